This is an optimization exercise on Yosys and OpenROAD, whose aim is small area and a short achievable clock period, not a production implementation.
At most, simulation tests tie the RTL to the original design; equivalence was not proved.
Runs are listed by start time; runs that overlapped did not see each other's results, and the first one shown may already differ from the original design.
Not every run is shown, and edits may drop behaviour that the tests do not exercise.
No functional check of the RTL was part of runs 2 to 10, 12, 18, 21 to 24, 38 and 39.

==> flow/design.v <==
module FIR1_MultiplyBlock (
  X,
  Y1,
  Y2,
  Y3,
  Y4,
  Y5,
  Y6,
  Y7,
  Y8,
  Y9,
  Y10,
  Y11,
  Y12,
  Y13,
  Y14,
  Y15,
  Y16,
  Y17,
  Y18,
  Y19,
	Y20,
	Y21,
	Y22,
	Y23
);
  input signed   [13:0] X;  
  output signed [13:0] Y2, Y4, Y6, Y8, Y10, Y14, Y16, Y18, Y20, Y22;
  output signed [17:0] Y1, Y23;
  output signed [20:0] Y3, Y21;
  output signed [22:0] Y5, Y19;
  output signed [23:0] Y7, Y17;
  output signed [25:0] Y9, Y15;
  output signed [27:0] Y11, Y12, Y13;
  wire signed [13:0] W1, W3, W5, W7, W9, W13, W15, W17, W19, W21;
  wire signed [17:0] W0, W22;
  wire signed [20:0] W2, W20;
  wire signed [22:0] W4, W18;
  wire signed [23:0] W6, W16;
  wire signed [25:0] W8, W14;
  wire signed [27:0] W10, W11, W12;
  assign Y1 = W0;
  assign Y2 = W1;
  assign Y3 = W2;
  assign Y4 = W3;
  assign Y5 = W4;
  assign Y6 = W5;
  assign Y7 = W6;
  assign Y8 = W7;
  assign Y9 = W8;
  assign Y10 = W9;
  assign Y11 = W10;
  assign Y12 = W11;
  assign Y13 = W12;
  assign Y14 = W13;
  assign Y15 = W14;
  assign Y16 = W15;
  assign Y17 = W16;
  assign Y18 = W17;
  assign Y19 = W18;
  assign Y20 = W19;
  assign Y21 = W20;
  assign Y22 = W21;
  assign Y23 = W22;
  wire signed [13:0] w0, w1;
  wire signed [15:0] w3, w4;
  wire signed [17:0] w12, w12_;
  wire signed [18:0] w21, w24;
  wire signed [19:0] w63, w64;
  wire signed [20:0] w84;
  wire signed [21:0] w252;
  wire signed [22:0] w315, w336, w337, w337_;
  wire signed [23:0] w1008;
  wire signed [25:0] w2693, w2693_, w2696;
  wire signed [26:0] w5071, w5386;
  wire signed [27:0] w10142, w16384;
  assign w1 = X;
  assign w0 = 0;
  assign w1008 = w63 << 4; 
  assign w10142 = w5071 << 1; 
  assign w12 = w3 << 2; 
  assign w12_ = -1 * w12; 
  assign w16384 = w1 << 14; 
  assign w21 = w24 - w3; 
  assign w24 = w3 << 3; 
  assign w252 = w63 << 2; 
  assign w2693 = w2696 - w3; 
  assign w2693_ = -1 * w2693;
  assign w2696 = w337 << 3; 
  assign w3 = w4 - w1; 
  assign w315 = w63 + w252;
  assign w336 = w21 << 4;
  assign w337 = w1 + w336;
  assign w337_ = -1 * w337;
  assign w4 = w1 << 2;
  assign w5071 = w5386 - w315;
  assign w5386 = w2693 << 1;
  assign w63 = w64 - w1;
  assign w64 = w1 << 6;
  assign w84 = w21 << 2;
  assign W0 = w12_; 
  assign W1 = w0; 
  assign W2 = w84; 
  assign W3 = w0; 
  assign W4 = w337_; 
  assign W5 = w0;
  assign W6 = w1008;
  assign W7 = w0;
  assign W8 = w2693_;
  assign W9 = w0;
  assign W10 = w10142;
  assign W11 = w16384;
  assign W12 = w10142;
  assign W13 = w0;
  assign W14 = w2693_;
  assign W15 = w0;
  assign W16 = w1008;
  assign W17 = w0;
  assign W18 = w337_;
  assign W19 = w0;
  assign W20 = w84;
  assign W21 = w0;
  assign W22 = w12_;
endmodule
module FIR1 (
    X,
    clk,
    Y,
    reset
);
  input   [13:0] X;
  input    clk;
  output  [13:0] Y;
  input    reset;
  reg [13:0] Y;
  wire [29:0] Y_in;
  always@(posedge clk or posedge reset) begin
    if(reset) begin
      Y <= 14'h0000;
    end  else begin
      Y <= Y_in[29:16];
    end
  end
  wire signed [13:0] multProducts1, multProducts3, multProducts5, multProducts7, multProducts9, multProducts13, multProducts15, multProducts17, multProducts19, multProducts21;
  wire signed [17:0] multProducts0, multProducts22;
  wire signed [20:0] multProducts2, multProducts20;
  wire signed [22:0] multProducts4, multProducts18;
  wire signed [23:0] multProducts6, multProducts16;
  wire signed [25:0] multProducts8, multProducts14;
  wire signed [27:0] multProducts10, multProducts11, multProducts12;
  FIR1_MultiplyBlock fir_multiply(
    .X(X),
    .Y1(multProducts0),
    .Y2(multProducts1),
    .Y3(multProducts2),
    .Y4(multProducts3),
    .Y5(multProducts4),
    .Y6(multProducts5),
    .Y7(multProducts6),
    .Y8(multProducts7),
    .Y9(multProducts8),
    .Y10(multProducts9),
    .Y11(multProducts10),
    .Y12(multProducts11),
    .Y13(multProducts12),
    .Y14(multProducts13),
    .Y15(multProducts14),
    .Y16(multProducts15),
    .Y17(multProducts16),
    .Y18(multProducts17),
    .Y19(multProducts18),
    .Y20(multProducts19),
    .Y21(multProducts20),
    .Y22(multProducts21),
    .Y23(multProducts22)
  );
  reg signed [17:0] firStep0, firStep1;
  reg signed [20:0] firStep2, firStep3;
  reg signed [22:0] firStep4, firStep5;
  reg signed [24:0] firStep6, firStep7;
  reg signed [26:0] firStep8, firStep9;
  reg signed [27:0] firStep10;
  reg signed [28:0] firStep11;
  reg signed [29:0] firStep12, firStep13, firStep14, firStep15, firStep16, firStep17, firStep18, firStep19, firStep20, firStep21;
  always@(posedge clk or posedge reset) begin
    if(reset) begin
      firStep0  <= 18'h00000;
      firStep1  <= 18'h00000;
      firStep2  <= 21'h000000;
      firStep3  <= 21'h000000;
      firStep4  <= 23'h000000;
      firStep5  <= 23'h000000;
      firStep6  <= 24'h000000;
      firStep7  <= 24'h000000;
      firStep8  <= 26'h0000000;
      firStep9  <= 26'h0000000;
      firStep10 <= 28'h0000000;
      firStep11 <= 29'h00000000;
      firStep12 <= 30'h00000000;
      firStep13 <= 30'h00000000;
      firStep14 <= 30'h00000000;
      firStep15 <= 30'h00000000;
      firStep16 <= 30'h00000000;
      firStep17 <= 30'h00000000;
      firStep18 <= 30'h00000000;
      firStep19 <= 30'h00000000;
	    firStep20 <= 30'h00000000;
	    firStep21 <= 30'h00000000;
    end
    else begin
      firStep0  <=  multProducts0;
      firStep1  <=  firStep0 + multProducts1;
      firStep2  <=  firStep1 + multProducts2;
      firStep3  <=  firStep2 + multProducts3;
      firStep4  <=  firStep3 + multProducts4;
      firStep5  <=  firStep4 + multProducts5;
      firStep6  <=  firStep5 + multProducts6;
      firStep7  <=  firStep6 + multProducts7;
      firStep8  <=  firStep7 + multProducts8;
      firStep9  <=  firStep8 + multProducts9;
      firStep10 <=  firStep9 + multProducts10;
      firStep11 <=  firStep10 + multProducts11;
      firStep12 <=  firStep11 + multProducts12;
      firStep13 <=  firStep12 + multProducts13;
      firStep14 <=  firStep13 + multProducts14;
      firStep15 <=  firStep14 + multProducts15;
      firStep16 <=  firStep15 + multProducts16;
      firStep17 <=  firStep16 + multProducts17;
	    firStep18 <=  firStep17 + multProducts18;
	    firStep19 <=  firStep18 + multProducts19;
	    firStep20 <=  firStep19 + multProducts20;
	    firStep21 <=  firStep20 + multProducts21;
    end
  end
  assign Y_in = firStep21+ multProducts22;
endmodule
==> flow/run.sh <==
#!/bin/bash
# synth_recipe.tcl (not shown) runs the flow's synth.tcl, then flattens the netlist and writes it again
# the make line also repeats each setting of config.mk as NAME=value (left out here)
make -C /OpenROAD-flow-scripts/flow DESIGN_CONFIG=/design/flow/config.mk WORK_HOME=/design/flow/orfs CLKGATE_MAP_FILE= SYNTH_SCRIPT=/design/flow/synth_recipe.tcl finish
==> flow/config.mk <==
export PLATFORM = sky130hd
export DESIGN_NAME = FIR1
export DESIGN_NICKNAME = FIR1
export VERILOG_FILES = /design/flow/design.v
export SDC_FILE = /design/flow/constraint.sdc
export NUM_CORES = 4
export LEC_CHECK = 0
export CAP_MARGIN = 20
export CORE_MARGIN = 2
export CORE_UTILIZATION = 40
export SLEW_MARGIN = 20
==> flow/constraint.sdc <==
create_clock -name core_clock -period 10.0 [get_ports {clk}]
set_input_delay 2.0000 -clock core_clock [delete_from_list [all_inputs] [get_ports {clk}]]
set_output_delay 2.0000 -clock core_clock [all_outputs]
set_load 0.01 [all_outputs]
==> qor.yml, run 1 <==
critPathKind: "in -> reg"
slowest_delay_ns: 0.53
synthAdderAreaFrac_pct: 16.8
io_buffer_count: 29
syn_inst: 3028
synth_simple_gate_area_share_pct: 9.86
required_ns: 10.50
crit_arrival_ns: 10.22
synth_area_leaders: "dfrtp_1, ha_1, xnor2_1, a21oi_1, xor2_1"
grt_pass1_vias: 24900
core.rowCount: 105
multi_input_area_um2: 18300
drc_errors: 0
cts_root_buffer: "clkbuf_16"
synth-compound-area-share_pct: 15.4
drtIter0Drc: 1277
cp-end-kind: "flip-flop"
crit_slowest_cell: "or4_4"
cts.sinks: 581
final-hold-violation-count: 0
pre_cts_slack_ns: -1.15
finalSetupTns_ns: 0
clock_latency_ns: 0.61
setup_viol: 0
yosys.area.top_type_share_pct: 44.3
fin_crit_ns: 9.72
yosysWarnings: 1
wl_per_cell_um: 17.3
num_io_pins: 30
fill_cells: 7258
synth_xor_area_share_pct: 11.0
netlist-cell-type-count: 107
vias: 24400
hold_depth: 0
mostFrequentLayoutCells: "dfrtp_1, buf_4, ha_1"
rrSetupSlack_ns: 5.20
synth_top_area_cell: "dfrtp_1"
die-area_um2: 84400
relSlewSlack_pct: 28.0
cts_buffers: 67
htreeDepth: 3
r2r_start: "firStep15[5]$_DFF_PP0_"
hold_path_class: "reg -> reg"
synth.avg_cell_area_um2: 10.8
fmaxAchievable_mhz: 103
synth_async_sr_flop_share_pct: 100
cts.clk_slew.worst_paths_ns: 0.06
synth_seq_cells: 581
drive_gt1_share_pct: 23.2
start_kind: "input port"
final_common_cell: "dfrtp_1"
status: "no timing/DRC/antenna violations"
cts_tree: "yes"
initial_core_util_pct: 40.2
synth_top_flop_cell: "dfrtp_1"
layout_setup_ws_ns: 0.280
grt.overflow.total: 0
period_share_pct: 97.2
seq_area_frac_synth_pct: 44.3
final_util_pct: 51.1
hold_start: "firStep14[8]$_DFF_PP0_"
grt_pass1_wl_mm: 133
synth_top_family_by_area: "adder cells"
first_pass_iters: 8
drv_slew: 0
synth.area.mux_share_pct: 0.137
seq_area_um2: 14500
crit_top_cell: "xnor2_2"
grt_max_degree: 183
r2r_cells: 15
skew_ns: 0.0310
vias_per_cell: 5.09
min_to: "firStep15[8]$_DFF_PP0_"
synth_fp_nets: 3464
synth-edff-count: 0
routed_wl_mm: 82.6
startpoint: "X[0]"
syn_area_um2: 32900
drv_cap: 0
grt_usage_pct: 19.9
drtAntennaViolNets: 0
core_area_um2: 81700
worstReg2RegEnd: "firStep16[29]$_DFF_PP0_"
syn_to_final_growth_pct: 27.0
worst_hold_slack_ns: 0.331
nets: 4099
worst_pin_slew_ns: 1.07
place_congestion: 0.887
dpl.hpwl_mm: 64.4
clockBufferDepth: 3
fp.dieW_um: 291
cp_max_fo: 6
grt_antenna_before_repair: 2
die_h_um: 291
-- metal layers --
metal	track usage [%]	routed length (um)	vias up	part of all wire [%]
met5	0	0	-	0
met4	5.12	1720	0	2.1
met3	2.24	3160	108	3.8
met2	32.1	37600	427	45
met1	28.6	40200	11800	49
li1	-	-	12000	-
-- timing repair --
item | in CTS | in global routing
hold buffers | 0 | 0
cloned | 0 | 0
resized for setup | 42 | 122
buffers inserted | 7 | 22
pin swaps | 20 | 62
hold endpoints to repair | 0 | 0
endpoints found under the setup margin | 12 | 25
-- final cells by class --
type / count / share of cell area, %
clock buffers: 88 / 4.57
clock inverters: 29 / 1.02
flip-flops and latches: 581 / 34.8
inverters: 200 / 1.81
well taps: 1070 / 3.21
diodes: 1 / 0.00600
multi-input cells: 2233 / 43.8
repair buffers: 580 / 10.7
-- state kept, by name, indices dropped and copies added (netlist names), 29 cells and up --
register   count
firStep16     30
firStep17     30
firStep14     30
firStep11     29
firStep15     30
firStep13     30
firStep12     30
-- metrics by stage --
| step | cell area (um^2) | std cells |
|---|---|---|
| 6_report | 41700 | 4782 |
| 2_1_floorplan | 32900 | 3028 |
| 3_3_place_gp | 38400 | 4635 |
| 4_1_cts | 41000 | 4759 |
| 5_1_grt | 41700 | 4781 |
| 3_5_place_dp | 38400 | 4635 |
-- kinds of logic after synthesis --
group           Yosys count
mux                       4
simple gates            646
xor+xnor                398
buf+inv                 214
compound gates          760
fa+ha+maj               425
flops                   581
-- cell usage after synthesis (all sizes together), types with 5 or more instances --
cell	n
dfrtp	581
ha	391
xnor2	306
a21oi	248
inv	200
nor2	196
nand2	120
o21ai	109
a21o	97
o21bai	90
xor2	88
nor3	77
nand3	59
o21a	45
nor2b	31
fa	29
a31oi	25
nand2b	25
and3	23
or3	23
and2	21
a211oi	18
nand4	17
a31o	14
o31ai	12
clkbuf	11
a41o	10
nor4	10
nor3b	9
a211o	8
or2	8
a21boi	7
o2111ai	6
o211ai	6
o41ai	6
or4	6
and3b	5
maj3	5
nand3b	5
o31a	5
-- worst max-delay path: cells and delay by family --
family | cells | cell delay, ns
AOI/OAI and AO/OA | 11 | 2.74
and+or+nand+nor | 9 | 2.00
adders and majority gates | 7 | 1.93
buffers and inverters | 8 | 0.85
xor gates and xnor gates | 5 | 0.69
-- how the worst max path moves through the flow --
stage	end	cells after the start
detailed placement	firStep10[27]$_DFF_PP0_	43
global placement	firStep12[28]$_DFF_PP0_	36
finish	firStep12[28]$_DFF_PP0_	40
CTS	firStep10[27]$_DFF_PP0_	42
global route	firStep12[28]$_DFF_PP0_	41
floorplan	firStep12[28]$_DFF_PP0_	40
Power of run 1 is not shown: default switching activity piles up to over one toggle a cycle in this logic, so the estimate is an artifact.
==> run 2: changes to the inputs <==
==> flow/design.v (replaced) <==
module FIR1 (X, clk, Y, reset);
  input  [13:0] X;
  input         clk;
  output [13:0] Y;
  input         reset;
  reg [13:0] d1;
  reg [13:0] d2;
  reg [13:0] d3;
  reg [13:0] d4;
  reg [13:0] d5;
  reg [13:0] d6;
  reg [13:0] d7;
  reg [13:0] d8;
  reg [13:0] d9;
  reg [13:0] d10;
  reg [13:0] d11;
  reg [13:0] d12;
  reg [13:0] d13;
  reg [13:0] d14;
  reg [13:0] d15;
  reg [13:0] d16;
  reg [13:0] d17;
  reg [13:0] d18;
  reg [13:0] d19;
  reg [13:0] d20;
  reg [27:0] r2;
  reg [27:0] r1;
  reg [13:0] Y;
  wire signed [14:0] p2_0 = $signed(d2) + $signed(d16);
  wire signed [14:0] p2_1 = $signed(d4) + $signed(d14);
  wire signed [14:0] p2_2 = $signed(d6) + $signed(d12);
  wire signed [14:0] p2_3 = $signed(d8) + $signed(d10);
  wire s1 = ~p2_0[11] ^ ~p2_0[7] ^ ~p2_0[5];
  wire c2 = (~p2_0[11] & ~p2_0[7]) | (~p2_0[11] & ~p2_0[5]) | (~p2_0[7] & ~p2_0[5]);
  wire s3 = ~p2_0[12] ^ ~p2_0[8] ^ ~p2_0[6];
  wire c4 = (~p2_0[12] & ~p2_0[8]) | (~p2_0[12] & ~p2_0[6]) | (~p2_0[8] & ~p2_0[6]);
  wire s5 = ~p2_0[13] ^ ~p2_0[9] ^ ~p2_0[7];
  wire c6 = (~p2_0[13] & ~p2_0[9]) | (~p2_0[13] & ~p2_0[7]) | (~p2_0[9] & ~p2_0[7]);
  wire s7 = ~p2_0[5] ^ ~p2_1[9];
  wire c8 = ~p2_0[5] & ~p2_1[9];
  wire s9 = p2_0[14] ^ ~p2_0[10] ^ ~p2_0[8];
  wire c10 = (p2_0[14] & ~p2_0[10]) | (p2_0[14] & ~p2_0[8]) | (~p2_0[10] & ~p2_0[8]);
  wire s11 = ~p2_0[6] ^ ~p2_1[10] ^ p2_1[4];
  wire c12 = (~p2_0[6] & ~p2_1[10]) | (~p2_0[6] & p2_1[4]) | (~p2_1[10] & p2_1[4]);
  wire s13 = p2_2[14] ^ ~p2_2[12];
  wire c14 = p2_2[14] & ~p2_2[12];
  wire s15 = ~p2_0[11] ^ ~p2_0[9] ^ ~p2_0[7];
  wire c16 = (~p2_0[11] & ~p2_0[9]) | (~p2_0[11] & ~p2_0[7]) | (~p2_0[9] & ~p2_0[7]);
  wire s17 = ~p2_1[11] ^ p2_1[5] ^ ~p2_2[13];
  wire c18 = (~p2_1[11] & p2_1[5]) | (~p2_1[11] & ~p2_2[13]) | (p2_1[5] & ~p2_2[13]);
  wire s19 = ~p2_0[12] ^ ~p2_0[10];
  wire c20 = ~p2_0[12] & ~p2_0[10];
  wire s21 = ~p2_0[6] ^ ~p2_0[2];
  wire c22 = ~p2_0[6] & ~p2_0[2];
  wire s23 = ~p2_0[7] ^ ~p2_0[3] ^ ~p2_0[1];
  wire c24 = (~p2_0[7] & ~p2_0[3]) | (~p2_0[7] & ~p2_0[1]) | (~p2_0[3] & ~p2_0[1]);
  wire s25 = ~p2_1[3] ^ ~p2_2[7];
  wire c26 = ~p2_1[3] & ~p2_2[7];
  wire s27 = ~p2_0[8] ^ ~p2_0[4] ^ ~p2_0[2];
  wire c28 = (~p2_0[8] & ~p2_0[4]) | (~p2_0[8] & ~p2_0[2]) | (~p2_0[4] & ~p2_0[2]);
  wire s29 = ~p2_0[0] ^ ~p2_1[4] ^ ~p2_2[8];
  wire c30 = (~p2_0[0] & ~p2_1[4]) | (~p2_0[0] & ~p2_2[8]) | (~p2_1[4] & ~p2_2[8]);
  wire s31 = ~p2_2[6] ^ ~p2_2[1];
  wire c32 = ~p2_2[6] & ~p2_2[1];
  wire s33 = ~p2_0[9] ^ ~p2_0[5] ^ ~p2_0[3];
  wire c34 = (~p2_0[9] & ~p2_0[5]) | (~p2_0[9] & ~p2_0[3]) | (~p2_0[5] & ~p2_0[3]);
  wire s35 = ~p2_0[1] ^ ~p2_1[5] ^ ~p2_2[9];
  wire c36 = (~p2_0[1] & ~p2_1[5]) | (~p2_0[1] & ~p2_2[9]) | (~p2_1[5] & ~p2_2[9]);
  wire s37 = ~p2_2[7] ^ ~p2_2[2] ^ ~p2_2[0];
  wire c38 = (~p2_2[7] & ~p2_2[2]) | (~p2_2[7] & ~p2_2[0]) | (~p2_2[2] & ~p2_2[0]);
  wire s39 = ~p2_3[8] ^ p2_3[4];
  wire c40 = ~p2_3[8] & p2_3[4];
  wire s41 = ~p2_0[10] ^ ~p2_0[6] ^ ~p2_0[4];
  wire c42 = (~p2_0[10] & ~p2_0[6]) | (~p2_0[10] & ~p2_0[4]) | (~p2_0[6] & ~p2_0[4]);
  wire s43 = ~p2_0[2] ^ ~p2_1[6] ^ p2_1[0];
  wire c44 = (~p2_0[2] & ~p2_1[6]) | (~p2_0[2] & p2_1[0]) | (~p2_1[6] & p2_1[0]);
  wire s45 = ~p2_2[10] ^ ~p2_2[8] ^ ~p2_2[3];
  wire c46 = (~p2_2[10] & ~p2_2[8]) | (~p2_2[10] & ~p2_2[3]) | (~p2_2[8] & ~p2_2[3]);
  wire s47 = ~p2_2[1] ^ ~p2_3[9] ^ p2_3[5];
  wire c48 = (~p2_2[1] & ~p2_3[9]) | (~p2_2[1] & p2_3[5]) | (~p2_3[9] & p2_3[5]);
  wire s49 = ~p2_3[3] ^ d18[8] ^ d18[6];
  wire c50 = (~p2_3[3] & d18[8]) | (~p2_3[3] & d18[6]) | (d18[8] & d18[6]);
  wire s51 = ~p2_0[3] ^ ~p2_1[7] ^ p2_1[1];
  wire c52 = (~p2_0[3] & ~p2_1[7]) | (~p2_0[3] & p2_1[1]) | (~p2_1[7] & p2_1[1]);
  wire s53 = ~p2_2[11] ^ ~p2_2[9] ^ ~p2_2[4];
  wire c54 = (~p2_2[11] & ~p2_2[9]) | (~p2_2[11] & ~p2_2[4]) | (~p2_2[9] & ~p2_2[4]);
  wire s55 = ~p2_2[2] ^ ~p2_2[0] ^ ~p2_3[10];
  wire c56 = (~p2_2[2] & ~p2_2[0]) | (~p2_2[2] & ~p2_3[10]) | (~p2_2[0] & ~p2_3[10]);
  wire s57 = p2_3[6] ^ ~p2_3[4] ^ p2_3[0];
  wire c58 = (p2_3[6] & ~p2_3[4]) | (p2_3[6] & p2_3[0]) | (~p2_3[4] & p2_3[0]);
  wire s59 = d18[9] ^ d18[7] ^ d18[5];
  wire c60 = (d18[9] & d18[7]) | (d18[9] & d18[5]) | (d18[7] & d18[5]);
  wire s61 = d20[9] ^ ~d20[7];
  wire c62 = d20[9] & ~d20[7];
  wire s63 = ~p2_0[4] ^ ~p2_1[8] ^ p2_1[2];
  wire c64 = (~p2_0[4] & ~p2_1[8]) | (~p2_0[4] & p2_1[2]) | (~p2_1[8] & p2_1[2]);
  wire s65 = ~p2_2[12] ^ ~p2_2[10] ^ ~p2_2[5];
  wire c66 = (~p2_2[12] & ~p2_2[10]) | (~p2_2[12] & ~p2_2[5]) | (~p2_2[10] & ~p2_2[5]);
  wire s67 = ~p2_2[3] ^ ~p2_2[1] ^ ~p2_3[11];
  wire c68 = (~p2_2[3] & ~p2_2[1]) | (~p2_2[3] & ~p2_3[11]) | (~p2_2[1] & ~p2_3[11]);
  wire s69 = p2_3[7] ^ ~p2_3[5] ^ p2_3[1];
  wire c70 = (p2_3[7] & ~p2_3[5]) | (p2_3[7] & p2_3[1]) | (~p2_3[5] & p2_3[1]);
  wire s71 = d18[10] ^ d18[8] ^ d18[6];
  wire c72 = (d18[10] & d18[8]) | (d18[10] & d18[6]) | (d18[8] & d18[6]);
  wire s73 = d20[10] ^ ~d20[8] ^ c2;
  wire c74 = (d20[10] & ~d20[8]) | (d20[10] & c2) | (~d20[8] & c2);
  wire s75 = p2_1[3] ^ ~p2_2[13] ^ ~p2_2[11];
  wire c76 = (p2_1[3] & ~p2_2[13]) | (p2_1[3] & ~p2_2[11]) | (~p2_2[13] & ~p2_2[11]);
  wire s77 = ~p2_2[6] ^ ~p2_2[4] ^ ~p2_2[2];
  wire c78 = (~p2_2[6] & ~p2_2[4]) | (~p2_2[6] & ~p2_2[2]) | (~p2_2[4] & ~p2_2[2]);
  wire s79 = ~p2_3[12] ^ p2_3[8] ^ ~p2_3[6];
  wire c80 = (~p2_3[12] & p2_3[8]) | (~p2_3[12] & ~p2_3[6]) | (p2_3[8] & ~p2_3[6]);
  wire s81 = p2_3[2] ^ p2_3[0] ^ d18[11];
  wire c82 = (p2_3[2] & p2_3[0]) | (p2_3[2] & d18[11]) | (p2_3[0] & d18[11]);
  wire s83 = d18[9] ^ d18[7] ^ d20[11];
  wire c84 = (d18[9] & d18[7]) | (d18[9] & d20[11]) | (d18[7] & d20[11]);
  wire s85 = ~d20[9] ^ c4 ^ s5;
  wire c86 = (~d20[9] & c4) | (~d20[9] & s5) | (c4 & s5);
  wire s87 = ~p2_2[7] ^ ~p2_2[5] ^ ~p2_2[3];
  wire c88 = (~p2_2[7] & ~p2_2[5]) | (~p2_2[7] & ~p2_2[3]) | (~p2_2[5] & ~p2_2[3]);
  wire s89 = ~p2_3[13] ^ p2_3[9] ^ ~p2_3[7];
  wire c90 = (~p2_3[13] & p2_3[9]) | (~p2_3[13] & ~p2_3[7]) | (p2_3[9] & ~p2_3[7]);
  wire s91 = p2_3[3] ^ p2_3[1] ^ d9[0];
  wire c92 = (p2_3[3] & p2_3[1]) | (p2_3[3] & d9[0]) | (p2_3[1] & d9[0]);
  wire s93 = d18[12] ^ d18[10] ^ d18[8];
  wire c94 = (d18[12] & d18[10]) | (d18[12] & d18[8]) | (d18[10] & d18[8]);
  wire s95 = d20[12] ^ ~d20[10] ^ c6;
  wire c96 = (d20[12] & ~d20[10]) | (d20[12] & c6) | (~d20[10] & c6);
  wire s97 = c8 ^ s9 ^ s11;
  wire c98 = (c8 & s9) | (c8 & s11) | (s9 & s11);
  wire s99 = ~p2_2[8] ^ ~p2_2[6] ^ ~p2_2[4];
  wire c100 = (~p2_2[8] & ~p2_2[6]) | (~p2_2[8] & ~p2_2[4]) | (~p2_2[6] & ~p2_2[4]);
  wire s101 = p2_3[14] ^ p2_3[10] ^ ~p2_3[8];
  wire c102 = (p2_3[14] & p2_3[10]) | (p2_3[14] & ~p2_3[8]) | (p2_3[10] & ~p2_3[8]);
  wire s103 = p2_3[4] ^ p2_3[2] ^ d9[1];
  wire c104 = (p2_3[4] & p2_3[2]) | (p2_3[4] & d9[1]) | (p2_3[2] & d9[1]);
  wire s105 = ~d18[13] ^ d18[11] ^ d18[9];
  wire c106 = (~d18[13] & d18[11]) | (~d18[13] & d18[9]) | (d18[11] & d18[9]);
  wire s107 = ~d20[13] ^ ~d20[11] ^ c10;
  wire c108 = (~d20[13] & ~d20[11]) | (~d20[13] & c10) | (~d20[11] & c10);
  wire s109 = c12 ^ c14 ^ s15;
  wire c110 = (c12 & c14) | (c12 & s15) | (c14 & s15);
  wire s111 = ~p2_0[8] ^ ~p2_1[12] ^ p2_1[6];
  wire c112 = (~p2_0[8] & ~p2_1[12]) | (~p2_0[8] & p2_1[6]) | (~p2_1[12] & p2_1[6]);
  wire s113 = p2_2[14] ^ ~p2_2[9] ^ ~p2_2[7];
  wire c114 = (p2_2[14] & ~p2_2[9]) | (p2_2[14] & ~p2_2[7]) | (~p2_2[9] & ~p2_2[7]);
  wire s115 = ~p2_2[5] ^ p2_3[11] ^ ~p2_3[9];
  wire c116 = (~p2_2[5] & p2_3[11]) | (~p2_2[5] & ~p2_3[9]) | (p2_3[11] & ~p2_3[9]);
  wire s117 = p2_3[5] ^ p2_3[3] ^ d9[2];
  wire c118 = (p2_3[5] & p2_3[3]) | (p2_3[5] & d9[2]) | (p2_3[3] & d9[2]);
  wire s119 = d18[12] ^ d18[10] ^ ~d20[12];
  wire c120 = (d18[12] & d18[10]) | (d18[12] & ~d20[12]) | (d18[10] & ~d20[12]);
  wire s121 = 1'b1 ^ c16 ^ c18;
  wire c122 = (1'b1 & c16) | (1'b1 & c18) | (c16 & c18);
  wire s123 = ~p2_0[13] ^ ~p2_0[11] ^ ~p2_0[9];
  wire c124 = (~p2_0[13] & ~p2_0[11]) | (~p2_0[13] & ~p2_0[9]) | (~p2_0[11] & ~p2_0[9]);
  wire s125 = ~p2_1[13] ^ p2_1[7] ^ ~p2_2[10];
  wire c126 = (~p2_1[13] & p2_1[7]) | (~p2_1[13] & ~p2_2[10]) | (p2_1[7] & ~p2_2[10]);
  wire s127 = ~p2_2[8] ^ ~p2_2[6] ^ p2_3[12];
  wire c128 = (~p2_2[8] & ~p2_2[6]) | (~p2_2[8] & p2_3[12]) | (~p2_2[6] & p2_3[12]);
  wire s129 = ~p2_3[10] ^ p2_3[6] ^ p2_3[4];
  wire c130 = (~p2_3[10] & p2_3[6]) | (~p2_3[10] & p2_3[4]) | (p2_3[6] & p2_3[4]);
  wire s131 = d9[3] ^ ~d18[13] ^ d18[11];
  wire c132 = (d9[3] & ~d18[13]) | (d9[3] & d18[11]) | (~d18[13] & d18[11]);
  wire s133 = p2_0[14] ^ ~p2_0[12] ^ ~p2_0[10];
  wire c134 = (p2_0[14] & ~p2_0[12]) | (p2_0[14] & ~p2_0[10]) | (~p2_0[12] & ~p2_0[10]);
  wire s135 = p2_1[14] ^ p2_1[8] ^ ~p2_2[11];
  wire c136 = (p2_1[14] & p2_1[8]) | (p2_1[14] & ~p2_2[11]) | (p2_1[8] & ~p2_2[11]);
  wire s137 = ~p2_2[9] ^ ~p2_2[7] ^ p2_3[13];
  wire c138 = (~p2_2[9] & ~p2_2[7]) | (~p2_2[9] & p2_3[13]) | (~p2_2[7] & p2_3[13]);
  wire s139 = ~p2_0[13] ^ ~p2_0[11] ^ p2_1[9];
  wire c140 = (~p2_0[13] & ~p2_0[11]) | (~p2_0[13] & p2_1[9]) | (~p2_0[11] & p2_1[9]);
  wire s141 = ~p2_0[4] ^ ~p2_0[0] ^ ~p2_1[0];
  wire c142 = (~p2_0[4] & ~p2_0[0]) | (~p2_0[4] & ~p2_1[0]) | (~p2_0[0] & ~p2_1[0]);
  wire s143 = ~p2_0[5] ^ ~p2_0[1] ^ ~p2_1[1];
  wire c144 = (~p2_0[5] & ~p2_0[1]) | (~p2_0[5] & ~p2_1[1]) | (~p2_0[1] & ~p2_1[1]);
  wire s145 = ~p2_2[5] ^ ~p2_2[3] ^ ~p2_3[4];
  wire c146 = (~p2_2[5] & ~p2_2[3]) | (~p2_2[5] & ~p2_3[4]) | (~p2_2[3] & ~p2_3[4]);
  wire s147 = ~p2_0[0] ^ ~p2_1[2] ^ ~p2_2[6];
  wire c148 = (~p2_0[0] & ~p2_1[2]) | (~p2_0[0] & ~p2_2[6]) | (~p2_1[2] & ~p2_2[6]);
  wire s149 = ~p2_2[4] ^ ~p2_3[5] ^ p2_3[1];
  wire c150 = (~p2_2[4] & ~p2_3[5]) | (~p2_2[4] & p2_3[1]) | (~p2_3[5] & p2_3[1]);
  wire s151 = d18[4] ^ d18[2] ^ d18[0];
  wire c152 = (d18[4] & d18[2]) | (d18[4] & d18[0]) | (d18[2] & d18[0]);
  wire s153 = ~p2_2[5] ^ ~p2_2[0] ^ ~p2_3[6];
  wire c154 = (~p2_2[5] & ~p2_2[0]) | (~p2_2[5] & ~p2_3[6]) | (~p2_2[0] & ~p2_3[6]);
  wire s155 = p2_3[2] ^ ~p2_3[0] ^ d18[5];
  wire c156 = (p2_3[2] & ~p2_3[0]) | (p2_3[2] & d18[5]) | (~p2_3[0] & d18[5]);
  wire s157 = d18[3] ^ d18[1] ^ d20[5];
  wire c158 = (d18[3] & d18[1]) | (d18[3] & d20[5]) | (d18[1] & d20[5]);
  wire s159 = ~d20[3] ^ c22;
  wire c160 = ~d20[3] & c22;
  wire s161 = ~p2_3[7] ^ p2_3[3] ^ ~p2_3[1];
  wire c162 = (~p2_3[7] & p2_3[3]) | (~p2_3[7] & ~p2_3[1]) | (p2_3[3] & ~p2_3[1]);
  wire s163 = d18[6] ^ d18[4] ^ d18[2];
  wire c164 = (d18[6] & d18[4]) | (d18[6] & d18[2]) | (d18[4] & d18[2]);
  wire s165 = d20[6] ^ ~d20[4] ^ c24;
  wire c166 = (d20[6] & ~d20[4]) | (d20[6] & c24) | (~d20[4] & c24);
  wire s167 = c26 ^ s27 ^ s29;
  wire c168 = (c26 & s27) | (c26 & s29) | (s27 & s29);
  wire s169 = ~p2_3[2] ^ d18[7] ^ d18[5];
  wire c170 = (~p2_3[2] & d18[7]) | (~p2_3[2] & d18[5]) | (d18[7] & d18[5]);
  wire s171 = d18[3] ^ d20[7] ^ ~d20[5];
  wire c172 = (d18[3] & d20[7]) | (d18[3] & ~d20[5]) | (d20[7] & ~d20[5]);
  wire s173 = c28 ^ c30 ^ c32;
  wire c174 = (c28 & c30) | (c28 & c32) | (c30 & c32);
  wire s175 = s33 ^ s35 ^ s37;
  wire c176 = (s33 & s35) | (s33 & s37) | (s35 & s37);
  wire s177 = d18[4] ^ d20[8] ^ ~d20[6];
  wire c178 = (d18[4] & d20[8]) | (d18[4] & ~d20[6]) | (d20[8] & ~d20[6]);
  wire s179 = 1'b1 ^ c34 ^ c36;
  wire c180 = (1'b1 & c34) | (1'b1 & c36) | (c34 & c36);
  wire s181 = c38 ^ c40 ^ s41;
  wire c182 = (c38 & c40) | (c38 & s41) | (c40 & s41);
  wire s183 = s43 ^ s45 ^ s47;
  wire c184 = (s43 & s45) | (s43 & s47) | (s45 & s47);
  wire s185 = 1'b1 ^ s1 ^ c42;
  wire c186 = (1'b1 & s1) | (1'b1 & c42) | (s1 & c42);
  wire s187 = c44 ^ c46 ^ c48;
  wire c188 = (c44 & c46) | (c44 & c48) | (c46 & c48);
  wire s189 = c50 ^ s51 ^ s53;
  wire c190 = (c50 & s51) | (c50 & s53) | (s51 & s53);
  wire s191 = s55 ^ s57 ^ s59;
  wire c192 = (s55 & s57) | (s55 & s59) | (s57 & s59);
  wire s193 = s3 ^ c52 ^ c54;
  wire c194 = (s3 & c52) | (s3 & c54) | (c52 & c54);
  wire s195 = c56 ^ c58 ^ c60;
  wire c196 = (c56 & c58) | (c56 & c60) | (c58 & c60);
  wire s197 = c62 ^ s63 ^ s65;
  wire c198 = (c62 & s63) | (c62 & s65) | (s63 & s65);
  wire s199 = s67 ^ s69 ^ s71;
  wire c200 = (s67 & s69) | (s67 & s71) | (s69 & s71);
  wire s201 = s7 ^ c64 ^ c66;
  wire c202 = (s7 & c64) | (s7 & c66) | (c64 & c66);
  wire s203 = c68 ^ c70 ^ c72;
  wire c204 = (c68 & c70) | (c68 & c72) | (c70 & c72);
  wire s205 = c74 ^ s75 ^ s77;
  wire c206 = (c74 & s75) | (c74 & s77) | (s75 & s77);
  wire s207 = s79 ^ s81 ^ s83;
  wire c208 = (s79 & s81) | (s79 & s83) | (s81 & s83);
  wire s209 = s13 ^ c76 ^ c78;
  wire c210 = (s13 & c76) | (s13 & c78) | (c76 & c78);
  wire s211 = c80 ^ c82 ^ c84;
  wire c212 = (c80 & c82) | (c80 & c84) | (c82 & c84);
  wire s213 = c86 ^ s87 ^ s89;
  wire c214 = (c86 & s87) | (c86 & s89) | (s87 & s89);
  wire s215 = s91 ^ s93 ^ s95;
  wire c216 = (s91 & s93) | (s91 & s95) | (s93 & s95);
  wire s217 = s17 ^ c88 ^ c90;
  wire c218 = (s17 & c88) | (s17 & c90) | (c88 & c90);
  wire s219 = c92 ^ c94 ^ c96;
  wire c220 = (c92 & c94) | (c92 & c96) | (c94 & c96);
  wire s221 = c98 ^ s99 ^ s101;
  wire c222 = (c98 & s99) | (c98 & s101) | (s99 & s101);
  wire s223 = s103 ^ s105 ^ s107;
  wire c224 = (s103 & s105) | (s103 & s107) | (s105 & s107);
  wire s225 = s19 ^ c100 ^ c102;
  wire c226 = (s19 & c100) | (s19 & c102) | (c100 & c102);
  wire s227 = c104 ^ c106 ^ c108;
  wire c228 = (c104 & c106) | (c104 & c108) | (c106 & c108);
  wire s229 = c110 ^ s111 ^ s113;
  wire c230 = (c110 & s111) | (c110 & s113) | (s111 & s113);
  wire s231 = s115 ^ s117 ^ s119;
  wire c232 = (s115 & s117) | (s115 & s119) | (s117 & s119);
  wire s233 = d20[13] ^ c20 ^ c112;
  wire c234 = (d20[13] & c20) | (d20[13] & c112) | (c20 & c112);
  wire s235 = c114 ^ c116 ^ c118;
  wire c236 = (c114 & c116) | (c114 & c118) | (c116 & c118);
  wire s237 = c120 ^ c122 ^ s123;
  wire c238 = (c120 & c122) | (c120 & s123) | (c122 & s123);
  wire s239 = s125 ^ s127 ^ s129;
  wire c240 = (s125 & s127) | (s125 & s129) | (s127 & s129);
  wire s241 = ~p2_3[11] ^ p2_3[7] ^ p2_3[5];
  wire c242 = (~p2_3[11] & p2_3[7]) | (~p2_3[11] & p2_3[5]) | (p2_3[7] & p2_3[5]);
  wire s243 = d9[4] ^ d18[12] ^ c124;
  wire c244 = (d9[4] & d18[12]) | (d9[4] & c124) | (d18[12] & c124);
  wire s245 = c126 ^ c128 ^ c130;
  wire c246 = (c126 & c128) | (c126 & c130) | (c128 & c130);
  wire s247 = c132 ^ s133 ^ s135;
  wire c248 = (c132 & s133) | (c132 & s135) | (s133 & s135);
  wire s249 = ~p2_2[12] ^ ~p2_2[10] ^ ~p2_2[8];
  wire c250 = (~p2_2[12] & ~p2_2[10]) | (~p2_2[12] & ~p2_2[8]) | (~p2_2[10] & ~p2_2[8]);
  wire s251 = ~p2_3[14] ^ ~p2_3[12] ^ p2_3[8];
  wire c252 = (~p2_3[14] & ~p2_3[12]) | (~p2_3[14] & p2_3[8]) | (~p2_3[12] & p2_3[8]);
  wire s253 = p2_3[6] ^ d9[5] ^ ~d18[13];
  wire c254 = (p2_3[6] & d9[5]) | (p2_3[6] & ~d18[13]) | (d9[5] & ~d18[13]);
  wire s255 = c134 ^ c136 ^ c138;
  wire c256 = (c134 & c136) | (c134 & c138) | (c136 & c138);
  wire s257 = p2_0[14] ^ ~p2_0[12] ^ p2_1[10];
  wire c258 = (p2_0[14] & ~p2_0[12]) | (p2_0[14] & p2_1[10]) | (~p2_0[12] & p2_1[10]);
  wire s259 = ~p2_2[13] ^ ~p2_2[11] ^ ~p2_2[9];
  wire c260 = (~p2_2[13] & ~p2_2[11]) | (~p2_2[13] & ~p2_2[9]) | (~p2_2[11] & ~p2_2[9]);
  wire s261 = ~p2_3[13] ^ p2_3[9] ^ p2_3[7];
  wire c262 = (~p2_3[13] & p2_3[9]) | (~p2_3[13] & p2_3[7]) | (p2_3[9] & p2_3[7]);
  wire s263 = d9[6] ^ 1'b1;
  wire c264 = d9[6] & 1'b1;
  wire s265 = ~p2_0[13] ^ p2_1[11] ^ p2_2[14];
  wire c266 = (~p2_0[13] & p2_1[11]) | (~p2_0[13] & p2_2[14]) | (p2_1[11] & p2_2[14]);
  wire s267 = ~p2_2[12] ^ ~p2_2[10] ^ p2_3[14];
  wire c268 = (~p2_2[12] & ~p2_2[10]) | (~p2_2[12] & p2_3[14]) | (~p2_2[10] & p2_3[14]);
  wire s269 = p2_0[14] ^ p2_1[12];
  wire c270 = p2_0[14] & p2_1[12];
  wire s271 = ~p2_0[3] ^ ~p2_2[3];
  wire c272 = ~p2_0[3] & ~p2_2[3];
  wire s273 = ~p2_2[4] ^ ~p2_2[2] ^ ~p2_3[3];
  wire c274 = (~p2_2[4] & ~p2_2[2]) | (~p2_2[4] & ~p2_3[3]) | (~p2_2[2] & ~p2_3[3]);
  wire s275 = d18[2] ^ d18[0] ^ d20[2];
  wire c276 = (d18[2] & d18[0]) | (d18[2] & d20[2]) | (d18[0] & d20[2]);
  wire s277 = p2_3[0] ^ d18[3] ^ d18[1];
  wire c278 = (p2_3[0] & d18[3]) | (p2_3[0] & d18[1]) | (d18[3] & d18[1]);
  wire s279 = d20[3] ^ ~d20[1] ^ 1'b1;
  wire c280 = (d20[3] & ~d20[1]) | (d20[3] & 1'b1) | (~d20[1] & 1'b1);
  wire s281 = c142 ^ s143;
  wire c282 = c142 & s143;
  wire s283 = d20[4] ^ ~d20[2] ^ 1'b1;
  wire c284 = (d20[4] & ~d20[2]) | (d20[4] & 1'b1) | (~d20[2] & 1'b1);
  wire s285 = s21 ^ c144 ^ c146;
  wire c286 = (s21 & c144) | (s21 & c146) | (c144 & c146);
  wire s287 = s147 ^ s149 ^ s151;
  wire c288 = (s147 & s149) | (s147 & s151) | (s149 & s151);
  wire s289 = s23 ^ s25 ^ c148;
  wire c290 = (s23 & s25) | (s23 & c148) | (s25 & c148);
  wire s291 = c150 ^ c152 ^ s153;
  wire c292 = (c150 & c152) | (c150 & s153) | (c152 & s153);
  wire s293 = s155 ^ s157 ^ s159;
  wire c294 = (s155 & s157) | (s155 & s159) | (s157 & s159);
  wire s295 = s31 ^ c154 ^ c156;
  wire c296 = (s31 & c154) | (s31 & c156) | (c154 & c156);
  wire s297 = c158 ^ c160 ^ s161;
  wire c298 = (c158 & c160) | (c158 & s161) | (c160 & s161);
  wire s299 = s163 ^ s165 ^ s167;
  wire c300 = (s163 & s165) | (s163 & s167) | (s165 & s167);
  wire s301 = s39 ^ c162 ^ c164;
  wire c302 = (s39 & c162) | (s39 & c164) | (c162 & c164);
  wire s303 = c166 ^ c168 ^ s169;
  wire c304 = (c166 & c168) | (c166 & s169) | (c168 & s169);
  wire s305 = s171 ^ s173 ^ s175;
  wire c306 = (s171 & s173) | (s171 & s175) | (s173 & s175);
  wire s307 = s49 ^ c170 ^ c172;
  wire c308 = (s49 & c170) | (s49 & c172) | (c170 & c172);
  wire s309 = c174 ^ c176 ^ s177;
  wire c310 = (c174 & c176) | (c174 & s177) | (c176 & s177);
  wire s311 = s179 ^ s181 ^ s183;
  wire c312 = (s179 & s181) | (s179 & s183) | (s181 & s183);
  wire s313 = s61 ^ c178 ^ c180;
  wire c314 = (s61 & c178) | (s61 & c180) | (c178 & c180);
  wire s315 = c182 ^ c184 ^ s185;
  wire c316 = (c182 & c184) | (c182 & s185) | (c184 & s185);
  wire s317 = s187 ^ s189 ^ s191;
  wire c318 = (s187 & s189) | (s187 & s191) | (s189 & s191);
  wire s319 = s73 ^ c186 ^ c188;
  wire c320 = (s73 & c186) | (s73 & c188) | (c186 & c188);
  wire s321 = c190 ^ c192 ^ s193;
  wire c322 = (c190 & c192) | (c190 & s193) | (c192 & s193);
  wire s323 = s195 ^ s197 ^ s199;
  wire c324 = (s195 & s197) | (s195 & s199) | (s197 & s199);
  wire s325 = s85 ^ c194 ^ c196;
  wire c326 = (s85 & c194) | (s85 & c196) | (c194 & c196);
  wire s327 = c198 ^ c200 ^ s201;
  wire c328 = (c198 & c200) | (c198 & s201) | (c200 & s201);
  wire s329 = s203 ^ s205 ^ s207;
  wire c330 = (s203 & s205) | (s203 & s207) | (s205 & s207);
  wire s331 = s97 ^ c202 ^ c204;
  wire c332 = (s97 & c202) | (s97 & c204) | (c202 & c204);
  wire s333 = c206 ^ c208 ^ s209;
  wire c334 = (c206 & c208) | (c206 & s209) | (c208 & s209);
  wire s335 = s211 ^ s213 ^ s215;
  wire c336 = (s211 & s213) | (s211 & s215) | (s213 & s215);
  wire s337 = s109 ^ c210 ^ c212;
  wire c338 = (s109 & c210) | (s109 & c212) | (c210 & c212);
  wire s339 = c214 ^ c216 ^ s217;
  wire c340 = (c214 & c216) | (c214 & s217) | (c216 & s217);
  wire s341 = s219 ^ s221 ^ s223;
  wire c342 = (s219 & s221) | (s219 & s223) | (s221 & s223);
  wire s343 = s121 ^ c218 ^ c220;
  wire c344 = (s121 & c218) | (s121 & c220) | (c218 & c220);
  wire s345 = c222 ^ c224 ^ s225;
  wire c346 = (c222 & c224) | (c222 & s225) | (c224 & s225);
  wire s347 = s227 ^ s229 ^ s231;
  wire c348 = (s227 & s229) | (s227 & s231) | (s229 & s231);
  wire s349 = s131 ^ c226 ^ c228;
  wire c350 = (s131 & c226) | (s131 & c228) | (c226 & c228);
  wire s351 = c230 ^ c232 ^ s233;
  wire c352 = (c230 & c232) | (c230 & s233) | (c232 & s233);
  wire s353 = s235 ^ s237 ^ s239;
  wire c354 = (s235 & s237) | (s235 & s239) | (s237 & s239);
  wire s355 = s137 ^ c234 ^ c236;
  wire c356 = (s137 & c234) | (s137 & c236) | (c234 & c236);
  wire s357 = c238 ^ c240 ^ s241;
  wire c358 = (c238 & c240) | (c238 & s241) | (c240 & s241);
  wire s359 = s243 ^ s245 ^ s247;
  wire c360 = (s243 & s245) | (s243 & s247) | (s245 & s247);
  wire s361 = s139 ^ c242 ^ c244;
  wire c362 = (s139 & c242) | (s139 & c244) | (c242 & c244);
  wire s363 = c246 ^ c248 ^ s249;
  wire c364 = (c246 & c248) | (c246 & s249) | (c248 & s249);
  wire s365 = s251 ^ s253 ^ s255;
  wire c366 = (s251 & s253) | (s251 & s255) | (s253 & s255);
  wire s367 = c140 ^ c250 ^ c252;
  wire c368 = (c140 & c250) | (c140 & c252) | (c250 & c252);
  wire s369 = c254 ^ c256 ^ s257;
  wire c370 = (c254 & c256) | (c254 & s257) | (c256 & s257);
  wire s371 = s259 ^ s261 ^ s263;
  wire c372 = (s259 & s261) | (s259 & s263) | (s261 & s263);
  wire s373 = p2_3[10] ^ p2_3[8] ^ d9[7];
  wire c374 = (p2_3[10] & p2_3[8]) | (p2_3[10] & d9[7]) | (p2_3[8] & d9[7]);
  wire s375 = c258 ^ c260 ^ c262;
  wire c376 = (c258 & c260) | (c258 & c262) | (c260 & c262);
  wire s377 = c264 ^ s265 ^ s267;
  wire c378 = (c264 & s265) | (c264 & s267) | (s265 & s267);
  wire s379 = ~p2_2[13] ^ ~p2_2[11] ^ p2_3[11];
  wire c380 = (~p2_2[13] & ~p2_2[11]) | (~p2_2[13] & p2_3[11]) | (~p2_2[11] & p2_3[11]);
  wire s381 = p2_3[9] ^ d9[8] ^ 1'b1;
  wire c382 = (p2_3[9] & d9[8]) | (p2_3[9] & 1'b1) | (d9[8] & 1'b1);
  wire s383 = c266 ^ c268 ^ s269;
  wire c384 = (c266 & c268) | (c266 & s269) | (c268 & s269);
  wire s385 = p2_1[13] ^ p2_2[14] ^ ~p2_2[12];
  wire c386 = (p2_1[13] & p2_2[14]) | (p2_1[13] & ~p2_2[12]) | (p2_2[14] & ~p2_2[12]);
  wire s387 = p2_3[12] ^ p2_3[10] ^ d9[9];
  wire c388 = (p2_3[12] & p2_3[10]) | (p2_3[12] & d9[9]) | (p2_3[10] & d9[9]);
  wire s389 = 1'b1 ^ c270;
  wire c390 = 1'b1 & c270;
  wire s391 = ~p2_1[14] ^ ~p2_2[13] ^ p2_3[13];
  wire c392 = (~p2_1[14] & ~p2_2[13]) | (~p2_1[14] & p2_3[13]) | (~p2_2[13] & p2_3[13]);
  wire s393 = p2_3[11] ^ d9[10];
  wire c394 = p2_3[11] & d9[10];
  wire s395 = ~p2_0[2] ^ ~p2_2[2] ^ ~p2_2[0];
  wire c396 = (~p2_0[2] & ~p2_2[2]) | (~p2_0[2] & ~p2_2[0]) | (~p2_2[2] & ~p2_2[0]);
  wire s397 = ~p2_2[1] ^ ~p2_3[2] ^ d18[1];
  wire c398 = (~p2_2[1] & ~p2_3[2]) | (~p2_2[1] & d18[1]) | (~p2_3[2] & d18[1]);
  wire s399 = d20[1] ^ 1'b1;
  wire c400 = d20[1] & 1'b1;
  wire s401 = ~d20[0] ^ 1'b1 ^ s141;
  wire c402 = (~d20[0] & 1'b1) | (~d20[0] & s141) | (1'b1 & s141);
  wire s403 = c272 ^ s273 ^ s275;
  wire c404 = (c272 & s273) | (c272 & s275) | (s273 & s275);
  wire s405 = s145 ^ c274 ^ c276;
  wire c406 = (s145 & c274) | (s145 & c276) | (c274 & c276);
  wire s407 = s277 ^ s279 ^ s281;
  wire c408 = (s277 & s279) | (s277 & s281) | (s279 & s281);
  wire s409 = c278 ^ c280 ^ c282;
  wire c410 = (c278 & c280) | (c278 & c282) | (c280 & c282);
  wire s411 = s283 ^ s285 ^ s287;
  wire c412 = (s283 & s285) | (s283 & s287) | (s285 & s287);
  wire s413 = c284 ^ c286 ^ c288;
  wire c414 = (c284 & c286) | (c284 & c288) | (c286 & c288);
  wire s415 = s289 ^ s291 ^ s293;
  wire c416 = (s289 & s291) | (s289 & s293) | (s291 & s293);
  wire s417 = c290 ^ c292 ^ c294;
  wire c418 = (c290 & c292) | (c290 & c294) | (c292 & c294);
  wire s419 = s295 ^ s297 ^ s299;
  wire c420 = (s295 & s297) | (s295 & s299) | (s297 & s299);
  wire s421 = c296 ^ c298 ^ c300;
  wire c422 = (c296 & c298) | (c296 & c300) | (c298 & c300);
  wire s423 = s301 ^ s303 ^ s305;
  wire c424 = (s301 & s303) | (s301 & s305) | (s303 & s305);
  wire s425 = c302 ^ c304 ^ c306;
  wire c426 = (c302 & c304) | (c302 & c306) | (c304 & c306);
  wire s427 = s307 ^ s309 ^ s311;
  wire c428 = (s307 & s309) | (s307 & s311) | (s309 & s311);
  wire s429 = c308 ^ c310 ^ c312;
  wire c430 = (c308 & c310) | (c308 & c312) | (c310 & c312);
  wire s431 = s313 ^ s315 ^ s317;
  wire c432 = (s313 & s315) | (s313 & s317) | (s315 & s317);
  wire s433 = c314 ^ c316 ^ c318;
  wire c434 = (c314 & c316) | (c314 & c318) | (c316 & c318);
  wire s435 = s319 ^ s321 ^ s323;
  wire c436 = (s319 & s321) | (s319 & s323) | (s321 & s323);
  wire s437 = c320 ^ c322 ^ c324;
  wire c438 = (c320 & c322) | (c320 & c324) | (c322 & c324);
  wire s439 = s325 ^ s327 ^ s329;
  wire c440 = (s325 & s327) | (s325 & s329) | (s327 & s329);
  wire s441 = c326 ^ c328 ^ c330;
  wire c442 = (c326 & c328) | (c326 & c330) | (c328 & c330);
  wire s443 = s331 ^ s333 ^ s335;
  wire c444 = (s331 & s333) | (s331 & s335) | (s333 & s335);
  wire s445 = c332 ^ c334 ^ c336;
  wire c446 = (c332 & c334) | (c332 & c336) | (c334 & c336);
  wire s447 = s337 ^ s339 ^ s341;
  wire c448 = (s337 & s339) | (s337 & s341) | (s339 & s341);
  wire s449 = c338 ^ c340 ^ c342;
  wire c450 = (c338 & c340) | (c338 & c342) | (c340 & c342);
  wire s451 = s343 ^ s345 ^ s347;
  wire c452 = (s343 & s345) | (s343 & s347) | (s345 & s347);
  wire s453 = c344 ^ c346 ^ c348;
  wire c454 = (c344 & c346) | (c344 & c348) | (c346 & c348);
  wire s455 = s349 ^ s351 ^ s353;
  wire c456 = (s349 & s351) | (s349 & s353) | (s351 & s353);
  wire s457 = c350 ^ c352 ^ c354;
  wire c458 = (c350 & c352) | (c350 & c354) | (c352 & c354);
  wire s459 = s355 ^ s357 ^ s359;
  wire c460 = (s355 & s357) | (s355 & s359) | (s357 & s359);
  wire s461 = c356 ^ c358 ^ c360;
  wire c462 = (c356 & c358) | (c356 & c360) | (c358 & c360);
  wire s463 = s361 ^ s363 ^ s365;
  wire c464 = (s361 & s363) | (s361 & s365) | (s363 & s365);
  wire s465 = c362 ^ c364 ^ c366;
  wire c466 = (c362 & c364) | (c362 & c366) | (c364 & c366);
  wire s467 = s367 ^ s369 ^ s371;
  wire c468 = (s367 & s369) | (s367 & s371) | (s369 & s371);
  wire s469 = c368 ^ c370 ^ c372;
  wire c470 = (c368 & c370) | (c368 & c372) | (c370 & c372);
  wire s471 = s373 ^ s375 ^ s377;
  wire c472 = (s373 & s375) | (s373 & s377) | (s375 & s377);
  wire s473 = c374 ^ c376 ^ c378;
  wire c474 = (c374 & c376) | (c374 & c378) | (c376 & c378);
  wire s475 = s379 ^ s381 ^ s383;
  wire c476 = (s379 & s381) | (s379 & s383) | (s381 & s383);
  wire s477 = c380 ^ c382 ^ c384;
  wire c478 = (c380 & c382) | (c380 & c384) | (c382 & c384);
  wire s479 = s385 ^ s387 ^ s389;
  wire c480 = (s385 & s387) | (s385 & s389) | (s387 & s389);
  wire s481 = 1'b1 ^ c386 ^ c388;
  wire c482 = (1'b1 & c386) | (1'b1 & c388) | (c386 & c388);
  wire s483 = c390 ^ s391 ^ s393;
  wire c484 = (c390 & s391) | (c390 & s393) | (s391 & s393);
  wire s485 = p2_2[14] ^ ~p2_3[14] ^ p2_3[12];
  wire c486 = (p2_2[14] & ~p2_3[14]) | (p2_2[14] & p2_3[12]) | (~p2_3[14] & p2_3[12]);
  wire s487 = d9[11] ^ c392 ^ c394;
  wire c488 = (d9[11] & c392) | (d9[11] & c394) | (c392 & c394);
  wire s489 = ~p2_3[1] ^ d18[0];
  wire c490 = ~p2_3[1] & d18[0];
  wire s491 = s271 ^ c396 ^ s397;
  wire c492 = (s271 & c396) | (s271 & s397) | (c396 & s397);
  wire s493 = c398 ^ c400 ^ s401;
  wire c494 = (c398 & c400) | (c398 & s401) | (c400 & s401);
  wire s495 = c402 ^ c404 ^ s405;
  wire c496 = (c402 & c404) | (c402 & s405) | (c404 & s405);
  wire s497 = c406 ^ c408 ^ s409;
  wire c498 = (c406 & c408) | (c406 & s409) | (c408 & s409);
  wire s499 = c410 ^ c412 ^ s413;
  wire c500 = (c410 & c412) | (c410 & s413) | (c412 & s413);
  wire s501 = c414 ^ c416 ^ s417;
  wire c502 = (c414 & c416) | (c414 & s417) | (c416 & s417);
  wire s503 = c418 ^ c420 ^ s421;
  wire c504 = (c418 & c420) | (c418 & s421) | (c420 & s421);
  wire s505 = c422 ^ c424 ^ s425;
  wire c506 = (c422 & c424) | (c422 & s425) | (c424 & s425);
  wire s507 = c426 ^ c428 ^ s429;
  wire c508 = (c426 & c428) | (c426 & s429) | (c428 & s429);
  wire s509 = c430 ^ c432 ^ s433;
  wire c510 = (c430 & c432) | (c430 & s433) | (c432 & s433);
  wire s511 = c434 ^ c436 ^ s437;
  wire c512 = (c434 & c436) | (c434 & s437) | (c436 & s437);
  wire s513 = c438 ^ c440 ^ s441;
  wire c514 = (c438 & c440) | (c438 & s441) | (c440 & s441);
  wire s515 = c442 ^ c444 ^ s445;
  wire c516 = (c442 & c444) | (c442 & s445) | (c444 & s445);
  wire s517 = c446 ^ c448 ^ s449;
  wire c518 = (c446 & c448) | (c446 & s449) | (c448 & s449);
  wire s519 = c450 ^ c452 ^ s453;
  wire c520 = (c450 & c452) | (c450 & s453) | (c452 & s453);
  wire s521 = c454 ^ c456 ^ s457;
  wire c522 = (c454 & c456) | (c454 & s457) | (c456 & s457);
  wire s523 = c458 ^ c460 ^ s461;
  wire c524 = (c458 & c460) | (c458 & s461) | (c460 & s461);
  wire s525 = c462 ^ c464 ^ s465;
  wire c526 = (c462 & c464) | (c462 & s465) | (c464 & s465);
  wire s527 = c466 ^ c468 ^ s469;
  wire c528 = (c466 & c468) | (c466 & s469) | (c468 & s469);
  wire s529 = c470 ^ c472 ^ s473;
  wire c530 = (c470 & c472) | (c470 & s473) | (c472 & s473);
  wire s531 = c474 ^ c476 ^ s477;
  wire c532 = (c474 & c476) | (c474 & s477) | (c476 & s477);
  wire s533 = c478 ^ c480 ^ s481;
  wire c534 = (c478 & c480) | (c478 & s481) | (c480 & s481);
  wire s535 = c482 ^ c484 ^ s485;
  wire c536 = (c482 & c484) | (c482 & s485) | (c484 & s485);
  wire s537 = p2_3[13] ^ d9[12] ^ c486;
  wire c538 = (p2_3[13] & d9[12]) | (p2_3[13] & c486) | (d9[12] & c486);
  wire s539 = ~p2_3[14] ^ ~d9[13];
  wire c540 = ~p2_3[14] & ~d9[13];
  wire s541 = ~p2_0[1] ^ ~p2_2[1];
  wire c542 = ~p2_0[1] & ~p2_2[1];
  wire s543 = d20[0] ^ s395 ^ s489;
  wire c544 = (d20[0] & s395) | (d20[0] & s489) | (s395 & s489);
  wire s545 = s399 ^ c490 ^ s491;
  wire c546 = (s399 & c490) | (s399 & s491) | (c490 & s491);
  wire s547 = s403 ^ c492 ^ s493;
  wire c548 = (s403 & c492) | (s403 & s493) | (c492 & s493);
  wire s549 = s407 ^ c494 ^ s495;
  wire c550 = (s407 & c494) | (s407 & s495) | (c494 & s495);
  wire s551 = s411 ^ c496 ^ s497;
  wire c552 = (s411 & c496) | (s411 & s497) | (c496 & s497);
  wire s553 = s415 ^ c498 ^ s499;
  wire c554 = (s415 & c498) | (s415 & s499) | (c498 & s499);
  wire s555 = s419 ^ c500 ^ s501;
  wire c556 = (s419 & c500) | (s419 & s501) | (c500 & s501);
  wire s557 = s423 ^ c502 ^ s503;
  wire c558 = (s423 & c502) | (s423 & s503) | (c502 & s503);
  wire s559 = s427 ^ c504 ^ s505;
  wire c560 = (s427 & c504) | (s427 & s505) | (c504 & s505);
  wire s561 = s431 ^ c506 ^ s507;
  wire c562 = (s431 & c506) | (s431 & s507) | (c506 & s507);
  wire s563 = s435 ^ c508 ^ s509;
  wire c564 = (s435 & c508) | (s435 & s509) | (c508 & s509);
  wire s565 = s439 ^ c510 ^ s511;
  wire c566 = (s439 & c510) | (s439 & s511) | (c510 & s511);
  wire s567 = s443 ^ c512 ^ s513;
  wire c568 = (s443 & c512) | (s443 & s513) | (c512 & s513);
  wire s569 = s447 ^ c514 ^ s515;
  wire c570 = (s447 & c514) | (s447 & s515) | (c514 & s515);
  wire s571 = s451 ^ c516 ^ s517;
  wire c572 = (s451 & c516) | (s451 & s517) | (c516 & s517);
  wire s573 = s455 ^ c518 ^ s519;
  wire c574 = (s455 & c518) | (s455 & s519) | (c518 & s519);
  wire s575 = s459 ^ c520 ^ s521;
  wire c576 = (s459 & c520) | (s459 & s521) | (c520 & s521);
  wire s577 = s463 ^ c522 ^ s523;
  wire c578 = (s463 & c522) | (s463 & s523) | (c522 & s523);
  wire s579 = s467 ^ c524 ^ s525;
  wire c580 = (s467 & c524) | (s467 & s525) | (c524 & s525);
  wire s581 = s471 ^ c526 ^ s527;
  wire c582 = (s471 & c526) | (s471 & s527) | (c526 & s527);
  wire s583 = s475 ^ c528 ^ s529;
  wire c584 = (s475 & c528) | (s475 & s529) | (c528 & s529);
  wire s585 = s479 ^ c530 ^ s531;
  wire c586 = (s479 & c530) | (s479 & s531) | (c530 & s531);
  wire s587 = s483 ^ c532 ^ s533;
  wire c588 = (s483 & c532) | (s483 & s533) | (c532 & s533);
  wire s589 = s487 ^ c534 ^ s535;
  wire c590 = (s487 & c534) | (s487 & s535) | (c534 & s535);
  wire s591 = c488 ^ c536 ^ s537;
  wire c592 = (c488 & c536) | (c488 & s537) | (c536 & s537);
  wire s593 = 1'b1 ^ c538 ^ s539;
  wire c594 = (1'b1 & c538) | (1'b1 & s539) | (c538 & s539);
  wire [29:0] ra2 = {1'b1, c540, c592, c590, c588, c586, c584, c582, c580, c578, c576, c574, c572, c570, c568, c566, c564, c562, c560, c558, c556, c554, c552, c550, c548, c546, c544, c542, ~p2_3[0], ~p2_0[0]};
  wire [29:0] rb2 = {1'b0, c594, s593, s591, s589, s587, s585, s583, s581, s579, s577, s575, s573, s571, s569, s567, s565, s563, s561, s559, s557, s555, s553, s551, s549, s547, s545, s543, s541, ~p2_2[0]};
  wire [29:0] rs2 = ra2 + rb2;
  wire s595 = r2[13] ^ ~d1[13];
  wire c596 = r2[13] & ~d1[13];
  wire s597 = r2[14] ^ d1[12];
  wire c598 = r2[14] & d1[12];
  wire s599 = r2[4] ^ d1[4];
  wire c600 = r2[4] & d1[4];
  wire s601 = r2[5] ^ d1[5] ^ d1[3];
  wire c602 = (r2[5] & d1[5]) | (r2[5] & d1[3]) | (d1[5] & d1[3]);
  wire s603 = r2[6] ^ d1[6] ^ d1[4];
  wire c604 = (r2[6] & d1[6]) | (r2[6] & d1[4]) | (d1[6] & d1[4]);
  wire s605 = r2[7] ^ d1[7] ^ d1[5];
  wire c606 = (r2[7] & d1[7]) | (r2[7] & d1[5]) | (d1[7] & d1[5]);
  wire s607 = r2[8] ^ d1[8] ^ d1[6];
  wire c608 = (r2[8] & d1[8]) | (r2[8] & d1[6]) | (d1[8] & d1[6]);
  wire s609 = r2[9] ^ d1[9] ^ d1[7];
  wire c610 = (r2[9] & d1[9]) | (r2[9] & d1[7]) | (d1[9] & d1[7]);
  wire s611 = r2[10] ^ d1[10] ^ d1[8];
  wire c612 = (r2[10] & d1[10]) | (r2[10] & d1[8]) | (d1[10] & d1[8]);
  wire s613 = r2[11] ^ d1[11] ^ d1[9];
  wire c614 = (r2[11] & d1[11]) | (r2[11] & d1[9]) | (d1[11] & d1[9]);
  wire s615 = r2[12] ^ d1[12] ^ d1[10];
  wire c616 = (r2[12] & d1[12]) | (r2[12] & d1[10]) | (d1[12] & d1[10]);
  wire s617 = d1[11] ^ d1[9] ^ 1'b1;
  wire c618 = (d1[11] & d1[9]) | (d1[11] & 1'b1) | (d1[9] & 1'b1);
  wire s619 = d1[10] ^ 1'b1 ^ c596;
  wire c620 = (d1[10] & 1'b1) | (d1[10] & c596) | (1'b1 & c596);
  wire s621 = r2[15] ^ ~d1[13] ^ d1[11];
  wire c622 = (r2[15] & ~d1[13]) | (r2[15] & d1[11]) | (~d1[13] & d1[11]);
  wire s623 = r2[16] ^ d1[12];
  wire c624 = r2[16] & d1[12];
  wire s625 = r2[2] ^ d1[2];
  wire c626 = r2[2] & d1[2];
  wire s627 = r2[3] ^ d1[3] ^ d1[1];
  wire c628 = (r2[3] & d1[3]) | (r2[3] & d1[1]) | (d1[3] & d1[1]);
  wire s629 = d1[2] ^ d1[0] ^ s599;
  wire c630 = (d1[2] & d1[0]) | (d1[2] & s599) | (d1[0] & s599);
  wire s631 = d1[1] ^ c600 ^ s601;
  wire c632 = (d1[1] & c600) | (d1[1] & s601) | (c600 & s601);
  wire s633 = d1[2] ^ c602 ^ s603;
  wire c634 = (d1[2] & c602) | (d1[2] & s603) | (c602 & s603);
  wire s635 = d1[3] ^ c604 ^ s605;
  wire c636 = (d1[3] & c604) | (d1[3] & s605) | (c604 & s605);
  wire s637 = d1[4] ^ c606 ^ s607;
  wire c638 = (d1[4] & c606) | (d1[4] & s607) | (c606 & s607);
  wire s639 = d1[5] ^ c608 ^ s609;
  wire c640 = (d1[5] & c608) | (d1[5] & s609) | (c608 & s609);
  wire s641 = d1[6] ^ c610 ^ s611;
  wire c642 = (d1[6] & c610) | (d1[6] & s611) | (c610 & s611);
  wire s643 = d1[7] ^ c612 ^ s613;
  wire c644 = (d1[7] & c612) | (d1[7] & s613) | (c612 & s613);
  wire s645 = d1[8] ^ c614 ^ s615;
  wire c646 = (d1[8] & c614) | (d1[8] & s615) | (c614 & s615);
  wire s647 = s595 ^ c616 ^ s617;
  wire c648 = (s595 & c616) | (s595 & s617) | (c616 & s617);
  wire s649 = s597 ^ c618 ^ s619;
  wire c650 = (s597 & c618) | (s597 & s619) | (c618 & s619);
  wire s651 = c598 ^ c620 ^ s621;
  wire c652 = (c598 & c620) | (c598 & s621) | (c620 & s621);
  wire s653 = 1'b1 ^ c622 ^ s623;
  wire c654 = (1'b1 & c622) | (1'b1 & s623) | (c622 & s623);
  wire s655 = r2[17] ^ ~d1[13] ^ c624;
  wire c656 = (r2[17] & ~d1[13]) | (r2[17] & c624) | (~d1[13] & c624);
  wire s657 = r2[18] ^ 1'b1;
  wire c658 = r2[18] & 1'b1;
  wire s659 = r2[19] ^ 1'b1;
  wire c660 = r2[19] & 1'b1;
  wire s661 = r2[20] ^ 1'b1;
  wire c662 = r2[20] & 1'b1;
  wire s663 = r2[21] ^ 1'b1;
  wire c664 = r2[21] & 1'b1;
  wire s665 = r2[22] ^ 1'b1;
  wire c666 = r2[22] & 1'b1;
  wire s667 = r2[23] ^ 1'b1;
  wire c668 = r2[23] & 1'b1;
  wire s669 = r2[24] ^ 1'b1;
  wire c670 = r2[24] & 1'b1;
  wire s671 = r2[25] ^ 1'b1;
  wire c672 = r2[25] & 1'b1;
  wire s673 = r2[26] ^ 1'b1;
  wire c674 = r2[26] & 1'b1;
  wire [29:0] ra1 = {~r2[27], c672, c670, c668, c666, c664, c662, c660, c658, c656, c654, c652, c650, c648, c646, c644, c642, c640, c638, c636, c634, c632, c630, c628, c626, d1[0], r2[1], r2[0], 1'b0, 1'b0};
  wire [29:0] rb1 = {c674, s673, s671, s669, s667, s665, s663, s661, s659, s657, s655, s653, s651, s649, s647, s645, s643, s641, s639, s637, s635, s633, s631, s629, s627, s625, d1[1], d1[0], 1'b0, 1'b0};
  wire [29:0] rs1 = ra1 + rb1;
  wire s675 = r1[2] ^ X[2];
  wire c676 = r1[2] & X[2];
  wire s677 = r1[3] ^ X[3];
  wire c678 = r1[3] & X[3];
  wire s679 = r1[4] ^ X[4];
  wire c680 = r1[4] & X[4];
  wire s681 = r1[5] ^ X[5];
  wire c682 = r1[5] & X[5];
  wire s683 = r1[6] ^ X[6];
  wire c684 = r1[6] & X[6];
  wire s685 = r1[7] ^ X[7];
  wire c686 = r1[7] & X[7];
  wire s687 = r1[8] ^ X[8];
  wire c688 = r1[8] & X[8];
  wire s689 = r1[9] ^ X[9];
  wire c690 = r1[9] & X[9];
  wire s691 = r1[10] ^ X[10];
  wire c692 = r1[10] & X[10];
  wire s693 = r1[11] ^ X[11];
  wire c694 = r1[11] & X[11];
  wire s695 = r1[12] ^ X[12];
  wire c696 = r1[12] & X[12];
  wire s697 = r1[13] ^ ~X[13] ^ ~X[11];
  wire c698 = (r1[13] & ~X[13]) | (r1[13] & ~X[11]) | (~X[13] & ~X[11]);
  wire s699 = r1[14] ^ ~X[12];
  wire c700 = r1[14] & ~X[12];
  wire s701 = ~X[0] ^ 1'b1;
  wire c702 = ~X[0] & 1'b1;
  wire s703 = ~X[1] ^ c676 ^ s677;
  wire c704 = (~X[1] & c676) | (~X[1] & s677) | (c676 & s677);
  wire s705 = ~X[2] ^ c678 ^ s679;
  wire c706 = (~X[2] & c678) | (~X[2] & s679) | (c678 & s679);
  wire s707 = ~X[3] ^ c680 ^ s681;
  wire c708 = (~X[3] & c680) | (~X[3] & s681) | (c680 & s681);
  wire s709 = ~X[4] ^ c682 ^ s683;
  wire c710 = (~X[4] & c682) | (~X[4] & s683) | (c682 & s683);
  wire s711 = ~X[5] ^ c684 ^ s685;
  wire c712 = (~X[5] & c684) | (~X[5] & s685) | (c684 & s685);
  wire s713 = ~X[6] ^ c686 ^ s687;
  wire c714 = (~X[6] & c686) | (~X[6] & s687) | (c686 & s687);
  wire s715 = ~X[7] ^ c688 ^ s689;
  wire c716 = (~X[7] & c688) | (~X[7] & s689) | (c688 & s689);
  wire s717 = ~X[8] ^ c690 ^ s691;
  wire c718 = (~X[8] & c690) | (~X[8] & s691) | (c690 & s691);
  wire s719 = ~X[9] ^ c692 ^ s693;
  wire c720 = (~X[9] & c692) | (~X[9] & s693) | (c692 & s693);
  wire s721 = ~X[10] ^ c694 ^ s695;
  wire c722 = (~X[10] & c694) | (~X[10] & s695) | (c694 & s695);
  wire s723 = 1'b1 ^ c696 ^ s697;
  wire c724 = (1'b1 & c696) | (1'b1 & s697) | (c696 & s697);
  wire s725 = 1'b1 ^ c698 ^ s699;
  wire c726 = (1'b1 & c698) | (1'b1 & s699) | (c698 & s699);
  wire s727 = r1[15] ^ X[13] ^ c700;
  wire c728 = (r1[15] & X[13]) | (r1[15] & c700) | (X[13] & c700);
  wire s729 = r1[16] ^ 1'b1;
  wire c730 = r1[16] & 1'b1;
  wire s731 = r1[17] ^ 1'b1;
  wire c732 = r1[17] & 1'b1;
  wire s733 = r1[18] ^ 1'b1;
  wire c734 = r1[18] & 1'b1;
  wire s735 = r1[19] ^ 1'b1;
  wire c736 = r1[19] & 1'b1;
  wire s737 = r1[20] ^ 1'b1;
  wire c738 = r1[20] & 1'b1;
  wire s739 = r1[21] ^ 1'b1;
  wire c740 = r1[21] & 1'b1;
  wire s741 = r1[22] ^ 1'b1;
  wire c742 = r1[22] & 1'b1;
  wire s743 = r1[23] ^ 1'b1;
  wire c744 = r1[23] & 1'b1;
  wire s745 = r1[24] ^ 1'b1;
  wire c746 = r1[24] & 1'b1;
  wire s747 = r1[25] ^ 1'b1;
  wire c748 = r1[25] & 1'b1;
  wire s749 = r1[26] ^ 1'b1;
  wire c750 = r1[26] & 1'b1;
  wire [29:0] fa = {~r1[27], c748, c746, c744, c742, c740, c738, c736, c734, c732, c730, c728, c726, c724, c722, c720, c718, c716, c714, c712, c710, c708, c706, c704, c702, s675, r1[1], r1[0], 1'b0, 1'b0};
  wire [29:0] fb = {c750, s749, s747, s745, s743, s741, s739, s737, s735, s733, s731, s729, s727, s725, s723, s721, s719, s717, s715, s713, s711, s709, s707, s705, s703, s701, X[1], X[0], 1'b0, 1'b0};
  wire [29:0] fs = fa + fb;
  always @(posedge clk or posedge reset) begin
    if (reset) begin
      d1 <= 14'd0;
      d2 <= 14'd0;
      d3 <= 14'd0;
      d4 <= 14'd0;
      d5 <= 14'd0;
      d6 <= 14'd0;
      d7 <= 14'd0;
      d8 <= 14'd0;
      d9 <= 14'd0;
      d10 <= 14'd0;
      d11 <= 14'd0;
      d12 <= 14'd0;
      d13 <= 14'd0;
      d14 <= 14'd0;
      d15 <= 14'd0;
      d16 <= 14'd0;
      d17 <= 14'd0;
      d18 <= 14'd0;
      d19 <= 14'd0;
      d20 <= 14'd0;
      r2 <= 28'd0;
      r1 <= 28'd0;
      Y <= 14'd0;
    end else begin
      d1 <= X;
      d2 <= d1;
      d3 <= d2;
      d4 <= d3;
      d5 <= d4;
      d6 <= d5;
      d7 <= d6;
      d8 <= d7;
      d9 <= d8;
      d10 <= d9;
      d11 <= d10;
      d12 <= d11;
      d13 <= d12;
      d14 <= d13;
      d15 <= d14;
      d16 <= d15;
      d17 <= d16;
      d18 <= d17;
      d19 <= d18;
      d20 <= d19;
      r2 <= rs2[29:2];
      r1 <= rs1[29:2];
      Y <= fs[29:16];
    end
  end
endmodule
==> run 2 against run 1 <==
Still clean on timing, DRC and antenna; sequential share of layout area down 0.73 points; clock-buffer cell count down 35; first-iteration DRC count down 45%; clock skew down 0.0062 ns; die area down 30%; largest cell class unchanged.
==> qor.yml, run 2 <==
crit_top_cell: "fa_1"
mostFrequentLayoutCells: "inv_1, dfrtp_1, fa_1"
relSlewSlack_pct: 31.1
syn_to_final_growth_pct: 11.5
reg_top3: "r1 x28, r2 x28"
synth_async_sr_flop_share_pct: 100
yosysWarnings: 1
synthTopCellsByCount: "inv_1, dfrtp_1, fa_1"
cp-end-kind: "flip-flop"
required_ns: 10.47
die_h_um: 244
cts.clk_slew.worst_paths_ns: 0.07
grt_usage_pct: 19.7
final_common_cell: "inv_1"
skew_ns: 0.0248
fp.dieW_um: 244
yosys.area.top_type_share_pct: 38.0
rrSetupSlack_ns: 1.49
multi_input_area_um2: 12600
grt.overflow.total: 0
hold_depth: 0
clockBufferDepth: 3
seq_area_um2: 8760
synth.avg_cell_area_um2: 11.9
drv_slew: 0
rsz0062_at_grt: "false"
netlist-cell-type-count: 70
num_antenna_cells: 0
htreeDepth: 2
synth_top_area_cell: "dfrtp_1"
hold_buffers: 0
startpoint: "d8[0]$_DFF_PP0_"
synth_top_flop_cell: "dfrtp_1"
fin_crit_ns: 8.51
crit_slowest_cell: "xnor2_1"
cts_setup_buffers: 0
cts_tree: "yes"
synth_seq_cells: 350
setup_viol: 0
clock_latency_ns: 0.58
syn_area_um2: 23000
vias_per_cell: 4.93
core.rowCount: 87
critPathKind: "reg -> reg"
drc_errors: 0
wl_per_cell_um: 19.7
initial_core_util_pct: 40.7
drv_cap: 0
nets: 2513
start_kind: "flip-flop"
crit_arrival_ns: 8.98
hold_start: "d15[13]$_DFF_PP0_"
routed_wl_mm: 55.3
seq_area_frac_synth_pct: 38.0
status: "no timing/DRC/antenna violations"
vias: 13800
cp_max_fo: 9
num_io_pins: 30
grt_antenna_before_repair: 3
hold_path_class: "reg -> reg"
grt_pass1_vias: 15500
finalSetupTns_ns: 0
grt_pass1_wl_mm: 88.3
fmaxAchievable_mhz: 118
drtIter0Drc: 701
drtAntennaViolNets: 0
fill_cells: 5192
core_area_um2: 56600
worst_pin_slew_ns: 1.03
drive_gt1_share_pct: 4.79
cts.sinks: 350
dpl.hpwl_mm: 45.0
min_to: "d16[13]$_DFF_PP0_"
r2r_cells: 26
synth_fp_nets: 2440
io_buffer_count: 29
slowest_delay_ns: 0.68
yosysMostFrequentCell: "inv_1"
r2r_start: "d8[0]$_DFF_PP0_"
worstReg2RegEnd: "r2[26]$_DFF_PP0_"
grt_max_degree: 139
synth_area_leaders: "dfrtp_1, fa_1, ha_1, inv_1, xnor2_1"
final-hold-violation-count: 0
place_congestion: 0.930
cts_buffers: 40
synth-edff-count: 0
die-area_um2: 59500
syn_inst: 1942
first_pass_iters: 5
cts-resized-gates: 0
period_share_pct: 85.1
cts_root_buffer: "clkbuf_16"
## run 2: cell count changes in the layout (fill, tap and decap cells not counted), sizes merged, moves of 77 or more
cell,previous run,this run
inv,204,442
dfrtp,581,350
ha,391,186
buf,551,11
nand2,120,43
xnor2,306,96
a21oi,248,75
fa,29,296
nor2,196,65
o21bai,90,8
## run 2: stage by stage
stage | hold WS, ns | instances | setup WS, ns | util [%] | area [um^2]
6_report | 0.341 | 2801 | 1.49 | 45.4 | 25700
5_1_grt | 0.350 | 2801 | 0.938 | 45.4 | 25700
4_1_cts | 0.345 | 2801 | 1.45 | 45.3 | 25700
3_5_place_dp | 0.335 | 2729 | 1.53 | 43.0 | 24300
3_3_place_gp | 0.331 | 2729 | 1.56 | 43.0 | 24300
2_1_floorplan | 0.331 | 1942 | 2.63 | - | 23000
## run 2: how the worst max path moves through the flow
stage / depth (start not counted) / endpoint / slack, ns
after floorplan: 25 / r2[26]$_DFF_PP0_ / 2.63
after global placement: 27 / r2[26]$_DFF_PP0_ / 1.56
after detailed placement: 27 / r2[26]$_DFF_PP0_ / 1.53
after CTS: 27 / r2[26]$_DFF_PP0_ / 1.45
after global routing: 27 / r2[26]$_DFF_PP0_ / 0.94
final: 26 / r2[26]$_DFF_PP0_ / 1.49
## run 2: cell type report
type | count | share of cell area [%]
multi-input cells | 1143 | 49.0
flip-flops and latches | 350 | 34.1
inverters | 440 | 6.45
clock buffers | 53 | 4.28
well taps | 756 | 3.68
repair buffers | 40 | 1.52
clock inverters | 19 | 0.945
## run 2: critical path, delay by kind of cell (launching register included)
kind	cells	cell delay (ns)
AOI/OAI and AO/OA	8	1.86
xor gates and xnor gates	1	0.68
adders and majority gates	9	4.04
buffers and inverters	3	0.34
DFF	1	0.36
and+or+nand+nor	5	1.12
## run 2: per-layer routing
| layer | track usage [%] | share of wire, % | vias up |
|---|---|---|---|
| met5 | 0 | 0 | - |
| met4 | 5.58 | 2.5 | 0 |
| met3 | 3.12 | 4.4 | 85 |
| met2 | 32.9 | 48 | 265 |
| met1 | 26.6 | 45 | 7137 |
| li1 | - | - | 6311 |
## run 2: kinds of logic (layout without fill, tap and decap cells)
family          Yosys count  after routing  share of synthesized area (%)
compound gates          280            280                           8.14
xor+xnor                123            123                           4.74
fa+ha+maj               492            492                           36.3
buf+inv                 449            552                           7.33
flops                   350            350                           38.0
mux                       1              1                         0.0435
simple gates            247            247                           5.42
Power of run 2 is left out for the same reason.
==> run 3: changes to the inputs <==
--- a/flow/config.mk
+++ b/flow/config.mk
@@ -10,2 +10,3 @@
 export CORE_UTILIZATION = 40
+export SETUP_SLACK_MARGIN = 5
 export SLEW_MARGIN = 20
==> run 3 against run 2 <==
Register-to-register slack improved by 1.2 ns; critical path type unchanged; synthesized area did not move; utilization rose by 3.4 points; still clean on timing, DRC and antenna; worst setup slack better by 1.2 ns; final area increased by 7.6%; die area is the same; wire length is 5.9% higher; maximum frequency is 16% higher; hold slack worse by 0.0084 ns; flip-flop and latch count stayed put; sequential share of layout area down 2.4 points; largest cell class unchanged.
==> qor.yml, run 3 <==
dr_wl_met2_mm: 27.8
crit_top_cell: "fa_2"
nets: 2597
grt_max_degree: 167
synth.avg_cell_area_um2: 11.9
wl_per_cell_um: 20.3
die-area_um2: 59500
seq_area_um2: 8760
rsz0062_at_grt: "true"
required_ns: 10.46
seq_area_frac_synth_pct: 38.0
drv_cap: 0
first_pass_iters: 5
initial_core_util_pct: 40.7
yosys.area.top_type_share_pct: 38.0
fmaxAchievable_mhz: 136
pre_cts_slack_ns: 2.01
grt.overflow.total: 0
r2r_cells: 30
yosysWarnings: 1
hold_start: "d19[9]$_DFF_PP0_"
wl_met1_mm: 26.5
die_h_um: 244
reg_top3: "r1 x28, r2 x28"
relSlewSlack_pct: 27.2
routed.top_layer: "met5"
cp_max_fo: 4
period_share_pct: 73.4
cts.sinks: 350
cts.clk_slew.worst_paths_ns: 0.06
rrSetupSlack_ns: 2.66
skew_ns: 0.0209
final_common_cell: "inv_1"
synth_area_leaders: "dfrtp_1, fa_1, ha_1, inv_1, xnor2_1"
final_cells: 2887
cts_tree: "yes"
vias: 14200
crit_slowest_cell: "fa_1"
worst_pin_slew_ns: 1.08
htreeDepth: 2
place_inst: 2724
hold_buffers: 0
grt_antenna_before_repair: 5
cts_buffers: 41
grt_pass1_wl_mm: 93.1
io_buffer_count: 29
drive_gt1_share_pct: 18.3
routed_wl_mm: 58.6
min_to: "d20[9]$_DFF_PP0_"
worstReg2RegEnd: "r2[17]$_DFF_PP0_"
syn_area_um2: 23000
synth_top_area_cell: "dfrtp_1"
layout_setup_ws_ns: 2.66
synth_top_flop_cell: "dfrtp_1"
fp.dieW_um: 244
multi_input_area_um2: 13800
finalSetupTns_ns: 0
synth_async_sr_flop_share_pct: 100
critPathKind: "reg -> reg"
num_io_pins: 30
clock_latency_ns: 0.58
core_area_um2: 56600
slowest_delay_ns: 0.58
syn_inst: 1942
synth-edff-count: 0
yosysMostFrequentCell: "inv_1"
place_congestion: 0.931
clockBufferDepth: 3
grt_usage_pct: 20.6
drv_slew: 0
drc_errors: 0
crit_arrival_ns: 7.80
mostFrequentLayoutCells: "inv_1, dfrtp_1, fa_1"
fin_crit_ns: 7.34
num_antenna_cells: 0
synthTopCellsByCount: "inv_1, dfrtp_1, fa_1"
core.rowCount: 87
synth_seq_cells: 350
syn_to_final_growth_pct: 20.0
cts_root_buffer: "clkbuf_16"
final-hold-violation-count: 0
dpl.hpwl_mm: 45.6
drtIter0Drc: 829
status: "no timing/DRC/antenna violations"
hold_depth: 0
setup_viol: 0
synth_fp_nets: 2440
drtAntennaViolNets: 0
r2r_start: "d6[0]$_DFF_PP0_"
vias_per_cell: 4.93
wl_met3_mm: 2.67
netlist-cell-type-count: 70
hold_path_class: "reg -> reg"
grt_pass1_vias: 15900
start_kind: "flip-flop"
fill_cells: 5082
cp-end-kind: "flip-flop"
## run 3: changes by cell type in the layout (fill, tap and decap cells not counted), sizes merged
cell,delta
buf,+83
clkinvlp,+2
clkdlybuf4s50,-2
clkbuf,+2
inv,+1
dlygate4sd2,+2
clkinv,+2
bufinv,-4
## run 3: metal layers
layer | global-route usage [%] | vias up
met4 | 5.34 | 2
li1 | - | 6461
met1 | 29.0 | 7419
met2 | 33.3 | 265
met3 | 3.49 | 96
met5 | 0 | -
## run 3: kinds of logic (layout without fill, tap and decap cells)
kind of cell    after synthesis  count (layout)  synth area share [%]
simple gates                247             247                  5.42
buf+inv                     449             638                  7.33
mux                           1               1                0.0435
flops                       350             350                  38.0
compound gates              280             280                  8.14
xor+xnor                    123             123                  4.74
fa+ha+maj                   492             492                  36.3
## run 3: area by class of cell
type / instances / share of cell area [%]
Sequential cell: 350 / 31.7
Inverter: 440 / 6.00
Tap cell: 756 / 3.42
Clock buffer: 55 / 4.16
Clock inverter: 20 / 0.593
Multi-Input combinational cell: 1143 / 50.1
Timing Repair Buffer: 123 / 4.00
## run 3: timing repair
item / CTS / global route
endpoints found under the setup margin: 32 / 28
gates resized for setup: 82 / 89
pin swaps: 73 / 85
buffers inserted: 33 / 55
## run 3: worst max-delay path, delay by kind of cell, from the launching register on
kind | cells | cell delay [ns]
compound gates | 11 | 2.36
xor+xnor | 2 | 0.49
fa+ha+maj | 9 | 3.31
buf+inv | 7 | 0.57
flops | 1 | 0.40
simple gates | 1 | 0.05
## run 3: worst max path at each step
stage / start / to / slack, ns / cells past startpoint
floorplan: d8[0]$_DFF_PP0_ / r2[27]$_DFF_PP0_ / 3.17 / 28
global placement: d6[0]$_DFF_PP0_ / r2[27]$_DFF_PP0_ / 2.06 / 28
detailed placement: d6[0]$_DFF_PP0_ / r2[27]$_DFF_PP0_ / 2.01 / 28
CTS: d6[0]$_DFF_PP0_ / r2[23]$_DFF_PP0_ / 2.63 / 28
global route: d6[1]$_DFF_PP0_ / r2[17]$_DFF_PP0_ / 2.46 / 27
finish: d6[0]$_DFF_PP0_ / r2[17]$_DFF_PP0_ / 2.66 / 30
## run 3: per-stage QoR
stage	utilization, %	instance area [um^2]	hold slack [ns]
final	48.8	27600	0.333
after global routing	48.8	27600	0.334
after CTS	47.3	26800	0.328
after detailed placement	43.7	24700	0.335
after global placement	43.7	24700	0.332
after floorplan	-	23500	0.331
Power of run 3 is left out for the same reason.
--- run 4: outline of the changes from run 3 ---
flow/design.v: 843 -> 977 lines; modules unchanged: 0
  FIR1: edited, 843 -> 977 lines, shown in part
==> module FIR1, changes in run 4, first 42 of 1672 lines <==
@@ -25,767 +25,895 @@
   reg [13:0] d20;
-  reg [27:0] r2;
+  reg [29:0] r3a;
+  reg [28:0] r3b;
+  reg [29:0] r2a;
+  reg [29:0] r2b;
   reg [27:0] r1;
   reg [13:0] Y;
+  wire signed [14:0] p3_0 = $signed(d7) + $signed(d9);
+  wire signed [14:0] p3_1 = $signed(d5) + $signed(d11);
+  wire s1 = ~p3_0[10] ^ p3_0[6];
+  wire c2 = ~p3_0[10] & p3_0[6];
+  wire s3 = ~p3_0[11] ^ p3_0[7];
+  wire c4 = ~p3_0[11] & p3_0[7];
+  wire s5 = ~p3_0[12] ^ p3_0[8] ^ ~p3_0[6];
+  wire c6 = (~p3_0[12] & p3_0[8]) | (~p3_0[12] & ~p3_0[6]) | (p3_0[8] & ~p3_0[6]);
+  wire s7 = ~p3_0[13] ^ p3_0[9] ^ ~p3_0[7];
+  wire c8 = (~p3_0[13] & p3_0[9]) | (~p3_0[13] & ~p3_0[7]) | (p3_0[9] & ~p3_0[7]);
+  wire s9 = p3_0[3] ^ p3_0[1] ^ p3_1[14];
+  wire c10 = (p3_0[3] & p3_0[1]) | (p3_0[3] & p3_1[14]) | (p3_0[1] & p3_1[14]);
+  wire s11 = p3_0[14] ^ p3_0[10] ^ ~p3_0[8];
+  wire c12 = (p3_0[14] & p3_0[10]) | (p3_0[14] & ~p3_0[8]) | (p3_0[10] & ~p3_0[8]);
+  wire s13 = p3_0[4] ^ p3_0[2];
+  wire c14 = p3_0[4] & p3_0[2];
+  wire s15 = p3_0[11] ^ ~p3_0[9] ^ p3_0[5];
+  wire c16 = (p3_0[11] & ~p3_0[9]) | (p3_0[11] & p3_0[5]) | (~p3_0[9] & p3_0[5]);
+  wire s17 = p3_0[12] ^ ~p3_0[10];
+  wire c18 = p3_0[12] & ~p3_0[10];
+  wire s19 = p3_0[13] ^ ~p3_0[11];
+  wire c20 = p3_0[13] & ~p3_0[11];
+  wire s21 = ~p3_0[7] ^ p3_0[3];
+  wire c22 = ~p3_0[7] & p3_0[3];
+  wire s23 = ~p3_0[8] ^ p3_0[4] ^ ~p3_0[2];
+  wire c24 = (~p3_0[8] & p3_0[4]) | (~p3_0[8] & ~p3_0[2]) | (p3_0[4] & ~p3_0[2]);
+  wire s25 = ~p3_1[9] ^ ~p3_1[7];
+  wire c26 = ~p3_1[9] & ~p3_1[7];
+  wire s27 = ~p3_0[9] ^ p3_0[5] ^ ~p3_0[3];
+  wire c28 = (~p3_0[9] & p3_0[5]) | (~p3_0[9] & ~p3_0[3]) | (p3_0[5] & ~p3_0[3]);
+  wire s29 = ~p3_1[10] ^ ~p3_1[8];
+  wire c30 = ~p3_1[10] & ~p3_1[8];
+  wire s31 = ~p3_0[4] ^ p3_0[0] ^ ~p3_1[11];
==> run 4 against run 3 <==
Wire length is 14% lower; maximum frequency is 48% higher; still clean on timing, DRC and antenna; synthesized area is 8.9% higher; via count is 6.5% lower; final area is 4.0% higher; synthesized cell count is 1.7% higher; die area is 8.8% higher; register-to-register slack better by 2.4 ns; clock skew is 0.0019 ns higher; critical path type unchanged; hold slack better by 0.0055 ns; critical path depth is 10 lower; clock-buffer cell count is 11 higher.
==> qor.yml, run 4 <==
cts_buffers: 48
core_area_um2: 61800
fp.dieW_um: 254
synth_area_leaders: "dfrtp_1, fa_1, ha_1, inv_1, xnor2_1"
drv_cap: 0
vias_per_cell: 4.49
multi_input_area_um2: 12600
setup_viol: 0
reg_top3: "r2a x30, r2b x30, r3b x29"
status: "no timing/DRC/antenna violations"
hold_path_class: "reg -> reg"
cp_max_fo: 3
required_ns: 10.46
crit_arrival_ns: 5.43
drv_slew: 0
clock_latency_ns: 0.59
die-area_um2: 64700
start_kind: "flip-flop"
core.rowCount: 91
yosysWarnings: 1
synth-edff-count: 0
seq_area_frac_synth_pct: 43.8
r2r_cells: 20
yosys.area.top_type_share_pct: 43.8
nets: 2620
num_io_pins: 30
period_share_pct: 49.7
htreeDepth: 2
synth_top_area_cell: "dfrtp_1"
syn_inst: 1975
drive_gt1_share_pct: 10.6
synthTopCellsByCount: "inv_1, dfrtp_1, fa_1"
seq_area_um2: 11000
netlist-cell-type-count: 63
fill_cells: 5470
mostFrequentLayoutCells: "inv_1, dfrtp_1, fa_1"
grt_pass1_vias: 15300
drc_errors: 0
cts_root_buffer: "clkbuf_16"
syn_area_um2: 25100
cts.clk_slew.worst_paths_ns: 0.06
rrSetupSlack_ns: 5.03
critPathKind: "reg -> reg"
grt_pass1_wl_mm: 83.2
drtIter0Drc: 676
synth_async_sr_flop_share_pct: 100
grt.overflow.total: 0
rsz0062_at_grt: "true"
die_h_um: 254
grt_max_degree: 161
grt_usage_pct: 16.9
hold_buffers: 0
place_congestion: 0.855
skew_ns: 0.0227
cts_tree: "yes"
syn_to_final_growth_pct: 14.6
num_antenna_cells: 0
synth.avg_cell_area_um2: 12.7
grt_antenna_before_repair: 1
relSlewSlack_pct: 35.2
final_common_cell: "inv_1"
first_pass_iters: 4
yosysMostFrequentCell: "inv_1"
drtAntennaViolNets: 0
vias: 13300
cts.sinks: 439
hold_depth: 0
dpl.hpwl_mm: 40.1
final-hold-violation-count: 0
fin_crit_ns: 4.97
routed_wl_mm: 50.6
fmaxAchievable_mhz: 201
io_buffer_count: 29
worst_pin_slew_ns: 0.968
synth_fp_nets: 2504
synth_top_flop_cell: "dfrtp_1"
cp-end-kind: "flip-flop"
finalSetupTns_ns: 0
synth_seq_cells: 439
wl_per_cell_um: 17.0
clockBufferDepth: 3
initial_core_util_pct: 40.6
-- run 4: cell types whose count changed after synthesis, sizes merged, moves of 13 or more --
| cell | delta |
|---|---|
| nor2b | -14 |
| nor2 | -16 |
| ha | +21 |
| a31oi | -13 |
| nand2 | -16 |
| dfrtp | +89 |
| o21ai | -21 |
| inv | +92 |
| a21o | -14 |
-- run 4: critical path: stages, from the launching register on --
cell      delay, ns
dfrtp_1        0.39
ha_2           0.19
inv_2          0.06
fa_2           0.20
nor2b_1        0.05
o21a_1         0.20
o21ai_2        0.19
a21oi_2        0.11
a211oi_2       0.35
o21bai_1       0.16
a21oi_2        0.29
xnor2_2        0.11
buf_4          0.17
fa_1           0.48
inv_1          0.05
fa_1           0.50
inv_2          0.04
fa_2           0.33
fa_1           0.50
inv_1          0.05
fa_1           0.42
-- run 4: area by class of cell --
cell class,count,share of cell area (%)
multi-input cells,1004,43.8
flip-flops and latches,439,38.2
well taps,837,3.65
clock buffers,66,4.66
clock inverters,22,0.671
repair buffers,66,2.05
inverters,532,6.97
-- run 4: logic make-up after synthesis --
logic type	count (synthesis)	synth area share [%]
xor gates and xnor gates	126	4.55
and+or+nand+nor	151	2.90
other	1	0.0150
AOI/OAI and AO/OA	202	5.54
adders and majority gates	523	35.2
DFF	439	43.8
buffers and inverters	532	7.96
muxes	1	0.0549
-- run 4: final timing paths --
check                                    end        startpoint
max in group asynchronous     Y[0]$_DFF_PP0_             reset
min in group asynchronous   d10[1]$_DFF_PP0_             reset
max reg2reg                r2b[13]$_DFF_PP0_   d2[0]$_DFF_PP0_
max                        r2b[13]$_DFF_PP0_   d2[0]$_DFF_PP0_
min                         d18[3]$_DFF_PP0_  d17[3]$_DFF_PP0_
min reg2reg                 d18[3]$_DFF_PP0_  d17[3]$_DFF_PP0_
-- run 4: layer usage --
layer  vias up  global-route usage [%]  share of wire (%)
met5         -                       0                  0
li1       6241                       -                  -
met4         0                    4.76                2.5
met3        70                    2.70                3.4
met1      6852                    22.3                 45
met2       151                    29.2                 49
-- run 4: metrics by stage --
step / utilization (%) / hold WS, ns / area (um^2) / worst slack, ns / cells
global route: 46.5 / 0.345 / 28700 / 4.84 / 2966
global placement: 42.9 / 0.331 / 26500 / 4.22 / 2851
floorplan: - / 0.331 / 25100 / 2.07 / 1975
CTS: 45.9 / 0.333 / 28300 / 4.99 / 2951
detailed placement: 42.9 / 0.335 / 26500 / 4.20 / 2851
finish: 46.5 / 0.338 / 28700 / 5.03 / 2966
-- run 4: timing repair --
action	in CTS	in global routing
gates resized for setup	39	56
buffers inserted	12	15
cloned	0	0
pin swaps	9	44
endpoints found under the setup margin	40	40
Power of run 4 is not shown: the default activity estimate is doubtful for this run.
## Run 5: large edit since run 4, in outline
flow/design.v: 977 -> 926 lines; modules unchanged: 0
  FIR1: edited, 977 -> 926 lines, not shown
removed: flow/run.sh
==> flow/flow/run.sh (new file) <==
#!/bin/bash
set -euo pipefail
bash standard.sh SETUP_SLACK_MARGIN=6 finish > standard_run.log 2>&1
==> flow/standard.sh (new file) <==
#!/bin/bash
# synth_recipe.tcl (not shown) runs the flow's synth.tcl, then flattens the netlist and writes it again
# the make line also repeats each setting of config.mk as NAME=value (left out here)
make -C /OpenROAD-flow-scripts/flow DESIGN_CONFIG=/design/flow/config.mk WORK_HOME=/design/flow/orfs CLKGATE_MAP_FILE= SYNTH_SCRIPT=/design/flow/synth_recipe.tcl "${@:-finish}"
--- a/flow/config.mk
+++ b/flow/config.mk
@@ -10,3 +10,2 @@
 export CORE_UTILIZATION = 40
-export SETUP_SLACK_MARGIN = 5
 export SLEW_MARGIN = 20
==> run 5 against run 4 <==
Register-to-register slack better by 0.57 ns; synthesized area is 4.5% lower; critical path type unchanged; clock-buffer cell count is 2 higher; non-clock buffer count is 8 higher; sequential share of layout area is 0.43 points higher; hold slack hardly changed; final area is 3.6% lower; maximum frequency is 13% higher; die area is 4.4% lower; flip-flop and latch count is 13 lower; utilization is 0.38 points higher.
==> qor.yml, run 5 <==
core_area_um2: 59100
core.rowCount: 89
grt_usage_pct: 17.7
seq_area_frac_synth_pct: 44.6
netlist-cell-type-count: 60
skew_ns: 0.0176
yosysMostFrequentCell: "inv_1"
final_common_cell: "inv_1"
fin_crit_ns: 4.40
dpl.hpwl_mm: 40.1
cts.clk_slew.worst_paths_ns: 0.06
cp-end-kind: "flip-flop"
fmaxAchievable_mhz: 227
wl_per_cell_um: 18.5
num_antenna_cells: 0
hold_start: "d13[7]$_DFF_PP0_"
regMostFlops: "r2a"
die-area_um2: 61900
hold_path_class: "reg -> reg"
io_buffer_count: 29
first_pass_iters: 22
synthTopCellsByCount: "inv_1, dfrtp_1, fa_1"
drtIter0Drc: 655
cts_root_buffer: "clkbuf_16"
cp_max_fo: 5
grt_pass1_wl_mm: 82.6
initial_core_util_pct: 40.5
synth_fp_nets: 2346
status: "no timing/DRC/antenna violations"
clock_latency_ns: 0.58
final_cell_area_um2: 27700
startpoint: "d1[4]$_DFF_PP0_"
fp.dieW_um: 249
grt_max_degree: 179
nets: 2463
synth.avg_cell_area_um2: 13.1
syn_inst: 1831
vias_per_cell: 4.59
drive_gt1_share_pct: 14.2
grt_antenna_before_repair: 0
period_share_pct: 44.0
crit_arrival_ns: 4.89
dpl_cell_area_um2: 25300
relSlewSlack_pct: 29.2
syn_to_final_growth_pct: 15.6
finalSetupTns_ns: 0
vias: 12700
cts_tree: "yes"
synth_async_sr_flop_share_pct: 100
reg_top3: "r2a x30, r2b x29, r1 x28"
r2r_start: "d1[4]$_DFF_PP0_"
critPathKind: "reg -> reg"
yosysWarnings: 1
largest_register_ffs: 30
die_h_um: 249
setup_viol: 0
syn_area_um2: 24000
place_congestion: 0.900
worst_pin_slew_ns: 1.06
synth-edff-count: 0
synth_top_area_cell: "dfrtp_1"
mostFrequentLayoutCells: "inv_1, dfrtp_1, fa_1"
final-hold-violation-count: 0
drv_cap: 0
worst_hold_slack_ns: 0.338
start_kind: "flip-flop"
grt.overflow.total: 0
routed_wl_mm: 51.1
drc_errors: 0
cts_buffers: 47
drv_slew: 0
required_ns: 10.49
synth_seq_cells: 426
htreeDepth: 2
num_io_pins: 30
rsz0062_at_grt: "true"
synth_top_flop_cell: "dfrtp_1"
clockBufferDepth: 3
synth_area_leaders: "dfrtp_1, fa_1, inv_1, ha_1, xnor2_1"
drtAntennaViolNets: 0
yosys.area.top_type_share_pct: 42.9
grt_pass1_vias: 14600
cts.sinks: 426
final_util_pct: 46.8
hold_buffers: 0
run 5: changes by cell type in the layout (fill, tap and decap cells not counted), moves of 11 or more:
cell             delta
fa_1               +52
a21o_1             -13
xor2_1             -11
clkdlybuf4s50_1    -13
xnor2_1            -29
ha_1               -66
dfrtp_1            -54
dfstp_2            +15
dfrtp_2            +26
a21oi_1            -17
run 5: cell type report:
class | count | area [um^2]
well taps | 773 | 967
clock buffers | 68 | 1390
clock inverters | 18 | 238
multi-input cells | 865 | 11700
fillers | 5145 | 31400
flip-flops and latches | 426 | 10700
repair buffers | 74 | 676
inverters | 534 | 2030
run 5: layer usage:
layer | share of wire [%] | vias up | global-route usage (%)
met4 | 2.3 | 0 | 4.61
met2 | 50 | 204 | 30.2
met5 | 0 | - | 0
li1 | - | 5696 | -
met1 | 44 | 6676 | 23.6
met3 | 3.4 | 74 | 2.87
run 5: through the flow:
step,setup slack (ns),cells
after floorplan,2.26,1831
after global placement,4.47,2630
after detailed placement,4.42,2630
after CTS,5.62,2745
after global routing,5.44,2758
final,5.60,2758
run 5: worst max-delay path, cell delays in order (launching register included):
cell and delay, ns:
dfrtp_2 0.40, inv_4 0.06, fa_2 0.53, inv_2 0.04
fa_2 0.32, fa_1 0.50, fa_1 0.45, ha_4 0.32
nand3_4 0.09, o211ai_1 0.37, nor3_4 0.09, o31ai_4 0.23
buf_12 0.15, a31oi_4 0.13, a21o_1 0.24, a21oi_2 0.16
xor2_1 0.21
run 5: cell families (layout without fill, tap and decap cells):
logic type | after synthesis | count (layout) | share of synthesized area, %
flip-flops | 426 | 426 | 44.6
buffers and inverters | 540 | 694 | 8.46
AND/OR/NAND/NOR | 147 | 147 | 2.93
XOR/XNOR | 70 | 70 | 2.56
AO/OA/AOI/OAI | 147 | 147 | 4.42
other | 1 | 1 | 0.0157
adder cells (fa/ha/maj) | 499 | 499 | 37.0
multiplexers | 1 | 1 | 0.0418
run 5: final timing paths:
kind | endpoint | slack (ns) | cells after the start
hold / removal | d14[7]$_DFF_PP0_ | 0.34 | 0
min in group asynchronous | d2[1]$_DFF_PP0_ | 2.08 | 3
max in group asynchronous | q2_0[9]$_DFF_PP0_ | 6.39 | 4
setup / recovery | r1[24]$_DFF_PP1_ | 5.60 | 16
setup reg to reg | r1[24]$_DFF_PP1_ | 5.60 | 16
hold reg to reg | d14[7]$_DFF_PP0_ | 0.34 | 0
run 5: timing repair:
item	4_1_cts	5_1_grt
buffers inserted	29	13
pin swaps	63	38
gates resized for setup	133	55
endpoints found under the setup margin	42	34
Power of run 5 is left out: the tool's default activity adds up to more than one toggle a clock period on the data nets, which glitch-free logic cannot reach.
==> run 6: changes to the inputs <==
==> flow/run.sh (new file) <==
#!/bin/bash
# synth_recipe.tcl (not shown) runs the flow's synth.tcl, then flattens the netlist and writes it again
# the make line also repeats each setting of config.mk as NAME=value (left out here)
make -C /OpenROAD-flow-scripts/flow DESIGN_CONFIG=/design/flow/config.mk WORK_HOME=/design/flow/orfs CLKGATE_MAP_FILE= SYNTH_SCRIPT=/design/flow/synth_recipe.tcl finish
--- a/flow/config.mk
+++ b/flow/config.mk
@@ -10,2 +10,3 @@
 export CORE_UTILIZATION = 40
+export SETUP_SLACK_MARGIN = 5
 export SLEW_MARGIN = 20
removed: flow/flow/run.sh
removed: flow/standard.sh
==> run 6 against run 5 <==
Sequential share of layout area increased by 0.74 points; clock-buffer cell count decreased by 15; flip-flop and latch count unchanged; clock skew about the same; hold slack improved by 0.0040 ns; highest routed layer unchanged; synthesized cell count unchanged; final area decreased by 2.1%; final cell count decreased by 1.5%; via count decreased by 0.62%; wire length decreased by 0.16%.
==> qor.yml, run 6 <==
rsz0062_at_grt: "false"
pre_cts_slack_ns: 4.55
required_ns: 10.51
grt_pass1_vias: 14600
cp-end-kind: "flip-flop"
fp.dieW_um: 249
crit_slowest_cell: "fa_1"
clockBufferDepth: 3
fmaxAchievable_mhz: 207
final_cells: 2718
grt_util_met3_pct: 2.53
grt_antenna_before_repair: 1
dpl.hpwl_mm: 40.2
num_antenna_cells: 0
syn_inst: 1831
synth_top_area_cell: "dfrtp_1"
crit_family: "adder cells"
netlist-cell-type-count: 60
regMostFlops: "r2a"
synth_fp_nets: 2346
io_buffer_count: 29
grt.overflow.total: 0
mostFrequentLayoutCells: "inv_1, dfrtp_1, fa_1"
synth_seq_cells: 426
yosys.area.top_type_share_pct: 42.9
setup_viol: 0
drv_slew: 0
final-hold-violation-count: 0
vias: 12600
syn_area_um2: 24000
place_inst: 2630
grt_usage_pct: 17.5
drive_gt1_share_pct: 6.79
synthTopCellsByCount: "inv_1, dfrtp_1, fa_1"
vias_per_cell: 4.63
largest_register_ffs: 30
worst_pin_slew_ns: 1.01
status: "no timing/DRC/antenna violations"
yosysMostFrequentCell: "inv_1"
clock_latency_ns: 0.59
worst-path-buf-inv: 3
initial_core_util_pct: 40.5
finalSetupTns_ns: 0
synth-edff-count: 0
cts_root_buffer: "clkbuf_16"
nets: 2423
cts_tree: "yes"
drtIter0Drc: 664
grt_use_met1_pct: 23.3
htreeDepth: 2
final_common_cell: "inv_1"
drtAntennaViolNets: 0
busiest_layer: "met2"
drv_cap: 0
synth_area_leaders: "dfrtp_1, fa_1, inv_1, ha_1, xnor2_1"
yosysWarnings: 1
seq_area_frac_synth_pct: 44.6
core_area_um2: 59100
grt_pass1_wl_mm: 82.3
drc_errors: 0
hold_path_class: "reg -> reg"
synth_top_flop_cell: "dfrtp_1"
synth_async_sr_flop_share_pct: 100
cts.sinks: 426
reg_top3: "r2a x30, r2b x29, r1 x28"
hold_buffers: 0
worst_hold_slack_ns: 0.342
fin_crit_ns: 4.83
die_h_um: 249
die-area_um2: 61900
cts.clk_slew.worst_paths_ns: 0.06
grt_max_degree: 180
crit_arrival_ns: 5.34
syn_to_final_growth_pct: 13.1
synth.avg_cell_area_um2: 13.1
critPathKind: "reg -> reg"
layout_setup_ws_ns: 5.17
num_io_pins: 30
first_pass_iters: 18
crit_top_cell: "fa_1"
cts_buffers: 46
path_cells: "inv_1, fa_1, inv_1, fa_1, fa_1, fa_1, ha_1, or3_1, nor3_4, o31ai_4, buf_12, a31oi_4, nor2_1, o41ai_2, xnor2_1"
use_met2_pct: 30.2
wl_per_cell_um: 18.8
slowest_delay_ns: 0.56
place_congestion: 0.922
core.rowCount: 89
period_share_pct: 48.3
skew_ns: 0.0176
start_kind: "flip-flop"
cp_max_fo: 5
relSlewSlack_pct: 32.9
routed_wl_mm: 51.0
[run 6: cell counts after synthesis]
Identical to the previous run, type by type.
[run 6: final timing paths]
kind | end | start | cells past startpoint | slack (ns)
setup / recovery | r1[27]$_DFF_PP1_ | d1[7]$_DFF_PP0_ | 15 | 5.17
hold / removal | d9[12]$_DFF_PP0_ | d8[12]$_DFF_PP0_ | 0 | 0.34
setup reg to reg | r1[27]$_DFF_PP1_ | d1[7]$_DFF_PP0_ | 15 | 5.17
hold reg to reg | d9[12]$_DFF_PP0_ | d8[12]$_DFF_PP0_ | 0 | 0.34
max in group asynchronous | d15[13]$_DFF_PP0_ | reset | 4 | 6.35
min in group asynchronous | d10[2]$_DFF_PP0_ | reset | 3 | 2.08
[run 6: timing repair]
action	in CTS	in global routing
setup endpoints to repair	0	9
hold endpoints to repair	0	0
buffers inserted	0	3
gates resized for setup	0	7
[run 6: layout make-up]
type | count | area (um^2)
multi-input cells | 865 | 11300
repair buffers | 35 | 373
well taps | 773 | 967
inverters | 534 | 2010
flip-flops and latches | 426 | 10700
fillers | 5211 | 32000
clock buffers | 53 | 1230
clock inverters | 32 | 569
[run 6: cell families (layout without fill, tap and decap cells)]
logic type                 Yosys count  after routing  share of synthesized area, %
AOI/OAI and AO/OA                  147            147                          4.42
xor gates and xnor gates            70             70                          2.56
adders and majority gates          499            499                          37.0
buffers and inverters              540            654                          8.46
DFF                                426            426                          44.6
muxes                                1              1                        0.0418
other                                1              1                        0.0157
and+or+nand+nor                    147            147                          2.93
[run 6: layer usage]
layer / wire [um] / up-vias
li1: - / 5609
met2: 25600 / 173
met3: 1530 / 75
met5: 0 / -
met4: 1170 / 0
met1: 22700 / 6715
[run 6: per-stage QoR]
step / cell area (um^2) / util, %
after detailed placement: 25200 / 42.7
final: 27100 / 45.8
after floorplan: 24000 / -
after CTS: 27000 / 45.7
after global placement: 25200 / 42.7
after global routing: 27100 / 45.8
Power of run 6 is left out for the same reason.
## Run 7: large edit since run 6, in outline
flow/design.v: 926 -> 911 lines; modules unchanged: 0
  FIR1: edited, 926 -> 911 lines, not shown
removed: flow/run.sh
==> flow/flow/run.sh (new file) <==
#!/bin/bash
set -euo pipefail
bash standard.sh SETUP_SLACK_MARGIN=6.3 finish > standard_run.log 2>&1
==> flow/standard.sh (new file) <==
#!/bin/bash
# synth_recipe.tcl (not shown) runs the flow's synth.tcl, then flattens the netlist and writes it again
# the make line also repeats each setting of config.mk as NAME=value (left out here)
make -C /OpenROAD-flow-scripts/flow DESIGN_CONFIG=/design/flow/config.mk WORK_HOME=/design/flow/orfs CLKGATE_MAP_FILE= SYNTH_SCRIPT=/design/flow/synth_recipe.tcl "${@:-finish}"
--- a/flow/config.mk
+++ b/flow/config.mk
@@ -10,3 +10,2 @@
 export CORE_UTILIZATION = 40
-export SETUP_SLACK_MARGIN = 5
 export SLEW_MARGIN = 20
==> run 7 against run 6 <==
Wire length is 11% higher; register-to-register slack gained 0.88 ns; utilization up 1.7 points; clock skew rose by 0.014 ns; first-iteration DRC count fell by 15%; sequential share of layout area down 1.5 points.
==> qor.yml, run 7 <==
initial_core_util_pct: 40.6
drc_errors: 0
drtIter0Drc: 564
num_antenna_cells: 0
synth_xor_area_share_pct: 2.82
relSlewSlack_pct: 36.2
synth_top_family_by_area: "adder cells"
pre_cts_slack_ns: 4.68
finalSetupTns_ns: 0
syn_inst: 1982
cts.clk_slew.worst_paths_ns: 0.06
status: "no timing/DRC/antenna violations"
final_common_cell: "inv_1"
crit_slowest_cell: "fa_2"
fmaxAchievable_mhz: 253
hold_buffers: 0
core_area_um2: 61900
critPathKind: "reg -> reg"
die-area_um2: 64800
place_congestion: 0.946
crit_arrival_ns: 4.41
synth_seq_cells: 443
die_h_um: 255
grt.overflow.total: 0
grt_antenna_before_repair: 0
grt_pass1_wl_mm: 88.9
start_kind: "flip-flop"
worst_pin_slew_ns: 0.956
htreeDepth: 2
first_pass_iters: 5
cp-end-kind: "flip-flop"
period_share_pct: 39.5
synth.avg_cell_area_um2: 12.7
synth_top_area_cell: "dfrtp_1"
final-hold-violation-count: 0
worst_hold_slack_ns: 0.330
drive_gt1_share_pct: 21.2
grt_max_degree: 179
num_io_pins: 30
clock_latency_ns: 0.59
synth-edff-count: 0
core.rowCount: 91
netlist-cell-type-count: 62
synth_simple_gate_area_share_pct: 3.28
drtAntennaViolNets: 0
cts_root_buffer: "clkbuf_16"
largest_register_ffs: 30
setup_viol: 0
synth-compound-area-share_pct: 5.69
cts_buffers: 48
syn_to_final_growth_pct: 17.1
fp.dieW_um: 255
cts_tree: "yes"
synthTopCellsByCount: "inv_1, dfrtp_1, fa_1"
synth.area.mux_share_pct: 0.0398
drv_slew: 0
vias_per_cell: 4.65
hold_path_class: "reg -> reg"
cp_max_fo: 2
grt_usage_pct: 18.4
skew_ns: 0.0318
syn_area_um2: 25100
io_buffer_count: 29
regMostFlops: "r2a"
seq_area_frac_synth_pct: 44.2
required_ns: 10.46
rsz0062_at_grt: "true"
dpl.hpwl_mm: 44.2
cts.sinks: 443
crit_top_cell: "fa_2"
yosys.area.top_type_share_pct: 42.6
reg_top3: "r2a x30, r2b x29, r1 x28"
synthAdderAreaFrac_pct: 35.4
nets: 2655
yosysWarnings: 1
clockBufferDepth: 3
mostFrequentLayoutCells: "inv_1, dfrtp_1, fa_1"
synth_async_sr_flop_share_pct: 100
layout_setup_ws_ns: 6.05
vias: 14000
fin_crit_ns: 3.95
grt_pass1_vias: 15500
slowest_delay_ns: 0.57
synth_area_leaders: "dfrtp_1, fa_1, ha_1, inv_1, xnor2_1"
wl_per_cell_um: 18.8
yosysMostFrequentCell: "inv_1"
drv_cap: 0
path_cells: "inv_2, fa_2, inv_2, fa_2, fa_1, fa_2, fa_2, fa_1, inv_2, fa_2"
synth_fp_nets: 2508
synth_top_flop_cell: "dfrtp_1"
routed_wl_mm: 56.4
run 7: what timing repair did:
action | 4_1_cts | 5_1_grt
hold endpoints to repair | 0 | 0
pin swaps | 62 | 78
endpoints found under the setup margin | 54 | 46
gates resized for setup | 229 | 101
setup buffers | 50 | 22
run 7: area by class of cell:
class / count / area [um^2]
Clock inverter: 21 / 229
Sequential cell: 443 / 11200
Clock buffer: 66 / 1360
Inverter: 564 / 2170
Multi-Input combinational cell: 968 / 12500
Fill cell: 5424 / 32500
Timing Repair Buffer: 104 / 980
Tap cell: 837 / 1050
run 7: worst paths after layout:
check	cells past startpoint	start	slack [ns]	end
setup / recovery	10	q2_0[8]$_DFF_PP0_	6.05	r2b[15]$_DFF_PP0_
hold / removal	0	d13[3]$_DFF_PP0_	0.33	d14[3]$_DFF_PP0_
setup reg to reg	10	q2_0[8]$_DFF_PP0_	6.05	r2b[15]$_DFF_PP0_
hold reg to reg	0	d13[3]$_DFF_PP0_	0.33	d14[3]$_DFF_PP0_
max in group asynchronous	3	reset	6.69	q2_3[10]$_DFF_PP0_
min in group asynchronous	2	reset	1.90	d20[3]$_DFF_PP0_
run 7: through the flow:
step / cell area [um^2] / instances / util, %
final: 29400 / 3003 / 47.5
after global placement: 26700 / 2844 / 43.2
after detailed placement: 26700 / 2844 / 43.2
after CTS: 29000 / 2981 / 46.8
after floorplan: 25400 / 1982 / -
after global routing: 29400 / 3003 / 47.5
run 7: kinds of logic after synthesis:
family	after synthesis
compound gates	211
xor+xnor	81
fa+ha+maj	510
buf+inv	571
flops	443
mux	1
other cells	1
simple gates	164
run 7: metal layers:
| layer | track usage (%) | share of wire [%] | vias to the layer above |
|---|---|---|---|
| met1 | 24.8 | 45 | 7194 |
| met3 | 2.52 | 4.1 | 144 |
| li1 | - | - | 6281 |
| met2 | 29.7 | 46 | 331 |
| met4 | 8.74 | 5.1 | 0 |
| met5 | 0 | 0 | - |
run 7: critical path: cells and delay by family (launching register included):
kind	cells	cell delay, ns
DFF	1	0.39
adders and majority gates	7	3.27
buffers and inverters	3	0.18
Power of run 7 is left out for the same reason.
==> run 8: changes to the inputs <==
--- a/flow/config.mk
+++ b/flow/config.mk
@@ -7,2 +7,3 @@
 export LEC_CHECK = 0
+export ABC_AREA = 1
 export CAP_MARGIN = 20
==> run 8 against run 7 <==
Hold slack improved by 0.015 ns; synthesized cell count is 33% higher; synthesized area grew 8.3%; first-iteration DRC count grew 82%; wire length grew 25%; maximum frequency decreased by 2.0%; via count grew 24%; critical path depth did not move.
==> qor.yml, run 8 <==
syn_area_um2: 27200
crit_arrival_ns: 4.57
yosysWarnings: 1
synth_top_flop_cell: "dfrtp_1"
cp_max_fo: 3
core.rowCount: 95
skew_ns: 0.0151
grt_pass1_wl_mm: 110
synthTopCellsByCount: "inv_1, nand2_1, dfrtp_1"
first_pass_iters: 5
cts_tree: "yes"
drtIter0Drc: 1025
synth_async_sr_flop_share_pct: 100
clock_latency_ns: 0.61
final_cells: 3709
synth.avg_cell_area_um2: 10.3
synth_top_area_cell: "dfrtp_1"
dpl.hpwl_mm: 56.8
yosys.area.top_type_share_pct: 39.4
cts_buffers: 51
cp-end-kind: "flip-flop"
grt_pass1_vias: 18900
hold_buffers: 0
synth_seq_cells: 443
initial_core_util_pct: 40.4
wl_per_cell_um: 19.0
clockBufferDepth: 3
num_io_pins: 30
fp.dieW_um: 265
fin_crit_ns: 4.03
crit_slowest_cell: "fa_1"
crit_top_cell: "fa_2"
layout_setup_ws_ns: 5.97
drv_cap: 0
crit_family: "adder cells"
regMostFlops: "r2a"
vias_per_cell: 4.66
path_cells: "inv_4, fa_1, fa_1, inv_1, fa_2, fa_2, fa_2, fa_1, inv_2, fa_2"
final_common_cell: "inv_1"
cts.clk_slew.worst_paths_ns: 0.06
place_inst: 3549
grt_antenna_before_repair: 6
synth_fp_nets: 3170
status: "no timing/DRC/antenna violations"
rsz0062_at_grt: "true"
finalSetupTns_ns: 0
slowest_delay_ns: 0.55
synth-edff-count: 0
worst_hold_slack_ns: 0.345
mostFrequentLayoutCells: "inv_1, nand2_1, dfrtp_1"
drtAntennaViolNets: 0
cts.sinks: 443
relSlewSlack_pct: 36.4
fill_cells: 6256
critPathKind: "reg -> reg"
io_buffer_count: 29
required_ns: 10.54
place_congestion: 0.888
syn_to_final_growth_pct: 15.4
netlist-cell-type-count: 34
drv_slew: 0
grt.overflow.total: 0
final-hold-violation-count: 0
fmaxAchievable_mhz: 248
drc_errors: 0
htreeDepth: 2
reg_top3: "r2a x30, r2b x29, r1 x28"
die_h_um: 265
die-area_um2: 70100
core_area_um2: 67300
cts_root_buffer: "clkbuf_16"
routed_wl_mm: 70.3
synth_area_leaders: "dfrtp_1, fa_1, inv_1, ha_1, nand2_1"
largest_register_ffs: 30
vias: 17300
hold_path_class: "reg -> reg"
worst-path-buf-inv: 3
grt_usage_pct: 21.1
worst_pin_slew_ns: 0.954
start_kind: "flip-flop"
seq_area_frac_synth_pct: 40.8
nets: 3318
yosysMostFrequentCell: "inv_1"
drive_gt1_share_pct: 14.7
pre_cts_slack_ns: 5.07
syn_inst: 2644
period_share_pct: 40.3
grt_max_degree: 180
setup_viol: 0
[run 8: cells by family (layout without fill, tap and decap cells)]
kind of cell	count (synthesis)	in the layout	share of synthesized area, %
adder cells (fa/ha/maj)	510	510	32.7
AO/OA/AOI/OAI	136	136	2.86
AND/OR/NAND/NOR	738	738	11.4
XOR/XNOR	54	54	1.74
flip-flops	443	443	40.8
buffers and inverters	762	953	10.5
other	1	2	0.0138
[run 8: worst register-to-register path, stage by stage, from the launching register on]
cell and delay (ns):
dfrtp_2 0.40, inv_4 0.07, fa_1 0.46, fa_1 0.55, inv_1 0.07, fa_2 0.54, fa_2 0.44, fa_2 0.35
fa_1 0.52, inv_2 0.04, fa_2 0.53
[run 8: cell type report]
class                   count  area [um^2]  share of cell area (%)
clock buffers              62         1410                    4.49
repair buffers             95          792                    2.52
flip-flops and latches    443        11200                    35.6
inverters                 762         2900                    9.25
well taps                 873         1090                    3.48
diodes                      1         2.50                 0.00797
multi-input cells        1439        13500                    42.9
clock inverters            34          563                    1.79
[run 8: final timing paths]
| check | from | endpoint | slack [ns] | depth (start not counted) |
|---|---|---|---|---|
| worst min register to register | d2[0]$_DFF_PP0_ | d3[0]$_DFF_PP0_ | 0.34 | 0 |
| max in group asynchronous | reset | d4[12]$_DFF_PP0_ | 6.77 | 3 |
| worst max register to register | q2_0[7]$_DFF_PP0_ | r2b[15]$_DFF_PP0_ | 5.97 | 10 |
| worst min-delay path | d2[0]$_DFF_PP0_ | d3[0]$_DFF_PP0_ | 0.34 | 0 |
| min in group asynchronous | reset | d9[3]$_DFF_PP0_ | 1.83 | 2 |
| worst max-delay path | q2_0[7]$_DFF_PP0_ | r2b[15]$_DFF_PP0_ | 5.97 | 10 |
[run 8: stage by stage]
stage	cell area [um^2]	utilization (%)
after global routing	31400	46.7
after global placement	28700	42.7
after detailed placement	28700	42.7
final	31400	46.7
after floorplan	27300	-
after CTS	31200	46.3
[run 8: what timing repair did]
item,CTS,global route
setup buffers,43,20
pin swaps,27,22
gates resized for setup,141,89
setup endpoints to repair,53,49
[run 8: layer usage]
metal  vias to the layer above  GRT usage, %  part of all wire, %
li1                       8030             -                    -
met1                      8731          27.7                   44
met2                       387          36.3                   49
met3                       135          2.97                  4.2
met4                         4          6.60                  3.2
met5                         -             0                0.030
Power of run 8 is left out for the same reason.
--- run 9: outline of the changes from run 8 ---
flow/design.v: 911 -> 917 lines; modules unchanged: 0
  FIR1: edited, 911 -> 905 lines, not shown
  FIR1_fa: new, 6 lines
  FIR1_ha: new, 6 lines
==> module FIR1_fa as of run 9 <==
module FIR1_fa (a, b, c, s, co);
  input a, b, c;
  output s, co;
  assign s = a ^ b ^ c;
  assign co = (a & b) | (a & c) | (b & c);
endmodule
==> module FIR1_ha as of run 9 <==
module FIR1_ha (a, b, s, co);
  input a, b;
  output s, co;
  assign s = a ^ b;
  assign co = a & b;
endmodule
removed: flow/flow/run.sh
removed: flow/standard.sh
==> flow/run.sh (new file) <==
#!/bin/bash
# synth_recipe.tcl (not shown) runs the flow's synth.tcl, then flattens the netlist and writes it again
# the make line also repeats each setting of config.mk as NAME=value (left out here)
make -C /OpenROAD-flow-scripts/flow DESIGN_CONFIG=/design/flow/config.mk WORK_HOME=/design/flow/orfs CLKGATE_MAP_FILE= SYNTH_SCRIPT=/design/flow/synth_recipe.tcl finish
--- a/flow/config.mk
+++ b/flow/config.mk
@@ -7,3 +7,2 @@
 export LEC_CHECK = 0
-export ABC_AREA = 1
 export CAP_MARGIN = 20
@@ -11,2 +10,5 @@
 export CORE_UTILIZATION = 40
+export SETUP_SLACK_MARGIN = 5
 export SLEW_MARGIN = 20
+export SYNTH_HIERARCHICAL = 1
+export SYNTH_MINIMUM_KEEP_SIZE = 0
==> run 9 against run 8 <==
Still clean on timing, DRC and antenna; global-route usage is 3.0 points lower; final cell count down 31%; first-iteration DRC count is 28% lower; die area decreased by 12%.
==> qor.yml, run 9 <==
netlist-cell-type-count: 63
crit_arrival_ns: 5.17
synth_top_flop_cell: "dfrtp_1"
first_pass_iters: 24
core_area_um2: 59100
final-hold-violation-count: 0
cts_buffers: 48
regMostFlops: "r2a"
rrSetupSlack_ns: 5.46
synth_fp_nets: 2180
yosys.area.top_type_share_pct: 43.0
synth_area_leaders: "dfrtp_1, fa_1, ha_1, dfstp_2, inv_1"
relSlewSlack_pct: 32.2
cp_max_fo: 8
worst_hold_slack_ns: 0.331
drtAntennaViolNets: 0
synth-edff-count: 0
vias: 12600
period_share_pct: 47.0
syn_area_um2: 23900
grt_pass1_wl_mm: 83.9
place_congestion: 0.875
reg_top3: "r2a x30, r2b x29, r1 x28"
vias_per_cell: 4.95
synthTopCellsByCount: "dfrtp_1, fa_1, inv_1"
nets: 2258
yosysMostFrequentCell: "dfrtp_1"
initial_core_util_pct: 40.5
finalSetupTns_ns: 0
drc_errors: 0
seq_area_um2: 11100
clock_latency_ns: 0.59
worst_pin_slew_ns: 1.02
layout_setup_ws_ns: 5.30
synth_seq_cells: 443
cts.sinks: 443
io_buffer_count: 29
status: "no timing/DRC/antenna violations"
drive_gt1_share_pct: 7.50
largest_register_ffs: 30
drtIter0Drc: 738
drv_cap: 0
mostFrequentLayoutCells: "dfrtp_1, fa_1, inv_1"
final_common_cell: "dfrtp_1"
start_kind: "input port"
synth.avg_cell_area_um2: 14.5
clockBufferDepth: 3
cts_root_buffer: "clkbuf_16"
fp.dieW_um: 249
skew_ns: 0.0286
fill_cells: 5159
die_h_um: 249
yosysWarnings: 7
pre_cts_slack_ns: 4.41
num_io_pins: 30
multi_input_area_um2: 12000
setup_viol: 0
num_antenna_cells: 0
hold_path_class: "reg -> reg"
final_cells: 2546
fmaxAchievable_mhz: 213
required_ns: 10.47
cp-end-kind: "flip-flop"
core.rowCount: 89
drv_slew: 0
routed_wl_mm: 52.7
fin_crit_ns: 4.70
grt_max_degree: 183
grt_antenna_before_repair: 2
die-area_um2: 61800
syn_to_final_growth_pct: 12.7
critPathKind: "in -> reg"
rsz0062_at_grt: "false"
synth_top_area_cell: "dfrtp_1"
grt.overflow.total: 0
synth_async_sr_flop_share_pct: 100
seq_area_frac_synth_pct: 46.5
dpl.hpwl_mm: 41.3
grt_pass1_vias: 14400
cts_tree: "yes"
htreeDepth: 2
grt_usage_pct: 18.1
wl_per_cell_um: 20.7
place_inst: 2455
cts.clk_slew.worst_paths_ns: 0.06
syn_inst: 1655
## run 9: cell count changes after synthesis, moves of 18 or more
cell	change
nand3_1	-76
xor2_1	-23
xnor2_1	+51
nand2_1	-451
a21o_1	+18
nor2_1	-39
inv_1	-558
## run 9: cell type report
| type | count | area share (%) |
|---|---|---|
| tap | 773 | 3.58 |
| clock buffer | 65 | 5.14 |
| multi-input combinational | 1004 | 44.6 |
| clock inverter | 25 | 1.27 |
| timing repair buffer | 33 | 1.33 |
| inverter | 203 | 2.84 |
| sequential | 443 | 41.2 |
## run 9: critical path, cell delays in order
cell and delay [ns]:
clkdlybuf4s50_1 0.69, inv_1 0.10, fa_1 0.46, ha_1 0.31, nand2_1 0.08, o21ai_0 0.30
a221oi_1 0.19, a31oi_2 0.46, and4_1 0.34, nand3_1 0.11, xnor2_1 0.13
## run 9: path summary, 6_finish.rpt
kind,from,cells after the start,end
worst max-delay path,X[8],11,Y[13]$_DFF_PP0_
worst min-delay path,d16[3]$_DFF_PP0_,0,d17[3]$_DFF_PP0_
worst max register to register,q2_3[3]$_DFF_PP0_,9,r2b[14]$_DFF_PP0_
worst min register to register,d16[3]$_DFF_PP0_,0,d17[3]$_DFF_PP0_
max in group asynchronous,reset,4,r2b[18]$_DFF_PP0_
min in group asynchronous,reset,2,d5[4]$_DFF_PP0_
## run 9: metrics by stage
step                      cell area (um^2)  util [%]
after floorplan                      23900         -
after global placement               25200      42.7
after detailed placement             25200      42.7
after CTS                            27000      45.6
after global routing                 27000      45.6
final                                27000      45.6
## run 9: repair_timing
item | in CTS | in global routing
resized for setup | 0 | 2
hold buffers | 0 | 0
endpoints found under the setup margin | 0 | 3
setup buffers | 0 | 0
## run 9: logic make-up after synthesis
kind of cell	share of synthesized area, %
other cells	0.0157
simple gates	3.78
compound gates	6.42
xor+xnor	3.00
flops	46.5
fa+ha+maj	37.0
buf+inv	3.26
## run 9: layer usage
metal | part of all wire [%] | vias up | global-route usage, %
met5 | 0 | - | 0
met4 | 2.3 | 0 | 4.66
met3 | 4.8 | 70 | 3.98
met2 | 48 | 245 | 29.9
met1 | 45 | 6710 | 24.4
li1 | - | 5584 | -
## run 9: per-module statistics from Yosys (local to each module, per instance)
module,flops+latches,cell area (um^2),cells
FIR1_ha,0,12.5,1
FIR1_fa,0,20.0,1
FIR1,443,16900,1289
Power of run 9 is left out for the same reason.
==> run 10: changes to the inputs <==
==> flow/flow/run.sh (new file) <==
#!/bin/bash
set -euo pipefail
bash standard.sh SETUP_SLACK_MARGIN=6.3 finish > standard_run.log 2>&1
==> flow/standard.sh (new file) <==
#!/bin/bash
# synth_recipe.tcl (not shown) runs the flow's synth.tcl, then flattens the netlist and writes it again
# the make line also repeats each setting of config.mk as NAME=value (left out here)
make -C /OpenROAD-flow-scripts/flow DESIGN_CONFIG=/design/flow/config.mk WORK_HOME=/design/flow/orfs CLKGATE_MAP_FILE= SYNTH_SCRIPT=/design/flow/synth_recipe.tcl "${@:-finish}"
--- a/flow/config.mk
+++ b/flow/config.mk
@@ -10,3 +10,2 @@
 export CORE_UTILIZATION = 40
-export SETUP_SLACK_MARGIN = 5
 export SLEW_MARGIN = 20
removed: flow/run.sh
==> run 10 against run 9 <==
Highest routed layer unchanged; flip-flop and latch count stayed put; wire length is 9.9% higher; still clean on timing, DRC and antenna; synthesized area stayed put; clock skew is 0.013 ns lower; global-route usage is 1.5 points higher; final cell count is 2.3% higher; non-clock buffer count is 68 higher; synthesized cell count stayed put.
==> qor.yml, run 10 <==
skew_ns: 0.0158
grt.overflow.total: 0
crit_slowest_cell: "fa_1"
synth_area_leaders: "dfrtp_1, fa_1, ha_1, dfstp_2, inv_1"
vias: 13000
grt_max_degree: 167
mostFrequentLayoutCells: "dfrtp_1, fa_1, inv_1"
synth_async_sr_flop_share_pct: 100
io_buffer_count: 29
synth_top_area_cell: "dfrtp_1"
worstReg2RegEnd: "r2b[13]$_DFF_PP1_"
fmaxAchievable_mhz: 240
hold_path_class: "reg -> reg"
synth_seq_cells: 443
core.rowCount: 89
status: "no timing/DRC/antenna violations"
final-hold-violation-count: 0
drtIter0Drc: 858
drc_errors: 0
cp_max_fo: 2
grt_usage_pct: 19.6
syn_inst: 1655
r2r_start: "q2_0[13]$_DFF_PP0_"
netlist-cell-type-count: 63
core_area_um2: 59100
synth-edff-count: 0
clock_latency_ns: 0.59
rrSetupSlack_ns: 5.83
largest_register_ffs: 30
syn_to_final_growth_pct: 16.6
grt_antenna_before_repair: 3
crit_arrival_ns: 4.70
reg_top3: "r2a x30, r2b x29, r1 x28"
drv_cap: 0
synthTopCellsByCount: "dfrtp_1, fa_1, inv_1"
fp.dieW_um: 249
cp-endpoint: "r2b[13]$_DFF_PP1_"
grt_pass1_vias: 14500
die-area_um2: 61800
wl_per_cell_um: 22.2
r2r_cells: 9
synth.avg_cell_area_um2: 14.5
routed_wl_mm: 57.9
cts_tree: "yes"
cts.clk_slew.worst_paths_ns: 0.06
cts.sinks: 443
place_congestion: 0.882
period_share_pct: 41.7
critPathKind: "reg -> reg"
cp-end-kind: "flip-flop"
synth_fp_nets: 2180
nets: 2323
setup_viol: 0
path_cells: "fa_1, inv_2, fa_1, fa_1, fa_1, fa_1, fa_1, inv_1, fa_2"
htreeDepth: 2
startpoint: "q2_0[13]$_DFF_PP0_"
final_common_cell: "dfrtp_1"
syn_area_um2: 23900
first_pass_iters: 16
cts_buffers: 45
cts_root_buffer: "clkbuf_16"
drive_gt1_share_pct: 19.9
dpl.hpwl_mm: 45.5
grt_pass1_wl_mm: 89.3
required_ns: 10.52
fin_crit_ns: 4.17
worst_hold_slack_ns: 0.342
drv_slew: 0
vias_per_cell: 4.98
clockBufferDepth: 3
crit_top_cell: "fa_1"
synth_top_flop_cell: "dfrtp_1"
yosysWarnings: 7
die_h_um: 249
drtAntennaViolNets: 0
rsz0062_at_grt: "true"
slowest_delay_ns: 0.57
initial_core_util_pct: 40.5
yosysMostFrequentCell: "dfrtp_1"
relSlewSlack_pct: 41.1
start_kind: "flip-flop"
worst_pin_slew_ns: 0.883
num_io_pins: 30
yosys.area.top_type_share_pct: 43.0
regMostFlops: "r2a"
finalSetupTns_ns: 0
seq_area_frac_synth_pct: 46.5
-- run 10: changes by cell type in the layout (fill, tap and decap cells not counted), moves of 13 or more --
cell	previous run	this run
inv_2	0	13
dfrtp_2	0	54
fa_1	333	282
inv_1	202	188
clkdlybuf4s50_1	29	15
fa_2	0	51
dfrtp_1	411	357
buf_4	1	63
-- run 10: worst min path at each step --
stage | startpoint | endpoint | slack (ns) | cells past startpoint
final | d10[7]$_DFF_PP0_ | d11[7]$_DFF_PP0_ | 0.34 | 0
after global routing | d17[8]$_DFF_PP0_ | d18[8]$_DFF_PP0_ | 0.35 | 0
after CTS | d17[8]$_DFF_PP0_ | d18[8]$_DFF_PP0_ | 0.34 | 0
after detailed placement | d12[8]$_DFF_PP0_ | d13[8]$_DFF_PP0_ | 0.33 | 0
after global placement | d19[1]$_DFF_PP0_ | d20[1]$_DFF_PP0_ | 0.33 | 0
after floorplan | d10[0]$_DFF_PP0_ | d11[0]$_DFF_PP0_ | 0.33 | 0
-- run 10: Yosys stat by module, one instance, submodules excluded --
module / cells / area (um^2) / flops+latches / times used
FIR1: 1289 / 16900 / 443 / 1
FIR1_fa: 1 / 20.0 / 0 / 329
FIR1_ha: 1 / 12.5 / 0 / 37
-- run 10: stage by stage --
stage	util [%]	cell area [um^2]	cells	setup slack, ns
floorplan	-	24100	1655	2.04
global placement	43.0	25400	2457	4.72
detailed placement	43.0	25400	2457	4.66
CTS	46.6	27600	2584	5.84
global route	47.2	27900	2601	5.75
finish	47.2	27900	2604	5.83
-- run 10: kinds of logic after synthesis --
group | synth area share [%]
other | 0.0157
AO/OA/AOI/OAI | 6.42
adder cells (fa/ha/maj) | 37.0
flip-flops | 46.5
buffers and inverters | 3.26
XOR/XNOR | 3.00
AND/OR/NAND/NOR | 3.78
-- run 10: critical path, delay by kind of cell, from the launching register on --
family,cells,cell delay [ns]
buffers and inverters,2,0.10
adders and majority gates,7,3.57
DFF,1,0.44
-- run 10: cell type report --
class                      count  area [um^2]
clock inverter                20          278
multi-input combinational   1004        12500
sequential                   443        11200
antenna                        3         7.51
inverter                     203          773
tap                          773          967
clock buffer                  57         1230
fill                        5057        31200
timing repair buffer         101          948
-- run 10: layer usage --
metal | GRT usage, % | up-vias | share of wire [%]
li1 | - | 5705 | -
met1 | 27.5 | 6914 | 45
met2 | 31.0 | 281 | 47
met3 | 4.13 | 72 | 5.7
met4 | 5.21 | 0 | 2.5
met5 | 0 | - | 0
-- run 10: what timing repair did --
| action | in CTS | in global routing |
|---|---|---|
| setup buffers | 50 | 17 |
| resized for setup | 202 | 61 |
| setup endpoints to repair | 59 | 279 |
| cloned | 0 | 0 |
| hold buffers | 0 | 0 |
| pin swaps | 67 | 78 |
Power of run 10 is left out for the same reason.
--- run 11: outline of the changes from run 10 ---
flow/design.v: 917 -> 884 lines; modules unchanged: 2
  FIR1: edited, 905 -> 872 lines, shown in part
==> module FIR1, changes in run 11, first 53 of 1215 lines <==
@@ -30,13 +30,12 @@
   reg [28:0] r2b;
-  reg [18:0] m1_0;
   reg [27:0] r1;
   reg [13:0] Y;
-  wire s1, c2;
-  FIR1_fa us1 (d4[0], d14[0], q2_3[5], s1, c2);
-  wire s3, c4;
-  FIR1_fa us3 (d4[1], d14[1], q2_3[6], s3, c4);
+  wire s1 = d4[0] ^ d14[0];
+  wire c2 = d4[0] | d14[0];
+  wire s3 = d4[1] ^ d14[1];
+  wire c4 = d4[1] | d14[1];
   wire s5, c6;
-  FIR1_fa us5 (q2_3[0], d20[9], d18[9], s5, c6);
+  FIR1_fa us5 (q2_3[6], q2_3[0], d20[9], s5, c6);
   wire s7, c8;
-  FIR1_ha us7 (d18[7], d18[5], s7, c8);
+  FIR1_ha us7 (d18[9], d18[7], s7, c8);
   wire s9, c10;
@@ -48,9 +47,9 @@
   wire s15, c16;
-  FIR1_fa us15 (q2_0[13], q2_0[9], q2_0[7], s15, c16);
+  FIR1_fa us15 (d4[3], d14[3], q2_3[8], s15, c16);
   wire s17, c18;
-  FIR1_fa us17 (q2_0[5], d4[9], d14[9], s17, c18);
+  FIR1_fa us17 (q2_3[2], q2_3[0], d20[11], s17, c18);
   wire s19, c20;
-  FIR1_fa us19 (d4[3], d14[3], q2_3[8], s19, c20);
-  wire s21, c22;
-  FIR1_ha us21 (q2_3[2], q2_3[0], s21, c22);
+  FIR1_fa us19 (d18[11], d18[9], d18[7], s19, c20);
+  wire s21 = q2_0[13] ^ q2_0[9];
+  wire c22 = q2_0[13] | q2_0[9];
   wire s23, c24;
@@ -58,23 +57,23 @@
   wire s25, c26;
-  FIR1_fa us25 (q2_0[10], q2_0[8], q2_0[6], s25, c26);
+  FIR1_fa us25 (q2_2[14], q2_3[9], q2_3[3], s25, c26);
   wire s27, c28;
-  FIR1_fa us27 (q2_2[14], q2_3[9], q2_3[3], s27, c28);
+  FIR1_fa us27 (q2_3[1], d9[0], d20[12], s27, c28);
   wire s29, c30;
-  FIR1_fa us29 (d4[10], d14[10], q2_2[12], s29, c30);
-  wire s31, c32;
-  FIR1_ha us31 (q2_3[1], d9[0], s31, c32);
+  FIR1_fa us29 (d18[12], d18[10], d18[8], s29, c30);
+  wire s31 = q2_0[10] ^ q2_0[8];
+  wire c32 = q2_0[10] | q2_0[8];
   wire s33, c34;
-  FIR1_fa us33 (q2_0[11], q2_0[9], q2_0[7], s33, c34);
+  FIR1_fa us33 (d4[5], d14[5], q2_3[14], s33, c34);
   wire s35, c36;
==> run 11 against run 10 <==
Wire length shrank 15%; synthesized cell count shrank 6.5%; final area shrank 3.0%; global-route usage shrank 1.6 points.
==> qor.yml, run 11 <==
period_share_pct: 39.6
skew_ns: 0.0249
cts.clk_slew.worst_paths_ns: 0.06
synthTopCellsByCount: "dfrtp_1, fa_1, inv_1"
synth_async_sr_flop_share_pct: 100
die-area_um2: 59100
drv_cap: 0
r2r_cells: 8
clockBufferDepth: 3
synth.area.mux_share_pct: 0.0438
r2r_start: "d18[11]$_DFF_PP0_"
core.rowCount: 87
hold_buffers: 0
yosysMostFrequentCell: "dfrtp_1"
core_area_um2: 56500
fp.dieW_um: 243
finalSetupTns_ns: 0
start_kind: "flip-flop"
synth-compound-area-share_pct: 4.69
grt_pass1_vias: 13800
crit_top_cell: "fa_2"
drc_errors: 0
final-hold-violation-count: 0
status: "no timing/DRC/antenna violations"
syn_to_final_growth_pct: 18.4
cts_root_buffer: "clkbuf_16"
worst-path-buf-inv: 1
critPathKind: "reg -> reg"
syn_inst: 1547
synth_area_leaders: "dfrtp_1, fa_1, dfstp_2, ha_1, inv_1"
setup_viol: 0
reg_top3: "r2a x30, r2b x29, r1 x28"
vias_per_cell: 4.73
hold_path_class: "reg -> reg"
htreeDepth: 2
worstReg2RegEnd: "r2b[16]$_DFF_PP1_"
synth_top_area_cell: "dfrtp_1"
grt_max_degree: 181
grt_pass1_wl_mm: 78.7
seq_area_frac_synth_pct: 46.9
vias: 11800
drv_slew: 0
cts_tree: "yes"
clock_latency_ns: 0.59
largest_register_ffs: 30
syn_area_um2: 22900
dpl_cell_area_um2: 24200
cp-end-kind: "flip-flop"
drtIter0Drc: 750
grt.overflow.total: 0
grt_usage_pct: 17.9
required_ns: 10.51
fin_crit_ns: 3.96
worst_pin_slew_ns: 0.980
grt_antenna_before_repair: 1
routed_wl_mm: 49.4
relSlewSlack_pct: 34.7
rrSetupSlack_ns: 6.04
regMostFlops: "r2a"
mostFrequentLayoutCells: "fa_1, dfrtp_1, inv_1"
nets: 2191
crit_arrival_ns: 4.48
synth_fp_nets: 2039
synth_top_family_by_area: "adder cells"
cts.sinks: 426
cp.depth: 8
first_pass_iters: 5
netlist-cell-type-count: 56
synthAdderAreaFrac_pct: 37.9
num_io_pins: 30
path_cells: "fa_1, fa_2, fa_2, fa_2, fa_2, inv_2, fa_1, fa_2"
cp-endpoint: "r2b[16]$_DFF_PP1_"
initial_core_util_pct: 40.5
crit_family: "adder cells"
synth.avg_cell_area_um2: 14.8
cp_max_fo: 3
slowest_delay_ns: 0.56
rsz0062_at_grt: "true"
synth-edff-count: 0
synth_seq_cells: 426
synth_simple_gate_area_share_pct: 2.92
crit_slowest_cell: "fa_2"
yosys.area.top_type_share_pct: 39.7
drtAntennaViolNets: 0
wl_per_cell_um: 19.8
dpl.hpwl_mm: 36.8
final_common_cell: "fa_1"
yosysWarnings: 7
final_cell_area_um2: 27100
io_buffer_count: 29
synth_xor_area_share_pct: 2.72
place_congestion: 0.893
startpoint: "d18[11]$_DFF_PP0_"
drive_gt1_share_pct: 26.1
synth_top_flop_cell: "dfrtp_1"
fmaxAchievable_mhz: 252
cts_buffers: 44
die_h_um: 243
[run 11: cell count changes in the layout (fill, tap and decap cells not counted), moves of 9 or more]
cell / change
ha_4: +10
a21oi_1: -40
dfstp_2: +31
a21oi_2: +10
dfrtp_1: -55
xor2_1: -9
fa_1: +26
inv_2: +13
o21ai_0: -29
o21a_1: -11
nand2_1: -10
ha_1: -71
inv_1: +70
[run 11: what timing repair did]
| action | 4_1_cts | 5_1_grt |
|---|---|---|
| pin swaps | 49 | 84 |
| endpoints found under the setup margin | 121 | 112 |
| gates cloned | 1 | 0 |
| buffers inserted | 48 | 27 |
| resized for setup | 175 | 112 |
[run 11: per-stage QoR]
stage               utilization [%]  hold WS [ns]  worst slack, ns  instances
global route                   47.9         0.339             5.97       2491
global placement               42.8         0.331             4.95       2332
CTS                            47.0         0.324             6.03       2462
floorplan                         -         0.331             2.30       1547
finish                         47.9         0.330             6.04       2491
detailed placement             42.8         0.335             4.88       2332
[run 11: logic make-up (layout without fill, tap and decap cells)]
family	count (synthesis)	in the layout
adder cells (fa/ha/maj)	476	476
buffers and inverters	290	477
other	1	2
flip-flops	426	426
XOR/XNOR	71	71
AND/OR/NAND/NOR	140	140
multiplexers	1	1
AO/OA/AOI/OAI	142	142
[run 11: cell type report]
type | count | area (um^2)
repair buffers | 109 | 1010
flip-flops and latches | 426 | 10800
well taps | 756 | 946
clock buffers | 57 | 1260
repair inverters | 1 | 5.00
multi-input cells | 831 | 11700
inverters | 286 | 1080
diodes | 1 | 2.50
fillers | 4803 | 29400
clock inverters | 24 | 302
[run 11: how the worst min path moves through the flow]
stage	from	end	slack [ns]	cells past startpoint
2_1_floorplan	d10[0]$_DFF_PP0_	d11[0]$_DFF_PP0_	0.33	0
3_3_place_gp	d19[5]$_DFF_PP0_	d20[5]$_DFF_PP0_	0.33	0
3_5_place_dp	d10[0]$_DFF_PP0_	d11[0]$_DFF_PP0_	0.33	0
4_1_cts	d13[5]$_DFF_PP0_	d14[5]$_DFF_PP0_	0.32	0
5_1_grt	d13[5]$_DFF_PP0_	d14[5]$_DFF_PP0_	0.34	0
6_report	d12[2]$_DFF_PP0_	d13[2]$_DFF_PP0_	0.33	0
[run 11: metal layers]
layer | track usage (%) | routed length, um | vias up
met5 | 0 | 0 | -
met1 | 23.4 | 20800 | 6393
met3 | 4.16 | 2580 | 81
met4 | 5.77 | 1440 | 0
met2 | 29.8 | 24600 | 210
li1 | - | - | 5101
[run 11: modules after synthesis, one instance, submodules excluded]
module,flops+latches,cells
FIR1,426,1176
FIR1_fa,0,1
FIR1_ha,0,1
Power of run 11 is left out for the same reason.
==> run 12: changes to the inputs <==
==> flow/design.v (replaced) <==
module FIR1 (X, clk, Y, reset);
  input  [13:0] X;
  input         clk;
  output [13:0] Y;
  input         reset;
  reg [13:0] d1;
  reg [13:0] d2;
  reg [13:0] d3;
  reg [13:0] d4;
  reg [13:0] d5;
  reg [13:0] d6;
  reg [13:0] d7;
  reg [13:0] d8;
  reg [13:0] d9;
  reg [13:0] d10;
  reg [13:0] d11;
  reg [13:0] d12;
  reg [13:0] d13;
  reg [13:0] d14;
  reg [13:0] d15;
  reg [13:0] d16;
  reg [13:0] d17;
  reg [13:0] d18;
  reg [13:0] d19;
  reg [13:0] d20;
  reg [14:0] q2_0;
  reg [14:0] q2_2;
  reg [14:0] q2_3;
  reg [29:0] r2a;
  reg [28:0] r2b;
  reg [27:0] r1;
  reg [13:0] Y;
  wire s1 = q2_0[10] ^ q2_0[6];
  wire c2 = q2_0[10] | q2_0[6];
  wire s3 = q2_0[11] ^ q2_0[7];
  wire c4 = q2_0[11] | q2_0[7];
  wire s5, c6;
  FIR1_fa us5 (q2_0[5], q2_0[3], d4[1], s5, c6);
  wire s7, c8;
  FIR1_ha us7 (d14[1], q2_2[11], s7, c8);
  wire s9, c10;
  FIR1_fa us9 (q2_0[12], q2_0[8], q2_0[6], s9, c10);
  wire s11, c12;
  FIR1_fa us11 (q2_0[4], d4[2], d14[2], s11, c12);
  wire s13, c14;
  FIR1_fa us13 (q2_2[12], q2_2[10], q2_2[5], s13, c14);
  wire s15, c16;
  FIR1_fa us15 (q2_0[13], q2_0[9], q2_0[7], s15, c16);
  wire s17, c18;
  FIR1_fa us17 (q2_0[5], d4[3], d14[3], s17, c18);
  wire s19, c20;
  FIR1_fa us19 (q2_2[13], q2_2[11], q2_2[6], s19, c20);
  wire s21, c22;
  FIR1_ha us21 (q2_2[4], q2_2[2], s21, c22);
  wire s23, c24;
  FIR1_fa us23 (q2_0[10], q2_0[8], q2_0[6], s23, c24);
  wire s25, c26;
  FIR1_fa us25 (d4[4], d14[4], q2_2[12], s25, c26);
  wire s27, c28;
  FIR1_fa us27 (q2_2[7], q2_2[5], q2_2[3], s27, c28);
  wire s29, c30;
  FIR1_fa us29 (q2_3[9], q2_3[3], q2_3[1], s29, c30);
  wire s31, c32;
  FIR1_ha us31 (d9[0], d20[12], s31, c32);
  wire s33, c34;
  FIR1_fa us33 (q2_0[11], q2_0[9], q2_0[7], s33, c34);
  wire s35, c36;
  FIR1_fa us35 (d4[5], d14[5], q2_2[13], s35, c36);
  wire s37, c38;
  FIR1_fa us37 (q2_2[8], q2_2[6], q2_2[4], s37, c38);
  wire s39, c40;
  FIR1_fa us39 (q2_3[14], q2_3[10], q2_3[4], s39, c40);
  wire s41 = q2_0[12] ^ q2_0[10];
  wire c42 = q2_0[12] | q2_0[10];
  wire s43, c44;
  FIR1_fa us43 (q2_0[8], d4[6], d14[6], s43, c44);
  wire s45, c46;
  FIR1_ha us45 (q2_2[9], q2_2[7], s45, c46);
  wire s47, c48;
  FIR1_fa us47 (q2_0[13], q2_0[11], q2_0[9], s47, c48);
  wire s49, c50;
  FIR1_ha us49 (q2_0[6], q2_0[2], s49, c50);
  wire s51 = q2_0[7] ^ q2_0[3];
  wire c52 = q2_0[7] | q2_0[3];
  wire s53, c54;
  FIR1_fa us53 (q2_0[1], q2_2[7], q2_2[5], s53, c54);
  wire s55, c56;
  FIR1_ha us55 (q2_2[0], q2_3[2], s55, c56);
  wire s57, c58;
  FIR1_fa us57 (q2_0[8], q2_0[4], q2_0[2], s57, c58);
  wire s59, c60;
  FIR1_fa us59 (q2_0[0], q2_2[8], q2_2[6], s59, c60);
  wire s61, c62;
  FIR1_fa us61 (q2_2[1], q2_3[3], d20[6], s61, c62);
  wire s63, c64;
  FIR1_ha us63 (d18[6], d18[4], s63, c64);
  wire s65, c66;
  FIR1_fa us65 (q2_0[9], q2_0[5], q2_0[3], s65, c66);
  wire s67, c68;
  FIR1_fa us67 (q2_0[1], q2_2[9], q2_2[7], s67, c68);
  wire s69, c70;
  FIR1_fa us69 (q2_2[2], q2_2[0], q2_3[4], s69, c70);
  wire s71, c72;
  FIR1_fa us71 (d20[7], d18[7], d18[5], s71, c72);
  wire s73 = d18[3] ^ d4[5];
  wire c74 = d18[3] & ~d4[5];
  wire s75, c76;
  FIR1_fa us75 (q2_0[4], q2_0[2], d4[0], s75, c76);
  wire s77, c78;
  FIR1_fa us77 (d14[0], q2_2[10], q2_2[8], s77, c78);
  wire s79, c80;
  FIR1_fa us79 (q2_2[3], q2_2[1], q2_3[5], s79, c80);
  wire s81, c82;
  FIR1_fa us81 (d20[8], d18[8], d18[6], s81, c82);
  wire s83, c84;
  FIR1_fa us83 (d4[6], d14[6], q2_3[9], s83, c84);
  wire s85 = d18[4] ^ q2_3[3];
  wire c86 = d18[4] & ~q2_3[3];
  wire s87, c88;
  FIR1_fa us87 (q2_2[9], q2_2[4], q2_2[2], s87, c88);
  wire s89, c90;
  FIR1_fa us89 (q2_2[0], q2_3[6], q2_3[0], s89, c90);
  wire s91, c92;
  FIR1_fa us91 (d20[9], d18[9], d18[7], s91, c92);
  wire s93, c94;
  FIR1_fa us93 (d4[7], d14[7], q2_3[10], s93, c94);
  wire s95, c96;
  FIR1_fa us95 (~d18[5], q2_3[4], d20[7], s95, c96);
  wire s97, c98;
  FIR1_fa us97 (c2, ~s3, s7, s97, c98);
  wire s99, c100;
  FIR1_fa us99 (q2_2[3], q2_2[1], q2_3[7], s99, c100);
  wire s101, c102;
  FIR1_fa us101 (q2_3[1], d20[10], d18[10], s101, c102);
  wire s103, c104;
  FIR1_fa us103 (d4[8], d14[8], q2_3[11], s103, c104);
  wire s105, c106;
  FIR1_fa us105 (d18[8], d18[6], ~q2_3[5], s105, c106);
  wire s107, c108;
  FIR1_fa us107 (~d20[8], c4, c8, s107, c108);
  wire s109, c110;
  FIR1_fa us109 (c6, s9, s11, s109, c110);
  wire s111, c112;
  FIR1_fa us111 (q2_3[8], q2_3[2], q2_3[0], s111, c112);
  wire s113, c114;
  FIR1_fa us113 (d20[11], d18[11], d18[9], s113, c114);
  wire s115, c116;
  FIR1_fa us115 (d4[9], d14[9], q2_3[12], s115, c116);
  wire s117, c118;
  FIR1_fa us117 (~d18[7], q2_3[6], d20[9], s117, c118);
  wire s119, c120;
  FIR1_fa us119 (s21, c10, c12, s119, c120);
  wire s121, c122;
  FIR1_fa us121 (c14, s15, s17, s121, c122);
  wire s123, c124;
  FIR1_fa us123 (d18[12], d18[10], d18[8], s123, c124);
  wire s125, c126;
  FIR1_fa us125 (q2_0[14], d4[10], d14[10], s125, c126);
  wire s127, c128;
  FIR1_fa us127 (q2_2[14], q2_3[13], q2_3[7], s127, c128);
  wire s129, c130;
  FIR1_fa us129 (~d20[10], c22, s31, s129, c130);
  wire s131, c132;
  FIR1_fa us131 (c16, c18, c20, s131, c132);
  wire s133, c134;
  FIR1_fa us133 (s23, s25, s27, s133, c134);
  wire s135, c136;
  FIR1_fa us135 (q2_3[2], d9[1], d18[11], s135, c136);
  wire s137, c138;
  FIR1_fa us137 (d4[11], d14[11], q2_3[8], s137, c138);
  wire s139, c140;
  FIR1_fa us139 (d20[13], d20[11], d18[13], s139, c140);
  wire s141, c142;
  FIR1_fa us141 (d18[9], c32, c24, s141, c142);
  wire s143, c144;
  FIR1_fa us143 (c26, c28, c30, s143, c144);
  wire s145, c146;
  FIR1_fa us145 (s33, s35, s37, s145, c146);
  wire s147, c148;
  FIR1_fa us147 (q2_2[5], q2_3[11], q2_3[5], s147, c148);
  wire s149, c150;
  FIR1_fa us149 (q2_3[3], d9[2], d18[12], s149, c150);
  wire s151, c152;
  FIR1_fa us151 (d4[12], d14[12], q2_2[14], s151, c152);
  wire s153, c154;
  FIR1_fa us153 (~d18[10], q2_3[9], d20[12], s153, c154);
  wire s155, c156;
  FIR1_fa us155 (s45, c34, c36, s155, c156);
  wire s157, c158;
  FIR1_fa us157 (~s41, c38, c40, s157, c158);
  wire s159, c160;
  FIR1_fa us159 (d4[13], d14[13], d4[7], s159, c160);
  wire s161, c162;
  FIR1_fa us161 (d14[7], q2_2[10], q2_2[8], s161, c162);
  wire s163, c164;
  FIR1_fa us163 (q2_2[6], q2_3[12], q2_3[6], s163, c164);
  wire s165, c166;
  FIR1_fa us165 (q2_3[4], d9[3], d20[13], s165, c166);
  wire s167, c168;
  FIR1_fa us167 (~d18[11], q2_3[10], d18[13], s167, c168);
  wire s169, c170;
  FIR1_fa us169 (c42, c46, c44, s169, c170);
  wire s171, c172;
  FIR1_fa us171 (q2_0[12], q2_0[10], d4[8], s171, c172);
  wire s173, c174;
  FIR1_fa us173 (d14[8], q2_2[11], q2_2[9], s173, c174);
  wire s175, c176;
  FIR1_fa us175 (q2_2[7], q2_3[13], q2_3[7], s175, c176);
  wire s177, c178;
  FIR1_fa us177 (q2_3[5], d9[4], d18[12], s177, c178);
  wire s179, c180;
  FIR1_fa us179 (q2_0[13], q2_0[11], d4[9], s179, c180);
  wire s181, c182;
  FIR1_fa us181 (d14[9], q2_2[12], q2_2[10], s181, c182);
  wire s183, c184;
  FIR1_fa us183 (q2_0[4], q2_0[0], q2_2[4], s183, c184);
  wire s185, c186;
  FIR1_fa us185 (q2_0[5], q2_0[1], q2_2[5], s185, c186);
  wire s187, c188;
  FIR1_fa us187 (q2_2[3], q2_3[0], d20[3], s187, c188);
  wire s189, c190;
  FIR1_fa us189 (q2_0[0], q2_2[6], q2_2[4], s189, c190);
  wire s191, c192;
  FIR1_fa us191 (q2_3[1], d20[4], d18[4], s191, c192);
  wire s193, c194;
  FIR1_fa us193 (d4[2], d14[2], q2_3[5], s193, c194);
  wire s195, c196;
  FIR1_fa us195 (d20[5], d18[5], d18[3], s195, c196);
  wire s197, c198;
  FIR1_fa us197 (d4[3], d14[3], q2_3[6], s197, c198);
  wire s199, c200;
  FIR1_fa us199 (~d18[1], q2_3[0], d20[3], s199, c200);
  wire s201 = c50 ^ s51;
  wire c202 = c50 & ~s51;
  wire s203, c204;
  FIR1_fa us203 (d4[4], d14[4], q2_3[7], s203, c204);
  wire s205, c206;
  FIR1_fa us205 (~d18[2], q2_3[1], d20[4], s205, c206);
  wire s207, c208;
  FIR1_fa us207 (c52, c56, s63, s207, c208);
  wire s209, c210;
  FIR1_fa us209 (c54, s57, s59, s209, c210);
  wire s211, c212;
  FIR1_fa us211 (d14[5], q2_3[8], q2_3[2], s211, c212);
  wire s213, c214;
  FIR1_fa us213 (d20[5], ~c64, s73, s213, c214);
  wire s215, c216;
  FIR1_fa us215 (c58, c60, c62, s215, c216);
  wire s217, c218;
  FIR1_fa us217 (s65, s67, s69, s217, c218);
  wire s219, c220;
  FIR1_fa us219 (d20[6], s1, s85, s219, c220);
  wire s221, c222;
  FIR1_fa us221 (c74, c66, c68, s221, c222);
  wire s223, c224;
  FIR1_fa us223 (c70, c72, s75, s223, c224);
  wire s225, c226;
  FIR1_fa us225 (s77, s79, s81, s225, c226);
  wire s227, c228;
  FIR1_fa us227 (c86, c76, c78, s227, c228);
  wire s229, c230;
  FIR1_fa us229 (c80, c82, ~c84, s229, c230);
  wire s231, c232;
  FIR1_fa us231 (s5, s87, s89, s231, c232);
  wire s233, c234;
  FIR1_fa us233 (~s91, s93, s95, s233, c234);
  wire s235, c236;
  FIR1_fa us235 (c88, c90, c92, s235, c236);
  wire s237, c238;
  FIR1_fa us237 (s13, s99, s101, s237, c238);
  wire s239, c240;
  FIR1_fa us239 (c94, c96, s103, s239, c240);
  wire s241, c242;
  FIR1_fa us241 (s105, c98, s107, s241, c242);
  wire s243, c244;
  FIR1_fa us243 (c100, c102, ~c104, s243, c244);
  wire s245, c246;
  FIR1_fa us245 (c106, s19, s111, s245, c246);
  wire s247, c248;
  FIR1_fa us247 (~s113, s115, s117, s247, c248);
  wire s249, c250;
  FIR1_fa us249 (c108, c110, s119, s249, c250);
  wire s251, c252;
  FIR1_fa us251 (c112, c114, ~c116, s251, c252);
  wire s253, c254;
  FIR1_fa us253 (c118, s125, s127, s253, c254);
  wire s255, c256;
  FIR1_fa us255 (s29, s123, c120, s255, c256);
  wire s257, c258;
  FIR1_fa us257 (s129, c122, s131, s257, c258);
  wire s259, c260;
  FIR1_fa us259 (~c124, c126, c128, s259, c260);
  wire s261, c262;
  FIR1_fa us261 (s39, s135, ~s137, s261, c262);
  wire s263, c264;
  FIR1_fa us263 (~s139, c130, c132, s263, c264);
  wire s265, c266;
  FIR1_fa us265 (c134, s141, s143, s265, c266);
  wire s267, c268;
  FIR1_fa us267 (~c136, c138, c140, s267, c268);
  wire s269, c270;
  FIR1_fa us269 (s43, s147, s149, s269, c270);
  wire s271, c272;
  FIR1_fa us271 (s151, s153, ~c142, s271, c272);
  wire s273, c274;
  FIR1_fa us273 (c144, c146, s155, s273, c274);
  wire s275, c276;
  FIR1_fa us275 (c148, c150, ~c152, s275, c276);
  wire s277, c278;
  FIR1_fa us277 (s47, s159, s161, s277, c278);
  wire s279, c280;
  FIR1_fa us279 (~c154, s163, s165, s279, c280);
  wire s281, c282;
  FIR1_fa us281 (c156, c158, s169, s281, c282);
  wire s283, c284;
  FIR1_fa us283 (c48, c160, c162, s283, c284);
  wire s285, c286;
  FIR1_fa us285 (q2_0[14], q2_3[11], ~c164, s285, c286);
  wire s287, c288;
  FIR1_fa us287 (c166, s171, s173, s287, c288);
  wire s289, c290;
  FIR1_fa us289 (~c168, s175, s177, s289, c290);
  wire s291, c292;
  FIR1_fa us291 (q2_2[8], q2_3[8], q2_3[6], s291, c292);
  wire s293, c294;
  FIR1_fa us293 (q2_3[14], q2_3[12], d18[13], s293, c294);
  wire s295, c296;
  FIR1_fa us295 (d9[5], c172, c174, s295, c296);
  wire s297, c298;
  FIR1_fa us297 (c176, c178, s179, s297, c298);
  wire s299, c300;
  FIR1_fa us299 (d4[10], d14[10], q2_2[13], s299, c300);
  wire s301, c302;
  FIR1_fa us301 (q2_2[11], q2_2[9], q2_3[9], s301, c302);
  wire s303, c304;
  FIR1_fa us303 (q2_3[7], d9[6], ~q2_0[14], s303, c304);
  wire s305, c306;
  FIR1_fa us305 (q2_3[13], q2_0[12], ~c180, s305, c306);
  wire s307, c308;
  FIR1_fa us307 (q2_0[13], d4[11], d14[11], s307, c308);
  wire s309, c310;
  FIR1_fa us309 (q2_2[12], q2_2[10], q2_3[14], s309, c310);
  wire s311, c312;
  FIR1_fa us311 (q2_3[10], q2_3[8], d9[7], s311, c312);
  wire s313 = d4[12] ^ d14[12];
  wire c314 = d4[12] | d14[12];
  wire s315, c316;
  FIR1_ha us315 (q2_2[13], q2_2[11], s315, c316);
  wire s317, c318;
  FIR1_fa us317 (q2_2[2], d20[2], d18[2], s317, c318);
  wire s319, c320;
  FIR1_fa us319 (d4[0], d14[0], q2_3[3], s319, c320);
  wire s321, c322;
  FIR1_fa us321 (d4[1], d14[1], q2_3[4], s321, c322);
  wire s323, c324;
  FIR1_fa us323 (d18[3], d18[1], ~d20[1], s323, c324);
  wire s325, c326;
  FIR1_ha us325 (c184, s185, s325, c326);
  wire s327, c328;
  FIR1_fa us327 (d18[2], d18[0], ~d20[2], s327, c328);
  wire s329, c330;
  FIR1_fa us329 (s49, c186, c188, s329, c330);
  wire s331, c332;
  FIR1_fa us331 (s189, s191, ~s193, s331, c332);
  wire s333, c334;
  FIR1_fa us333 (s55, c190, c192, s333, c334);
  wire s335, c336;
  FIR1_fa us335 (c194, s197, s201, s335, c336);
  wire s337, c338;
  FIR1_fa us337 (s53, s195, ~s199, s337, c338);
  wire s339, c340;
  FIR1_fa us339 (c196, s61, c202, s339, c340);
  wire s341, c342;
  FIR1_fa us341 (c198, c200, s203, s341, c342);
  wire s343, c344;
  FIR1_fa us343 (~s205, s207, s209, s343, c344);
  wire s345, c346;
  FIR1_fa us345 (c204, c206, s211, s345, c346);
  wire s347, c348;
  FIR1_fa us347 (s71, c208, c210, s347, c348);
  wire s349, c350;
  FIR1_fa us349 (~s213, s215, s217, s349, c350);
  wire s351, c352;
  FIR1_fa us351 (c212, s83, c214, s351, c352);
  wire s353, c354;
  FIR1_fa us353 (c216, c218, s221, s353, c354);
  wire s355, c356;
  FIR1_fa us355 (~s219, s223, s225, s355, c356);
  wire s357, c358;
  FIR1_fa us357 (c222, s97, c224, s357, c358);
  wire s359, c360;
  FIR1_fa us359 (~c220, c226, s227, s359, c360);
  wire s361, c362;
  FIR1_fa us361 (s229, s231, ~s233, s361, c362);
  wire s363, c364;
  FIR1_fa us363 (c228, c230, c232, s363, c364);
  wire s365, c366;
  FIR1_fa us365 (s235, s109, s237, s365, c366);
  wire s367, c368;
  FIR1_fa us367 (s239, c234, ~s241, s367, c368);
  wire s369, c370;
  FIR1_fa us369 (c236, c238, ~c240, s369, c370);
  wire s371, c372;
  FIR1_fa us371 (s243, s121, s245, s371, c372);
  wire s373, c374;
  FIR1_fa us373 (~s247, c242, s249, s373, c374);
  wire s375, c376;
  FIR1_fa us375 (c244, c246, s251, s375, c376);
  wire s377, c378;
  FIR1_fa us377 (~s133, s253, c248, s377, c378);
  wire s379, c380;
  FIR1_fa us379 (c250, s255, s257, s379, c380);
  wire s381, c382;
  FIR1_fa us381 (~c252, c254, s259, s381, c382);
  wire s383, c384;
  FIR1_fa us383 (s145, s261, c256, s383, c384);
  wire s385, c386;
  FIR1_fa us385 (c258, s263, s265, s385, c386);
  wire s387, c388;
  FIR1_fa us387 (s157, c262, s269, s387, c388);
  wire s389, c390;
  FIR1_fa us389 (c260, s267, ~c264, s389, c390);
  wire s391, c392;
  FIR1_fa us391 (c266, ~s271, s273, s391, c392);
  wire s393, c394;
  FIR1_fa us393 (s167, c268, ~c270, s393, c394);
  wire s395, c396;
  FIR1_fa us395 (s275, s277, s279, s395, c396);
  wire s397, c398;
  FIR1_fa us397 (~c272, c274, s281, s397, c398);
  wire s399, c400;
  FIR1_fa us399 (c170, c276, c278, s399, c400);
  wire s401, c402;
  FIR1_fa us401 (s283, c280, s287, s401, c402);
  wire s403, c404;
  FIR1_fa us403 (~s285, s289, c282, s403, c404);
  wire s405, c406;
  FIR1_fa us405 (s181, s291, ~s293, s405, c406);
  wire s407, c408;
  FIR1_fa us407 (c284, c288, s295, s407, c408);
  wire s409, c410;
  FIR1_fa us409 (~c286, c290, s297, s409, c410);
  wire s411, c412;
  FIR1_fa us411 (c182, c292, ~c294, s411, c412);
  wire s413, c414;
  FIR1_fa us413 (s299, s301, s303, s413, c414);
  wire s415, c416;
  FIR1_fa us415 (c296, c298, ~s305, s415, c416);
  wire s417, c418;
  FIR1_fa us417 (q2_0[12], c300, c302, s417, c418);
  wire s419, c420;
  FIR1_fa us419 (c304, s307, s309, s419, c420);
  wire s421, c422;
  FIR1_fa us421 (q2_2[14], ~s311, c306, s421, c422);
  wire s423, c424;
  FIR1_fa us423 (q2_3[11], q2_3[9], d9[8], s423, c424);
  wire s425, c426;
  FIR1_fa us425 (q2_0[14], s313, ~s315, s425, c426);
  wire s427, c428;
  FIR1_fa us427 (c308, c310, c312, s427, c428);
  wire s429, c430;
  FIR1_fa us429 (q2_3[12], q2_3[10], d9[9], s429, c430);
  wire s431, c432;
  FIR1_fa us431 (d4[13], d14[13], q2_2[14], s431, c432);
  wire s433, c434;
  FIR1_fa us433 (c314, c316, ~q2_2[12], s433, c434);
  wire s435 = q2_2[13] ^ q2_3[13];
  wire c436 = q2_2[13] | q2_3[13];
  wire s437, c438;
  FIR1_ha us437 (q2_3[11], d9[10], s437, c438);
  wire s439, c440;
  FIR1_fa us439 (q2_0[2], q2_2[2], q2_2[0], s439, c440);
  wire s441, c442;
  FIR1_fa us441 (q2_2[3], q2_2[1], d20[1], s441, c442);
  wire s443 = d18[1] ^ q2_3[2];
  wire c444 = d18[1] & ~q2_3[2];
  wire s445, c446;
  FIR1_fa us445 (d18[0], ~d20[0], q2_0[3], s445, c446);
  wire s447, c448;
  FIR1_fa us447 (s183, s317, ~s319, s447, c448);
  wire s449, c450;
  FIR1_fa us449 (c318, ~c320, s187, s449, c450);
  wire s451, c452;
  FIR1_fa us451 (~s321, s323, s325, s451, c452);
  wire s453, c454;
  FIR1_fa us453 (~c322, c324, s327, s453, c454);
  wire s455, c456;
  FIR1_fa us455 (c326, s329, s331, s455, c456);
  wire s457, c458;
  FIR1_fa us457 (c328, c330, s333, s457, c458);
  wire s459, c460;
  FIR1_fa us459 (c332, ~s335, s337, s459, c460);
  wire s461, c462;
  FIR1_fa us461 (c334, s339, c338, s461, c462);
  wire s463, c464;
  FIR1_fa us463 (c336, s341, ~s343, s463, c464);
  wire s465, c466;
  FIR1_fa us465 (~c340, c342, s345, s465, c466);
  wire s467, c468;
  FIR1_fa us467 (s347, c344, s349, s467, c468);
  wire s469, c470;
  FIR1_fa us469 (c346, s351, ~c348, s469, c470);
  wire s471, c472;
  FIR1_fa us471 (s353, c350, s355, s471, c472);
  wire s473, c474;
  FIR1_fa us473 (~c352, c354, s357, s473, c474);
  wire s475, c476;
  FIR1_fa us475 (s359, c356, s361, s475, c476);
  wire s477, c478;
  FIR1_fa us477 (c358, c360, s363, s477, c478);
  wire s479, c480;
  FIR1_fa us479 (s365, c362, ~s367, s479, c480);
  wire s481, c482;
  FIR1_fa us481 (c364, c366, s369, s481, c482);
  wire s483, c484;
  FIR1_fa us483 (s371, ~c368, s373, s483, c484);
  wire s485, c486;
  FIR1_fa us485 (c370, c372, s375, s485, c486);
  wire s487, c488;
  FIR1_fa us487 (~s377, c374, s379, s487, c488);
  wire s489, c490;
  FIR1_fa us489 (~c376, c378, s381, s489, c490);
  wire s491, c492;
  FIR1_fa us491 (s383, c380, s385, s491, c492);
  wire s493, c494;
  FIR1_fa us493 (~c382, s387, c384, s493, c494);
  wire s495, c496;
  FIR1_fa us495 (c386, ~s389, s391, s495, c496);
  wire s497, c498;
  FIR1_fa us497 (c388, ~s393, s395, s497, c498);
  wire s499, c500;
  FIR1_fa us499 (~c390, c392, s397, s499, c500);
  wire s501, c502;
  FIR1_fa us501 (s399, c396, s401, s501, c502);
  wire s503, c504;
  FIR1_fa us503 (~c394, c398, s403, s503, c504);
  wire s505, c506;
  FIR1_fa us505 (s405, c400, c402, s505, c506);
  wire s507, c508;
  FIR1_fa us507 (s407, s409, c404, s507, c508);
  wire s509, c510;
  FIR1_fa us509 (s411, c406, s413, s509, c510);
  wire s511, c512;
  FIR1_fa us511 (c408, c410, s415, s511, c512);
  wire s513, c514;
  FIR1_fa us513 (c412, s417, c414, s513, c514);
  wire s515, c516;
  FIR1_fa us515 (s419, c416, ~s421, s515, c516);
  wire s517, c518;
  FIR1_fa us517 (s423, c418, c420, s517, c518);
  wire s519, c520;
  FIR1_fa us519 (s425, ~s427, c422, s519, c520);
  wire s521, c522;
  FIR1_fa us521 (c424, s429, ~s431, s521, c522);
  wire s523, c524;
  FIR1_fa us523 (~c426, c428, s433, s523, c524);
  wire s525, c526;
  FIR1_fa us525 (q2_2[12], ~s435, s437, s525, c526);
  wire s527, c528;
  FIR1_fa us527 (c430, ~c432, c434, s527, c528);
  wire s529, c530;
  FIR1_fa us529 (q2_3[12], d9[11], ~q2_2[14], s529, c530);
  wire s531, c532;
  FIR1_fa us531 (~q2_3[14], c436, c438, s531, c532);
  wire s533, c534;
  FIR1_ha us533 (d20[0], d18[0], s533, c534);
  wire s535, c536;
  FIR1_fa us535 (q2_0[3], s443, ~c440, s535, c536);
  wire s537, c538;
  FIR1_fa us537 (c444, c442, s445, s537, c538);
  wire s539, c540;
  FIR1_fa us539 (c446, c448, s449, s539, c540);
  wire s541, c542;
  FIR1_fa us541 (c450, s453, c452, s541, c542);
  wire s543, c544;
  FIR1_fa us543 (c454, s457, c456, s543, c544);
  wire s545, c546;
  FIR1_fa us545 (c458, s461, c460, s545, c546);
  wire s547, c548;
  FIR1_fa us547 (~c462, s465, c464, s547, c548);
  wire s549, c550;
  FIR1_fa us549 (c466, s469, ~c468, s549, c550);
  wire s551, c552;
  FIR1_fa us551 (~c470, s473, c472, s551, c552);
  wire s553, c554;
  FIR1_fa us553 (c474, s477, c476, s553, c554);
  wire s555, c556;
  FIR1_fa us555 (c478, s481, c480, s555, c556);
  wire s557, c558;
  FIR1_fa us557 (c482, s485, c484, s557, c558);
  wire s559, c560;
  FIR1_fa us559 (c486, c488, s491, s559, c560);
  wire s561, c562;
  FIR1_fa us561 (~c490, s493, c492, s561, c562);
  wire s563, c564;
  FIR1_fa us563 (c494, s497, c496, s563, c564);
  wire s565, c566;
  FIR1_fa us565 (s501, c498, c500, s565, c566);
  wire s567, c568;
  FIR1_fa us567 (c502, s505, s507, s567, c568);
  wire s569, c570;
  FIR1_fa us569 (s509, c506, s511, s569, c570);
  wire s571, c572;
  FIR1_fa us571 (c510, s513, c512, s571, c572);
  wire s573, c574;
  FIR1_fa us573 (c514, s517, c516, s573, c574);
  wire s575, c576;
  FIR1_fa us575 (s521, c518, s523, s575, c576);
  wire s577, c578;
  FIR1_fa us577 (s525, c522, c524, s577, c578);
  wire s579, c580;
  FIR1_fa us579 (s529, c526, s531, s579, c580);
  wire s581, c582;
  FIR1_fa us581 (q2_3[13], d9[12], c530, s581, c582);
  wire s583, c584;
  FIR1_ha us583 (q2_0[1], q2_2[1], s583, c584);
  wire s585, c586;
  FIR1_fa us585 (~q2_3[1], s533, s439, s585, c586);
  wire s587, c588;
  FIR1_fa us587 (c534, s441, ~s535, s587, c588);
  wire s589, c590;
  FIR1_fa us589 (~c536, s447, s537, s589, c590);
  wire s591, c592;
  FIR1_fa us591 (c538, s451, s539, s591, c592);
  wire s593, c594;
  FIR1_fa us593 (c540, s455, s541, s593, c594);
  wire s595, c596;
  FIR1_fa us595 (c542, s459, s543, s595, c596);
  wire s597, c598;
  FIR1_fa us597 (c544, s545, ~s463, s597, c598);
  wire s599, c600;
  FIR1_fa us599 (c546, s467, ~s547, s599, c600);
  wire s601, c602;
  FIR1_fa us601 (~s471, c548, s549, s601, c602);
  wire s603, c604;
  FIR1_fa us603 (s475, ~c550, s551, s603, c604);
  wire s605, c606;
  FIR1_fa us605 (c552, s479, s553, s605, c606);
  wire s607, c608;
  FIR1_fa us607 (c554, s483, s555, s607, c608);
  wire s609, c610;
  FIR1_fa us609 (s487, c556, s557, s609, c610);
  wire s611, c612;
  FIR1_fa us611 (~s489, c558, s559, s611, c612);
  wire s613, c614;
  FIR1_fa us613 (s495, c560, s561, s613, c614);
  wire s615, c616;
  FIR1_fa us615 (s499, c562, s563, s615, c616);
  wire s617, c618;
  FIR1_fa us617 (s503, c564, s565, s617, c618);
  wire s619, c620;
  FIR1_fa us619 (c504, s567, c566, s619, c620);
  wire s621, c622;
  FIR1_fa us621 (c508, s569, c568, s621, c622);
  wire s623, c624;
  FIR1_fa us623 (s515, c570, s571, s623, c624);
  wire s625, c626;
  FIR1_fa us625 (~s519, c572, s573, s625, c626);
  wire s627, c628;
  FIR1_fa us627 (~c520, s575, c574, s627, c628);
  wire s629, c630;
  FIR1_fa us629 (s527, c576, s577, s629, c630);
  wire s631, c632;
  FIR1_fa us631 (c528, s579, c578, s631, c632);
  wire s633, c634;
  FIR1_fa us633 (c532, s581, c580, s633, c634);
  wire s635, c636;
  FIR1_fa us635 (~d9[13], q2_3[14], c582, s635, c636);
  wire s637, c638;
  FIR1_ha us637 (r2a[6], r2b[6], s637, c638);
  wire s639, c640;
  FIR1_fa us639 (r2a[7], r2b[7], d1[5], s639, c640);
  wire s641, c642;
  FIR1_fa us641 (r2a[8], r2b[8], d1[6], s641, c642);
  wire s643, c644;
  FIR1_fa us643 (r2a[9], r2b[9], d1[7], s643, c644);
  wire s645, c646;
  FIR1_fa us645 (r2a[10], d1[8], d1[6], s645, c646);
  wire s647, c648;
  FIR1_fa us647 (r2b[11], d1[9], d1[7], s647, c648);
  wire s649, c650;
  FIR1_fa us649 (r2a[12], r2b[12], d1[10], s649, c650);
  wire s651, c652;
  FIR1_fa us651 (r2a[13], r2b[13], d1[11], s651, c652);
  wire s653, c654;
  FIR1_fa us653 (r2a[14], r2b[14], d1[12], s653, c654);
  wire s655, c656;
  FIR1_fa us655 (r2a[15], r2b[15], d1[11], s655, c656);
  wire s657, c658;
  FIR1_ha us657 (r2a[16], r2b[16], s657, c658);
  wire s659, c660;
  FIR1_ha us659 (r2a[17], r2b[17], s659, c660);
  wire s661 = r2a[3] ^ r2b[3];
  wire c662 = r2a[3] | r2b[3];
  wire s663, c664;
  FIR1_fa us663 (r2a[4], r2b[4], d1[2], s663, c664);
  wire s665, c666;
  FIR1_fa us665 (r2a[5], r2b[5], d1[3], s665, c666);
  wire s667, c668;
  FIR1_fa us667 (d1[4], d1[2], d1[0], s667, c668);
  wire s669, c670;
  FIR1_fa us669 (d1[3], d1[1], c638, s669, c670);
  wire s671, c672;
  FIR1_fa us671 (d1[4], d1[2], c640, s671, c672);
  wire s673, c674;
  FIR1_fa us673 (d1[5], d1[3], c642, s673, c674);
  wire s675, c676;
  FIR1_fa us675 (d1[4], ~r2b[10], c644, s675, c676);
  wire s677, c678;
  FIR1_fa us677 (d1[5], ~r2a[11], c646, s677, c678);
  wire s679, c680;
  FIR1_fa us679 (d1[8], d1[6], c648, s679, c680);
  wire s681, c682;
  FIR1_fa us681 (d1[9], d1[7], c650, s681, c682);
  wire s683, c684;
  FIR1_fa us683 (d1[10], d1[8], c652, s683, c684);
  wire s685, c686;
  FIR1_fa us685 (d1[9], ~d1[13], c654, s685, c686);
  wire s687, c688;
  FIR1_fa us687 (d1[12], d1[10], s657, s687, c688);
  wire s689, c690;
  FIR1_fa us689 (d1[11], c658, s659, s689, c690);
  wire s691, c692;
  FIR1_fa us691 (r2b[18], d1[12], c660, s691, c692);
  wire s693, c694;
  FIR1_fa us693 (r2a[19], r2b[19], ~d1[13], s693, c694);
  wire s695, c696;
  FIR1_ha us695 (r2b[2], d1[0], s695, c696);
  wire s697, c698;
  FIR1_fa us697 (d1[1], r2a[2], ~s661, s697, c698);
  wire s699, c700;
  FIR1_fa us699 (d1[0], c662, s663, s699, c700);
  wire s701, c702;
  FIR1_fa us701 (d1[1], c664, s665, s701, c702);
  wire s703, c704;
  FIR1_fa us703 (s637, c666, s667, s703, c704);
  wire s705, c706;
  FIR1_fa us705 (c668, s639, s669, s705, c706);
  wire s707, c708;
  FIR1_fa us707 (s641, c670, s671, s707, c708);
  wire s709, c710;
  FIR1_fa us709 (s643, c672, s673, s709, c710);
  wire s711, c712;
  FIR1_fa us711 (s645, c674, s675, s711, c712);
  wire s713, c714;
  FIR1_fa us713 (s647, c676, s677, s713, c714);
  wire s715, c716;
  FIR1_fa us715 (s649, c678, s679, s715, c716);
  wire s717, c718;
  FIR1_fa us717 (s651, c680, s681, s717, c718);
  wire s719, c720;
  FIR1_fa us719 (s653, c682, s683, s719, c720);
  wire s721, c722;
  FIR1_fa us721 (s655, c684, s685, s721, c722);
  wire s723, c724;
  FIR1_fa us723 (c656, s687, c686, s723, c724);
  wire s725, c726;
  FIR1_fa us725 (~d1[13], c688, s689, s725, c726);
  wire s727, c728;
  FIR1_fa us727 (~r2a[18], c690, s691, s727, c728);
  wire s729, c730;
  FIR1_fa us729 (r2a[18], s693, c692, s729, c730);
  wire s731, c732;
  FIR1_fa us731 (r2b[20], ~r2a[20], c694, s731, c732);
  wire s733, c734;
  FIR1_fa us733 (r2b[21], r2a[20], ~r2a[21], s733, c734);
  wire s735, c736;
  FIR1_fa us735 (r2b[22], r2a[21], ~r2a[22], s735, c736);
  wire s737, c738;
  FIR1_fa us737 (r2b[23], r2a[22], ~r2a[23], s737, c738);
  wire s739, c740;
  FIR1_fa us739 (r2b[24], r2a[23], ~r2a[24], s739, c740);
  wire s741, c742;
  FIR1_fa us741 (r2b[25], r2a[24], ~r2a[25], s741, c742);
  wire s743, c744;
  FIR1_fa us743 (r2b[26], r2a[25], ~r2a[26], s743, c744);
  wire s745, c746;
  FIR1_fa us745 (r2b[27], r2a[26], ~r2a[27], s745, c746);
  wire s747, c748;
  FIR1_fa us747 (r2a[28], ~r2a[27], r2b[28], s747, c748);
  wire s749 = r2a[29] ^ r2b[28];
  wire c750 = r2a[29] | r2b[28];
  wire [29:0] rs1 = {~c748, c746, c744, c742, c740, c738, c736, c734, c732, c730, c728, c726, c724, c722, c720, c718, c716, c714, c712, c710, c708, c706, c704, c702, c700, c698, c696, ~r2a[2], r2b[1], r2a[0]} + {~s749, ~s747, s745, s743, s741, s739, s737, s735, s733, s731, s729, s727, s725, s723, s721, s719, s717, s715, s713, s711, s709, s707, s705, s703, s701, s699, s697, s695, ~r2a[1], r2b[0]};
  wire s751 = r1[1] ^ X[0];
  wire c752 = r1[1] & ~X[0];
  wire s753, c754;
  FIR1_fa us753 (~r1[2], X[1], X[2], s753, c754);
  wire s755, c756;
  FIR1_fa us755 (~r1[3], X[2], X[3], s755, c756);
  wire s757, c758;
  FIR1_fa us757 (~r1[4], X[3], X[4], s757, c758);
  wire s759, c760;
  FIR1_fa us759 (~r1[5], X[4], X[5], s759, c760);
  wire s761, c762;
  FIR1_fa us761 (~r1[6], X[5], X[6], s761, c762);
  wire s763, c764;
  FIR1_fa us763 (~r1[7], X[6], X[7], s763, c764);
  wire s765, c766;
  FIR1_fa us765 (~r1[8], X[7], X[8], s765, c766);
  wire s767, c768;
  FIR1_fa us767 (~r1[9], X[8], X[9], s767, c768);
  wire s769, c770;
  FIR1_fa us769 (~r1[10], X[9], X[10], s769, c770);
  wire s771, c772;
  FIR1_fa us771 (~r1[11], X[10], X[11], s771, c772);
  wire s773, c774;
  FIR1_fa us773 (~r1[12], X[11], X[12], s773, c774);
  wire s775, c776;
  FIR1_fa us775 (r1[13], X[13], ~X[12], s775, c776);
  wire s777, c778;
  FIR1_ha us777 (r1[14], X[13], s777, c778);
  wire [29:0] fs = {r1[27], r1[26], r1[25], r1[24], r1[23], r1[22], r1[21], r1[20], r1[19], r1[18], r1[17], r1[16], r1[15], c776, ~c774, ~c772, ~c770, ~c768, ~c766, ~c764, ~c762, ~c760, ~c758, ~c756, ~c754, c752, ~X[1], r1[0], 1'b0, 1'b0} + {1'b0, 1'b0, 1'b0, 1'b0, 1'b0, 1'b0, 1'b0, 1'b0, 1'b0, 1'b0, 1'b0, 1'b0, c778, s777, s775, ~s773, ~s771, ~s769, ~s767, ~s765, ~s763, ~s761, ~s759, ~s757, ~s755, ~s753, ~s751, ~X[0], 1'b0, 1'b0};
  always @(posedge clk or posedge reset) begin
    if (reset) begin
      d1 <= 14'd0;
      d2 <= 14'd0;
      d3 <= 14'd0;
      d4 <= 14'd0;
      d5 <= 14'd0;
      d6 <= 14'd0;
      d7 <= 14'd0;
      d8 <= 14'd0;
      d9 <= 14'd0;
      d10 <= 14'd0;
      d11 <= 14'd0;
      d12 <= 14'd0;
      d13 <= 14'd0;
      d14 <= 14'd0;
      d15 <= 14'd0;
      d16 <= 14'd0;
      d17 <= 14'd0;
      d18 <= 14'd0;
      d19 <= 14'd0;
      d20 <= 14'd0;
      q2_0 <= 15'd32767;
      q2_2 <= 15'd32767;
      q2_3 <= 15'd0;
      r2a <= 30'd268437506;
      r2b <= 29'd1024;
      r1 <= 28'd268410883;
      Y <= 14'd0;
    end else begin
      d1 <= X;
      d2 <= d1;
      d3 <= d2;
      d4 <= d3;
      d5 <= d4;
      d6 <= d5;
      d7 <= d6;
      d8 <= d7;
      d9 <= d8;
      d10 <= d9;
      d11 <= d10;
      d12 <= d11;
      d13 <= d12;
      d14 <= d13;
      d15 <= d14;
      d16 <= d15;
      d17 <= d16;
      d18 <= d17;
      d19 <= d18;
      d20 <= d19;
      q2_0 <= ~({d1[13], d1} + {d15[13], d15});
      q2_2 <= ~({d5[13], d5} + {d11[13], d11});
      q2_3 <= {d7[13], d7} + {d9[13], d9};
      r2a <= {1'b1, q2_3[14], c634, c632, c630, c628, c626, c624, c622, c620, c618, c616, c614, c612, c610, c608, c606, c604, c602, c600, c598, c596, c594, c592, c590, c588, c586, c584, q2_3[0], q2_0[0]};
      r2b <= {c636, s635, s633, s631, s629, s627, s625, s623, s621, s619, s617, s615, s613, s611, s609, s607, s605, s603, s601, s599, s597, s595, s593, s591, s589, s587, s585, s583, q2_2[0]};
      r1 <= rs1[29:2];
      Y <= fs[29:16];
    end
  end
endmodule
module FIR1_fa (a, b, c, s, co);
  input a, b, c;
  output s, co;
  assign s = a ^ b ^ c;
  assign co = (a & b) | (a & c) | (b & c);
endmodule
module FIR1_ha (a, b, s, co);
  input a, b;
  output s, co;
  assign s = a ^ b;
  assign co = a & b;
endmodule
==> run 12 against run 11 <==
Critical path depth down 1; final cell count down 4.2%; clock skew down 0.0079 ns; final area down 1.5%; clock-buffer cell count up 8; synthesized area down 2.1%; maximum frequency down 4.4%; sequential share of layout area up 0.42 points; first-iteration DRC count down 17%; flip-flop and latch count unchanged; synthesized cell count down 6.4%; highest routed layer unchanged.
==> qor.yml, run 12 <==
cp-endpoint: "r2b[15]$_DFF_PP0_"
worst_hold_slack_ns: 0.338
final-hold-violation-count: 0
fmaxAchievable_mhz: 241
cts_buffers: 45
status: "no timing/DRC/antenna violations"
cts_root_buffer: "clkbuf_16"
fp.dieW_um: 241
dpl.hpwl_mm: 36.8
seq_area_frac_synth_pct: 47.9
drv_slew: 0
rsz0062_at_grt: "true"
nets: 2094
drv_cap: 0
drtAntennaViolNets: 0
syn_inst: 1448
syn_area_um2: 22400
cts.sinks: 426
grt_antenna_before_repair: 0
synth_top_flop_cell: "dfrtp_1"
critPathKind: "reg -> reg"
synthTopCellsByCount: "dfrtp_1, fa_1, inv_1"
routed_wl_mm: 49.6
dpl_cell_area_um2: 23800
startpoint: "q2_2[12]$_DFF_PP1_"
mostFrequentLayoutCells: "dfrtp_1, fa_1, inv_1"
rrSetupSlack_ns: 5.86
start_kind: "flip-flop"
clock_latency_ns: 0.57
synth-edff-count: 0
cp_max_fo: 3
htreeDepth: 2
finalSetupTns_ns: 0
yosysWarnings: 7
grt_pass1_wl_mm: 76.6
r2r_cells: 7
hold_buffers: 0
initial_core_util_pct: 40.6
cts.clk_slew.worst_paths_ns: 0.06
drc_errors: 0
grt_pass1_vias: 13000
fin_crit_ns: 4.14
worstReg2RegEnd: "r2b[15]$_DFF_PP0_"
grt.overflow.total: 0
vias_per_cell: 4.83
synth_seq_cells: 426
die_h_um: 241
relSlewSlack_pct: 31.6
final_cell_area_um2: 26700
num_antenna_cells: 0
syn_to_final_growth_pct: 19.1
netlist-cell-type-count: 46
worst_pin_slew_ns: 1.03
grt_max_degree: 188
synth_fp_nets: 1940
vias: 11500
clockBufferDepth: 3
num_io_pins: 30
yosysMostFrequentCell: "dfrtp_1"
place_congestion: 0.894
die-area_um2: 57900
drtIter0Drc: 623
final_common_cell: "dfrtp_1"
r2r_start: "q2_2[12]$_DFF_PP1_"
synth_area_leaders: "dfrtp_1, fa_1, ha_1, dfstp_2, inv_1"
drive_gt1_share_pct: 24.5
reg_top3: "r2a x30, r2b x29, r1 x28"
first_pass_iters: 5
period_share_pct: 41.4
regMostFlops: "r2a"
setup_viol: 0
synth.avg_cell_area_um2: 15.5
largest_register_ffs: 30
yosys.area.top_type_share_pct: 42.0
synth_top_area_cell: "dfrtp_1"
required_ns: 10.51
io_buffer_count: 29
skew_ns: 0.0170
hold_path_class: "reg -> reg"
fill_cells: 4700
cp-end-kind: "flip-flop"
wl_per_cell_um: 20.8
cts_tree: "yes"
core_area_um2: 55200
grt_usage_pct: 18.1
synth_async_sr_flop_share_pct: 100
core.rowCount: 86
crit_arrival_ns: 4.65
## run 12: cell count changes in the layout (fill, tap and decap cells not counted), sizes merged, moves of 8 or more
cell,change
nor2,-18
clkbuf,+11
a21o,-9
inv,-83
dfstp,-13
and3,+8
clkinv,-9
dfrtp,+13
## run 12: kinds of logic after synthesis
family	Yosys count	share of synthesized area, %
flip-flops	426	47.9
buffers and inverters	203	3.41
AND/OR/NAND/NOR	129	2.80
AO/OA/AOI/OAI	139	4.26
XOR/XNOR	74	2.89
adder cells (fa/ha/maj)	476	38.7
other	1	0.0167
## run 12: worst min-delay path by stage
stage / start / to / slack [ns] / cells past startpoint
after global placement: d13[1]$_DFF_PP0_ / d14[1]$_DFF_PP0_ / 0.33 / 0
after global routing: d16[1]$_DFF_PP0_ / d17[1]$_DFF_PP0_ / 0.35 / 0
final: d19[10]$_DFF_PP0_ / d20[10]$_DFF_PP0_ / 0.34 / 0
after floorplan: d10[0]$_DFF_PP0_ / d11[0]$_DFF_PP0_ / 0.33 / 0
after detailed placement: d10[8]$_DFF_PP0_ / d11[8]$_DFF_PP0_ / 0.33 / 0
after CTS: d19[10]$_DFF_PP0_ / d20[10]$_DFF_PP0_ / 0.35 / 0
## run 12: critical path, cell delays in order, from the launching register on
cell and delay (ns):
dfstp_4 0.66, fa_2 0.47, fa_2 0.40, fa_2 0.55
fa_2 0.45, fa_2 0.58, fa_2 0.44, fa_2 0.54
## run 12: per-module statistics from Yosys, one instance, submodules excluded
module / flops+latches / copies in the design / area [um^2] / cells inside
FIR1_ha: 0 / 17 / 12.5 / 1
FIR1_fa: 0 / 359 / 20.0 / 1
FIR1: 426 / 1 / 15000 / 1072
## run 12: through the flow
step	util [%]	worst slack, ns	instances
2_1_floorplan	-	2.29	1448
3_3_place_gp	43.2	4.68	2227
3_5_place_dp	43.2	4.61	2227
4_1_cts	47.5	5.79	2364
5_1_grt	48.3	5.80	2386
6_report	48.3	5.86	2386
## run 12: area by class of cell
class / count / area [um^2] / share of cell area, %
timing repair buffer: 108 / 995 / 3.73
clock buffer: 65 / 1330 / 5.00
tap: 748 / 936 / 3.51
clock inverter: 18 / 283 / 1.06
inverter: 202 / 762 / 2.86
sequential: 426 / 10800 / 40.4
multi-input combinational: 819 / 11600 / 43.5
## run 12: timing repair
item	in CTS	in global routing
gates resized for setup	159	77
setup buffers	54	21
cloned	0	1
endpoints found under the setup margin	205	199
pin swaps	53	56
## run 12: per-layer routing
layer	up-vias	part of all wire [%]	global-route usage [%]
met3	63	3.5	2.44
met1	6354	43	24.8
li1	4911	-	-
met5	-	0	0
met4	0	2.1	5.10
met2	185	51	30.5
Power of run 12 is left out for the same reason.
==> run 13: changes to the inputs <==
==> flow/design.v: back to that of run 11 <==
==> flow/flow/run.sh (replaced) <==
#!/bin/bash
set -euo pipefail
bash standard.sh SETUP_SLACK_MARGIN=6.6 finish > standard_run.log 2>&1
==> run 13 against run 12 <==
Die area increased by 2.1%; synthesized area grew 2.2%; hold slack is essentially flat; sequential share of layout area decreased by 0.86 points; via count up 3.4%; synthesized cell count increased by 6.8%; critical path type unchanged; critical endpoint is now r2b[16]$_DFF_PP1_.
==> qor.yml, run 13 <==
worst_hold_slack_ns: 0.338
vias_per_cell: 4.74
syn_to_final_growth_pct: 19.8
drv_slew: 0
finalSetupTns_ns: 0
grt_pass1_vias: 13700
crit_arrival_ns: 4.45
dpl.hpwl_mm: 36.9
final_cells: 2513
synth.avg_cell_area_um2: 14.8
period_share_pct: 39.4
hold_path_class: "reg -> reg"
clock_latency_ns: 0.58
cts.sinks: 426
grt_usage_pct: 18.3
fin_crit_ns: 3.94
initial_core_util_pct: 40.5
synth_top_flop_cell: "dfrtp_1"
routed_wl_mm: 50.9
fmaxAchievable_mhz: 254
io_buffer_count: 29
yosys.area.top_type_share_pct: 39.7
setup_viol: 0
drc_errors: 0
clockBufferDepth: 3
start_kind: "flip-flop"
synth-edff-count: 0
num_io_pins: 30
largest_register_ffs: 30
synth_fp_nets: 2039
place_congestion: 0.868
critPathKind: "reg -> reg"
drtAntennaViolNets: 0
final_common_cell: "dfrtp_1"
worst_pin_slew_ns: 0.754
cts.clk_slew.worst_paths_ns: 0.06
regMostFlops: "r2a"
rsz0062_at_grt: "true"
seq_area_frac_synth_pct: 46.9
status: "no timing/DRC/antenna violations"
drive_gt1_share_pct: 30.3
hold_start: "d8[0]$_DFF_PP0_"
synth_area_leaders: "dfrtp_1, fa_1, dfstp_2, ha_1, inv_1"
synth_async_sr_flop_share_pct: 100
drtIter0Drc: 625
mostFrequentLayoutCells: "dfrtp_1, fa_1, inv_1"
final-hold-violation-count: 0
wl_per_cell_um: 20.2
syn_inst: 1547
dpl_cell_area_um2: 24200
die-area_um2: 59100
place_inst: 2333
cts_buffers: 43
first_pass_iters: 7
yosysMostFrequentCell: "dfrtp_1"
cp_max_fo: 2
synth_top_area_cell: "dfrtp_1"
reg_top3: "r2a x30, r2b x29, r1 x28"
num_antenna_cells: 0
vias: 11900
syn_area_um2: 22900
required_ns: 10.50
cp-end-kind: "flip-flop"
relSlewSlack_pct: 49.4
grt_antenna_before_repair: 2
grt.overflow.total: 0
grt_pass1_wl_mm: 80.2
startpoint: "q2_3[14]$_DFF_PP0_"
yosysWarnings: 7
netlist-cell-type-count: 56
hold_buffers: 0
nets: 2220
skew_ns: 0.0244
final_cell_area_um2: 27400
fp.dieW_um: 243
drv_cap: 0
htreeDepth: 2
core.rowCount: 87
grt_max_degree: 89
cts_root_buffer: "clkbuf_16"
r2r_start: "q2_3[14]$_DFF_PP0_"
core_area_um2: 56500
cts_tree: "yes"
synthTopCellsByCount: "dfrtp_1, fa_1, inv_1"
synth_seq_cells: 426
die_h_um: 243
## run 13: cell types whose count changed after synthesis, moves of 7 or more
cell	delta
inv_1	+84
nor2_1	+18
dfrtp_1	-13
dfstp_2	+13
o21ai_0	-13
a21o_1	+9
a21oi_2	+8
and3_1	-8
nor3_1	-7
## run 13: final timing paths
kind | depth (start not counted) | end | slack [ns]
worst min-delay path | 0 | d9[0]$_DFF_PP0_ | 0.34
max in group asynchronous | 4 | r2a[28]$_DFF_PP1_ | 6.91
worst max register to register | 8 | r2b[16]$_DFF_PP1_ | 6.06
min in group asynchronous | 2 | d7[4]$_DFF_PP0_ | 2.01
worst max-delay path | 8 | r2b[16]$_DFF_PP1_ | 6.06
worst min register to register | 0 | d9[0]$_DFF_PP0_ | 0.34
## run 13: modules after synthesis (local to each module, per instance)
module | times used | cells
FIR1_ha | 12 | 1
FIR1_fa | 359 | 1
FIR1 | 1 | 1176
## run 13: routing by layer
| layer | track usage, % | up-vias | part of all wire, % |
|---|---|---|---|
| met1 | 24.7 | 6452 | 43 |
| li1 | - | 5155 | - |
| met5 | 0 | - | 0.026 |
| met4 | 4.94 | 2 | 2.6 |
| met2 | 30.4 | 205 | 49 |
| met3 | 3.77 | 88 | 4.9 |
## run 13: cell type report
type	count	area [um^2]
timing repair buffer	139	1290
sequential	426	10800
multi-input combinational	831	11800
tap	756	946
inverter	286	1080
fill	4746	29100
clock buffer	58	1210
timing repair inverter	1	5.00
clock inverter	16	225
## run 13: what timing repair did
item                                    in CTS  in global routing
buffers inserted                            66                 38
gates cloned                                 2                  0
hold endpoints to repair                     0                  0
pin swaps                                   90                 61
endpoints found under the setup margin     301                191
gates resized for setup                    311                 67
## run 13: metrics by stage
stage / util, % / setup slack (ns)
finish: 48.5 / 6.06
global route: 48.5 / 5.97
CTS: 47.7 / 6.02
detailed placement: 42.8 / 4.88
global placement: 42.8 / 4.90
floorplan: - / 2.30
## run 13: cells by family (layout without fill, tap and decap cells)
| family | Yosys count | in the layout | synth area share [%] |
|---|---|---|---|
| fa+ha+maj | 476 | 476 | 37.9 |
| flops | 426 | 426 | 46.9 |
| buf+inv | 290 | 500 | 4.76 |
| compound gates | 142 | 142 | 4.69 |
| simple gates | 140 | 140 | 2.92 |
| xor+xnor | 71 | 71 | 2.72 |
| other cells | 1 | 1 | 0.0164 |
| mux | 1 | 1 | 0.0438 |
## run 13: worst max-delay path: stages, from the launching register on
cell     delay (ns)
dfrtp_2        0.47
fa_2           0.60
fa_2           0.43
fa_1           0.51
fa_2           0.46
fa_2           0.37
inv_2          0.06
fa_1           0.43
fa_2           0.56
Power of run 13 is left out for the same reason.
==> run 14: changes to the inputs <==
==> flow/flow/run.sh (replaced) <==
#!/bin/bash
set -euo pipefail
bash standard.sh SETUP_SLACK_MARGIN=6.3 finish > standard_run.log 2>&1
--- a/flow/config.mk
+++ b/flow/config.mk
@@ -9,3 +9,4 @@
 export CORE_MARGIN = 2
-export CORE_UTILIZATION = 40
+export CORE_UTILIZATION = 55
+export PLACE_DENSITY = 0.7
 export SLEW_MARGIN = 20
==> run 14 against run 13 <==
Largest cell class unchanged; hold slack improved by 0.0023 ns; final area fell by 2.9%; flip-flop and latch count did not move; maximum frequency fell by 2.0%; synthesized area did not move; still clean on timing, DRC and antenna; non-clock buffer count fell by 42; die area fell by 27%.
==> qor.yml, run 14 <==
core_area_um2: 40900
grt_max_degree: 183
fmaxAchievable_mhz: 249
crit_top_cell: "nand4_1"
cp-end-kind: "flip-flop"
required_ns: 10.45
synth_area_leaders: "dfrtp_1, fa_1, dfstp_2, ha_1, inv_1"
drtAntennaViolNets: 0
cp_max_fo: 6
path_cells: "buf_8, fa_1, inv_2, ha_4, nand4_1, a21oi_2, o21ai_2, a21o_1, a21bo_4, nor3_4, nand4_1, xnor2_1"
largest_register_ffs: 30
hold_path_class: "reg -> reg"
clockBufferDepth: 3
clock_latency_ns: 0.58
worst_hold_slack_ns: 0.341
cp-endpoint: "Y[11]$_DFF_PP0_"
slowest_delay_ns: 0.56
mostFrequentLayoutCells: "fa_1, dfrtp_1, inv_1"
die-area_um2: 43200
multi_input_area_um2: 11600
place_inst: 2107
grt_usage_pct: 24.9
regMostFlops: "r2a"
synth_fp_nets: 2039
synth_top_area_cell: "dfrtp_1"
syn_inst: 1547
initial_core_util_pct: 55.9
grt_pass1_vias: 14300
dpl_cell_area_um2: 23900
drc_errors: 0
relSlewSlack_pct: 38.6
io_buffer_count: 29
syn_to_final_growth_pct: 16.3
htreeDepth: 2
fill_cells: 2885
netlist-cell-type-count: 56
vias_per_cell: 5.33
place_congestion: 0.906
start_kind: "input port"
status: "no timing/DRC/antenna violations"
r2r_start: "d18[11]$_DFF_PP0_"
fp.dieW_um: 208
cts.sinks: 426
setup_viol: 0
synthTopCellsByCount: "dfrtp_1, fa_1, inv_1"
startpoint: "X[7]"
drtIter0Drc: 671
wl_per_cell_um: 22.1
cts_buffers: 44
drive_gt1_share_pct: 24.3
synth_seq_cells: 426
drv_cap: 0
syn_area_um2: 22900
num_io_pins: 30
fin_crit_ns: 4.02
first_pass_iters: 5
crit_slowest_cell: "fa_1"
finalSetupTns_ns: 0
seq_area_um2: 10800
r2r_cells: 8
hold_depth: 0
yosys.area.top_type_share_pct: 39.7
final_cells: 2254
worst_pin_slew_ns: 0.920
hold_buffers: 0
final-hold-violation-count: 0
grt_antenna_before_repair: 1
synth-edff-count: 0
grt.overflow.total: 0
skew_ns: 0.0195
nets: 2178
grt_pass1_wl_mm: 79.6
cts_tree: "yes"
yosysWarnings: 7
cts.clk_slew.worst_paths_ns: 0.06
dpl.hpwl_mm: 35.8
core.rowCount: 74
rrSetupSlack_ns: 6.05
yosysMostFrequentCell: "dfrtp_1"
reg_top3: "r2a x30, r2b x29, r1 x28"
period_share_pct: 40.2
routed_wl_mm: 49.9
final_common_cell: "fa_1"
critPathKind: "in -> reg"
seq_area_frac_synth_pct: 46.9
cts_root_buffer: "clkbuf_16"
vias: 12000
rsz0062_at_grt: "true"
synth.avg_cell_area_um2: 14.8
synth_async_sr_flop_share_pct: 100
worstReg2RegEnd: "r2b[16]$_DFF_PP1_"
crit_arrival_ns: 4.48
drv_slew: 0
synth_top_flop_cell: "dfrtp_1"
final_cell_area_um2: 26600
die_h_um: 208
==> run 14: through the flow <==
stage,utilization [%],worst slack [ns]
after floorplan,-,2.30
after global placement,58.4,5.00
after detailed placement,58.4,4.88
after CTS,64.1,5.96
after global routing,65.0,5.92
final,65.0,5.98
==> run 14: worst min path at each step <==
| stage | start | slack, ns | end |
|---|---|---|---|
| finish | d2[12]$_DFF_PP0_ | 0.34 | d3[12]$_DFF_PP0_ |
| global route | d17[6]$_DFF_PP0_ | 0.35 | d18[6]$_DFF_PP0_ |
| CTS | d2[12]$_DFF_PP0_ | 0.34 | d3[12]$_DFF_PP0_ |
| detailed placement | d10[9]$_DFF_PP0_ | 0.33 | d11[9]$_DFF_PP0_ |
| global placement | d10[5]$_DFF_PP0_ | 0.33 | d11[5]$_DFF_PP0_ |
| floorplan | d10[0]$_DFF_PP0_ | 0.33 | d11[0]$_DFF_PP0_ |
==> run 14: repair_timing <==
item	in CTS	in global routing
endpoints found under the setup margin	51	325
resized for setup	169	79
pin swaps	50	49
buffers inserted	51	13
cloned	0	1
==> run 14: logic make-up (layout without fill, tap and decap cells) <==
kind of cell / after synthesis / in the layout / synth area share [%]
other cells: 1 / 2 / 0.0164
flops: 426 / 426 / 46.9
mux: 1 / 1 / 0.0438
buf+inv: 290 / 464 / 4.76
simple gates: 140 / 140 / 2.92
fa+ha+maj: 476 / 476 / 37.9
xor+xnor: 71 / 71 / 2.72
compound gates: 142 / 142 / 4.69
==> run 14: critical path: cells and delay by family <==
family | cells | cell delay (ns)
XOR/XNOR | 1 | 0.16
adder cells (fa/ha/maj) | 2 | 0.85
AO/OA/AOI/OAI | 4 | 0.70
buffers and inverters | 2 | 0.16
AND/OR/NAND/NOR | 3 | 0.59
==> run 14: area by class of cell <==
class	count	share of cell area [%]
multi-input combinational	831	43.5
sequential	426	40.7
clock buffer	61	4.80
inverter	286	4.05
timing repair buffer	97	3.29
tap	532	2.50
clock inverter	20	1.21
antenna	1	0.00940
==> run 14: per-module statistics from Yosys (local to each module, per instance) <==
module	flip-flops and latches	cell area (um^2)
FIR1	426	15500
FIR1_ha	0	12.5
FIR1_fa	0	20.0
==> run 14: layer usage <==
layer / vias up / GRT usage, % / wire length, um
li1: 5075 / - / -
met1: 6529 / 31.8 / 19900
met2: 284 / 42.8 / 25600
met3: 129 / 4.17 / 2240
met4: 0 / 10.3 / 2070
met5: - / 0 / 0
Power of run 14 is left out for the same reason.
==> run 15: changes to the inputs <==
--- a/flow/config.mk
+++ b/flow/config.mk
@@ -9,4 +9,5 @@
 export CORE_MARGIN = 2
-export CORE_UTILIZATION = 55
-export PLACE_DENSITY = 0.7
+export CORE_UTILIZATION = 40
+export CTS_BUF_LIST = sky130_fd_sc_hd__clkbuf_4 sky130_fd_sc_hd__clkbuf_8
+export CTS_CLUSTER_SIZE = 30
 export SLEW_MARGIN = 20
==> run 15 against run 14 <==
Synthesized cell count unchanged; final cell count is 12% higher; still clean on timing, DRC and antenna; critical path depth shrank 4; final area is 1.4% higher; largest cell class unchanged; critical path type is now reg -> reg; die area grew 37%; hold slack worse by 0.0098 ns; flip-flop and latch count unchanged; highest routed layer unchanged.
==> qor.yml, run 15 <==
drv_slew: 0
drc_errors: 0
drv_cap: 0
fmaxAchievable_mhz: 254
cts.clk_slew.worst_paths_ns: 0.06
routed_wl_mm: 49.5
syn_inst: 1547
hold_buffers: 0
reg_top3: "r2a x30, r2b x29, r1 x28"
num_io_pins: 30
htreeDepth: 3
seq_area_frac_synth_pct: 46.9
synth.avg_cell_area_um2: 14.8
clockBufferDepth: 3
synth_fp_nets: 2039
synthTopCellsByCount: "dfrtp_1, fa_1, inv_1"
core_area_um2: 56500
drtAntennaViolNets: 0
grt_pass1_vias: 13900
grt_antenna_before_repair: 2
grt_usage_pct: 18.0
yosysMostFrequentCell: "dfrtp_1"
regMostFlops: "r2a"
cp_max_fo: 2
vias_per_cell: 4.71
critPathKind: "reg -> reg"
relSlewSlack_pct: 34.7
grt_max_degree: 181
synth_top_flop_cell: "dfrtp_1"
status: "no timing/DRC/antenna violations"
cts_root_buffer: "clkbuf_8"
cts_tree: "yes"
rsz0062_at_grt: "true"
hold_path_class: "reg -> reg"
nets: 2209
grt.overflow.total: 0
die_h_um: 243
final_util_pct: 47.8
cts.sinks: 426
netlist-cell-type-count: 56
period_share_pct: 39.3
crit_arrival_ns: 4.50
synth-edff-count: 0
synth_seq_cells: 426
syn_to_final_growth_pct: 18.0
final-hold-violation-count: 0
core.rowCount: 87
clock_latency_ns: 0.65
fp.dieW_um: 243
required_ns: 10.57
die-area_um2: 59100
mostFrequentLayoutCells: "fa_1, dfrtp_1, inv_1"
setup_viol: 0
finalSetupTns_ns: 0
fin_crit_ns: 3.93
worst_pin_slew_ns: 0.980
io_buffer_count: 29
first_pass_iters: 5
cp-end-kind: "flip-flop"
drive_gt1_share_pct: 26.5
skew_ns: 0.0323
yosysWarnings: 7
fill_cells: 4840
wl_per_cell_um: 19.6
synth_area_leaders: "dfrtp_1, fa_1, dfstp_2, ha_1, inv_1"
vias: 11900
final_common_cell: "fa_1"
initial_core_util_pct: 40.5
dpl.hpwl_mm: 36.8
synth_top_area_cell: "dfrtp_1"
syn_area_um2: 22900
grt_pass1_wl_mm: 78.9
largest_register_ffs: 30
place_congestion: 0.893
drtIter0Drc: 750
yosys.area.top_type_share_pct: 39.7
start_kind: "flip-flop"
synth_async_sr_flop_share_pct: 100
cts_buffers: 71
==> run 15: worst paths after layout <==
path                                    startpoint           endpoint  slack (ns)  cells after the start
worst max-delay path            q2_3[14]$_DFF_PP0_  r2b[16]$_DFF_PP1_        6.07                      8
worst min-delay path               d2[4]$_DFF_PP0_    d3[4]$_DFF_PP0_        0.33                      0
worst max register to register  q2_3[14]$_DFF_PP0_  r2b[16]$_DFF_PP1_        6.07                      8
worst min register to register     d2[4]$_DFF_PP0_    d3[4]$_DFF_PP0_        0.33                      0
max in group asynchronous                    reset  q2_3[0]$_DFF_PP0_        6.69                      4
min in group asynchronous                    reset  q2_3[9]$_DFF_PP0_        1.87                      2
==> run 15: logic make-up after synthesis <==
kind of cell	synth area share, %
AO/OA/AOI/OAI	4.69
XOR/XNOR	2.72
adder cells (fa/ha/maj)	37.9
buffers and inverters	4.76
flip-flops	46.9
multiplexers	0.0438
other	0.0164
AND/OR/NAND/NOR	2.92
==> run 15: worst max-delay path, stage by stage (launching register included) <==
cell     delay (ns)
dfrtp_2        0.45
fa_2           0.50
fa_2           0.58
fa_1           0.42
fa_1           0.50
fa_2           0.36
inv_2          0.07
fa_1           0.42
fa_2           0.56
==> run 15: per-module statistics from Yosys (local to each module, per instance) <==
module / flops+latches / area (um^2)
FIR1_ha: 0 / 12.5
FIR1_fa: 0 / 20.0
FIR1: 426 / 15500
==> run 15: cell type report <==
cell class                 count  area, um^2  area share (%)
timing repair buffer         100         927            3.44
timing repair inverter         1        5.00          0.0185
inverter                     286        1080            3.99
clock inverter                19         218           0.807
tap                          756         946            3.50
multi-input combinational    831       11600            43.0
clock buffer                 109        1390            5.14
antenna                        2        5.00          0.0185
sequential                   426       10800            40.0
==> run 15: routing by layer <==
metal  track usage, %  share of wire [%]  wire length [um]  vias to the layer above
met5                0                  0                 0                        -
met4             5.49                2.8              1390                        0
met3             5.06                5.7              2830                       90
met2             29.6                 50             24500                      250
met1             23.3                 42             20800                     6443
li1                 -                  -                 -                     5145
==> run 15: through the flow <==
step | cells | cell area (um^2) | hold WS [ns] | setup WS [ns]
2_1_floorplan | 1547 | 22900 | 0.331 | 2.30
3_3_place_gp | 2332 | 24200 | 0.331 | 4.95
3_5_place_dp | 2332 | 24200 | 0.335 | 4.88
4_1_cts | 2511 | 26600 | 0.326 | 6.06
5_1_grt | 2529 | 27000 | 0.345 | 6.03
6_report | 2530 | 27000 | 0.331 | 6.07
==> run 15: what timing repair did <==
item / in CTS / in global routing
pin swaps: 49 / 62
gates cloned: 0 / 1
gates resized for setup: 183 / 72
buffers inserted: 51 / 15
setup endpoints to repair: 119 / 109
hold endpoints to repair: 0 / 0
Power of run 15 is left out for the same reason.
==> run 16: changes to the inputs <==
==> flow/flow/run.sh (replaced) <==
#!/bin/bash
set -euo pipefail
bash standard.sh SETUP_SLACK_MARGIN=6.0 finish > standard_run.log 2>&1
--- a/flow/config.mk
+++ b/flow/config.mk
@@ -10,4 +10,2 @@
 export CORE_UTILIZATION = 40
-export CTS_BUF_LIST = sky130_fd_sc_hd__clkbuf_4 sky130_fd_sc_hd__clkbuf_8
-export CTS_CLUSTER_SIZE = 30
 export SLEW_MARGIN = 20
==> run 16 against run 15 <==
Register-to-register slack worse by 0.03 ns; global-route usage is 0.64 points lower; final area fell by 2.4%; first-iteration DRC count decreased by 8.7%; utilization is 1.2 points lower; final cell count shrank 2.7%; hold slack improved by 0.011 ns; still clean; clock-buffer cell count is 47 lower; die area unchanged; maximum frequency decreased by 0.74%.
==> qor.yml, run 16 <==
grt_usage_pct: 17.4
critPathKind: "reg -> reg"
die-area_um2: 59100
synthTopCellsByCount: "dfrtp_1, fa_1, inv_1"
dpl.hpwl_mm: 36.8
nets: 2163
cp-end-kind: "flip-flop"
num_io_pins: 30
slowest_delay_ns: 0.57
crit_top_cell: "fa_1"
drtIter0Drc: 685
final_util_pct: 46.6
worst_pin_slew_ns: 0.884
relSlewSlack_pct: 41.1
clock_latency_ns: 0.56
path_cells: "fa_1, fa_1, fa_1, fa_1, fa_1, inv_1, fa_1, fa_1"
clockBufferDepth: 3
yosys.area.top_type_share_pct: 39.7
yosysMostFrequentCell: "dfrtp_1"
crit_slowest_cell: "fa_1"
cts.clk_slew.worst_paths_ns: 0.06
drv_cap: 0
skew_ns: 0.0111
wl_per_cell_um: 19.6
yosysWarnings: 7
drive_gt1_share_pct: 17.1
synth_top_area_cell: "dfrtp_1"
fp.dieW_um: 243
cts_buffers: 43
syn_area_um2: 22900
seq_area_frac_synth_pct: 46.9
crit_arrival_ns: 4.46
final_common_cell: "fa_1"
reg_top3: "r2a x30, r2b x29, r1 x28"
finalSetupTns_ns: 0
start_kind: "flip-flop"
syn_inst: 1547
drc_errors: 0
place_congestion: 0.898
grt_antenna_before_repair: 0
mostFrequentLayoutCells: "fa_1, dfrtp_1, inv_1"
drv_slew: 0
synth_area_leaders: "dfrtp_1, fa_1, dfstp_2, ha_1, inv_1"
initial_core_util_pct: 40.5
synth.avg_cell_area_um2: 14.8
fmaxAchievable_mhz: 253
grt_pass1_wl_mm: 76.5
rsz0062_at_grt: "true"
htreeDepth: 2
hold_buffers: 0
largest_register_ffs: 30
io_buffer_count: 29
dpl_cell_area_um2: 24200
vias: 11700
final_cell_area_um2: 26300
synth-edff-count: 0
cts_tree: "yes"
regMostFlops: "r2a"
syn_to_final_growth_pct: 15.1
synth_fp_nets: 2039
drtAntennaViolNets: 0
die_h_um: 243
status: "no timing/DRC/antenna violations"
cp_max_fo: 2
synth_top_flop_cell: "dfrtp_1"
synth_async_sr_flop_share_pct: 100
core.rowCount: 87
synth_seq_cells: 426
cts.sinks: 426
routed_wl_mm: 48.3
grt.overflow.total: 0
place_inst: 2331
setup_viol: 0
num_antenna_cells: 0
cts_root_buffer: "clkbuf_16"
vias_per_cell: 4.74
grt_max_degree: 185
required_ns: 10.50
fin_crit_ns: 3.96
final_cells: 2461
period_share_pct: 39.6
hold_path_class: "reg -> reg"
netlist-cell-type-count: 56
first_pass_iters: 5
grt_pass1_vias: 13400
final-hold-violation-count: 0
core_area_um2: 56500
## run 16: timing repair
item	in CTS	in global routing
setup buffers	17	33
gates cloned	0	1
resized for setup	81	55
pin swaps	17	28
setup endpoints to repair	34	77
## run 16: layer usage
layer / share of wire [%] / wire [um] / global-route usage (%)
met1: 43 / 21000 / 22.9
met2: 50 / 24300 / 29.5
met3: 3.6 / 1740 / 2.92
met4: 2.8 / 1350 / 5.54
met5: 0 / 0 / 0
## run 16: logic make-up (layout without fill, tap and decap cells)
group / count (synthesis) / after routing / synth area share [%]
adder cells (fa/ha/maj): 476 / 476 / 37.9
flip-flops: 426 / 426 / 46.9
buffers and inverters: 290 / 448 / 4.76
AO/OA/AOI/OAI: 142 / 142 / 4.69
AND/OR/NAND/NOR: 140 / 140 / 2.92
XOR/XNOR: 71 / 71 / 2.72
other: 1 / 1 / 0.0164
multiplexers: 1 / 1 / 0.0438
## run 16: layout make-up
class	count	area [um^2]
Fill cell	4929	30200
Multi-Input combinational cell	831	11300
Sequential cell	426	10800
Clock buffer	62	1240
Inverter	286	1080
Tap cell	756	946
Timing Repair Buffer	83	728
Clock inverter	17	277
## run 16: path summary, 6_finish.rpt
kind / startpoint / endpoint / slack [ns] / depth (start not counted)
max in group asynchronous: reset / d1[2]$_DFF_PP0_ / 6.44 / 4
setup reg to reg: d4[5]$_DFF_PP0_ / r2b[16]$_DFF_PP1_ / 6.04 / 8
setup / recovery: d4[5]$_DFF_PP0_ / r2b[16]$_DFF_PP1_ / 6.04 / 8
hold / removal: d13[12]$_DFF_PP0_ / d14[12]$_DFF_PP0_ / 0.34 / 0
hold reg to reg: d13[12]$_DFF_PP0_ / d14[12]$_DFF_PP0_ / 0.34 / 0
min in group asynchronous: reset / d6[8]$_DFF_PP0_ / 1.95 / 2
## run 16: metrics by stage
step	setup slack, ns	hold WS (ns)
after floorplan	2.30	0.331
after global placement	4.94	0.331
after detailed placement	4.90	0.335
after CTS	5.99	0.346
after global routing	5.93	0.345
final	6.04	0.341
## run 16: Yosys stat by module, one instance, submodules excluded
module,cells inside,area [um^2],flops+latches,copies in the design
FIR1,1176,15500,426,1
FIR1_fa,1,20.0,0,359
FIR1_ha,1,12.5,0,12
## run 16: critical path, delay by kind of cell (launching register included)
| family | cells | cell delay, ns |
|---|---|---|
| adders and majority gates | 7 | 3.36 |
| buffers and inverters | 1 | 0.08 |
| DFF | 1 | 0.46 |
Power of run 16 is left out for the same reason.
==> run 17: changes to the inputs <==
==> flow/flow/run.sh (replaced) <==
#!/bin/bash
set -euo pipefail
bash standard.sh SETUP_SLACK_MARGIN=5.7 finish > standard_run.log 2>&1
==> run 17 against run 16 <==
Synthesized area unchanged; largest cell class unchanged; highest routed layer unchanged; clock skew grew 0.0076 ns; still clean; wire length shrank 1.2%; flip-flop and latch count unchanged; via count down 2.1%.
==> qor.yml, run 17 <==
rrSetupSlack_ns: 5.79
num_antenna_cells: 0
synth_fp_nets: 2039
synth_seq_cells: 426
drtIter0Drc: 617
clock_latency_ns: 0.57
mostFrequentLayoutCells: "fa_1, dfrtp_1, inv_1"
required_ns: 10.49
crit_slowest_cell: "dfrtp_1"
num_io_pins: 30
cts.sinks: 426
drtAntennaViolNets: 0
final-hold-violation-count: 0
grt_antenna_before_repair: 0
slowest_delay_ns: 0.69
crit_arrival_ns: 4.70
core_area_um2: 56500
synth_top_flop_cell: "dfrtp_1"
start_kind: "flip-flop"
drive_gt1_share_pct: 11.3
grt_pass1_vias: 13300
synth_top_area_cell: "dfrtp_1"
place_congestion: 0.896
grt_use_met1_pct: 22.7
path_cells: "fa_1, fa_1, fa_1, fa_1, fa_1, inv_1, fa_1, fa_1"
routed_wl_mm: 47.8
finalSetupTns_ns: 0
syn_area_um2: 22900
io_buffer_count: 29
first_pass_iters: 5
synth_area_leaders: "dfrtp_1, fa_1, dfstp_2, ha_1, inv_1"
status: "no timing/DRC/antenna violations"
grt_pass1_wl_mm: 76.9
seq_area_frac_synth_pct: 46.9
rsz0062_at_grt: "false"
drv_cap: 0
cts_tree: "yes"
reg_top3: "r2a x30, r2b x29, r1 x28"
busiest_layer: "met2"
grt_usage_pct: 17.5
relSlewSlack_pct: 38.4
setup_viol: 0
dpl.hpwl_mm: 37.3
syn_inst: 1547
cts_buffers: 44
die-area_um2: 59100
clockBufferDepth: 3
grt_max_degree: 150
r2r_cells: 8
fp.dieW_um: 243
critPathKind: "reg -> reg"
synthTopCellsByCount: "dfrtp_1, fa_1, inv_1"
worst-path-buf-inv: 1
crit_family: "adder cells"
cp-end-kind: "flip-flop"
cp.depth: 8
synth.avg_cell_area_um2: 14.8
nets: 2117
htreeDepth: 2
use_met2_pct: 29.2
hold_depth: 0
cts.clk_slew.worst_paths_ns: 0.06
netlist-cell-type-count: 56
yosysWarnings: 7
largest_register_ffs: 30
crit_top_cell: "fa_1"
drc_errors: 0
fin_crit_ns: 4.21
cp_max_fo: 5
die_h_um: 243
period_share_pct: 42.1
regMostFlops: "r2a"
skew_ns: 0.0187
fmaxAchievable_mhz: 237
hold_path_class: "reg -> reg"
yosys.area.top_type_share_pct: 39.7
grt_util_met3_pct: 3.62
synth-edff-count: 0
initial_core_util_pct: 40.5
drv_slew: 0
core.rowCount: 87
wl_per_cell_um: 19.8
vias: 11400
yosysMostFrequentCell: "dfrtp_1"
final_common_cell: "fa_1"
synth_async_sr_flop_share_pct: 100
worst_pin_slew_ns: 0.924
vias_per_cell: 4.73
syn_to_final_growth_pct: 13.1
grt.overflow.total: 0
hold_buffers: 0
cts_root_buffer: "clkbuf_16"
==> run 17: cell counts after synthesis <==
No cell type changed its count.
==> run 17: layout make-up <==
class	count	area [um^2]
Multi-Input combinational cell	831	11100
Clock buffer	57	1230
Clock inverter	23	403
Fill cell	4930	30600
Sequential cell	426	10700
Timing Repair Buffer	36	368
Inverter	286	1080
Tap cell	756	946
==> run 17: logic make-up (layout without fill, tap and decap cells) <==
kind of cell | Yosys count | after routing | synth area share, %
adder cells (fa/ha/maj) | 476 | 476 | 37.9
AO/OA/AOI/OAI | 142 | 142 | 4.69
XOR/XNOR | 71 | 71 | 2.72
buffers and inverters | 290 | 402 | 4.76
other | 1 | 1 | 0.0164
flip-flops | 426 | 426 | 46.9
AND/OR/NAND/NOR | 140 | 140 | 2.92
multiplexers | 1 | 1 | 0.0438
==> run 17: per-layer routing <==
metal,wire length [um],up-vias
met4,1780,0
met5,0,-
met2,23700,215
met3,2250,104
li1,-,4954
met1,20000,6143
==> run 17: modules after synthesis, one instance, submodules excluded <==
module	cells	times used	flip-flops and latches
FIR1_fa	1	359	0
FIR1_ha	1	12	0
FIR1	1176	1	426
==> run 17: path summary, 6_finish.rpt <==
kind,startpoint,to
setup / recovery,q2_3[9]$_DFF_PP0_,r2b[16]$_DFF_PP1_
hold / removal,d19[9]$_DFF_PP0_,d20[9]$_DFF_PP0_
setup reg to reg,q2_3[9]$_DFF_PP0_,r2b[16]$_DFF_PP1_
hold reg to reg,d19[9]$_DFF_PP0_,d20[9]$_DFF_PP0_
max in group asynchronous,reset,d17[7]$_DFF_PP0_
min in group asynchronous,reset,d6[8]$_DFF_PP0_
==> run 17: what timing repair did <==
item | 4_1_cts | 5_1_grt
endpoints found under the setup margin | 11 | 13
buffers inserted | 1 | 1
gates resized for setup | 13 | 24
endpoints found under the hold margin | 0 | 0
pin swaps | 1 | 10
==> run 17: through the flow <==
stage / instances / cell area, um^2 / worst slack (ns) / util [%] / hold WS, ns
2_1_floorplan: 1547 / 22900 / 2.30 / - / 0.331
3_5_place_dp: 2332 / 24200 / 4.80 / 42.8 / 0.335
3_3_place_gp: 2332 / 24200 / 4.85 / 42.8 / 0.332
5_1_grt: 2415 / 25900 / 5.70 / 45.8 / 0.348
6_report: 2415 / 25900 / 5.79 / 45.8 / 0.339
4_1_cts: 2413 / 25800 / 5.71 / 45.7 / 0.341
==> run 17: worst register-to-register path, stage by stage (launching register included) <==
cell,delay (ns)
dfrtp_1,0.69
fa_1,0.54
fa_1,0.43
fa_1,0.56
fa_1,0.46
fa_1,0.38
inv_1,0.11
fa_1,0.44
fa_1,0.54
Power of run 17 is left out for the same reason.
--- run 18: outline of the changes from run 17 ---
flow/design.v: 884 -> 1016 lines; modules unchanged: 2
  FIR1: edited, 872 -> 1004 lines, shown in part
==> module FIR1, changes in run 18, first 48 of 1289 lines <==
@@ -31,97 +31,98 @@
   reg [27:0] r1;
+  reg [14:0] r1d;
   reg [13:0] Y;
-  wire s1 = d4[0] ^ d14[0];
-  wire c2 = d4[0] | d14[0];
-  wire s3 = d4[1] ^ d14[1];
-  wire c4 = d4[1] | d14[1];
+  wire s1 = q2_0[10] ^ q2_0[6];
+  wire c2 = q2_0[10] | q2_0[6];
+  wire s3 = q2_0[11] ^ q2_0[7];
+  wire c4 = q2_0[11] | q2_0[7];
   wire s5, c6;
-  FIR1_fa us5 (q2_3[6], q2_3[0], d20[9], s5, c6);
+  FIR1_fa us5 (q2_0[5], q2_0[3], d4[1], s5, c6);
   wire s7, c8;
-  FIR1_ha us7 (d18[9], d18[7], s7, c8);
+  FIR1_ha us7 (d14[1], q2_2[11], s7, c8);
   wire s9, c10;
-  FIR1_fa us9 (d4[2], d14[2], q2_3[7], s9, c10);
+  FIR1_fa us9 (q2_0[12], q2_0[8], q2_0[6], s9, c10);
   wire s11, c12;
-  FIR1_fa us11 (q2_3[1], d20[10], d18[10], s11, c12);
+  FIR1_fa us11 (q2_0[4], d4[2], d14[2], s11, c12);
   wire s13, c14;
-  FIR1_fa us13 (q2_0[12], q2_0[8], q2_0[6], s13, c14);
+  FIR1_fa us13 (q2_2[12], q2_2[10], q2_2[5], s13, c14);
   wire s15, c16;
-  FIR1_fa us15 (d4[3], d14[3], q2_3[8], s15, c16);
+  FIR1_fa us15 (q2_0[13], q2_0[9], q2_0[7], s15, c16);
   wire s17, c18;
-  FIR1_fa us17 (q2_3[2], q2_3[0], d20[11], s17, c18);
+  FIR1_fa us17 (q2_0[5], d4[3], d14[3], s17, c18);
   wire s19, c20;
-  FIR1_fa us19 (d18[11], d18[9], d18[7], s19, c20);
-  wire s21 = q2_0[13] ^ q2_0[9];
-  wire c22 = q2_0[13] | q2_0[9];
+  FIR1_fa us19 (q2_2[13], q2_2[11], q2_2[6], s19, c20);
+  wire s21, c22;
+  FIR1_ha us21 (q2_2[4], q2_2[2], s21, c22);
   wire s23, c24;
-  FIR1_fa us23 (q2_0[14], d4[4], d14[4], s23, c24);
+  FIR1_fa us23 (q2_0[10], q2_0[8], q2_0[6], s23, c24);
   wire s25, c26;
-  FIR1_fa us25 (q2_2[14], q2_3[9], q2_3[3], s25, c26);
+  FIR1_fa us25 (d4[4], d14[4], q2_2[12], s25, c26);
   wire s27, c28;
-  FIR1_fa us27 (q2_3[1], d9[0], d20[12], s27, c28);
==> flow/flow/run.sh (replaced) <==
#!/bin/bash
set -euo pipefail
bash standard.sh SETUP_SLACK_MARGIN=6.0 finish > standard_run.log 2>&1
==> run 18 against run 17 <==
Via count is 2.7% higher; still clean on timing, DRC and antenna; utilization is 1.4 points higher; critical endpoint is now r1[27]$_DFF_PP1_; synthesized area is 0.46% higher.
==> qor.yml, run 18 <==
fmaxAchievable_mhz: 236
syn_area_um2: 23000
period_share_pct: 42.4
hold_buffers: 0
mostFrequentLayoutCells: "dfrtp_1, fa_1, inv_1"
synth-edff-count: 0
slowest_delay_ns: 0.56
vias_per_cell: 4.79
die-area_um2: 59400
final-hold-violation-count: 0
relSlewSlack_pct: 37.4
fin_crit_ns: 4.24
setup_viol: 0
cts_tree: "yes"
drv_slew: 0
synth_top_flop_cell: "dfrtp_1"
rsz0062_at_grt: "true"
synth_seq_cells: 440
drtAntennaViolNets: 0
clock_latency_ns: 0.57
pre_cts_slack_ns: 4.97
grt_pass1_wl_mm: 77.8
worst_pin_slew_ns: 0.940
r2r_start: "d1[6]$_DFF_PP0_"
synth_async_sr_flop_share_pct: 100
busiest_layer: "met2"
io_buffer_count: 29
grt_util_met3_pct: 2.65
initial_core_util_pct: 40.6
yosysMostFrequentCell: "dfrtp_1"
place_congestion: 0.874
grt_pass1_vias: 13100
syn_to_final_growth_pct: 16.2
yosysWarnings: 7
required_ns: 10.50
cp-end-kind: "flip-flop"
regMostFlops: "r2a"
hold_depth: 0
seq_area_frac_synth_pct: 48.2
fp.dieW_um: 244
finalSetupTns_ns: 0
use_met2_pct: 29.2
grt_usage_pct: 17.5
nets: 2122
grt_use_met1_pct: 23.9
synth_area_leaders: "dfrtp_1, fa_1, dfstp_2, ha_1, inv_1"
largest_register_ffs: 30
layout_setup_ws_ns: 5.76
hold_start: "d12[1]$_DFF_PP0_"
status: "no timing/DRC/antenna violations"
cts_buffers: 45
vias: 11700
worstReg2RegEnd: "r1[27]$_DFF_PP1_"
grt_antenna_before_repair: 0
num_antenna_cells: 0
drc_errors: 0
crit_slowest_cell: "fa_1"
wl_per_cell_um: 20.2
netlist-cell-type-count: 72
hold_path_class: "reg -> reg"
reg_top3: "r2a x30, r2b x29, r1 x27"
crit_arrival_ns: 4.74
final_common_cell: "dfrtp_1"
critPathKind: "reg -> reg"
fill_cells: 4920
cts.clk_slew.worst_paths_ns: 0.06
synth.avg_cell_area_um2: 15.1
drtIter0Drc: 663
syn_inst: 1519
synthTopCellsByCount: "dfrtp_1, fa_1, inv_1"
routed_wl_mm: 49.4
yosys.area.top_type_share_pct: 41.3
min_to: "d13[1]$_DFF_PP0_"
path_cells: "fa_2, fa_1, fa_1, ha_4, and3_4, a221o_1, a221o_1, nor4b_4, o31ai_4, a211oi_2, o21ai_2, a21oi_2, xnor2_1"
grt.overflow.total: 0
num_io_pins: 30
drv_cap: 0
first_pass_iters: 5
worst_hold_slack_ns: 0.340
skew_ns: 0.0140
r2r_cells: 13
cp_max_fo: 4
core.rowCount: 87
clockBufferDepth: 3
rrSetupSlack_ns: 5.76
synth_top_area_cell: "dfrtp_1"
drive_gt1_share_pct: 18.7
cts_root_buffer: "clkbuf_16"
die_h_um: 244
core_area_um2: 56600
dpl.hpwl_mm: 37.3
htreeDepth: 2
synth_fp_nets: 1987
start_kind: "flip-flop"
cts.sinks: 440
grt_max_degree: 191
[run 18: changes by cell type in the layout (fill, tap and decap cells not counted), moves of 14 or more]
| cell | previous run | this run |
|---|---|---|
| inv_1 | 285 | 186 |
| ha_1 | 112 | 95 |
| fa_1 | 362 | 324 |
| buf_4 | 4 | 57 |
| o21ai_0 | 3 | 22 |
| fa_2 | 0 | 26 |
| a21o_1 | 28 | 14 |
[run 18: layout make-up]
class                   instances  area [um^2]  share of cell area, %
flip-flops and latches        440        11100                   41.7
inverters                     191          723                   2.71
repair buffers                 96          833                   3.12
clock inverters                20          239                  0.895
clock buffers                  63         1260                   4.74
multi-input cells             880        11600                   43.3
well taps                     756          946                   3.54
[run 18: how the worst max path moves through the flow]
stage / from / endpoint / slack (ns) / depth (start not counted)
2_1_floorplan: reset / Y[0]$_DFF_PP0_ / 2.10 / 1
3_3_place_gp: X[7] / Y[11]$_DFF_PP0_ / 5.05 / 10
3_5_place_dp: X[7] / Y[9]$_DFF_PP0_ / 4.97 / 10
4_1_cts: d1[6]$_DFF_PP0_ / r1[27]$_DFF_PP1_ / 5.69 / 13
5_1_grt: d1[6]$_DFF_PP0_ / r1[24]$_DFF_PP1_ / 5.60 / 13
6_report: d1[6]$_DFF_PP0_ / r1[27]$_DFF_PP1_ / 5.76 / 13
[run 18: Yosys stat by module, one instance, submodules excluded]
module,copies in the design,area [um^2]
FIR1_fa,347,20.0
FIR1,1,15800
FIR1_ha,16,12.5
[run 18: kinds of logic (layout without fill, tap and decap cells)]
| kind of cell | count (synthesis) | in the layout | share of synthesized area [%] |
|---|---|---|---|
| buf+inv | 199 | 370 | 3.29 |
| xor+xnor | 84 | 84 | 3.20 |
| flops | 440 | 440 | 48.2 |
| compound gates | 170 | 170 | 5.22 |
| fa+ha+maj | 454 | 454 | 36.1 |
| mux | 3 | 3 | 0.131 |
| simple gates | 168 | 168 | 3.77 |
| other cells | 1 | 1 | 0.0163 |
[run 18: repair_timing]
| action | 4_1_cts | 5_1_grt |
|---|---|---|
| pin swaps | 37 | 33 |
| buffers inserted | 34 | 29 |
| resized for setup | 79 | 60 |
| setup endpoints to repair | 45 | 37 |
[run 18: per-stage QoR]
step / util (%) / instance area (um^2) / cells
finish: 47.2 / 26700 / 2446
global route: 47.2 / 26700 / 2446
global placement: 42.9 / 24300 / 2299
floorplan: - / 23100 / 1519
detailed placement: 42.9 / 24300 / 2299
CTS: 46.5 / 26300 / 2416
[run 18: worst max-delay path: cells and delay by family, from the launching register on]
| kind | cells | cell delay [ns] |
|---|---|---|
| AO/OA/AOI/OAI | 6 | 1.44 |
| XOR/XNOR | 1 | 0.14 |
| adder cells (fa/ha/maj) | 4 | 1.59 |
| flip-flops | 1 | 0.46 |
| AND/OR/NAND/NOR | 2 | 0.55 |
[run 18: layer usage]
layer  vias up  share of wire [%]
met5         -                  0
met4         0                2.5
met3        68                3.4
met2       168                 51
met1      6324                 43
li1       5161                  -
Power of run 18 is left out for the same reason.
==> run 19: changes to the inputs <==
==> flow/design.v: back to that of run 11 <==
--- a/flow/config.mk
+++ b/flow/config.mk
@@ -10,2 +10,4 @@
 export CORE_UTILIZATION = 40
+export CTS_CLUSTER_DIAMETER = 150
+export CTS_CLUSTER_SIZE = 26
 export SLEW_MARGIN = 20
==> run 19 against run 18 <==
Wire length shrank 3.5%; global-route usage decreased by 0.50 points; die area decreased by 0.45%.
==> qor.yml, run 19 <==
synth_top_area_cell: "dfrtp_1"
die-area_um2: 59100
skew_ns: 0.0260
required_ns: 10.44
synth-edff-count: 0
initial_core_util_pct: 40.5
drive_gt1_share_pct: 15.2
reg_top3: "r2a x30, r2b x29, r1 x28"
drtIter0Drc: 762
drtAntennaViolNets: 0
dpl.hpwl_mm: 36.8
grt_pass1_vias: 13100
fmaxAchievable_mhz: 254
rsz0062_at_grt: "true"
syn_area_um2: 22900
cts_tree: "yes"
grt_usage_pct: 17.0
startpoint: "X[12]"
critPathKind: "in -> reg"
mostFrequentLayoutCells: "fa_1, dfrtp_1, inv_1"
wl_per_cell_um: 19.7
grt_max_degree: 185
core_area_um2: 56500
nets: 2144
drc_errors: 0
drv_slew: 0
fin_crit_ns: 3.93
seq_area_frac_synth_pct: 46.9
netlist-cell-type-count: 56
cts.sinks: 426
final_common_cell: "fa_1"
syn_to_final_growth_pct: 11.1
synthTopCellsByCount: "dfrtp_1, fa_1, inv_1"
start_kind: "input port"
synth_async_sr_flop_share_pct: 100
status: "no timing/DRC/antenna violations"
first_pass_iters: 5
setup_viol: 0
synth.avg_cell_area_um2: 14.8
syn_inst: 1547
grt.overflow.total: 0
cp-end-kind: "flip-flop"
yosysWarnings: 7
vias: 11500
synth_seq_cells: 426
cp_max_fo: 6
routed_wl_mm: 47.7
io_buffer_count: 29
vias_per_cell: 4.74
cts.clk_slew.worst_paths_ns: 0.10
hold_buffers: 0
cts_root_buffer: "clkbuf_16"
hold_start: "d8[6]$_DFF_PP0_"
final-hold-violation-count: 0
crit_arrival_ns: 4.37
htreeDepth: 1
yosys.area.top_type_share_pct: 39.7
period_share_pct: 39.3
clockBufferDepth: 3
hold_path_class: "reg -> reg"
cts_buffers: 20
relSlewSlack_pct: 42.5
grt_antenna_before_repair: 1
regMostFlops: "r2a"
finalSetupTns_ns: 0
r2r_start: "q2_3[14]$_DFF_PP0_"
worst_pin_slew_ns: 0.863
synth_fp_nets: 2039
fp.dieW_um: 243
place_congestion: 0.898
clock_latency_ns: 0.56
largest_register_ffs: 30
yosysMostFrequentCell: "dfrtp_1"
die_h_um: 243
core.rowCount: 87
num_antenna_cells: 0
synth_top_flop_cell: "dfrtp_1"
grt_pass1_wl_mm: 75.1
drv_cap: 0
num_io_pins: 30
synth_area_leaders: "dfrtp_1, fa_1, dfstp_2, ha_1, inv_1"
## run 19: cell count changes in the layout (fill, tap and decap cells not counted), sizes merged, moves of 7 or more
cell,delta
a21o,+12
clkbuf,-35
clkinv,-13
dfrtp,-16
fa,+12
ha,+12
inv,+95
nand2b,-7
o21ai,-14
xor2,-12
## run 19: final timing paths
| check | end | slack (ns) | cells after the start |
|---|---|---|---|
| worst max register to register | r2b[16]$_DFF_PP1_ | 6.08 | 8 |
| max in group asynchronous | d4[6]$_DFF_PP0_ | 6.45 | 4 |
| worst min-delay path | d9[6]$_DFF_PP0_ | 0.34 | 0 |
| worst max-delay path | Y[11]$_DFF_PP0_ | 6.07 | 11 |
| min in group asynchronous | d6[8]$_DFF_PP0_ | 1.95 | 2 |
| worst min register to register | d9[6]$_DFF_PP0_ | 0.34 | 0 |
## run 19: logic make-up (layout without fill, tap and decap cells)
| group | after synthesis | count (layout) | share of synthesized area (%) |
|---|---|---|---|
| xor+xnor | 71 | 71 | 2.72 |
| fa+ha+maj | 476 | 476 | 37.9 |
| other cells | 1 | 1 | 0.0164 |
| mux | 1 | 1 | 0.0438 |
| buf+inv | 290 | 409 | 4.76 |
| simple gates | 140 | 140 | 2.92 |
| compound gates | 142 | 142 | 4.69 |
| flops | 426 | 426 | 46.9 |
## run 19: worst max-delay path, cell delays in order
cell and delay (ns):
dlygate4sd2_1 0.29, fa_1 0.50, inv_1 0.06, ha_4 0.27
a21o_1 0.10, a21o_1 0.15, a31oi_2 0.12, a21bo_4 0.27
nor3_4 0.29, nand4_1 0.15, xnor2_1 0.15
## run 19: cell type report
cell class,instances,area (um^2)
Fill cell,5023,31100
Sequential cell,426,10800
Clock buffer,35,578
Clock inverter,1,16.3
Tap cell,756,946
Inverter,286,1080
Multi-Input combinational cell,831,11300
Timing Repair Buffer,87,754
## run 19: Yosys stat by module (local to each module, per instance)
module	cells inside	area, um^2
FIR1	1176	15500
FIR1_ha	1	12.5
FIR1_fa	1	20.0
## run 19: what timing repair did
action                                  in CTS  in global routing
resized for setup                           89                 43
endpoints found under the setup margin      35                 76
buffers inserted                            18                 36
pin swaps                                   21                 25
cloned                                       0                  1
## run 19: through the flow
| stage | utilization [%] | cell area (um^2) | hold WS [ns] | setup WS, ns | cells |
|---|---|---|---|---|---|
| detailed placement | 42.8 | 24200 | 0.335 | 4.90 | 2331 |
| finish | 45.0 | 25400 | 0.338 | 6.07 | 2422 |
| global route | 45.0 | 25400 | 0.338 | 5.94 | 2422 |
| floorplan | - | 22900 | 0.331 | 2.30 | 1547 |
| CTS | 44.2 | 24900 | 0.337 | 6.00 | 2385 |
| global placement | 42.8 | 24200 | 0.331 | 4.94 | 2331 |
## run 19: layer usage
metal / wire, um / part of all wire (%) / up-vias / global-route usage, %
li1: - / - / 4989 / -
met1: 20600 / 43 / 6215 / 22.7
met2: 23700 / 50 / 200 / 29.0
met3: 1810 / 3.8 / 81 / 2.52
met4: 1560 / 3.3 / 0 / 4.84
met5: 0 / 0 / - / 0
Power of run 19 is left out for the same reason.
==> run 20: changes to the inputs <==
--- a/flow/config.mk
+++ b/flow/config.mk
@@ -11,3 +11,3 @@
 export CTS_CLUSTER_DIAMETER = 150
-export CTS_CLUSTER_SIZE = 26
+export CTS_CLUSTER_SIZE = 20
 export SLEW_MARGIN = 20
==> run 20 against run 19 <==
Maximum frequency increased by 0.44%; non-clock buffer count decreased by 12; global-route usage increased by 0.10 points; highest routed layer unchanged.
==> qor.yml, run 20 <==
dpl.hpwl_mm: 36.8
synth_seq_cells: 426
mostFrequentLayoutCells: "fa_1, dfrtp_1, inv_1"
reg_top3: "r2a x30, r2b x29, r1 x28"
synth_area_leaders: "dfrtp_1, fa_1, dfstp_2, ha_1, inv_1"
grt_antenna_before_repair: 1
crit_slowest_cell: "fa_1"
core.rowCount: 87
crit_family: "adder cells"
skew_ns: 0.0233
netlist-cell-type-count: 56
die_h_um: 243
yosys.area.top_type_share_pct: 39.7
wl_per_cell_um: 19.8
fmaxAchievable_mhz: 255
drv_slew: 0
clockBufferDepth: 3
drv_cap: 0
cts.sinks: 426
critPathKind: "reg -> reg"
synth-edff-count: 0
grt_pass1_wl_mm: 75.5
synth_fp_nets: 2039
period_share_pct: 39.2
rsz0062_at_grt: "true"
vias: 11500
first_pass_iters: 5
die-area_um2: 59100
status: "no timing/DRC/antenna violations"
syn_area_um2: 22900
crit_arrival_ns: 4.42
cts_buffers: 25
fin_crit_ns: 3.92
synth_async_sr_flop_share_pct: 100
finalSetupTns_ns: 0
worst-path-buf-inv: 1
drtIter0Drc: 734
place_congestion: 0.898
fp.dieW_um: 243
syn_inst: 1547
required_ns: 10.50
seq_area_frac_synth_pct: 46.9
cp-end-kind: "flip-flop"
clock_latency_ns: 0.58
cts_tree: "yes"
start_kind: "flip-flop"
synth_top_flop_cell: "dfrtp_1"
hold_buffers: 0
yosysMostFrequentCell: "dfrtp_1"
initial_core_util_pct: 40.5
yosysWarnings: 7
largest_register_ffs: 30
regMostFlops: "r2a"
vias_per_cell: 4.75
grt.overflow.total: 0
nets: 2137
cts_root_buffer: "clkbuf_16"
fill_cells: 5018
num_io_pins: 30
setup_viol: 0
syn_to_final_growth_pct: 11.3
final-hold-violation-count: 0
htreeDepth: 1
hold_path_class: "reg -> reg"
path_cells: "fa_2, fa_1, fa_1, fa_1, fa_2, inv_1, fa_1, fa_1"
num_antenna_cells: 0
cp_max_fo: 2
relSlewSlack_pct: 42.2
core_area_um2: 56500
multi_input_area_um2: 11300
worst_pin_slew_ns: 0.867
routed_wl_mm: 47.9
seq_area_um2: 10800
cts.clk_slew.worst_paths_ns: 0.08
synth.avg_cell_area_um2: 14.8
synth_top_area_cell: "dfrtp_1"
final_common_cell: "fa_1"
drive_gt1_share_pct: 14.7
drtAntennaViolNets: 0
grt_pass1_vias: 13200
grt_max_degree: 185
synthTopCellsByCount: "dfrtp_1, fa_1, inv_1"
grt_usage_pct: 17.1
slowest_delay_ns: 0.57
io_buffer_count: 29
crit_top_cell: "fa_1"
drc_errors: 0
-- run 20: cell counts after synthesis --
Identical to the previous run, type by type.
-- run 20: final cells by class --
cell class	instances	share of cell area, %
Multi-Input combinational cell	831	44.3
Sequential cell	426	42.4
Inverter	286	4.23
Tap cell	756	3.71
Clock buffer	44	2.74
Timing Repair Buffer	75	2.53
Clock inverter	2	0.0982
-- run 20: routing by layer --
metal | track usage, % | up-vias | routed length, um
li1 | - | 4981 | -
met1 | 22.9 | 6249 | 20500
met2 | 29.0 | 201 | 23700
met3 | 2.85 | 73 | 2070
met4 | 4.89 | 0 | 1610
met5 | 0 | - | 0
-- run 20: cell families (layout without fill, tap and decap cells) --
group | count (synthesis) | in the layout | synth area share [%]
mux | 1 | 1 | 0.0438
compound gates | 142 | 142 | 4.69
simple gates | 140 | 140 | 2.92
fa+ha+maj | 476 | 476 | 37.9
buf+inv | 290 | 407 | 4.76
flops | 426 | 426 | 46.9
other cells | 1 | 1 | 0.0164
xor+xnor | 71 | 71 | 2.72
-- run 20: per-stage QoR --
step	utilization, %	hold WS (ns)	instance area, um^2	cells	worst slack, ns
final	45.1	0.335	25500	2420	6.08
after floorplan	-	0.331	22900	1547	2.30
after global routing	45.1	0.344	25500	2420	5.98
after global placement	42.8	0.331	24200	2331	4.94
after CTS	44.5	0.332	25100	2400	6.00
after detailed placement	42.8	0.335	24200	2331	4.90
-- run 20: path summary, 6_finish.rpt --
kind                                  from           endpoint  slack, ns  cells past startpoint
max in group asynchronous            reset    d1[1]$_DFF_PP0_       6.46                      4
max reg2reg                d4[5]$_DFF_PP0_  r2b[16]$_DFF_PP1_       6.08                      8
min reg2reg                d6[9]$_DFF_PP0_    d7[9]$_DFF_PP0_       0.33                      0
min                        d6[9]$_DFF_PP0_    d7[9]$_DFF_PP0_       0.33                      0
min in group asynchronous            reset    d6[8]$_DFF_PP0_       1.93                      2
max                        d4[5]$_DFF_PP0_  r2b[16]$_DFF_PP1_       6.08                      8
-- run 20: modules after synthesis (local to each module, per instance) --
module   times used  cell area, um^2
FIR1              1            15500
FIR1_fa         359             20.0
FIR1_ha          12             12.5
-- run 20: timing repair --
| action | CTS | global route |
|---|---|---|
| setup endpoints to repair | 33 | 78 |
| cloned | 0 | 1 |
| pin swaps | 18 | 27 |
| buffers inserted | 23 | 19 |
| gates resized for setup | 80 | 48 |
Power of run 20 is left out for the same reason.
==> run 21: changes to the inputs <==
==> flow/design.v: back to that of run 12 <==
==> run 21 against run 20 <==
Final cell count down 4.2%; utilization up 0.39 points; maximum frequency down 5.3%; largest cell class unchanged.
==> qor.yml, run 21 <==
syn_area_um2: 22400
place_inst: 2227
htreeDepth: 1
initial_core_util_pct: 40.6
nets: 2044
synth_fp_nets: 1940
worst_pin_slew_ns: 0.987
cts.clk_slew.worst_paths_ns: 0.09
wl_met1_mm: 20.7
start_kind: "flip-flop"
wl_met3_mm: 1.93
io_buffer_count: 29
first_pass_iters: 5
setup_viol: 0
num_antenna_cells: 0
core.rowCount: 86
fp.dieW_um: 241
finalSetupTns_ns: 0
skew_ns: 0.0193
critPathKind: "reg -> reg"
cts_root_buffer: "clkbuf_16"
crit_top_cell: "fa_2"
grt_usage_pct: 17.5
path_cells: "buf_4, buf_6, buf_4, fa_2, fa_1, fa_2, fa_1, fa_2, fa_2, fa_2"
fin_crit_ns: 4.14
dr_wl_met2_mm: 23.8
fmaxAchievable_mhz: 242
cp-end-kind: "flip-flop"
synth-edff-count: 0
period_share_pct: 41.4
core_area_um2: 55200
drtAntennaViolNets: 0
cts.sinks: 426
crit_arrival_ns: 4.58
yosysWarnings: 7
rsz0062_at_grt: "true"
hold_path_class: "reg -> reg"
grt_antenna_before_repair: 0
cp_max_fo: 3
slowest_delay_ns: 0.55
final_common_cell: "dfrtp_1"
grt_max_degree: 190
status: "no timing/DRC/antenna violations"
netlist-cell-type-count: 46
required_ns: 10.45
synth_async_sr_flop_share_pct: 100
synth_area_leaders: "dfrtp_1, fa_1, ha_1, dfstp_2, inv_1"
relSlewSlack_pct: 34.2
syn_to_final_growth_pct: 12.1
vias: 11100
reg_top3: "r2a x30, r2b x29, r1 x28"
die_h_um: 241
drtIter0Drc: 598
final-hold-violation-count: 0
grt_pass1_wl_mm: 74.0
die-area_um2: 57900
drv_slew: 0
mostFrequentLayoutCells: "dfrtp_1, fa_1, inv_1"
cts_buffers: 25
routed_wl_mm: 47.8
drive_gt1_share_pct: 14.6
final_cells: 2319
place_congestion: 0.916
grt.overflow.total: 0
crit_family: "adder cells"
dpl.hpwl_mm: 36.9
clock_latency_ns: 0.58
wl_per_cell_um: 20.6
crit_slowest_cell: "fa_2"
synth.avg_cell_area_um2: 15.5
fill_cells: 4859
drc_errors: 0
regMostFlops: "r2a"
synth_top_flop_cell: "dfrtp_1"
drv_cap: 0
synth_seq_cells: 426
yosysMostFrequentCell: "dfrtp_1"
grt_pass1_vias: 12500
worst-path-buf-inv: 3
synthTopCellsByCount: "dfrtp_1, fa_1, inv_1"
yosys.area.top_type_share_pct: 42.0
syn_inst: 1448
clockBufferDepth: 3
largest_register_ffs: 30
num_io_pins: 30
vias_per_cell: 4.78
routed.top_layer: "met4"
cts_tree: "yes"
seq_area_frac_synth_pct: 47.9
synth_top_area_cell: "dfrtp_1"
==> run 21: cell count changes in the layout (fill, tap and decap cells not counted), moves of 9 or more <==
cell | before | now
nor2_1 | 50 | 35
dfstp_2 | 63 | 45
dfrtp_2 | 41 | 13
o21ai_0 | 3 | 15
fa_1 | 356 | 336
dfrtp_1 | 322 | 363
fa_2 | 6 | 26
a21o_1 | 28 | 19
inv_1 | 282 | 191
==> run 21: final timing paths <==
path                                      to  cells after the start  slack [ns]               from
setup / recovery           r2b[18]$_DFF_PP0_                     10        5.86  q2_0[8]$_DFF_PP1_
hold / removal               d4[8]$_DFF_PP0_                      0        0.34    d3[8]$_DFF_PP0_
setup reg to reg           r2b[18]$_DFF_PP0_                     10        5.86  q2_0[8]$_DFF_PP1_
hold reg to reg              d4[8]$_DFF_PP0_                      0        0.34    d3[8]$_DFF_PP0_
max in group asynchronous    d4[3]$_DFF_PP0_                      4        6.41              reset
min in group asynchronous  r2b[28]$_DFF_PP0_                      3        1.98              reset
==> run 21: repair_timing <==
item	4_1_cts	5_1_grt
setup endpoints to repair	36	29
setup buffers	32	14
gates resized for setup	102	39
pin swaps	33	26
hold buffers	0	0
==> run 21: final cells by class <==
type	instances	area [um^2]	share of cell area (%)
repair buffers	78	687	2.74
well taps	748	936	3.73
multi-input cells	819	11200	44.8
clock buffers	44	697	2.78
inverters	202	762	3.04
clock inverters	2	25.0	0.0997
flip-flops and latches	426	10800	42.9
==> run 21: Yosys stat by module, one instance, submodules excluded <==
module	cells	area (um^2)	copies in the design	flip-flops and latches
FIR1	1072	15000	1	426
FIR1_fa	1	20.0	359	0
FIR1_ha	1	12.5	17	0
==> run 21: logic make-up after synthesis <==
| logic type | share of synthesized area [%] |
|---|---|
| adder cells (fa/ha/maj) | 38.7 |
| flip-flops | 47.9 |
| AND/OR/NAND/NOR | 2.80 |
| AO/OA/AOI/OAI | 4.26 |
| other | 0.0167 |
| XOR/XNOR | 2.89 |
| buffers and inverters | 3.41 |
==> run 21: metrics by stage <==
stage,instance area [um^2],util [%],hold slack (ns),setup WS (ns)
floorplan,22500,-,0.331,2.29
global placement,23800,43.1,0.331,4.67
detailed placement,23800,43.1,0.335,4.64
CTS,24900,45.1,0.343,5.83
global route,25100,45.5,0.353,5.82
finish,25100,45.5,0.341,5.86
==> run 21: layer usage <==
layer	track usage (%)	vias to the layer above
li1	-	4786
met1	23.8	6049
met2	29.1	172
met3	3.15	69
met4	4.82	0
met5	0	-
Power of run 21 is left out for the same reason.
==> run 22: changes to the inputs <==
==> flow/design.v: back to that of run 18 <==
==> flow/flow/run.sh (replaced) <==
#!/bin/bash
set -euo pipefail
bash standard.sh SETUP_SLACK_MARGIN=6.6 finish > standard_run.log 2>&1
==> run 22 against run 21 <==
Die area rose by 2.6%; utilization rose by 1.7 points; wire length rose by 4.2%; maximum frequency fell by 3.2%; highest routed layer unchanged; clock-buffer cell count did not move; final cell count rose by 5.1%; largest cell class unchanged.
==> qor.yml, run 22 <==
syn_inst: 1519
mostFrequentLayoutCells: "dfrtp_1, fa_1, inv_1"
yosysMostFrequentCell: "dfrtp_1"
grt_use_met1_pct: 23.9
grt_usage_pct: 17.5
drtIter0Drc: 573
die-area_um2: 59400
clock_latency_ns: 0.57
cp_max_fo: 3
wl_per_cell_um: 20.4
grt_pass1_vias: 13400
period_share_pct: 42.7
final-hold-violation-count: 0
largest_register_ffs: 30
drv_cap: 0
synth_top_family_by_area: "adder cells"
initial_core_util_pct: 40.6
fp.dieW_um: 244
num_antenna_cells: 0
synth_top_area_cell: "dfrtp_1"
finalSetupTns_ns: 0
grt_antenna_before_repair: 0
fill_cells: 4949
vias_per_cell: 4.83
grt_util_met3_pct: 2.29
clockBufferDepth: 3
setup_viol: 0
io_buffer_count: 29
drive_gt1_share_pct: 23.5
final_common_cell: "dfrtp_1"
synthTopCellsByCount: "dfrtp_1, fa_1, inv_1"
synth_xor_area_share_pct: 3.20
dpl_cell_area_um2: 24400
synth-compound-area-share_pct: 5.22
r2r_start: "r2a[7]$_DFF_PP0_"
critPathKind: "reg -> reg"
cts.sinks: 440
synth_fp_nets: 1987
worst_pin_slew_ns: 0.722
relSlewSlack_pct: 51.9
synth.avg_cell_area_um2: 15.1
synth_top_flop_cell: "dfrtp_1"
grt.overflow.total: 0
synthAdderAreaFrac_pct: 36.1
rsz0062_at_grt: "true"
cp-end-kind: "flip-flop"
hold_path_class: "reg -> reg"
synth_simple_gate_area_share_pct: 3.77
worst_hold_slack_ns: 0.348
required_ns: 10.50
fmaxAchievable_mhz: 234
netlist-cell-type-count: 72
drtAntennaViolNets: 0
seq_area_frac_synth_pct: 48.2
drc_errors: 0
fin_crit_ns: 4.27
reg_top3: "r2a x30, r2b x29, r1 x27"
crit_arrival_ns: 4.77
startpoint: "r2a[7]$_DFF_PP0_"
syn_to_final_growth_pct: 16.3
start_kind: "flip-flop"
yosys.area.top_type_share_pct: 41.3
hold_buffers: 0
skew_ns: 0.0132
synth_async_sr_flop_share_pct: 100
final_cell_area_um2: 26700
core.rowCount: 87
busiest_layer: "met2"
cts_root_buffer: "clkbuf_16"
place_congestion: 0.872
cts.clk_slew.worst_paths_ns: 0.08
regMostFlops: "r2a"
syn_area_um2: 23000
routed_wl_mm: 49.8
die_h_um: 244
cts_tree: "yes"
yosysWarnings: 7
synth-edff-count: 0
num_io_pins: 30
htreeDepth: 1
first_pass_iters: 5
vias: 11800
status: "no timing/DRC/antenna violations"
cts_buffers: 25
hold_start: "d8[7]$_DFF_PP0_"
nets: 2132
drv_slew: 0
dpl.hpwl_mm: 37.3
core_area_um2: 56600
grt_max_degree: 172
synth_seq_cells: 440
synth.area.mux_share_pct: 0.131
use_met2_pct: 30.2
grt_pass1_wl_mm: 78.5
synth_area_leaders: "dfrtp_1, fa_1, dfstp_2, ha_1, inv_1"
==> run 22: critical path, cell delays in order, from the launching register on <==
cell and delay, ns:
dfrtp_1 0.40, fa_2 0.39, fa_1 0.45, fa_1 0.54, ha_4 0.21, a21o_1 0.17
a221o_1 0.37, a221o_1 0.43, buf_4 0.17, buf_6 0.11, o31ai_4 0.27, nand2_2 0.12
a31o_4 0.27, a31oi_4 0.17, xnor2_1 0.14
==> run 22: final cells by class <==
class / count / area (um^2) / share of cell area, %
Timing Repair Buffer: 126 / 1230 / 4.60
Sequential cell: 440 / 11100 / 41.6
Inverter: 191 / 726 / 2.72
Clock inverter: 1 / 8.76 / 0.0328
Clock buffer: 44 / 697 / 2.61
Tap cell: 756 / 946 / 3.54
Multi-Input combinational cell: 880 / 12000 / 44.9
==> run 22: path summary, 6_finish.rpt <==
kind | cells past startpoint | slack, ns | endpoint
setup / recovery | 14 | 5.73 | r1[25]$_DFF_PP1_
hold / removal | 0 | 0.35 | d9[7]$_DFF_PP0_
setup reg to reg | 14 | 5.73 | r1[25]$_DFF_PP1_
hold reg to reg | 0 | 0.35 | d9[7]$_DFF_PP0_
max in group asynchronous | 4 | 6.83 | q2_3[3]$_DFF_PP0_
min in group asynchronous | 3 | 2.00 | Y[2]$_DFF_PP0_
==> run 22: kinds of logic (layout without fill, tap and decap cells) <==
logic type,Yosys count,count (layout)
adder cells (fa/ha/maj),454,454
flip-flops,440,440
buffers and inverters,199,362
AO/OA/AOI/OAI,170,170
AND/OR/NAND/NOR,168,168
XOR/XNOR,84,84
multiplexers,3,3
other,1,1
==> run 22: routing by layer <==
metal,vias to the layer above,share of wire (%)
met5,-,0
met4,0,2.1
met3,61,3.3
met2,138,51
met1,6429,43
li1,5149,-
==> run 22: repair_timing <==
action / in CTS / in global routing
setup buffers: 70 / 22
resized for setup: 237 / 60
setup endpoints to repair: 272 / 287
pin swaps: 78 / 63
hold endpoints to repair: 0 / 0
gates cloned: 0 / 1
==> run 22: metrics by stage <==
stage / std cells / util [%] / setup WS (ns)
floorplan: 1519 / - / 2.10
global route: 2438 / 47.2 / 5.55
CTS: 2415 / 46.4 / 5.76
global placement: 2300 / 43.2 / 5.07
detailed placement: 2300 / 43.2 / 4.99
finish: 2438 / 47.2 / 5.73
==> run 22: per-module statistics from Yosys (local to each module, per instance) <==
module   area (um^2)  times used  cells inside  flops+latches
FIR1_ha         12.5          16             1              0
FIR1           15800           1          1156            440
FIR1_fa         20.0         347             1              0
Power of run 22 is left out for the same reason.
--- run 23: outline of the changes from run 22 ---
flow/design.v: 1016 -> 906 lines; modules unchanged: 2
  FIR1: edited, 1004 -> 894 lines, shown in part
==> module FIR1, changes in run 23, first 52 of 1138 lines <==
@@ -24,8 +24,10 @@
   reg [13:0] d19;
-  reg [13:0] d20;
   reg [14:0] q2_0;
+  reg [14:0] q2_1;
   reg [14:0] q2_2;
   reg [14:0] q2_3;
+  reg [16:0] t2_5;
   reg [29:0] r2a;
   reg [28:0] r2b;
+  reg [16:0] m1_0;
   reg [27:0] r1;
@@ -33,753 +35,637 @@
   reg [13:0] Y;
-  wire s1 = q2_0[10] ^ q2_0[6];
-  wire c2 = q2_0[10] | q2_0[6];
-  wire s3 = q2_0[11] ^ q2_0[7];
-  wire c4 = q2_0[11] | q2_0[7];
+  wire s1 = d17[2] ^ d19[2];
+  wire c2 = d17[2] | d19[2];
+  wire s3, c4;
+  FIR1_fa us3 (~d17[0], d17[3], d19[3], s3, c4);
   wire s5, c6;
-  FIR1_fa us5 (q2_0[5], q2_0[3], d4[1], s5, c6);
+  FIR1_fa us5 (d17[4], d19[4], ~d17[1], s5, c6);
   wire s7, c8;
-  FIR1_ha us7 (d14[1], q2_2[11], s7, c8);
+  FIR1_fa us7 (~d17[2], d17[5], d19[5], s7, c8);
   wire s9, c10;
-  FIR1_fa us9 (q2_0[12], q2_0[8], q2_0[6], s9, c10);
+  FIR1_fa us9 (~d17[3], d17[6], d19[6], s9, c10);
   wire s11, c12;
-  FIR1_fa us11 (q2_0[4], d4[2], d14[2], s11, c12);
+  FIR1_fa us11 (~d17[4], d17[7], d19[7], s11, c12);
   wire s13, c14;
-  FIR1_fa us13 (q2_2[12], q2_2[10], q2_2[5], s13, c14);
+  FIR1_fa us13 (~d17[5], d17[8], d19[8], s13, c14);
   wire s15, c16;
-  FIR1_fa us15 (q2_0[13], q2_0[9], q2_0[7], s15, c16);
+  FIR1_fa us15 (~d17[6], d17[9], d19[9], s15, c16);
   wire s17, c18;
-  FIR1_fa us17 (q2_0[5], d4[3], d14[3], s17, c18);
+  FIR1_fa us17 (~d17[7], d17[10], d19[10], s17, c18);
   wire s19, c20;
-  FIR1_fa us19 (q2_2[13], q2_2[11], q2_2[6], s19, c20);
+  FIR1_fa us19 (~d17[8], d17[11], d19[11], s19, c20);
   wire s21, c22;
-  FIR1_ha us21 (q2_2[4], q2_2[2], s21, c22);
+  FIR1_fa us21 (~d17[9], d17[12], d19[12], s21, c22);
   wire s23, c24;
-  FIR1_fa us23 (q2_0[10], q2_0[8], q2_0[6], s23, c24);
+  FIR1_fa us23 (d17[13], d17[10], d19[13], s23, c24);
==> flow/flow/run.sh (replaced) <==
#!/bin/bash
set -euo pipefail
bash standard.sh SETUP_SLACK_MARGIN=6.4 finish > standard_run.log 2>&1
==> run 23 against run 22 <==
Sequential share of layout area grew 1.3 points; utilization shrank 1.2 points; worst setup slack gained 0.53 ns; flip-flop and latch count grew 31; synthesized area grew 6.3%; die area grew 6.2%; via count grew 11%; final cell count grew 10%.
==> qor.yml, run 23 <==
netlist-cell-type-count: 82
cts.clk_slew.worst_paths_ns: 0.09
synthAdderAreaFrac_pct: 31.3
io_buffer_count: 29
start_kind: "flip-flop"
cts_root_buffer: "clkbuf_16"
crit_slowest_cell: "dfstp_2"
worst_pin_slew_ns: 0.876
die-area_um2: 63000
relSlewSlack_pct: 41.6
synth_async_sr_flop_share_pct: 100
core_area_um2: 60400
syn_inst: 1762
required_ns: 10.45
drtIter0Drc: 637
syn_area_um2: 24400
cts_tree: "yes"
syn_to_final_growth_pct: 13.6
cp_max_fo: 4
rsz0062_at_grt: "true"
synth-edff-count: 0
synth_xor_area_share_pct: 4.38
drtAntennaViolNets: 0
synth_simple_gate_area_share_pct: 4.65
vias_per_cell: 4.88
core.rowCount: 90
seq_area_frac_synth_pct: 48.7
crit_arrival_ns: 4.20
skew_ns: 0.0223
dpl.hpwl_mm: 41.4
first_pass_iters: 6
grt_pass1_wl_mm: 83.4
synth_top_family_by_area: "adder cells"
cp-end-kind: "flip-flop"
clock_latency_ns: 0.59
clockBufferDepth: 3
synth_area_leaders: "dfrtp_1, fa_1, ha_1, dfstp_2, inv_1"
htreeDepth: 1
fp.dieW_um: 251
grt.overflow.total: 0
critPathKind: "reg -> reg"
initial_core_util_pct: 40.5
period_share_pct: 37.5
nets: 2342
final-hold-violation-count: 0
hold_path_class: "reg -> reg"
path_cells: "fa_1, fa_2, fa_2, fa_2, fa_2, fa_2"
drv_slew: 0
fmaxAchievable_mhz: 267
vias: 13100
synth_top_flop_cell: "dfrtp_1"
final_common_cell: "dfrtp_1"
setup_viol: 0
reg_top3: "r2a x29, r2b x29, r1 x27"
grt_pass1_vias: 14500
drv_cap: 0
grt_antenna_before_repair: 0
crit_top_cell: "fa_2"
synthTopCellsByCount: "dfrtp_1, fa_1, inv_1"
grt_max_degree: 178
synth.area.mux_share_pct: 0.297
synth_seq_cells: 471
fin_crit_ns: 3.75
yosysMostFrequentCell: "dfrtp_1"
num_io_pins: 30
drc_errors: 0
finalSetupTns_ns: 0
cts_buffers: 27
slowest_delay_ns: 0.69
drive_gt1_share_pct: 18.2
die_h_um: 251
grt_usage_pct: 17.6
synth_top_area_cell: "dfrtp_1"
mostFrequentLayoutCells: "dfrtp_1, fa_1, inv_1"
synth_fp_nets: 2219
wl_per_cell_um: 19.9
yosysWarnings: 7
hold_buffers: 0
synth.avg_cell_area_um2: 13.9
status: "no timing/DRC/antenna violations"
cts.sinks: 471
yosys.area.top_type_share_pct: 40.5
synth-compound-area-share_pct: 6.78
place_congestion: 0.892
routed_wl_mm: 53.6
-- run 23: cell types whose count changed in the layout (fill, tap and decap cells not counted), moves of 20 or more --
cell     before  now
fa_1        271  251
ha_1         93  148
buf_6        36    7
a21oi_1      36   64
nor2_1       42   72
inv_1       181  230
fa_2         79   29
xnor2_1      48   71
-- run 23: cells by family after synthesis --
logic type               after synthesis
adder cells (fa/ha/maj)              444
AO/OA/AOI/OAI                        244
AND/OR/NAND/NOR                      227
buffers and inverters                250
multiplexers                           7
XOR/XNOR                             119
flip-flops                           471
-- run 23: modules after synthesis, one instance, submodules excluded --
module / times used / area (um^2)
FIR1_ha: 26 / 12.5
FIR1_fa: 274 / 20.0
FIR1: 1 / 18600
-- run 23: path summary, 6_finish.rpt --
check / start / end / slack (ns) / cells after the start
min reg2reg: d10[3]$_DFF_PP0_ / d11[3]$_DFF_PP0_ / 0.35 / 0
min in group asynchronous: reset / d11[1]$_DFF_PP0_ / 1.75 / 2
max in group asynchronous: reset / r2a[27]$_DFF_PP1_ / 6.81 / 4
max: q2_0[12]$_DFF_PP1_ / r2b[19]$_DFF_PP0_ / 6.25 / 6
min: d10[3]$_DFF_PP0_ / d11[3]$_DFF_PP0_ / 0.35 / 0
max reg2reg: q2_0[12]$_DFF_PP1_ / r2b[19]$_DFF_PP0_ / 6.25 / 6
-- run 23: cell type report --
cell class | instances | area (um^2)
repair buffers | 106 | 1030
flip-flops and latches | 471 | 11900
well taps | 782 | 978
diodes | 1 | 2.50
clock buffers | 47 | 751
multi-input cells | 1041 | 12200
fillers | 5308 | 32600
inverters | 238 | 902
clock inverters | 1 | 11.3
-- run 23: critical path, delay by kind of cell (launching register included) --
kind                     cells  cell delay [ns]
flip-flops                   1             0.69
adder cells (fa/ha/maj)      6             2.92
-- run 23: per-layer routing --
layer,wire length [um],GRT usage (%)
met5,0,0
met4,1530,5.07
met3,1940,2.03
met2,26100,29.5
met1,24000,24.2
-- run 23: per-stage QoR --
step | hold WS [ns] | instance area (um^2) | util [%] | setup slack, ns | instances
floorplan | 0.331 | 24600 | - | 1.68 | 1762
global placement | 0.332 | 25800 | 42.7 | 4.85 | 2565
detailed placement | 0.335 | 25800 | 42.7 | 4.78 | 2565
CTS | 0.345 | 27200 | 45.1 | 6.25 | 2658
global route | 0.347 | 27700 | 46.0 | 6.19 | 2686
finish | 0.345 | 27700 | 46.0 | 6.25 | 2687
-- run 23: timing repair --
item | 4_1_cts | 5_1_grt
setup endpoints to repair | 120 | 248
setup buffers | 45 | 27
gates cloned | 0 | 1
pin swaps | 47 | 62
gates resized for setup | 153 | 72
Power of run 23 is left out for the same reason.
==> run 24: changes to the inputs <==
==> flow/flow/run.sh (replaced) <==
#!/bin/bash
set -euo pipefail
bash standard.sh SETUP_SLACK_MARGIN=6.2 finish > standard_run.log 2>&1
==> run 24 against run 23 <==
Wire length decreased by 2.4%; highest routed layer unchanged; synthesized area unchanged; largest cell class unchanged; clock skew decreased by 0.00082 ns; utilization decreased by 1.2 points; flip-flop and latch count unchanged; critical path depth unchanged; via count decreased by 1.2%; die area unchanged.
==> qor.yml, run 24 <==
status: "no timing/DRC/antenna violations"
nets: 2299
crit_arrival_ns: 4.18
drtAntennaViolNets: 0
setup_viol: 0
cts.clk_slew.worst_paths_ns: 0.08
synth_async_sr_flop_share_pct: 100
drv_cap: 0
syn_to_final_growth_pct: 10.7
htreeDepth: 1
seq_area_frac_synth_pct: 48.7
rsz0062_at_grt: "true"
hold_buffers: 0
synth_seq_cells: 471
grt_antenna_before_repair: 3
yosys.area.top_type_share_pct: 40.5
synth_fp_nets: 2219
r2r_start: "q2_3[10]$_DFF_PP0_"
initial_core_util_pct: 40.5
fin_crit_ns: 3.74
cp_max_fo: 5
grt.overflow.total: 0
hold_start: "d4[6]$_DFF_PP0_"
synthTopCellsByCount: "dfrtp_1, fa_1, inv_1"
vias: 13000
min_to: "d5[6]$_DFF_PP0_"
cts_buffers: 27
num_antenna_cells: 0
grt_pass1_vias: 14600
startpoint: "q2_3[10]$_DFF_PP0_"
final-hold-violation-count: 0
final_common_cell: "dfrtp_1"
synth_top_flop_cell: "dfrtp_1"
first_pass_iters: 4
syn_inst: 1762
clock_latency_ns: 0.58
critPathKind: "reg -> reg"
fp.dieW_um: 251
synth_top_area_cell: "dfrtp_1"
hold_path_class: "reg -> reg"
cp-end-kind: "flip-flop"
drive_gt1_share_pct: 13.3
rrSetupSlack_ns: 6.26
num_io_pins: 30
yosysWarnings: 7
place_congestion: 0.893
finalSetupTns_ns: 0
cts_tree: "yes"
mostFrequentLayoutCells: "dfrtp_1, fa_1, inv_1"
cts.sinks: 471
grt_pass1_wl_mm: 83.8
netlist-cell-type-count: 82
skew_ns: 0.0214
r2r_cells: 6
drc_errors: 0
drv_slew: 0
yosysMostFrequentCell: "dfrtp_1"
final_util_pct: 44.8
vias_per_cell: 4.90
syn_area_um2: 24400
fill_cells: 5386
core_area_um2: 60400
start_kind: "flip-flop"
required_ns: 10.44
die-area_um2: 63000
synth.avg_cell_area_um2: 13.9
reg_top3: "r2a x29, r2b x29, r1 x27"
fmaxAchievable_mhz: 267
grt_max_degree: 168
grt_usage_pct: 17.5
core.rowCount: 90
wl_per_cell_um: 19.8
hold_depth: 0
dpl.hpwl_mm: 41.0
relSlewSlack_pct: 33.2
worst_pin_slew_ns: 1.00
routed_wl_mm: 52.3
synth_area_leaders: "dfrtp_1, fa_1, ha_1, dfstp_2, inv_1"
io_buffer_count: 29
die_h_um: 251
drtIter0Drc: 627
synth-edff-count: 0
clockBufferDepth: 3
period_share_pct: 37.4
cts_root_buffer: "clkbuf_16"
worstReg2RegEnd: "r2b[16]$_DFF_PP0_"
-- run 24: final cells by class --
class                      count  area [um^2]  area share (%)
sequential                   471        11900            44.1
clock inverter                 1         11.3          0.0417
timing repair buffer          63          553            2.05
inverter                     238          897            3.32
clock buffer                  47          751            2.78
tap                          782          978            3.62
multi-input combinational   1041        11900            44.1
-- run 24: metal layers --
layer	global-route usage (%)	vias up	share of wire [%]
met1	24.1	6848	45
li1	-	5856	-
met4	4.64	0	2.5
met5	0	-	0
met3	2.13	60	3.5
met2	29.4	195	49
-- run 24: critical path: stages, from the launching register on --
cell and delay [ns]:
dfrtp_1 0.67, fa_1 0.51, fa_1 0.53, fa_1 0.44
fa_1 0.42, fa_1 0.54, fa_1 0.48
-- run 24: metrics by stage --
step / worst slack, ns / instances / hold WS (ns) / cell area, um^2
after floorplan: 1.68 / 1762 / 0.331 / 24500
after global placement: 4.84 / 2565 / 0.331 / 25800
after detailed placement: 4.73 / 2565 / 0.335 / 25800
after CTS: 6.21 / 2621 / 0.348 / 26700
after global routing: 6.13 / 2643 / 0.349 / 27000
final: 6.26 / 2643 / 0.344 / 27000
-- run 24: kinds of logic (layout without fill, tap and decap cells) --
logic type	after synthesis	after routing	share of synthesized area (%)
buffers and inverters	250	349	3.93
XOR/XNOR	119	119	4.38
multiplexers	7	7	0.297
AND/OR/NAND/NOR	227	227	4.65
AO/OA/AOI/OAI	244	244	6.78
flip-flops	471	471	48.7
adder cells (fa/ha/maj)	444	444	31.3
-- run 24: Yosys stat by module, one instance, submodules excluded --
module | copies in the design | cells
FIR1 | 1 | 1462
FIR1_fa | 274 | 1
FIR1_ha | 26 | 1
-- run 24: how the worst max path moves through the flow --
stage	to	depth (start not counted)	slack (ns)
2_1_floorplan	Y[0]$_DFF_PP0_	1	1.68
3_3_place_gp	Y[3]$_DFF_PP0_	12	4.84
3_5_place_dp	Y[3]$_DFF_PP0_	12	4.73
4_1_cts	r1[27]$_DFF_PP1_	13	6.21
5_1_grt	r1[26]$_DFF_PP1_	13	6.13
6_report	r2b[16]$_DFF_PP0_	6	6.26
-- run 24: timing repair --
item	CTS	global route
buffers inserted	8	22
setup endpoints to repair	28	153
pin swaps	8	19
resized for setup	83	46
Power of run 24 is left out for the same reason.
==> run 25: changes to the inputs <==
==> flow/design.v: back to that of run 11 <==
==> flow/flow/run.sh (replaced) <==
#!/bin/bash
set -euo pipefail
bash standard.sh SETUP_SLACK_MARGIN=6.0 finish > standard_run.log 2>&1
--- a/flow/config.mk
+++ b/flow/config.mk
@@ -9,5 +9,6 @@
 export CORE_MARGIN = 2
-export CORE_UTILIZATION = 40
+export CORE_UTILIZATION = 50
 export CTS_CLUSTER_DIAMETER = 150
 export CTS_CLUSTER_SIZE = 20
+export PLACE_DENSITY = 0.7
 export SLEW_MARGIN = 20
==> run 25 against run 24 <==
Still clean on timing, DRC and antenna; wire length shrank 12%; final area shrank 6.8%; clock skew grew 0.0071 ns; via count shrank 11%; non-clock buffer count grew 14; highest routed layer unchanged.
==> qor.yml, run 25 <==
synthAdderAreaFrac_pct: 37.9
core.rowCount: 78
syn_area_um2: 22900
yosysMostFrequentCell: "dfrtp_1"
critPathKind: "reg -> reg"
synth_xor_area_share_pct: 2.72
drtAntennaViolNets: 0
required_ns: 10.50
clock_latency_ns: 0.58
min_to: "d7[5]$_DFF_PP0_"
routed_wl_mm: 46.0
fmaxAchievable_mhz: 250
period_share_pct: 40.0
vias: 11600
grt_antenna_before_repair: 2
crit_family: "adder cells"
grt_pass1_wl_mm: 73.6
slowest_delay_ns: 0.61
cts_root_buffer: "clkbuf_16"
worst_pin_slew_ns: 1.08
die-area_um2: 47500
worst-path-buf-inv: 1
initial_core_util_pct: 50.5
core_area_um2: 45300
final-hold-violation-count: 0
synth_top_flop_cell: "dfrtp_1"
crit_arrival_ns: 4.50
cp-end-kind: "flip-flop"
synth_fp_nets: 2039
synth.area.mux_share_pct: 0.0438
io_buffer_count: 29
grt.overflow.total: 0
drv_slew: 0
wl_met1_mm: 18.9
cts_buffers: 25
largest_register_ffs: 30
grt_pass1_vias: 13100
final_cell_area_um2: 25200
dr_wl_met2_mm: 23.3
netlist-cell-type-count: 56
hold_start: "d6[5]$_DFF_PP0_"
yosysWarnings: 7
worstReg2RegEnd: "r2b[16]$_DFF_PP1_"
synth_seq_cells: 426
drtIter0Drc: 845
skew_ns: 0.0285
fp.dieW_um: 218
cp_max_fo: 2
final_common_cell: "fa_1"
synthTopCellsByCount: "dfrtp_1, fa_1, inv_1"
routed.top_layer: "met4"
htreeDepth: 1
start_kind: "flip-flop"
hold_buffers: 0
die_h_um: 218
place_congestion: 0.908
syn_to_final_growth_pct: 10.1
num_io_pins: 30
r2r_cells: 8
synth_area_leaders: "dfrtp_1, fa_1, dfstp_2, ha_1, inv_1"
crit_top_cell: "fa_1"
wl_per_cell_um: 20.3
relSlewSlack_pct: 28.3
cts.sinks: 426
grt_max_degree: 181
rsz0062_at_grt: "true"
fin_crit_ns: 4.00
status: "no timing/DRC/antenna violations"
synth_async_sr_flop_share_pct: 100
setup_viol: 0
vias_per_cell: 5.10
yosys.area.top_type_share_pct: 39.7
dpl.hpwl_mm: 35.5
synth_simple_gate_area_share_pct: 2.92
synth_top_family_by_area: "adder cells"
synth-edff-count: 0
seq_area_frac_synth_pct: 46.9
drv_cap: 0
nets: 2139
finalSetupTns_ns: 0
drive_gt1_share_pct: 14.0
synth-compound-area-share_pct: 4.69
drc_errors: 0
first_pass_iters: 6
reg_top3: "r2a x30, r2b x29, r1 x28"
synth_top_area_cell: "dfrtp_1"
crit_slowest_cell: "fa_2"
dpl_cell_area_um2: 24000
rrSetupSlack_ns: 6.00
synth.avg_cell_area_um2: 14.8
r2r_start: "q2_3[14]$_DFF_PP0_"
cts.clk_slew.worst_paths_ns: 0.08
hold_depth: 0
mostFrequentLayoutCells: "fa_1, dfrtp_1, inv_1"
syn_inst: 1547
hold_path_class: "reg -> reg"
path_cells: "fa_2, fa_2, fa_1, fa_1, fa_1, inv_1, fa_1, fa_1"
wl_met3_mm: 2.33
clockBufferDepth: 3
regMostFlops: "r2a"
grt_usage_pct: 21.0
cts_tree: "yes"
## run 25: cell count changes in the layout (fill, tap and decap cells not counted), moves of 22 or more
cell / before / now
dfrtp_2: 15 / 37
nor2_1: 73 / 50
fa_1: 277 / 357
dfrtp_1: 380 / 326
a21oi_1: 69 / 36
inv_1: 236 / 283
o21ai_0: 34 / 3
ha_1: 154 / 108
xor2_1: 37 / 15
## run 25: cell families after synthesis
group / after synthesis
other cells: 1
xor+xnor: 71
flops: 426
simple gates: 140
mux: 1
fa+ha+maj: 476
compound gates: 142
buf+inv: 290
## run 25: layout make-up
type | count | area (um^2)
well taps | 600 | 751
repair buffers | 77 | 637
diodes | 2 | 5.00
fillers | 3604 | 20100
flip-flops and latches | 426 | 10800
inverters | 286 | 1080
multi-input cells | 831 | 11200
clock buffers | 44 | 697
clock inverters | 2 | 25.0
## run 25: how the worst max path moves through the flow
stage                       start                end  depth (start not counted)
3_3_place_gp                 X[6]    Y[13]$_DFF_PP0_                         12
2_1_floorplan               reset     Y[0]$_DFF_PP0_                          1
4_1_cts                      X[7]    Y[13]$_DFF_PP0_                         12
5_1_grt                      X[9]    Y[13]$_DFF_PP0_                         12
3_5_place_dp                 X[6]    Y[13]$_DFF_PP0_                         12
6_report       q2_3[14]$_DFF_PP0_  r2b[16]$_DFF_PP1_                          8
## run 25: worst register-to-register path, cell delays in order, from the launching register on
cell and delay, ns:
dfrtp_2 0.47, fa_2 0.62, fa_2 0.43, fa_1 0.52
fa_1 0.44, fa_1 0.38, inv_1 0.11, fa_1 0.44
fa_1 0.52
## run 25: repair_timing
action,4_1_cts,5_1_grt
pin swaps,15,23
gates resized for setup,72,38
setup buffers,14,30
endpoints found under the setup margin,29,26
endpoints found under the hold margin,0,0
## run 25: per-layer routing
| layer | vias up | GRT usage, % |
|---|---|---|
| met5 | - | 0 |
| met4 | 0 | 6.26 |
| met3 | 78 | 3.86 |
| met2 | 245 | 35.4 |
| met1 | 6265 | 28.0 |
| li1 | 4975 | - |
## run 25: modules after synthesis, one instance, submodules excluded
module / flip-flops and latches / area (um^2)
FIR1_fa: 0 / 20.0
FIR1_ha: 0 / 12.5
FIR1: 426 / 15500
## run 25: through the flow
step | worst slack (ns) | std cells | hold slack [ns] | utilization, %
2_1_floorplan | 2.30 | 1547 | 0.331 | -
3_3_place_gp | 5.00 | 2176 | 0.331 | 52.9
6_report | 6.00 | 2268 | 0.336 | 55.6
3_5_place_dp | 4.91 | 2176 | 0.335 | 52.9
4_1_cts | 5.99 | 2236 | 0.344 | 54.9
5_1_grt | 5.89 | 2266 | 0.350 | 55.6
Power of run 25 is left out for the same reason.
==> run 26: changes to the inputs <==
--- a/flow/config.mk
+++ b/flow/config.mk
@@ -7,9 +7,8 @@
 export LEC_CHECK = 0
-export CAP_MARGIN = 20
+export CAP_MARGIN = 10
 export CORE_MARGIN = 2
-export CORE_UTILIZATION = 50
+export CORE_UTILIZATION = 40
 export CTS_CLUSTER_DIAMETER = 150
 export CTS_CLUSTER_SIZE = 20
-export PLACE_DENSITY = 0.7
-export SLEW_MARGIN = 20
+export SLEW_MARGIN = 10
 export SYNTH_HIERARCHICAL = 1
==> run 26 against run 25 <==
Clock-buffer cell count unchanged; wire length rose by 4.2%; critical path depth unchanged; register-to-register slack better by 0.08 ns; worst setup slack gained 0.083 ns; maximum frequency is 2.1% higher; still clean on timing, DRC and antenna; non-clock buffer count down 2; sequential share of layout area down 0.46 points.
==> qor.yml, run 26 <==
rsz0062_at_grt: "true"
period_share_pct: 39.2
cts_buffers: 25
final_common_cell: "fa_1"
final_cell_area_um2: 25500
critPathKind: "reg -> reg"
vias_per_cell: 4.75
synth_seq_cells: 426
num_io_pins: 30
rrSetupSlack_ns: 6.08
mostFrequentLayoutCells: "fa_1, dfrtp_1, inv_1"
place_inst: 2331
worst_pin_slew_ns: 0.867
cts.sinks: 426
drv_cap: 0
die-area_um2: 59100
cts_tree: "yes"
core_area_um2: 56500
synth_fp_nets: 2039
synthTopCellsByCount: "dfrtp_1, fa_1, inv_1"
required_ns: 10.50
fp.dieW_um: 243
grt_max_degree: 185
final_util_pct: 45.1
grt_antenna_before_repair: 1
grt_pass1_vias: 13200
syn_to_final_growth_pct: 11.3
status: "no timing/DRC/antenna violations"
synth.avg_cell_area_um2: 14.8
setup_viol: 0
synth_top_flop_cell: "dfrtp_1"
finalSetupTns_ns: 0
yosysMostFrequentCell: "dfrtp_1"
yosys.area.top_type_share_pct: 39.7
syn_inst: 1547
yosysWarnings: 7
seq_area_frac_synth_pct: 46.9
htreeDepth: 1
fill_cells: 5018
regMostFlops: "r2a"
final_cells: 2420
first_pass_iters: 5
clock_latency_ns: 0.58
nets: 2137
drc_errors: 0
crit_top_cell: "fa_1"
min_to: "d7[9]$_DFF_PP0_"
slowest_delay_ns: 0.57
start_kind: "flip-flop"
vias: 11500
drive_gt1_share_pct: 14.7
synth_async_sr_flop_share_pct: 100
hold_path_class: "reg -> reg"
fmaxAchievable_mhz: 255
cp_max_fo: 2
place_congestion: 0.898
dpl.hpwl_mm: 36.8
relSlewSlack_pct: 42.2
grt.overflow.total: 0
drtIter0Drc: 734
cts_root_buffer: "clkbuf_16"
grt_usage_pct: 17.1
crit_arrival_ns: 4.42
num_antenna_cells: 0
synth_top_area_cell: "dfrtp_1"
hold_depth: 0
wl_per_cell_um: 19.8
drv_slew: 0
drtAntennaViolNets: 0
cp-end-kind: "flip-flop"
reg_top3: "r2a x30, r2b x29, r1 x28"
synth_area_leaders: "dfrtp_1, fa_1, dfstp_2, ha_1, inv_1"
largest_register_ffs: 30
skew_ns: 0.0233
r2r_cells: 8
die_h_um: 243
hold_start: "d6[9]$_DFF_PP0_"
io_buffer_count: 29
synth-edff-count: 0
netlist-cell-type-count: 56
r2r_start: "d4[5]$_DFF_PP0_"
worstReg2RegEnd: "r2b[16]$_DFF_PP1_"
fin_crit_ns: 3.92
cts.clk_slew.worst_paths_ns: 0.08
path_cells: "fa_2, fa_1, fa_1, fa_1, fa_2, inv_1, fa_1, fa_1"
routed_wl_mm: 47.9
crit_slowest_cell: "fa_1"
grt_pass1_wl_mm: 75.5
final-hold-violation-count: 0
initial_core_util_pct: 40.5
clockBufferDepth: 3
core.rowCount: 87
dpl_cell_area_um2: 24200
syn_area_um2: 22900
==> run 26: cell families after synthesis <==
logic type / count (synthesis) / synth area share (%)
AND/OR/NAND/NOR: 140 / 2.92
adder cells (fa/ha/maj): 476 / 37.9
buffers and inverters: 290 / 4.76
flip-flops: 426 / 46.9
XOR/XNOR: 71 / 2.72
other: 1 / 0.0164
multiplexers: 1 / 0.0438
AO/OA/AOI/OAI: 142 / 4.69
==> run 26: per-stage QoR <==
step                      hold WS (ns)  setup WS, ns
after floorplan                  0.331          2.30
after global placement           0.331          4.94
after detailed placement         0.335          4.90
after CTS                        0.332          6.00
after global routing             0.344          5.98
final                            0.335          6.08
==> run 26: worst max path at each step <==
stage	to	from	slack (ns)
5_1_grt	r2b[16]$_DFF_PP1_	q2_2[14]$_DFF_PP0_	5.98
6_report	r2b[16]$_DFF_PP1_	d4[5]$_DFF_PP0_	6.08
3_5_place_dp	Y[11]$_DFF_PP0_	X[7]	4.90
4_1_cts	Y[11]$_DFF_PP0_	X[8]	6.00
3_3_place_gp	Y[13]$_DFF_PP0_	X[6]	4.94
2_1_floorplan	Y[0]$_DFF_PP0_	reset	2.30
==> run 26: critical path, delay by kind of cell (launching register included) <==
kind,cells,cell delay [ns]
DFF,1,0.47
adders and majority gates,7,3.30
buffers and inverters,1,0.07
==> run 26: layout make-up <==
cell class	instances	area, um^2	share of cell area (%)
inverter	286	1080	4.23
clock inverter	2	25.0	0.0982
multi-input combinational	831	11300	44.3
timing repair buffer	75	646	2.53
tap	756	946	3.71
clock buffer	44	697	2.74
sequential	426	10800	42.4
==> run 26: modules after synthesis, one instance, submodules excluded <==
module   cells inside  flip-flops and latches  area [um^2]  times used
FIR1             1176                     426        15500           1
FIR1_fa             1                       0         20.0         359
FIR1_ha             1                       0         12.5          12
==> run 26: what timing repair did <==
item / 4_1_cts / 5_1_grt
buffers inserted: 23 / 19
pin swaps: 18 / 27
setup endpoints to repair: 33 / 78
cloned: 0 / 1
hold buffers: 0 / 0
resized for setup: 80 / 48
==> run 26: layer usage <==
layer | track usage (%) | part of all wire, %
met1 | 22.9 | 43
met3 | 2.85 | 4.3
met5 | 0 | 0
met2 | 29.0 | 50
met4 | 4.89 | 3.4
Power of run 26 is left out for the same reason.
==> run 27: changes to the inputs <==
--- a/flow/config.mk
+++ b/flow/config.mk
@@ -7,3 +7,3 @@
 export LEC_CHECK = 0
-export CAP_MARGIN = 10
+export CAP_MARGIN = 20
 export CORE_MARGIN = 2
@@ -12,4 +12,5 @@
 export CTS_CLUSTER_SIZE = 20
-export SLEW_MARGIN = 10
+export SLEW_MARGIN = 20
 export SYNTH_HIERARCHICAL = 1
 export SYNTH_MINIMUM_KEEP_SIZE = 0
+export TNS_END_PERCENT = 10
==> run 27 against run 26 <==
Still clean on timing, DRC and antenna; synthesized cell count unchanged; synthesized area did not move; utilization is 0.095 points lower; sequential share of layout area increased by 0.090 points; via count decreased by 0.77%; critical path depth unchanged; flip-flop and latch count stayed put; critical endpoint unchanged.
==> qor.yml, run 27 <==
status: "no timing/DRC/antenna violations"
die_h_um: 243
synth_area_leaders: "dfrtp_1, fa_1, dfstp_2, ha_1, inv_1"
critPathKind: "reg -> reg"
crit_top_cell: "fa_1"
io_buffer_count: 29
slowest_delay_ns: 0.58
synth_simple_gate_area_share_pct: 2.92
crit_slowest_cell: "fa_1"
drc_errors: 0
synth-compound-area-share_pct: 4.69
cts_root_buffer: "clkbuf_16"
initial_core_util_pct: 40.5
path_cells: "fa_1, fa_1, fa_1, fa_1, fa_1, inv_1, fa_1, fa_1"
cts_tree: "yes"
vias: 11400
grt_antenna_before_repair: 0
final_common_cell: "fa_1"
synthTopCellsByCount: "dfrtp_1, fa_1, inv_1"
place_congestion: 0.896
grt_max_degree: 150
nets: 2137
final_cells: 2419
seq_area_frac_synth_pct: 46.9
cts.clk_slew.worst_paths_ns: 0.09
core.rowCount: 87
final-hold-violation-count: 0
synth_seq_cells: 426
finalSetupTns_ns: 0
skew_ns: 0.0261
clockBufferDepth: 3
worst_pin_slew_ns: 0.852
fin_crit_ns: 4.06
drtIter0Drc: 621
synth_top_flop_cell: "dfrtp_1"
syn_inst: 1547
pre_cts_slack_ns: 4.80
hold_path_class: "reg -> reg"
required_ns: 10.49
mostFrequentLayoutCells: "fa_1, dfrtp_1, inv_1"
regMostFlops: "r2a"
start_kind: "flip-flop"
routed_wl_mm: 47.7
relSlewSlack_pct: 43.2
place_inst: 2332
cp-end-kind: "flip-flop"
synth.area.mux_share_pct: 0.0438
drtAntennaViolNets: 0
grt_usage_pct: 17.2
synth_fp_nets: 2039
grt.overflow.total: 0
dpl.hpwl_mm: 37.3
synthAdderAreaFrac_pct: 37.9
synth_xor_area_share_pct: 2.72
fp.dieW_um: 243
cts.sinks: 426
drv_slew: 0
first_pass_iters: 5
period_share_pct: 40.6
drv_cap: 0
synth-edff-count: 0
fill_cells: 5018
synth_top_family_by_area: "adder cells"
clock_latency_ns: 0.57
synth_async_sr_flop_share_pct: 100
crit_arrival_ns: 4.55
syn_area_um2: 22900
largest_register_ffs: 30
grt_pass1_vias: 13100
fmaxAchievable_mhz: 247
yosysMostFrequentCell: "dfrtp_1"
rrSetupSlack_ns: 5.94
cp_max_fo: 3
die-area_um2: 59100
setup_viol: 0
synth_top_area_cell: "dfrtp_1"
layout_setup_ws_ns: 5.94
num_antenna_cells: 0
drive_gt1_share_pct: 13.9
worst-path-buf-inv: 1
core_area_um2: 56500
crit_family: "adder cells"
synth.avg_cell_area_um2: 14.8
netlist-cell-type-count: 56
final_util_pct: 45.0
htreeDepth: 1
yosysWarnings: 7
reg_top3: "r2a x30, r2b x29, r1 x28"
yosys.area.top_type_share_pct: 39.7
syn_to_final_growth_pct: 11.1
rsz0062_at_grt: "true"
wl_per_cell_um: 19.7
cts_buffers: 25
grt_pass1_wl_mm: 76.1
vias_per_cell: 4.72
num_io_pins: 30
[run 27: cell counts after synthesis]
No cell type changed its count.
[run 27: kinds of logic after synthesis]
| logic type | Yosys count |
|---|---|
| adders and majority gates | 476 |
| DFF | 426 |
| buffers and inverters | 290 |
| AOI/OAI and AO/OA | 142 |
| and+or+nand+nor | 140 |
| xor gates and xnor gates | 71 |
| other | 1 |
| muxes | 1 |
[run 27: area by class of cell]
cell class                 count  area, um^2  area share, %
clock buffer                  44         697           2.74
clock inverter                 1        16.3         0.0640
inverter                     286        1080           4.24
multi-input combinational    831       11200           44.1
sequential                   426       10800           42.5
tap                          756         946           3.72
timing repair buffer          75         671           2.64
[run 27: final timing paths]
| path | startpoint | to | cells past startpoint |
|---|---|---|---|
| setup / recovery | d4[5]$_DFF_PP0_ | r2b[16]$_DFF_PP1_ | 8 |
| hold / removal | d19[9]$_DFF_PP0_ | d20[9]$_DFF_PP0_ | 0 |
| setup reg to reg | d4[5]$_DFF_PP0_ | r2b[16]$_DFF_PP1_ | 8 |
| hold reg to reg | d19[9]$_DFF_PP0_ | d20[9]$_DFF_PP0_ | 0 |
| max in group asynchronous | reset | q2_0[8]$_DFF_PP0_ | 4 |
| min in group asynchronous | reset | d8[9]$_DFF_PP0_ | 2 |
[run 27: repair_timing]
item,in CTS,in global routing
pin swaps,12,16
setup endpoints to repair,109,31
setup buffers,2,39
hold buffers,0,0
resized for setup,62,60
[run 27: per-module statistics from Yosys, one instance, submodules excluded]
module,copies in the design,flops+latches
FIR1_fa,359,0
FIR1_ha,12,0
FIR1,1,426
[run 27: layer usage]
metal / share of wire (%) / global-route usage, % / vias to the layer above
li1: - / - / 4969
met1: 43 / 22.8 / 6174
met2: 50 / 29.2 / 198
met3: 4.0 / 3.11 / 74
met4: 3.1 / 4.98 / 0
met5: 0 / 0 / -
[run 27: through the flow]
step	area [um^2]	hold WS, ns
finish	25400	0.339
global route	25400	0.332
CTS	25000	0.322
detailed placement	24200	0.335
global placement	24200	0.332
floorplan	22900	0.331
Power of run 27 is left out for the same reason.
==> run 28: changes to the inputs <==
==> flow/flow/run.sh (replaced) <==
#!/bin/bash
set -euo pipefail
bash standard.sh SETUP_SLACK_MARGIN=6.2 finish > standard_run.log 2>&1
==> run 28 against run 27 <==
Largest cell class unchanged; worst setup slack improved by 0.067 ns; flip-flop and latch count unchanged; synthesized cell count unchanged; sequential share of layout area down 0.27 points; die area did not move; final area up 0.67%; still clean.
==> qor.yml, run 28 <==
status: "no timing/DRC/antenna violations"
core_area_um2: 56500
regMostFlops: "r2a"
yosys.area.top_type_share_pct: 39.7
hold_buffers: 0
cp_max_fo: 2
io_buffer_count: 29
relSlewSlack_pct: 42.5
period_share_pct: 39.9
critPathKind: "reg -> reg"
nets: 2148
num_io_pins: 30
syn_area_um2: 22900
fill_cells: 4987
grt_usage_pct: 17.4
drive_gt1_share_pct: 15.7
wl_per_cell_um: 19.8
synth_area_leaders: "dfrtp_1, fa_1, dfstp_2, ha_1, inv_1"
yosysMostFrequentCell: "dfrtp_1"
fp.dieW_um: 243
synthTopCellsByCount: "dfrtp_1, fa_1, inv_1"
clockBufferDepth: 3
hold_path_class: "reg -> reg"
synth_fp_nets: 2039
dpl.hpwl_mm: 37.3
cts.sinks: 426
rsz0062_at_grt: "true"
cts_root_buffer: "clkbuf_16"
routed_wl_mm: 48.2
synth_top_flop_cell: "dfrtp_1"
drc_errors: 0
htreeDepth: 1
cts.clk_slew.worst_paths_ns: 0.09
num_antenna_cells: 0
final-hold-violation-count: 0
grt_pass1_wl_mm: 76.8
vias: 11500
synth-edff-count: 0
cp-end-kind: "flip-flop"
clock_latency_ns: 0.57
start_kind: "flip-flop"
grt_max_degree: 150
skew_ns: 0.0242
yosysWarnings: 7
largest_register_ffs: 30
initial_core_util_pct: 40.5
cts_tree: "yes"
die-area_um2: 59100
finalSetupTns_ns: 0
die_h_um: 243
synth_async_sr_flop_share_pct: 100
synth.avg_cell_area_um2: 14.8
syn_to_final_growth_pct: 11.8
drv_cap: 0
fin_crit_ns: 3.99
drtIter0Drc: 645
required_ns: 10.50
vias_per_cell: 4.72
place_congestion: 0.896
reg_top3: "r2a x30, r2b x29, r1 x28"
setup_viol: 0
drv_slew: 0
synth_top_area_cell: "dfrtp_1"
final_common_cell: "fa_1"
syn_inst: 1547
grt.overflow.total: 0
mostFrequentLayoutCells: "fa_1, dfrtp_1, inv_1"
fmaxAchievable_mhz: 251
synth_seq_cells: 426
grt_antenna_before_repair: 0
netlist-cell-type-count: 56
cts_buffers: 25
core.rowCount: 87
drtAntennaViolNets: 0
worst_pin_slew_ns: 0.863
seq_area_frac_synth_pct: 46.9
crit_arrival_ns: 4.48
grt_pass1_vias: 13200
first_pass_iters: 5
==> run 28: cell counts after synthesis <==
Identical to the previous run, type by type.
==> run 28: critical path, cell delays in order (launching register included) <==
cell and delay (ns):
dfrtp_2 0.46, fa_1 0.52, fa_1 0.58, fa_1 0.43, fa_1 0.50, fa_2 0.36
inv_2 0.07, fa_1 0.43, fa_1 0.56
==> run 28: cells by family (layout without fill, tap and decap cells) <==
group | count (synthesis) | count (layout) | share of synthesized area [%]
AOI/OAI and AO/OA | 142 | 142 | 4.69
buffers and inverters | 290 | 417 | 4.76
and+or+nand+nor | 140 | 140 | 2.92
muxes | 1 | 1 | 0.0438
DFF | 426 | 426 | 46.9
adders and majority gates | 476 | 476 | 37.9
other | 1 | 1 | 0.0164
xor gates and xnor gates | 71 | 71 | 2.72
==> run 28: area by class of cell <==
cell class | instances | area [um^2] | share of cell area [%]
clock inverter | 1 | 16.3 | 0.0636
tap | 756 | 946 | 3.70
timing repair buffer | 86 | 764 | 2.99
sequential | 426 | 10800 | 42.2
clock buffer | 44 | 697 | 2.72
inverter | 286 | 1080 | 4.21
multi-input combinational | 831 | 11300 | 44.1
==> run 28: timing repair <==
item                                    in CTS  in global routing
endpoints found under the setup margin     138                 42
pin swaps                                   22                 23
setup buffers                               28                 24
gates cloned                                 0                  0
hold endpoints to repair                     0                  0
gates resized for setup                    111                 34
==> run 28: routing by layer <==
layer | vias up | wire (um) | track usage (%) | share of wire (%)
met3 | 72 | 1870 | 3.02 | 3.9
met1 | 6242 | 20800 | 23.1 | 43
met4 | 0 | 1470 | 5.09 | 3.0
met2 | 177 | 24000 | 29.4 | 50
met5 | - | 0 | 0 | 0
li1 | 4989 | - | - | -
==> run 28: Yosys stat by module (local to each module, per instance) <==
module | area (um^2) | times used | cells inside
FIR1_fa | 20.0 | 359 | 1
FIR1_ha | 12.5 | 12 | 1
FIR1 | 15500 | 1 | 1176
==> run 28: per-stage QoR <==
stage	std cells	utilization (%)	instance area, um^2	setup slack (ns)	hold WS [ns]
after floorplan	1547	-	22900	2.30	0.331
after global placement	2332	42.8	24200	4.85	0.332
after detailed placement	2332	42.8	24200	4.80	0.335
after CTS	2405	44.7	25200	6.00	0.322
after global routing	2430	45.3	25600	5.91	0.332
final	2430	45.3	25600	6.01	0.337
==> run 28: final timing paths <==
check,from,to,slack (ns),cells after the start
setup / recovery,q2_3[14]$_DFF_PP0_,r2b[16]$_DFF_PP1_,6.01,8
hold / removal,d19[9]$_DFF_PP0_,d20[9]$_DFF_PP0_,0.34,0
setup reg to reg,q2_3[14]$_DFF_PP0_,r2b[16]$_DFF_PP1_,6.01,8
hold reg to reg,d19[9]$_DFF_PP0_,d20[9]$_DFF_PP0_,0.34,0
max in group asynchronous,reset,q2_0[8]$_DFF_PP0_,6.50,4
min in group asynchronous,reset,d8[9]$_DFF_PP0_,1.85,2
Power of run 28 is left out for the same reason.
==> run 29: too many edits to list; what changed since run 28 <==
flow/design.v: 884 -> 939 lines; modules unchanged: 2
  FIR1: edited, 872 -> 927 lines, shown in part
==> module FIR1, changes in run 29, first 55 of 1362 lines <==
@@ -24,790 +24,835 @@
   reg [13:0] d19;
-  reg [13:0] d20;
   reg [14:0] q2_0;
+  reg [14:0] q2_1;
   reg [14:0] q2_2;
   reg [14:0] q2_3;
+  reg [16:0] t2_5;
   reg [29:0] r2a;
   reg [28:0] r2b;
-  reg [27:0] r1;
+  reg [15:0] r1;
+  reg [0:0] r1c;
+  reg [11:0] r1ha;
+  reg [11:0] r1hb;
+  reg [14:0] r1d;
   reg [13:0] Y;
-  wire s1 = d4[0] ^ d14[0];
-  wire c2 = d4[0] | d14[0];
-  wire s3 = d4[1] ^ d14[1];
-  wire c4 = d4[1] | d14[1];
+  wire s1 = d17[2] ^ d19[2];
+  wire c2 = d17[2] | d19[2];
+  wire s3, c4;
+  FIR1_fa us3 (~d17[0], d17[3], d19[3], s3, c4);
   wire s5, c6;
-  FIR1_fa us5 (q2_3[6], q2_3[0], d20[9], s5, c6);
+  FIR1_fa us5 (d17[4], d19[4], ~d17[1], s5, c6);
   wire s7, c8;
-  FIR1_ha us7 (d18[9], d18[7], s7, c8);
+  FIR1_fa us7 (~d17[2], d17[5], d19[5], s7, c8);
   wire s9, c10;
-  FIR1_fa us9 (d4[2], d14[2], q2_3[7], s9, c10);
+  FIR1_fa us9 (~d17[3], d17[6], d19[6], s9, c10);
   wire s11, c12;
-  FIR1_fa us11 (q2_3[1], d20[10], d18[10], s11, c12);
+  FIR1_fa us11 (~d17[4], d17[7], d19[7], s11, c12);
   wire s13, c14;
-  FIR1_fa us13 (q2_0[12], q2_0[8], q2_0[6], s13, c14);
+  FIR1_fa us13 (~d17[5], d17[8], d19[8], s13, c14);
   wire s15, c16;
-  FIR1_fa us15 (d4[3], d14[3], q2_3[8], s15, c16);
+  FIR1_fa us15 (~d17[6], d17[9], d19[9], s15, c16);
   wire s17, c18;
-  FIR1_fa us17 (q2_3[2], q2_3[0], d20[11], s17, c18);
+  FIR1_fa us17 (~d17[7], d17[10], d19[10], s17, c18);
   wire s19, c20;
-  FIR1_fa us19 (d18[11], d18[9], d18[7], s19, c20);
-  wire s21 = q2_0[13] ^ q2_0[9];
-  wire c22 = q2_0[13] | q2_0[9];
+  FIR1_fa us19 (~d17[8], d17[11], d19[11], s19, c20);
+  wire s21, c22;
+  FIR1_fa us21 (~d17[9], d17[12], d19[12], s21, c22);
   wire s23, c24;
-  FIR1_fa us23 (q2_0[14], d4[4], d14[4], s23, c24);
==> flow/flow/run.sh (replaced) <==
#!/bin/bash
set -euo pipefail
bash standard.sh SETUP_SLACK_MARGIN=6.4 finish > standard_run.log 2>&1
--- a/flow/config.mk
+++ b/flow/config.mk
@@ -15,2 +15 @@
 export SYNTH_MINIMUM_KEEP_SIZE = 0
-export TNS_END_PERCENT = 10
==> run 29 against run 28 <==
Still clean on timing, DRC and antenna; clock skew is 0.0017 ns higher; via count is 10% higher; flip-flop and latch count is 43 higher; sequential share of layout area is 1.8 points higher; non-clock buffer count is 12 higher; highest routed layer unchanged.
==> qor.yml, run 29 <==
yosys.area.top_type_share_pct: 41.2
fp.dieW_um: 249
routed_wl_mm: 50.8
synth-edff-count: 0
startpoint: "X[8]"
fmaxAchievable_mhz: 264
final-hold-violation-count: 0
final_cells: 2592
setup_viol: 0
synth_top_area_cell: "dfrtp_1"
yosysMostFrequentCell: "dfrtp_1"
grt_pass1_wl_mm: 82.1
yosysWarnings: 7
grt_max_degree: 171
netlist-cell-type-count: 69
worst_pin_slew_ns: 0.881
core.rowCount: 89
initial_core_util_pct: 40.5
critPathKind: "in -> reg"
clockBufferDepth: 3
cp-endpoint: "Y[13]$_DFF_PP0_"
first_pass_iters: 22
mostFrequentLayoutCells: "dfrtp_1, fa_1, inv_1"
cts_buffers: 27
cts.clk_slew.worst_paths_ns: 0.09
place_congestion: 0.870
skew_ns: 0.0259
grt_pass1_vias: 14200
dpl.hpwl_mm: 38.9
htreeDepth: 1
syn_area_um2: 23900
r2r_cells: 7
worst_hold_slack_ns: 0.344
hold_buffers: 0
drv_slew: 0
start_kind: "input port"
synth_seq_cells: 469
grt.overflow.total: 0
reg_top3: "r2a x29, r2b x29, t2_5 x17"
die-area_um2: 61800
syn_to_final_growth_pct: 12.6
core_area_um2: 59100
clock_latency_ns: 0.60
syn_inst: 1681
status: "no timing/DRC/antenna violations"
period_share_pct: 37.9
drtAntennaViolNets: 0
place_inst: 2477
die_h_um: 249
cts.sinks: 469
drv_cap: 0
final_common_cell: "dfrtp_1"
worstReg2RegEnd: "r2b[16]$_DFF_PP0_"
fin_crit_ns: 3.79
drc_errors: 0
cp-end-kind: "flip-flop"
seq_area_frac_synth_pct: 49.4
num_io_pins: 30
vias_per_cell: 4.89
grt_usage_pct: 17.2
hold_path_class: "reg -> reg"
nets: 2253
relSlewSlack_pct: 41.2
cts_tree: "yes"
cts_root_buffer: "clkbuf_16"
synthTopCellsByCount: "dfrtp_1, fa_1, inv_1"
final_util_pct: 45.6
synth_area_leaders: "dfrtp_1, fa_1, dfstp_2, ha_1, inv_1"
rrSetupSlack_ns: 6.32
rsz0062_at_grt: "true"
synth_fp_nets: 2136
crit_arrival_ns: 4.27
io_buffer_count: 29
drive_gt1_share_pct: 15.5
synth_top_flop_cell: "dfrtp_1"
drtIter0Drc: 688
finalSetupTns_ns: 0
r2r_start: "q2_2[6]$_DFF_PP1_"
synth_async_sr_flop_share_pct: 100
wl_per_cell_um: 19.6
grt_antenna_before_repair: 2
required_ns: 10.48
vias: 12700
cp_max_fo: 9
synth.avg_cell_area_um2: 14.2
==> run 29: changes by cell type after synthesis, sizes merged, moves of 17 or more <==
cell   before  now
ha        114  147
fa        362  292
a21o       28   11
inv       286  225
o21ai      11   34
dfrtp     363  394
nor3       15   34
nand3      12   29
xor2       15   42
==> run 29: how the worst min path moves through the flow <==
stage | cells after the start | to | slack, ns | start
after CTS | 0 | d17[12]$_DFF_PP0_ | 0.35 | d16[12]$_DFF_PP0_
final | 0 | d15[3]$_DFF_PP0_ | 0.34 | d14[3]$_DFF_PP0_
after floorplan | 0 | d11[0]$_DFF_PP0_ | 0.33 | d10[0]$_DFF_PP0_
after global routing | 0 | d9[6]$_DFF_PP0_ | 0.35 | d8[6]$_DFF_PP0_
after detailed placement | 0 | d17[12]$_DFF_PP0_ | 0.33 | d16[12]$_DFF_PP0_
after global placement | 0 | d9[1]$_DFF_PP0_ | 0.33 | d8[1]$_DFF_PP0_
==> run 29: kinds of logic after synthesis <==
| family | after synthesis | share of synthesized area [%] |
|---|---|---|
| XOR/XNOR | 110 | 4.09 |
| adder cells (fa/ha/maj) | 439 | 32.1 |
| AND/OR/NAND/NOR | 228 | 4.83 |
| multiplexers | 8 | 0.340 |
| flip-flops | 469 | 49.4 |
| buffers and inverters | 236 | 3.76 |
| AO/OA/AOI/OAI | 191 | 5.50 |
==> run 29: timing repair <==
action | 4_1_cts | 5_1_grt
setup buffers | 53 | 10
pin swaps | 43 | 29
gates cloned | 1 | 1
resized for setup | 140 | 24
endpoints found under the setup margin | 84 | 82
==> run 29: worst max-delay path: stages <==
cell and delay (ns):
buf_6 0.13, xor2_4 0.19, o211a_1 0.13, nor4_2 0.32, nand3_1 0.13, buf_6 0.16, a21oi_1 0.36, nor4_4 0.10
buf_12 0.16, nor4_4 0.26, nand4_1 0.16, xnor2_1 0.15
==> run 29: Yosys stat by module, one instance, submodules excluded <==
module   cells inside  times used  cell area (um^2)  flops+latches
FIR1_ha             1          26              12.5              0
FIR1             1370           1             17900            469
FIR1_fa             1         285              20.0              0
==> run 29: through the flow <==
stage / setup slack, ns / instance area (um^2)
2_1_floorplan: 1.71 / 24100
3_3_place_gp: 4.97 / 25300
3_5_place_dp: 4.90 / 25300
4_1_cts: 6.13 / 26800
5_1_grt: 6.05 / 27000
6_report: 6.21 / 27000
==> run 29: layer usage <==
metal	global-route usage (%)	routed length (um)
met1	25.0	23800
met5	0	0
met4	4.50	1310
met2	28.0	24000
met3	1.72	1710
==> run 29: cell type report <==
type,instances,area [um^2]
diodes,1,2.50
clock buffers,47,751
clock inverters,2,25.0
fillers,5166,32200
inverters,225,848
multi-input cells,976,11600
flip-flops and latches,469,11900
well taps,773,967
repair buffers,98,901
repair inverters,1,5.00
Power of run 29 is left out for the same reason.
==> run 30: changes to the inputs <==
==> flow/flow/run.sh (replaced) <==
#!/bin/bash
set -euo pipefail
bash standard.sh SETUP_SLACK_MARGIN=6.2 finish > standard_run.log 2>&1
==> run 30 against run 29 <==
Die area is the same; clock skew shrank 0.0020 ns; worst setup slack lost 0.066 ns; still clean; flip-flop and latch count is the same; via count shrank 2.3%; hold slack lost 0.0052 ns; synthesized area is the same; final area shrank 2.2%.
==> qor.yml, run 30 <==
fmaxAchievable_mhz: 259
worst-path-buf-inv: 3
core_area_um2: 59100
clockBufferDepth: 3
seq_area_frac_synth_pct: 49.4
drc_errors: 0
synth_seq_cells: 469
crit_top_cell: "nand2_1"
fin_crit_ns: 3.85
nets: 2207
yosysMostFrequentCell: "dfrtp_1"
critPathKind: "in -> reg"
grt_max_degree: 177
first_pass_iters: 21
wl_per_cell_um: 19.6
hold_depth: 0
finalSetupTns_ns: 0
slowest_delay_ns: 0.39
setup_viol: 0
synth_area_leaders: "dfrtp_1, fa_1, dfstp_2, ha_1, inv_1"
crit_arrival_ns: 4.32
synth_top_area_cell: "dfrtp_1"
synth.area.mux_share_pct: 0.340
dpl.hpwl_mm: 38.9
grt_antenna_before_repair: 3
status: "no timing/DRC/antenna violations"
cts_root_buffer: "clkbuf_16"
path_cells: "buf_2, nand2_1, nand2_1, o21ai_1, ha_2, inv_1, a21oi_1, nor2_1, or3b_4, or2_4, nor4_4, buf_4, nand4_1, xnor2_1"
grt_pass1_vias: 14200
cp-end-kind: "flip-flop"
layout_setup_ws_ns: 6.15
start_kind: "input port"
synthAdderAreaFrac_pct: 32.1
reg_top3: "r2a x29, r2b x29, t2_5 x17"
htreeDepth: 1
required_ns: 10.47
syn_to_final_growth_pct: 10.1
r2r_cells: 6
synth.avg_cell_area_um2: 14.2
drtIter0Drc: 788
die-area_um2: 61800
cts.clk_slew.worst_paths_ns: 0.09
syn_inst: 1681
period_share_pct: 38.5
vias: 12400
synth-edff-count: 0
yosysWarnings: 7
synth_fp_nets: 2136
final-hold-violation-count: 0
synth_xor_area_share_pct: 4.09
synthTopCellsByCount: "dfrtp_1, fa_1, inv_1"
cp_max_fo: 8
mostFrequentLayoutCells: "dfrtp_1, fa_1, inv_1"
place_congestion: 0.861
initial_core_util_pct: 40.5
cp.depth: 14
cts_buffers: 27
vias_per_cell: 4.87
drive_gt1_share_pct: 11.3
synth_top_family_by_area: "adder cells"
pre_cts_slack_ns: 4.88
crit_slowest_cell: "or3b_4"
num_io_pins: 30
clock_latency_ns: 0.58
relSlewSlack_pct: 36.3
grt.overflow.total: 0
crit_family: "simple AND/OR/NAND/NOR gates"
cts_tree: "yes"
synth_top_flop_cell: "dfrtp_1"
grt_usage_pct: 16.9
synth_simple_gate_area_share_pct: 4.83
core.rowCount: 89
drv_cap: 0
io_buffer_count: 29
final_common_cell: "dfrtp_1"
routed_wl_mm: 49.8
place_inst: 2476
hold_path_class: "reg -> reg"
drv_slew: 0
yosys.area.top_type_share_pct: 41.2
synth-compound-area-share_pct: 5.50
synth_async_sr_flop_share_pct: 100
final_cells: 2545
skew_ns: 0.0239
drtAntennaViolNets: 0
die_h_um: 249
grt_pass1_wl_mm: 80.3
netlist-cell-type-count: 69
rsz0062_at_grt: "true"
syn_area_um2: 23900
worst_pin_slew_ns: 0.956
fp.dieW_um: 249
cts.sinks: 469
run 30: cell counts after synthesis:
Identical to the previous run, type by type.
run 30: area by class of cell:
class                           count  area [um^2]
Timing Repair Buffer               53          493
Sequential cell                   469        11800
Multi-Input combinational cell    976        11400
Inverter                          225          848
Clock buffer                       47          751
Antenna cell                        1         2.50
Clock inverter                      1         16.3
Fill cell                        5242        32800
Tap cell                          773          967
run 30: cell families (layout without fill, tap and decap cells):
group                      Yosys count  in the layout
DFF                                469            469
xor gates and xnor gates           110            110
adders and majority gates          439            439
AOI/OAI and AO/OA                  191            191
muxes                                8              8
buffers and inverters              236            326
other                                0              1
and+or+nand+nor                    228            228
run 30: path summary, 6_finish.rpt:
kind	startpoint	endpoint	slack [ns]
setup reg to reg	q2_2[4]$_DFF_PP1_	r2b[16]$_DFF_PP0_	6.28
max in group asynchronous	reset	r1hb[6]$_DFF_PP0_	6.51
hold reg to reg	d16[3]$_DFF_PP0_	d17[3]$_DFF_PP0_	0.34
min in group asynchronous	reset	d11[0]$_DFF_PP0_	2.07
setup / recovery	X[12]	Y[13]$_DFF_PP0_	6.15
hold / removal	d16[3]$_DFF_PP0_	d17[3]$_DFF_PP0_	0.34
run 30: through the flow:
stage	cell area, um^2	hold WS [ns]	util (%)
finish	26400	0.339	44.6
global route	26400	0.344	44.6
CTS	26300	0.341	44.4
detailed placement	25300	0.335	42.8
global placement	25300	0.331	42.8
floorplan	24100	0.331	-
run 30: Yosys stat by module, one instance, submodules excluded:
module   copies in the design  flops+latches  cells  area [um^2]
FIR1_fa                   285              0      1         20.0
FIR1_ha                    26              0      1         12.5
FIR1                        1            469   1370        17900
run 30: timing repair:
item                                    4_1_cts  5_1_grt
buffers inserted                             15        5
hold buffers                                  0        0
resized for setup                            87       27
gates cloned                                  0        0
pin swaps                                    20       16
endpoints found under the setup margin       20       25
run 30: metal layers:
| layer | vias up | part of all wire, % | wire [um] | global-route usage, % |
|---|---|---|---|---|
| met2 | 180 | 48 | 23800 | 28.3 |
| li1 | 5576 | - | - | - |
| met3 | 55 | 3.8 | 1900 | 2.46 |
| met1 | 6586 | 46 | 23100 | 23.7 |
| met4 | 0 | 2.0 | 973 | 3.45 |
| met5 | - | 0 | 0 | 0 |
Power of run 30 is not shown: the default activity estimate is doubtful for this run.
==> run 31: changes to the inputs <==
==> flow/design.v: back to that of run 11 <==
==> flow/run.sh (new file) <==
#!/bin/bash
# synth_recipe.tcl (not shown) runs the flow's synth.tcl, then flattens the netlist and writes it again
# the make line also repeats each setting of config.mk as NAME=value (left out here)
make -C /OpenROAD-flow-scripts/flow DESIGN_CONFIG=/design/flow/config.mk WORK_HOME=/design/flow/orfs CLKGATE_MAP_FILE= SYNTH_SCRIPT=/design/flow/synth_recipe.tcl finish
--- a/flow/config.mk
+++ b/flow/config.mk
@@ -12,2 +12,3 @@
 export CTS_CLUSTER_SIZE = 20
+export SETUP_SLACK_MARGIN = 5
 export SLEW_MARGIN = 20
removed: flow/flow/run.sh
removed: flow/standard.sh
==> run 31 against run 30 <==
Synthesized area is 4.5% lower; final area is 5.6% lower; first-iteration DRC count is 22% lower; final cell count is 6.6% lower; die area is 4.4% lower; clock skew is 0.0039 ns higher; sequential share of layout area is 1.8 points lower; register-to-register slack worse by 0.57 ns; maximum frequency is 15% lower; hold slack worse by 0.0032 ns; worst setup slack worse by 0.68 ns; via count is 9.1% lower; largest cell class is now multi-input combinational cells.
==> qor.yml, run 31 <==
status: "no timing/DRC/antenna violations"
fill_cells: 5033
multi_input_area_um2: 11000
yosysMostFrequentCell: "dfrtp_1"
cts-resized-gates: 0
core.rowCount: 87
rsz0062_at_grt: "false"
cts.sinks: 426
worst_pin_slew_ns: 0.923
required_ns: 10.45
io_buffer_count: 29
synth_top_family_by_area: "adder cells"
vias: 11300
first_pass_iters: 5
finalSetupTns_ns: 0
critPathKind: "in -> reg"
synth_xor_area_share_pct: 2.72
dpl.hpwl_mm: 37.3
yosysWarnings: 7
core_area_um2: 56500
synth_fp_nets: 2039
start_kind: "input port"
final_cell_area_um2: 24900
cts_tree: "yes"
grt_antenna_before_repair: 0
fmaxAchievable_mhz: 221
regMostFlops: "r2a"
relSlewSlack_pct: 38.5
cts_root_buffer: "clkbuf_16"
synth_area_leaders: "dfrtp_1, fa_1, dfstp_2, ha_1, inv_1"
synth.area.mux_share_pct: 0.0438
synth_seq_cells: 426
worst_hold_slack_ns: 0.336
yosys.area.top_type_share_pct: 39.7
drive_gt1_share_pct: 7.46
cts.clk_slew.worst_paths_ns: 0.09
synth.avg_cell_area_um2: 14.8
grt_pass1_wl_mm: 75.9
final_common_cell: "dfrtp_1"
cts_buffers: 25
period_share_pct: 45.3
wl_per_cell_um: 19.8
grt_usage_pct: 17.2
drtAntennaViolNets: 0
final-hold-violation-count: 0
vias_per_cell: 4.74
skew_ns: 0.0278
nets: 2096
num_io_pins: 30
num_antenna_cells: 0
clockBufferDepth: 3
cts_setup_buffers: 0
cp-end-kind: "flip-flop"
drtIter0Drc: 612
hold_buffers: 0
crit_arrival_ns: 4.98
syn_area_um2: 22900
synth-compound-area-share_pct: 4.69
synth-edff-count: 0
dpl_cell_area_um2: 24200
die-area_um2: 59100
reg_top3: "r2a x30, r2b x29, r1 x28"
htreeDepth: 1
drv_slew: 0
hold_path_class: "reg -> reg"
synth_top_area_cell: "dfrtp_1"
grt_pass1_vias: 13100
grt_max_degree: 150
synth_simple_gate_area_share_pct: 2.92
syn_to_final_growth_pct: 8.83
setup_viol: 0
drc_errors: 0
final_util_pct: 44.1
grt.overflow.total: 0
routed_wl_mm: 47.1
synth_top_flop_cell: "dfrtp_1"
fin_crit_ns: 4.53
drv_cap: 0
netlist-cell-type-count: 56
synth_async_sr_flop_share_pct: 100
seq_area_um2: 10700
fp.dieW_um: 243
die_h_um: 243
mostFrequentLayoutCells: "dfrtp_1, fa_1, inv_1"
syn_inst: 1547
synthTopCellsByCount: "dfrtp_1, fa_1, inv_1"
cp_max_fo: 6
seq_area_frac_synth_pct: 46.9
largest_register_ffs: 30
synthAdderAreaFrac_pct: 37.9
initial_core_util_pct: 40.5
place_congestion: 0.896
rrSetupSlack_ns: 5.71
clock_latency_ns: 0.57
run 31: cell count changes after synthesis, sizes merged, moves of 12 or more:
cell,change
xnor2,-12
dfstp,-12
a21o,+17
xor2,-27
o21ai,-23
fa,+70
ha,-33
nand3,-17
dfrtp,-31
nor2,-12
nor3,-19
inv,+61
run 31: worst paths after layout:
check | start | to | depth (start not counted)
worst max-delay path | X[1] | Y[11]$_DFF_PP0_ | 12
worst min-delay path | d19[9]$_DFF_PP0_ | d20[9]$_DFF_PP0_ | 0
worst max register to register | q2_3[14]$_DFF_PP0_ | r2b[16]$_DFF_PP1_ | 8
worst min register to register | d19[9]$_DFF_PP0_ | d20[9]$_DFF_PP0_ | 0
max in group asynchronous | reset | q2_0[8]$_DFF_PP0_ | 4
min in group asynchronous | reset | d8[9]$_DFF_PP0_ | 2
run 31: final cells by class:
cell class | count | area share [%]
multi-input cells | 831 | 44.4
flip-flops and latches | 426 | 43.1
inverters | 286 | 4.33
well taps | 756 | 3.80
clock buffers | 44 | 2.80
repair buffers | 34 | 1.50
clock inverters | 1 | 0.0653
run 31: kinds of logic after synthesis:
kind of cell | count (synthesis)
fa+ha+maj | 476
flops | 426
buf+inv | 290
compound gates | 142
simple gates | 140
xor+xnor | 71
other cells | 1
mux | 1
run 31: critical path, stage by stage:
cell,delay [ns]
clkdlybuf4s50_1,0.49
fa_1,0.53
inv_1,0.05
ha_1,0.30
nand4b_1,0.11
a21oi_1,0.16
o21ai_0,0.22
a21o_1,0.23
a21bo_2,0.27
nor3_4,0.32
nand4_1,0.16
xnor2_1,0.14
run 31: metal layers:
metal	routed length, um	up-vias	track usage [%]
li1	-	4885	-
met1	20100	6109	22.7
met2	23400	199	29.1
met3	2030	81	3.08
met4	1590	0	4.93
met5	0	-	0
run 31: per-stage QoR:
stage | setup WS, ns | cells
floorplan | 2.30 | 1547
global placement | 4.85 | 2332
detailed placement | 4.80 | 2332
CTS | 5.40 | 2377
global route | 5.28 | 2378
finish | 5.47 | 2378
run 31: modules after synthesis (local to each module, per instance):
module   copies in the design  cell area, um^2  cells inside
FIR1_ha                    12             12.5             1
FIR1                        1            15500          1176
FIR1_fa                   359             20.0             1
Power of run 31 is not shown: default switching activity piles up to over one toggle a cycle in this logic, so the estimate is an artifact.
==> run 32: changes to the inputs <==
==> flow/flow/run.sh (new file) <==
#!/bin/bash
set -euo pipefail
bash standard.sh SETUP_SLACK_MARGIN=6.1 finish > standard_run.log 2>&1
==> flow/standard.sh (new file) <==
#!/bin/bash
# synth_recipe.tcl (not shown) runs the flow's synth.tcl, then flattens the netlist and writes it again
# the make line also repeats each setting of config.mk as NAME=value (left out here)
make -C /OpenROAD-flow-scripts/flow DESIGN_CONFIG=/design/flow/config.mk WORK_HOME=/design/flow/orfs CLKGATE_MAP_FILE= SYNTH_SCRIPT=/design/flow/synth_recipe.tcl "${@:-finish}"
--- a/flow/config.mk
+++ b/flow/config.mk
@@ -12,3 +12,2 @@
 export CTS_CLUSTER_SIZE = 20
-export SETUP_SLACK_MARGIN = 5
 export SLEW_MARGIN = 20
removed: flow/run.sh
==> run 32 against run 31 <==
Clock-buffer cell count stayed put; flip-flop and latch count is the same; non-clock buffer count increased by 64; clock skew is 0.0016 ns higher; hold slack worse by 0.0016 ns; die area did not move; maximum frequency increased by 14%; register-to-register slack improved by 0.32 ns; sequential share of layout area shrank 1.3 points; largest cell class unchanged.
==> qor.yml, run 32 <==
num_io_pins: 30
seq_area_um2: 10800
io_buffer_count: 29
drive_gt1_share_pct: 18.3
yosysMostFrequentCell: "dfrtp_1"
syn_inst: 1547
synth-edff-count: 0
drv_cap: 0
status: "no timing/DRC/antenna violations"
startpoint: "X[6]"
setup_viol: 0
syn_area_um2: 22900
die-area_um2: 59100
period_share_pct: 39.9
yosysWarnings: 7
drtIter0Drc: 706
fill_cells: 4959
fmaxAchievable_mhz: 251
fin_crit_ns: 3.99
synth_top_flop_cell: "dfrtp_1"
vias_per_cell: 4.76
yosys.area.top_type_share_pct: 39.7
hold_buffers: 0
dpl.hpwl_mm: 37.0
clock_latency_ns: 0.57
mostFrequentLayoutCells: "fa_1, dfrtp_1, inv_1"
drtAntennaViolNets: 0
largest_register_ffs: 30
nets: 2160
grt_max_degree: 178
start_kind: "input port"
num_antenna_cells: 0
cts_root_buffer: "clkbuf_16"
htreeDepth: 1
critPathKind: "in -> reg"
synth_fp_nets: 2039
hold_path_class: "reg -> reg"
regMostFlops: "r2a"
grt_antenna_before_repair: 0
vias: 11600
reg_top3: "r2a x30, r2b x29, r1 x28"
synthTopCellsByCount: "dfrtp_1, fa_1, inv_1"
cts_tree: "yes"
worst_hold_slack_ns: 0.334
place_congestion: 0.901
synth_seq_cells: 426
wl_per_cell_um: 19.9
cts_buffers: 25
synth_async_sr_flop_share_pct: 100
cts.clk_slew.worst_paths_ns: 0.09
grt_usage_pct: 17.3
grt_pass1_vias: 13300
required_ns: 10.44
cp-end-kind: "flip-flop"
routed_wl_mm: 48.5
initial_core_util_pct: 40.5
drc_errors: 0
r2r_start: "q2_3[10]$_DFF_PP0_"
multi_input_area_um2: 11400
skew_ns: 0.0294
grt.overflow.total: 0
die_h_um: 243
syn_to_final_growth_pct: 12.9
final_common_cell: "fa_1"
synth_area_leaders: "dfrtp_1, fa_1, dfstp_2, ha_1, inv_1"
core_area_um2: 56500
cts.sinks: 426
rsz0062_at_grt: "true"
cp_max_fo: 6
clockBufferDepth: 3
worst_pin_slew_ns: 0.886
synth_top_area_cell: "dfrtp_1"
relSlewSlack_pct: 40.9
crit_arrival_ns: 4.43
grt_pass1_wl_mm: 76.2
fp.dieW_um: 243
finalSetupTns_ns: 0
drv_slew: 0
final-hold-violation-count: 0
netlist-cell-type-count: 56
synth.avg_cell_area_um2: 14.8
seq_area_frac_synth_pct: 46.9
core.rowCount: 87
first_pass_iters: 5
hold_start: "d13[3]$_DFF_PP0_"
## run 32: per-stage QoR
step                util [%]  instances  setup slack, ns  cell area, um^2
finish                  45.7       2442             6.01            25800
global route            45.7       2442             5.91            25800
CTS                     44.7       2407             5.95            25300
detailed placement      42.8       2331             4.85            24200
global placement        42.8       2331             4.94            24200
floorplan                  -       1547             2.30            22900
## run 32: cell families (layout without fill, tap and decap cells)
kind of cell | Yosys count | in the layout | synth area share [%]
xor gates and xnor gates | 71 | 71 | 2.72
other | 1 | 1 | 0.0164
muxes | 1 | 1 | 0.0438
AOI/OAI and AO/OA | 142 | 142 | 4.69
DFF | 426 | 426 | 46.9
and+or+nand+nor | 140 | 140 | 2.92
buffers and inverters | 290 | 429 | 4.76
adders and majority gates | 476 | 476 | 37.9
## run 32: modules after synthesis (local to each module, per instance)
module | flip-flops and latches | times used | cells inside
FIR1_fa | 0 | 359 | 1
FIR1 | 426 | 1 | 1176
FIR1_ha | 0 | 12 | 1
## run 32: per-layer routing
metal | GRT usage (%) | vias to the layer above | wire (um) | share of wire (%)
li1 | - | 5016 | - | -
met1 | 22.8 | 6311 | 20600 | 42
met2 | 29.5 | 225 | 24200 | 50
met3 | 3.34 | 82 | 2270 | 4.7
met4 | 4.20 | 0 | 1430 | 3.0
met5 | 0 | - | 0 | 0
## run 32: final cells by class
| class | instances | area share, % |
|---|---|---|
| clock inverters | 1 | 0.0630 |
| clock buffers | 44 | 2.70 |
| flip-flops and latches | 426 | 41.8 |
| inverters | 286 | 4.17 |
| repair buffers | 98 | 3.28 |
| well taps | 756 | 3.66 |
| multi-input cells | 831 | 44.3 |
## run 32: repair_timing
item | 4_1_cts | 5_1_grt
pin swaps | 29 | 40
cloned | 0 | 1
setup endpoints to repair | 112 | 102
buffers inserted | 31 | 34
resized for setup | 115 | 63
endpoints found under the hold margin | 0 | 0
## run 32: worst max-delay path: stages
cell and delay, ns:
buf_8 0.10, fa_1 0.52, inv_2 0.05, ha_4 0.27
nand4_1 0.13, a21oi_2 0.17, o21ai_2 0.11, a21o_1 0.19
a21bo_4 0.26, nor3_4 0.29, nand4_1 0.17, xnor2_1 0.17
## run 32: path summary, 6_finish.rpt
path | endpoint | cells past startpoint | slack, ns
setup / recovery | Y[11]$_DFF_PP0_ | 12 | 6.01
max in group asynchronous | d4[6]$_DFF_PP0_ | 4 | 6.56
hold reg to reg | d14[3]$_DFF_PP0_ | 0 | 0.33
min in group asynchronous | q2_2[12]$_DFF_PP0_ | 2 | 1.90
setup reg to reg | r2b[16]$_DFF_PP1_ | 8 | 6.03
hold / removal | d14[3]$_DFF_PP0_ | 0 | 0.33
Power of run 32 is left out for the same reason.
==> run 33: changes to the inputs <==
==> flow/flow/run.sh (replaced) <==
#!/bin/bash
set -euo pipefail
bash standard.sh SETUP_SLACK_MARGIN=6.0 finish > standard_run.log 2>&1
--- a/flow/config.mk
+++ b/flow/config.mk
@@ -7,2 +7,3 @@
 export LEC_CHECK = 0
+export ABC_AREA = 1
 export CAP_MARGIN = 20
==> run 33 against run 32 <==
Clock skew grew 0.0031 ns; non-clock buffer count shrank 23; final area grew 6.5%; worst setup slack gained 0.036 ns; utilization shrank 1.1 points; hold slack lost 0.015 ns; still clean; via count grew 27%; maximum frequency grew 0.92%; wire length grew 22%.
==> qor.yml, run 33 <==
core.rowCount: 91
final_common_cell: "nand2_1"
critPathKind: "reg -> reg"
die-area_um2: 64400
setup_viol: 0
required_ns: 10.51
syn_inst: 2199
synthTopCellsByCount: "inv_1, nand2_1, dfrtp_1"
fp.dieW_um: 254
vias: 14800
vias_per_cell: 4.69
seq_area_frac_synth_pct: 43.0
grt_pass1_wl_mm: 93.3
drc_errors: 0
relSlewSlack_pct: 35.3
yosysWarnings: 7
hold_path_class: "reg -> reg"
io_buffer_count: 29
synth_seq_cells: 426
dr_wl_met2_mm: 28.2
core_area_um2: 61700
status: "no timing/DRC/antenna violations"
finalSetupTns_ns: 0
clock_latency_ns: 0.60
place_congestion: 0.879
nets: 2794
cts_root_buffer: "clkbuf_16"
largest_register_ffs: 30
rsz0062_at_grt: "false"
period_share_pct: 39.5
syn_to_final_growth_pct: 10.2
drv_cap: 0
cts.sinks: 426
drtIter0Drc: 1066
worst_pin_slew_ns: 0.970
drtAntennaViolNets: 0
skew_ns: 0.0326
yosysMostFrequentCell: "inv_1"
start_kind: "flip-flop"
cp_max_fo: 4
final-hold-violation-count: 0
initial_core_util_pct: 40.4
htreeDepth: 1
synth_area_leaders: "dfrtp_1, fa_1, inv_1, nand2_1, dfstp_2"
reg_top3: "r2a x30, r2b x29, r1 x28"
grt.overflow.total: 0
grt_usage_pct: 19.5
synth_top_flop_cell: "dfrtp_1"
crit_arrival_ns: 4.46
wl_met1_mm: 26.8
grt_pass1_vias: 16200
routed.top_layer: "met5"
fin_crit_ns: 3.95
cts_buffers: 25
rrSetupSlack_ns: 6.05
grt_antenna_before_repair: 3
hold_buffers: 0
clockBufferDepth: 3
die_h_um: 254
grt_max_degree: 179
cp-end-kind: "flip-flop"
synth_async_sr_flop_share_pct: 100
dpl.hpwl_mm: 47.5
drv_slew: 0
first_pass_iters: 5
drive_gt1_share_pct: 9.69
cts.clk_slew.worst_paths_ns: 0.10
netlist-cell-type-count: 31
wl_per_cell_um: 18.7
mostFrequentLayoutCells: "nand2_1, inv_1, fa_1"
synth_fp_nets: 2691
syn_area_um2: 25000
fmaxAchievable_mhz: 253
cts_tree: "yes"
synth.avg_cell_area_um2: 11.4
synth-edff-count: 0
synth_top_area_cell: "dfrtp_1"
num_io_pins: 30
yosys.area.top_type_share_pct: 36.4
routed_wl_mm: 59.2
regMostFlops: "r2a"
wl_met3_mm: 2.70
==> run 33: changes by cell type in the layout (fill, tap and decap cells not counted), moves of 27 or more <==
cell / delta
xnor2_1: -53
nand3_1: +61
xor2_1: +27
inv_1: +187
nand2_1: +439
a21oi_1: +27
nor2_1: +44
==> run 33: metrics by stage <==
step	std cells	util (%)	hold WS [ns]	instance area (um^2)	setup slack (ns)
2_1_floorplan	2199	-	0.331	25000	2.30
4_1_cts	3115	43.9	0.334	27100	5.97
5_1_grt	3158	44.6	0.339	27500	5.96
6_report	3159	44.6	0.319	27500	6.05
3_3_place_gp	3068	42.7	0.331	26400	5.42
3_5_place_dp	3068	42.7	0.335	26400	5.36
==> run 33: repair_timing <==
action,4_1_cts,5_1_grt
gates cloned,0,1
buffers inserted,1,42
resized for setup,20,28
endpoints found under the setup margin,12,172
pin swaps,0,10
==> run 33: final cells by class <==
cell class              count  area (um^2)
diodes                      1         2.50
clock buffers              44          697
clock inverters             2         36.3
fillers                  5772        34200
inverters                 470         1770
multi-input cells        1303        12500
flip-flops and latches    426        10800
well taps                 837         1050
repair buffers             75          672
repair inverters            1         5.00
==> run 33: final timing paths <==
path                                     endpoint  depth (start not counted)              start
max in group asynchronous       d18[12]$_DFF_PP0_                          4              reset
min in group asynchronous        d14[5]$_DFF_PP0_                          2              reset
worst max-delay path            r2b[15]$_DFF_PP1_                         11  q2_0[8]$_DFF_PP0_
worst min-delay path             d18[8]$_DFF_PP0_                          0   d17[8]$_DFF_PP0_
worst min register to register   d18[8]$_DFF_PP0_                          0   d17[8]$_DFF_PP0_
worst max register to register  r2b[15]$_DFF_PP1_                         11  q2_0[8]$_DFF_PP0_
==> run 33: kinds of logic (layout without fill, tap and decap cells) <==
group | Yosys count | in the layout | synth area share, %
compound gates | 96 | 96 | 2.20
simple gates | 685 | 685 | 11.4
fa+ha+maj | 476 | 476 | 34.7
other cells | 1 | 2 | 0.0150
buf+inv | 470 | 592 | 7.07
xor+xnor | 45 | 45 | 1.58
flops | 426 | 426 | 43.0
==> run 33: routing by layer <==
metal  GRT usage (%)  vias to the layer above
met2            32.4                      312
li1                -                     6735
met3            2.85                       86
met1            27.1                     7691
met4            4.91                        2
met5               0                        -
==> run 33: per-module statistics from Yosys (local to each module, per instance) <==
module | flip-flops and latches | times used | cells
FIR1 | 426 | 1 | 1828
FIR1_ha | 0 | 12 | 1
FIR1_fa | 0 | 359 | 1
==> run 33: critical path, stage by stage (launching register included) <==
cell	delay (ns)
dfrtp_2	0.46
inv_1	0.07
ha_1	0.29
inv_1	0.05
fa_1	0.49
inv_1	0.07
fa_2	0.57
fa_1	0.43
fa_1	0.37
inv_1	0.08
fa_1	0.43
fa_1	0.58
Power of run 33 is left out for the same reason.
==> run 34: changes to the inputs <==
==> flow/design.v: back to that of run 29 <==
==> flow/flow/run.sh (replaced) <==
#!/bin/bash
set -euo pipefail
bash standard.sh SETUP_SLACK_MARGIN=6.5 finish > standard_run.log 2>&1
==> run 34 against run 33 <==
Synthesized cell count decreased by 9.9%; utilization rose by 0.45 points; wire length decreased by 8.2%; register-to-register slack better by 0.33 ns; clock skew is 0.0030 ns lower; hold slack better by 0.019 ns; non-clock buffer count is 6 lower; synthesized area down 1.3%; clock-buffer cell count increased by 4; final area decreased by 0.83%; global-route usage fell by 1.7 points; die area shrank 1.3%; largest cell class unchanged.
==> qor.yml, run 34 <==
min_to: "d5[3]$_DFF_PP0_"
rsz0062_at_grt: "true"
synth_async_sr_flop_share_pct: 100
crit_arrival_ns: 4.16
cts.sinks: 469
synthAdderAreaFrac_pct: 31.2
wl_per_cell_um: 18.8
synth.avg_cell_area_um2: 12.4
final_util_pct: 45.0
r2r_cells: 7
yosysMostFrequentCell: "dfrtp_1"
r2r_start: "q2_2[6]$_DFF_PP1_"
die-area_um2: 63600
syn_area_um2: 24600
synth_simple_gate_area_share_pct: 9.40
grt_pass1_wl_mm: 85.8
drtAntennaViolNets: 0
hold_buffers: 0
worst_pin_slew_ns: 0.922
reg_top3: "r2a x29, r2b x29, t2_5 x17"
synth.area.mux_share_pct: 0
io_buffer_count: 29
grt_pass1_vias: 15200
num_io_pins: 30
die_h_um: 252
synth_fp_nets: 2437
synth_top_family_by_area: "adder cells"
hold_path_class: "reg -> reg"
final-hold-violation-count: 0
yosys.area.top_type_share_pct: 40.0
required_ns: 10.53
initial_core_util_pct: 40.7
clock_latency_ns: 0.59
first_pass_iters: 5
synth_xor_area_share_pct: 3.06
cts_root_buffer: "clkbuf_16"
start_kind: "flip-flop"
hold_start: "d4[3]$_DFF_PP0_"
finalSetupTns_ns: 0
cts_buffers: 27
place_congestion: 0.887
worstReg2RegEnd: "r2b[14]$_DFF_PP1_"
pre_cts_slack_ns: 5.57
slowest_delay_ns: 0.65
drc_errors: 0
relSlewSlack_pct: 38.6
final_common_cell: "dfrtp_1"
setup_viol: 0
grt_usage_pct: 17.8
routed_wl_mm: 54.3
core_area_um2: 60600
fin_crit_ns: 3.62
layout_setup_ws_ns: 6.38
drv_slew: 0
drive_gt1_share_pct: 11.8
clockBufferDepth: 3
seq_area_frac_synth_pct: 48.0
status: "no timing/DRC/antenna violations"
path_cells: "fa_1, fa_1, fa_2, fa_1, inv_2, fa_1, fa_2"
mostFrequentLayoutCells: "dfrtp_1, nand2_1, inv_1"
skew_ns: 0.0295
nets: 2534
grt_max_degree: 200
cts.clk_slew.worst_paths_ns: 0.08
grt.overflow.total: 0
critPathKind: "reg -> reg"
synth_seq_cells: 469
vias: 14000
synth_top_area_cell: "dfrtp_1"
rrSetupSlack_ns: 6.38
period_share_pct: 36.2
drv_cap: 0
drtIter0Drc: 985
synth_area_leaders: "dfrtp_1, fa_1, dfstp_2, ha_1, nand2_1"
synthTopCellsByCount: "dfrtp_1, nand2_1, fa_1"
synth-edff-count: 0
synth-compound-area-share_pct: 3.85
fp.dieW_um: 252
crit_top_cell: "fa_1"
hold_depth: 0
grt_antenna_before_repair: 3
core.rowCount: 90
cts_tree: "yes"
synth_top_flop_cell: "dfrtp_1"
yosysWarnings: 7
syn_to_final_growth_pct: 10.7
dpl.hpwl_mm: 42.7
cp_max_fo: 4
cp-end-kind: "flip-flop"
htreeDepth: 1
fmaxAchievable_mhz: 276
netlist-cell-type-count: 40
syn_inst: 1982
worst_hold_slack_ns: 0.338
vias_per_cell: 4.87
crit_slowest_cell: "dfstp_2"
run 34: cell types whose count changed after synthesis, sizes merged, moves of 12 or more:
cell / before / now
inv: 470 / 288
nand2: 481 / 335
fa: 362 / 292
nor2: 101 / 64
ha: 114 / 147
o21ai: 13 / 45
dfrtp: 363 / 394
xnor2: 3 / 30
a21oi: 61 / 82
nand3: 77 / 97
xor2: 42 / 56
dfstp: 63 / 75
run 34: cell families after synthesis:
family                     count (synthesis)
and+or+nand+nor                          530
DFF                                      469
adders and majority gates                439
buffers and inverters                    291
AOI/OAI and AO/OA                        167
xor gates and xnor gates                  86
run 34: worst max-delay path, delay by kind of cell, from the launching register on:
| family | cells | cell delay (ns) |
|---|---|---|
| buffers and inverters | 1 | 0.07 |
| flip-flops | 1 | 0.65 |
| adder cells (fa/ha/maj) | 6 | 2.85 |
run 34: stage by stage:
step                area (um^2)  std cells
finish                    27300       2883
global route              27300       2882
CTS                       27000       2869
detailed placement        25900       2793
global placement          25900       2793
floorplan                 24600       1982
run 34: worst max-delay path by stage:
| stage | startpoint | to | cells after the start |
|---|---|---|---|
| 6_report | q2_2[6]$_DFF_PP1_ | r2b[14]$_DFF_PP1_ | 7 |
| 5_1_grt | q2_0[12]$_DFF_PP1_ | r2b[13]$_DFF_PP0_ | 8 |
| 4_1_cts | q2_2[10]$_DFF_PP1_ | r2b[13]$_DFF_PP0_ | 8 |
| 3_5_place_dp | X[13] | Y[2]$_DFF_PP0_ | 11 |
| 3_3_place_gp | X[13] | Y[2]$_DFF_PP0_ | 11 |
| 2_1_floorplan | reset | Y[0]$_DFF_PP0_ | 1 |
run 34: layout make-up:
cell class              instances  area, um^2
fillers                      5404       33300
multi-input cells            1223       11900
flip-flops and latches        469       11800
inverters                     288        1090
well taps                     782         978
clock buffers                  48         754
repair buffers                 69         682
clock inverters                 2        25.0
repair inverters                1        5.00
diodes                          1        2.50
run 34: Yosys stat by module (local to each module, per instance):
module	area, um^2	cells inside
FIR1_fa	20.0	1
FIR1	18600	1671
FIR1_ha	12.5	1
run 34: repair_timing:
item | 4_1_cts | 5_1_grt
setup buffers | 25 | 11
endpoints found under the setup margin | 50 | 351
resized for setup | 55 | 41
pin swaps | 12 | 16
gates cloned | 1 | 1
run 34: routing by layer:
layer	vias up	track usage, %	part of all wire [%]
met3	81	3.85	6.0
met2	317	29.0	47
met1	7248	24.2	44
li1	6400	-	-
met4	2	5.02	2.8
met5	-	0	0.024
Power of run 34 is left out for the same reason.
==> run 35: changes to the inputs <==
==> flow/flow/run.sh (replaced) <==
#!/bin/bash
set -euo pipefail
bash standard.sh SETUP_SLACK_MARGIN=6.3 finish > standard_run.log 2>&1
==> run 35 against run 34 <==
Still clean on timing, DRC and antenna; die area stayed put; largest cell class is now registers; flip-flop and latch count stayed put; register-to-register slack hardly changed; first-iteration DRC count is 11% higher; via count is 0.79% lower; synthesized area stayed put.
==> qor.yml, run 35 <==
grt_max_degree: 200
yosysWarnings: 7
fin_crit_ns: 3.62
place_inst: 2793
wl_per_cell_um: 18.8
netlist-cell-type-count: 40
synth_top_area_cell: "dfrtp_1"
rrSetupSlack_ns: 6.38
crit_arrival_ns: 4.08
synthTopCellsByCount: "dfrtp_1, nand2_1, fa_1"
synth_seq_cells: 469
synth.avg_cell_area_um2: 12.4
first_pass_iters: 6
rsz0062_at_grt: "false"
cts_tree: "yes"
core_area_um2: 60600
grt_pass1_vias: 15000
die_h_um: 252
grt_antenna_before_repair: 3
setup_viol: 0
drc_errors: 0
synth-edff-count: 0
num_io_pins: 30
die-area_um2: 63600
final-hold-violation-count: 0
syn_to_final_growth_pct: 9.73
syn_inst: 1982
final_common_cell: "dfrtp_1"
grt.overflow.total: 0
start_kind: "flip-flop"
synth_async_sr_flop_share_pct: 100
drive_gt1_share_pct: 9.14
vias_per_cell: 4.85
cts.clk_slew.worst_paths_ns: 0.08
cp_max_fo: 4
routed_wl_mm: 53.9
cts_root_buffer: "clkbuf_16"
drtIter0Drc: 1089
synth_area_leaders: "dfrtp_1, fa_1, dfstp_2, ha_1, nand2_1"
cts_buffers: 27
drtAntennaViolNets: 0
synth_fp_nets: 2437
place_congestion: 0.887
drv_slew: 0
dpl.hpwl_mm: 42.7
grt_pass1_wl_mm: 84.9
period_share_pct: 36.2
reg_top3: "r2a x29, r2b x29, t2_5 x17"
clockBufferDepth: 3
final_cells: 2871
drv_cap: 0
yosys.area.top_type_share_pct: 40.0
clock_latency_ns: 0.59
worst_pin_slew_ns: 0.994
skew_ns: 0.0271
cp-end-kind: "flip-flop"
critPathKind: "reg -> reg"
yosysMostFrequentCell: "dfrtp_1"
grt_usage_pct: 17.6
syn_area_um2: 24600
cts.sinks: 469
seq_area_frac_synth_pct: 48.0
num_antenna_cells: 0
core.rowCount: 90
fmaxAchievable_mhz: 276
status: "no timing/DRC/antenna violations"
vias: 13900
synth_top_flop_cell: "dfrtp_1"
initial_core_util_pct: 40.7
required_ns: 10.46
fp.dieW_um: 252
relSlewSlack_pct: 33.8
hold_path_class: "reg -> reg"
nets: 2523
mostFrequentLayoutCells: "dfrtp_1, nand2_1, fa_1"
finalSetupTns_ns: 0
io_buffer_count: 29
htreeDepth: 1
==> run 35: cell counts after synthesis <==
No cell type changed its count.
==> run 35: layout make-up <==
| type | instances | area, um^2 |
|---|---|---|
| Clock buffer | 48 | 754 |
| Clock inverter | 2 | 25.0 |
| Fill cell | 5428 | 33500 |
| Inverter | 288 | 1080 |
| Multi-Input combinational cell | 1223 | 11800 |
| Sequential cell | 469 | 11800 |
| Tap cell | 782 | 978 |
| Timing Repair Buffer | 59 | 581 |
==> run 35: through the flow <==
stage	utilization (%)	setup WS [ns]	hold WS (ns)	cell area, um^2
finish	44.6	6.38	0.339	27000
global route	44.6	6.28	0.356	27000
CTS	44.2	6.30	0.344	26800
detailed placement	42.8	5.57	0.335	25900
global placement	42.8	5.59	0.332	25900
floorplan	-	1.71	0.331	24600
==> run 35: cell families (layout without fill, tap and decap cells) <==
kind of cell	count (synthesis)	after routing	share of synthesized area [%]
AOI/OAI and AO/OA	167	167	3.85
and+or+nand+nor	530	531	9.40
xor gates and xnor gates	86	86	3.06
buffers and inverters	291	397	4.49
adders and majority gates	439	439	31.2
DFF	469	469	48.0
==> run 35: metal layers <==
| metal | up-vias | track usage, % | routed length [um] |
|---|---|---|---|
| met5 | - | 0 | 24 |
| met4 | 2 | 5.00 | 1530 |
| met3 | 81 | 3.65 | 3210 |
| met2 | 290 | 28.5 | 25300 |
| met1 | 7191 | 24.1 | 23800 |
| li1 | 6373 | - | - |
==> run 35: worst paths after layout <==
kind                                    from           endpoint  depth (start not counted)
hold / removal               d4[3]$_DFF_PP0_    d5[3]$_DFF_PP0_                          0
setup reg to reg           q2_0[9]$_DFF_PP1_  r2b[18]$_DFF_PP0_                          7
min in group asynchronous              reset   d15[3]$_DFF_PP0_                          2
setup / recovery           q2_0[9]$_DFF_PP1_  r2b[18]$_DFF_PP0_                          7
max in group asynchronous              reset  r2b[22]$_DFF_PP0_                          4
hold reg to reg              d4[3]$_DFF_PP0_    d5[3]$_DFF_PP0_                          0
==> run 35: modules after synthesis, one instance, submodules excluded <==
| module | cell area (um^2) | cells | copies in the design | flip-flops and latches |
|---|---|---|---|---|
| FIR1 | 18600 | 1671 | 1 | 469 |
| FIR1_fa | 20.0 | 1 | 285 | 0 |
| FIR1_ha | 12.5 | 1 | 26 | 0 |
==> run 35: timing repair <==
item,4_1_cts,5_1_grt
gates resized for setup,3,20
setup endpoints to repair,10,27
hold buffers,0,0
pin swaps,0,6
cloned,0,1
setup buffers,4,22
==> run 35: worst max-delay path: stages, from the launching register on <==
cell and delay [ns]:
dfstp_2 0.61, buf_4 0.14, fa_1 0.40, fa_1 0.56, fa_1 0.44, fa_1 0.40, fa_1 0.51, fa_1 0.42
Power of run 35 is left out for the same reason.
==> run 36: changes to the inputs <==
==> flow/design.v: back to that of run 11 <==
==> flow/flow/run.sh (replaced) <==
#!/bin/bash
set -euo pipefail
bash standard.sh SETUP_SLACK_MARGIN=6.0 "BUFFER_PORTS_ARGS=-buffer_cell sky130_fd_sc_hd__buf_4" finish > standard_run.log 2>&1
--- a/flow/config.mk
+++ b/flow/config.mk
@@ -7,3 +7,2 @@
 export LEC_CHECK = 0
-export ABC_AREA = 1
 export CAP_MARGIN = 20
==> run 36 against run 35 <==
Critical path depth up 1; non-clock buffer count up 35; clock-buffer cell count down 4; first-iteration DRC count down 41%; die area down 7.0%.
==> qor.yml, run 36 <==
status: "no timing/DRC/antenna violations"
hold_depth: 0
yosysMostFrequentCell: "dfrtp_1"
grt_pass1_vias: 13200
cp_max_fo: 3
worst_pin_slew_ns: 0.877
clock_latency_ns: 0.57
crit_arrival_ns: 4.51
final-hold-violation-count: 0
drv_cap: 0
use_met2_pct: 29.2
cts_buffers: 25
synth_area_leaders: "dfrtp_1, fa_1, dfstp_2, ha_1, inv_1"
htreeDepth: 1
die_h_um: 243
mostFrequentLayoutCells: "fa_1, dfrtp_1, inv_1"
fp.dieW_um: 243
yosysWarnings: 7
grt.overflow.total: 0
vias_per_cell: 4.72
num_antenna_cells: 0
cts_tree: "yes"
cts_root_buffer: "clkbuf_16"
netlist-cell-type-count: 56
fin_crit_ns: 4.00
grt_pass1_wl_mm: 76.0
layout_setup_ws_ns: 6.00
rrSetupSlack_ns: 6.00
num_io_pins: 30
die-area_um2: 59100
synth.avg_cell_area_um2: 14.8
syn_area_um2: 22900
startpoint: "d4[5]$_DFF_PP0_"
clockBufferDepth: 3
place_inst: 2333
first_pass_iters: 5
largest_register_ffs: 30
grt_max_degree: 153
routed_wl_mm: 47.6
grt_antenna_before_repair: 0
core.rowCount: 87
r2r_cells: 8
grt_use_met1_pct: 23.0
critPathKind: "reg -> reg"
synthTopCellsByCount: "dfrtp_1, fa_1, inv_1"
final_cells: 2438
grt_util_met3_pct: 2.87
wl_per_cell_um: 19.5
pre_cts_slack_ns: 5.28
io_buffer_count: 29
drc_errors: 0
period_share_pct: 40.0
synth-edff-count: 0
drtIter0Drc: 641
synth_async_sr_flop_share_pct: 100
cts.clk_slew.worst_paths_ns: 0.09
dpl.hpwl_mm: 37.4
core_area_um2: 56500
initial_core_util_pct: 40.5
drv_slew: 0
final_common_cell: "fa_1"
synth_fp_nets: 2039
dpl_cell_area_um2: 24100
cp-endpoint: "r2b[16]$_DFF_PP1_"
relSlewSlack_pct: 41.4
syn_inst: 1547
worstReg2RegEnd: "r2b[16]$_DFF_PP1_"
setup_viol: 0
vias: 11500
final_cell_area_um2: 25500
synth_top_flop_cell: "dfrtp_1"
finalSetupTns_ns: 0
synth_top_area_cell: "dfrtp_1"
drive_gt1_share_pct: 16.3
hold_path_class: "reg -> reg"
yosys.area.top_type_share_pct: 39.7
hold_buffers: 0
drtAntennaViolNets: 0
skew_ns: 0.0321
r2r_start: "d4[5]$_DFF_PP0_"
grt_usage_pct: 17.1
seq_area_frac_synth_pct: 46.9
cts.sinks: 426
start_kind: "flip-flop"
busiest_layer: "met2"
synth_seq_cells: 426
reg_top3: "r2a x30, r2b x29, r1 x28"
syn_to_final_growth_pct: 11.5
fmaxAchievable_mhz: 250
nets: 2156
rsz0062_at_grt: "true"
regMostFlops: "r2a"
required_ns: 10.50
place_congestion: 0.902
cp-end-kind: "flip-flop"
==> run 36: critical path, stage by stage (launching register included) <==
cell     delay [ns]
dfrtp_2        0.48
fa_1           0.48
fa_2           0.59
fa_1           0.44
fa_1           0.51
fa_1           0.38
inv_1          0.09
fa_1           0.43
fa_1           0.52
==> run 36: final cells by class <==
cell class	instances	area, um^2
multi-input combinational	831	11200
inverter	286	1080
timing repair buffer	94	758
sequential	426	10800
tap	756	946
clock buffer	44	697
clock inverter	1	16.3
fill	4994	31000
==> run 36: how the worst min path moves through the flow <==
stage,from,to,slack (ns)
final,d10[8]$_DFF_PP0_,d11[8]$_DFF_PP0_,0.33
after global routing,d10[7]$_DFF_PP0_,d11[7]$_DFF_PP0_,0.34
after detailed placement,d10[5]$_DFF_PP0_,d11[5]$_DFF_PP0_,0.33
after CTS,d10[8]$_DFF_PP0_,d11[8]$_DFF_PP0_,0.34
after floorplan,d10[0]$_DFF_PP0_,d11[0]$_DFF_PP0_,0.33
after global placement,d17[0]$_DFF_PP0_,d18[0]$_DFF_PP0_,0.33
==> run 36: per-layer routing <==
layer / share of wire (%) / vias up
met5: 0 / -
li1: - / 5001
met2: 51 / 197
met4: 2.1 / 0
met3: 3.9 / 52
met1: 43 / 6262
==> run 36: repair_timing <==
action / in CTS / in global routing
endpoints found under the setup margin: 24 / 86
resized for setup: 29 / 45
pin swaps: 5 / 29
buffers inserted: 5 / 55
==> run 36: kinds of logic (layout without fill, tap and decap cells) <==
group	after synthesis	count (layout)	share of synthesized area, %
mux	1	1	0.0438
flops	426	426	46.9
simple gates	140	140	2.92
buf+inv	290	425	4.76
xor+xnor	71	71	2.72
fa+ha+maj	476	476	37.9
compound gates	142	142	4.69
other cells	1	1	0.0164
==> run 36: per-module statistics from Yosys (local to each module, per instance) <==
module | cells inside | area [um^2]
FIR1_fa | 1 | 20.0
FIR1_ha | 1 | 12.5
FIR1 | 1176 | 15500
==> run 36: per-stage QoR <==
stage	util, %	hold slack [ns]
CTS	44.1	0.339
detailed placement	42.6	0.335
global route	45.2	0.340
floorplan	-	0.331
finish	45.2	0.335
global placement	42.6	0.332
Power of run 36 is left out for the same reason.
==> run 37: changes to the inputs <==
==> flow/design.v: back to that of run 29 <==
==> flow/flow/run.sh (replaced) <==
#!/bin/bash
set -euo pipefail
bash standard.sh SETUP_SLACK_MARGIN=6.3 "BUFFER_PORTS_ARGS=-buffer_cell sky130_fd_sc_hd__buf_4" finish > standard_run.log 2>&1
--- a/flow/config.mk
+++ b/flow/config.mk
@@ -7,2 +7,3 @@
 export LEC_CHECK = 0
+export ABC_AREA = 1
 export CAP_MARGIN = 20
==> run 37 against run 36 <==
Global-route usage up 0.53 points; clock-buffer cell count rose by 4; final area increased by 5.3%; utilization shrank 0.81 points; flip-flop and latch count grew 43; clock skew is 0.015 ns lower; maximum frequency increased by 10%; synthesized area rose by 7.7%; register-to-register slack improved by 0.36 ns; critical path depth down 1; via count increased by 21%; critical path type unchanged; highest routed layer unchanged.
==> qor.yml, run 37 <==
status: "no timing/DRC/antenna violations"
yosysMostFrequentCell: "dfrtp_1"
drc_errors: 0
start_kind: "flip-flop"
fin_crit_ns: 3.64
worst-path-buf-inv: 1
synth_area_leaders: "dfrtp_1, fa_1, dfstp_2, ha_1, nand2_1"
core.rowCount: 90
drive_gt1_share_pct: 10.0
cp-end-kind: "flip-flop"
slowest_delay_ns: 0.60
grt_pass1_wl_mm: 85.3
crit_arrival_ns: 4.10
drtAntennaViolNets: 0
seq_area_frac_synth_pct: 48.0
skew_ns: 0.0169
final_cells: 2868
vias_per_cell: 4.87
num_io_pins: 30
period_share_pct: 36.4
num_antenna_cells: 0
mostFrequentLayoutCells: "dfrtp_1, nand2_1, fa_1"
drv_slew: 0
final-hold-violation-count: 0
synth.avg_cell_area_um2: 12.4
htreeDepth: 1
drtIter0Drc: 979
grt.overflow.total: 0
place_inst: 2795
critPathKind: "reg -> reg"
routed_wl_mm: 53.6
clockBufferDepth: 3
vias: 14000
grt_pass1_vias: 15100
fill_cells: 5483
cts.sinks: 469
relSlewSlack_pct: 22.3
synth_top_area_cell: "dfrtp_1"
clock_latency_ns: 0.58
cp_max_fo: 2
synth_top_flop_cell: "dfrtp_1"
synth_seq_cells: 469
crit_slowest_cell: "dfstp_2"
synth_fp_nets: 2437
worst_pin_slew_ns: 1.17
syn_inst: 1982
required_ns: 10.46
die_h_um: 252
netlist-cell-type-count: 40
io_buffer_count: 29
wl_per_cell_um: 18.7
die-area_um2: 63600
yosys.area.top_type_share_pct: 40.0
synthTopCellsByCount: "dfrtp_1, nand2_1, fa_1"
first_pass_iters: 5
cts_buffers: 27
grt_max_degree: 187
path_cells: "buf_4, fa_1, fa_1, fa_1, fa_1, fa_1, fa_1"
syn_area_um2: 24600
yosysWarnings: 7
syn_to_final_growth_pct: 9.03
dpl.hpwl_mm: 42.7
grt_antenna_before_repair: 3
grt_usage_pct: 17.6
initial_core_util_pct: 40.7
drv_cap: 0
place_congestion: 0.913
synth_async_sr_flop_share_pct: 100
nets: 2521
synth-edff-count: 0
cts.clk_slew.worst_paths_ns: 0.09
finalSetupTns_ns: 0
setup_viol: 0
fp.dieW_um: 252
cts_tree: "yes"
rsz0062_at_grt: "true"
fmaxAchievable_mhz: 275
hold_path_class: "reg -> reg"
cts_root_buffer: "clkbuf_16"
core_area_um2: 60600
crit_family: "adder cells"
final_common_cell: "dfrtp_1"
reg_top3: "r2a x29, r2b x29, t2_5 x17"
crit_top_cell: "fa_1"
run 37: area by class of cell:
cell class	count	area, um^2	area share, %
Inverter	288	1080	4.04
Multi-Input combinational cell	1222	11700	43.6
Clock inverter	1	16.3	0.0605
Timing Repair Buffer	58	475	1.77
Sequential cell	469	11800	44.1
Tap cell	782	978	3.64
Clock buffer	48	754	2.81
run 37: Yosys stat by module, one instance, submodules excluded:
module   flops+latches  copies in the design  cells inside
FIR1               469                     1          1671
FIR1_fa              0                   285             1
FIR1_ha              0                    26             1
run 37: metal layers:
metal	share of wire, %	up-vias	track usage, %
met5	0	-	0
met4	2.6	0	4.73
met3	4.2	84	1.76
met2	47	294	28.8
met1	46	7227	25.4
li1	-	6369	-
run 37: through the flow:
stage	setup slack [ns]	area, um^2	util (%)	hold slack, ns
finish	6.36	26900	44.3	0.341
global route	6.28	26900	44.3	0.347
CTS	6.32	26700	44.0	0.344
detailed placement	5.44	25900	42.7	0.335
global placement	5.52	25900	42.7	0.332
floorplan	1.71	24600	-	0.331
run 37: final timing paths:
kind / start / endpoint / slack (ns) / depth (start not counted)
worst max-delay path: q2_0[11]$_DFF_PP1_ / r2b[17]$_DFF_PP0_ / 6.36 / 7
min in group asynchronous: reset / q2_3[3]$_DFF_PP0_ / 1.39 / 2
worst max register to register: q2_0[11]$_DFF_PP1_ / r2b[17]$_DFF_PP0_ / 6.36 / 7
worst min register to register: d12[0]$_DFF_PP0_ / d13[0]$_DFF_PP0_ / 0.34 / 0
max in group asynchronous: reset / d1[2]$_DFF_PP0_ / 6.78 / 4
worst min-delay path: d12[0]$_DFF_PP0_ / d13[0]$_DFF_PP0_ / 0.34 / 0
run 37: timing repair:
action,4_1_cts,5_1_grt
hold buffers,0,0
gates resized for setup,5,6
setup endpoints to repair,241,9
pin swaps,0,1
setup buffers,0,23
run 37: cell families after synthesis:
logic type | count (synthesis) | synth area share [%]
xor+xnor | 86 | 3.06
fa+ha+maj | 439 | 31.2
simple gates | 530 | 9.40
compound gates | 167 | 3.85
buf+inv | 291 | 4.49
flops | 469 | 48.0
Power of run 37 is left out for the same reason.
## Run 38: large edit since run 37, in outline
flow/design.v: 939 -> 937 lines; modules unchanged: 2
  FIR1: edited, 927 -> 925 lines, shown in part
==> module FIR1, changes in run 38, first 44 of 1016 lines <==
@@ -63,31 +63,31 @@
   wire s25, c26;
-  FIR1_ha us25 (q2_0[9], q2_0[5], s25, c26);
-  wire s27 = q2_0[10] ^ q2_0[6];
-  wire c28 = q2_0[10] | q2_0[6];
+  FIR1_ha us25 (q2_3[4], t2_5[5], s25, c26);
+  wire s27 = q2_1[0] ^ q2_3[5];
+  wire c28 = q2_1[0] | q2_3[5];
   wire s29, c30;
-  FIR1_fa us29 (q2_0[4], q2_0[2], q2_1[0], s29, c30);
-  wire s31 = q2_0[11] ^ q2_0[7];
-  wire c32 = q2_0[11] | q2_0[7];
+  FIR1_fa us29 (q2_0[10], q2_0[6], q2_0[4], s29, c30);
+  wire s31 = q2_1[1] ^ q2_3[6];
+  wire c32 = q2_1[1] | q2_3[6];
   wire s33, c34;
-  FIR1_fa us33 (q2_0[5], q2_0[3], q2_1[1], s33, c34);
+  FIR1_fa us33 (q2_0[11], q2_0[7], q2_0[5], s33, c34);
   wire s35, c36;
-  FIR1_fa us35 (q2_2[11], q2_2[9], q2_2[4], s35, c36);
+  FIR1_fa us35 (q2_0[3], q2_1[7], q2_2[11], s35, c36);
   wire s37, c38;
-  FIR1_ha us37 (q2_2[2], q2_2[0], s37, c38);
+  FIR1_ha us37 (q2_3[0], t2_5[7], s37, c38);
   wire s39, c40;
-  FIR1_fa us39 (q2_0[12], q2_0[8], q2_0[6], s39, c40);
+  FIR1_fa us39 (q2_1[2], q2_3[7], q2_3[1], s39, c40);
   wire s41, c42;
-  FIR1_fa us41 (q2_0[4], q2_1[2], q2_2[12], s41, c42);
+  FIR1_fa us41 (q2_0[12], q2_0[8], q2_0[6], s41, c42);
   wire s43, c44;
-  FIR1_fa us43 (q2_2[10], q2_2[5], q2_2[3], s43, c44);
+  FIR1_fa us43 (q2_0[4], q2_1[8], q2_2[12], s43, c44);
   wire s45, c46;
-  FIR1_fa us45 (q2_2[1], q2_3[7], q2_3[1], s45, c46);
+  FIR1_fa us45 (q2_2[10], q2_2[5], q2_2[3], s45, c46);
   wire s47, c48;
-  FIR1_fa us47 (q2_0[13], q2_0[9], q2_0[7], s47, c48);
+  FIR1_fa us47 (q2_1[3], q2_3[8], q2_3[2], s47, c48);
   wire s49, c50;
-  FIR1_fa us49 (q2_0[5], q2_1[3], q2_2[13], s49, c50);
+  FIR1_fa us49 (q2_0[13], q2_0[9], q2_0[7], s49, c50);
   wire s51, c52;
-  FIR1_fa us51 (q2_2[11], q2_2[6], q2_2[4], s51, c52);
==> run 38 against run 37 <==
Hold slack got worse by 0.014 ns; die area increased by 0.71%; largest cell class unchanged; flip-flop and latch count unchanged; critical path depth increased by 1; critical path type unchanged; clock skew increased by 0.014 ns; maximum frequency increased by 0.84%; global-route usage decreased by 0.75 points; first-iteration DRC count decreased by 4.2%.
==> qor.yml, run 38 <==
cp_max_fo: 5
drv_cap: 0
cp-end-kind: "flip-flop"
setup_viol: 0
finalSetupTns_ns: 0
hold_buffers: 0
synth_top_area_cell: "dfrtp_1"
grt_pass1_wl_mm: 82.6
die-area_um2: 64100
place_congestion: 0.877
grt_usage_pct: 16.9
period_share_pct: 36.1
dpl_cell_area_um2: 26100
core.rowCount: 91
status: "no timing/DRC/antenna violations"
synth_area_leaders: "dfrtp_1, fa_1, ha_1, dfstp_2, inv_1"
drtAntennaViolNets: 0
cts_buffers: 27
clockBufferDepth: 3
crit_arrival_ns: 4.14
synth.avg_cell_area_um2: 12.1
syn_inst: 2052
final_common_cell: "dfrtp_1"
dpl.hpwl_mm: 41.5
synth_seq_cells: 469
synth_fp_nets: 2507
start_kind: "flip-flop"
skew_ns: 0.0307
nets: 2572
synth_top_flop_cell: "dfrtp_1"
rsz0062_at_grt: "true"
mostFrequentLayoutCells: "dfrtp_1, inv_1, nand2_1"
grt_pass1_vias: 15200
syn_area_um2: 24800
syn_to_final_growth_pct: 8.60
grt.overflow.total: 0
wl_met3_mm: 2.95
yosysWarnings: 7
num_antenna_cells: 0
dr_wl_met2_mm: 23.7
num_io_pins: 30
netlist-cell-type-count: 40
seq_area_um2: 11900
final-hold-violation-count: 0
vias: 14100
grt_max_degree: 194
drv_slew: 0
initial_core_util_pct: 40.4
reg_top3: "r2a x29, r2b x29, t2_5 x17"
drtIter0Drc: 938
fin_crit_ns: 3.61
fill_cells: 5603
final_cell_area_um2: 27000
synth-edff-count: 0
io_buffer_count: 29
required_ns: 10.53
relSlewSlack_pct: 37.1
worst_pin_slew_ns: 0.944
fmaxAchievable_mhz: 277
yosysMostFrequentCell: "dfrtp_1"
vias_per_cell: 4.82
first_pass_iters: 7
htreeDepth: 1
die_h_um: 253
critPathKind: "reg -> reg"
cts_tree: "yes"
synth_async_sr_flop_share_pct: 100
final_util_pct: 43.8
seq_area_frac_synth_pct: 47.6
core_area_um2: 61500
cts_root_buffer: "clkbuf_16"
clock_latency_ns: 0.60
hold_path_class: "reg -> reg"
fp.dieW_um: 253
wl_per_cell_um: 17.7
yosys.area.top_type_share_pct: 40.4
wl_met1_mm: 23.3
multi_input_area_um2: 11600
rrSetupSlack_ns: 6.39
grt_antenna_before_repair: 5
synthTopCellsByCount: "dfrtp_1, inv_1, nand2_1"
cts.sinks: 469
routed_wl_mm: 51.7
cts.clk_slew.worst_paths_ns: 0.08
routed.top_layer: "met4"
drc_errors: 0
drive_gt1_share_pct: 9.78
-- run 38: layout make-up --
class / instances / area share (%)
clock buffers: 48 / 2.80
clock inverters: 2 / 0.135
inverters: 369 / 5.15
multi-input cells: 1211 / 43.0
flip-flops and latches: 469 / 44.0
well taps: 790 / 3.67
repair buffers: 39 / 1.23
-- run 38: path summary, 6_finish.rpt --
kind                                   startpoint           endpoint  cells past startpoint
worst max-delay path            q2_2[3]$_DFF_PP0_  r2b[15]$_DFF_PP1_                      8
worst min-delay path              d6[0]$_DFF_PP0_    d7[0]$_DFF_PP0_                      0
worst min register to register    d6[0]$_DFF_PP0_    d7[0]$_DFF_PP0_                      0
max in group asynchronous                   reset  q2_2[7]$_DFF_PP0_                      4
worst max register to register  q2_2[3]$_DFF_PP0_  r2b[15]$_DFF_PP1_                      8
min in group asynchronous                   reset  t2_5[0]$_DFF_PP0_                      2
-- run 38: cell families after synthesis --
kind of cell             Yosys count  share of synthesized area (%)
XOR/XNOR                          83                           2.93
adder cells (fa/ha/maj)          439                           31.0
AND/OR/NAND/NOR                  531                           9.19
AO/OA/AOI/OAI                    158                           3.57
buffers and inverters            372                           5.69
flip-flops                       469                           47.6
-- run 38: worst max-delay path, stage by stage, from the launching register on --
cell	delay (ns)
dfrtp_1	0.66
fa_1	0.53
fa_1	0.47
fa_1	0.50
inv_1	0.05
fa_1	0.35
inv_1	0.08
fa_1	0.43
fa_1	0.49
-- run 38: metal layers --
layer	vias to the layer above	global-route usage (%)
li1	6446	-
met1	7215	23.6
met2	348	27.0
met3	109	2.86
met4	0	5.36
met5	-	0
-- run 38: per-module statistics from Yosys (local to each module, per instance) --
| module | copies in the design | cells | cell area [um^2] | flip-flops and latches |
|---|---|---|---|---|
| FIR1 | 1 | 1751 | 18900 | 469 |
| FIR1_fa | 286 | 1 | 20.0 | 0 |
| FIR1_ha | 15 | 1 | 12.5 | 0 |
-- run 38: metrics by stage --
step | worst slack, ns | hold slack [ns] | std cells
2_1_floorplan | 1.70 | 0.331 | 2052
3_3_place_gp | 5.76 | 0.331 | 2873
3_5_place_dp | 5.72 | 0.335 | 2873
4_1_cts | 6.31 | 0.322 | 2923
5_1_grt | 6.27 | 0.347 | 2928
6_report | 6.39 | 0.328 | 2928
-- run 38: repair_timing --
item / in CTS / in global routing
endpoints found under the setup margin: 2 / 72
buffers inserted: 0 / 4
cloned: 0 / 1
pin swaps: 0 / 0
gates resized for setup: 2 / 32
Power of run 38 is left out for the same reason.
==> run 39: changes to the inputs <==
--- a/flow/config.mk
+++ b/flow/config.mk
@@ -12,3 +12,3 @@
 export CTS_CLUSTER_DIAMETER = 150
-export CTS_CLUSTER_SIZE = 20
+export CTS_CLUSTER_SIZE = 26
 export SLEW_MARGIN = 20
==> run 39 against run 38 <==
Still clean on timing, DRC and antenna; register-to-register slack got worse by 0.02 ns; clock-buffer cell count is 11 lower; hold slack worse by 0.0019 ns; synthesized area did not move; largest cell class unchanged.
==> qor.yml, run 39 <==
syn_area_um2: 24800
synth-edff-count: 0
cp-end-kind: "flip-flop"
cts_root_buffer: "clkbuf_16"
crit_top_cell: "fa_1"
initial_core_util_pct: 40.4
place_inst: 2873
startpoint: "q2_2[3]$_DFF_PP0_"
worst-path-buf-inv: 2
cts.sinks: 469
place_congestion: 0.877
hold_buffers: 0
cts_buffers: 22
synth.avg_cell_area_um2: 12.1
dpl.hpwl_mm: 41.5
die_h_um: 253
drtIter0Drc: 1045
rsz0062_at_grt: "true"
cp-endpoint: "r2b[15]$_DFF_PP1_"
drtAntennaViolNets: 0
num_io_pins: 30
skew_ns: 0.0354
io_buffer_count: 29
grt_usage_pct: 16.9
drc_errors: 0
synth_async_sr_flop_share_pct: 100
grt_max_degree: 194
yosys.area.top_type_share_pct: 40.4
syn_to_final_growth_pct: 8.06
synth_top_area_cell: "dfrtp_1"
fill_cells: 5626
setup_viol: 0
synthTopCellsByCount: "dfrtp_1, inv_1, nand2_1"
drv_cap: 0
path_cells: "fa_1, fa_1, fa_1, inv_1, fa_1, inv_1, fa_1, fa_1"
grt_pass1_vias: 15100
cp_max_fo: 5
core.rowCount: 91
vias: 14000
final-hold-violation-count: 0
vias_per_cell: 4.81
crit_family: "adder cells"
fp.dieW_um: 253
cp.depth: 8
crit_arrival_ns: 4.16
final_common_cell: "dfrtp_1"
drv_slew: 0
clockBufferDepth: 3
fin_crit_ns: 3.63
cts.clk_slew.worst_paths_ns: 0.10
required_ns: 10.53
netlist-cell-type-count: 40
grt.overflow.total: 0
drive_gt1_share_pct: 9.45
cts_tree: "yes"
r2r_start: "q2_2[3]$_DFF_PP0_"
htreeDepth: 1
yosysWarnings: 7
seq_area_frac_synth_pct: 47.6
wl_per_cell_um: 17.8
mostFrequentLayoutCells: "dfrtp_1, inv_1, nand2_1"
worst_pin_slew_ns: 0.943
nets: 2567
r2r_cells: 8
synth_area_leaders: "dfrtp_1, fa_1, ha_1, dfstp_2, inv_1"
hold_path_class: "reg -> reg"
synth_top_flop_cell: "dfrtp_1"
period_share_pct: 36.3
yosysMostFrequentCell: "dfrtp_1"
relSlewSlack_pct: 37.1
synth_fp_nets: 2507
first_pass_iters: 7
worstReg2RegEnd: "r2b[15]$_DFF_PP1_"
critPathKind: "reg -> reg"
slowest_delay_ns: 0.69
routed_wl_mm: 51.9
grt_pass1_wl_mm: 82.6
syn_inst: 2052
final_cells: 2920
crit_slowest_cell: "dfrtp_1"
grt_antenna_before_repair: 4
reg_top3: "r2a x29, r2b x29, t2_5 x17"
fmaxAchievable_mhz: 276
synth_seq_cells: 469
start_kind: "flip-flop"
clock_latency_ns: 0.58
rrSetupSlack_ns: 6.37
die-area_um2: 64100
core_area_um2: 61500
status: "no timing/DRC/antenna violations"
finalSetupTns_ns: 0
run 39: kinds of logic (layout without fill, tap and decap cells):
logic type,after synthesis,after routing,share of synthesized area [%]
compound gates,158,158,3.57
xor+xnor,83,83,2.93
fa+ha+maj,439,439,31.0
buf+inv,372,448,5.69
flops,469,469,47.6
other cells,0,2,0
simple gates,531,531,9.19
run 39: modules after synthesis, one instance, submodules excluded:
module | flops+latches | area (um^2)
FIR1 | 469 | 18900
FIR1_fa | 0 | 20.0
FIR1_ha | 0 | 12.5
run 39: cell type report:
cell class                      instances  area [um^2]  area share (%)
Clock inverter                          3         48.8           0.182
Antenna cell                            2         5.00          0.0187
Sequential cell                       469        11900            44.2
Multi-Input combinational cell       1211        11600            43.2
Inverter                              369         1390            5.18
Tap cell                              790          988            3.69
Clock buffer                           37          607            2.26
Timing Repair Buffer                   39          330            1.23
run 39: what timing repair did:
| item | CTS | global route |
|---|---|---|
| gates resized for setup | 2 | 28 |
| cloned | 0 | 1 |
| endpoints found under the setup margin | 2 | 71 |
| setup buffers | 0 | 4 |
run 39: worst min path at each step:
stage	to	from	slack (ns)	depth (start not counted)
after floorplan	d11[0]$_DFF_PP0_	d10[0]$_DFF_PP0_	0.33	0
final	d13[0]$_DFF_PP0_	d12[0]$_DFF_PP0_	0.33	0
after CTS	d7[0]$_DFF_PP0_	d6[0]$_DFF_PP0_	0.33	0
after global placement	d19[3]$_DFF_PP0_	d18[3]$_DFF_PP0_	0.33	0
after global routing	d13[0]$_DFF_PP0_	d12[0]$_DFF_PP0_	0.34	0
after detailed placement	d17[5]$_DFF_PP0_	d16[5]$_DFF_PP0_	0.33	0
run 39: worst reg2reg max path, delay by kind of cell (launching register included):
kind                     cells  cell delay [ns]
adder cells (fa/ha/maj)      6             2.79
buffers and inverters        2             0.13
flip-flops                   1             0.69
run 39: metal layers:
metal	global-route usage, %	wire length, um	vias up
li1	-	-	6433
met1	23.5	23700	7196
met2	27.3	23900	323
met3	3.11	2730	84
met4	4.89	1530	0
met5	0	0	-
run 39: per-stage QoR:
| stage | setup WS (ns) | instance area (um^2) | utilization (%) | hold WS (ns) |
|---|---|---|---|---|
| final | 6.37 | 26800 | 43.6 | 0.326 |
| after global routing | 6.27 | 26800 | 43.6 | 0.340 |
| after CTS | 6.32 | 26700 | 43.4 | 0.332 |
| after detailed placement | 5.72 | 26100 | 42.4 | 0.335 |
| after global placement | 5.76 | 26100 | 42.4 | 0.331 |
| after floorplan | 1.70 | 24800 | - | 0.331 |
Power of run 39 is left out for the same reason.
==> run 40: changes to the inputs <==
==> flow/design.v: back to that of run 29 <==
==> run 40 against run 39 <==
Flip-flop and latch count unchanged; non-clock buffer count increased by 20; sequential share of layout area about the same; clock skew decreased by 0.0046 ns; hold slack got worse by 0.00078 ns; critical endpoint is now r2b[19]$_DFF_PP0_; worst setup slack improved by 0.0064 ns; synthesized area decreased by 0.72%; critical path type unchanged; wire length increased by 2.3%; still clean; die area decreased by 0.71%; utilization increased by 0.56 points.
==> qor.yml, run 40 <==
status: "no timing/DRC/antenna violations"
routed_wl_mm: 53.0
drv_slew: 0
num_io_pins: 30
synth_xor_area_share_pct: 3.06
start_kind: "flip-flop"
cts_tree: "yes"
mostFrequentLayoutCells: "dfrtp_1, nand2_1, fa_1"
netlist-cell-type-count: 40
drc_errors: 0
synthAdderAreaFrac_pct: 31.2
slowest_delay_ns: 0.61
pre_cts_slack_ns: 5.44
finalSetupTns_ns: 0
syn_inst: 1982
drive_gt1_share_pct: 9.87
core_area_um2: 60600
cp-end-kind: "flip-flop"
final-hold-violation-count: 0
drtIter0Drc: 996
hold_start: "d8[5]$_DFF_PP0_"
synth_top_flop_cell: "dfrtp_1"
rsz0062_at_grt: "false"
crit_slowest_cell: "dfstp_2"
grt_usage_pct: 17.4
hold_buffers: 0
drv_cap: 0
cts.clk_slew.worst_paths_ns: 0.10
crit_arrival_ns: 4.07
synth-edff-count: 0
required_ns: 10.45
crit_family: "adder cells"
crit_top_cell: "fa_1"
yosys.area.top_type_share_pct: 40.0
synth_top_area_cell: "dfrtp_1"
cts_root_buffer: "clkbuf_16"
synth_async_sr_flop_share_pct: 100
wl_per_cell_um: 18.5
clock_latency_ns: 0.57
die-area_um2: 63600
grt_antenna_before_repair: 3
vias: 13800
dpl.hpwl_mm: 42.7
htreeDepth: 1
r2r_start: "q2_0[11]$_DFF_PP1_"
first_pass_iters: 5
vias_per_cell: 4.82
cp_max_fo: 2
syn_area_um2: 24600
fill_cells: 5478
worst_pin_slew_ns: 0.958
hold_depth: 0
synth_fp_nets: 2437
rrSetupSlack_ns: 6.38
period_share_pct: 36.2
min_to: "d9[5]$_DFF_PP0_"
critPathKind: "reg -> reg"
num_antenna_cells: 0
syn_to_final_growth_pct: 8.62
grt_pass1_vias: 15000
clockBufferDepth: 3
synth_area_leaders: "dfrtp_1, fa_1, dfstp_2, ha_1, nand2_1"
die_h_um: 252
setup_viol: 0
grt_max_degree: 187
fp.dieW_um: 252
nets: 2517
fin_crit_ns: 3.62
worst-path-buf-inv: 2
core.rowCount: 90
synth.avg_cell_area_um2: 12.4
synth-compound-area-share_pct: 3.85
initial_core_util_pct: 40.7
path_cells: "inv_1, ha_4, inv_1, fa_1, fa_1, fa_1, fa_1, fa_1"
synth_simple_gate_area_share_pct: 9.40
fmaxAchievable_mhz: 276
cp.depth: 8
grt_pass1_wl_mm: 83.9
reg_top3: "r2a x29, r2b x29, t2_5 x17"
drtAntennaViolNets: 0
synth_top_family_by_area: "adder cells"
seq_area_frac_synth_pct: 48.0
grt.overflow.total: 0
io_buffer_count: 29
final_common_cell: "dfrtp_1"
synth.area.mux_share_pct: 0
relSlewSlack_pct: 36.2
place_congestion: 0.913
cts_buffers: 22
synthTopCellsByCount: "dfrtp_1, nand2_1, fa_1"
yosysMostFrequentCell: "dfrtp_1"
synth_seq_cells: 469
skew_ns: 0.0308
cts.sinks: 469
hold_path_class: "reg -> reg"
worstReg2RegEnd: "r2b[19]$_DFF_PP0_"
layout_setup_ws_ns: 6.38
r2r_cells: 8
yosysWarnings: 7
## run 40: changes by cell type in the layout (fill, tap and decap cells not counted), moves of 6 or more
cell / previous run / this run
dfstp_2: 68 / 75
dfrtp_1: 374 / 391
xnor2_1: 21 / 30
xor2_1: 62 / 56
inv_1: 357 / 281
buf_4: 37 / 55
dfrtp_2: 27 / 3
nand2_1: 336 / 318
nor2_1: 50 / 59
nand3_1: 86 / 94
## run 40: worst max-delay path by stage
stage                             from  slack, ns                  to
global route         q2_0[9]$_DFF_PP1_       6.30   r2b[15]$_DFF_PP1_
finish              q2_0[11]$_DFF_PP1_       6.38   r2b[19]$_DFF_PP0_
global placement                 reset       5.52  t2_5[16]$_DFF_PP0_
CTS                 q2_2[12]$_DFF_PP1_       6.32   r2b[13]$_DFF_PP0_
detailed placement               reset       5.44   d19[12]$_DFF_PP0_
floorplan                        reset       1.71      Y[0]$_DFF_PP0_
## run 40: cell families (layout without fill, tap and decap cells)
logic type,after synthesis,after routing
simple gates,530,530
flops,469,469
fa+ha+maj,439,439
buf+inv,291,387
compound gates,167,167
xor+xnor,86,86
## run 40: what timing repair did
| item | in CTS | in global routing |
|---|---|---|
| gates resized for setup | 5 | 4 |
| setup buffers | 0 | 24 |
| endpoints found under the setup margin | 240 | 9 |
| pin swaps | 0 | 2 |
## run 40: cell type report
cell class                 count  area, um^2  share of cell area, %
tap                          782         978                   3.66
timing repair buffer          59         483                   1.80
multi-input combinational   1222       11700                   43.8
sequential                   469       11800                   44.2
clock buffer                  38         632                   2.36
inverter                     288        1080                   4.05
clock inverter                 2        35.0                  0.131
## run 40: Yosys stat by module, one instance, submodules excluded
| module | copies in the design | cell area (um^2) |
|---|---|---|
| FIR1_fa | 285 | 20.0 |
| FIR1 | 1 | 18600 |
| FIR1_ha | 26 | 12.5 |
## run 40: metal layers
layer / vias up / global-route usage [%] / share of wire [%]
met4: 0 / 4.73 / 2.5
met5: - / 0 / 0
met3: 76 / 2.57 / 4.4
met2: 248 / 28.4 / 47
li1: 6361 / - / -
met1: 7092 / 24.6 / 46
## run 40: through the flow
step	util (%)	cells	cell area [um^2]	hold slack (ns)
2_1_floorplan	-	1982	24600	0.331
4_1_cts	43.8	2835	26500	0.329
6_report	44.2	2860	26800	0.325
3_5_place_dp	42.7	2795	25900	0.335
5_1_grt	44.2	2860	26800	0.330
3_3_place_gp	42.7	2795	25900	0.332
Power of run 40 is left out for the same reason.
==> run 41: changes to the inputs <==
==> flow/flow/run.sh (replaced) <==
#!/bin/bash
set -euo pipefail
bash standard.sh SETUP_SLACK_MARGIN=6.2 "BUFFER_PORTS_ARGS=-buffer_cell sky130_fd_sc_hd__buf_4" finish > standard_run.log 2>&1
==> run 41 against run 40 <==
Via count shrank 0.56%; synthesized area unchanged; non-clock buffer count decreased by 24; flip-flop and latch count stayed put; clock-buffer cell count stayed put; highest routed layer unchanged.
==> qor.yml, run 41 <==
synth-edff-count: 0
wl_per_cell_um: 18.6
nets: 2493
final-hold-violation-count: 0
crit_arrival_ns: 4.14
dpl_cell_area_um2: 25900
final_cell_area_um2: 26600
cp-end-kind: "flip-flop"
rsz0062_at_grt: "false"
initial_core_util_pct: 40.7
crit_slowest_cell: "dfstp_2"
vias: 13700
place_congestion: 0.913
core_area_um2: 60600
path_cells: "fa_1, fa_1, fa_1, fa_1, fa_1, fa_1"
place_inst: 2795
synth_fp_nets: 2437
required_ns: 10.45
cts_buffers: 22
drc_errors: 0
hold_path_class: "reg -> reg"
fp.dieW_um: 252
yosys.area.top_type_share_pct: 40.0
synthTopCellsByCount: "dfrtp_1, nand2_1, fa_1"
cts.sinks: 469
drtAntennaViolNets: 0
critPathKind: "reg -> reg"
synth_area_leaders: "dfrtp_1, fa_1, dfstp_2, ha_1, nand2_1"
htreeDepth: 1
hold_buffers: 0
seq_area_frac_synth_pct: 48.0
first_pass_iters: 5
yosysWarnings: 7
yosysMostFrequentCell: "dfrtp_1"
num_io_pins: 30
slowest_delay_ns: 0.71
grt_pass1_vias: 15000
skew_ns: 0.0321
syn_area_um2: 24600
syn_to_final_growth_pct: 7.80
drv_cap: 0
relSlewSlack_pct: 35.3
setup_viol: 0
drv_slew: 0
final_cells: 2836
synth.avg_cell_area_um2: 12.4
mostFrequentLayoutCells: "dfrtp_1, nand2_1, fa_1"
dpl.hpwl_mm: 42.7
period_share_pct: 36.9
final_common_cell: "dfrtp_1"
die_h_um: 252
cts.clk_slew.worst_paths_ns: 0.10
netlist-cell-type-count: 40
fmaxAchievable_mhz: 271
grt_max_degree: 187
drive_gt1_share_pct: 8.62
fill_cells: 5488
vias_per_cell: 4.83
synth_async_sr_flop_share_pct: 100
syn_inst: 1982
clock_latency_ns: 0.57
io_buffer_count: 29
grt.overflow.total: 0
die-area_um2: 63600
cts_tree: "yes"
core.rowCount: 90
clockBufferDepth: 3
routed_wl_mm: 52.8
fin_crit_ns: 3.69
synth_seq_cells: 469
grt_pass1_wl_mm: 83.9
drtIter0Drc: 1033
cp_max_fo: 5
grt_usage_pct: 17.4
reg_top3: "r2a x29, r2b x29, t2_5 x17"
cts_root_buffer: "clkbuf_16"
grt_antenna_before_repair: 3
worst_pin_slew_ns: 0.971
start_kind: "flip-flop"
synth_top_area_cell: "dfrtp_1"
hold_depth: 0
finalSetupTns_ns: 0
crit_top_cell: "fa_1"
cts_setup_buffers: 0
synth_top_flop_cell: "dfrtp_1"
num_antenna_cells: 0
status: "no timing/DRC/antenna violations"
r2r_cells: 6
## run 41: critical path, delay by kind of cell (launching register included)
kind | cells | cell delay [ns]
adders and majority gates | 6 | 2.84
DFF | 1 | 0.71
## run 41: per-module statistics from Yosys (local to each module, per instance)
module   cells inside  flops+latches  times used  cell area, um^2
FIR1_fa             1              0         285             20.0
FIR1_ha             1              0          26             12.5
FIR1             1671            469           1            18600
## run 41: area by class of cell
cell class / instances / area [um^2] / share of cell area, %
multi-input combinational: 1222 / 11700 / 44.1
tap: 782 / 978 / 3.68
timing repair buffer: 35 / 299 / 1.13
inverter: 288 / 1080 / 4.08
clock inverter: 2 / 35.0 / 0.132
sequential: 469 / 11800 / 44.5
clock buffer: 38 / 632 / 2.38
## run 41: cell families (layout without fill, tap and decap cells)
family	after synthesis	after routing	share of synthesized area, %
and+or+nand+nor	530	530	9.40
DFF	469	469	48.0
adders and majority gates	439	439	31.2
buffers and inverters	291	363	4.49
AOI/OAI and AO/OA	167	167	3.85
xor gates and xnor gates	86	86	3.06
## run 41: final timing paths
path | to | slack, ns | start
hold reg to reg | d9[5]$_DFF_PP0_ | 0.32 | d8[5]$_DFF_PP0_
setup / recovery | r2b[16]$_DFF_PP0_ | 6.31 | q2_2[7]$_DFF_PP1_
hold / removal | d9[5]$_DFF_PP0_ | 0.32 | d8[5]$_DFF_PP0_
setup reg to reg | r2b[16]$_DFF_PP0_ | 6.31 | q2_2[7]$_DFF_PP1_
max in group asynchronous | d11[3]$_DFF_PP0_ | 6.69 | reset
min in group asynchronous | d6[1]$_DFF_PP0_ | 1.41 | reset
## run 41: layer usage
metal / part of all wire, % / GRT usage (%)
met4: 2.7 / 4.73
met2: 47 / 28.4
met1: 46 / 24.6
met5: 0 / 0
met3: 4.3 / 2.57
## run 41: metrics by stage
step / setup slack (ns) / utilization [%] / hold WS [ns]
2_1_floorplan: 1.71 / - / 0.331
3_3_place_gp: 5.52 / 42.7 / 0.332
3_5_place_dp: 5.44 / 42.7 / 0.335
4_1_cts: 6.25 / 43.8 / 0.329
5_1_grt: 6.20 / 43.8 / 0.330
6_report: 6.31 / 43.8 / 0.324
## run 41: timing repair
action                     4_1_cts  5_1_grt
hold endpoints to repair         0        0
setup endpoints to repair      158        3
gates cloned                     0        0
gates resized for setup          2        2
Power of run 41 is left out for the same reason.
==> run 42: changes to the inputs <==
==> flow/flow/run.sh (replaced) <==
#!/bin/bash
set -euo pipefail
bash standard.sh SETUP_SLACK_MARGIN=6.45 "BUFFER_PORTS_ARGS=-buffer_cell sky130_fd_sc_hd__buf_4" finish > standard_run.log 2>&1
==> run 42 against run 41 <==
Via count rose by 1.7%; synthesized cell count did not move; utilization rose by 0.55 points; critical path depth rose by 1; worst setup slack improved by 0.091 ns; first-iteration DRC count down 8.4%.
==> qor.yml, run 42 <==
r2r_cells: 7
syn_to_final_growth_pct: 9.15
num_antenna_cells: 0
drv_slew: 0
cts_tree: "yes"
mostFrequentLayoutCells: "dfrtp_1, nand2_1, inv_1"
start_kind: "flip-flop"
crit_slowest_cell: "dfstp_2"
min_to: "d9[5]$_DFF_PP0_"
wl_per_cell_um: 18.7
final_util_pct: 44.4
hold_depth: 0
die-area_um2: 63600
grt_antenna_before_repair: 2
r2r_start: "q2_0[11]$_DFF_PP1_"
path_cells: "buf_4, fa_1, fa_1, fa_2, fa_2, fa_1, fa_1"
fmaxAchievable_mhz: 278
initial_core_util_pct: 40.7
reg_top3: "r2a x29, r2b x29, t2_5 x17"
syn_area_um2: 24600
setup_viol: 0
rrSetupSlack_ns: 6.40
htreeDepth: 1
grt_max_degree: 187
drtAntennaViolNets: 0
place_congestion: 0.913
grt_pass1_vias: 15000
synth_area_leaders: "dfrtp_1, fa_1, dfstp_2, ha_1, nand2_1"
synth_top_flop_cell: "dfrtp_1"
hold_buffers: 0
hold_start: "d8[5]$_DFF_PP0_"
required_ns: 10.46
hold_path_class: "reg -> reg"
final_common_cell: "dfrtp_1"
cp-end-kind: "flip-flop"
dpl.hpwl_mm: 42.7
clock_latency_ns: 0.57
cp_max_fo: 2
core.rowCount: 90
final-hold-violation-count: 0
io_buffer_count: 29
cts.sinks: 469
worstReg2RegEnd: "r2b[16]$_DFF_PP0_"
synth_top_area_cell: "dfrtp_1"
grt_pass1_wl_mm: 84.6
yosysMostFrequentCell: "dfrtp_1"
finalSetupTns_ns: 0
fp.dieW_um: 252
cts_buffers: 22
drive_gt1_share_pct: 11.7
rsz0062_at_grt: "true"
cts.clk_slew.worst_paths_ns: 0.10
drv_cap: 0
first_pass_iters: 5
crit_arrival_ns: 4.05
synth-edff-count: 0
seq_area_frac_synth_pct: 48.0
vias: 13900
routed_wl_mm: 53.7
cts_root_buffer: "clkbuf_16"
drtIter0Drc: 946
worst_pin_slew_ns: 0.805
final_cells: 2866
vias_per_cell: 4.86
period_share_pct: 36.0
synth_fp_nets: 2437
netlist-cell-type-count: 40
synth_async_sr_flop_share_pct: 100
grt.overflow.total: 0
synthTopCellsByCount: "dfrtp_1, nand2_1, fa_1"
grt_usage_pct: 17.6
fin_crit_ns: 3.60
crit_top_cell: "fa_1"
yosysWarnings: 7
synth_seq_cells: 469
place_inst: 2795
yosys.area.top_type_share_pct: 40.0
skew_ns: 0.0306
drc_errors: 0
num_io_pins: 30
synth.avg_cell_area_um2: 12.4
nets: 2523
critPathKind: "reg -> reg"
die_h_um: 252
relSlewSlack_pct: 46.4
syn_inst: 1982
slowest_delay_ns: 0.61
clockBufferDepth: 3
status: "no timing/DRC/antenna violations"
core_area_um2: 60600
==> run 42: Yosys stat by module, one instance, submodules excluded <==
| module | copies in the design | area [um^2] | flip-flops and latches |
|---|---|---|---|
| FIR1_ha | 26 | 12.5 | 0 |
| FIR1_fa | 285 | 20.0 | 0 |
| FIR1 | 1 | 18600 | 469 |
==> run 42: routing by layer <==
layer | global-route usage, % | routed length, um | vias to the layer above
li1 | - | - | 6367
met1 | 24.9 | 24400 | 7202
met2 | 29.0 | 25600 | 289
met3 | 2.41 | 2510 | 74
met4 | 4.40 | 1300 | 0
met5 | 0 | 0 | -
==> run 42: what timing repair did <==
action                                  CTS  global route
hold endpoints to repair                  0             0
endpoints found under the setup margin  257           142
pin swaps                                13            15
gates cloned                              1             1
buffers inserted                         26             3
resized for setup                        29            14
==> run 42: how the worst max path moves through the flow <==
stage,start,to,slack [ns],cells after the start
after floorplan,reset,Y[0]$_DFF_PP0_,1.71,1
after global placement,reset,t2_5[16]$_DFF_PP0_,5.52,4
after detailed placement,reset,d19[12]$_DFF_PP0_,5.44,4
after CTS,q2_0[11]$_DFF_PP1_,r2b[16]$_DFF_PP0_,6.44,7
after global routing,q2_0[11]$_DFF_PP1_,r2b[16]$_DFF_PP0_,6.34,7
final,q2_0[11]$_DFF_PP1_,r2b[16]$_DFF_PP0_,6.40,7
==> run 42: cell families (layout without fill, tap and decap cells) <==
family	count (synthesis)	in the layout	share of synthesized area, %
simple gates	530	530	9.40
buf+inv	291	393	4.49
fa+ha+maj	439	439	31.2
flops	469	469	48.0
xor+xnor	86	86	3.06
compound gates	167	167	3.85
==> run 42: final cells by class <==
type                       instances  area [um^2]
clock buffer                      38          632
clock inverter                     2         35.0
fill                            5447        33700
inverter                         288         1080
multi-input combinational       1222        11800
sequential                       469        11800
tap                              782          978
timing repair buffer              64          542
timing repair inverter             1         7.51
==> run 42: stage by stage <==
step / instance area (um^2) / setup WS, ns / hold slack (ns)
after floorplan: 24600 / 1.71 / 0.331
after global placement: 25900 / 5.52 / 0.332
after detailed placement: 25900 / 5.44 / 0.335
after CTS: 26800 / 6.44 / 0.329
after global routing: 26900 / 6.34 / 0.330
final: 26900 / 6.40 / 0.324
==> run 42: worst max-delay path: cells and delay by family (launching register included) <==
family	cells	cell delay [ns]
adders and majority gates	6	2.73
buffers and inverters	1	0.14
DFF	1	0.61
Power of run 42 is left out for the same reason.

==> port drivers added, routing unchanged <==
In the flow no input, the clock included, has a driving cell. The finished layouts below were timed again as built, in two steps. Step 1 sets driving cells, clkbuf_16 on the clock port and buf_2 on the other inputs (assumed; they add their load-dependent delay and slew). Step 2, shift: input delay + t, output delay - t, t = (earliest + latest rising clock arrival at the registers) / 2. This alone moves slack from input paths to output paths. Three values: ideal, step 1, step 2; two values: the first two.
| run | shift t [ns] | slack for setup (ns) | worst setup path after step 2 | clock arrival spread, ns | pins driven straight from the clock port |
|---|---|---|---|---|---|
| run 1 | 0.661 | 0.280 / 0.270 / -0.391 | input to register | 0.035 / 0.035 | 1 |
| run 2 | 0.621 | 1.492 / 1.492 / 1.492 | register to register | 0.026 / 0.026 | 1 |
| run 3 | 0.631 | 2.656 / 2.656 / 2.656 | register to register | 0.022 / 0.021 | 1 |
| run 4 | 0.645 | 5.033 / 5.033 / 4.593 | input to register | 0.023 / 0.023 | 1 |
| run 5 | 0.631 | 5.600 / 5.600 / 5.241 | input to register | 0.018 / 0.018 | 1 |
| run 6 | 0.643 | 5.167 / 5.167 / 4.703 | input to register | 0.019 / 0.019 | 1 |
| run 7 | 0.642 | 6.052 / 6.052 / 5.484 | input to register | 0.032 / 0.032 | 1 |
| run 8 | 0.658 | 5.971 / 5.971 / 5.850 | input to register | 0.015 / 0.016 | 1 |
| run 9 | 0.639 | 5.298 / 5.335 / 4.695 | input to register | 0.029 / 0.029 | 1 |
| run 10 | 0.635 | 5.825 / 5.825 / 5.517 | input to register | 0.016 / 0.016 | 1 |
| run 11 | 0.629 | 6.036 / 6.036 / 5.485 | input to register | 0.027 / 0.027 | 1 |
| run 12 | 0.623 | 5.855 / 5.855 / 5.261 | input to register | 0.017 / 0.017 | 1 |
| run 13 | 0.623 | 6.056 / 6.056 / 5.442 | input to register | 0.025 / 0.024 | 1 |
| run 14 | 0.626 | 5.977 / 5.988 / 5.362 | input to register | 0.019 / 0.020 | 1 |
| run 15 | 0.683 | 6.069 / 6.069 / 5.474 | input to register | 0.040 / 0.040 | 1 |
| run 16 | 0.613 | 6.040 / 6.040 / 5.461 | input to register | 0.011 / 0.011 | 1 |
| run 17 | 0.611 | 5.787 / 5.787 / 5.275 | input to register | 0.019 / 0.019 | 1 |
| run 18 | 0.625 | 5.755 / 5.755 / 5.488 | input to register | 0.016 / 0.017 | 1 |
| run 19 | 0.599 | 6.066 / 6.083 / 5.500 | input to register | 0.026 / 0.027 | 1 |
| run 20 | 0.622 | 6.083 / 6.083 / 5.525 | input to register | 0.024 / 0.024 | 1 |
| run 21 | 0.623 | 5.864 / 5.864 / 5.297 | input to register | 0.020 / 0.019 | 1 |
| run 22 | 0.617 | 5.726 / 5.726 / 5.698 | input to register | 0.015 / 0.015 | 1 |
| run 23 | 0.639 | 6.253 / 6.253 / 5.672 | input to register | 0.023 / 0.023 | 1 |
| run 24 | 0.635 | 6.258 / 6.258 / 5.679 | input to register | 0.024 / 0.025 | 1 |
| run 25 | 0.618 | 6.000 / 6.000 / 5.428 | input to register | 0.032 / 0.032 | 1 |
| run 26 | 0.622 | 6.083 / 6.083 / 5.525 | input to register | 0.024 / 0.024 | 1 |
| run 27 | 0.609 | 5.943 / 5.943 / 5.441 | input to register | 0.026 / 0.026 | 1 |
| run 28 | 0.611 | 6.010 / 6.010 / 5.449 | input to register | 0.025 / 0.025 | 1 |
| run 29 | 0.641 | 6.212 / 6.222 / 5.581 | input to register | 0.028 / 0.029 | 1 |
| run 30 | 0.624 | 6.146 / 6.161 / 5.537 | input to register | 0.026 / 0.026 | 1 |
| run 31 | 0.609 | 5.469 / 5.501 / 4.892 | input to register | 0.028 / 0.028 | 1 |
| run 32 | 0.614 | 6.014 / 6.025 / 5.415 | input to register | 0.035 / 0.036 | 1 |
| run 33 | 0.641 | 6.050 / 6.050 / 5.568 | input to register | 0.035 / 0.035 | 1 |
| run 34 | 0.639 | 6.377 / 6.377 / 6.071 | input to register | 0.033 / 0.033 | 1 |
| run 35 | 0.637 | 6.380 / 6.380 / 5.784 | input to register | 0.031 / 0.030 | 1 |
| run 36 | 0.616 | 5.997 / 5.997 / 5.437 | input to register | 0.032 / 0.032 | 1 |
| run 37 | 0.638 | 6.361 / 6.361 / 5.985 | input to register | 0.026 / 0.026 | 1 |
| run 38 | 0.647 | 6.391 / 6.391 / 6.076 | input to register | 0.032 / 0.032 | 1 |
| run 39 | 0.624 | 6.371 / 6.371 / 6.081 | input to register | 0.038 / 0.038 | 1 |
| run 40 | 0.617 | 6.377 / 6.377 / 6.001 | input to register | 0.034 / 0.033 | 1 |
| run 41 | 0.615 | 6.314 / 6.314 / 6.002 | input to register | 0.034 / 0.033 | 1 |
| run 42 | 0.617 | 6.405 / 6.405 / 6.153 | input to register | 0.033 / 0.033 | 1 |
Met with ideal ports but missed after step 2: setup timing in run 1. The setup slack of run 1, which loses most, moves by -0.010 ns with the drivers and by -0.671 ns with both steps.
